Background: an optimization exercise with open tools, aiming at small area. Do not read the settings as production practice. In this exercise RTL edits were held to simulation tests only and were not proved equivalent to the original. Order is by start time. A run may have started before the one above it ended, and the first run may already hold edits. Not every run is shown, and edits may drop behaviour that the tests do not exercise.

===== flow/design.v =====
`resetall
`timescale 1ns/1ps
module rom_addr_generate(clk,
                         rst,
                         enable,
                         addr2,
                         addr3,
                         addr4,
                         addr5,
								 addr6);
  input clk,rst;
  input enable;
  output[3:0] addr2;
  output[5:0] addr3;
  output[7:0] addr4;
  output[9:0] addr5;
  output[11:0] addr6;
  reg[11:0] ad_reg2,ad_reg3,ad_reg4,ad_reg5,ad_reg6;
  always @ (posedge clk or negedge rst)
  begin
    if (!rst) begin
      ad_reg2<=-11;    
      ad_reg3<=-21;   
      ad_reg4<=-31;   
      ad_reg5<=-41;   
		ad_reg6<=-51;   
    end
    else if(enable == 1'b1)
    begin
	  begin
      ad_reg2<=ad_reg2+1;
      ad_reg3<=ad_reg3+1;
      ad_reg4<=ad_reg4+1;
      ad_reg5<=ad_reg5+1;
		ad_reg6<=ad_reg6+1;
	  end
    end
  end
  assign addr2 = {ad_reg2[11:10],ad_reg2[1:0]};
  assign addr3 = {ad_reg3[11:8],ad_reg3[1:0]};
  assign addr4={ad_reg4[11:6],ad_reg4[1:0]};
  assign addr5={ad_reg5[11:4],ad_reg5[1:0]};
  assign addr6=ad_reg6;
endmodule
`resetall
`timescale 1ns/1ps
module ROM5_omega (ROM_data, ROM_addr,clk,rst,enable);
  parameter WORDLENGTH=18,ADDRLENGTH=10;
  output [WORDLENGTH-1:0] ROM_data;
  input 	[ADDRLENGTH-1:0] ROM_addr;
  input  clk;
  input  rst;
  input  enable;
  reg    [WORDLENGTH-1:0] ROM_data;
  always @ (posedge clk or negedge rst)
  begin
    if (!rst)
      ROM_data <= 18'b101010000101001001;
    else if (enable == 1'b1)
    case(ROM_addr)
        10'b0000000000:ROM_data<=18'b011111111000000000;
        10'b0000000001:ROM_data<=18'b011111111000000000;
        10'b0000000010:ROM_data<=18'b011111111000000000;
        10'b0000000011:ROM_data<=18'b011111111000000000;
        10'b0000000100:ROM_data<=18'b011111111000000000;
        10'b0000000101:ROM_data<=18'b011101011110011111;
        10'b0000000110:ROM_data<=18'b010110100101001100;
        10'b0000000111:ROM_data<=18'b001100001100010101;
        10'b0000001000:ROM_data<=18'b011111111000000000;
        10'b0000001001:ROM_data<=18'b010110100101001100;
        10'b0000001010:ROM_data<=18'b000000000100000001;
        10'b0000001011:ROM_data<=18'b101001100101001100;
        10'b0000001100:ROM_data<=18'b011111111000000000;
        10'b0000001101:ROM_data<=18'b001100001100010101;
        10'b0000001110:ROM_data<=18'b101001100101001100;
        10'b0000001111:ROM_data<=18'b100010101001100001;
        10'b0000010000:ROM_data<=18'b011111111000000000;
        10'b0000010001:ROM_data<=18'b011111101111101000;
        10'b0000010010:ROM_data<=18'b011111010111001111;
        10'b0000010011:ROM_data<=18'b011110100110110110;
        10'b0000010100:ROM_data<=18'b011111111000000000;
        10'b0000010101:ROM_data<=18'b011100000110001000;
        10'b0000010110:ROM_data<=18'b010001101100101100;
        10'b0000010111:ROM_data<=18'b000011000100000011;
        10'b0000011000:ROM_data<=18'b011111111000000000;
        10'b0000011001:ROM_data<=18'b010100001100111011;
        10'b0000011010:ROM_data<=18'b111001111100000110;
        10'b0000011011:ROM_data<=18'b100100000110001000;
        10'b0000011100:ROM_data<=18'b011111111000000000;
        10'b0000011101:ROM_data<=18'b001001010100001100;
        10'b0000011110:ROM_data<=18'b100101100101110011;
        10'b0000011111:ROM_data<=18'b100111011010100001;
        10'b0000100000:ROM_data<=18'b011111111000000000;
        10'b0000100001:ROM_data<=18'b011111010111001111;
        10'b0000100010:ROM_data<=18'b011101011110011111;
        10'b0000100011:ROM_data<=18'b011010100101110011;
        10'b0000100100:ROM_data<=18'b011111111000000000;
        10'b0000100101:ROM_data<=18'b011010100101110011;
        10'b0000100110:ROM_data<=18'b001100001100010101;
        10'b0000100111:ROM_data<=18'b111001111100000110;
        10'b0000101000:ROM_data<=18'b011111111000000000;
        10'b0000101001:ROM_data<=18'b010001101100101100;
        10'b0000101010:ROM_data<=18'b110011111100010101;
        10'b0000101011:ROM_data<=18'b100000110111001111;
        10'b0000101100:ROM_data<=18'b011111111000000000;
        10'b0000101101:ROM_data<=18'b000110001100000110;
        10'b0000101110:ROM_data<=18'b100010101110011111;
        10'b0000101111:ROM_data<=18'b101110011011010100;
        10'b0000110000:ROM_data<=18'b011111111000000000;
        10'b0000110001:ROM_data<=18'b011110100110110110;
        10'b0000110010:ROM_data<=18'b011010100101110011;
        10'b0000110011:ROM_data<=18'b010100001100111011;
        10'b0000110100:ROM_data<=18'b011111111000000000;
        10'b0000110101:ROM_data<=18'b011000101101011111;
        10'b0000110110:ROM_data<=18'b000110001100000110;
        10'b0000110111:ROM_data<=18'b110001000100100000;
        10'b0000111000:ROM_data<=18'b011111111000000000;
        10'b0000111001:ROM_data<=18'b001111000100100000;
        10'b0000111010:ROM_data<=18'b101110011100101100;
        10'b0000111011:ROM_data<=18'b100000011000011000;
        10'b0000111100:ROM_data<=18'b011111111000000000;
        10'b0000111101:ROM_data<=18'b000011000100000011;
        10'b0000111110:ROM_data<=18'b100000110111001111;
        10'b0000111111:ROM_data<=18'b110110110011110100;
        10'b0001000000:ROM_data<=18'b011111111000000000;
        10'b0001000001:ROM_data<=18'b011111110111111010;
        10'b0001000010:ROM_data<=18'b011111110111110100;
        10'b0001000011:ROM_data<=18'b011111110111101110;
        10'b0001000100:ROM_data<=18'b011111111000000000;
        10'b0001000101:ROM_data<=18'b011101001110011001;
        10'b0001000110:ROM_data<=18'b010101011101000100;
        10'b0001000111:ROM_data<=18'b001001111100001110;
        10'b0001001000:ROM_data<=18'b011111111000000000;
        10'b0001001001:ROM_data<=18'b010101111101001000;
        10'b0001001010:ROM_data<=18'b111110100100000010;
        10'b0001001011:ROM_data<=18'b100111111101011010;
        10'b0001001100:ROM_data<=18'b011111111000000000;
        10'b0001001101:ROM_data<=18'b001011011100010011;
        10'b0001001110:ROM_data<=18'b101000100101010101;
        10'b0001001111:ROM_data<=18'b100011101001110010;
        10'b0001010000:ROM_data<=18'b011111111000000000;
        10'b0001010001:ROM_data<=18'b011111101111100001;
        10'b0001010010:ROM_data<=18'b011110111111000011;
        10'b0001010011:ROM_data<=18'b011101101110100101;
        10'b0001010100:ROM_data<=18'b011111111000000000;
        10'b0001010101:ROM_data<=18'b011011101110000011;
        10'b0001010110:ROM_data<=18'b010000011100100110;
        10'b0001010111:ROM_data<=18'b000000110100000010;
        10'b0001011000:ROM_data<=18'b011111111000000000;
        10'b0001011001:ROM_data<=18'b010011100100110111;
        10'b0001011010:ROM_data<=18'b111000011100001001;
        10'b0001011011:ROM_data<=18'b100010111110011001;
        10'b0001011100:ROM_data<=18'b011111111000000000;
        10'b0001011101:ROM_data<=18'b001000100100001011;
        10'b0001011110:ROM_data<=18'b100100110101111101;
        10'b0001011111:ROM_data<=18'b101001000010101111;
        10'b0001100000:ROM_data<=18'b011111111000000000;
        10'b0001100001:ROM_data<=18'b011111000111001001;
        10'b0001100010:ROM_data<=18'b011100110110010011;
        10'b0001100011:ROM_data<=18'b011001001101100100;
        10'b0001100100:ROM_data<=18'b011111111000000000;
        10'b0001100101:ROM_data<=18'b011010000101101110;
        10'b0001100110:ROM_data<=18'b001010101100010000;
        10'b0001100111:ROM_data<=18'b110111100100001011;
        10'b0001101000:ROM_data<=18'b011111111000000000;
        10'b0001101001:ROM_data<=18'b010001000100101001;
        10'b0001101010:ROM_data<=18'b110010011100011010;
        10'b0001101011:ROM_data<=18'b100000011111100001;
        10'b0001101100:ROM_data<=18'b011111111000000000;
        10'b0001101101:ROM_data<=18'b000101011100000101;
        10'b0001101110:ROM_data<=18'b100010000110101011;
        10'b0001101111:ROM_data<=18'b110000011011011101;
        10'b0001110000:ROM_data<=18'b011111111000000000;
        10'b0001110001:ROM_data<=18'b011110010110110001;
        10'b0001110010:ROM_data<=18'b011001100101101001;
        10'b0001110011:ROM_data<=18'b010010010100110000;
        10'b0001110100:ROM_data<=18'b011111111000000000;
        10'b0001110101:ROM_data<=18'b011000001101011010;
        10'b0001110110:ROM_data<=18'b000100101100000100;
        10'b0001110111:ROM_data<=18'b101111000100101001;
        10'b0001111000:ROM_data<=18'b011111111000000000;
        10'b0001111001:ROM_data<=18'b001110010100011101;
        10'b0001111010:ROM_data<=18'b101101001100110100;
        10'b0001111011:ROM_data<=18'b100000101000101011;
        10'b0001111100:ROM_data<=18'b011111111000000000;
        10'b0001111101:ROM_data<=18'b000010010100000010;
        10'b0001111110:ROM_data<=18'b100000100111011011;
        10'b0001111111:ROM_data<=18'b111001001011111000;
        10'b0010000000:ROM_data<=18'b011111111000000000;
        10'b0010000001:ROM_data<=18'b011111110111110100;
        10'b0010000010:ROM_data<=18'b011111101111101000;
        10'b0010000011:ROM_data<=18'b011111100111011011;
        10'b0010000100:ROM_data<=18'b011111111000000000;
        10'b0010000101:ROM_data<=18'b011100110110010011;
        10'b0010000110:ROM_data<=18'b010100001100111011;
        10'b0010000111:ROM_data<=18'b000111101100001001;
        10'b0010001000:ROM_data<=18'b011111111000000000;
        10'b0010001001:ROM_data<=18'b010101011101000100;
        10'b0010001010:ROM_data<=18'b111101000100000011;
        10'b0010001011:ROM_data<=18'b100110100101101001;
        10'b0010001100:ROM_data<=18'b011111111000000000;
        10'b0010001101:ROM_data<=18'b001010101100010000;
        10'b0010001110:ROM_data<=18'b100111011101011111;
        10'b0010001111:ROM_data<=18'b100100110010000011;
        10'b0010010000:ROM_data<=18'b011111111000000000;
        10'b0010010001:ROM_data<=18'b011111100111011011;
        10'b0010010010:ROM_data<=18'b011110100110110110;
        10'b0010010011:ROM_data<=18'b011100110110010011;
        10'b0010010100:ROM_data<=18'b011111111000000000;
        10'b0010010101:ROM_data<=18'b011011010101111101;
        10'b0010010110:ROM_data<=18'b001111000100100000;
        10'b0010010111:ROM_data<=18'b111110100100000010;
        10'b0010011000:ROM_data<=18'b011111111000000000;
        10'b0010011001:ROM_data<=18'b010010111100110100;
        10'b0010011010:ROM_data<=18'b110110110100001100;
        10'b0010011011:ROM_data<=18'b100010000110101011;
        10'b0010011100:ROM_data<=18'b011111111000000000;
        10'b0010011101:ROM_data<=18'b000111101100001001;
        10'b0010011110:ROM_data<=18'b100100000110001000;
        10'b0010011111:ROM_data<=18'b101010101010111100;
        10'b0010100000:ROM_data<=18'b011111111000000000;
        10'b0010100001:ROM_data<=18'b011110111111000011;
        10'b0010100010:ROM_data<=18'b011100000110001000;
        10'b0010100011:ROM_data<=18'b010111100101010101;
        10'b0010100100:ROM_data<=18'b011111111000000000;
        10'b0010100101:ROM_data<=18'b011001100101101001;
        10'b0010100110:ROM_data<=18'b001001010100001100;
        10'b0010100111:ROM_data<=18'b110101011100010000;
        10'b0010101000:ROM_data<=18'b011111111000000000;
        10'b0010101001:ROM_data<=18'b010000011100100110;
        10'b0010101010:ROM_data<=18'b110001000100100000;
        10'b0010101011:ROM_data<=18'b100000010111110100;
        10'b0010101100:ROM_data<=18'b011111111000000000;
        10'b0010101101:ROM_data<=18'b000100101100000100;
        10'b0010101110:ROM_data<=18'b100001100110110110;
        10'b0010101111:ROM_data<=18'b110010011011100110;
        10'b0010110000:ROM_data<=18'b011111111000000000;
        10'b0010110001:ROM_data<=18'b011110000110101011;
        10'b0010110010:ROM_data<=18'b011000101101011111;
        10'b0010110011:ROM_data<=18'b010000011100100110;
        10'b0010110100:ROM_data<=18'b011111111000000000;
        10'b0010110101:ROM_data<=18'b010111100101010101;
        10'b0010110110:ROM_data<=18'b000011000100000011;
        10'b0010110111:ROM_data<=18'b101101001100110100;
        10'b0010111000:ROM_data<=18'b011111111000000000;
        10'b0010111001:ROM_data<=18'b001101101100011010;
        10'b0010111010:ROM_data<=18'b101011111100111011;
        10'b0010111011:ROM_data<=18'b100001001000111101;
        10'b0010111100:ROM_data<=18'b011111111000000000;
        10'b0010111101:ROM_data<=18'b000001100100000010;
        10'b0010111110:ROM_data<=18'b100000011111101000;
        10'b0010111111:ROM_data<=18'b111011011011111100;
        10'b0011000000:ROM_data<=18'b011111111000000000;
        10'b0011000001:ROM_data<=18'b011111110111101110;
        10'b0011000010:ROM_data<=18'b011111100111011011;
        10'b0011000011:ROM_data<=18'b011111000111001001;
        10'b0011000100:ROM_data<=18'b011111111000000000;
        10'b0011000101:ROM_data<=18'b011100011110001110;
        10'b0011000110:ROM_data<=18'b010010111100110100;
        10'b0011000111:ROM_data<=18'b000101011100000101;
        10'b0011001000:ROM_data<=18'b011111111000000000;
        10'b0011001001:ROM_data<=18'b010100110100111111;
        10'b0011001010:ROM_data<=18'b111011011100000100;
        10'b0011001011:ROM_data<=18'b100101001101111000;
        10'b0011001100:ROM_data<=18'b011111111000000000;
        10'b0011001101:ROM_data<=18'b001001111100001110;
        10'b0011001110:ROM_data<=18'b100110100101101001;
        10'b0011001111:ROM_data<=18'b100110000010010010;
        10'b0011010000:ROM_data<=18'b011111111000000000;
        10'b0011010001:ROM_data<=18'b011111011111010101;
        10'b0011010010:ROM_data<=18'b011110000110101011;
        10'b0011010011:ROM_data<=18'b011011101110000011;
        10'b0011010100:ROM_data<=18'b011111111000000000;
        10'b0011010101:ROM_data<=18'b011010111101111000;
        10'b0011010110:ROM_data<=18'b001101101100011010;
        10'b0011010111:ROM_data<=18'b111100001100000011;
        10'b0011011000:ROM_data<=18'b011111111000000000;
        10'b0011011001:ROM_data<=18'b010010010100110000;
        10'b0011011010:ROM_data<=18'b110101011100010000;
        10'b0011011011:ROM_data<=18'b100001011110111100;
        10'b0011011100:ROM_data<=18'b011111111000000000;
        10'b0011011101:ROM_data<=18'b000110111100001000;
        10'b0011011110:ROM_data<=18'b100011010110010011;
        10'b0011011111:ROM_data<=18'b101100100011001001;
        10'b0011100000:ROM_data<=18'b011111111000000000;
        10'b0011100001:ROM_data<=18'b011110101110111100;
        10'b0011100010:ROM_data<=18'b011011010101111101;
        10'b0011100011:ROM_data<=18'b010101111101001000;
        10'b0011100100:ROM_data<=18'b011111111000000000;
        10'b0011100101:ROM_data<=18'b011001001101100100;
        10'b0011100110:ROM_data<=18'b000111101100001001;
        10'b0011100111:ROM_data<=18'b110011001100010111;
        10'b0011101000:ROM_data<=18'b011111111000000000;
        10'b0011101001:ROM_data<=18'b001111101100100011;
        10'b0011101010:ROM_data<=18'b101111101100100110;
        10'b0011101011:ROM_data<=18'b100000010000000110;
        10'b0011101100:ROM_data<=18'b011111111000000000;
        10'b0011101101:ROM_data<=18'b000011111100000011;
        10'b0011101110:ROM_data<=18'b100001001111000011;
        10'b0011101111:ROM_data<=18'b110100101011101101;
        10'b0011110000:ROM_data<=18'b011111111000000000;
        10'b0011110001:ROM_data<=18'b011101101110100101;
        10'b0011110010:ROM_data<=18'b010111100101010101;
        10'b0011110011:ROM_data<=18'b001110010100011101;
        10'b0011110100:ROM_data<=18'b011111111000000000;
        10'b0011110101:ROM_data<=18'b010111000101010001;
        10'b0011110110:ROM_data<=18'b000001100100000010;
        10'b0011110111:ROM_data<=18'b101011010100111111;
        10'b0011111000:ROM_data<=18'b011111111000000000;
        10'b0011111001:ROM_data<=18'b001100111100010111;
        10'b0011111010:ROM_data<=18'b101010101101000100;
        10'b0011111011:ROM_data<=18'b100001110001001111;
        10'b0011111100:ROM_data<=18'b011111111000000000;
        10'b0011111101:ROM_data<=18'b000000110100000010;
        10'b0011111110:ROM_data<=18'b100000010111110100;
        10'b0011111111:ROM_data<=18'b111101110011111110;
        10'b0100000000:ROM_data<=18'b011111111000000000;
        10'b0100000001:ROM_data<=18'b011111110111111111;
        10'b0100000010:ROM_data<=18'b011111110111111101;
        10'b0100000011:ROM_data<=18'b011111110111111100;
        10'b0100000100:ROM_data<=18'b011111111000000000;
        10'b0100000101:ROM_data<=18'b011101010110011101;
        10'b0100000110:ROM_data<=18'b010110010101001010;
        10'b0100000111:ROM_data<=18'b001011101100010011;
        10'b0100001000:ROM_data<=18'b011111111000000000;
        10'b0100001001:ROM_data<=18'b010110011101001011;
        10'b0100001010:ROM_data<=18'b111111101100000010;
        10'b0100001011:ROM_data<=18'b101001001101010000;
        10'b0100001100:ROM_data<=18'b011111111000000000;
        10'b0100001101:ROM_data<=18'b001100000100010100;
        10'b0100001110:ROM_data<=18'b101001010101001110;
        10'b0100001111:ROM_data<=18'b100010111001100101;
        10'b0100010000:ROM_data<=18'b011111111000000000;
        10'b0100010001:ROM_data<=18'b011111101111100110;
        10'b0100010010:ROM_data<=18'b011111001111001100;
        10'b0100010011:ROM_data<=18'b011110010110110010;
        10'b0100010100:ROM_data<=18'b011111111000000000;
        10'b0100010101:ROM_data<=18'b011100000110000111;
        10'b0100010110:ROM_data<=18'b010001011100101011;
        10'b0100010111:ROM_data<=18'b000010100100000010;
        10'b0100011000:ROM_data<=18'b011111111000000000;
        10'b0100011001:ROM_data<=18'b010100000100111010;
        10'b0100011010:ROM_data<=18'b111001100100000111;
        10'b0100011011:ROM_data<=18'b100011101110001100;
        10'b0100011100:ROM_data<=18'b011111111000000000;
        10'b0100011101:ROM_data<=18'b001001000100001100;
        10'b0100011110:ROM_data<=18'b100101011101110101;
        10'b0100011111:ROM_data<=18'b100111110010100101;
        10'b0100100000:ROM_data<=18'b011111111000000000;
        10'b0100100001:ROM_data<=18'b011111001111001101;
        10'b0100100010:ROM_data<=18'b011101010110011100;
        10'b0100100011:ROM_data<=18'b011010001101101111;
        10'b0100100100:ROM_data<=18'b011111111000000000;
        10'b0100100101:ROM_data<=18'b011010011101110010;
        10'b0100100110:ROM_data<=18'b001011110100010100;
        10'b0100100111:ROM_data<=18'b111001010100000111;
        10'b0100101000:ROM_data<=18'b011111111000000000;
        10'b0100101001:ROM_data<=18'b010001100100101100;
        10'b0100101010:ROM_data<=18'b110011100100010110;
        10'b0100101011:ROM_data<=18'b100000110111010011;
        10'b0100101100:ROM_data<=18'b011111111000000000;
        10'b0100101101:ROM_data<=18'b000110000100000110;
        10'b0100101110:ROM_data<=18'b100010100110100010;
        10'b0100101111:ROM_data<=18'b101110111011010110;
        10'b0100110000:ROM_data<=18'b011111111000000000;
        10'b0100110001:ROM_data<=18'b011110011110110101;
        10'b0100110010:ROM_data<=18'b011010010101110000;
        10'b0100110011:ROM_data<=18'b010011110100111000;
        10'b0100110100:ROM_data<=18'b011111111000000000;
        10'b0100110101:ROM_data<=18'b011000100101011110;
        10'b0100110110:ROM_data<=18'b000101110100000110;
        10'b0100110111:ROM_data<=18'b110000100100100010;
        10'b0100111000:ROM_data<=18'b011111111000000000;
        10'b0100111001:ROM_data<=18'b001110110100011111;
        10'b0100111010:ROM_data<=18'b101110000100101110;
        10'b0100111011:ROM_data<=18'b100000011000011101;
        10'b0100111100:ROM_data<=18'b011111111000000000;
        10'b0100111101:ROM_data<=18'b000010111100000011;
        10'b0100111110:ROM_data<=18'b100000110111010010;
        10'b0100111111:ROM_data<=18'b110111011011110101;
        10'b0101000000:ROM_data<=18'b011111111000000000;
        10'b0101000001:ROM_data<=18'b011111110111111001;
        10'b0101000010:ROM_data<=18'b011111110111110001;
        10'b0101000011:ROM_data<=18'b011111101111101001;
        10'b0101000100:ROM_data<=18'b011111111000000000;
        10'b0101000101:ROM_data<=18'b011101000110011000;
        10'b0101000110:ROM_data<=18'b010101000101000001;
        10'b0101000111:ROM_data<=18'b001001011100001101;
        10'b0101001000:ROM_data<=18'b011111111000000000;
        10'b0101001001:ROM_data<=18'b010101110101000111;
        10'b0101001010:ROM_data<=18'b111110001100000010;
        10'b0101001011:ROM_data<=18'b100111100101011110;
        10'b0101001100:ROM_data<=18'b011111111000000000;
        10'b0101001101:ROM_data<=18'b001011010100010010;
        10'b0101001110:ROM_data<=18'b101000001101011000;
        10'b0101001111:ROM_data<=18'b100011111001110110;
        10'b0101010000:ROM_data<=18'b011111111000000000;
        10'b0101010001:ROM_data<=18'b011111100111100000;
        10'b0101010010:ROM_data<=18'b011110110111000000;
        10'b0101010011:ROM_data<=18'b011101100110100000;
        10'b0101010100:ROM_data<=18'b011111111000000000;
        10'b0101010101:ROM_data<=18'b011011101110000001;
        10'b0101010110:ROM_data<=18'b010000000100100100;
        10'b0101010111:ROM_data<=18'b000000001100000010;
        10'b0101011000:ROM_data<=18'b011111111000000000;
        10'b0101011001:ROM_data<=18'b010011011100110111;
        10'b0101011010:ROM_data<=18'b111000000100001010;
        10'b0101011011:ROM_data<=18'b100010110110011101;
        10'b0101011100:ROM_data<=18'b011111111000000000;
        10'b0101011101:ROM_data<=18'b001000010100001010;
        10'b0101011110:ROM_data<=18'b100100100110000000;
        10'b0101011111:ROM_data<=18'b101001011010110011;
        10'b0101100000:ROM_data<=18'b011111111000000000;
        10'b0101100001:ROM_data<=18'b011111000111000111;
        10'b0101100010:ROM_data<=18'b011100101110010001;
        10'b0101100011:ROM_data<=18'b011000110101100000;
        10'b0101100100:ROM_data<=18'b011111111000000000;
        10'b0101100101:ROM_data<=18'b011001111101101100;
        10'b0101100110:ROM_data<=18'b001010010100001111;
        10'b0101100111:ROM_data<=18'b110111000100001100;
        10'b0101101000:ROM_data<=18'b011111111000000000;
        10'b0101101001:ROM_data<=18'b010000111100101000;
        10'b0101101010:ROM_data<=18'b110010001100011011;
        10'b0101101011:ROM_data<=18'b100000011111100110;
        10'b0101101100:ROM_data<=18'b011111111000000000;
        10'b0101101101:ROM_data<=18'b000101010100000101;
        10'b0101101110:ROM_data<=18'b100001111110101110;
        10'b0101101111:ROM_data<=18'b110000111011100000;
        10'b0101110000:ROM_data<=18'b011111111000000000;
        10'b0101110001:ROM_data<=18'b011110001110101111;
        10'b0101110010:ROM_data<=18'b011001010101100110;
        10'b0101110011:ROM_data<=18'b010001110100101101;
        10'b0101110100:ROM_data<=18'b011111111000000000;
        10'b0101110101:ROM_data<=18'b011000000101011001;
        10'b0101110110:ROM_data<=18'b000100010100000100;
        10'b0101110111:ROM_data<=18'b101110100100101100;
        10'b0101111000:ROM_data<=18'b011111111000000000;
        10'b0101111001:ROM_data<=18'b001110001100011100;
        10'b0101111010:ROM_data<=18'b101100110100110110;
        10'b0101111011:ROM_data<=18'b100000110000110000;
        10'b0101111100:ROM_data<=18'b011111111000000000;
        10'b0101111101:ROM_data<=18'b000010001100000010;
        10'b0101111110:ROM_data<=18'b100000100111011110;
        10'b0101111111:ROM_data<=18'b111001101011111001;
        10'b0110000000:ROM_data<=18'b011111111000000000;
        10'b0110000001:ROM_data<=18'b011111110111110010;
        10'b0110000010:ROM_data<=18'b011111101111100100;
        10'b0110000011:ROM_data<=18'b011111011111010110;
        10'b0110000100:ROM_data<=18'b011111111000000000;
        10'b0110000101:ROM_data<=18'b011100101110010010;
        10'b0110000110:ROM_data<=18'b010011111100111001;
        10'b0110000111:ROM_data<=18'b000111001100001000;
        10'b0110001000:ROM_data<=18'b011111111000000000;
        10'b0110001001:ROM_data<=18'b010101010101000011;
        10'b0110001010:ROM_data<=18'b111100100100000011;
        10'b0110001011:ROM_data<=18'b100110001101101100;
        10'b0110001100:ROM_data<=18'b011111111000000000;
        10'b0110001101:ROM_data<=18'b001010100100010000;
        10'b0110001110:ROM_data<=18'b100111001101100001;
        10'b0110001111:ROM_data<=18'b100101000010000111;
        10'b0110010000:ROM_data<=18'b011111111000000000;
        10'b0110010001:ROM_data<=18'b011111100111011010;
        10'b0110010010:ROM_data<=18'b011110011110110011;
        10'b0110010011:ROM_data<=18'b011100100110001111;
        10'b0110010100:ROM_data<=18'b011111111000000000;
        10'b0110010101:ROM_data<=18'b011011001101111100;
        10'b0110010110:ROM_data<=18'b001110101100011110;
        10'b0110010111:ROM_data<=18'b111101111100000010;
        10'b0110011000:ROM_data<=18'b011111111000000000;
        10'b0110011001:ROM_data<=18'b010010110100110011;
        10'b0110011010:ROM_data<=18'b110110011100001101;
        10'b0110011011:ROM_data<=18'b100001111110101111;
        10'b0110011100:ROM_data<=18'b011111111000000000;
        10'b0110011101:ROM_data<=18'b000111100100001001;
        10'b0110011110:ROM_data<=18'b100011110110001011;
        10'b0110011111:ROM_data<=18'b101011001011000000;
        10'b0110100000:ROM_data<=18'b011111111000000000;
        10'b0110100001:ROM_data<=18'b011110110111000001;
        10'b0110100010:ROM_data<=18'b011011111110000110;
        10'b0110100011:ROM_data<=18'b010111001101010010;
        10'b0110100100:ROM_data<=18'b011111111000000000;
        10'b0110100101:ROM_data<=18'b011001011101100111;
        10'b0110100110:ROM_data<=18'b001000111100001100;
        10'b0110100111:ROM_data<=18'b110100110100010010;
        10'b0110101000:ROM_data<=18'b011111111000000000;
        10'b0110101001:ROM_data<=18'b010000001100100101;
        10'b0110101010:ROM_data<=18'b110000110100100001;
        10'b0110101011:ROM_data<=18'b100000010111111001;
        10'b0110101100:ROM_data<=18'b011111111000000000;
        10'b0110101101:ROM_data<=18'b000100011100000100;
        10'b0110101110:ROM_data<=18'b100001100110111001;
        10'b0110101111:ROM_data<=18'b110011000011101000;
        10'b0110110000:ROM_data<=18'b011111111000000000;
        10'b0110110001:ROM_data<=18'b011101111110101001;
        10'b0110110010:ROM_data<=18'b011000011101011100;
        10'b0110110011:ROM_data<=18'b001111111100100011;
        10'b0110110100:ROM_data<=18'b011111111000000000;
        10'b0110110101:ROM_data<=18'b010111011101010100;
        10'b0110110110:ROM_data<=18'b000010101100000010;
        10'b0110110111:ROM_data<=18'b101100101100110111;
        10'b0110111000:ROM_data<=18'b011111111000000000;
        10'b0110111001:ROM_data<=18'b001101011100011001;
        10'b0110111010:ROM_data<=18'b101011100100111101;
        10'b0110111011:ROM_data<=18'b100001010001000010;
        10'b0110111100:ROM_data<=18'b011111111000000000;
        10'b0110111101:ROM_data<=18'b000001010100000010;
        10'b0110111110:ROM_data<=18'b100000010111101011;
        10'b0110111111:ROM_data<=18'b111100000011111100;
        10'b0111000000:ROM_data<=18'b011111111000000000;
        10'b0111000001:ROM_data<=18'b011111110111101100;
        10'b0111000010:ROM_data<=18'b011111011111011000;
        10'b0111000011:ROM_data<=18'b011110111111000100;
        10'b0111000100:ROM_data<=18'b011111111000000000;
        10'b0111000101:ROM_data<=18'b011100011110001100;
        10'b0111000110:ROM_data<=18'b010010101100110010;
        10'b0111000111:ROM_data<=18'b000100110100000100;
        10'b0111001000:ROM_data<=18'b011111111000000000;
        10'b0111001001:ROM_data<=18'b010100101100111110;
        10'b0111001010:ROM_data<=18'b111011000100000101;
        10'b0111001011:ROM_data<=18'b100100111101111100;
        10'b0111001100:ROM_data<=18'b011111111000000000;
        10'b0111001101:ROM_data<=18'b001001110100001110;
        10'b0111001110:ROM_data<=18'b100110010101101011;
        10'b0111001111:ROM_data<=18'b100110011010010110;
        10'b0111010000:ROM_data<=18'b011111111000000000;
        10'b0111010001:ROM_data<=18'b011111010111010011;
        10'b0111010010:ROM_data<=18'b011101111110101000;
        10'b0111010011:ROM_data<=18'b011011011101111111;
        10'b0111010100:ROM_data<=18'b011111111000000000;
        10'b0111010101:ROM_data<=18'b011010110101110111;
        10'b0111010110:ROM_data<=18'b001101010100011001;
        10'b0111010111:ROM_data<=18'b111011101100000100;
        10'b0111011000:ROM_data<=18'b011111111000000000;
        10'b0111011001:ROM_data<=18'b010010001100101111;
        10'b0111011010:ROM_data<=18'b110101000100010001;
        10'b0111011011:ROM_data<=18'b100001010111000001;
        10'b0111011100:ROM_data<=18'b011111111000000000;
        10'b0111011101:ROM_data<=18'b000110110100000111;
        10'b0111011110:ROM_data<=18'b100011001110010110;
        10'b0111011111:ROM_data<=18'b101100111011001011;
        10'b0111100000:ROM_data<=18'b011111111000000000;
        10'b0111100001:ROM_data<=18'b011110101110111011;
        10'b0111100010:ROM_data<=18'b011011001101111011;
        10'b0111100011:ROM_data<=18'b010101100101000101;
        10'b0111100100:ROM_data<=18'b011111111000000000;
        10'b0111100101:ROM_data<=18'b011001000101100010;
        10'b0111100110:ROM_data<=18'b000111010100001000;
        10'b0111100111:ROM_data<=18'b110010101100011001;
        10'b0111101000:ROM_data<=18'b011111111000000000;
        10'b0111101001:ROM_data<=18'b001111100100100010;
        10'b0111101010:ROM_data<=18'b101111011100100111;
        10'b0111101011:ROM_data<=18'b100000010000001010;
        10'b0111101100:ROM_data<=18'b011111111000000000;
        10'b0111101101:ROM_data<=18'b000011101100000011;
        10'b0111101110:ROM_data<=18'b100001000111000110;
        10'b0111101111:ROM_data<=18'b110101001011101111;
        10'b0111110000:ROM_data<=18'b011111111000000000;
        10'b0111110001:ROM_data<=18'b011101101110100011;
        10'b0111110010:ROM_data<=18'b010111010101010011;
        10'b0111110011:ROM_data<=18'b001101110100011011;
        10'b0111110100:ROM_data<=18'b011111111000000000;
        10'b0111110101:ROM_data<=18'b010110111101010000;
        10'b0111110110:ROM_data<=18'b000001001100000010;
        10'b0111110111:ROM_data<=18'b101010110101000011;
        10'b0111111000:ROM_data<=18'b011111111000000000;
        10'b0111111001:ROM_data<=18'b001100101100010111;
        10'b0111111010:ROM_data<=18'b101010011101000110;
        10'b0111111011:ROM_data<=18'b100010000001010100;
        10'b0111111100:ROM_data<=18'b011111111000000000;
        10'b0111111101:ROM_data<=18'b000000100100000010;
        10'b0111111110:ROM_data<=18'b100000010111110111;
        10'b0111111111:ROM_data<=18'b111110010011111110;
        10'b1000000000:ROM_data<=18'b011111111000000000;
        10'b1000000001:ROM_data<=18'b011111110111111101;
        10'b1000000010:ROM_data<=18'b011111110111111010;
        10'b1000000011:ROM_data<=18'b011111110111110111;
        10'b1000000100:ROM_data<=18'b011111111000000000;
        10'b1000000101:ROM_data<=18'b011101010110011100;
        10'b1000000110:ROM_data<=18'b010101111101001000;
        10'b1000000111:ROM_data<=18'b001011000100010001;
        10'b1000001000:ROM_data<=18'b011111111000000000;
        10'b1000001001:ROM_data<=18'b010110010101001010;
        10'b1000001010:ROM_data<=18'b111111010100000010;
        10'b1000001011:ROM_data<=18'b101000110101010011;
        10'b1000001100:ROM_data<=18'b011111111000000000;
        10'b1000001101:ROM_data<=18'b001011110100010100;
        10'b1000001110:ROM_data<=18'b101001000101010001;
        10'b1000001111:ROM_data<=18'b100011001001101010;
        10'b1000010000:ROM_data<=18'b011111111000000000;
        10'b1000010001:ROM_data<=18'b011111101111100100;
        10'b1000010010:ROM_data<=18'b011111000111001001;
        10'b1000010011:ROM_data<=18'b011110001110101110;
        10'b1000010100:ROM_data<=18'b011111111000000000;
        10'b1000010101:ROM_data<=18'b011011111110000110;
        10'b1000010110:ROM_data<=18'b010001000100101001;
        10'b1000010111:ROM_data<=18'b000001111100000010;
        10'b1000011000:ROM_data<=18'b011111111000000000;
        10'b1000011001:ROM_data<=18'b010011111100111001;
        10'b1000011010:ROM_data<=18'b111001001100001000;
        10'b1000011011:ROM_data<=18'b100011011110010001;
        10'b1000011100:ROM_data<=18'b011111111000000000;
        10'b1000011101:ROM_data<=18'b001000111100001100;
        10'b1000011110:ROM_data<=18'b100101001101111000;
        10'b1000011111:ROM_data<=18'b101000001010101000;
        10'b1000100000:ROM_data<=18'b011111111000000000;
        10'b1000100001:ROM_data<=18'b011111001111001100;
        10'b1000100010:ROM_data<=18'b011101001110011001;
        10'b1000100011:ROM_data<=18'b011001110101101011;
        10'b1000100100:ROM_data<=18'b011111111000000000;
        10'b1000100101:ROM_data<=18'b011010010101110000;
        10'b1000100110:ROM_data<=18'b001011011100010011;
        10'b1000100111:ROM_data<=18'b111000110100001000;
        10'b1000101000:ROM_data<=18'b011111111000000000;
        10'b1000101001:ROM_data<=18'b010001011100101011;
        10'b1000101010:ROM_data<=18'b110011001100010111;
        10'b1000101011:ROM_data<=18'b100000101111011000;
        10'b1000101100:ROM_data<=18'b011111111000000000;
        10'b1000101101:ROM_data<=18'b000101110100000110;
        10'b1000101110:ROM_data<=18'b100010011110100101;
        10'b1000101111:ROM_data<=18'b101111011011011001;
        10'b1000110000:ROM_data<=18'b011111111000000000;
        10'b1000110001:ROM_data<=18'b011110011110110011;
        10'b1000110010:ROM_data<=18'b011010000101101110;
        10'b1000110011:ROM_data<=18'b010011010100110110;
        10'b1000110100:ROM_data<=18'b011111111000000000;
        10'b1000110101:ROM_data<=18'b011000011101011100;
        10'b1000110110:ROM_data<=18'b000101011100000101;
        10'b1000110111:ROM_data<=18'b110000000100100100;
        10'b1000111000:ROM_data<=18'b011111111000000000;
        10'b1000111001:ROM_data<=18'b001110101100011110;
        10'b1000111010:ROM_data<=18'b101101110100110000;
        10'b1000111011:ROM_data<=18'b100000100000100010;
        10'b1000111100:ROM_data<=18'b011111111000000000;
        10'b1000111101:ROM_data<=18'b000010101100000010;
        10'b1000111110:ROM_data<=18'b100000101111010101;
        10'b1000111111:ROM_data<=18'b111000000011110110;
        10'b1001000000:ROM_data<=18'b011111111000000000;
        10'b1001000001:ROM_data<=18'b011111110111110111;
        10'b1001000010:ROM_data<=18'b011111110111101110;
        10'b1001000011:ROM_data<=18'b011111101111100100;
        10'b1001000100:ROM_data<=18'b011111111000000000;
        10'b1001000101:ROM_data<=18'b011100111110010110;
        10'b1001000110:ROM_data<=18'b010100110100111111;
        10'b1001000111:ROM_data<=18'b001000111100001100;
        10'b1001001000:ROM_data<=18'b011111111000000000;
        10'b1001001001:ROM_data<=18'b010101101101000110;
        10'b1001001010:ROM_data<=18'b111101110100000010;
        10'b1001001011:ROM_data<=18'b100111001101100001;
        10'b1001001100:ROM_data<=18'b011111111000000000;
        10'b1001001101:ROM_data<=18'b001011000100010001;
        10'b1001001110:ROM_data<=18'b100111111101011010;
        10'b1001001111:ROM_data<=18'b100100001001111010;
        10'b1001010000:ROM_data<=18'b011111111000000000;
        10'b1001010001:ROM_data<=18'b011111100111011110;
        10'b1001010010:ROM_data<=18'b011110101110111100;
        10'b1001010011:ROM_data<=18'b011101010110011100;
        10'b1001010100:ROM_data<=18'b011111111000000000;
        10'b1001010101:ROM_data<=18'b011011100110000000;
        10'b1001010110:ROM_data<=18'b001111101100100011;
        10'b1001010111:ROM_data<=18'b111111101100000010;
        10'b1001011000:ROM_data<=18'b011111111000000000;
        10'b1001011001:ROM_data<=18'b010011010100110110;
        10'b1001011010:ROM_data<=18'b110111100100001011;
        10'b1001011011:ROM_data<=18'b100010100110100010;
        10'b1001011100:ROM_data<=18'b011111111000000000;
        10'b1001011101:ROM_data<=18'b001000000100001010;
        10'b1001011110:ROM_data<=18'b100100011110000011;
        10'b1001011111:ROM_data<=18'b101001110010110110;
        10'b1001100000:ROM_data<=18'b011111111000000000;
        10'b1001100001:ROM_data<=18'b011111000111000110;
        10'b1001100010:ROM_data<=18'b011100011110001110;
        10'b1001100011:ROM_data<=18'b011000011101011100;
        10'b1001100100:ROM_data<=18'b011111111000000000;
        10'b1001100101:ROM_data<=18'b011001110101101011;
        10'b1001100110:ROM_data<=18'b001001111100001110;
        10'b1001100111:ROM_data<=18'b110110011100001101;
        10'b1001101000:ROM_data<=18'b011111111000000000;
        10'b1001101001:ROM_data<=18'b010000101100100111;
        10'b1001101010:ROM_data<=18'b110001110100011101;
        10'b1001101011:ROM_data<=18'b100000010111101011;
        10'b1001101100:ROM_data<=18'b011111111000000000;
        10'b1001101101:ROM_data<=18'b000101000100000101;
        10'b1001101110:ROM_data<=18'b100001110110110001;
        10'b1001101111:ROM_data<=18'b110001011011100010;
        10'b1001110000:ROM_data<=18'b011111111000000000;
        10'b1001110001:ROM_data<=18'b011110001110101110;
        10'b1001110010:ROM_data<=18'b011001001101100100;
        10'b1001110011:ROM_data<=18'b010001011100101011;
        10'b1001110100:ROM_data<=18'b011111111000000000;
        10'b1001110101:ROM_data<=18'b010111111101011000;
        10'b1001110110:ROM_data<=18'b000011111100000011;
        10'b1001110111:ROM_data<=18'b101110000100101110;
        10'b1001111000:ROM_data<=18'b011111111000000000;
        10'b1001111001:ROM_data<=18'b001101111100011011;
        10'b1001111010:ROM_data<=18'b101100100100110111;
        10'b1001111011:ROM_data<=18'b100000111000110100;
        10'b1001111100:ROM_data<=18'b011111111000000000;
        10'b1001111101:ROM_data<=18'b000001111100000010;
        10'b1001111110:ROM_data<=18'b100000011111100001;
        10'b1001111111:ROM_data<=18'b111010010011111010;
        10'b1010000000:ROM_data<=18'b011111111000000000;
        10'b1010000001:ROM_data<=18'b011111110111110001;
        10'b1010000010:ROM_data<=18'b011111101111100001;
        10'b1010000011:ROM_data<=18'b011111010111010010;
        10'b1010000100:ROM_data<=18'b011111111000000000;
        10'b1010000101:ROM_data<=18'b011100101110010001;
        10'b1010000110:ROM_data<=18'b010011100100110111;
        10'b1010000111:ROM_data<=18'b000110100100000111;
        10'b1010001000:ROM_data<=18'b011111111000000000;
        10'b1010001001:ROM_data<=18'b010101000101000001;
        10'b1010001010:ROM_data<=18'b111100001100000011;
        10'b1010001011:ROM_data<=18'b100101110101110000;
        10'b1010001100:ROM_data<=18'b011111111000000000;
        10'b1010001101:ROM_data<=18'b001010010100001111;
        10'b1010001110:ROM_data<=18'b100110111101100100;
        10'b1010001111:ROM_data<=18'b100101011010001011;
        10'b1010010000:ROM_data<=18'b011111111000000000;
        10'b1010010001:ROM_data<=18'b011111011111011000;
        10'b1010010010:ROM_data<=18'b011110010110110001;
        10'b1010010011:ROM_data<=18'b011100010110001011;
        10'b1010010100:ROM_data<=18'b011111111000000000;
        10'b1010010101:ROM_data<=18'b011011001101111011;
        10'b1010010110:ROM_data<=18'b001110010100011101;
        10'b1010010111:ROM_data<=18'b111101011100000010;
        10'b1010011000:ROM_data<=18'b011111111000000000;
        10'b1010011001:ROM_data<=18'b010010101100110010;
        10'b1010011010:ROM_data<=18'b110110001100001110;
        10'b1010011011:ROM_data<=18'b100001101110110011;
        10'b1010011100:ROM_data<=18'b011111111000000000;
        10'b1010011101:ROM_data<=18'b000111010100001000;
        10'b1010011110:ROM_data<=18'b100011101110001110;
        10'b1010011111:ROM_data<=18'b101011100011000011;
        10'b1010100000:ROM_data<=18'b011111111000000000;
        10'b1010100001:ROM_data<=18'b011110110111000000;
        10'b1010100010:ROM_data<=18'b011011101110000011;
        10'b1010100011:ROM_data<=18'b010110110101001110;
        10'b1010100100:ROM_data<=18'b011111111000000000;
        10'b1010100101:ROM_data<=18'b011001010101100110;
        10'b1010100110:ROM_data<=18'b001000100100001011;
        10'b1010100111:ROM_data<=18'b110100010100010100;
        10'b1010101000:ROM_data<=18'b011111111000000000;
        10'b1010101001:ROM_data<=18'b010000000100100100;
        10'b1010101010:ROM_data<=18'b110000011100100011;
        10'b1010101011:ROM_data<=18'b100000010111111101;
        10'b1010101100:ROM_data<=18'b011111111000000000;
        10'b1010101101:ROM_data<=18'b000100010100000100;
        10'b1010101110:ROM_data<=18'b100001011110111100;
        10'b1010101111:ROM_data<=18'b110011100011101010;
        10'b1010110000:ROM_data<=18'b011111111000000000;
        10'b1010110001:ROM_data<=18'b011101111110101000;
        10'b1010110010:ROM_data<=18'b011000001101011010;
        10'b1010110011:ROM_data<=18'b001111010100100001;
        10'b1010110100:ROM_data<=18'b011111111000000000;
        10'b1010110101:ROM_data<=18'b010111010101010011;
        10'b1010110110:ROM_data<=18'b000010010100000010;
        10'b1010110111:ROM_data<=18'b101100001100111001;
        10'b1010111000:ROM_data<=18'b011111111000000000;
        10'b1010111001:ROM_data<=18'b001101010100011001;
        10'b1010111010:ROM_data<=18'b101011010100111111;
        10'b1010111011:ROM_data<=18'b100001100001000111;
        10'b1010111100:ROM_data<=18'b011111111000000000;
        10'b1010111101:ROM_data<=18'b000001001100000010;
        10'b1010111110:ROM_data<=18'b100000010111101110;
        10'b1010111111:ROM_data<=18'b111100100011111101;
        10'b1011000000:ROM_data<=18'b011111111000000000;
        10'b1011000001:ROM_data<=18'b011111110111101011;
        10'b1011000010:ROM_data<=18'b011111011111010101;
        10'b1011000011:ROM_data<=18'b011110110111000000;
        10'b1011000100:ROM_data<=18'b011111111000000000;
        10'b1011000101:ROM_data<=18'b011100010110001011;
        10'b1011000110:ROM_data<=18'b010010010100110000;
        10'b1011000111:ROM_data<=18'b000100010100000100;
        10'b1011001000:ROM_data<=18'b011111111000000000;
        10'b1011001001:ROM_data<=18'b010100100100111101;
        10'b1011001010:ROM_data<=18'b111010101100000101;
        10'b1011001011:ROM_data<=18'b100100100110000000;
        10'b1011001100:ROM_data<=18'b011111111000000000;
        10'b1011001101:ROM_data<=18'b001001101100001101;
        10'b1011001110:ROM_data<=18'b100110000101101110;
        10'b1011001111:ROM_data<=18'b100110110010011010;
        10'b1011010000:ROM_data<=18'b011111111000000000;
        10'b1011010001:ROM_data<=18'b011111010111010010;
        10'b1011010010:ROM_data<=18'b011101101110100101;
        10'b1011010011:ROM_data<=18'b011011001101111011;
        10'b1011010100:ROM_data<=18'b011111111000000000;
        10'b1011010101:ROM_data<=18'b011010101101110101;
        10'b1011010110:ROM_data<=18'b001100111100010111;
        10'b1011010111:ROM_data<=18'b111011000100000101;
        10'b1011011000:ROM_data<=18'b011111111000000000;
        10'b1011011001:ROM_data<=18'b010010000100101110;
        10'b1011011010:ROM_data<=18'b110100101100010011;
        10'b1011011011:ROM_data<=18'b100001000111000110;
        10'b1011011100:ROM_data<=18'b011111111000000000;
        10'b1011011101:ROM_data<=18'b000110100100000111;
        10'b1011011110:ROM_data<=18'b100010111110011001;
        10'b1011011111:ROM_data<=18'b101101011011001110;
        10'b1011100000:ROM_data<=18'b011111111000000000;
        10'b1011100001:ROM_data<=18'b011110100110111001;
        10'b1011100010:ROM_data<=18'b011010111101111000;
        10'b1011100011:ROM_data<=18'b010101000101000001;
        10'b1011100100:ROM_data<=18'b011111111000000000;
        10'b1011100101:ROM_data<=18'b011000111101100001;
        10'b1011100110:ROM_data<=18'b000110111100001000;
        10'b1011100111:ROM_data<=18'b110010001100011011;
        10'b1011101000:ROM_data<=18'b011111111000000000;
        10'b1011101001:ROM_data<=18'b001111010100100001;
        10'b1011101010:ROM_data<=18'b101111000100101001;
        10'b1011101011:ROM_data<=18'b100000010000001111;
        10'b1011101100:ROM_data<=18'b011111111000000000;
        10'b1011101101:ROM_data<=18'b000011100100000011;
        10'b1011101110:ROM_data<=18'b100001000111001001;
        10'b1011101111:ROM_data<=18'b110101110011110001;
        10'b1011110000:ROM_data<=18'b011111111000000000;
        10'b1011110001:ROM_data<=18'b011101100110100010;
        10'b1011110010:ROM_data<=18'b010111000101010001;
        10'b1011110011:ROM_data<=18'b001101010100011001;
        10'b1011110100:ROM_data<=18'b011111111000000000;
        10'b1011110101:ROM_data<=18'b010110110101001110;
        10'b1011110110:ROM_data<=18'b000000110100000010;
        10'b1011110111:ROM_data<=18'b101010011101000110;
        10'b1011111000:ROM_data<=18'b011111111000000000;
        10'b1011111001:ROM_data<=18'b001100100100010110;
        10'b1011111010:ROM_data<=18'b101010001101001000;
        10'b1011111011:ROM_data<=18'b100010001001011000;
        10'b1011111100:ROM_data<=18'b011111111000000000;
        10'b1011111101:ROM_data<=18'b000000011100000010;
        10'b1011111110:ROM_data<=18'b100000010111111010;
        10'b1011111111:ROM_data<=18'b111110111011111110;
        10'b1100000000:ROM_data<=18'b011111111000000000;
        10'b1100000001:ROM_data<=18'b011111110111111100;
        10'b1100000010:ROM_data<=18'b011111110111110111;
        10'b1100000011:ROM_data<=18'b011111110111110010;
        10'b1100000100:ROM_data<=18'b011111111000000000;
        10'b1100000101:ROM_data<=18'b011101001110011011;
        10'b1100000110:ROM_data<=18'b010101101101000110;
        10'b1100000111:ROM_data<=18'b001010100100010000;
        10'b1100001000:ROM_data<=18'b011111111000000000;
        10'b1100001001:ROM_data<=18'b010110000101001001;
        10'b1100001010:ROM_data<=18'b111110111100000010;
        10'b1100001011:ROM_data<=18'b101000011101010110;
        10'b1100001100:ROM_data<=18'b011111111000000000;
        10'b1100001101:ROM_data<=18'b001011101100010011;
        10'b1100001110:ROM_data<=18'b101000110101010011;
        10'b1100001111:ROM_data<=18'b100011011001101110;
        10'b1100010000:ROM_data<=18'b011111111000000000;
        10'b1100010001:ROM_data<=18'b011111101111100011;
        10'b1100010010:ROM_data<=18'b011111000111000110;
        10'b1100010011:ROM_data<=18'b011101111110101001;
        10'b1100010100:ROM_data<=18'b011111111000000000;
        10'b1100010101:ROM_data<=18'b011011110110000100;
        10'b1100010110:ROM_data<=18'b010000101100100111;
        10'b1100010111:ROM_data<=18'b000001010100000010;
        10'b1100011000:ROM_data<=18'b011111111000000000;
        10'b1100011001:ROM_data<=18'b010011110100111000;
        10'b1100011010:ROM_data<=18'b111000110100001000;
        10'b1100011011:ROM_data<=18'b100011001110010101;
        10'b1100011100:ROM_data<=18'b011111111000000000;
        10'b1100011101:ROM_data<=18'b001000101100001011;
        10'b1100011110:ROM_data<=18'b100100111101111011;
        10'b1100011111:ROM_data<=18'b101000101010101100;
        10'b1100100000:ROM_data<=18'b011111111000000000;
        10'b1100100001:ROM_data<=18'b011111001111001010;
        10'b1100100010:ROM_data<=18'b011100111110010110;
        10'b1100100011:ROM_data<=18'b011001011101100111;
        10'b1100100100:ROM_data<=18'b011111111000000000;
        10'b1100100101:ROM_data<=18'b011010001101101111;
        10'b1100100110:ROM_data<=18'b001011000100010001;
        10'b1100100111:ROM_data<=18'b111000001100001010;
        10'b1100101000:ROM_data<=18'b011111111000000000;
        10'b1100101001:ROM_data<=18'b010001001100101010;
        10'b1100101010:ROM_data<=18'b110010110100011001;
        10'b1100101011:ROM_data<=18'b100000100111011101;
        10'b1100101100:ROM_data<=18'b011111111000000000;
        10'b1100101101:ROM_data<=18'b000101101100000110;
        10'b1100101110:ROM_data<=18'b100010001110101000;
        10'b1100101111:ROM_data<=18'b101111111011011011;
        10'b1100110000:ROM_data<=18'b011111111000000000;
        10'b1100110001:ROM_data<=18'b011110010110110010;
        10'b1100110010:ROM_data<=18'b011001110101101011;
        10'b1100110011:ROM_data<=18'b010010110100110011;
        10'b1100110100:ROM_data<=18'b011111111000000000;
        10'b1100110101:ROM_data<=18'b011000010101011011;
        10'b1100110110:ROM_data<=18'b000101000100000101;
        10'b1100110111:ROM_data<=18'b101111100100100111;
        10'b1100111000:ROM_data<=18'b011111111000000000;
        10'b1100111001:ROM_data<=18'b001110100100011101;
        10'b1100111010:ROM_data<=18'b101101011100110010;
        10'b1100111011:ROM_data<=18'b100000100000100110;
        10'b1100111100:ROM_data<=18'b011111111000000000;
        10'b1100111101:ROM_data<=18'b000010100100000010;
        10'b1100111110:ROM_data<=18'b100000101111011000;
        10'b1100111111:ROM_data<=18'b111000100011110111;
        10'b1101000000:ROM_data<=18'b011111111000000000;
        10'b1101000001:ROM_data<=18'b011111110111110110;
        10'b1101000010:ROM_data<=18'b011111110111101011;
        10'b1101000011:ROM_data<=18'b011111100111100000;
        10'b1101000100:ROM_data<=18'b011111111000000000;
        10'b1101000101:ROM_data<=18'b011100111110010101;
        10'b1101000110:ROM_data<=18'b010100100100111101;
        10'b1101000111:ROM_data<=18'b001000010100001010;
        10'b1101001000:ROM_data<=18'b011111111000000000;
        10'b1101001001:ROM_data<=18'b010101100101000101;
        10'b1101001010:ROM_data<=18'b111101011100000010;
        10'b1101001011:ROM_data<=18'b100110111101100101;
        10'b1101001100:ROM_data<=18'b011111111000000000;
        10'b1101001101:ROM_data<=18'b001010111100010001;
        10'b1101001110:ROM_data<=18'b100111101101011100;
        10'b1101001111:ROM_data<=18'b100100011001111111;
        10'b1101010000:ROM_data<=18'b011111111000000000;
        10'b1101010001:ROM_data<=18'b011111100111011101;
        10'b1101010010:ROM_data<=18'b011110100110111001;
        10'b1101010011:ROM_data<=18'b011101000110011000;
        10'b1101010100:ROM_data<=18'b011111111000000000;
        10'b1101010101:ROM_data<=18'b011011011101111111;
        10'b1101010110:ROM_data<=18'b001111010100100001;
        10'b1101010111:ROM_data<=18'b111111001100000010;
        10'b1101011000:ROM_data<=18'b011111111000000000;
        10'b1101011001:ROM_data<=18'b010011001100110101;
        10'b1101011010:ROM_data<=18'b110111001100001100;
        10'b1101011011:ROM_data<=18'b100010010110100110;
        10'b1101011100:ROM_data<=18'b011111111000000000;
        10'b1101011101:ROM_data<=18'b000111111100001010;
        10'b1101011110:ROM_data<=18'b100100001110000110;
        10'b1101011111:ROM_data<=18'b101010010010111001;
        10'b1101100000:ROM_data<=18'b011111111000000000;
        10'b1101100001:ROM_data<=18'b011110111111000100;
        10'b1101100010:ROM_data<=18'b011100010110001011;
        10'b1101100011:ROM_data<=18'b011000000101011001;
        10'b1101100100:ROM_data<=18'b011111111000000000;
        10'b1101100101:ROM_data<=18'b011001101101101010;
        10'b1101100110:ROM_data<=18'b001001101100001101;
        10'b1101100111:ROM_data<=18'b110101111100001111;
        10'b1101101000:ROM_data<=18'b011111111000000000;
        10'b1101101001:ROM_data<=18'b010000100100100111;
        10'b1101101010:ROM_data<=18'b110001011100011110;
        10'b1101101011:ROM_data<=18'b100000010111101111;
        10'b1101101100:ROM_data<=18'b011111111000000000;
        10'b1101101101:ROM_data<=18'b000100110100000100;
        10'b1101101110:ROM_data<=18'b100001101110110011;
        10'b1101101111:ROM_data<=18'b110001111011100100;
        10'b1101110000:ROM_data<=18'b011111111000000000;
        10'b1101110001:ROM_data<=18'b011110000110101100;
        10'b1101110010:ROM_data<=18'b011000111101100001;
        10'b1101110011:ROM_data<=18'b010000111100101000;
        10'b1101110100:ROM_data<=18'b011111111000000000;
        10'b1101110101:ROM_data<=18'b010111101101010110;
        10'b1101110110:ROM_data<=18'b000011100100000011;
        10'b1101110111:ROM_data<=18'b101101100100110001;
        10'b1101111000:ROM_data<=18'b011111111000000000;
        10'b1101111001:ROM_data<=18'b001101110100011011;
        10'b1101111010:ROM_data<=18'b101100001100111001;
        10'b1101111011:ROM_data<=18'b100001000000111001;
        10'b1101111100:ROM_data<=18'b011111111000000000;
        10'b1101111101:ROM_data<=18'b000001110100000010;
        10'b1101111110:ROM_data<=18'b100000011111100100;
        10'b1101111111:ROM_data<=18'b111010110011111011;
        10'b1110000000:ROM_data<=18'b011111111000000000;
        10'b1110000001:ROM_data<=18'b011111110111101111;
        10'b1110000010:ROM_data<=18'b011111100111011110;
        10'b1110000011:ROM_data<=18'b011111001111001101;
        10'b1110000100:ROM_data<=18'b011111111000000000;
        10'b1110000101:ROM_data<=18'b011100100110001111;
        10'b1110000110:ROM_data<=18'b010011010100110110;
        10'b1110000111:ROM_data<=18'b000110000100000110;
        10'b1110001000:ROM_data<=18'b011111111000000000;
        10'b1110001001:ROM_data<=18'b010100111101000000;
        10'b1110001010:ROM_data<=18'b111011110100000100;
        10'b1110001011:ROM_data<=18'b100101100101110100;
        10'b1110001100:ROM_data<=18'b011111111000000000;
        10'b1110001101:ROM_data<=18'b001010001100001111;
        10'b1110001110:ROM_data<=18'b100110110101100110;
        10'b1110001111:ROM_data<=18'b100101101010001110;
        10'b1110010000:ROM_data<=18'b011111111000000000;
        10'b1110010001:ROM_data<=18'b011111011111010110;
        10'b1110010010:ROM_data<=18'b011110001110101110;
        10'b1110010011:ROM_data<=18'b011100000110000111;
        10'b1110010100:ROM_data<=18'b011111111000000000;
        10'b1110010101:ROM_data<=18'b011011000101111001;
        10'b1110010110:ROM_data<=18'b001101111100011011;
        10'b1110010111:ROM_data<=18'b111100110100000011;
        10'b1110011000:ROM_data<=18'b011111111000000000;
        10'b1110011001:ROM_data<=18'b010010100100110001;
        10'b1110011010:ROM_data<=18'b110101110100001111;
        10'b1110011011:ROM_data<=18'b100001100110111000;
        10'b1110011100:ROM_data<=18'b011111111000000000;
        10'b1110011101:ROM_data<=18'b000111001100001000;
        10'b1110011110:ROM_data<=18'b100011011110010001;
        10'b1110011111:ROM_data<=18'b101100000011000110;
        10'b1110100000:ROM_data<=18'b011111111000000000;
        10'b1110100001:ROM_data<=18'b011110110110111110;
        10'b1110100010:ROM_data<=18'b011011100110000000;
        10'b1110100011:ROM_data<=18'b010110011101001011;
        10'b1110100100:ROM_data<=18'b011111111000000000;
        10'b1110100101:ROM_data<=18'b011001001101100101;
        10'b1110100110:ROM_data<=18'b001000000100001010;
        10'b1110100111:ROM_data<=18'b110011101100010110;
        10'b1110101000:ROM_data<=18'b011111111000000000;
        10'b1110101001:ROM_data<=18'b001111111100100011;
        10'b1110101010:ROM_data<=18'b110000000100100100;
        10'b1110101011:ROM_data<=18'b100000010000000001;
        10'b1110101100:ROM_data<=18'b011111111000000000;
        10'b1110101101:ROM_data<=18'b000100000100000100;
        10'b1110101110:ROM_data<=18'b100001010111000000;
        10'b1110101111:ROM_data<=18'b110100000011101100;
        10'b1110110000:ROM_data<=18'b011111111000000000;
        10'b1110110001:ROM_data<=18'b011101110110100110;
        10'b1110110010:ROM_data<=18'b010111111101011000;
        10'b1110110011:ROM_data<=18'b001110110100011111;
        10'b1110110100:ROM_data<=18'b011111111000000000;
        10'b1110110101:ROM_data<=18'b010111001101010010;
        10'b1110110110:ROM_data<=18'b000001111100000010;
        10'b1110110111:ROM_data<=18'b101011110100111100;
        10'b1110111000:ROM_data<=18'b011111111000000000;
        10'b1110111001:ROM_data<=18'b001101000100011000;
        10'b1110111010:ROM_data<=18'b101011000101000001;
        10'b1110111011:ROM_data<=18'b100001101001001011;
        10'b1110111100:ROM_data<=18'b011111111000000000;
        10'b1110111101:ROM_data<=18'b000000111100000010;
        10'b1110111110:ROM_data<=18'b100000010111110001;
        10'b1110111111:ROM_data<=18'b111101001011111101;
        10'b1111000000:ROM_data<=18'b011111111000000000;
        10'b1111000001:ROM_data<=18'b011111101111101001;
        10'b1111000010:ROM_data<=18'b011111010111010010;
        10'b1111000011:ROM_data<=18'b011110101110111011;
        10'b1111000100:ROM_data<=18'b011111111000000000;
        10'b1111000101:ROM_data<=18'b011100001110001010;
        10'b1111000110:ROM_data<=18'b010010000100101110;
        10'b1111000111:ROM_data<=18'b000011101100000011;
        10'b1111001000:ROM_data<=18'b011111111000000000;
        10'b1111001001:ROM_data<=18'b010100010100111100;
        10'b1111001010:ROM_data<=18'b111010010100000110;
        10'b1111001011:ROM_data<=18'b100100010110000100;
        10'b1111001100:ROM_data<=18'b011111111000000000;
        10'b1111001101:ROM_data<=18'b001001011100001101;
        10'b1111001110:ROM_data<=18'b100101110101110000;
        10'b1111001111:ROM_data<=18'b100111000010011110;
        10'b1111010000:ROM_data<=18'b011111111000000000;
        10'b1111010001:ROM_data<=18'b011111010111010000;
        10'b1111010010:ROM_data<=18'b011101100110100010;
        10'b1111010011:ROM_data<=18'b011010110101110111;
        10'b1111010100:ROM_data<=18'b011111111000000000;
        10'b1111010101:ROM_data<=18'b011010100101110100;
        10'b1111010110:ROM_data<=18'b001100100100010110;
        10'b1111010111:ROM_data<=18'b111010011100000110;
        10'b1111011000:ROM_data<=18'b011111111000000000;
        10'b1111011001:ROM_data<=18'b010001110100101101;
        10'b1111011010:ROM_data<=18'b110100010100010100;
        10'b1111011011:ROM_data<=18'b100000111111001010;
        10'b1111011100:ROM_data<=18'b011111111000000000;
        10'b1111011101:ROM_data<=18'b000110011100000111;
        10'b1111011110:ROM_data<=18'b100010110110011100;
        10'b1111011111:ROM_data<=18'b101101111011010001;
        10'b1111100000:ROM_data<=18'b011111111000000000;
        10'b1111100001:ROM_data<=18'b011110100110111000;
        10'b1111100010:ROM_data<=18'b011010101101110101;
        10'b1111100011:ROM_data<=18'b010100101100111110;
        10'b1111100100:ROM_data<=18'b011111111000000000;
        10'b1111100101:ROM_data<=18'b011000110101100000;
        10'b1111100110:ROM_data<=18'b000110100100000111;
        10'b1111100111:ROM_data<=18'b110001100100011101;
        10'b1111101000:ROM_data<=18'b011111111000000000;
        10'b1111101001:ROM_data<=18'b001111001100100000;
        10'b1111101010:ROM_data<=18'b101110101100101011;
        10'b1111101011:ROM_data<=18'b100000010000010100;
        10'b1111101100:ROM_data<=18'b011111111000000000;
        10'b1111101101:ROM_data<=18'b000011010100000011;
        10'b1111101110:ROM_data<=18'b100000111111001100;
        10'b1111101111:ROM_data<=18'b110110010011110010;
        10'b1111110000:ROM_data<=18'b011111111000000000;
        10'b1111110001:ROM_data<=18'b011101100110100000;
        10'b1111110010:ROM_data<=18'b010110110101001110;
        10'b1111110011:ROM_data<=18'b001100101100010111;
        10'b1111110100:ROM_data<=18'b011111111000000000;
        10'b1111110101:ROM_data<=18'b010110101101001101;
        10'b1111110110:ROM_data<=18'b000000011100000010;
        10'b1111110111:ROM_data<=18'b101010000101001001;
        10'b1111111000:ROM_data<=18'b011111111000000000;
        10'b1111111001:ROM_data<=18'b001100011100010110;
        10'b1111111010:ROM_data<=18'b101001110101001010;
        10'b1111111011:ROM_data<=18'b100010011001011101;
        10'b1111111100:ROM_data<=18'b011111111000000000;
        10'b1111111101:ROM_data<=18'b000000001100000010;
        10'b1111111110:ROM_data<=18'b100000010111111101;
        10'b1111111111:ROM_data<=18'b111111100011111110;
    endcase
  end
endmodule
`resetall
`timescale 1ns/1ps
module s4p1_5(clk,
            rst,
            enable,
            counter,
            data_in,
            data_out0,
            data_out1,
            data_out2,
            data_out3);
  parameter WORDLENGTH=16;
  input clk,rst;
  input [1:0]counter;
  input enable;
  input [WORDLENGTH-1:0] data_in;
  output[WORDLENGTH-1:0] data_out0,
                         data_out1,
                         data_out2,
                         data_out3;
  reg   [WORDLENGTH-1:0] data_out0,
                         data_out1,
                         data_out2,
                         data_out3;
  reg   [WORDLENGTH-1:0] data0,
                         data1,
                         data2,
                         data3;
  always @ (posedge clk or negedge rst)
  begin
    if (!rst) 
	 begin
     data0<=0;
     data1<=0;
     data2<=0;
     data3<=0;
    end
    else if (enable == 1'b1) 
	 begin
      data0<=data_in;   
		data1<=data0;
      data2<=data1;
      data3<=data2;
    end
	end
 always @ (posedge clk or negedge rst)
begin
  if (!rst) begin
    data_out0<=0;
    data_out1<=0;
    data_out2<=0;
    data_out3<=0;
  end
  else if(enable == 1'b1 && counter==3) 
  begin
    data_out0<=data0;
    data_out1<=data1;
    data_out2<=data2;
    data_out3<=data3;
  end
end
endmodule
`resetall
`timescale 1ns/1ps
module b4_unit_david (
                      clk,
							 rst,
							 ena,
							 enable,
                      ar,ai,
                      br,bi,
                      cr,ci,
                      dr,di,
                      w1pr,w1pi,
                      w2pr,w2pi,
                      w3pr,w3pi,
                      er,ei,
                      fr,fi,
                      gr,gi,
                      hr,hi);
  parameter 
  WORDLENGTH_IO = 16,
  WORDLENGTH_WP = 9; 
  input clk;
  input rst;
  input enable;
  input ena;
  input [WORDLENGTH_IO-1:0] 
  ar,ai,
  br,bi,
  cr,ci,
  dr,di;
  input [WORDLENGTH_WP-1:0]
  w1pr,w1pi,
  w2pr,w2pi,                       
  w3pr,w3pi; 
  output [WORDLENGTH_IO-1:0]   
  er,ei,
  fr,fi,
  gr,gi,            
  hr,hi;
  reg [WORDLENGTH_IO+WORDLENGTH_WP-1:0] 
  arw0pr,aiw0pi,
  brw1pr,biw1pi,
  crw2pr,ciw2pi,
  drw3pr,diw3pi,
  brw1pi,biw1pr,
  crw2pi,ciw2pr,
  drw3pi,diw3pr;
  wire [WORDLENGTH_IO-1:0] 
  ar1,ai1,
  br1,bi1,
  cr1,ci1,
  dr1,di1;
  wire [WORDLENGTH_WP-1:0]
  w0pr, w0pi,
  w1pr1,w1pi1,
  w2pr1,w2pi1,                       
  w3pr1,w3pi1;
  reg [WORDLENGTH_IO+WORDLENGTH_WP-1:0]   
  mer,mei,
  mfr,mfi,
  mgr,mgi,            
  mhr,mhi;
  reg [WORDLENGTH_IO+WORDLENGTH_WP-1:0]   
  mer1,mei1,
  mfr1,mfi1,
  mgr1,mgi1,            
  mhr1,mhi1;
  reg [WORDLENGTH_IO+WORDLENGTH_WP-1:0]   
  mer2,mei2,
  mfr2,mfi2,
  mgr2,mgi2,            
  mhr2,mhi2;
  reg [WORDLENGTH_IO+WORDLENGTH_WP-1:0]   
  mer3,mei3,
  mfr3,mfi3,
  mgr3,mgi3,            
  mhr3,mhi3;
 always @(posedge clk or negedge rst)
  begin
   if(!rst)
    begin
	   arw0pr <= 0;aiw0pi <= 0;
	   brw1pr <= 0;biw1pi <= 0;
      crw2pr <= 0;ciw2pi <= 0;
      drw3pr <= 0;diw3pi <= 0;
	   brw1pi <= 0;biw1pr <= 0;
      crw2pi <= 0;ciw2pr <= 0;
      drw3pi <= 0;diw3pr <= 0;
	 end
	else if(enable==1)
	 begin
	   arw0pr <= $signed(ar)*256;
		aiw0pi <= $signed(ai)*256;
	   brw1pr <= $signed(br)*$signed(w1pr);
		biw1pi <= $signed(bi)*$signed(w1pi);
      crw2pr <= $signed(cr)*$signed(w2pr);
		ciw2pi <= $signed(ci)*$signed(w2pi);
      drw3pr <= $signed(dr)*$signed(w3pr);
		diw3pi <= $signed(di)*$signed(w3pi);
	   brw1pi <= $signed(br)*$signed(w1pi);
		biw1pr <= $signed(bi)*$signed(w1pr);
      crw2pi <= $signed(cr)*$signed(w2pi);
		ciw2pr <= $signed(ci)*$signed(w2pr);
      drw3pi <= $signed(dr)*$signed(w3pi);
		diw3pr <= $signed(di)*$signed(w3pr);
	end
end
always @(posedge clk or negedge rst)
begin
  if(!rst)
  begin
   	  mer1 <= 0; mer2 <= 0;
		  mei1 <= 0; mei2 <= 0;
        mfr1 <= 0; mfr2 <= 0;
		  mfi1 <= 0; mfi2 <= 0;
        mgr1 <= 0; mgr2 <= 0;
        mgi1 <= 0; mgi2 <= 0;
		  mhr1 <= 0; mhr2 <= 0;
        mhi1 <= 0; mhi2 <= 0;	  
        mer3 <= 0; mei3 <= 0;
        mfr3 <= 0; mfi3 <= 0;
        mgr3 <= 0; mgi3 <= 0;
        mhr3 <= 0; mhi3 <= 0;
  end
  else if(enable==1)
  begin
       mer1 <= $signed(arw0pr)+$signed(brw1pr);
		 mer3 <= -$signed(biw1pi)+$signed(crw2pr);
		 mer2 <= -$signed(ciw2pi)+$signed(drw3pr)-$signed(diw3pi);
       mei1 <= $signed(aiw0pi)+$signed(brw1pi);
		 mei3 <= $signed(biw1pr)+$signed(crw2pi);
		 mei2 <= $signed(ciw2pr)+$signed(drw3pi)+$signed(diw3pr);
	    mfr1 <= $signed(arw0pr)+$signed(brw1pi);
		 mfr3 <= $signed(biw1pr)-$signed(crw2pr);
		 mfr2 <= $signed(ciw2pi)-$signed(drw3pi)-$signed(diw3pr);  
       mfi1 <= $signed(aiw0pi)-$signed(brw1pr);
		 mfi3 <= $signed(biw1pi)-$signed(crw2pi);
		 mfi2 <= -$signed(ciw2pr)+$signed(drw3pr)-$signed(diw3pi);
		 mgr1 <= $signed(arw0pr)-$signed(brw1pr);
		 mgr3 <= $signed(biw1pi)+$signed(crw2pr);
		 mgr2 <= -$signed(ciw2pi)-$signed(drw3pr)+$signed(diw3pi);
    	 mgi1 <= $signed(aiw0pi)-$signed(brw1pi);
		 mgi3 <= -$signed(biw1pr)+$signed(crw2pi);
		 mgi2 <= $signed(ciw2pr)-$signed(drw3pi)-$signed(diw3pr);
		 mhr1 <= $signed(arw0pr)-$signed(brw1pi);
		 mhr3 <= -$signed(biw1pr)-$signed(crw2pr);
		 mhr2 <= $signed(ciw2pi)+$signed(drw3pi)+$signed(diw3pr);  
		 mhi1 <= $signed(aiw0pi)+$signed(brw1pr);
		 mhi3 <= -$signed(biw1pi)-$signed(crw2pi);
		 mhi2 <= -$signed(ciw2pr)-$signed(drw3pr)+$signed(diw3pi);
  end
end
 always @(posedge clk or negedge rst)
 begin
   if(!rst)
	begin
	   mer <= 0; mei <= 0;
	   mfr <= 0; mfi <= 0;
	   mgr <= 0; mgi <= 0;
	   mhr <= 0; mhi <= 0; 
	end
	else if(enable == 1)
	 begin
	    mer <= $signed(mer1)+$signed(mer2)+$signed(mer3);
	    mei <= $signed(mei1)+$signed(mei2)+$signed(mei3);
	    mfr <= $signed(mfr1)+$signed(mfr2)+$signed(mfr3);
	    mfi <= $signed(mfi1)+$signed(mfi2)+$signed(mfi3);
	    mgr <= $signed(mgr1)+$signed(mgr2)+$signed(mgr3);
	    mgi <= $signed(mgi1)+$signed(mgi2)+$signed(mgi3);
	    mhr <= $signed(mhr1)+$signed(mhr2)+$signed(mhr3);
	    mhi <= $signed(mhi1)+$signed(mhi2)+$signed(mhi3); 
	 end
 end
  	 assign er = (mer[WORDLENGTH_WP-1])?{1'b0,(mer>>WORDLENGTH_WP)+1}:{1'b0,(mer>>WORDLENGTH_WP)};
    assign ei = (mei[WORDLENGTH_WP-1])?{1'b0,(mei>>WORDLENGTH_WP)+1}:{1'b0,(mei>>WORDLENGTH_WP)};
	 assign fr = (mfr[WORDLENGTH_WP-1])?{1'b0,(mfr>>WORDLENGTH_WP)+1}:{1'b0,(mfr>>WORDLENGTH_WP)};
	 assign fi = (mfi[WORDLENGTH_WP-1])?{1'b0,(mfi>>WORDLENGTH_WP)+1}:{1'b0,(mfi>>WORDLENGTH_WP)};
	 assign gr = (mgr[WORDLENGTH_WP-1])?{1'b0,(mgr>>WORDLENGTH_WP)+1}:{1'b0,(mgr>>WORDLENGTH_WP)};
	 assign gi = (mgi[WORDLENGTH_WP-1])?{1'b0,(mgi>>WORDLENGTH_WP)+1}:{1'b0,(mgi>>WORDLENGTH_WP)};
	 assign hr = (mhr[WORDLENGTH_WP-1])?{1'b0,(mhr>>WORDLENGTH_WP)+1}:{1'b0,(mhr>>WORDLENGTH_WP)};
	 assign hi = (mhi[WORDLENGTH_WP-1])?{1'b0,(mhi>>WORDLENGTH_WP)+1}:{1'b0,(mhi>>WORDLENGTH_WP)}; 
endmodule
`resetall
`timescale 1ns/1ps
module pipe_line_b4_top_5(clk,
                        rst,
                        enable,
                        data_in,
                        omega_in,
                        data_out);
  parameter WORDLENGTH_IO = 16,
            WORDLENGTH_WP = 9;
  input clk,rst;
  input enable;
  input [(WORDLENGTH_IO<<1)-1:0] data_in;
  input [(WORDLENGTH_WP<<1)-1:0] omega_in;
  output[(WORDLENGTH_IO<<1)-1:0] data_out;
  reg [1:0] counter;
  reg [(WORDLENGTH_IO<<1)-1:0] data_out_1;
  reg [(WORDLENGTH_IO<<1)-1:0] data_out_2;
  reg [(WORDLENGTH_IO<<1)-1:0] data_out_3;
  reg [(WORDLENGTH_IO<<1)-1:0] data_out_4;
  always @ (posedge clk or negedge rst)
  begin
     if (!rst)
     begin
      counter <= 1;
    end
  else if(enable == 1'b1)
    begin
       counter <= counter+1;
    end
 end	 
  wire  [(WORDLENGTH_IO<<1)-1:0] data_out_00,
                                 data_out_01,
                                 data_out_02,
                                 data_out_03;
  wire  [(WORDLENGTH_WP<<1)-1:0] omega_out_00,
                                 omega_out_01,
                                 omega_out_02,
                                 omega_out_03;
  s4p1_5 #(WORDLENGTH_IO<<1) s4pd1(.clk(clk),
                                 .rst(rst),
                                 .enable(enable),
                                 .counter(counter),
                                 .data_in(data_in),
                                 .data_out0(data_out_00),
                                 .data_out1(data_out_01),
                                 .data_out2(data_out_02),
                                 .data_out3(data_out_03));
  s4p1_5 #(WORDLENGTH_WP<<1) s4pw1(.clk(clk),
                                 .rst(rst),
                                 .enable(enable),
											.counter(counter),
                                 .data_in(omega_in),
                                 .data_out0(omega_out_00),
                                 .data_out1(omega_out_01),
                                 .data_out2(omega_out_02),
                                 .data_out3(omega_out_03));
  wire [WORDLENGTH_IO-1:0] ar,ai,br,bi,cr,ci,dr,di;
  wire [WORDLENGTH_IO-1:0] er,ei,fr,fi,gr,gi,hr,hi;
  wire [WORDLENGTH_WP-1:0] w0r,w0i,w1r,w1i,w2r,w2i,w3r,w3i;
  assign ar=data_out_03[(WORDLENGTH_IO<<1)-1:WORDLENGTH_IO];
  assign br=data_out_02[(WORDLENGTH_IO<<1)-1:WORDLENGTH_IO];
  assign cr=data_out_01[(WORDLENGTH_IO<<1)-1:WORDLENGTH_IO];
  assign dr=data_out_00[(WORDLENGTH_IO<<1)-1:WORDLENGTH_IO];
  assign ai=data_out_03[WORDLENGTH_IO-1:0];
  assign bi=data_out_02[WORDLENGTH_IO-1:0];
  assign ci=data_out_01[WORDLENGTH_IO-1:0];
  assign di=data_out_00[WORDLENGTH_IO-1:0];
  assign w0r=omega_out_03[(WORDLENGTH_WP<<1)-1:WORDLENGTH_WP];
  assign w1r=omega_out_02[(WORDLENGTH_WP<<1)-1:WORDLENGTH_WP];
  assign w2r=omega_out_01[(WORDLENGTH_WP<<1)-1:WORDLENGTH_WP];
  assign w3r=omega_out_00[(WORDLENGTH_WP<<1)-1:WORDLENGTH_WP];
  assign w0i=omega_out_03[WORDLENGTH_WP-1:0];
  assign w1i=omega_out_02[WORDLENGTH_WP-1:0];
  assign w2i=omega_out_01[WORDLENGTH_WP-1:0];
  assign w3i=omega_out_00[WORDLENGTH_WP-1:0];
  b4_unit_david b4_u(.clk(clk),.ena(1'b0),
                     .rst(rst),.enable(enable),
                     .ar(ar),.ai(ai),
                     .br(br),.bi(bi),
                     .cr(cr),.ci(ci),
                     .dr(dr),.di(di),
                     .w1pr(w1r),.w1pi(w1i),
                     .w2pr(w2r),.w2pi(w2i),
                     .w3pr(w3r),.w3pi(w3i),
                     .er(er),.ei(ei),
                     .fr(fr),.fi(fi),
                     .gr(gr),.gi(gi),
                     .hr(hr),.hi(hi));
always @(posedge clk or negedge rst)
begin
   if(!rst)
	begin
      data_out_1 <= 0;
      data_out_2 <= 0;
      data_out_3 <= 0;
      data_out_4 <= 0;
	end
   else if(enable == 1)
    begin
	   if(counter==0) 
		   begin
		     data_out_1 <= {er,ei};
	        data_out_2 <= {fr,fi};
	        data_out_3 <= {gr,gi};
	        data_out_4 <= {hr,hi};
			 end
    end	 
end
assign data_out=(counter==0)?{er,ei}:
                  ((counter==1)?{data_out_2}:
                  ((counter==2)?{data_out_3}:{data_out_4}));
endmodule
`resetall
`timescale 1ns/1ps
module fft_r4_stage5(clk,
                     rst,
                     enable,
                     data_in,
                     data_out);
  input clk;
  input rst;
  input enable;
  input  [31:0] data_in;
  output [31:0] data_out;
  wire [3:0]  addr2;
  wire [5:0]  addr3;
  wire [7:0]  addr4;
  wire [9:0]  addr5;
  wire [11:0] addr6;
  wire [17:0] omega5;
  rom_addr_generate rom_ad_gen(.clk(clk),
                               .rst(rst),
                               .enable(enable),
                               .addr2(addr2),
                               .addr3(addr3),
                               .addr4(addr4),
                               .addr5(addr5),
                               .addr6(addr6));
  ROM5_omega rm5(.ROM_data(omega5),
                 .ROM_addr(addr5),
                 .clk(clk),
                 .rst(rst),
                 .enable(enable));
  pipe_line_b4_top_5 #(16,9) L5_PPL_FFT(.clk(clk),
                                        .rst(rst),
                                        .enable(enable),
                                        .data_in(data_in),
                                        .omega_in(omega5),
                                        .data_out(data_out));
endmodule

===== flow/config.mk =====
export PLATFORM = sky130hd
export DESIGN_NAME = fft_r4_stage5
export DESIGN_NICKNAME = fft_r4_stage5
export VERILOG_FILES = /design/flow/design.v
export SDC_FILE = /design/flow/constraint.sdc
export NUM_CORES = 4
export LEC_CHECK = 0
export CAP_MARGIN = 20
export CORE_MARGIN = 2
export CORE_UTILIZATION = 40
export SLEW_MARGIN = 20
export SYNTH_MEMORY_MAX_BITS = 32768

===== flow/run.sh =====
#!/bin/bash
# synth_recipe.tcl (not shown) runs the flow's synth.tcl, then flattens the netlist and writes it again
# the make line also repeats each setting of config.mk as NAME=value (left out here)
make -C /OpenROAD-flow-scripts/flow DESIGN_CONFIG=/design/flow/config.mk WORK_HOME=/design/flow/orfs CLKGATE_MAP_FILE= SYNTH_SCRIPT=/design/flow/synth_recipe.tcl finish

===== flow/constraint.sdc =====
create_clock -name core_clock -period 7.0 [get_ports {clk}]
set_input_delay 1.4000 -clock core_clock [delete_from_list [all_inputs] [get_ports {clk}]]
set_output_delay 1.4000 -clock core_clock [all_outputs]
set_load 0.01 [all_outputs]

==> impl_results.md, run 1 <==
- Area leader, netlist: dfrtp_1
- Number of global-route vias before repair: about 130k
- Avg Inst Size Synth: 9.54 um^2
- Final Hold Viols: 0
- Top cell type's share of synthesized area: 22.7%
- Startpoint Class: register
- Pins over their slew limit: 0
- IO Count: 67
- Status: complete, no violations
- Placed instance count: roughly 22000
- WS Path Type: reg2reg
- Synth Flop Type: dfrtp_1
- Max-slew headroom: 14.3%
- YS warnings: 6
- Sequential area share after synthesis: a little under a quarter
- Post-synthesis register bit count: between 1500 and 2000
- Finished Layout Cells: approximately 23000
- Critical Path Sink Type: register
- DRT Pass-1 Iters: 6
- CP max-delay cell: dfrtp_1
- Htree depth: 4
- Crit path top cell by count: fa_1
- Initial antenna violation count: 83
- Setup Viol. Count Final: 0
- Top cells by area, synth: dfrtp_1 23%, fa_1 22%, ha_1 10%, mux2_2 6.5%, xnor2_1 4.2%
- Worst slew pin tran: 1.28 ns
- Overall Global Routing Usage: a little under a third
- Core box area: 413000 um^2
- # rows: about 240
- Nets: roughly 20000
- Clk latency of the worst-skew pair: 0.96 ns
- Clock-pin slew on the worst setup and hold paths: 0.07 ns
- Resize count post-CTS: 0
- Async SR Flop Fraction: 100%
- Period utilisation layout: 94.0%
- Utilization after layout: a little over two fifths
- Die span in x: approximately 650 um
- Largest net degree at the start of global routing: 171
- Syn_nets: 20600
- Setup TNS: 0 ns
- Initial Util: about two fifths
- GP Congestion: 1.03
- Critical path peak fanout: 20
- Max Cap Viol: 0
- Post-synth EDFFs: 0
- Cell variety after synth: around 90
- Final wirelength: 666 mm
- Hold_buf cts: 0
- Iteration-0 DRC Markers: ~14000
- Syn-to-layout area delta: 8.97%
- Post-CTS Setup Bufs: 0
- Clock buffer depth: 4
- Crit path required time: ~7.8 ns
- Fmax: ~150 MHz
- WL/cell: 29.1 um
- Synth Cell Area: roughly 170000 um^2
- Port bufs: 66
- Global route overflow: 0
- Ratio of cells with drive above 1 in the final layout: 11.0%
- Final worst slack: roughly 0.42 ns
- Via Count: roughly 130k
- Die area: between 400000 and 500000 um^2
- Global-route wire length before repair: ~950 mm
- Avg Vias per Cell: 5.82
- # DRC: 0
- Hold Path Class: in2async
- Setup repair after global routing missed its margin: no
- Num CTS Buffers: roughly 190
- Fill cells: 40200
- TritonCTS clock tree: done
- Cell Chain, Critical Path: nand2_1, fa_1, inv_1, fa_1, ha_1, inv_1, fa_1, inv_1, ha_1, ha_1, fa_1, a21o_1, a21o_1, a2111oi_0, o21ai_0, nand2_1, o211ai_1, a31o_2, a31oi_1, xnor2_1, mux2_2
- Minimum clock period: between 6 and 7 ns
- Chip Height: about 650 um
- Syn Inst Count: about 17000
- Post-route ant nets: 0
- Root Buffer: clkbuf_16
- Clock Skews: between 0.1 and 0.15 ns
- Post-Place Setup Slack: roughly 0.48 ns
- Critical Path Max Stage Delay: 0.91 ns
- Clock sink count: roughly 1500
- Dpl hpwl: 537 mm
- Critical Path AT: ~7.4 ns
flip-flops by register name, summed over array words and instances, names as in the netlist, 32 cells and up:
name,flops
L5_PPL_FFT.s4pd1.data0,32
L5_PPL_FFT.s4pd1.data_out3,32
L5_PPL_FFT.s4pd1.data_out0,32
L5_PPL_FFT.s4pd1.data_out2,32
L5_PPL_FFT.s4pd1.data_out1,32
L5_PPL_FFT.s4pd1.data3,32
L5_PPL_FFT.s4pd1.data2,32
L5_PPL_FFT.data_out_3,32
L5_PPL_FFT.s4pd1.data1,32
L5_PPL_FFT.data_out_2,32
L5_PPL_FFT.data_out_4,32
layer usage:
layer  global-route usage, %  up-vias  share of wire, %
met5                       0        -             0.042
met3                    7.79     1543               9.2
met4                    19.4       42               7.5
li1                        -    58300                 -
met1                    40.7    67300                40
met2                    47.2     5932                43
critical path: cells and delay by family (launching register included):
| kind | cells | cell delay [ns] |
|---|---|---|
| AOI/OAI and AO/OA | 7 | 2.01 |
| xor gates and xnor gates | 1 | 0.10 |
| adders and majority gates | 7 | 2.71 |
| buffers and inverters | 3 | 0.15 |
| DFF | 1 | 0.91 |
| muxes | 1 | 0.26 |
| and+or+nand+nor | 2 | 0.34 |
cell usage after synthesis (27+ instances only):
cell and instances:
a211oi_1 153, o21a_1 96, inv_1 1534, buf_2 44, o31ai_1 89, buf_1 95, nand2_1 1593, a21o_1 289
o21ai_0 737, xnor2_1 796, a31oi_1 172, or3_1 75, nand2b_1 147, nor4_1 36, clkbuf_1 745, nand4_1 87
fa_1 1818, nor2_1 1111, o22ai_1 31, and4_1 27, xor2_1 313, nor2b_1 118, a31o_2 35, nand3_1 264
o211ai_1 88, a211o_1 38, o21bai_1 97, a311oi_1 38, o311ai_0 52, and3_1 79, and2_1 843, a21oi_1 1091
o2111ai_1 28, ha_1 1347, mux2i_1 73, a221oi_1 52, nor3_1 239, mux2_2 958, a2111oi_0 35, dfrtp_1 1504
worst paths after layout:
path	cells after the start	end	startpoint	slack (ns)
max	21	L5_PPL_FFT.b4_u.ciw2pr[23]	L5_PPL_FFT.s4pw1.data_out1[10]	0.42
min	1	L5_PPL_FFT.data_out_2[23]	rst	0.33
max reg2reg	21	L5_PPL_FFT.b4_u.ciw2pr[23]	L5_PPL_FFT.s4pw1.data_out1[10]	0.42
min reg2reg	1	L5_PPL_FFT.b4_u.aiw0pi[8]	L5_PPL_FFT.s4pd1.data_out3[0]	0.41
max in group asynchronous	2	L5_PPL_FFT.s4pd1.data_out1[31]	rst	4.68
min in group core_clock	1	L5_PPL_FFT.b4_u.aiw0pi[8]	L5_PPL_FFT.s4pd1.data_out3[0]	0.41
layout by cell type, fill, tap and decap left out, types with 50 or more instances in the layout:
cell                n
a21oi_1          1091
inv_1            1531
ha_1             1342
and3_1             79
or3_1              75
nor2_1           1105
clkbuf_16         191
nand2_1          1589
o211ai_1           88
xnor2_1           793
a21o_1            289
a221oi_1           52
nand2b_1          145
mux2_2            958
xor2_1            313
buf_4             446
o21ai_0           733
dfrtp_1          1503
o31ai_1            89
a31oi_1           172
nand4_1            87
clkdlybuf4s50_1    64
nor2b_1           114
o21bai_1           97
fa_1             1818
o311ai_0           50
mux2i_1            72
nor3_1            237
o21a_1             96
nand3_1           264
and2_1            842
a211oi_1          153
logic make-up (layout without fill, tap and decap cells):
kind of cell,after synthesis,in the layout,synth area share [%]
flip-flops,1522,1522,23.0
adder cells (fa/ha/maj),3165,3165,32.2
multiplexers,1040,1040,7.08
AND/OR/NAND/NOR,4730,4730,13.6
AO/OA/AOI/OAI,3366,3366,12.8
buffers and inverters,2432,2433,5.55
other,0,30,0
XOR/XNOR,1111,1111,5.88
layout make-up:
type / count / area (um^2) / share of cell area [%]
flip-flops and latches: 1522 / 38100 / 21.1
well taps: 5474 / 6850 / 3.80
repair buffers: 539 / 4570 / 2.53
diodes: 30 / 75.1 / 0.0416
clock buffers: 235 / 5190 / 2.88
clock inverters: 114 / 1400 / 0.774
multi-input cells: 13400 / 118000 / 65.6
inverters: 1545 / 5810 / 3.22
through the flow:
step           cell area [um^2]  hold slack [ns]
3_5_place_dp             174000            0.462
6_report                 180000            0.335
3_3_place_gp             174000            0.453
2_1_floorplan            166000            0.438
4_1_cts                  180000            0.398
5_1_grt                  180000            0.394
Power of run 1 is not shown: default switching activity piles up to over one toggle a cycle in this logic, so the estimate is an artifact.
==> run 2: changes to the inputs <==
==> flow/design.v (replaced) <==
`resetall
`timescale 1ns/1ps
module rom_addr_generate(clk, rst, enable, slot, valid, wr, wi);
  input clk, rst;
  input enable;
  output [1:0] slot;             
  output valid;
  output reg signed [9:0] wr;
  output reg signed [8:0] wi;
  reg [11:0] c;
  reg fresh, vld;
  assign slot = c[1:0];
  assign valid = vld | (c[2:0] == 3'b010);
  wire special = fresh && (c[2:0] == 3'b110);
  wire [1:0] k = {c[1], c[0] | special};
  wire [7:0] m = c[11:4];
  wire [9:0] r = {2'b00, m[1:0], m[3:2], m[5:4], m[7:6]};
  wire [9:0] e = (k[0] ? r : 10'd0) + (k[1] ? {r[8:0], 1'b0} : 10'd0);
  wire [7:0] tc, ts;
  ROM5_omega tab(.j(e[7:0]), .c(tc), .s(ts));
  reg signed [9:0] nwr;
  reg signed [8:0] nwi;
  always @(*) begin
    case (e[9:8])
      2'd0: begin nwr = {2'b00, tc};  nwi = -$signed({1'b0, ts}); end
      2'd1: begin nwr = -$signed({2'b00, ts}); nwi = -$signed({1'b0, tc}); end
      2'd2: begin nwr = -$signed({2'b00, tc}); nwi = {1'b0, ts}; end
      default: begin nwr = {2'b00, ts}; nwi = {1'b0, tc}; end
    endcase
    if (k == 2'd0) begin nwr = 10'sd256; nwi = 9'sd0; end
  end
  always @(posedge clk or negedge rst) begin
    if (!rst) begin
      c <= 12'd4052;             
      fresh <= 1'b1;
      vld <= 1'b0;
    end else if (enable) begin
      c <= c + 12'd1;
      if (c[2:0] == 3'b110) fresh <= 1'b0;
      if (c[2:0] == 3'b010) vld <= 1'b1;
    end
  end
  always @(posedge clk) begin
    if (enable) begin
      wr <= nwr;
      wi <= nwi;
    end
  end
endmodule
`resetall
`timescale 1ns/1ps
module ROM5_omega(j, c, s);
  input  [7:0] j;
  output reg [7:0] c;
  output reg [7:0] s;
  always @(*) begin
    case (j)
      8'd0: begin c = 8'd255; s = 8'd0; end
      8'd1: begin c = 8'd254; s = 8'd1; end
      8'd2: begin c = 8'd254; s = 8'd3; end
      8'd3: begin c = 8'd254; s = 8'd4; end
      8'd4: begin c = 8'd254; s = 8'd6; end
      8'd5: begin c = 8'd254; s = 8'd7; end
      8'd6: begin c = 8'd254; s = 8'd9; end
      8'd7: begin c = 8'd254; s = 8'd10; end
      8'd8: begin c = 8'd254; s = 8'd12; end
      8'd9: begin c = 8'd254; s = 8'd14; end
      8'd10: begin c = 8'd254; s = 8'd15; end
      8'd11: begin c = 8'd254; s = 8'd17; end
      8'd12: begin c = 8'd254; s = 8'd18; end
      8'd13: begin c = 8'd254; s = 8'd20; end
      8'd14: begin c = 8'd254; s = 8'd21; end
      8'd15: begin c = 8'd253; s = 8'd23; end
      8'd16: begin c = 8'd253; s = 8'd24; end
      8'd17: begin c = 8'd253; s = 8'd26; end
      8'd18: begin c = 8'd253; s = 8'd28; end
      8'd19: begin c = 8'd253; s = 8'd29; end
      8'd20: begin c = 8'd253; s = 8'd31; end
      8'd21: begin c = 8'd252; s = 8'd32; end
      8'd22: begin c = 8'd252; s = 8'd34; end
      8'd23: begin c = 8'd252; s = 8'd35; end
      8'd24: begin c = 8'd252; s = 8'd37; end
      8'd25: begin c = 8'd252; s = 8'd38; end
      8'd26: begin c = 8'd251; s = 8'd40; end
      8'd27: begin c = 8'd251; s = 8'd42; end
      8'd28: begin c = 8'd251; s = 8'd43; end
      8'd29: begin c = 8'd250; s = 8'd45; end
      8'd30: begin c = 8'd250; s = 8'd46; end
      8'd31: begin c = 8'd250; s = 8'd48; end
      8'd32: begin c = 8'd250; s = 8'd49; end
      8'd33: begin c = 8'd249; s = 8'd51; end
      8'd34: begin c = 8'd249; s = 8'd52; end
      8'd35: begin c = 8'd249; s = 8'd54; end
      8'd36: begin c = 8'd248; s = 8'd55; end
      8'd37: begin c = 8'd248; s = 8'd57; end
      8'd38: begin c = 8'd248; s = 8'd58; end
      8'd39: begin c = 8'd247; s = 8'd60; end
      8'd40: begin c = 8'd247; s = 8'd61; end
      8'd41: begin c = 8'd246; s = 8'd63; end
      8'd42: begin c = 8'd246; s = 8'd64; end
      8'd43: begin c = 8'd246; s = 8'd66; end
      8'd44: begin c = 8'd245; s = 8'd68; end
      8'd45: begin c = 8'd245; s = 8'd69; end
      8'd46: begin c = 8'd244; s = 8'd71; end
      8'd47: begin c = 8'd244; s = 8'd72; end
      8'd48: begin c = 8'd244; s = 8'd74; end
      8'd49: begin c = 8'd243; s = 8'd75; end
      8'd50: begin c = 8'd243; s = 8'd77; end
      8'd51: begin c = 8'd242; s = 8'd78; end
      8'd52: begin c = 8'd242; s = 8'd79; end
      8'd53: begin c = 8'd241; s = 8'd81; end
      8'd54: begin c = 8'd241; s = 8'd82; end
      8'd55: begin c = 8'd240; s = 8'd84; end
      8'd56: begin c = 8'd240; s = 8'd85; end
      8'd57: begin c = 8'd239; s = 8'd87; end
      8'd58: begin c = 8'd239; s = 8'd88; end
      8'd59: begin c = 8'd238; s = 8'd90; end
      8'd60: begin c = 8'd237; s = 8'd91; end
      8'd61: begin c = 8'd237; s = 8'd93; end
      8'd62: begin c = 8'd236; s = 8'd94; end
      8'd63: begin c = 8'd236; s = 8'd96; end
      8'd64: begin c = 8'd235; s = 8'd97; end
      8'd65: begin c = 8'd234; s = 8'd99; end
      8'd66: begin c = 8'd234; s = 8'd100; end
      8'd67: begin c = 8'd233; s = 8'd101; end
      8'd68: begin c = 8'd233; s = 8'd103; end
      8'd69: begin c = 8'd232; s = 8'd104; end
      8'd70: begin c = 8'd231; s = 8'd106; end
      8'd71: begin c = 8'd231; s = 8'd107; end
      8'd72: begin c = 8'd230; s = 8'd109; end
      8'd73: begin c = 8'd229; s = 8'd110; end
      8'd74: begin c = 8'd229; s = 8'd111; end
      8'd75: begin c = 8'd228; s = 8'd113; end
      8'd76: begin c = 8'd227; s = 8'd114; end
      8'd77: begin c = 8'd227; s = 8'd116; end
      8'd78: begin c = 8'd226; s = 8'd117; end
      8'd79: begin c = 8'd225; s = 8'd118; end
      8'd80: begin c = 8'd224; s = 8'd120; end
      8'd81: begin c = 8'd224; s = 8'd121; end
      8'd82: begin c = 8'd223; s = 8'd122; end
      8'd83: begin c = 8'd222; s = 8'd124; end
      8'd84: begin c = 8'd221; s = 8'd125; end
      8'd85: begin c = 8'd221; s = 8'd127; end
      8'd86: begin c = 8'd220; s = 8'd128; end
      8'd87: begin c = 8'd219; s = 8'd129; end
      8'd88: begin c = 8'd218; s = 8'd131; end
      8'd89: begin c = 8'd217; s = 8'd132; end
      8'd90: begin c = 8'd217; s = 8'd133; end
      8'd91: begin c = 8'd216; s = 8'd135; end
      8'd92: begin c = 8'd215; s = 8'd136; end
      8'd93: begin c = 8'd214; s = 8'd137; end
      8'd94: begin c = 8'd213; s = 8'd139; end
      8'd95: begin c = 8'd212; s = 8'd140; end
      8'd96: begin c = 8'd212; s = 8'd141; end
      8'd97: begin c = 8'd211; s = 8'd142; end
      8'd98: begin c = 8'd210; s = 8'd144; end
      8'd99: begin c = 8'd209; s = 8'd145; end
      8'd100: begin c = 8'd208; s = 8'd146; end
      8'd101: begin c = 8'd207; s = 8'd148; end
      8'd102: begin c = 8'd206; s = 8'd149; end
      8'd103: begin c = 8'd205; s = 8'd150; end
      8'd104: begin c = 8'd204; s = 8'd151; end
      8'd105: begin c = 8'd203; s = 8'd153; end
      8'd106: begin c = 8'd202; s = 8'd154; end
      8'd107: begin c = 8'd201; s = 8'd155; end
      8'd108: begin c = 8'd201; s = 8'd156; end
      8'd109: begin c = 8'd200; s = 8'd158; end
      8'd110: begin c = 8'd199; s = 8'd159; end
      8'd111: begin c = 8'd198; s = 8'd160; end
      8'd112: begin c = 8'd197; s = 8'd161; end
      8'd113: begin c = 8'd196; s = 8'd162; end
      8'd114: begin c = 8'd195; s = 8'd164; end
      8'd115: begin c = 8'd194; s = 8'd165; end
      8'd116: begin c = 8'd193; s = 8'd166; end
      8'd117: begin c = 8'd192; s = 8'd167; end
      8'd118: begin c = 8'd191; s = 8'd168; end
      8'd119: begin c = 8'd189; s = 8'd170; end
      8'd120: begin c = 8'd188; s = 8'd171; end
      8'd121: begin c = 8'd187; s = 8'd172; end
      8'd122: begin c = 8'd186; s = 8'd173; end
      8'd123: begin c = 8'd185; s = 8'd174; end
      8'd124: begin c = 8'd184; s = 8'd175; end
      8'd125: begin c = 8'd183; s = 8'd176; end
      8'd126: begin c = 8'd182; s = 8'd178; end
      8'd127: begin c = 8'd181; s = 8'd179; end
      8'd128: begin c = 8'd180; s = 8'd180; end
      8'd129: begin c = 8'd179; s = 8'd181; end
      8'd130: begin c = 8'd178; s = 8'd182; end
      8'd131: begin c = 8'd176; s = 8'd183; end
      8'd132: begin c = 8'd175; s = 8'd184; end
      8'd133: begin c = 8'd174; s = 8'd185; end
      8'd134: begin c = 8'd173; s = 8'd186; end
      8'd135: begin c = 8'd172; s = 8'd187; end
      8'd136: begin c = 8'd171; s = 8'd188; end
      8'd137: begin c = 8'd170; s = 8'd189; end
      8'd138: begin c = 8'd168; s = 8'd191; end
      8'd139: begin c = 8'd167; s = 8'd192; end
      8'd140: begin c = 8'd166; s = 8'd193; end
      8'd141: begin c = 8'd165; s = 8'd194; end
      8'd142: begin c = 8'd164; s = 8'd195; end
      8'd143: begin c = 8'd162; s = 8'd196; end
      8'd144: begin c = 8'd161; s = 8'd197; end
      8'd145: begin c = 8'd160; s = 8'd198; end
      8'd146: begin c = 8'd159; s = 8'd199; end
      8'd147: begin c = 8'd158; s = 8'd200; end
      8'd148: begin c = 8'd156; s = 8'd201; end
      8'd149: begin c = 8'd155; s = 8'd201; end
      8'd150: begin c = 8'd154; s = 8'd202; end
      8'd151: begin c = 8'd153; s = 8'd203; end
      8'd152: begin c = 8'd151; s = 8'd204; end
      8'd153: begin c = 8'd150; s = 8'd205; end
      8'd154: begin c = 8'd149; s = 8'd206; end
      8'd155: begin c = 8'd148; s = 8'd207; end
      8'd156: begin c = 8'd146; s = 8'd208; end
      8'd157: begin c = 8'd145; s = 8'd209; end
      8'd158: begin c = 8'd144; s = 8'd210; end
      8'd159: begin c = 8'd142; s = 8'd211; end
      8'd160: begin c = 8'd141; s = 8'd212; end
      8'd161: begin c = 8'd140; s = 8'd212; end
      8'd162: begin c = 8'd139; s = 8'd213; end
      8'd163: begin c = 8'd137; s = 8'd214; end
      8'd164: begin c = 8'd136; s = 8'd215; end
      8'd165: begin c = 8'd135; s = 8'd216; end
      8'd166: begin c = 8'd133; s = 8'd217; end
      8'd167: begin c = 8'd132; s = 8'd217; end
      8'd168: begin c = 8'd131; s = 8'd218; end
      8'd169: begin c = 8'd129; s = 8'd219; end
      8'd170: begin c = 8'd128; s = 8'd220; end
      8'd171: begin c = 8'd127; s = 8'd221; end
      8'd172: begin c = 8'd125; s = 8'd221; end
      8'd173: begin c = 8'd124; s = 8'd222; end
      8'd174: begin c = 8'd122; s = 8'd223; end
      8'd175: begin c = 8'd121; s = 8'd224; end
      8'd176: begin c = 8'd120; s = 8'd224; end
      8'd177: begin c = 8'd118; s = 8'd225; end
      8'd178: begin c = 8'd117; s = 8'd226; end
      8'd179: begin c = 8'd116; s = 8'd227; end
      8'd180: begin c = 8'd114; s = 8'd227; end
      8'd181: begin c = 8'd113; s = 8'd228; end
      8'd182: begin c = 8'd111; s = 8'd229; end
      8'd183: begin c = 8'd110; s = 8'd229; end
      8'd184: begin c = 8'd109; s = 8'd230; end
      8'd185: begin c = 8'd107; s = 8'd231; end
      8'd186: begin c = 8'd106; s = 8'd231; end
      8'd187: begin c = 8'd104; s = 8'd232; end
      8'd188: begin c = 8'd103; s = 8'd233; end
      8'd189: begin c = 8'd101; s = 8'd233; end
      8'd190: begin c = 8'd100; s = 8'd234; end
      8'd191: begin c = 8'd99; s = 8'd234; end
      8'd192: begin c = 8'd97; s = 8'd235; end
      8'd193: begin c = 8'd96; s = 8'd236; end
      8'd194: begin c = 8'd94; s = 8'd236; end
      8'd195: begin c = 8'd93; s = 8'd237; end
      8'd196: begin c = 8'd91; s = 8'd237; end
      8'd197: begin c = 8'd90; s = 8'd238; end
      8'd198: begin c = 8'd88; s = 8'd239; end
      8'd199: begin c = 8'd87; s = 8'd239; end
      8'd200: begin c = 8'd85; s = 8'd240; end
      8'd201: begin c = 8'd84; s = 8'd240; end
      8'd202: begin c = 8'd82; s = 8'd241; end
      8'd203: begin c = 8'd81; s = 8'd241; end
      8'd204: begin c = 8'd79; s = 8'd242; end
      8'd205: begin c = 8'd78; s = 8'd242; end
      8'd206: begin c = 8'd77; s = 8'd243; end
      8'd207: begin c = 8'd75; s = 8'd243; end
      8'd208: begin c = 8'd74; s = 8'd244; end
      8'd209: begin c = 8'd72; s = 8'd244; end
      8'd210: begin c = 8'd71; s = 8'd244; end
      8'd211: begin c = 8'd69; s = 8'd245; end
      8'd212: begin c = 8'd68; s = 8'd245; end
      8'd213: begin c = 8'd66; s = 8'd246; end
      8'd214: begin c = 8'd64; s = 8'd246; end
      8'd215: begin c = 8'd63; s = 8'd246; end
      8'd216: begin c = 8'd61; s = 8'd247; end
      8'd217: begin c = 8'd60; s = 8'd247; end
      8'd218: begin c = 8'd58; s = 8'd248; end
      8'd219: begin c = 8'd57; s = 8'd248; end
      8'd220: begin c = 8'd55; s = 8'd248; end
      8'd221: begin c = 8'd54; s = 8'd249; end
      8'd222: begin c = 8'd52; s = 8'd249; end
      8'd223: begin c = 8'd51; s = 8'd249; end
      8'd224: begin c = 8'd49; s = 8'd250; end
      8'd225: begin c = 8'd48; s = 8'd250; end
      8'd226: begin c = 8'd46; s = 8'd250; end
      8'd227: begin c = 8'd45; s = 8'd250; end
      8'd228: begin c = 8'd43; s = 8'd251; end
      8'd229: begin c = 8'd42; s = 8'd251; end
      8'd230: begin c = 8'd40; s = 8'd251; end
      8'd231: begin c = 8'd38; s = 8'd252; end
      8'd232: begin c = 8'd37; s = 8'd252; end
      8'd233: begin c = 8'd35; s = 8'd252; end
      8'd234: begin c = 8'd34; s = 8'd252; end
      8'd235: begin c = 8'd32; s = 8'd252; end
      8'd236: begin c = 8'd31; s = 8'd253; end
      8'd237: begin c = 8'd29; s = 8'd253; end
      8'd238: begin c = 8'd28; s = 8'd253; end
      8'd239: begin c = 8'd26; s = 8'd253; end
      8'd240: begin c = 8'd24; s = 8'd253; end
      8'd241: begin c = 8'd23; s = 8'd253; end
      8'd242: begin c = 8'd21; s = 8'd254; end
      8'd243: begin c = 8'd20; s = 8'd254; end
      8'd244: begin c = 8'd18; s = 8'd254; end
      8'd245: begin c = 8'd17; s = 8'd254; end
      8'd246: begin c = 8'd15; s = 8'd254; end
      8'd247: begin c = 8'd14; s = 8'd254; end
      8'd248: begin c = 8'd12; s = 8'd254; end
      8'd249: begin c = 8'd10; s = 8'd254; end
      8'd250: begin c = 8'd9; s = 8'd254; end
      8'd251: begin c = 8'd7; s = 8'd254; end
      8'd252: begin c = 8'd6; s = 8'd254; end
      8'd253: begin c = 8'd4; s = 8'd254; end
      8'd254: begin c = 8'd3; s = 8'd254; end
      8'd255: begin c = 8'd1; s = 8'd254; end
      default: begin c = 8'd0; s = 8'd0; end
    endcase
  end
endmodule
`resetall
`timescale 1ns/1ps
module s4p1_5(clk, rst, enable, data_in, data_out);
  parameter WORDLENGTH = 32;
  input clk, rst, enable;
  input  [WORDLENGTH-1:0] data_in;
  output [WORDLENGTH-1:0] data_out;
  reg [WORDLENGTH-1:0] d0, d1, d2;
  assign data_out = d2;
  always @(posedge clk or negedge rst) begin
    if (!rst) begin
      d0 <= 0; d1 <= 0;
    end else if (enable) begin
      d0 <= data_in; d1 <= d0;
    end
  end
  always @(posedge clk) begin
    if (enable) d2 <= d1;
  end
endmodule
`resetall
`timescale 1ns/1ps
module b4_unit_david(clk, enable, slot, pr, pi, zr, zi);
  input clk, enable;
  input [1:0] slot;
  input [24:0] pr, pi;
  output [24:0] zr, zi;
  reg [24:0] m1r, m1i, m2r, m2i, nr, ni;
  wire cd = slot[1];                        
  wire sd = (slot == 2'd3);
  wire sbd = slot[0];                       
  wire [24:0] ar, ai, sr, si;
  bkadd #(25) a1(.a(m2r), .b(pr), .cin(1'b0), .s(ar));
  bkadd #(25) a2(.a(m2i), .b(pi), .cin(1'b0), .s(ai));
  bkadd #(25) s1(.a(m2r), .b(~pr), .cin(1'b1), .s(sr));
  bkadd #(25) s2(.a(m2i), .b(~pi), .cin(1'b1), .s(si));
  wire [24:0] ur = cd ? ar : m2r;
  wire [24:0] ui = cd ? ai : m2i;
  wire [24:0] vr = sd ? ur : ui;
  wire [24:0] vi = sd ? ui : ur;
  wire [24:0] xr, xi, yr, yi;
  bkadd #(25) a3(.a(nr), .b(vr), .cin(1'b0), .s(xr));
  bkadd #(25) s3(.a(nr), .b(~vr), .cin(1'b1), .s(yr));
  bkadd #(25) a4(.a(ni), .b(vi), .cin(1'b0), .s(xi));
  bkadd #(25) s4(.a(ni), .b(~vi), .cin(1'b1), .s(yi));
  assign zr = sbd ? xr : nr;
  assign zi = sbd ? (sd ? xi : yi) : ni;
  wire [15:0] nhr = sbd ? yr[24:9] : ur[24:9];
  wire [15:0] nhi = sbd ? (sd ? yi[24:9] : xi[24:9]) : ui[24:9];
  always @(posedge clk) begin
    if (enable) begin
      m1r <= cd ? sr : pr;
      m1i <= cd ? si : pi;
      m2r <= m1r; m2i <= m1i;
      nr <= {nhr, ur[8:0]};
      ni <= {nhi, ui[8:0]};
    end
  end
endmodule
module bkadd(a, b, cin, s);
  parameter N = 25;
  input [N-1:0] a, b;
  input cin;
  output [N-1:0] s;
  parameter L = 5;                  
  wire [N-1:0] g [0:L];
  wire [N-1:0] p [0:L];
  wire [N-1:0] p0 = a ^ b;
  assign g[0] = (a & b) | {{(N-1){1'b0}}, p0[0] & cin};
  assign p[0] = p0;
  genvar l, i;
  generate
    for (l = 0; l < L; l = l + 1) begin : lv
      for (i = 0; i < N; i = i + 1) begin : bt
        if ((i >> l) & 1) begin : cmb
          localparam integer J = ((i >> l) << l) - 1;
          assign g[l+1][i] = g[l][i] | (p[l][i] & g[l][J]);
          assign p[l+1][i] = p[l][i] & p[l][J];
        end else begin : pass
          assign g[l+1][i] = g[l][i];
          assign p[l+1][i] = p[l][i];
        end
      end
    end
  endgenerate
  assign s = p0 ^ {g[L][N-2:0], cin};
endmodule
`resetall
`timescale 1ns/1ps
module pipe_line_b4_top_5(clk, rst, enable, slot, valid, x, wr, wi, data_out);
  input clk, rst, enable;
  input [1:0] slot;              
  input valid;
  input [31:0] x;
  input [9:0] wr;
  input [8:0] wi;
  output [31:0] data_out;
  wire [24:0] pr, pi;
  cmul mul(.xr(x[31:16]), .xi(x[15:0]), .wr(wr), .wi(wi),
           .bias(slot == 2'd1), .pr(pr), .pi(pi));
  reg [24:0] ppr, ppi;
  always @(posedge clk) begin
    if (enable) begin
      ppr <= pr; ppi <= pi;
    end
  end
  wire [1:0] bslot = slot - 2'd2;     
  wire [24:0] zr, zi;
  b4_unit_david bf(.clk(clk), .enable(enable), .slot(bslot),
                   .pr(ppr), .pi(ppi), .zr(zr), .zi(zi));
  wire [31:0] z = {zr[24:9], zi[24:9]};
  reg [31:0] hr, dout;
  assign data_out = dout;
  wire sb = (bslot == 2'd1);
  always @(posedge clk or negedge rst) begin
    if (!rst) begin
      dout <= 0;
    end else if (enable) begin
      dout <= valid ? (sb ? z : hr) : 32'd0;
    end
  end
  always @(posedge clk) begin
    if (enable && !sb) hr <= z;
  end
endmodule
module cmul(xr, xi, wr, wi, bias, pr, pi);
  input [15:0] xr, xi;
  input [9:0] wr;
  input [8:0] wi;
  input bias;
  output [24:0] pr, pi;
  wire r_0 = wr[0] ^ 1'b0;
  wire r_1 = (wr[1] & ~wr[0] & ~1'b0) | (~wr[1] & wr[0] & 1'b0);
  wire r_2 = wr[1];
  wire r_3 = ((r_0 & xr[0]) | (r_1 & 1'b0)) ^ r_2;
  wire r_4 = ((r_0 & xr[1]) | (r_1 & xr[0])) ^ r_2;
  wire r_5 = ((r_0 & xr[2]) | (r_1 & xr[1])) ^ r_2;
  wire r_6 = ((r_0 & xr[3]) | (r_1 & xr[2])) ^ r_2;
  wire r_7 = ((r_0 & xr[4]) | (r_1 & xr[3])) ^ r_2;
  wire r_8 = ((r_0 & xr[5]) | (r_1 & xr[4])) ^ r_2;
  wire r_9 = ((r_0 & xr[6]) | (r_1 & xr[5])) ^ r_2;
  wire r_10 = ((r_0 & xr[7]) | (r_1 & xr[6])) ^ r_2;
  wire r_11 = ((r_0 & xr[8]) | (r_1 & xr[7])) ^ r_2;
  wire r_12 = ((r_0 & xr[9]) | (r_1 & xr[8])) ^ r_2;
  wire r_13 = ((r_0 & xr[10]) | (r_1 & xr[9])) ^ r_2;
  wire r_14 = ((r_0 & xr[11]) | (r_1 & xr[10])) ^ r_2;
  wire r_15 = ((r_0 & xr[12]) | (r_1 & xr[11])) ^ r_2;
  wire r_16 = ((r_0 & xr[13]) | (r_1 & xr[12])) ^ r_2;
  wire r_17 = ((r_0 & xr[14]) | (r_1 & xr[13])) ^ r_2;
  wire r_18 = ((r_0 & xr[15]) | (r_1 & xr[14])) ^ r_2;
  wire r_19 = ((r_0 & xr[15]) | (r_1 & xr[15])) ^ r_2;
  wire r_20 = ~r_19;
  wire r_21 = wr[2] ^ wr[1];
  wire r_22 = (wr[3] & ~wr[2] & ~wr[1]) | (~wr[3] & wr[2] & wr[1]);
  wire r_23 = wr[3];
  wire r_24 = ((r_21 & xr[0]) | (r_22 & 1'b0)) ^ r_23;
  wire r_25 = ((r_21 & xr[1]) | (r_22 & xr[0])) ^ r_23;
  wire r_26 = ((r_21 & xr[2]) | (r_22 & xr[1])) ^ r_23;
  wire r_27 = ((r_21 & xr[3]) | (r_22 & xr[2])) ^ r_23;
  wire r_28 = ((r_21 & xr[4]) | (r_22 & xr[3])) ^ r_23;
  wire r_29 = ((r_21 & xr[5]) | (r_22 & xr[4])) ^ r_23;
  wire r_30 = ((r_21 & xr[6]) | (r_22 & xr[5])) ^ r_23;
  wire r_31 = ((r_21 & xr[7]) | (r_22 & xr[6])) ^ r_23;
  wire r_32 = ((r_21 & xr[8]) | (r_22 & xr[7])) ^ r_23;
  wire r_33 = ((r_21 & xr[9]) | (r_22 & xr[8])) ^ r_23;
  wire r_34 = ((r_21 & xr[10]) | (r_22 & xr[9])) ^ r_23;
  wire r_35 = ((r_21 & xr[11]) | (r_22 & xr[10])) ^ r_23;
  wire r_36 = ((r_21 & xr[12]) | (r_22 & xr[11])) ^ r_23;
  wire r_37 = ((r_21 & xr[13]) | (r_22 & xr[12])) ^ r_23;
  wire r_38 = ((r_21 & xr[14]) | (r_22 & xr[13])) ^ r_23;
  wire r_39 = ((r_21 & xr[15]) | (r_22 & xr[14])) ^ r_23;
  wire r_40 = ((r_21 & xr[15]) | (r_22 & xr[15])) ^ r_23;
  wire r_41 = ~r_40;
  wire r_42 = wr[4] ^ wr[3];
  wire r_43 = (wr[5] & ~wr[4] & ~wr[3]) | (~wr[5] & wr[4] & wr[3]);
  wire r_44 = wr[5];
  wire r_45 = ((r_42 & xr[0]) | (r_43 & 1'b0)) ^ r_44;
  wire r_46 = ((r_42 & xr[1]) | (r_43 & xr[0])) ^ r_44;
  wire r_47 = ((r_42 & xr[2]) | (r_43 & xr[1])) ^ r_44;
  wire r_48 = ((r_42 & xr[3]) | (r_43 & xr[2])) ^ r_44;
  wire r_49 = ((r_42 & xr[4]) | (r_43 & xr[3])) ^ r_44;
  wire r_50 = ((r_42 & xr[5]) | (r_43 & xr[4])) ^ r_44;
  wire r_51 = ((r_42 & xr[6]) | (r_43 & xr[5])) ^ r_44;
  wire r_52 = ((r_42 & xr[7]) | (r_43 & xr[6])) ^ r_44;
  wire r_53 = ((r_42 & xr[8]) | (r_43 & xr[7])) ^ r_44;
  wire r_54 = ((r_42 & xr[9]) | (r_43 & xr[8])) ^ r_44;
  wire r_55 = ((r_42 & xr[10]) | (r_43 & xr[9])) ^ r_44;
  wire r_56 = ((r_42 & xr[11]) | (r_43 & xr[10])) ^ r_44;
  wire r_57 = ((r_42 & xr[12]) | (r_43 & xr[11])) ^ r_44;
  wire r_58 = ((r_42 & xr[13]) | (r_43 & xr[12])) ^ r_44;
  wire r_59 = ((r_42 & xr[14]) | (r_43 & xr[13])) ^ r_44;
  wire r_60 = ((r_42 & xr[15]) | (r_43 & xr[14])) ^ r_44;
  wire r_61 = ((r_42 & xr[15]) | (r_43 & xr[15])) ^ r_44;
  wire r_62 = ~r_61;
  wire r_63 = wr[6] ^ wr[5];
  wire r_64 = (wr[7] & ~wr[6] & ~wr[5]) | (~wr[7] & wr[6] & wr[5]);
  wire r_65 = wr[7];
  wire r_66 = ((r_63 & xr[0]) | (r_64 & 1'b0)) ^ r_65;
  wire r_67 = ((r_63 & xr[1]) | (r_64 & xr[0])) ^ r_65;
  wire r_68 = ((r_63 & xr[2]) | (r_64 & xr[1])) ^ r_65;
  wire r_69 = ((r_63 & xr[3]) | (r_64 & xr[2])) ^ r_65;
  wire r_70 = ((r_63 & xr[4]) | (r_64 & xr[3])) ^ r_65;
  wire r_71 = ((r_63 & xr[5]) | (r_64 & xr[4])) ^ r_65;
  wire r_72 = ((r_63 & xr[6]) | (r_64 & xr[5])) ^ r_65;
  wire r_73 = ((r_63 & xr[7]) | (r_64 & xr[6])) ^ r_65;
  wire r_74 = ((r_63 & xr[8]) | (r_64 & xr[7])) ^ r_65;
  wire r_75 = ((r_63 & xr[9]) | (r_64 & xr[8])) ^ r_65;
  wire r_76 = ((r_63 & xr[10]) | (r_64 & xr[9])) ^ r_65;
  wire r_77 = ((r_63 & xr[11]) | (r_64 & xr[10])) ^ r_65;
  wire r_78 = ((r_63 & xr[12]) | (r_64 & xr[11])) ^ r_65;
  wire r_79 = ((r_63 & xr[13]) | (r_64 & xr[12])) ^ r_65;
  wire r_80 = ((r_63 & xr[14]) | (r_64 & xr[13])) ^ r_65;
  wire r_81 = ((r_63 & xr[15]) | (r_64 & xr[14])) ^ r_65;
  wire r_82 = ((r_63 & xr[15]) | (r_64 & xr[15])) ^ r_65;
  wire r_83 = ~r_82;
  wire r_84 = wr[8] ^ wr[7];
  wire r_85 = (wr[9] & ~wr[8] & ~wr[7]) | (~wr[9] & wr[8] & wr[7]);
  wire r_86 = wr[9];
  wire r_87 = ((r_84 & xr[0]) | (r_85 & 1'b0)) ^ r_86;
  wire r_88 = ((r_84 & xr[1]) | (r_85 & xr[0])) ^ r_86;
  wire r_89 = ((r_84 & xr[2]) | (r_85 & xr[1])) ^ r_86;
  wire r_90 = ((r_84 & xr[3]) | (r_85 & xr[2])) ^ r_86;
  wire r_91 = ((r_84 & xr[4]) | (r_85 & xr[3])) ^ r_86;
  wire r_92 = ((r_84 & xr[5]) | (r_85 & xr[4])) ^ r_86;
  wire r_93 = ((r_84 & xr[6]) | (r_85 & xr[5])) ^ r_86;
  wire r_94 = ((r_84 & xr[7]) | (r_85 & xr[6])) ^ r_86;
  wire r_95 = ((r_84 & xr[8]) | (r_85 & xr[7])) ^ r_86;
  wire r_96 = ((r_84 & xr[9]) | (r_85 & xr[8])) ^ r_86;
  wire r_97 = ((r_84 & xr[10]) | (r_85 & xr[9])) ^ r_86;
  wire r_98 = ((r_84 & xr[11]) | (r_85 & xr[10])) ^ r_86;
  wire r_99 = ((r_84 & xr[12]) | (r_85 & xr[11])) ^ r_86;
  wire r_100 = ((r_84 & xr[13]) | (r_85 & xr[12])) ^ r_86;
  wire r_101 = ((r_84 & xr[14]) | (r_85 & xr[13])) ^ r_86;
  wire r_102 = ((r_84 & xr[15]) | (r_85 & xr[14])) ^ r_86;
  wire r_103 = ((r_84 & xr[15]) | (r_85 & xr[15])) ^ r_86;
  wire r_104 = ~r_103;
  wire r_105 = wi[0] ^ 1'b0;
  wire r_106 = (wi[1] & ~wi[0] & ~1'b0) | (~wi[1] & wi[0] & 1'b0);
  wire r_107 = ~wi[1];
  wire r_108 = ((r_105 & xi[0]) | (r_106 & 1'b0)) ^ r_107;
  wire r_109 = ((r_105 & xi[1]) | (r_106 & xi[0])) ^ r_107;
  wire r_110 = ((r_105 & xi[2]) | (r_106 & xi[1])) ^ r_107;
  wire r_111 = ((r_105 & xi[3]) | (r_106 & xi[2])) ^ r_107;
  wire r_112 = ((r_105 & xi[4]) | (r_106 & xi[3])) ^ r_107;
  wire r_113 = ((r_105 & xi[5]) | (r_106 & xi[4])) ^ r_107;
  wire r_114 = ((r_105 & xi[6]) | (r_106 & xi[5])) ^ r_107;
  wire r_115 = ((r_105 & xi[7]) | (r_106 & xi[6])) ^ r_107;
  wire r_116 = ((r_105 & xi[8]) | (r_106 & xi[7])) ^ r_107;
  wire r_117 = ((r_105 & xi[9]) | (r_106 & xi[8])) ^ r_107;
  wire r_118 = ((r_105 & xi[10]) | (r_106 & xi[9])) ^ r_107;
  wire r_119 = ((r_105 & xi[11]) | (r_106 & xi[10])) ^ r_107;
  wire r_120 = ((r_105 & xi[12]) | (r_106 & xi[11])) ^ r_107;
  wire r_121 = ((r_105 & xi[13]) | (r_106 & xi[12])) ^ r_107;
  wire r_122 = ((r_105 & xi[14]) | (r_106 & xi[13])) ^ r_107;
  wire r_123 = ((r_105 & xi[15]) | (r_106 & xi[14])) ^ r_107;
  wire r_124 = ((r_105 & xi[15]) | (r_106 & xi[15])) ^ r_107;
  wire r_125 = ~r_124;
  wire r_126 = wi[2] ^ wi[1];
  wire r_127 = (wi[3] & ~wi[2] & ~wi[1]) | (~wi[3] & wi[2] & wi[1]);
  wire r_128 = ~wi[3];
  wire r_129 = ((r_126 & xi[0]) | (r_127 & 1'b0)) ^ r_128;
  wire r_130 = ((r_126 & xi[1]) | (r_127 & xi[0])) ^ r_128;
  wire r_131 = ((r_126 & xi[2]) | (r_127 & xi[1])) ^ r_128;
  wire r_132 = ((r_126 & xi[3]) | (r_127 & xi[2])) ^ r_128;
  wire r_133 = ((r_126 & xi[4]) | (r_127 & xi[3])) ^ r_128;
  wire r_134 = ((r_126 & xi[5]) | (r_127 & xi[4])) ^ r_128;
  wire r_135 = ((r_126 & xi[6]) | (r_127 & xi[5])) ^ r_128;
  wire r_136 = ((r_126 & xi[7]) | (r_127 & xi[6])) ^ r_128;
  wire r_137 = ((r_126 & xi[8]) | (r_127 & xi[7])) ^ r_128;
  wire r_138 = ((r_126 & xi[9]) | (r_127 & xi[8])) ^ r_128;
  wire r_139 = ((r_126 & xi[10]) | (r_127 & xi[9])) ^ r_128;
  wire r_140 = ((r_126 & xi[11]) | (r_127 & xi[10])) ^ r_128;
  wire r_141 = ((r_126 & xi[12]) | (r_127 & xi[11])) ^ r_128;
  wire r_142 = ((r_126 & xi[13]) | (r_127 & xi[12])) ^ r_128;
  wire r_143 = ((r_126 & xi[14]) | (r_127 & xi[13])) ^ r_128;
  wire r_144 = ((r_126 & xi[15]) | (r_127 & xi[14])) ^ r_128;
  wire r_145 = ((r_126 & xi[15]) | (r_127 & xi[15])) ^ r_128;
  wire r_146 = ~r_145;
  wire r_147 = wi[4] ^ wi[3];
  wire r_148 = (wi[5] & ~wi[4] & ~wi[3]) | (~wi[5] & wi[4] & wi[3]);
  wire r_149 = ~wi[5];
  wire r_150 = ((r_147 & xi[0]) | (r_148 & 1'b0)) ^ r_149;
  wire r_151 = ((r_147 & xi[1]) | (r_148 & xi[0])) ^ r_149;
  wire r_152 = ((r_147 & xi[2]) | (r_148 & xi[1])) ^ r_149;
  wire r_153 = ((r_147 & xi[3]) | (r_148 & xi[2])) ^ r_149;
  wire r_154 = ((r_147 & xi[4]) | (r_148 & xi[3])) ^ r_149;
  wire r_155 = ((r_147 & xi[5]) | (r_148 & xi[4])) ^ r_149;
  wire r_156 = ((r_147 & xi[6]) | (r_148 & xi[5])) ^ r_149;
  wire r_157 = ((r_147 & xi[7]) | (r_148 & xi[6])) ^ r_149;
  wire r_158 = ((r_147 & xi[8]) | (r_148 & xi[7])) ^ r_149;
  wire r_159 = ((r_147 & xi[9]) | (r_148 & xi[8])) ^ r_149;
  wire r_160 = ((r_147 & xi[10]) | (r_148 & xi[9])) ^ r_149;
  wire r_161 = ((r_147 & xi[11]) | (r_148 & xi[10])) ^ r_149;
  wire r_162 = ((r_147 & xi[12]) | (r_148 & xi[11])) ^ r_149;
  wire r_163 = ((r_147 & xi[13]) | (r_148 & xi[12])) ^ r_149;
  wire r_164 = ((r_147 & xi[14]) | (r_148 & xi[13])) ^ r_149;
  wire r_165 = ((r_147 & xi[15]) | (r_148 & xi[14])) ^ r_149;
  wire r_166 = ((r_147 & xi[15]) | (r_148 & xi[15])) ^ r_149;
  wire r_167 = ~r_166;
  wire r_168 = wi[6] ^ wi[5];
  wire r_169 = (wi[7] & ~wi[6] & ~wi[5]) | (~wi[7] & wi[6] & wi[5]);
  wire r_170 = ~wi[7];
  wire r_171 = ((r_168 & xi[0]) | (r_169 & 1'b0)) ^ r_170;
  wire r_172 = ((r_168 & xi[1]) | (r_169 & xi[0])) ^ r_170;
  wire r_173 = ((r_168 & xi[2]) | (r_169 & xi[1])) ^ r_170;
  wire r_174 = ((r_168 & xi[3]) | (r_169 & xi[2])) ^ r_170;
  wire r_175 = ((r_168 & xi[4]) | (r_169 & xi[3])) ^ r_170;
  wire r_176 = ((r_168 & xi[5]) | (r_169 & xi[4])) ^ r_170;
  wire r_177 = ((r_168 & xi[6]) | (r_169 & xi[5])) ^ r_170;
  wire r_178 = ((r_168 & xi[7]) | (r_169 & xi[6])) ^ r_170;
  wire r_179 = ((r_168 & xi[8]) | (r_169 & xi[7])) ^ r_170;
  wire r_180 = ((r_168 & xi[9]) | (r_169 & xi[8])) ^ r_170;
  wire r_181 = ((r_168 & xi[10]) | (r_169 & xi[9])) ^ r_170;
  wire r_182 = ((r_168 & xi[11]) | (r_169 & xi[10])) ^ r_170;
  wire r_183 = ((r_168 & xi[12]) | (r_169 & xi[11])) ^ r_170;
  wire r_184 = ((r_168 & xi[13]) | (r_169 & xi[12])) ^ r_170;
  wire r_185 = ((r_168 & xi[14]) | (r_169 & xi[13])) ^ r_170;
  wire r_186 = ((r_168 & xi[15]) | (r_169 & xi[14])) ^ r_170;
  wire r_187 = ((r_168 & xi[15]) | (r_169 & xi[15])) ^ r_170;
  wire r_188 = ~r_187;
  wire r_189 = wi[8] ^ wi[7];
  wire r_190 = (wi[8] & ~wi[8] & ~wi[7]) | (~wi[8] & wi[8] & wi[7]);
  wire r_191 = ~wi[8];
  wire r_192 = ((r_189 & xi[0]) | (r_190 & 1'b0)) ^ r_191;
  wire r_193 = ((r_189 & xi[1]) | (r_190 & xi[0])) ^ r_191;
  wire r_194 = ((r_189 & xi[2]) | (r_190 & xi[1])) ^ r_191;
  wire r_195 = ((r_189 & xi[3]) | (r_190 & xi[2])) ^ r_191;
  wire r_196 = ((r_189 & xi[4]) | (r_190 & xi[3])) ^ r_191;
  wire r_197 = ((r_189 & xi[5]) | (r_190 & xi[4])) ^ r_191;
  wire r_198 = ((r_189 & xi[6]) | (r_190 & xi[5])) ^ r_191;
  wire r_199 = ((r_189 & xi[7]) | (r_190 & xi[6])) ^ r_191;
  wire r_200 = ((r_189 & xi[8]) | (r_190 & xi[7])) ^ r_191;
  wire r_201 = ((r_189 & xi[9]) | (r_190 & xi[8])) ^ r_191;
  wire r_202 = ((r_189 & xi[10]) | (r_190 & xi[9])) ^ r_191;
  wire r_203 = ((r_189 & xi[11]) | (r_190 & xi[10])) ^ r_191;
  wire r_204 = ((r_189 & xi[12]) | (r_190 & xi[11])) ^ r_191;
  wire r_205 = ((r_189 & xi[13]) | (r_190 & xi[12])) ^ r_191;
  wire r_206 = ((r_189 & xi[14]) | (r_190 & xi[13])) ^ r_191;
  wire r_207 = ((r_189 & xi[15]) | (r_190 & xi[14])) ^ r_191;
  wire r_208 = ((r_189 & xi[15]) | (r_190 & xi[15])) ^ r_191;
  wire r_209 = ~r_208;
  wire r_210 = r_9 ^ r_28;
  wire r_211 = r_9 & r_28;
  wire r_212 = r_11 ^ r_30 ^ r_49;
  wire r_213 = (r_11 & r_30) | (r_11 & r_49) | (r_30 & r_49);
  wire r_214 = r_68 ^ r_87 ^ r_86;
  wire r_215 = (r_68 & r_87) | (r_68 & r_86) | (r_87 & r_86);
  wire r_216 = r_12 ^ r_31 ^ r_50;
  wire r_217 = (r_12 & r_31) | (r_12 & r_50) | (r_31 & r_50);
  wire r_218 = r_69 ^ r_88;
  wire r_219 = r_69 & r_88;
  wire r_220 = r_13 ^ r_32 ^ r_51;
  wire r_221 = (r_13 & r_32) | (r_13 & r_51) | (r_32 & r_51);
  wire r_222 = r_70 ^ r_89;
  wire r_223 = r_70 & r_89;
  wire r_224 = r_14 ^ r_33 ^ r_52;
  wire r_225 = (r_14 & r_33) | (r_14 & r_52) | (r_33 & r_52);
  wire r_226 = r_71 ^ r_90;
  wire r_227 = r_71 & r_90;
  wire r_228 = r_15 ^ r_34 ^ r_53;
  wire r_229 = (r_15 & r_34) | (r_15 & r_53) | (r_34 & r_53);
  wire r_230 = r_72 ^ r_91;
  wire r_231 = r_72 & r_91;
  wire r_232 = r_16 ^ r_35 ^ r_54;
  wire r_233 = (r_16 & r_35) | (r_16 & r_54) | (r_35 & r_54);
  wire r_234 = r_73 ^ r_92;
  wire r_235 = r_73 & r_92;
  wire r_236 = r_17 ^ r_36 ^ r_55;
  wire r_237 = (r_17 & r_36) | (r_17 & r_55) | (r_36 & r_55);
  wire r_238 = r_74 ^ r_93;
  wire r_239 = r_74 & r_93;
  wire r_240 = r_18 ^ r_37 ^ r_56;
  wire r_241 = (r_18 & r_37) | (r_18 & r_56) | (r_37 & r_56);
  wire r_242 = r_75 ^ r_94;
  wire r_243 = r_75 & r_94;
  wire r_244 = r_20 ^ r_38 ^ r_57;
  wire r_245 = (r_20 & r_38) | (r_20 & r_57) | (r_38 & r_57);
  wire r_246 = r_76 ^ r_95;
  wire r_247 = r_76 & r_95;
  wire r_248 = r_39 ^ r_58 ^ r_77;
  wire r_249 = (r_39 & r_58) | (r_39 & r_77) | (r_58 & r_77);
  wire r_250 = r_41 ^ r_59;
  wire r_251 = r_41 & r_59;
  wire r_252 = r_7 ^ r_26 ^ r_45;
  wire r_253 = (r_7 & r_26) | (r_7 & r_45) | (r_26 & r_45);
  wire r_254 = r_8 ^ r_27;
  wire r_255 = r_8 & r_27;
  wire r_256 = r_210 ^ r_47 ^ r_66;
  wire r_257 = (r_210 & r_47) | (r_210 & r_66) | (r_47 & r_66);
  wire r_258 = r_65 ^ r_114 ^ r_133;
  wire r_259 = (r_65 & r_114) | (r_65 & r_133) | (r_114 & r_133);
  wire r_260 = r_211 ^ r_10 ^ r_29;
  wire r_261 = (r_211 & r_10) | (r_211 & r_29) | (r_10 & r_29);
  wire r_262 = r_48 ^ r_67 ^ r_115;
  wire r_263 = (r_48 & r_67) | (r_48 & r_115) | (r_67 & r_115);
  wire r_264 = r_134 ^ r_153;
  wire r_265 = r_134 & r_153;
  wire r_266 = r_212 ^ r_214 ^ r_116;
  wire r_267 = (r_212 & r_214) | (r_212 & r_116) | (r_214 & r_116);
  wire r_268 = r_135 ^ r_154 ^ r_173;
  wire r_269 = (r_135 & r_154) | (r_135 & r_173) | (r_154 & r_173);
  wire r_270 = r_192 ^ r_191 ^ bias;
  wire r_271 = (r_192 & r_191) | (r_192 & bias) | (r_191 & bias);
  wire r_272 = r_213 ^ r_215 ^ r_216;
  wire r_273 = (r_213 & r_215) | (r_213 & r_216) | (r_215 & r_216);
  wire r_274 = r_218 ^ r_117 ^ r_136;
  wire r_275 = (r_218 & r_117) | (r_218 & r_136) | (r_117 & r_136);
  wire r_276 = r_155 ^ r_174 ^ r_193;
  wire r_277 = (r_155 & r_174) | (r_155 & r_193) | (r_174 & r_193);
  wire r_278 = r_217 ^ r_219 ^ r_220;
  wire r_279 = (r_217 & r_219) | (r_217 & r_220) | (r_219 & r_220);
  wire r_280 = r_222 ^ r_118 ^ r_137;
  wire r_281 = (r_222 & r_118) | (r_222 & r_137) | (r_118 & r_137);
  wire r_282 = r_156 ^ r_175 ^ r_194;
  wire r_283 = (r_156 & r_175) | (r_156 & r_194) | (r_175 & r_194);
  wire r_284 = r_221 ^ r_223 ^ r_224;
  wire r_285 = (r_221 & r_223) | (r_221 & r_224) | (r_223 & r_224);
  wire r_286 = r_226 ^ r_119 ^ r_138;
  wire r_287 = (r_226 & r_119) | (r_226 & r_138) | (r_119 & r_138);
  wire r_288 = r_157 ^ r_176 ^ r_195;
  wire r_289 = (r_157 & r_176) | (r_157 & r_195) | (r_176 & r_195);
  wire r_290 = r_225 ^ r_227 ^ r_228;
  wire r_291 = (r_225 & r_227) | (r_225 & r_228) | (r_227 & r_228);
  wire r_292 = r_230 ^ r_120 ^ r_139;
  wire r_293 = (r_230 & r_120) | (r_230 & r_139) | (r_120 & r_139);
  wire r_294 = r_158 ^ r_177 ^ r_196;
  wire r_295 = (r_158 & r_177) | (r_158 & r_196) | (r_177 & r_196);
  wire r_296 = r_229 ^ r_231 ^ r_232;
  wire r_297 = (r_229 & r_231) | (r_229 & r_232) | (r_231 & r_232);
  wire r_298 = r_234 ^ r_121 ^ r_140;
  wire r_299 = (r_234 & r_121) | (r_234 & r_140) | (r_121 & r_140);
  wire r_300 = r_159 ^ r_178 ^ r_197;
  wire r_301 = (r_159 & r_178) | (r_159 & r_197) | (r_178 & r_197);
  wire r_302 = r_233 ^ r_235 ^ r_236;
  wire r_303 = (r_233 & r_235) | (r_233 & r_236) | (r_235 & r_236);
  wire r_304 = r_238 ^ r_122 ^ r_141;
  wire r_305 = (r_238 & r_122) | (r_238 & r_141) | (r_122 & r_141);
  wire r_306 = r_160 ^ r_179 ^ r_198;
  wire r_307 = (r_160 & r_179) | (r_160 & r_198) | (r_179 & r_198);
  wire r_308 = r_237 ^ r_239 ^ r_240;
  wire r_309 = (r_237 & r_239) | (r_237 & r_240) | (r_239 & r_240);
  wire r_310 = r_242 ^ r_123 ^ r_142;
  wire r_311 = (r_242 & r_123) | (r_242 & r_142) | (r_123 & r_142);
  wire r_312 = r_161 ^ r_180 ^ r_199;
  wire r_313 = (r_161 & r_180) | (r_161 & r_199) | (r_180 & r_199);
  wire r_314 = r_241 ^ r_243 ^ r_244;
  wire r_315 = (r_241 & r_243) | (r_241 & r_244) | (r_243 & r_244);
  wire r_316 = r_246 ^ r_125 ^ r_143;
  wire r_317 = (r_246 & r_125) | (r_246 & r_143) | (r_125 & r_143);
  wire r_318 = r_162 ^ r_181 ^ r_200;
  wire r_319 = (r_162 & r_181) | (r_162 & r_200) | (r_181 & r_200);
  wire r_320 = r_245 ^ r_247 ^ r_248;
  wire r_321 = (r_245 & r_247) | (r_245 & r_248) | (r_247 & r_248);
  wire r_322 = r_96 ^ r_144 ^ r_163;
  wire r_323 = (r_96 & r_144) | (r_96 & r_163) | (r_144 & r_163);
  wire r_324 = r_182 ^ r_201 ^ 1'b1;
  wire r_325 = (r_182 & r_201) | (r_182 & 1'b1) | (r_201 & 1'b1);
  wire r_326 = r_249 ^ r_250 ^ r_78;
  wire r_327 = (r_249 & r_250) | (r_249 & r_78) | (r_250 & r_78);
  wire r_328 = r_97 ^ r_146 ^ r_164;
  wire r_329 = (r_97 & r_146) | (r_97 & r_164) | (r_146 & r_164);
  wire r_330 = r_183 ^ r_202 ^ 1'b1;
  wire r_331 = (r_183 & r_202) | (r_183 & 1'b1) | (r_202 & 1'b1);
  wire r_332 = r_251 ^ r_60 ^ r_79;
  wire r_333 = (r_251 & r_60) | (r_251 & r_79) | (r_60 & r_79);
  wire r_334 = r_98 ^ r_165 ^ r_184;
  wire r_335 = (r_98 & r_165) | (r_98 & r_184) | (r_165 & r_184);
  wire r_336 = r_62 ^ r_80 ^ r_99;
  wire r_337 = (r_62 & r_80) | (r_62 & r_99) | (r_80 & r_99);
  wire r_338 = r_167 ^ r_185;
  wire r_339 = r_167 & r_185;
  wire r_340 = r_5 ^ r_24 ^ r_23;
  wire r_341 = (r_5 & r_24) | (r_5 & r_23) | (r_24 & r_23);
  wire r_342 = r_6 ^ r_25;
  wire r_343 = r_6 & r_25;
  wire r_344 = r_252 ^ r_44 ^ r_112;
  wire r_345 = (r_252 & r_44) | (r_252 & r_112) | (r_44 & r_112);
  wire r_346 = r_131 ^ r_150;
  wire r_347 = r_131 & r_150;
  wire r_348 = r_253 ^ r_254 ^ r_46;
  wire r_349 = (r_253 & r_254) | (r_253 & r_46) | (r_254 & r_46);
  wire r_350 = r_113 ^ r_132 ^ r_151;
  wire r_351 = (r_113 & r_132) | (r_113 & r_151) | (r_132 & r_151);
  wire r_352 = r_255 ^ r_256 ^ r_258;
  wire r_353 = (r_255 & r_256) | (r_255 & r_258) | (r_256 & r_258);
  wire r_354 = r_152 ^ r_171 ^ r_170;
  wire r_355 = (r_152 & r_171) | (r_152 & r_170) | (r_171 & r_170);
  wire r_356 = r_257 ^ r_259 ^ r_260;
  wire r_357 = (r_257 & r_259) | (r_257 & r_260) | (r_259 & r_260);
  wire r_358 = r_262 ^ r_264 ^ r_172;
  wire r_359 = (r_262 & r_264) | (r_262 & r_172) | (r_264 & r_172);
  wire r_360 = r_261 ^ r_263 ^ r_265;
  wire r_361 = (r_261 & r_263) | (r_261 & r_265) | (r_263 & r_265);
  wire r_362 = r_266 ^ r_268 ^ r_270;
  wire r_363 = (r_266 & r_268) | (r_266 & r_270) | (r_268 & r_270);
  wire r_364 = r_267 ^ r_269 ^ r_271;
  wire r_365 = (r_267 & r_269) | (r_267 & r_271) | (r_269 & r_271);
  wire r_366 = r_272 ^ r_274 ^ r_276;
  wire r_367 = (r_272 & r_274) | (r_272 & r_276) | (r_274 & r_276);
  wire r_368 = r_273 ^ r_275 ^ r_277;
  wire r_369 = (r_273 & r_275) | (r_273 & r_277) | (r_275 & r_277);
  wire r_370 = r_278 ^ r_280 ^ r_282;
  wire r_371 = (r_278 & r_280) | (r_278 & r_282) | (r_280 & r_282);
  wire r_372 = r_279 ^ r_281 ^ r_283;
  wire r_373 = (r_279 & r_281) | (r_279 & r_283) | (r_281 & r_283);
  wire r_374 = r_284 ^ r_286 ^ r_288;
  wire r_375 = (r_284 & r_286) | (r_284 & r_288) | (r_286 & r_288);
  wire r_376 = r_285 ^ r_287 ^ r_289;
  wire r_377 = (r_285 & r_287) | (r_285 & r_289) | (r_287 & r_289);
  wire r_378 = r_290 ^ r_292 ^ r_294;
  wire r_379 = (r_290 & r_292) | (r_290 & r_294) | (r_292 & r_294);
  wire r_380 = r_291 ^ r_293 ^ r_295;
  wire r_381 = (r_291 & r_293) | (r_291 & r_295) | (r_293 & r_295);
  wire r_382 = r_296 ^ r_298 ^ r_300;
  wire r_383 = (r_296 & r_298) | (r_296 & r_300) | (r_298 & r_300);
  wire r_384 = r_297 ^ r_299 ^ r_301;
  wire r_385 = (r_297 & r_299) | (r_297 & r_301) | (r_299 & r_301);
  wire r_386 = r_302 ^ r_304 ^ r_306;
  wire r_387 = (r_302 & r_304) | (r_302 & r_306) | (r_304 & r_306);
  wire r_388 = r_303 ^ r_305 ^ r_307;
  wire r_389 = (r_303 & r_305) | (r_303 & r_307) | (r_305 & r_307);
  wire r_390 = r_308 ^ r_310 ^ r_312;
  wire r_391 = (r_308 & r_310) | (r_308 & r_312) | (r_310 & r_312);
  wire r_392 = r_309 ^ r_311 ^ r_313;
  wire r_393 = (r_309 & r_311) | (r_309 & r_313) | (r_311 & r_313);
  wire r_394 = r_314 ^ r_316 ^ r_318;
  wire r_395 = (r_314 & r_316) | (r_314 & r_318) | (r_316 & r_318);
  wire r_396 = r_315 ^ r_317 ^ r_319;
  wire r_397 = (r_315 & r_317) | (r_315 & r_319) | (r_317 & r_319);
  wire r_398 = r_320 ^ r_322 ^ r_324;
  wire r_399 = (r_320 & r_322) | (r_320 & r_324) | (r_322 & r_324);
  wire r_400 = r_321 ^ r_323 ^ r_325;
  wire r_401 = (r_321 & r_323) | (r_321 & r_325) | (r_323 & r_325);
  wire r_402 = r_326 ^ r_328 ^ r_330;
  wire r_403 = (r_326 & r_328) | (r_326 & r_330) | (r_328 & r_330);
  wire r_404 = r_327 ^ r_329 ^ r_331;
  wire r_405 = (r_327 & r_329) | (r_327 & r_331) | (r_329 & r_331);
  wire r_406 = r_332 ^ r_334 ^ r_203;
  wire r_407 = (r_332 & r_334) | (r_332 & r_203) | (r_334 & r_203);
  wire r_408 = r_333 ^ r_335 ^ r_336;
  wire r_409 = (r_333 & r_335) | (r_333 & r_336) | (r_335 & r_336);
  wire r_410 = r_338 ^ r_204 ^ 1'b1;
  wire r_411 = (r_338 & r_204) | (r_338 & 1'b1) | (r_204 & 1'b1);
  wire r_412 = r_337 ^ r_339 ^ r_81;
  wire r_413 = (r_337 & r_339) | (r_337 & r_81) | (r_339 & r_81);
  wire r_414 = r_100 ^ r_186 ^ r_205;
  wire r_415 = (r_100 & r_186) | (r_100 & r_205) | (r_186 & r_205);
  wire r_416 = r_83 ^ r_101 ^ r_188;
  wire r_417 = (r_83 & r_101) | (r_83 & r_188) | (r_101 & r_188);
  wire r_418 = r_206 ^ 1'b1;
  wire r_419 = r_206 & 1'b1;
  wire r_420 = r_3 ^ r_2;
  wire r_421 = r_3 & r_2;
  wire r_422 = r_340 ^ r_110;
  wire r_423 = r_340 & r_110;
  wire r_424 = r_341 ^ r_342 ^ r_111;
  wire r_425 = (r_341 & r_342) | (r_341 & r_111) | (r_342 & r_111);
  wire r_426 = r_343 ^ r_344 ^ r_346;
  wire r_427 = (r_343 & r_344) | (r_343 & r_346) | (r_344 & r_346);
  wire r_428 = r_345 ^ r_347 ^ r_348;
  wire r_429 = (r_345 & r_347) | (r_345 & r_348) | (r_347 & r_348);
  wire r_430 = r_349 ^ r_351 ^ r_352;
  wire r_431 = (r_349 & r_351) | (r_349 & r_352) | (r_351 & r_352);
  wire r_432 = r_353 ^ r_355 ^ r_356;
  wire r_433 = (r_353 & r_355) | (r_353 & r_356) | (r_355 & r_356);
  wire r_434 = r_357 ^ r_359 ^ r_360;
  wire r_435 = (r_357 & r_359) | (r_357 & r_360) | (r_359 & r_360);
  wire r_436 = r_361 ^ r_363 ^ r_364;
  wire r_437 = (r_361 & r_363) | (r_361 & r_364) | (r_363 & r_364);
  wire r_438 = r_365 ^ r_367 ^ r_368;
  wire r_439 = (r_365 & r_367) | (r_365 & r_368) | (r_367 & r_368);
  wire r_440 = r_369 ^ r_371 ^ r_372;
  wire r_441 = (r_369 & r_371) | (r_369 & r_372) | (r_371 & r_372);
  wire r_442 = r_373 ^ r_375 ^ r_376;
  wire r_443 = (r_373 & r_375) | (r_373 & r_376) | (r_375 & r_376);
  wire r_444 = r_377 ^ r_379 ^ r_380;
  wire r_445 = (r_377 & r_379) | (r_377 & r_380) | (r_379 & r_380);
  wire r_446 = r_381 ^ r_383 ^ r_384;
  wire r_447 = (r_381 & r_383) | (r_381 & r_384) | (r_383 & r_384);
  wire r_448 = r_385 ^ r_387 ^ r_388;
  wire r_449 = (r_385 & r_387) | (r_385 & r_388) | (r_387 & r_388);
  wire r_450 = r_389 ^ r_391 ^ r_392;
  wire r_451 = (r_389 & r_391) | (r_389 & r_392) | (r_391 & r_392);
  wire r_452 = r_393 ^ r_395 ^ r_396;
  wire r_453 = (r_393 & r_395) | (r_393 & r_396) | (r_395 & r_396);
  wire r_454 = r_397 ^ r_399 ^ r_400;
  wire r_455 = (r_397 & r_399) | (r_397 & r_400) | (r_399 & r_400);
  wire r_456 = r_401 ^ r_403 ^ r_404;
  wire r_457 = (r_401 & r_403) | (r_401 & r_404) | (r_403 & r_404);
  wire r_458 = r_405 ^ r_407 ^ r_408;
  wire r_459 = (r_405 & r_407) | (r_405 & r_408) | (r_407 & r_408);
  wire r_460 = r_409 ^ r_411 ^ r_412;
  wire r_461 = (r_409 & r_411) | (r_409 & r_412) | (r_411 & r_412);
  wire r_462 = r_413 ^ r_415 ^ r_416;
  wire r_463 = (r_413 & r_415) | (r_413 & r_416) | (r_415 & r_416);
  wire r_464 = r_417 ^ r_419 ^ r_102;
  wire r_465 = (r_417 & r_419) | (r_417 & r_102) | (r_419 & r_102);
  wire r_466 = r_104 ^ r_209;
  wire r_467 = r_104 & r_209;
  wire r_468 = r_420 ^ r_108;
  wire r_469 = r_420 & r_108;
  wire r_470 = r_421 ^ r_4 ^ r_109;
  wire r_471 = (r_421 & r_4) | (r_421 & r_109) | (r_4 & r_109);
  wire r_472 = r_422 ^ r_129 ^ r_128;
  wire r_473 = (r_422 & r_129) | (r_422 & r_128) | (r_129 & r_128);
  wire r_474 = r_423 ^ r_424 ^ r_130;
  wire r_475 = (r_423 & r_424) | (r_423 & r_130) | (r_424 & r_130);
  wire r_476 = r_425 ^ r_426 ^ r_149;
  wire r_477 = (r_425 & r_426) | (r_425 & r_149) | (r_426 & r_149);
  wire r_478 = r_427 ^ r_428 ^ r_350;
  wire r_479 = (r_427 & r_428) | (r_427 & r_350) | (r_428 & r_350);
  wire r_480 = r_429 ^ r_430 ^ r_354;
  wire r_481 = (r_429 & r_430) | (r_429 & r_354) | (r_430 & r_354);
  wire r_482 = r_431 ^ r_432 ^ r_358;
  wire r_483 = (r_431 & r_432) | (r_431 & r_358) | (r_432 & r_358);
  wire r_484 = r_433 ^ r_434 ^ r_362;
  wire r_485 = (r_433 & r_434) | (r_433 & r_362) | (r_434 & r_362);
  wire r_486 = r_435 ^ r_436 ^ r_366;
  wire r_487 = (r_435 & r_436) | (r_435 & r_366) | (r_436 & r_366);
  wire r_488 = r_437 ^ r_438 ^ r_370;
  wire r_489 = (r_437 & r_438) | (r_437 & r_370) | (r_438 & r_370);
  wire r_490 = r_439 ^ r_440 ^ r_374;
  wire r_491 = (r_439 & r_440) | (r_439 & r_374) | (r_440 & r_374);
  wire r_492 = r_441 ^ r_442 ^ r_378;
  wire r_493 = (r_441 & r_442) | (r_441 & r_378) | (r_442 & r_378);
  wire r_494 = r_443 ^ r_444 ^ r_382;
  wire r_495 = (r_443 & r_444) | (r_443 & r_382) | (r_444 & r_382);
  wire r_496 = r_445 ^ r_446 ^ r_386;
  wire r_497 = (r_445 & r_446) | (r_445 & r_386) | (r_446 & r_386);
  wire r_498 = r_447 ^ r_448 ^ r_390;
  wire r_499 = (r_447 & r_448) | (r_447 & r_390) | (r_448 & r_390);
  wire r_500 = r_449 ^ r_450 ^ r_394;
  wire r_501 = (r_449 & r_450) | (r_449 & r_394) | (r_450 & r_394);
  wire r_502 = r_451 ^ r_452 ^ r_398;
  wire r_503 = (r_451 & r_452) | (r_451 & r_398) | (r_452 & r_398);
  wire r_504 = r_453 ^ r_454 ^ r_402;
  wire r_505 = (r_453 & r_454) | (r_453 & r_402) | (r_454 & r_402);
  wire r_506 = r_455 ^ r_456 ^ r_406;
  wire r_507 = (r_455 & r_456) | (r_455 & r_406) | (r_456 & r_406);
  wire r_508 = r_457 ^ r_458 ^ r_410;
  wire r_509 = (r_457 & r_458) | (r_457 & r_410) | (r_458 & r_410);
  wire r_510 = r_459 ^ r_460 ^ r_414;
  wire r_511 = (r_459 & r_460) | (r_459 & r_414) | (r_460 & r_414);
  wire r_512 = r_461 ^ r_462 ^ r_418;
  wire r_513 = (r_461 & r_462) | (r_461 & r_418) | (r_462 & r_418);
  wire r_514 = r_463 ^ r_464 ^ r_207;
  wire r_515 = (r_463 & r_464) | (r_463 & r_207) | (r_464 & r_207);
  wire r_516 = r_465 ^ r_466 ^ 1'b1;
  wire r_517 = (r_465 & r_466) | (r_465 & 1'b1) | (r_466 & 1'b1);
  bkadd #(25) fpr(.a({r_515,r_513,r_511,r_509,r_507,r_505,r_503,r_501,r_499,r_497,r_495,r_493,r_491,r_489,r_487,r_485,r_483,r_481,r_479,r_477,r_475,r_473,r_471,r_469,r_468}), .b({r_516,r_514,r_512,r_510,r_508,r_506,r_504,r_502,r_500,r_498,r_496,r_494,r_492,r_490,r_488,r_486,r_484,r_482,r_480,r_478,r_476,r_474,r_472,r_470,r_107}), .cin(1'b0), .s(pr));
  wire i_0 = wi[0] ^ 1'b0;
  wire i_1 = (wi[1] & ~wi[0] & ~1'b0) | (~wi[1] & wi[0] & 1'b0);
  wire i_2 = wi[1];
  wire i_3 = ((i_0 & xr[0]) | (i_1 & 1'b0)) ^ i_2;
  wire i_4 = ((i_0 & xr[1]) | (i_1 & xr[0])) ^ i_2;
  wire i_5 = ((i_0 & xr[2]) | (i_1 & xr[1])) ^ i_2;
  wire i_6 = ((i_0 & xr[3]) | (i_1 & xr[2])) ^ i_2;
  wire i_7 = ((i_0 & xr[4]) | (i_1 & xr[3])) ^ i_2;
  wire i_8 = ((i_0 & xr[5]) | (i_1 & xr[4])) ^ i_2;
  wire i_9 = ((i_0 & xr[6]) | (i_1 & xr[5])) ^ i_2;
  wire i_10 = ((i_0 & xr[7]) | (i_1 & xr[6])) ^ i_2;
  wire i_11 = ((i_0 & xr[8]) | (i_1 & xr[7])) ^ i_2;
  wire i_12 = ((i_0 & xr[9]) | (i_1 & xr[8])) ^ i_2;
  wire i_13 = ((i_0 & xr[10]) | (i_1 & xr[9])) ^ i_2;
  wire i_14 = ((i_0 & xr[11]) | (i_1 & xr[10])) ^ i_2;
  wire i_15 = ((i_0 & xr[12]) | (i_1 & xr[11])) ^ i_2;
  wire i_16 = ((i_0 & xr[13]) | (i_1 & xr[12])) ^ i_2;
  wire i_17 = ((i_0 & xr[14]) | (i_1 & xr[13])) ^ i_2;
  wire i_18 = ((i_0 & xr[15]) | (i_1 & xr[14])) ^ i_2;
  wire i_19 = ((i_0 & xr[15]) | (i_1 & xr[15])) ^ i_2;
  wire i_20 = ~i_19;
  wire i_21 = wi[2] ^ wi[1];
  wire i_22 = (wi[3] & ~wi[2] & ~wi[1]) | (~wi[3] & wi[2] & wi[1]);
  wire i_23 = wi[3];
  wire i_24 = ((i_21 & xr[0]) | (i_22 & 1'b0)) ^ i_23;
  wire i_25 = ((i_21 & xr[1]) | (i_22 & xr[0])) ^ i_23;
  wire i_26 = ((i_21 & xr[2]) | (i_22 & xr[1])) ^ i_23;
  wire i_27 = ((i_21 & xr[3]) | (i_22 & xr[2])) ^ i_23;
  wire i_28 = ((i_21 & xr[4]) | (i_22 & xr[3])) ^ i_23;
  wire i_29 = ((i_21 & xr[5]) | (i_22 & xr[4])) ^ i_23;
  wire i_30 = ((i_21 & xr[6]) | (i_22 & xr[5])) ^ i_23;
  wire i_31 = ((i_21 & xr[7]) | (i_22 & xr[6])) ^ i_23;
  wire i_32 = ((i_21 & xr[8]) | (i_22 & xr[7])) ^ i_23;
  wire i_33 = ((i_21 & xr[9]) | (i_22 & xr[8])) ^ i_23;
  wire i_34 = ((i_21 & xr[10]) | (i_22 & xr[9])) ^ i_23;
  wire i_35 = ((i_21 & xr[11]) | (i_22 & xr[10])) ^ i_23;
  wire i_36 = ((i_21 & xr[12]) | (i_22 & xr[11])) ^ i_23;
  wire i_37 = ((i_21 & xr[13]) | (i_22 & xr[12])) ^ i_23;
  wire i_38 = ((i_21 & xr[14]) | (i_22 & xr[13])) ^ i_23;
  wire i_39 = ((i_21 & xr[15]) | (i_22 & xr[14])) ^ i_23;
  wire i_40 = ((i_21 & xr[15]) | (i_22 & xr[15])) ^ i_23;
  wire i_41 = ~i_40;
  wire i_42 = wi[4] ^ wi[3];
  wire i_43 = (wi[5] & ~wi[4] & ~wi[3]) | (~wi[5] & wi[4] & wi[3]);
  wire i_44 = wi[5];
  wire i_45 = ((i_42 & xr[0]) | (i_43 & 1'b0)) ^ i_44;
  wire i_46 = ((i_42 & xr[1]) | (i_43 & xr[0])) ^ i_44;
  wire i_47 = ((i_42 & xr[2]) | (i_43 & xr[1])) ^ i_44;
  wire i_48 = ((i_42 & xr[3]) | (i_43 & xr[2])) ^ i_44;
  wire i_49 = ((i_42 & xr[4]) | (i_43 & xr[3])) ^ i_44;
  wire i_50 = ((i_42 & xr[5]) | (i_43 & xr[4])) ^ i_44;
  wire i_51 = ((i_42 & xr[6]) | (i_43 & xr[5])) ^ i_44;
  wire i_52 = ((i_42 & xr[7]) | (i_43 & xr[6])) ^ i_44;
  wire i_53 = ((i_42 & xr[8]) | (i_43 & xr[7])) ^ i_44;
  wire i_54 = ((i_42 & xr[9]) | (i_43 & xr[8])) ^ i_44;
  wire i_55 = ((i_42 & xr[10]) | (i_43 & xr[9])) ^ i_44;
  wire i_56 = ((i_42 & xr[11]) | (i_43 & xr[10])) ^ i_44;
  wire i_57 = ((i_42 & xr[12]) | (i_43 & xr[11])) ^ i_44;
  wire i_58 = ((i_42 & xr[13]) | (i_43 & xr[12])) ^ i_44;
  wire i_59 = ((i_42 & xr[14]) | (i_43 & xr[13])) ^ i_44;
  wire i_60 = ((i_42 & xr[15]) | (i_43 & xr[14])) ^ i_44;
  wire i_61 = ((i_42 & xr[15]) | (i_43 & xr[15])) ^ i_44;
  wire i_62 = ~i_61;
  wire i_63 = wi[6] ^ wi[5];
  wire i_64 = (wi[7] & ~wi[6] & ~wi[5]) | (~wi[7] & wi[6] & wi[5]);
  wire i_65 = wi[7];
  wire i_66 = ((i_63 & xr[0]) | (i_64 & 1'b0)) ^ i_65;
  wire i_67 = ((i_63 & xr[1]) | (i_64 & xr[0])) ^ i_65;
  wire i_68 = ((i_63 & xr[2]) | (i_64 & xr[1])) ^ i_65;
  wire i_69 = ((i_63 & xr[3]) | (i_64 & xr[2])) ^ i_65;
  wire i_70 = ((i_63 & xr[4]) | (i_64 & xr[3])) ^ i_65;
  wire i_71 = ((i_63 & xr[5]) | (i_64 & xr[4])) ^ i_65;
  wire i_72 = ((i_63 & xr[6]) | (i_64 & xr[5])) ^ i_65;
  wire i_73 = ((i_63 & xr[7]) | (i_64 & xr[6])) ^ i_65;
  wire i_74 = ((i_63 & xr[8]) | (i_64 & xr[7])) ^ i_65;
  wire i_75 = ((i_63 & xr[9]) | (i_64 & xr[8])) ^ i_65;
  wire i_76 = ((i_63 & xr[10]) | (i_64 & xr[9])) ^ i_65;
  wire i_77 = ((i_63 & xr[11]) | (i_64 & xr[10])) ^ i_65;
  wire i_78 = ((i_63 & xr[12]) | (i_64 & xr[11])) ^ i_65;
  wire i_79 = ((i_63 & xr[13]) | (i_64 & xr[12])) ^ i_65;
  wire i_80 = ((i_63 & xr[14]) | (i_64 & xr[13])) ^ i_65;
  wire i_81 = ((i_63 & xr[15]) | (i_64 & xr[14])) ^ i_65;
  wire i_82 = ((i_63 & xr[15]) | (i_64 & xr[15])) ^ i_65;
  wire i_83 = ~i_82;
  wire i_84 = wi[8] ^ wi[7];
  wire i_85 = (wi[8] & ~wi[8] & ~wi[7]) | (~wi[8] & wi[8] & wi[7]);
  wire i_86 = wi[8];
  wire i_87 = ((i_84 & xr[0]) | (i_85 & 1'b0)) ^ i_86;
  wire i_88 = ((i_84 & xr[1]) | (i_85 & xr[0])) ^ i_86;
  wire i_89 = ((i_84 & xr[2]) | (i_85 & xr[1])) ^ i_86;
  wire i_90 = ((i_84 & xr[3]) | (i_85 & xr[2])) ^ i_86;
  wire i_91 = ((i_84 & xr[4]) | (i_85 & xr[3])) ^ i_86;
  wire i_92 = ((i_84 & xr[5]) | (i_85 & xr[4])) ^ i_86;
  wire i_93 = ((i_84 & xr[6]) | (i_85 & xr[5])) ^ i_86;
  wire i_94 = ((i_84 & xr[7]) | (i_85 & xr[6])) ^ i_86;
  wire i_95 = ((i_84 & xr[8]) | (i_85 & xr[7])) ^ i_86;
  wire i_96 = ((i_84 & xr[9]) | (i_85 & xr[8])) ^ i_86;
  wire i_97 = ((i_84 & xr[10]) | (i_85 & xr[9])) ^ i_86;
  wire i_98 = ((i_84 & xr[11]) | (i_85 & xr[10])) ^ i_86;
  wire i_99 = ((i_84 & xr[12]) | (i_85 & xr[11])) ^ i_86;
  wire i_100 = ((i_84 & xr[13]) | (i_85 & xr[12])) ^ i_86;
  wire i_101 = ((i_84 & xr[14]) | (i_85 & xr[13])) ^ i_86;
  wire i_102 = ((i_84 & xr[15]) | (i_85 & xr[14])) ^ i_86;
  wire i_103 = ((i_84 & xr[15]) | (i_85 & xr[15])) ^ i_86;
  wire i_104 = ~i_103;
  wire i_105 = wr[0] ^ 1'b0;
  wire i_106 = (wr[1] & ~wr[0] & ~1'b0) | (~wr[1] & wr[0] & 1'b0);
  wire i_107 = wr[1];
  wire i_108 = ((i_105 & xi[0]) | (i_106 & 1'b0)) ^ i_107;
  wire i_109 = ((i_105 & xi[1]) | (i_106 & xi[0])) ^ i_107;
  wire i_110 = ((i_105 & xi[2]) | (i_106 & xi[1])) ^ i_107;
  wire i_111 = ((i_105 & xi[3]) | (i_106 & xi[2])) ^ i_107;
  wire i_112 = ((i_105 & xi[4]) | (i_106 & xi[3])) ^ i_107;
  wire i_113 = ((i_105 & xi[5]) | (i_106 & xi[4])) ^ i_107;
  wire i_114 = ((i_105 & xi[6]) | (i_106 & xi[5])) ^ i_107;
  wire i_115 = ((i_105 & xi[7]) | (i_106 & xi[6])) ^ i_107;
  wire i_116 = ((i_105 & xi[8]) | (i_106 & xi[7])) ^ i_107;
  wire i_117 = ((i_105 & xi[9]) | (i_106 & xi[8])) ^ i_107;
  wire i_118 = ((i_105 & xi[10]) | (i_106 & xi[9])) ^ i_107;
  wire i_119 = ((i_105 & xi[11]) | (i_106 & xi[10])) ^ i_107;
  wire i_120 = ((i_105 & xi[12]) | (i_106 & xi[11])) ^ i_107;
  wire i_121 = ((i_105 & xi[13]) | (i_106 & xi[12])) ^ i_107;
  wire i_122 = ((i_105 & xi[14]) | (i_106 & xi[13])) ^ i_107;
  wire i_123 = ((i_105 & xi[15]) | (i_106 & xi[14])) ^ i_107;
  wire i_124 = ((i_105 & xi[15]) | (i_106 & xi[15])) ^ i_107;
  wire i_125 = ~i_124;
  wire i_126 = wr[2] ^ wr[1];
  wire i_127 = (wr[3] & ~wr[2] & ~wr[1]) | (~wr[3] & wr[2] & wr[1]);
  wire i_128 = wr[3];
  wire i_129 = ((i_126 & xi[0]) | (i_127 & 1'b0)) ^ i_128;
  wire i_130 = ((i_126 & xi[1]) | (i_127 & xi[0])) ^ i_128;
  wire i_131 = ((i_126 & xi[2]) | (i_127 & xi[1])) ^ i_128;
  wire i_132 = ((i_126 & xi[3]) | (i_127 & xi[2])) ^ i_128;
  wire i_133 = ((i_126 & xi[4]) | (i_127 & xi[3])) ^ i_128;
  wire i_134 = ((i_126 & xi[5]) | (i_127 & xi[4])) ^ i_128;
  wire i_135 = ((i_126 & xi[6]) | (i_127 & xi[5])) ^ i_128;
  wire i_136 = ((i_126 & xi[7]) | (i_127 & xi[6])) ^ i_128;
  wire i_137 = ((i_126 & xi[8]) | (i_127 & xi[7])) ^ i_128;
  wire i_138 = ((i_126 & xi[9]) | (i_127 & xi[8])) ^ i_128;
  wire i_139 = ((i_126 & xi[10]) | (i_127 & xi[9])) ^ i_128;
  wire i_140 = ((i_126 & xi[11]) | (i_127 & xi[10])) ^ i_128;
  wire i_141 = ((i_126 & xi[12]) | (i_127 & xi[11])) ^ i_128;
  wire i_142 = ((i_126 & xi[13]) | (i_127 & xi[12])) ^ i_128;
  wire i_143 = ((i_126 & xi[14]) | (i_127 & xi[13])) ^ i_128;
  wire i_144 = ((i_126 & xi[15]) | (i_127 & xi[14])) ^ i_128;
  wire i_145 = ((i_126 & xi[15]) | (i_127 & xi[15])) ^ i_128;
  wire i_146 = ~i_145;
  wire i_147 = wr[4] ^ wr[3];
  wire i_148 = (wr[5] & ~wr[4] & ~wr[3]) | (~wr[5] & wr[4] & wr[3]);
  wire i_149 = wr[5];
  wire i_150 = ((i_147 & xi[0]) | (i_148 & 1'b0)) ^ i_149;
  wire i_151 = ((i_147 & xi[1]) | (i_148 & xi[0])) ^ i_149;
  wire i_152 = ((i_147 & xi[2]) | (i_148 & xi[1])) ^ i_149;
  wire i_153 = ((i_147 & xi[3]) | (i_148 & xi[2])) ^ i_149;
  wire i_154 = ((i_147 & xi[4]) | (i_148 & xi[3])) ^ i_149;
  wire i_155 = ((i_147 & xi[5]) | (i_148 & xi[4])) ^ i_149;
  wire i_156 = ((i_147 & xi[6]) | (i_148 & xi[5])) ^ i_149;
  wire i_157 = ((i_147 & xi[7]) | (i_148 & xi[6])) ^ i_149;
  wire i_158 = ((i_147 & xi[8]) | (i_148 & xi[7])) ^ i_149;
  wire i_159 = ((i_147 & xi[9]) | (i_148 & xi[8])) ^ i_149;
  wire i_160 = ((i_147 & xi[10]) | (i_148 & xi[9])) ^ i_149;
  wire i_161 = ((i_147 & xi[11]) | (i_148 & xi[10])) ^ i_149;
  wire i_162 = ((i_147 & xi[12]) | (i_148 & xi[11])) ^ i_149;
  wire i_163 = ((i_147 & xi[13]) | (i_148 & xi[12])) ^ i_149;
  wire i_164 = ((i_147 & xi[14]) | (i_148 & xi[13])) ^ i_149;
  wire i_165 = ((i_147 & xi[15]) | (i_148 & xi[14])) ^ i_149;
  wire i_166 = ((i_147 & xi[15]) | (i_148 & xi[15])) ^ i_149;
  wire i_167 = ~i_166;
  wire i_168 = wr[6] ^ wr[5];
  wire i_169 = (wr[7] & ~wr[6] & ~wr[5]) | (~wr[7] & wr[6] & wr[5]);
  wire i_170 = wr[7];
  wire i_171 = ((i_168 & xi[0]) | (i_169 & 1'b0)) ^ i_170;
  wire i_172 = ((i_168 & xi[1]) | (i_169 & xi[0])) ^ i_170;
  wire i_173 = ((i_168 & xi[2]) | (i_169 & xi[1])) ^ i_170;
  wire i_174 = ((i_168 & xi[3]) | (i_169 & xi[2])) ^ i_170;
  wire i_175 = ((i_168 & xi[4]) | (i_169 & xi[3])) ^ i_170;
  wire i_176 = ((i_168 & xi[5]) | (i_169 & xi[4])) ^ i_170;
  wire i_177 = ((i_168 & xi[6]) | (i_169 & xi[5])) ^ i_170;
  wire i_178 = ((i_168 & xi[7]) | (i_169 & xi[6])) ^ i_170;
  wire i_179 = ((i_168 & xi[8]) | (i_169 & xi[7])) ^ i_170;
  wire i_180 = ((i_168 & xi[9]) | (i_169 & xi[8])) ^ i_170;
  wire i_181 = ((i_168 & xi[10]) | (i_169 & xi[9])) ^ i_170;
  wire i_182 = ((i_168 & xi[11]) | (i_169 & xi[10])) ^ i_170;
  wire i_183 = ((i_168 & xi[12]) | (i_169 & xi[11])) ^ i_170;
  wire i_184 = ((i_168 & xi[13]) | (i_169 & xi[12])) ^ i_170;
  wire i_185 = ((i_168 & xi[14]) | (i_169 & xi[13])) ^ i_170;
  wire i_186 = ((i_168 & xi[15]) | (i_169 & xi[14])) ^ i_170;
  wire i_187 = ((i_168 & xi[15]) | (i_169 & xi[15])) ^ i_170;
  wire i_188 = ~i_187;
  wire i_189 = wr[8] ^ wr[7];
  wire i_190 = (wr[9] & ~wr[8] & ~wr[7]) | (~wr[9] & wr[8] & wr[7]);
  wire i_191 = wr[9];
  wire i_192 = ((i_189 & xi[0]) | (i_190 & 1'b0)) ^ i_191;
  wire i_193 = ((i_189 & xi[1]) | (i_190 & xi[0])) ^ i_191;
  wire i_194 = ((i_189 & xi[2]) | (i_190 & xi[1])) ^ i_191;
  wire i_195 = ((i_189 & xi[3]) | (i_190 & xi[2])) ^ i_191;
  wire i_196 = ((i_189 & xi[4]) | (i_190 & xi[3])) ^ i_191;
  wire i_197 = ((i_189 & xi[5]) | (i_190 & xi[4])) ^ i_191;
  wire i_198 = ((i_189 & xi[6]) | (i_190 & xi[5])) ^ i_191;
  wire i_199 = ((i_189 & xi[7]) | (i_190 & xi[6])) ^ i_191;
  wire i_200 = ((i_189 & xi[8]) | (i_190 & xi[7])) ^ i_191;
  wire i_201 = ((i_189 & xi[9]) | (i_190 & xi[8])) ^ i_191;
  wire i_202 = ((i_189 & xi[10]) | (i_190 & xi[9])) ^ i_191;
  wire i_203 = ((i_189 & xi[11]) | (i_190 & xi[10])) ^ i_191;
  wire i_204 = ((i_189 & xi[12]) | (i_190 & xi[11])) ^ i_191;
  wire i_205 = ((i_189 & xi[13]) | (i_190 & xi[12])) ^ i_191;
  wire i_206 = ((i_189 & xi[14]) | (i_190 & xi[13])) ^ i_191;
  wire i_207 = ((i_189 & xi[15]) | (i_190 & xi[14])) ^ i_191;
  wire i_208 = ((i_189 & xi[15]) | (i_190 & xi[15])) ^ i_191;
  wire i_209 = ~i_208;
  wire i_210 = i_9 ^ i_28;
  wire i_211 = i_9 & i_28;
  wire i_212 = i_11 ^ i_30 ^ i_49;
  wire i_213 = (i_11 & i_30) | (i_11 & i_49) | (i_30 & i_49);
  wire i_214 = i_68 ^ i_87 ^ i_86;
  wire i_215 = (i_68 & i_87) | (i_68 & i_86) | (i_87 & i_86);
  wire i_216 = i_12 ^ i_31 ^ i_50;
  wire i_217 = (i_12 & i_31) | (i_12 & i_50) | (i_31 & i_50);
  wire i_218 = i_69 ^ i_88;
  wire i_219 = i_69 & i_88;
  wire i_220 = i_13 ^ i_32 ^ i_51;
  wire i_221 = (i_13 & i_32) | (i_13 & i_51) | (i_32 & i_51);
  wire i_222 = i_70 ^ i_89;
  wire i_223 = i_70 & i_89;
  wire i_224 = i_14 ^ i_33 ^ i_52;
  wire i_225 = (i_14 & i_33) | (i_14 & i_52) | (i_33 & i_52);
  wire i_226 = i_71 ^ i_90;
  wire i_227 = i_71 & i_90;
  wire i_228 = i_15 ^ i_34 ^ i_53;
  wire i_229 = (i_15 & i_34) | (i_15 & i_53) | (i_34 & i_53);
  wire i_230 = i_72 ^ i_91;
  wire i_231 = i_72 & i_91;
  wire i_232 = i_16 ^ i_35 ^ i_54;
  wire i_233 = (i_16 & i_35) | (i_16 & i_54) | (i_35 & i_54);
  wire i_234 = i_73 ^ i_92;
  wire i_235 = i_73 & i_92;
  wire i_236 = i_17 ^ i_36 ^ i_55;
  wire i_237 = (i_17 & i_36) | (i_17 & i_55) | (i_36 & i_55);
  wire i_238 = i_74 ^ i_93;
  wire i_239 = i_74 & i_93;
  wire i_240 = i_18 ^ i_37 ^ i_56;
  wire i_241 = (i_18 & i_37) | (i_18 & i_56) | (i_37 & i_56);
  wire i_242 = i_75 ^ i_94;
  wire i_243 = i_75 & i_94;
  wire i_244 = i_20 ^ i_38 ^ i_57;
  wire i_245 = (i_20 & i_38) | (i_20 & i_57) | (i_38 & i_57);
  wire i_246 = i_76 ^ i_95;
  wire i_247 = i_76 & i_95;
  wire i_248 = i_39 ^ i_58 ^ i_77;
  wire i_249 = (i_39 & i_58) | (i_39 & i_77) | (i_58 & i_77);
  wire i_250 = i_41 ^ i_59;
  wire i_251 = i_41 & i_59;
  wire i_252 = i_7 ^ i_26 ^ i_45;
  wire i_253 = (i_7 & i_26) | (i_7 & i_45) | (i_26 & i_45);
  wire i_254 = i_8 ^ i_27;
  wire i_255 = i_8 & i_27;
  wire i_256 = i_210 ^ i_47 ^ i_66;
  wire i_257 = (i_210 & i_47) | (i_210 & i_66) | (i_47 & i_66);
  wire i_258 = i_65 ^ i_114 ^ i_133;
  wire i_259 = (i_65 & i_114) | (i_65 & i_133) | (i_114 & i_133);
  wire i_260 = i_211 ^ i_10 ^ i_29;
  wire i_261 = (i_211 & i_10) | (i_211 & i_29) | (i_10 & i_29);
  wire i_262 = i_48 ^ i_67 ^ i_115;
  wire i_263 = (i_48 & i_67) | (i_48 & i_115) | (i_67 & i_115);
  wire i_264 = i_134 ^ i_153;
  wire i_265 = i_134 & i_153;
  wire i_266 = i_212 ^ i_214 ^ i_116;
  wire i_267 = (i_212 & i_214) | (i_212 & i_116) | (i_214 & i_116);
  wire i_268 = i_135 ^ i_154 ^ i_173;
  wire i_269 = (i_135 & i_154) | (i_135 & i_173) | (i_154 & i_173);
  wire i_270 = i_192 ^ i_191 ^ bias;
  wire i_271 = (i_192 & i_191) | (i_192 & bias) | (i_191 & bias);
  wire i_272 = i_213 ^ i_215 ^ i_216;
  wire i_273 = (i_213 & i_215) | (i_213 & i_216) | (i_215 & i_216);
  wire i_274 = i_218 ^ i_117 ^ i_136;
  wire i_275 = (i_218 & i_117) | (i_218 & i_136) | (i_117 & i_136);
  wire i_276 = i_155 ^ i_174 ^ i_193;
  wire i_277 = (i_155 & i_174) | (i_155 & i_193) | (i_174 & i_193);
  wire i_278 = i_217 ^ i_219 ^ i_220;
  wire i_279 = (i_217 & i_219) | (i_217 & i_220) | (i_219 & i_220);
  wire i_280 = i_222 ^ i_118 ^ i_137;
  wire i_281 = (i_222 & i_118) | (i_222 & i_137) | (i_118 & i_137);
  wire i_282 = i_156 ^ i_175 ^ i_194;
  wire i_283 = (i_156 & i_175) | (i_156 & i_194) | (i_175 & i_194);
  wire i_284 = i_221 ^ i_223 ^ i_224;
  wire i_285 = (i_221 & i_223) | (i_221 & i_224) | (i_223 & i_224);
  wire i_286 = i_226 ^ i_119 ^ i_138;
  wire i_287 = (i_226 & i_119) | (i_226 & i_138) | (i_119 & i_138);
  wire i_288 = i_157 ^ i_176 ^ i_195;
  wire i_289 = (i_157 & i_176) | (i_157 & i_195) | (i_176 & i_195);
  wire i_290 = i_225 ^ i_227 ^ i_228;
  wire i_291 = (i_225 & i_227) | (i_225 & i_228) | (i_227 & i_228);
  wire i_292 = i_230 ^ i_120 ^ i_139;
  wire i_293 = (i_230 & i_120) | (i_230 & i_139) | (i_120 & i_139);
  wire i_294 = i_158 ^ i_177 ^ i_196;
  wire i_295 = (i_158 & i_177) | (i_158 & i_196) | (i_177 & i_196);
  wire i_296 = i_229 ^ i_231 ^ i_232;
  wire i_297 = (i_229 & i_231) | (i_229 & i_232) | (i_231 & i_232);
  wire i_298 = i_234 ^ i_121 ^ i_140;
  wire i_299 = (i_234 & i_121) | (i_234 & i_140) | (i_121 & i_140);
  wire i_300 = i_159 ^ i_178 ^ i_197;
  wire i_301 = (i_159 & i_178) | (i_159 & i_197) | (i_178 & i_197);
  wire i_302 = i_233 ^ i_235 ^ i_236;
  wire i_303 = (i_233 & i_235) | (i_233 & i_236) | (i_235 & i_236);
  wire i_304 = i_238 ^ i_122 ^ i_141;
  wire i_305 = (i_238 & i_122) | (i_238 & i_141) | (i_122 & i_141);
  wire i_306 = i_160 ^ i_179 ^ i_198;
  wire i_307 = (i_160 & i_179) | (i_160 & i_198) | (i_179 & i_198);
  wire i_308 = i_237 ^ i_239 ^ i_240;
  wire i_309 = (i_237 & i_239) | (i_237 & i_240) | (i_239 & i_240);
  wire i_310 = i_242 ^ i_123 ^ i_142;
  wire i_311 = (i_242 & i_123) | (i_242 & i_142) | (i_123 & i_142);
  wire i_312 = i_161 ^ i_180 ^ i_199;
  wire i_313 = (i_161 & i_180) | (i_161 & i_199) | (i_180 & i_199);
  wire i_314 = i_241 ^ i_243 ^ i_244;
  wire i_315 = (i_241 & i_243) | (i_241 & i_244) | (i_243 & i_244);
  wire i_316 = i_246 ^ i_125 ^ i_143;
  wire i_317 = (i_246 & i_125) | (i_246 & i_143) | (i_125 & i_143);
  wire i_318 = i_162 ^ i_181 ^ i_200;
  wire i_319 = (i_162 & i_181) | (i_162 & i_200) | (i_181 & i_200);
  wire i_320 = i_245 ^ i_247 ^ i_248;
  wire i_321 = (i_245 & i_247) | (i_245 & i_248) | (i_247 & i_248);
  wire i_322 = i_96 ^ i_144 ^ i_163;
  wire i_323 = (i_96 & i_144) | (i_96 & i_163) | (i_144 & i_163);
  wire i_324 = i_182 ^ i_201 ^ 1'b1;
  wire i_325 = (i_182 & i_201) | (i_182 & 1'b1) | (i_201 & 1'b1);
  wire i_326 = i_249 ^ i_250 ^ i_78;
  wire i_327 = (i_249 & i_250) | (i_249 & i_78) | (i_250 & i_78);
  wire i_328 = i_97 ^ i_146 ^ i_164;
  wire i_329 = (i_97 & i_146) | (i_97 & i_164) | (i_146 & i_164);
  wire i_330 = i_183 ^ i_202 ^ 1'b1;
  wire i_331 = (i_183 & i_202) | (i_183 & 1'b1) | (i_202 & 1'b1);
  wire i_332 = i_251 ^ i_60 ^ i_79;
  wire i_333 = (i_251 & i_60) | (i_251 & i_79) | (i_60 & i_79);
  wire i_334 = i_98 ^ i_165 ^ i_184;
  wire i_335 = (i_98 & i_165) | (i_98 & i_184) | (i_165 & i_184);
  wire i_336 = i_62 ^ i_80 ^ i_99;
  wire i_337 = (i_62 & i_80) | (i_62 & i_99) | (i_80 & i_99);
  wire i_338 = i_167 ^ i_185;
  wire i_339 = i_167 & i_185;
  wire i_340 = i_5 ^ i_24 ^ i_23;
  wire i_341 = (i_5 & i_24) | (i_5 & i_23) | (i_24 & i_23);
  wire i_342 = i_6 ^ i_25;
  wire i_343 = i_6 & i_25;
  wire i_344 = i_252 ^ i_44 ^ i_112;
  wire i_345 = (i_252 & i_44) | (i_252 & i_112) | (i_44 & i_112);
  wire i_346 = i_131 ^ i_150;
  wire i_347 = i_131 & i_150;
  wire i_348 = i_253 ^ i_254 ^ i_46;
  wire i_349 = (i_253 & i_254) | (i_253 & i_46) | (i_254 & i_46);
  wire i_350 = i_113 ^ i_132 ^ i_151;
  wire i_351 = (i_113 & i_132) | (i_113 & i_151) | (i_132 & i_151);
  wire i_352 = i_255 ^ i_256 ^ i_258;
  wire i_353 = (i_255 & i_256) | (i_255 & i_258) | (i_256 & i_258);
  wire i_354 = i_152 ^ i_171 ^ i_170;
  wire i_355 = (i_152 & i_171) | (i_152 & i_170) | (i_171 & i_170);
  wire i_356 = i_257 ^ i_259 ^ i_260;
  wire i_357 = (i_257 & i_259) | (i_257 & i_260) | (i_259 & i_260);
  wire i_358 = i_262 ^ i_264 ^ i_172;
  wire i_359 = (i_262 & i_264) | (i_262 & i_172) | (i_264 & i_172);
  wire i_360 = i_261 ^ i_263 ^ i_265;
  wire i_361 = (i_261 & i_263) | (i_261 & i_265) | (i_263 & i_265);
  wire i_362 = i_266 ^ i_268 ^ i_270;
  wire i_363 = (i_266 & i_268) | (i_266 & i_270) | (i_268 & i_270);
  wire i_364 = i_267 ^ i_269 ^ i_271;
  wire i_365 = (i_267 & i_269) | (i_267 & i_271) | (i_269 & i_271);
  wire i_366 = i_272 ^ i_274 ^ i_276;
  wire i_367 = (i_272 & i_274) | (i_272 & i_276) | (i_274 & i_276);
  wire i_368 = i_273 ^ i_275 ^ i_277;
  wire i_369 = (i_273 & i_275) | (i_273 & i_277) | (i_275 & i_277);
  wire i_370 = i_278 ^ i_280 ^ i_282;
  wire i_371 = (i_278 & i_280) | (i_278 & i_282) | (i_280 & i_282);
  wire i_372 = i_279 ^ i_281 ^ i_283;
  wire i_373 = (i_279 & i_281) | (i_279 & i_283) | (i_281 & i_283);
  wire i_374 = i_284 ^ i_286 ^ i_288;
  wire i_375 = (i_284 & i_286) | (i_284 & i_288) | (i_286 & i_288);
  wire i_376 = i_285 ^ i_287 ^ i_289;
  wire i_377 = (i_285 & i_287) | (i_285 & i_289) | (i_287 & i_289);
  wire i_378 = i_290 ^ i_292 ^ i_294;
  wire i_379 = (i_290 & i_292) | (i_290 & i_294) | (i_292 & i_294);
  wire i_380 = i_291 ^ i_293 ^ i_295;
  wire i_381 = (i_291 & i_293) | (i_291 & i_295) | (i_293 & i_295);
  wire i_382 = i_296 ^ i_298 ^ i_300;
  wire i_383 = (i_296 & i_298) | (i_296 & i_300) | (i_298 & i_300);
  wire i_384 = i_297 ^ i_299 ^ i_301;
  wire i_385 = (i_297 & i_299) | (i_297 & i_301) | (i_299 & i_301);
  wire i_386 = i_302 ^ i_304 ^ i_306;
  wire i_387 = (i_302 & i_304) | (i_302 & i_306) | (i_304 & i_306);
  wire i_388 = i_303 ^ i_305 ^ i_307;
  wire i_389 = (i_303 & i_305) | (i_303 & i_307) | (i_305 & i_307);
  wire i_390 = i_308 ^ i_310 ^ i_312;
  wire i_391 = (i_308 & i_310) | (i_308 & i_312) | (i_310 & i_312);
  wire i_392 = i_309 ^ i_311 ^ i_313;
  wire i_393 = (i_309 & i_311) | (i_309 & i_313) | (i_311 & i_313);
  wire i_394 = i_314 ^ i_316 ^ i_318;
  wire i_395 = (i_314 & i_316) | (i_314 & i_318) | (i_316 & i_318);
  wire i_396 = i_315 ^ i_317 ^ i_319;
  wire i_397 = (i_315 & i_317) | (i_315 & i_319) | (i_317 & i_319);
  wire i_398 = i_320 ^ i_322 ^ i_324;
  wire i_399 = (i_320 & i_322) | (i_320 & i_324) | (i_322 & i_324);
  wire i_400 = i_321 ^ i_323 ^ i_325;
  wire i_401 = (i_321 & i_323) | (i_321 & i_325) | (i_323 & i_325);
  wire i_402 = i_326 ^ i_328 ^ i_330;
  wire i_403 = (i_326 & i_328) | (i_326 & i_330) | (i_328 & i_330);
  wire i_404 = i_327 ^ i_329 ^ i_331;
  wire i_405 = (i_327 & i_329) | (i_327 & i_331) | (i_329 & i_331);
  wire i_406 = i_332 ^ i_334 ^ i_203;
  wire i_407 = (i_332 & i_334) | (i_332 & i_203) | (i_334 & i_203);
  wire i_408 = i_333 ^ i_335 ^ i_336;
  wire i_409 = (i_333 & i_335) | (i_333 & i_336) | (i_335 & i_336);
  wire i_410 = i_338 ^ i_204 ^ 1'b1;
  wire i_411 = (i_338 & i_204) | (i_338 & 1'b1) | (i_204 & 1'b1);
  wire i_412 = i_337 ^ i_339 ^ i_81;
  wire i_413 = (i_337 & i_339) | (i_337 & i_81) | (i_339 & i_81);
  wire i_414 = i_100 ^ i_186 ^ i_205;
  wire i_415 = (i_100 & i_186) | (i_100 & i_205) | (i_186 & i_205);
  wire i_416 = i_83 ^ i_101 ^ i_188;
  wire i_417 = (i_83 & i_101) | (i_83 & i_188) | (i_101 & i_188);
  wire i_418 = i_206 ^ 1'b1;
  wire i_419 = i_206 & 1'b1;
  wire i_420 = i_3 ^ i_2;
  wire i_421 = i_3 & i_2;
  wire i_422 = i_340 ^ i_110;
  wire i_423 = i_340 & i_110;
  wire i_424 = i_341 ^ i_342 ^ i_111;
  wire i_425 = (i_341 & i_342) | (i_341 & i_111) | (i_342 & i_111);
  wire i_426 = i_343 ^ i_344 ^ i_346;
  wire i_427 = (i_343 & i_344) | (i_343 & i_346) | (i_344 & i_346);
  wire i_428 = i_345 ^ i_347 ^ i_348;
  wire i_429 = (i_345 & i_347) | (i_345 & i_348) | (i_347 & i_348);
  wire i_430 = i_349 ^ i_351 ^ i_352;
  wire i_431 = (i_349 & i_351) | (i_349 & i_352) | (i_351 & i_352);
  wire i_432 = i_353 ^ i_355 ^ i_356;
  wire i_433 = (i_353 & i_355) | (i_353 & i_356) | (i_355 & i_356);
  wire i_434 = i_357 ^ i_359 ^ i_360;
  wire i_435 = (i_357 & i_359) | (i_357 & i_360) | (i_359 & i_360);
  wire i_436 = i_361 ^ i_363 ^ i_364;
  wire i_437 = (i_361 & i_363) | (i_361 & i_364) | (i_363 & i_364);
  wire i_438 = i_365 ^ i_367 ^ i_368;
  wire i_439 = (i_365 & i_367) | (i_365 & i_368) | (i_367 & i_368);
  wire i_440 = i_369 ^ i_371 ^ i_372;
  wire i_441 = (i_369 & i_371) | (i_369 & i_372) | (i_371 & i_372);
  wire i_442 = i_373 ^ i_375 ^ i_376;
  wire i_443 = (i_373 & i_375) | (i_373 & i_376) | (i_375 & i_376);
  wire i_444 = i_377 ^ i_379 ^ i_380;
  wire i_445 = (i_377 & i_379) | (i_377 & i_380) | (i_379 & i_380);
  wire i_446 = i_381 ^ i_383 ^ i_384;
  wire i_447 = (i_381 & i_383) | (i_381 & i_384) | (i_383 & i_384);
  wire i_448 = i_385 ^ i_387 ^ i_388;
  wire i_449 = (i_385 & i_387) | (i_385 & i_388) | (i_387 & i_388);
  wire i_450 = i_389 ^ i_391 ^ i_392;
  wire i_451 = (i_389 & i_391) | (i_389 & i_392) | (i_391 & i_392);
  wire i_452 = i_393 ^ i_395 ^ i_396;
  wire i_453 = (i_393 & i_395) | (i_393 & i_396) | (i_395 & i_396);
  wire i_454 = i_397 ^ i_399 ^ i_400;
  wire i_455 = (i_397 & i_399) | (i_397 & i_400) | (i_399 & i_400);
  wire i_456 = i_401 ^ i_403 ^ i_404;
  wire i_457 = (i_401 & i_403) | (i_401 & i_404) | (i_403 & i_404);
  wire i_458 = i_405 ^ i_407 ^ i_408;
  wire i_459 = (i_405 & i_407) | (i_405 & i_408) | (i_407 & i_408);
  wire i_460 = i_409 ^ i_411 ^ i_412;
  wire i_461 = (i_409 & i_411) | (i_409 & i_412) | (i_411 & i_412);
  wire i_462 = i_413 ^ i_415 ^ i_416;
  wire i_463 = (i_413 & i_415) | (i_413 & i_416) | (i_415 & i_416);
  wire i_464 = i_417 ^ i_419 ^ i_102;
  wire i_465 = (i_417 & i_419) | (i_417 & i_102) | (i_419 & i_102);
  wire i_466 = i_104 ^ i_209;
  wire i_467 = i_104 & i_209;
  wire i_468 = i_420 ^ i_108;
  wire i_469 = i_420 & i_108;
  wire i_470 = i_421 ^ i_4 ^ i_109;
  wire i_471 = (i_421 & i_4) | (i_421 & i_109) | (i_4 & i_109);
  wire i_472 = i_422 ^ i_129 ^ i_128;
  wire i_473 = (i_422 & i_129) | (i_422 & i_128) | (i_129 & i_128);
  wire i_474 = i_423 ^ i_424 ^ i_130;
  wire i_475 = (i_423 & i_424) | (i_423 & i_130) | (i_424 & i_130);
  wire i_476 = i_425 ^ i_426 ^ i_149;
  wire i_477 = (i_425 & i_426) | (i_425 & i_149) | (i_426 & i_149);
  wire i_478 = i_427 ^ i_428 ^ i_350;
  wire i_479 = (i_427 & i_428) | (i_427 & i_350) | (i_428 & i_350);
  wire i_480 = i_429 ^ i_430 ^ i_354;
  wire i_481 = (i_429 & i_430) | (i_429 & i_354) | (i_430 & i_354);
  wire i_482 = i_431 ^ i_432 ^ i_358;
  wire i_483 = (i_431 & i_432) | (i_431 & i_358) | (i_432 & i_358);
  wire i_484 = i_433 ^ i_434 ^ i_362;
  wire i_485 = (i_433 & i_434) | (i_433 & i_362) | (i_434 & i_362);
  wire i_486 = i_435 ^ i_436 ^ i_366;
  wire i_487 = (i_435 & i_436) | (i_435 & i_366) | (i_436 & i_366);
  wire i_488 = i_437 ^ i_438 ^ i_370;
  wire i_489 = (i_437 & i_438) | (i_437 & i_370) | (i_438 & i_370);
  wire i_490 = i_439 ^ i_440 ^ i_374;
  wire i_491 = (i_439 & i_440) | (i_439 & i_374) | (i_440 & i_374);
  wire i_492 = i_441 ^ i_442 ^ i_378;
  wire i_493 = (i_441 & i_442) | (i_441 & i_378) | (i_442 & i_378);
  wire i_494 = i_443 ^ i_444 ^ i_382;
  wire i_495 = (i_443 & i_444) | (i_443 & i_382) | (i_444 & i_382);
  wire i_496 = i_445 ^ i_446 ^ i_386;
  wire i_497 = (i_445 & i_446) | (i_445 & i_386) | (i_446 & i_386);
  wire i_498 = i_447 ^ i_448 ^ i_390;
  wire i_499 = (i_447 & i_448) | (i_447 & i_390) | (i_448 & i_390);
  wire i_500 = i_449 ^ i_450 ^ i_394;
  wire i_501 = (i_449 & i_450) | (i_449 & i_394) | (i_450 & i_394);
  wire i_502 = i_451 ^ i_452 ^ i_398;
  wire i_503 = (i_451 & i_452) | (i_451 & i_398) | (i_452 & i_398);
  wire i_504 = i_453 ^ i_454 ^ i_402;
  wire i_505 = (i_453 & i_454) | (i_453 & i_402) | (i_454 & i_402);
  wire i_506 = i_455 ^ i_456 ^ i_406;
  wire i_507 = (i_455 & i_456) | (i_455 & i_406) | (i_456 & i_406);
  wire i_508 = i_457 ^ i_458 ^ i_410;
  wire i_509 = (i_457 & i_458) | (i_457 & i_410) | (i_458 & i_410);
  wire i_510 = i_459 ^ i_460 ^ i_414;
  wire i_511 = (i_459 & i_460) | (i_459 & i_414) | (i_460 & i_414);
  wire i_512 = i_461 ^ i_462 ^ i_418;
  wire i_513 = (i_461 & i_462) | (i_461 & i_418) | (i_462 & i_418);
  wire i_514 = i_463 ^ i_464 ^ i_207;
  wire i_515 = (i_463 & i_464) | (i_463 & i_207) | (i_464 & i_207);
  wire i_516 = i_465 ^ i_466 ^ 1'b1;
  wire i_517 = (i_465 & i_466) | (i_465 & 1'b1) | (i_466 & 1'b1);
  bkadd #(25) fpi(.a({i_515,i_513,i_511,i_509,i_507,i_505,i_503,i_501,i_499,i_497,i_495,i_493,i_491,i_489,i_487,i_485,i_483,i_481,i_479,i_477,i_475,i_473,i_471,i_469,i_468}), .b({i_516,i_514,i_512,i_510,i_508,i_506,i_504,i_502,i_500,i_498,i_496,i_494,i_492,i_490,i_488,i_486,i_484,i_482,i_480,i_478,i_476,i_474,i_472,i_470,i_107}), .cin(1'b0), .s(pi));
endmodule
`resetall
`timescale 1ns/1ps
module fft_r4_stage5(clk, rst, enable, data_in, data_out);
  input clk;
  input rst;
  input enable;
  input  [31:0] data_in;
  output [31:0] data_out;
  wire [1:0] slot;
  wire valid;
  wire [9:0] wr;
  wire [8:0] wi;
  wire [31:0] x;
  rom_addr_generate tw(.clk(clk), .rst(rst), .enable(enable),
                       .slot(slot), .valid(valid), .wr(wr), .wi(wi));
  s4p1_5 #(32) dly(.clk(clk), .rst(rst), .enable(enable),
                   .data_in(data_in), .data_out(x));
  pipe_line_b4_top_5 dp(.clk(clk), .rst(rst), .enable(enable), .slot(slot),
                        .valid(valid), .x(x), .wr(wr), .wi(wi),
                        .data_out(data_out));
endmodule
==> run 2 against run 1 <==
  * Still clean on timing, DRC and antenna
  * Register-to-register slack worse by 0.09 ns
  * Die area is 71% lower
  * Non-clock buffer count fell by 251
  * Clock skew fell by 0.092 ns
  * Core utilization is 0.064 points higher
  * Sequential share of layout area increased by 0.35 points
  * Critical endpoint is now dp.ppi[24]
==> impl_results.md, run 2 <==
- Global-route wire length before repair: 229 mm (-76%)
- Setup TNS: 0 ns (unchanged)
- Final Hold Viols: 0 (unchanged)
- GP Congestion: 0.914 (-11%)
- Global route overflow: 0 (unchanged)
- Ratio of cells with drive above 1 in the final layout: 8.41% (-2.6 points)
- Nets: 6371 (-69%)
- Top cell type's share of synthesized area: 17.6% (-5.1 points)
- Htree depth: 2 (-2)
- Placed Area: 50900 um^2 (-71%)
- R2R depth: 22 (+4.8%)
- YS warnings: 6 (unchanged)
- Overall Global Routing Usage: 23.4% (-8.0 points)
- Iteration-0 DRC Markers: 3798 (-73%)
- # DRC: 0 (unchanged)
- Crit path max-delay family: adder cells
- Fill cells: 11800 (-71%)
- Post-synth EDFFs: 283 (+283)
- Finished Cell Area: 52500 um^2 (-71%)
- Synth Flop Type: edfxtp_1
- Setup repair after global routing missed its margin: no
- Async SR Flop Fraction: 28.0% (-72 points)
- Post-CTS Setup Bufs: 0 (unchanged)
- Avg Inst Size Synth: 8.11 um^2 (-15%)
- Area taken by multi-input logic gates: 33200 um^2 (-72%)
- DRT met1 WL: 65.5 mm (-76%)
- Critical Path Sink Type: register
- Max-slew headroom: 20.1% (+5.9 points)
- Pins over their slew limit: 0 (unchanged)
- Clock Skews: 0.0361 ns (-0.0923 ns)
- Hold Path Class: reg2reg
- Crit path required time: 7.34 ns (-0.43 ns)
- Root Buffer: clkbuf_16
- Buf/Inv on CP: 3 (unchanged)
- IO Count: 67 (unchanged)
- Clock sink count: 393 (-74%)
- Clk latency of the worst-skew pair: 0.63 ns (-0.33 ns)
- Startpoint Class: register
- Synth Cell Area: 48300 um^2 (-71%)
- Die area: 124000 um^2 (-71%)
- Fmax: 150 MHz (-1.3%)
- Most common cell after layout, fill and taps aside: nand2_1
- Clock-pin slew on the worst setup and hold paths: 0.06 ns (about the same)
- Minimum clock period: 6.66 ns (+0.0862 ns)
- Area leader, netlist: edfxtp_1
- Initial Util: 40.3% (+0.19 points)
- Area taken by flip-flops and latches: 11300 um^2 (-70%)
- CP max-delay cell: edfxtp_1
- Syn-to-layout area delta: 8.62%
- Syn_nets: 6582 (-68%)
- Critical Path Max Stage Delay: 0.55 ns (-0.36 ns)
- Most frequent cells in the layout: 690 x nand2_1, 564 x o21ai_0, 546 x nor2_1, 461 x a21oi_1, 451 x inv_1
- Post-synthesis register bit count: 393 (-74%)
- DRT Pass-1 Iters: 6 (unchanged)
- Largest net degree at the start of global routing: 170 (-0.58%)
- Critical Path AT: 7.01 ns (-0.34 ns)
- Period utilisation layout: 95.2% (+1.2 points)
- Via Count: 42300 (-68%)
- Top cells by area, synth: edfxtp_1 18%, fa_1 12%, ha_1 8.0%, o21ai_0 5.9%, nand2_1 5.4%
- Post-route ant nets: 0 (unchanged)
- Die span in x: 351 um (-46%)
- Final wirelength: 147 mm (-78%)
- Status: complete, no violations
- WS Path Type: reg2reg
- Crit path top cell by count: fa_1
- Met2 wire len: 65.1 mm (-77%)
- Cell Chain, Critical Path: inv_2, or3_1, o21ai_0, a21oi_1, fa_1, fa_1, fa_1, inv_1, fa_1, inv_1, fa_1, ha_1, a21o_1, a2111o_1, a31oi_1, o21ai_0, o211ai_1, a21boi_0, o21a_1, o21a_1, o31ai_1, xnor2_1
- Chip Height: 351 um (-46%)
- WL/cell: 19.9 um (-32%)
- Number of diodes: 0 (-100%)
- # rows: 127 (-46%)
- Core box area: 120000 um^2 (-71%)
- Syn Inst Count: 5952 (-66%)
- Port bufs: 66 (unchanged)
- Most common library cells after synthesis: 690 x nand2_1, 565 x o21ai_0, 548 x nor2_1, 462 x a21oi_1, 454 x inv_1
- Clock buffer depth: 3 (-1)
- Initial antenna violation count: 4 (-95%)
- Setup Viol. Count Final: 0 (unchanged)
- Dpl hpwl: 109 mm (-80%)
- Uppermost layer routed: met5
- Hold depth: 0
- TritonCTS clock tree: done
- Num CTS Buffers: 46 (-76%)
- Avg Vias per Cell: 5.72 (-1.7%)
- Worst slew pin tran: 1.19 ns (-0.0858 ns)
- CP Depth: 22 (+4.8%)
- Sequential area share after synthesis: 23.3% (+0.31 points)
- Most frequent cell after synthesis: nand2_1
- Number of global-route vias before repair: 39400 (-70%)
- Met3 routed WL: 9.74 mm (-84%)
- Critical path peak fanout: 13 (-35%)
- Max Cap Viol: 0 (unchanged)
- Cell variety after synth: 99 (+11%)
[run 2: logic make-up after synthesis]
group                    after synthesis  share of synthesized area (%)
AND/OR/NAND/NOR                     1629                           14.5
multiplexers                         235                           5.36
XOR/XNOR                             228                           4.18
buffers and inverters               1005                           8.09
flip-flops                           393                           23.3
adder cells (fa/ha/maj)              722                           22.5
AO/OA/AOI/OAI                       1740                           22.0
[run 2: worst paths after layout]
path                                     from       endpoint  slack, ns
worst max-delay path                 tw.wi[1]     dp.ppi[24]       0.34
worst min-delay path            dp.bf.m1i[17]  dp.bf.m2i[17]       0.38
worst max register to register       tw.wi[1]     dp.ppi[24]       0.34
worst min register to register  dp.bf.m1i[17]  dp.bf.m2i[17]       0.38
max in group asynchronous                 rst      dly.d1[1]       5.01
min in group asynchronous                 rst    dp.dout[17]       0.70
[run 2: area by class of cell]
type | count | share of cell area (%)
repair buffers | 288 | 5.14
clock inverters | 22 | 0.460
multi-input cells | 4554 | 63.3
flip-flops and latches | 393 | 21.5
inverters | 458 | 3.28
well taps | 1612 | 3.85
clock buffers | 63 | 2.50
[run 2: metrics by stage]
step | hold slack [ns] | util [%] | std cells | worst slack (ns)
5_1_grt | 0.390 | 43.8 | 7390 | 0.00250
4_1_cts | 0.385 | 43.8 | 7390 | 0.221
6_report | 0.384 | 43.8 | 7390 | 0.337
3_5_place_dp | 0.405 | 42.5 | 7305 | 0.246
2_1_floorplan | 0.400 | - | 5952 | 0.0402
3_3_place_gp | 0.401 | 42.5 | 7304 | 0.289
[run 2: repair_timing]
action / CTS / global route
resized for setup: 0 / 4
hold buffers: 0 / 0
endpoints found under the setup margin: 0 / 2
[run 2: layer usage]
layer / global-route usage (%) / vias up
li1: - / 20300
met4: 9.99 / 4
met2: 36.8 / 1480
met5: 0 / -
met3: 3.28 / 282
met1: 32.2 / 20300
Power of run 2 is left out for the same reason.
==> run 3: changes to the inputs <==
--- a/flow/config.mk
+++ b/flow/config.mk
@@ -7,2 +7,3 @@
 export LEC_CHECK = 0
+export ABC_AREA = 1
 export CAP_MARGIN = 20
==> run 3 against run 2 <==
  * First-iteration DRC count down 22%
  * Die area shrank 14%
  * Cell count fell by 9.6%
  * Hold slack improved by 0.022 ns
  * Sequential share of layout area grew 3.3 points
  * Wire length down 18%
  * Core utilization is 0.23 points higher
  * Critical endpoint is now dp.ppi[23]
  * Highest routed layer is now met4
==> impl_results.md, run 3 <==
- Root Buffer: clkbuf_16
- Via Count: 35200 (-17%)
- Top cells by area, synth: edfxtp_1 20%, fa_1 14%, nand2_1 10%, ha_1 9.3%, xor2_1 7.4%
- Crit path top cell by count: inv_1
- Critical Path AT: 6.97 ns (-0.04 ns)
- Clock-pin slew on the worst setup and hold paths: 0.06 ns (about the same)
- Clk latency of the worst-skew pair: 0.64 ns (about the same)
- Critical Path Max Stage Delay: 0.50 ns (-0.05 ns)
- Syn_nets: 5918 (-10%)
- CP max-delay cell: fa_1
- Number of diodes: 0 (unchanged)
- Avg Inst Size Synth: 7.87 um^2 (-3.0%)
- DRT met1 WL: 53.4 mm (-18%)
- GP Congestion: 0.961 (+5.1%)
- Final wirelength: 121 mm (-18%)
- Clock sink count: 393 (unchanged)
- Global route overflow: 0 (unchanged)
- Post-CTS Setup Bufs: 0 (unchanged)
- WS Path Type: reg2reg
- Critical path peak fanout: 10 (-3)
- Hold depth: 0 (unchanged)
- Hold EP: dp.bf.m2r[20]
- Nets: 5896 (-7.5%)
- Met2 wire len: 53.1 mm (-18%)
- Synth Cell Area: 41600 um^2 (-14%)
- Max Cap Viol: 0 (unchanged)
- WL/cell: 18.1 um (-9.0%)
- Async SR Flop Fraction: 28.0% (unchanged)
- R2R Path Start: tw.wr[5]
- Num CTS Buffers: 48 (+4.3%)
- Status: complete, no violations
- Die span in x: 327 um (-7.1%)
- Uppermost layer routed: met4
- Initial Util: 40.3% (about the same)
- Number of global-route vias before repair: 33900 (-14%)
- Synth Flop Type: edfxtp_1
- Hold_buf cts: 0 (unchanged)
- Clock buffer depth: 3 (unchanged)
- Min-delay src: dp.bf.m1r[20]
- Hold Path Class: reg2reg
- Sequential area share after synthesis: 27.1% (+3.7 points)
- Internal reg-to-reg setup slack: 0.41 ns (+0.07 ns)
- Dpl hpwl: 90.1 mm (-17%)
- Overall Global Routing Usage: 22.5% (-0.91 points)
- Largest net degree at the start of global routing: 100 (-41%)
- Minimum clock period: 6.59 ns (-0.0709 ns)
- Ratio of cells with drive above 1 in the final layout: 5.86% (-2.5 points)
- Post-route ant nets: 0 (unchanged)
- Clock Skews: 0.0185 ns (-0.0176 ns)
- Startpoint Class: register
- Reg-to-Reg End: dp.ppi[23]
- Met3 routed WL: 9.77 mm (+0.30%)
- Post-synth EDFFs: 283 (unchanged)
- Period utilisation layout: 94.2% (-1.0 points)
- Top cell type's share of synthesized area: 20.4% (+2.8 points)
- Critical Path Sink Type: register
- Crit path required time: 7.38 ns (+0.04 ns)
- Syn-to-layout area delta: 9.28%
- Htree depth: 2 (unchanged)
- Iteration-0 DRC Markers: 2947 (-22%)
- Most common cell after layout, fill and taps aside: nand2_1
- Resize count post-CTS: 0 (unchanged)
- Fill cells: 10400 (-12%)
- Setup repair after global routing missed its margin: no
- # rows: 118 (-7.1%)
- Syn Inst Count: 5288 (-11%)
- Max-slew headroom: 33.5% (+13 points)
- Post-synthesis register bit count: 393 (unchanged)
- # DRC: 0 (unchanged)
- R2R depth: 23 (+4.5%)
- Global-route wire length before repair: 190 mm (-17%)
- Fmax: 152 MHz (+1.1%)
- Setup TNS: 0 ns (unchanged)
- Initial antenna violation count: 2 (-2)
- TritonCTS clock tree: done
- Core box area: 103000 um^2 (-14%)
- Most frequent cell after synthesis: nand2_1
- Most common library cells after synthesis: 1139 x nand2_1, 764 x inv_1, 351 x xor2_1, 337 x o21ai_0, 315 x nor2_1
- Cell Chain, Critical Path: nand2_1, inv_1, nor2_1, inv_1, buf_4, o22ai_1, xor2_1, fa_1, fa_1, inv_1, fa_1, inv_1, fa_1, ha_1, inv_1, nor3_1, nand2_1, o21ai_0, buf_4, nand4_1, o211ai_1, a31oi_1, xnor2_1
- Worst slew pin tran: 0.997 ns (-0.194 ns)
- Pins over their slew limit: 0 (unchanged)
- Die area: 107000 um^2 (-14%)
- Cell variety after synth: 60 (-39%)
- Setup Viol. Count Final: 0 (unchanged)
- Most frequent cells in the layout: 1139 x nand2_1, 763 x inv_1, 351 x xor2_1, 330 x o21ai_0, 314 x nor2_1
- Chip Height: 327 um (-7.1%)
- YS warnings: 6 (unchanged)
- DRT Pass-1 Iters: 6 (unchanged)
- Port bufs: 66 (unchanged)
- IO Count: 67 (unchanged)
- Final Hold Viols: 0 (unchanged)
- Avg Vias per Cell: 5.27 (-7.9%)
- Area leader, netlist: edfxtp_1
==> run 3: cell types whose count changed after synthesis, sizes merged, moves of 137 or more <==
cell,before,now
xor2,66,352
o22ai,104,293
clkbuf,384,170
o21ai,571,380
inv,455,790
nor2,550,331
nand2,692,1155
xnor2,162,25
a21oi,462,185
nand3,72,282
==> run 3: area by class of cell <==
cell class | count | area (um^2) | share of cell area, %
Clock buffer | 68 | 1420 | 3.12
Clock inverter | 20 | 196 | 0.432
Inverter | 822 | 3100 | 6.80
Multi-Input combinational cell | 3817 | 26200 | 57.6
Sequential cell | 393 | 11300 | 24.8
Tap cell | 1380 | 1730 | 3.80
Timing Repair Buffer | 184 | 1580 | 3.47
==> run 3: stage by stage <==
stage	worst slack, ns	util, %	hold slack [ns]	cells	cell area [um^2]
after floorplan	0.635	-	0.400	5288	41600
after global placement	0.502	42.5	0.400	6596	43900
after detailed placement	0.466	42.5	0.405	6596	43900
after CTS	0.428	44.0	0.388	6684	45500
after global routing	0.168	44.0	0.405	6684	45500
final	0.408	44.0	0.407	6684	45500
==> run 3: worst max-delay path by stage <==
stage | slack [ns] | cells after the start | endpoint | startpoint
global placement | 0.50 | 23 | dp.ppr[17] | tw.wr[5]
floorplan | 0.64 | 25 | dp.ppr[17] | tw.c[1]
CTS | 0.43 | 22 | dp.ppr[17] | tw.wr[3]
finish | 0.41 | 23 | dp.ppi[23] | tw.wr[5]
global route | 0.17 | 24 | dp.ppr[17] | tw.wr[3]
detailed placement | 0.47 | 22 | dp.ppr[17] | tw.wr[3]
==> run 3: cells by family after synthesis <==
kind of cell             synth area share (%)
buffers and inverters                    10.1
AO/OA/AOI/OAI                            13.3
multiplexers                           0.0270
XOR/XNOR                                 7.95
adder cells (fa/ha/maj)                  23.0
flip-flops                               27.1
AND/OR/NAND/NOR                          18.6
==> run 3: routing by layer <==
layer	vias up	track usage (%)
met1	16500	30.7
met4	0	8.46
met5	-	0
met3	261	4.66
met2	1323	35.3
li1	17100	-
==> run 3: critical path, delay by kind of cell, from the launching register on <==
kind / cells / cell delay [ns]
flip-flops: 1 / 0.49
buffers and inverters: 7 / 1.30
adder cells (fa/ha/maj): 5 / 2.09
XOR/XNOR: 2 / 0.38
AO/OA/AOI/OAI: 4 / 0.98
AND/OR/NAND/NOR: 5 / 1.07
Power of run 3 is left out for the same reason.
==> run 4: changes to the inputs <==
--- a/flow/design.v
+++ b/flow/design.v
@@ -2,3 +2,3 @@
 `timescale 1ns/1ps
-module rom_addr_generate(clk, rst, enable, slot, valid, wr, wi);
+module rom_addr_generate(clk, rst, enable, slot, valid, mr, nr, mi, ni);
   input clk, rst;
@@ -7,4 +7,6 @@
   output valid;
-  output reg signed [9:0] wr;
-  output reg signed [8:0] wi;
+  output reg [8:0] mr;
+  output reg nr;
+  output reg [7:0] mi;
+  output reg ni;
   reg [11:0] c;
@@ -18,15 +20,10 @@
   wire [9:0] e = (k[0] ? r : 10'd0) + (k[1] ? {r[8:0], 1'b0} : 10'd0);
+  wire hi = e[7] & (e[6:0] != 7'd0);
+  wire [7:0] jo = hi ? 8'd0 - e[7:0] : e[7:0];
   wire [7:0] tc, ts;
-  ROM5_omega tab(.j(e[7:0]), .c(tc), .s(ts));
-  reg signed [9:0] nwr;
-  reg signed [8:0] nwi;
-  always @(*) begin
-    case (e[9:8])
-      2'd0: begin nwr = {2'b00, tc};  nwi = -$signed({1'b0, ts}); end
-      2'd1: begin nwr = -$signed({2'b00, ts}); nwi = -$signed({1'b0, tc}); end
-      2'd2: begin nwr = -$signed({2'b00, tc}); nwi = {1'b0, ts}; end
-      default: begin nwr = {2'b00, ts}; nwi = {1'b0, tc}; end
-    endcase
-    if (k == 2'd0) begin nwr = 10'sd256; nwi = 9'sd0; end
-  end
+  ROM5_omega tab(.j(jo), .c(tc), .s(ts));
+  wire [7:0] qc = hi ? ts : tc;            
+  wire [7:0] qs = hi ? tc : ts;            
+  wire q1 = (e[9:8] == 2'd1);
+  wire kz = (k == 2'd0);
   always @(posedge clk or negedge rst) begin
@@ -44,4 +41,6 @@
     if (enable) begin
-      wr <= nwr;
-      wi <= nwi;
+      mr <= kz ? 9'd256 : {1'b0, q1 ? qs : qc};
+      nr <= ~kz & (e[9:8] != 2'd0);
+      mi <= kz ? 8'd0 : (q1 ? qc : qs);
+      ni <= e[9:8] != 2'd2;
     end
@@ -186,129 +185,2 @@
       8'd128: begin c = 8'd180; s = 8'd180; end
-      8'd129: begin c = 8'd179; s = 8'd181; end
-      8'd130: begin c = 8'd178; s = 8'd182; end
-      8'd131: begin c = 8'd176; s = 8'd183; end
-      8'd132: begin c = 8'd175; s = 8'd184; end
-      8'd133: begin c = 8'd174; s = 8'd185; end
-      8'd134: begin c = 8'd173; s = 8'd186; end
-      8'd135: begin c = 8'd172; s = 8'd187; end
-      8'd136: begin c = 8'd171; s = 8'd188; end
-      8'd137: begin c = 8'd170; s = 8'd189; end
-      8'd138: begin c = 8'd168; s = 8'd191; end
-      8'd139: begin c = 8'd167; s = 8'd192; end
-      8'd140: begin c = 8'd166; s = 8'd193; end
-      8'd141: begin c = 8'd165; s = 8'd194; end
-      8'd142: begin c = 8'd164; s = 8'd195; end
-      8'd143: begin c = 8'd162; s = 8'd196; end
-      8'd144: begin c = 8'd161; s = 8'd197; end
-      8'd145: begin c = 8'd160; s = 8'd198; end
-      8'd146: begin c = 8'd159; s = 8'd199; end
-      8'd147: begin c = 8'd158; s = 8'd200; end
-      8'd148: begin c = 8'd156; s = 8'd201; end
-      8'd149: begin c = 8'd155; s = 8'd201; end
-      8'd150: begin c = 8'd154; s = 8'd202; end
-      8'd151: begin c = 8'd153; s = 8'd203; end
-      8'd152: begin c = 8'd151; s = 8'd204; end
-      8'd153: begin c = 8'd150; s = 8'd205; end
-      8'd154: begin c = 8'd149; s = 8'd206; end
-      8'd155: begin c = 8'd148; s = 8'd207; end
-      8'd156: begin c = 8'd146; s = 8'd208; end
-      8'd157: begin c = 8'd145; s = 8'd209; end
-      8'd158: begin c = 8'd144; s = 8'd210; end
-      8'd159: begin c = 8'd142; s = 8'd211; end
-      8'd160: begin c = 8'd141; s = 8'd212; end
-      8'd161: begin c = 8'd140; s = 8'd212; end
-      8'd162: begin c = 8'd139; s = 8'd213; end
-      8'd163: begin c = 8'd137; s = 8'd214; end
-      8'd164: begin c = 8'd136; s = 8'd215; end
-      8'd165: begin c = 8'd135; s = 8'd216; end
-      8'd166: begin c = 8'd133; s = 8'd217; end
-      8'd167: begin c = 8'd132; s = 8'd217; end
-      8'd168: begin c = 8'd131; s = 8'd218; end
-      8'd169: begin c = 8'd129; s = 8'd219; end
-      8'd170: begin c = 8'd128; s = 8'd220; end
-      8'd171: begin c = 8'd127; s = 8'd221; end
-      8'd172: begin c = 8'd125; s = 8'd221; end
-      8'd173: begin c = 8'd124; s = 8'd222; end
-      8'd174: begin c = 8'd122; s = 8'd223; end
-      8'd175: begin c = 8'd121; s = 8'd224; end
-      8'd176: begin c = 8'd120; s = 8'd224; end
-      8'd177: begin c = 8'd118; s = 8'd225; end
-      8'd178: begin c = 8'd117; s = 8'd226; end
-      8'd179: begin c = 8'd116; s = 8'd227; end
-      8'd180: begin c = 8'd114; s = 8'd227; end
-      8'd181: begin c = 8'd113; s = 8'd228; end
-      8'd182: begin c = 8'd111; s = 8'd229; end
-      8'd183: begin c = 8'd110; s = 8'd229; end
-      8'd184: begin c = 8'd109; s = 8'd230; end
-      8'd185: begin c = 8'd107; s = 8'd231; end
-      8'd186: begin c = 8'd106; s = 8'd231; end
-      8'd187: begin c = 8'd104; s = 8'd232; end
-      8'd188: begin c = 8'd103; s = 8'd233; end
-      8'd189: begin c = 8'd101; s = 8'd233; end
-      8'd190: begin c = 8'd100; s = 8'd234; end
-      8'd191: begin c = 8'd99; s = 8'd234; end
-      8'd192: begin c = 8'd97; s = 8'd235; end
-      8'd193: begin c = 8'd96; s = 8'd236; end
-      8'd194: begin c = 8'd94; s = 8'd236; end
-      8'd195: begin c = 8'd93; s = 8'd237; end
-      8'd196: begin c = 8'd91; s = 8'd237; end
-      8'd197: begin c = 8'd90; s = 8'd238; end
-      8'd198: begin c = 8'd88; s = 8'd239; end
-      8'd199: begin c = 8'd87; s = 8'd239; end
-      8'd200: begin c = 8'd85; s = 8'd240; end
-      8'd201: begin c = 8'd84; s = 8'd240; end
-      8'd202: begin c = 8'd82; s = 8'd241; end
-      8'd203: begin c = 8'd81; s = 8'd241; end
-      8'd204: begin c = 8'd79; s = 8'd242; end
-      8'd205: begin c = 8'd78; s = 8'd242; end
-      8'd206: begin c = 8'd77; s = 8'd243; end
-      8'd207: begin c = 8'd75; s = 8'd243; end
-      8'd208: begin c = 8'd74; s = 8'd244; end
-      8'd209: begin c = 8'd72; s = 8'd244; end
-      8'd210: begin c = 8'd71; s = 8'd244; end
-      8'd211: begin c = 8'd69; s = 8'd245; end
-      8'd212: begin c = 8'd68; s = 8'd245; end
-      8'd213: begin c = 8'd66; s = 8'd246; end
-      8'd214: begin c = 8'd64; s = 8'd246; end
-      8'd215: begin c = 8'd63; s = 8'd246; end
-      8'd216: begin c = 8'd61; s = 8'd247; end
-      8'd217: begin c = 8'd60; s = 8'd247; end
-      8'd218: begin c = 8'd58; s = 8'd248; end
-      8'd219: begin c = 8'd57; s = 8'd248; end
-      8'd220: begin c = 8'd55; s = 8'd248; end
-      8'd221: begin c = 8'd54; s = 8'd249; end
-      8'd222: begin c = 8'd52; s = 8'd249; end
-      8'd223: begin c = 8'd51; s = 8'd249; end
-      8'd224: begin c = 8'd49; s = 8'd250; end
-      8'd225: begin c = 8'd48; s = 8'd250; end
-      8'd226: begin c = 8'd46; s = 8'd250; end
-      8'd227: begin c = 8'd45; s = 8'd250; end
-      8'd228: begin c = 8'd43; s = 8'd251; end
-      8'd229: begin c = 8'd42; s = 8'd251; end
-      8'd230: begin c = 8'd40; s = 8'd251; end
-      8'd231: begin c = 8'd38; s = 8'd252; end
-      8'd232: begin c = 8'd37; s = 8'd252; end
-      8'd233: begin c = 8'd35; s = 8'd252; end
-      8'd234: begin c = 8'd34; s = 8'd252; end
-      8'd235: begin c = 8'd32; s = 8'd252; end
-      8'd236: begin c = 8'd31; s = 8'd253; end
-      8'd237: begin c = 8'd29; s = 8'd253; end
-      8'd238: begin c = 8'd28; s = 8'd253; end
-      8'd239: begin c = 8'd26; s = 8'd253; end
-      8'd240: begin c = 8'd24; s = 8'd253; end
-      8'd241: begin c = 8'd23; s = 8'd253; end
-      8'd242: begin c = 8'd21; s = 8'd254; end
-      8'd243: begin c = 8'd20; s = 8'd254; end
-      8'd244: begin c = 8'd18; s = 8'd254; end
-      8'd245: begin c = 8'd17; s = 8'd254; end
-      8'd246: begin c = 8'd15; s = 8'd254; end
-      8'd247: begin c = 8'd14; s = 8'd254; end
-      8'd248: begin c = 8'd12; s = 8'd254; end
-      8'd249: begin c = 8'd10; s = 8'd254; end
-      8'd250: begin c = 8'd9; s = 8'd254; end
-      8'd251: begin c = 8'd7; s = 8'd254; end
-      8'd252: begin c = 8'd6; s = 8'd254; end
-      8'd253: begin c = 8'd4; s = 8'd254; end
-      8'd254: begin c = 8'd3; s = 8'd254; end
-      8'd255: begin c = 8'd1; s = 8'd254; end
       default: begin c = 8'd0; s = 8'd0; end
@@ -378,27 +250,76 @@
   parameter N = 25;
-  input [N-1:0] a, b;
+  parameter L = 5;
+  input [24:0] a, b;
   input cin;
-  output [N-1:0] s;
-  parameter L = 5;                  
-  wire [N-1:0] g [0:L];
-  wire [N-1:0] p [0:L];
-  wire [N-1:0] p0 = a ^ b;
-  assign g[0] = (a & b) | {{(N-1){1'b0}}, p0[0] & cin};
-  assign p[0] = p0;
-  genvar l, i;
-  generate
-    for (l = 0; l < L; l = l + 1) begin : lv
-      for (i = 0; i < N; i = i + 1) begin : bt
-        if ((i >> l) & 1) begin : cmb
-          localparam integer J = ((i >> l) << l) - 1;
-          assign g[l+1][i] = g[l][i] | (p[l][i] & g[l][J]);
-          assign p[l+1][i] = p[l][i] & p[l][J];
-        end else begin : pass
-          assign g[l+1][i] = g[l][i];
-          assign p[l+1][i] = p[l][i];
-        end
-      end
-    end
-  endgenerate
-  assign s = p0 ^ {g[L][N-2:0], cin};
+  output [24:0] s;
+  wire [24:0] p0 = a ^ b;
+  wire [24:0] g0 = a & b;
+  wire gc0 = g0[0] | (p0[0] & cin);
+  wire gg0 = g0[1] | (p0[1] & gc0); wire pp0 = p0[1] & p0[0];
+  wire gg1 = g0[3] | (p0[3] & g0[2]); wire pp1 = p0[3] & p0[2];
+  wire gg2 = g0[5] | (p0[5] & g0[4]); wire pp2 = p0[5] & p0[4];
+  wire gg3 = g0[7] | (p0[7] & g0[6]); wire pp3 = p0[7] & p0[6];
+  wire gg4 = g0[9] | (p0[9] & g0[8]); wire pp4 = p0[9] & p0[8];
+  wire gg5 = g0[11] | (p0[11] & g0[10]); wire pp5 = p0[11] & p0[10];
+  wire gg6 = g0[13] | (p0[13] & g0[12]); wire pp6 = p0[13] & p0[12];
+  wire gg7 = g0[15] | (p0[15] & g0[14]); wire pp7 = p0[15] & p0[14];
+  wire gg8 = g0[17] | (p0[17] & g0[16]); wire pp8 = p0[17] & p0[16];
+  wire gg9 = g0[19] | (p0[19] & g0[18]); wire pp9 = p0[19] & p0[18];
+  wire gg10 = g0[21] | (p0[21] & g0[20]); wire pp10 = p0[21] & p0[20];
+  wire gg11 = g0[23] | (p0[23] & g0[22]); wire pp11 = p0[23] & p0[22];
+  wire gg12 = gg1 | (pp1 & gg0); wire pp12 = pp1 & pp0;
+  wire gg13 = gg3 | (pp3 & gg2); wire pp13 = pp3 & pp2;
+  wire gg14 = gg5 | (pp5 & gg4); wire pp14 = pp5 & pp4;
+  wire gg15 = gg7 | (pp7 & gg6); wire pp15 = pp7 & pp6;
+  wire gg16 = gg9 | (pp9 & gg8); wire pp16 = pp9 & pp8;
+  wire gg17 = gg11 | (pp11 & gg10); wire pp17 = pp11 & pp10;
+  wire gg18 = gg13 | (pp13 & gg12); wire pp18 = pp13 & pp12;
+  wire gg19 = gg15 | (pp15 & gg14); wire pp19 = pp15 & pp14;
+  wire gg20 = gg17 | (pp17 & gg16); wire pp20 = pp17 & pp16;
+  wire gg21 = gg19 | (pp19 & gg18); wire pp21 = pp19 & pp18;
+  wire gg22 = gg20 | (pp20 & gg21); wire pp22 = pp20 & pp21;
+  wire gg23 = gg14 | (pp14 & gg18); wire pp23 = pp14 & pp18;
+  wire gg24 = gg16 | (pp16 & gg21); wire pp24 = pp16 & pp21;
+  wire gg25 = gg2 | (pp2 & gg12); wire pp25 = pp2 & pp12;
+  wire gg26 = gg4 | (pp4 & gg18); wire pp26 = pp4 & pp18;
+  wire gg27 = gg6 | (pp6 & gg23); wire pp27 = pp6 & pp23;
+  wire gg28 = gg8 | (pp8 & gg21); wire pp28 = pp8 & pp21;
+  wire gg29 = gg10 | (pp10 & gg24); wire pp29 = pp10 & pp24;
+  wire gg30 = g0[2] | (p0[2] & gg0); wire pp30 = p0[2] & pp0;
+  wire gg31 = g0[4] | (p0[4] & gg12); wire pp31 = p0[4] & pp12;
+  wire gg32 = g0[6] | (p0[6] & gg25); wire pp32 = p0[6] & pp25;
+  wire gg33 = g0[8] | (p0[8] & gg18); wire pp33 = p0[8] & pp18;
+  wire gg34 = g0[10] | (p0[10] & gg26); wire pp34 = p0[10] & pp26;
+  wire gg35 = g0[12] | (p0[12] & gg23); wire pp35 = p0[12] & pp23;
+  wire gg36 = g0[14] | (p0[14] & gg27); wire pp36 = p0[14] & pp27;
+  wire gg37 = g0[16] | (p0[16] & gg21); wire pp37 = p0[16] & pp21;
+  wire gg38 = g0[18] | (p0[18] & gg28); wire pp38 = p0[18] & pp28;
+  wire gg39 = g0[20] | (p0[20] & gg24); wire pp39 = p0[20] & pp24;
+  wire gg40 = g0[22] | (p0[22] & gg29); wire pp40 = p0[22] & pp29;
+  wire gg41 = g0[24] | (p0[24] & gg22); wire pp41 = p0[24] & pp22;
+  assign s[0] = p0[0] ^ cin;
+  assign s[1] = p0[1] ^ gc0;
+  assign s[2] = p0[2] ^ gg0;
+  assign s[3] = p0[3] ^ gg30;
+  assign s[4] = p0[4] ^ gg12;
+  assign s[5] = p0[5] ^ gg31;
+  assign s[6] = p0[6] ^ gg25;
+  assign s[7] = p0[7] ^ gg32;
+  assign s[8] = p0[8] ^ gg18;
+  assign s[9] = p0[9] ^ gg33;
+  assign s[10] = p0[10] ^ gg26;
+  assign s[11] = p0[11] ^ gg34;
+  assign s[12] = p0[12] ^ gg23;
+  assign s[13] = p0[13] ^ gg35;
+  assign s[14] = p0[14] ^ gg27;
+  assign s[15] = p0[15] ^ gg36;
+  assign s[16] = p0[16] ^ gg21;
+  assign s[17] = p0[17] ^ gg37;
+  assign s[18] = p0[18] ^ gg28;
+  assign s[19] = p0[19] ^ gg38;
+  assign s[20] = p0[20] ^ gg24;
+  assign s[21] = p0[21] ^ gg39;
+  assign s[22] = p0[22] ^ gg29;
+  assign s[23] = p0[23] ^ gg40;
+  assign s[24] = p0[24] ^ gg22;
 endmodule
@@ -406,3 +327,3 @@
 `timescale 1ns/1ps
-module pipe_line_b4_top_5(clk, rst, enable, slot, valid, x, wr, wi, data_out);
+module pipe_line_b4_top_5(clk, rst, enable, slot, valid, x, mr, nr, mi, ni, data_out);
   input clk, rst, enable;
@@ -411,7 +332,9 @@
   input [31:0] x;
-  input [9:0] wr;
-  input [8:0] wi;
+  input [8:0] mr;               
+  input nr;
+  input [7:0] mi;
+  input ni;
   output [31:0] data_out;
   wire [24:0] pr, pi;
-  cmul mul(.xr(x[31:16]), .xi(x[15:0]), .wr(wr), .wi(wi),
+  cmul mul(.xr(x[31:16]), .xi(x[15:0]), .mr(mr), .nr(nr), .mi(mi), .ni(ni),
            .bias(slot == 2'd1), .pr(pr), .pi(pi));
@@ -442,11 +365,13 @@
 endmodule
-module cmul(xr, xi, wr, wi, bias, pr, pi);
+module cmul(xr, xi, mr, nr, mi, ni, bias, pr, pi);
   input [15:0] xr, xi;
-  input [9:0] wr;
-  input [8:0] wi;
+  input [8:0] mr;
+  input nr;
+  input [7:0] mi;
+  input ni;
   input bias;
   output [24:0] pr, pi;
-  wire r_0 = wr[0] ^ 1'b0;
-  wire r_1 = (wr[1] & ~wr[0] & ~1'b0) | (~wr[1] & wr[0] & 1'b0);
-  wire r_2 = wr[1];
+  wire r_0 = mr[0] ^ 1'b0;
+  wire r_1 = (mr[1] & ~mr[0] & ~1'b0) | (~mr[1] & mr[0] & 1'b0);
+  wire r_2 = mr[1] ^ nr;
   wire r_3 = ((r_0 & xr[0]) | (r_1 & 1'b0)) ^ r_2;
@@ -469,5 +394,5 @@
   wire r_20 = ~r_19;
-  wire r_21 = wr[2] ^ wr[1];
-  wire r_22 = (wr[3] & ~wr[2] & ~wr[1]) | (~wr[3] & wr[2] & wr[1]);
-  wire r_23 = wr[3];
+  wire r_21 = mr[2] ^ mr[1];
+  wire r_22 = (mr[3] & ~mr[2] & ~mr[1]) | (~mr[3] & mr[2] & mr[1]);
+  wire r_23 = mr[3] ^ nr;
   wire r_24 = ((r_21 & xr[0]) | (r_22 & 1'b0)) ^ r_23;
@@ -490,5 +415,5 @@
   wire r_41 = ~r_40;
-  wire r_42 = wr[4] ^ wr[3];
-  wire r_43 = (wr[5] & ~wr[4] & ~wr[3]) | (~wr[5] & wr[4] & wr[3]);
-  wire r_44 = wr[5];
+  wire r_42 = mr[4] ^ mr[3];
+  wire r_43 = (mr[5] & ~mr[4] & ~mr[3]) | (~mr[5] & mr[4] & mr[3]);
+  wire r_44 = mr[5] ^ nr;
   wire r_45 = ((r_42 & xr[0]) | (r_43 & 1'b0)) ^ r_44;
@@ -511,5 +436,5 @@
   wire r_62 = ~r_61;
-  wire r_63 = wr[6] ^ wr[5];
-  wire r_64 = (wr[7] & ~wr[6] & ~wr[5]) | (~wr[7] & wr[6] & wr[5]);
-  wire r_65 = wr[7];
+  wire r_63 = mr[6] ^ mr[5];
+  wire r_64 = (mr[7] & ~mr[6] & ~mr[5]) | (~mr[7] & mr[6] & mr[5]);
+  wire r_65 = mr[7] ^ nr;
   wire r_66 = ((r_63 & xr[0]) | (r_64 & 1'b0)) ^ r_65;
@@ -532,5 +457,5 @@
   wire r_83 = ~r_82;
-  wire r_84 = wr[8] ^ wr[7];
-  wire r_85 = (wr[9] & ~wr[8] & ~wr[7]) | (~wr[9] & wr[8] & wr[7]);
-  wire r_86 = wr[9];
+  wire r_84 = mr[8] ^ mr[7];
+  wire r_85 = (1'b0 & ~mr[8] & ~mr[7]) | (~1'b0 & mr[8] & mr[7]);
+  wire r_86 = 1'b0 ^ nr;
   wire r_87 = ((r_84 & xr[0]) | (r_85 & 1'b0)) ^ r_86;
@@ -553,5 +478,5 @@
   wire r_104 = ~r_103;
-  wire r_105 = wi[0] ^ 1'b0;
-  wire r_106 = (wi[1] & ~wi[0] & ~1'b0) | (~wi[1] & wi[0] & 1'b0);
-  wire r_107 = ~wi[1];
+  wire r_105 = mi[0] ^ 1'b0;
+  wire r_106 = (mi[1] & ~mi[0] & ~1'b0) | (~mi[1] & mi[0] & 1'b0);
+  wire r_107 = ~(mi[1] ^ ni);
   wire r_108 = ((r_105 & xi[0]) | (r_106 & 1'b0)) ^ r_107;
@@ -574,5 +499,5 @@
   wire r_125 = ~r_124;
-  wire r_126 = wi[2] ^ wi[1];
-  wire r_127 = (wi[3] & ~wi[2] & ~wi[1]) | (~wi[3] & wi[2] & wi[1]);
-  wire r_128 = ~wi[3];
+  wire r_126 = mi[2] ^ mi[1];
+  wire r_127 = (mi[3] & ~mi[2] & ~mi[1]) | (~mi[3] & mi[2] & mi[1]);
+  wire r_128 = ~(mi[3] ^ ni);
   wire r_129 = ((r_126 & xi[0]) | (r_127 & 1'b0)) ^ r_128;
@@ -595,5 +520,5 @@
   wire r_146 = ~r_145;
-  wire r_147 = wi[4] ^ wi[3];
-  wire r_148 = (wi[5] & ~wi[4] & ~wi[3]) | (~wi[5] & wi[4] & wi[3]);
-  wire r_149 = ~wi[5];
+  wire r_147 = mi[4] ^ mi[3];
+  wire r_148 = (mi[5] & ~mi[4] & ~mi[3]) | (~mi[5] & mi[4] & mi[3]);
+  wire r_149 = ~(mi[5] ^ ni);
   wire r_150 = ((r_147 & xi[0]) | (r_148 & 1'b0)) ^ r_149;
@@ -616,5 +541,5 @@
   wire r_167 = ~r_166;
-  wire r_168 = wi[6] ^ wi[5];
-  wire r_169 = (wi[7] & ~wi[6] & ~wi[5]) | (~wi[7] & wi[6] & wi[5]);
-  wire r_170 = ~wi[7];
+  wire r_168 = mi[6] ^ mi[5];
+  wire r_169 = (mi[7] & ~mi[6] & ~mi[5]) | (~mi[7] & mi[6] & mi[5]);
+  wire r_170 = ~(mi[7] ^ ni);
   wire r_171 = ((r_168 & xi[0]) | (r_169 & 1'b0)) ^ r_170;
@@ -637,5 +562,5 @@
   wire r_188 = ~r_187;
-  wire r_189 = wi[8] ^ wi[7];
-  wire r_190 = (wi[8] & ~wi[8] & ~wi[7]) | (~wi[8] & wi[8] & wi[7]);
-  wire r_191 = ~wi[8];
+  wire r_189 = 1'b0 ^ mi[7];
+  wire r_190 = (1'b0 & ~1'b0 & ~mi[7]) | (~1'b0 & 1'b0 & mi[7]);
+  wire r_191 = ~(1'b0 ^ ni);
   wire r_192 = ((r_189 & xi[0]) | (r_190 & 1'b0)) ^ r_191;
@@ -967,5 +892,5 @@
   bkadd #(25) fpr(.a({r_515,r_513,r_511,r_509,r_507,r_505,r_503,r_501,r_499,r_497,r_495,r_493,r_491,r_489,r_487,r_485,r_483,r_481,r_479,r_477,r_475,r_473,r_471,r_469,r_468}), .b({r_516,r_514,r_512,r_510,r_508,r_506,r_504,r_502,r_500,r_498,r_496,r_494,r_492,r_490,r_488,r_486,r_484,r_482,r_480,r_478,r_476,r_474,r_472,r_470,r_107}), .cin(1'b0), .s(pr));
-  wire i_0 = wi[0] ^ 1'b0;
-  wire i_1 = (wi[1] & ~wi[0] & ~1'b0) | (~wi[1] & wi[0] & 1'b0);
-  wire i_2 = wi[1];
+  wire i_0 = mi[0] ^ 1'b0;
+  wire i_1 = (mi[1] & ~mi[0] & ~1'b0) | (~mi[1] & mi[0] & 1'b0);
+  wire i_2 = mi[1] ^ ni;
   wire i_3 = ((i_0 & xr[0]) | (i_1 & 1'b0)) ^ i_2;
@@ -988,5 +913,5 @@
   wire i_20 = ~i_19;
-  wire i_21 = wi[2] ^ wi[1];
-  wire i_22 = (wi[3] & ~wi[2] & ~wi[1]) | (~wi[3] & wi[2] & wi[1]);
-  wire i_23 = wi[3];
+  wire i_21 = mi[2] ^ mi[1];
+  wire i_22 = (mi[3] & ~mi[2] & ~mi[1]) | (~mi[3] & mi[2] & mi[1]);
+  wire i_23 = mi[3] ^ ni;
   wire i_24 = ((i_21 & xr[0]) | (i_22 & 1'b0)) ^ i_23;
@@ -1009,5 +934,5 @@
   wire i_41 = ~i_40;
-  wire i_42 = wi[4] ^ wi[3];
-  wire i_43 = (wi[5] & ~wi[4] & ~wi[3]) | (~wi[5] & wi[4] & wi[3]);
-  wire i_44 = wi[5];
+  wire i_42 = mi[4] ^ mi[3];
+  wire i_43 = (mi[5] & ~mi[4] & ~mi[3]) | (~mi[5] & mi[4] & mi[3]);
+  wire i_44 = mi[5] ^ ni;
   wire i_45 = ((i_42 & xr[0]) | (i_43 & 1'b0)) ^ i_44;
@@ -1030,5 +955,5 @@
   wire i_62 = ~i_61;
-  wire i_63 = wi[6] ^ wi[5];
-  wire i_64 = (wi[7] & ~wi[6] & ~wi[5]) | (~wi[7] & wi[6] & wi[5]);
-  wire i_65 = wi[7];
+  wire i_63 = mi[6] ^ mi[5];
+  wire i_64 = (mi[7] & ~mi[6] & ~mi[5]) | (~mi[7] & mi[6] & mi[5]);
+  wire i_65 = mi[7] ^ ni;
   wire i_66 = ((i_63 & xr[0]) | (i_64 & 1'b0)) ^ i_65;
@@ -1051,5 +976,5 @@
   wire i_83 = ~i_82;
-  wire i_84 = wi[8] ^ wi[7];
-  wire i_85 = (wi[8] & ~wi[8] & ~wi[7]) | (~wi[8] & wi[8] & wi[7]);
-  wire i_86 = wi[8];
+  wire i_84 = 1'b0 ^ mi[7];
+  wire i_85 = (1'b0 & ~1'b0 & ~mi[7]) | (~1'b0 & 1'b0 & mi[7]);
+  wire i_86 = 1'b0 ^ ni;
   wire i_87 = ((i_84 & xr[0]) | (i_85 & 1'b0)) ^ i_86;
@@ -1072,5 +997,5 @@
   wire i_104 = ~i_103;
-  wire i_105 = wr[0] ^ 1'b0;
-  wire i_106 = (wr[1] & ~wr[0] & ~1'b0) | (~wr[1] & wr[0] & 1'b0);
-  wire i_107 = wr[1];
+  wire i_105 = mr[0] ^ 1'b0;
+  wire i_106 = (mr[1] & ~mr[0] & ~1'b0) | (~mr[1] & mr[0] & 1'b0);
+  wire i_107 = mr[1] ^ nr;
   wire i_108 = ((i_105 & xi[0]) | (i_106 & 1'b0)) ^ i_107;
@@ -1093,5 +1018,5 @@
   wire i_125 = ~i_124;
-  wire i_126 = wr[2] ^ wr[1];
-  wire i_127 = (wr[3] & ~wr[2] & ~wr[1]) | (~wr[3] & wr[2] & wr[1]);
-  wire i_128 = wr[3];
+  wire i_126 = mr[2] ^ mr[1];
+  wire i_127 = (mr[3] & ~mr[2] & ~mr[1]) | (~mr[3] & mr[2] & mr[1]);
+  wire i_128 = mr[3] ^ nr;
   wire i_129 = ((i_126 & xi[0]) | (i_127 & 1'b0)) ^ i_128;
@@ -1114,5 +1039,5 @@
   wire i_146 = ~i_145;
-  wire i_147 = wr[4] ^ wr[3];
-  wire i_148 = (wr[5] & ~wr[4] & ~wr[3]) | (~wr[5] & wr[4] & wr[3]);
-  wire i_149 = wr[5];
+  wire i_147 = mr[4] ^ mr[3];
+  wire i_148 = (mr[5] & ~mr[4] & ~mr[3]) | (~mr[5] & mr[4] & mr[3]);
+  wire i_149 = mr[5] ^ nr;
   wire i_150 = ((i_147 & xi[0]) | (i_148 & 1'b0)) ^ i_149;
@@ -1135,5 +1060,5 @@
   wire i_167 = ~i_166;
-  wire i_168 = wr[6] ^ wr[5];
-  wire i_169 = (wr[7] & ~wr[6] & ~wr[5]) | (~wr[7] & wr[6] & wr[5]);
-  wire i_170 = wr[7];
+  wire i_168 = mr[6] ^ mr[5];
+  wire i_169 = (mr[7] & ~mr[6] & ~mr[5]) | (~mr[7] & mr[6] & mr[5]);
+  wire i_170 = mr[7] ^ nr;
   wire i_171 = ((i_168 & xi[0]) | (i_169 & 1'b0)) ^ i_170;
@@ -1156,5 +1081,5 @@
   wire i_188 = ~i_187;
-  wire i_189 = wr[8] ^ wr[7];
-  wire i_190 = (wr[9] & ~wr[8] & ~wr[7]) | (~wr[9] & wr[8] & wr[7]);
-  wire i_191 = wr[9];
+  wire i_189 = mr[8] ^ mr[7];
+  wire i_190 = (1'b0 & ~mr[8] & ~mr[7]) | (~1'b0 & mr[8] & mr[7]);
+  wire i_191 = 1'b0 ^ nr;
   wire i_192 = ((i_189 & xi[0]) | (i_190 & 1'b0)) ^ i_191;
@@ -1497,7 +1422,10 @@
   wire valid;
-  wire [9:0] wr;
-  wire [8:0] wi;
+  wire [8:0] mr;
+  wire nr;
+  wire [7:0] mi;
+  wire ni;
   wire [31:0] x;
   rom_addr_generate tw(.clk(clk), .rst(rst), .enable(enable),
-                       .slot(slot), .valid(valid), .wr(wr), .wi(wi));
+                       .slot(slot), .valid(valid),
+                       .mr(mr), .nr(nr), .mi(mi), .ni(ni));
   s4p1_5 #(32) dly(.clk(clk), .rst(rst), .enable(enable),
@@ -1505,3 +1433,4 @@
   pipe_line_b4_top_5 dp(.clk(clk), .rst(rst), .enable(enable), .slot(slot),
-                        .valid(valid), .x(x), .wr(wr), .wi(wi),
+                        .valid(valid), .x(x),
+                        .mr(mr), .nr(nr), .mi(mi), .ni(ni),
                         .data_out(data_out));
==> run 4 against run 3 <==
  * Still clean on timing, DRC and antenna
  * Critical path depth grew 2
  * Via count shrank 11%
  * Flip-flop and latch count is the same
  * Setup slack lost 0.0048 ns
  * Global-route usage shrank 1.1 points
  * Clock-buffer cell count grew 1
  * Wire length shrank 10%
  * Non-clock buffer count grew 1
  * Register-to-register slack is essentially flat
  * Cell count shrank 11%
  * Design area shrank 3.4%
  * Critical path type unchanged
  * Highest routed layer unchanged
==> impl_results.md, run 4 <==
- Fill cells: 9676 (-7.3%)
- Sequential area share after synthesis: 28.1% (+1.1 points)
- GP Congestion: 0.944 (-1.8%)
- Number of diodes: 0 (unchanged)
- Fmax: 152 MHz (about the same)
- Global-route wire length before repair: 175 mm (-7.9%)
- Setup Viol. Count Final: 0 (unchanged)
- Critical path peak fanout: 21 (+11)
- DRT Pass-1 Iters: 5 (-1)
- Top cells by area, synth: edfxtp_1 21%, fa_1 18%, ha_1 9.2%, xor2_1 8.1%, nand2_1 7.4%
- Async SR Flop Fraction: 28.0% (unchanged)
- # rows: 116 (-1.7%)
- IO Count: 67 (unchanged)
- Syn Inst Count: 4645 (-12%)
- Status: complete, no violations
- Port bufs: 66 (unchanged)
- Global route overflow: 0 (unchanged)
- Htree depth: 2 (unchanged)
- Synth Cell Area: 40100 um^2 (-3.7%)
- Most common library cells after synthesis: 793 x nand2_1, 698 x inv_1, 372 x xor2_1, 351 x fa_1, 337 x o21ai_0
- Die area: 103000 um^2 (-3.7%)
- Max Cap Viol: 0 (unchanged)
- Post-synth EDFFs: 283 (unchanged)
- R2R depth: 25 (+8.7%)
- Cell variety after synth: 53 (-12%)
- Hold Path Class: reg2reg
- Max-slew headroom: 26.4% (-7.1 points)
- YS warnings: 5 (-1)
- Via Count: 31200 (-11%)
- Hold depth: 0 (unchanged)
- Final wirelength: 109 mm (-10%)
- Avg Inst Size Synth: 8.63 um^2 (+9.6%)
- Utilization after layout: 44.1% (about the same)
- Setup repair after global routing missed its margin: no
- Clk latency of the worst-skew pair: 0.63 ns (about the same)
- Crit path required time: 7.37 ns (about the same)
- Post-Place Setup Slack: 0.373 ns (-0.0926 ns)
- Pins over their slew limit: 0 (unchanged)
- Most frequent cells in the layout: 793 x nand2_1, 696 x inv_1, 370 x xor2_1, 351 x fa_1, 337 x o21ai_0
- Area leader, netlist: edfxtp_1
- WS Path Type: reg2reg
- Avg Vias per Cell: 5.25 (-0.45%)
- Clock sink count: 393 (unchanged)
- Initial antenna violation count: 0 (-2)
- Post-route ant nets: 0 (unchanged)
- Num CTS Buffers: 46 (-4.2%)
- Clock buffer depth: 3 (unchanged)
- Critical Path Sink Type: register
- Setup TNS: 0 ns (unchanged)
- Worst slew pin tran: 1.10 ns (+0.0987 ns)
- Synth Flop Type: edfxtp_1
- Startpoint Class: register
- Core box area: 99700 um^2 (-3.5%)
- Largest net degree at the start of global routing: 86 (-14%)
- Finished Cell Area: 43900 um^2 (-3.4%)
- Hold_buf cts: 0 (unchanged)
- WL/cell: 18.3 um (+0.98%)
- Minimum clock period: 6.60 ns (+0.00476 ns)
- # DRC: 0 (unchanged)
- Dpl hpwl: 81.1 mm (-10%)
- Initial Util: 40.2% (-0.091 points)
- Final worst slack: 0.403 ns (-0.00476 ns)
- Clock Skews: 0.0267 ns (+0.00814 ns)
- Top cell type's share of synthesized area: 21.2% (+0.79 points)
- Ratio of cells with drive above 1 in the final layout: 6.34% (+0.47 points)
- Die span in x: 321 um (-1.9%)
- Syn_nets: 5325 (-10%)
- Period utilisation layout: 94.2% (about the same)
- Iteration-0 DRC Markers: 2851 (-3.3%)
- Placed Area: 42300 um^2 (-3.5%)
- Chip Height: 321 um (-1.9%)
- Most frequent cell after synthesis: nand2_1
- Syn-to-layout area delta: 9.63%
- Clock-pin slew on the worst setup and hold paths: 0.06 ns (about the same)
- TritonCTS clock tree: done
- Post-synthesis register bit count: 393 (unchanged)
- Number of global-route vias before repair: 31400 (-7.4%)
- Overall Global Routing Usage: 21.4% (-1.1 points)
- Root Buffer: clkbuf_16
- Final Hold Viols: 0 (unchanged)
- Nets: 5298 (-10%)
- Most common cell after layout, fill and taps aside: nand2_1
- Critical Path AT: 6.96 ns (about the same)
run 4: changes by cell type in the layout (fill, tap and decap cells not counted), sizes merged, moves of 22 or more:
cell,change
nand2,-346
nand3,-134
nor2,-100
inv,-72
fa,+66
xnor2,+36
clkinv,-25
o21ai,-25
a21oi,-23
o22ai,-22
xor2,+22
run 4: metrics by stage:
stage / instances / hold WS, ns
after floorplan: 4645 / 0.400
after global placement: 5868 / 0.401
after detailed placement: 5868 / 0.405
after CTS: 5954 / 0.407
after global routing: 5954 / 0.423
final: 5954 / 0.415
run 4: worst paths after layout:
path                                     from             to  slack, ns
max in group asynchronous                 rst     dly.d0[20]       4.91
min in group asynchronous                 rst    dp.dout[16]       0.80
worst min register to register  dp.bf.m1r[14]  dp.bf.m2r[14]       0.42
worst min-delay path            dp.bf.m1r[14]  dp.bf.m2r[14]       0.42
worst max-delay path                 tw.mr[1]     dp.ppr[23]       0.40
worst max register to register       tw.mr[1]     dp.ppr[23]       0.40
run 4: kinds of logic (layout without fill, tap and decap cells):
group           after synthesis  in the layout  synth area share [%]
compound gates              906            906                  12.9
xor+xnor                    435            435                  9.55
fa+ha+maj                   645            645                  26.7
buf+inv                     990           1001                  9.47
flops                       393            393                  28.1
mux                           1              1                0.0250
simple gates               1275           1275                  13.2
run 4: layer usage:
| metal | vias up | share of wire, % | global-route usage, % |
|---|---|---|---|
| li1 | 15000 | - | - |
| met1 | 14900 | 45 | 29.9 |
| met2 | 1105 | 46 | 34.7 |
| met3 | 220 | 6.4 | 2.53 |
| met4 | 0 | 3.1 | 6.77 |
| met5 | - | 0 | 0 |
run 4: what timing repair did:
item,4_1_cts,5_1_grt
setup endpoints to repair,0,9
buffers inserted,0,0
resized for setup,0,5
run 4: critical path, stage by stage (launching register included):
cell and delay (ns):
edfxtp_1 0.49, nand2_1 0.15, nor2_1 0.06, a21oi_2 0.28, buf_12 0.21, o22ai_1 0.10
xor2_1 0.16, ha_1 0.29, inv_1 0.05, fa_1 0.53, inv_1 0.06, fa_1 0.52
fa_1 0.44, fa_1 0.57, ha_1 0.24, a21o_1 0.18, a21oi_1 0.39, o21ai_0 0.27
nand3_1 0.12, nand2_1 0.08, nand2_1 0.07, nand3_1 0.13, a21oi_1 0.27, o21ai_0 0.14
fa_1 0.39, xor2_1 0.15
run 4: final cells by class:
class	count	area, um^2	share of cell area, %
multi-input combinational	3262	25100	57.2
sequential	393	11300	25.6
inverter	730	2740	6.25
tap	1298	1620	3.70
timing repair buffer	185	1580	3.60
clock buffer	69	1350	3.07
clock inverter	17	229	0.521
Power of run 4 is left out for the same reason.
## Run 5: large edit since run 4, in outline
flow/design.v: 1437 -> 1508 lines; modules unchanged: 3
  rom_addr_generate: edited, 46 -> 47 lines
  s4p1_5: edited, 18 -> 13 lines
  b4_unit_david: edited, 37 -> 37 lines
  bksub: new, 77 lines
  cmul: edited, 1047 -> 1045 lines, shown in part
  fft_r4_stage5: edited, 23 -> 23 lines
==> module rom_addr_generate, changes in run 5 <==
@@ -1,2 +1,2 @@
-module rom_addr_generate(clk, rst, enable, slot, valid, mr, nr, mi, ni);
+module rom_addr_generate(clk, rst, enable, slot, valid, fresh, mr, nr, mi, ni);
   input clk, rst;
@@ -5,2 +5,3 @@
   output valid;
+  output reg fresh;              
   output reg [8:0] mr;
@@ -10,3 +11,3 @@
   reg [11:0] c;
-  reg fresh, vld;
+  reg vld;
   assign slot = c[1:0];
==> module s4p1_5 as of run 5 <==
module s4p1_5(clk, enable, data_in, data_out);
  parameter WORDLENGTH = 32;
  input clk, enable;
  input  [WORDLENGTH-1:0] data_in;
  output [WORDLENGTH-1:0] data_out;
  reg [WORDLENGTH-1:0] d0, d1, d2;
  assign data_out = d2;
  always @(posedge clk) begin
    if (enable) begin
      d0 <= data_in; d1 <= d0; d2 <= d1;
    end
  end
endmodule
==> module b4_unit_david as of run 5 <==
module b4_unit_david(clk, enable, slot, pr, pi, zr, zi);
  input clk, enable;
  input [1:0] slot;
  input [24:0] pr, pi;
  output [24:0] zr, zi;
  reg [24:0] m1r, m1i, m2r, m2i, nr, ni;
  wire cd = slot[1];                        
  wire sd = (slot == 2'd3);
  wire sbd = slot[0];                       
  wire [24:0] ar, ai, sr, si;
  bkadd #(25) a1(.a(m2r), .b(pr), .cin(1'b0), .s(ar));
  bkadd #(25) a2(.a(m2i), .b(pi), .cin(1'b0), .s(ai));
  bksub #(25) s1(.a(m2r), .b(pr), .cin(1'b1), .s(sr));
  bksub #(25) s2(.a(m2i), .b(pi), .cin(1'b1), .s(si));
  wire [24:0] ur = cd ? ar : m2r;
  wire [24:0] ui = cd ? ai : m2i;
  wire [24:0] vr = sd ? ur : ui;
  wire [24:0] wi = sd ? ui : ~ur;
  wire [24:0] xr, xi, yr, yi;
  bkadd #(25) a3(.a(nr), .b(vr), .cin(1'b0), .s(xr));
  bksub #(25) s3(.a(nr), .b(vr), .cin(1'b1), .s(yr));
  bkadd #(25) a4(.a(ni), .b(wi), .cin(~sd), .s(xi));
  bksub #(25) s4(.a(ni), .b(wi), .cin(sd), .s(yi));
  assign zr = sbd ? xr : nr;
  assign zi = sbd ? xi : ni;
  wire [15:0] nhr = sbd ? yr[24:9] : ur[24:9];
  wire [15:0] nhi = sbd ? yi[24:9] : ui[24:9];
  always @(posedge clk) begin
    if (enable) begin
      m1r <= cd ? sr : pr;
      m1i <= cd ? si : pi;
      m2r <= m1r; m2i <= m1i;
      nr <= {nhr, ur[8:0]};
      ni <= {nhi, ui[8:0]};
    end
  end
endmodule
==> module bksub as of run 5 <==
module bksub(a, b, cin, s);
  parameter N = 25;
  parameter L = 5;
  input [24:0] a, b;
  input cin;
  output [24:0] s;
  wire [24:0] p0 = ~(a ^ b);
  wire [24:0] g0 = a & ~b;
  wire gc0 = g0[0] | (p0[0] & cin);
  wire gg0 = g0[1] | (p0[1] & gc0); wire pp0 = p0[1] & p0[0];
  wire gg1 = g0[3] | (p0[3] & g0[2]); wire pp1 = p0[3] & p0[2];
  wire gg2 = g0[5] | (p0[5] & g0[4]); wire pp2 = p0[5] & p0[4];
  wire gg3 = g0[7] | (p0[7] & g0[6]); wire pp3 = p0[7] & p0[6];
  wire gg4 = g0[9] | (p0[9] & g0[8]); wire pp4 = p0[9] & p0[8];
  wire gg5 = g0[11] | (p0[11] & g0[10]); wire pp5 = p0[11] & p0[10];
  wire gg6 = g0[13] | (p0[13] & g0[12]); wire pp6 = p0[13] & p0[12];
  wire gg7 = g0[15] | (p0[15] & g0[14]); wire pp7 = p0[15] & p0[14];
  wire gg8 = g0[17] | (p0[17] & g0[16]); wire pp8 = p0[17] & p0[16];
  wire gg9 = g0[19] | (p0[19] & g0[18]); wire pp9 = p0[19] & p0[18];
  wire gg10 = g0[21] | (p0[21] & g0[20]); wire pp10 = p0[21] & p0[20];
  wire gg11 = g0[23] | (p0[23] & g0[22]); wire pp11 = p0[23] & p0[22];
  wire gg12 = gg1 | (pp1 & gg0); wire pp12 = pp1 & pp0;
  wire gg13 = gg3 | (pp3 & gg2); wire pp13 = pp3 & pp2;
  wire gg14 = gg5 | (pp5 & gg4); wire pp14 = pp5 & pp4;
  wire gg15 = gg7 | (pp7 & gg6); wire pp15 = pp7 & pp6;
  wire gg16 = gg9 | (pp9 & gg8); wire pp16 = pp9 & pp8;
  wire gg17 = gg11 | (pp11 & gg10); wire pp17 = pp11 & pp10;
  wire gg18 = gg13 | (pp13 & gg12); wire pp18 = pp13 & pp12;
  wire gg19 = gg15 | (pp15 & gg14); wire pp19 = pp15 & pp14;
  wire gg20 = gg17 | (pp17 & gg16); wire pp20 = pp17 & pp16;
  wire gg21 = gg19 | (pp19 & gg18); wire pp21 = pp19 & pp18;
  wire gg22 = gg20 | (pp20 & gg21); wire pp22 = pp20 & pp21;
  wire gg23 = gg14 | (pp14 & gg18); wire pp23 = pp14 & pp18;
  wire gg24 = gg16 | (pp16 & gg21); wire pp24 = pp16 & pp21;
  wire gg25 = gg2 | (pp2 & gg12); wire pp25 = pp2 & pp12;
  wire gg26 = gg4 | (pp4 & gg18); wire pp26 = pp4 & pp18;
  wire gg27 = gg6 | (pp6 & gg23); wire pp27 = pp6 & pp23;
  wire gg28 = gg8 | (pp8 & gg21); wire pp28 = pp8 & pp21;
  wire gg29 = gg10 | (pp10 & gg24); wire pp29 = pp10 & pp24;
  wire gg30 = g0[2] | (p0[2] & gg0); wire pp30 = p0[2] & pp0;
  wire gg31 = g0[4] | (p0[4] & gg12); wire pp31 = p0[4] & pp12;
  wire gg32 = g0[6] | (p0[6] & gg25); wire pp32 = p0[6] & pp25;
  wire gg33 = g0[8] | (p0[8] & gg18); wire pp33 = p0[8] & pp18;
  wire gg34 = g0[10] | (p0[10] & gg26); wire pp34 = p0[10] & pp26;
  wire gg35 = g0[12] | (p0[12] & gg23); wire pp35 = p0[12] & pp23;
  wire gg36 = g0[14] | (p0[14] & gg27); wire pp36 = p0[14] & pp27;
  wire gg37 = g0[16] | (p0[16] & gg21); wire pp37 = p0[16] & pp21;
  wire gg38 = g0[18] | (p0[18] & gg28); wire pp38 = p0[18] & pp28;
  wire gg39 = g0[20] | (p0[20] & gg24); wire pp39 = p0[20] & pp24;
  wire gg40 = g0[22] | (p0[22] & gg29); wire pp40 = p0[22] & pp29;
  wire gg41 = g0[24] | (p0[24] & gg22); wire pp41 = p0[24] & pp22;
  assign s[0] = p0[0] ^ cin;
  assign s[1] = p0[1] ^ gc0;
  assign s[2] = p0[2] ^ gg0;
  assign s[3] = p0[3] ^ gg30;
  assign s[4] = p0[4] ^ gg12;
  assign s[5] = p0[5] ^ gg31;
  assign s[6] = p0[6] ^ gg25;
  assign s[7] = p0[7] ^ gg32;
  assign s[8] = p0[8] ^ gg18;
  assign s[9] = p0[9] ^ gg33;
  assign s[10] = p0[10] ^ gg26;
  assign s[11] = p0[11] ^ gg34;
  assign s[12] = p0[12] ^ gg23;
  assign s[13] = p0[13] ^ gg35;
  assign s[14] = p0[14] ^ gg27;
  assign s[15] = p0[15] ^ gg36;
  assign s[16] = p0[16] ^ gg21;
  assign s[17] = p0[17] ^ gg37;
  assign s[18] = p0[18] ^ gg28;
  assign s[19] = p0[19] ^ gg38;
  assign s[20] = p0[20] ^ gg24;
  assign s[21] = p0[21] ^ gg39;
  assign s[22] = p0[22] ^ gg29;
  assign s[23] = p0[23] ^ gg40;
  assign s[24] = p0[24] ^ gg22;
endmodule
==> module cmul as of run 5, first 40 of 1045 lines <==
module cmul(xr, xi, mr, nr, mi, ni, bias, pr, pi);
  input [15:0] xr, xi;
  input [8:0] mr;
  input nr;
  input [7:0] mi;
  input ni;
  input bias;
  output [24:0] pr, pi;
  wire r_0 = mr[0] ^ 1'b0;
  wire r_1 = (mr[1] & ~mr[0] & ~1'b0) | (~mr[1] & mr[0] & 1'b0);
  wire r_2 = mr[1] ^ nr;
  wire r_3 = ((r_0 & xr[0]) | (r_1 & 1'b0)) ^ r_2;
  wire r_4 = ((r_0 & xr[1]) | (r_1 & xr[0])) ^ r_2;
  wire r_5 = ((r_0 & xr[2]) | (r_1 & xr[1])) ^ r_2;
  wire r_6 = ((r_0 & xr[3]) | (r_1 & xr[2])) ^ r_2;
  wire r_7 = ((r_0 & xr[4]) | (r_1 & xr[3])) ^ r_2;
  wire r_8 = ((r_0 & xr[5]) | (r_1 & xr[4])) ^ r_2;
  wire r_9 = ((r_0 & xr[6]) | (r_1 & xr[5])) ^ r_2;
  wire r_10 = ((r_0 & xr[7]) | (r_1 & xr[6])) ^ r_2;
  wire r_11 = ((r_0 & xr[8]) | (r_1 & xr[7])) ^ r_2;
  wire r_12 = ((r_0 & xr[9]) | (r_1 & xr[8])) ^ r_2;
  wire r_13 = ((r_0 & xr[10]) | (r_1 & xr[9])) ^ r_2;
  wire r_14 = ((r_0 & xr[11]) | (r_1 & xr[10])) ^ r_2;
  wire r_15 = ((r_0 & xr[12]) | (r_1 & xr[11])) ^ r_2;
  wire r_16 = ((r_0 & xr[13]) | (r_1 & xr[12])) ^ r_2;
  wire r_17 = ((r_0 & xr[14]) | (r_1 & xr[13])) ^ r_2;
  wire r_18 = ((r_0 & xr[15]) | (r_1 & xr[14])) ^ r_2;
  wire r_19 = ((r_0 & xr[15]) | (r_1 & xr[15])) ^ r_2;
  wire r_20 = ~r_19;
  wire r_21 = mr[2] ^ mr[1];
  wire r_22 = (mr[3] & ~mr[2] & ~mr[1]) | (~mr[3] & mr[2] & mr[1]);
  wire r_23 = mr[3] ^ nr;
  wire r_24 = ((r_21 & xr[0]) | (r_22 & 1'b0)) ^ r_23;
  wire r_25 = ((r_21 & xr[1]) | (r_22 & xr[0])) ^ r_23;
  wire r_26 = ((r_21 & xr[2]) | (r_22 & xr[1])) ^ r_23;
  wire r_27 = ((r_21 & xr[3]) | (r_22 & xr[2])) ^ r_23;
  wire r_28 = ((r_21 & xr[4]) | (r_22 & xr[3])) ^ r_23;
  wire r_29 = ((r_21 & xr[5]) | (r_22 & xr[4])) ^ r_23;
  wire r_30 = ((r_21 & xr[6]) | (r_22 & xr[5])) ^ r_23;
  wire r_31 = ((r_21 & xr[7]) | (r_22 & xr[6])) ^ r_23;
==> module fft_r4_stage5 as of run 5 <==
module fft_r4_stage5(clk, rst, enable, data_in, data_out);
  input clk;
  input rst;
  input enable;
  input  [31:0] data_in;
  output [31:0] data_out;
  wire [1:0] slot;
  wire valid, fresh;
  wire [8:0] mr;
  wire nr;
  wire [7:0] mi;
  wire ni;
  wire [31:0] x;
  rom_addr_generate tw(.clk(clk), .rst(rst), .enable(enable),
                       .slot(slot), .valid(valid), .fresh(fresh),
                       .mr(mr), .nr(nr), .mi(mi), .ni(ni));
  s4p1_5 #(32) dly(.clk(clk), .enable(enable),
                   .data_in(data_in), .data_out(x));
  pipe_line_b4_top_5 dp(.clk(clk), .rst(rst), .enable(enable), .slot(slot),
                        .valid(valid), .x(fresh ? 32'd0 : x),
                        .mr(mr), .nr(nr), .mi(mi), .ni(ni),
                        .data_out(data_out));
endmodule
==> run 5 against run 4 <==
  * Wire length fell by 6.4%
  * Cell count is 4.9% lower
  * Area after synthesis shrank 2.3%
  * Die area down 2.3%
  * Design area fell by 2.2%
  * Clock skew up 0.0099 ns
  * Non-clock buffer count decreased by 3
  * Hold slack lost 0.0073 ns
  * Clock-buffer cell count decreased by 11
==> impl_results.md, run 5 <==
- Setup TNS: 0 ns (unchanged)
- Async SR Flop Fraction: 11.7% (-16 points)
- Core box area: 96900 um^2 (-2.9%)
- Sequential area share after synthesis: 29.6% (+1.5 points)
- Minimum clock period: 6.62 ns (+0.0225 ns)
- Iteration-0 DRC Markers: 1964 (-31%)
- Crit path required time: 7.38 ns (about the same)
- Most frequent cells in the layout: 661 x nand2_1, 647 x inv_1, 358 x xor2_1, 351 x fa_1, 347 x edfxtp_1
- Ratio of cells with drive above 1 in the final layout: 6.77% (+0.43 points)
- Most frequent cell after synthesis: nand2_1
- Final wirelength: 102 mm (-6.4%)
- Critical path peak fanout: 14 (-33%)
- Syn_nets: 5014 (-5.8%)
- Initial Util: 40.4% (+0.22 points)
- Post-synth EDFFs: 347 (+23%)
- WS Path Type: reg2reg
- Max Cap Viol: 0 (unchanged)
- Clock Skews: 0.0366 ns (+0.00989 ns)
- Most common library cells after synthesis: 661 x nand2_1, 648 x inv_1, 360 x xor2_1, 351 x fa_1, 347 x edfxtp_1
- Area leader, netlist: edfxtp_1
- Post-CTS Setup Bufs: 0 (unchanged)
- Syn-to-layout area delta: 9.79%
- TritonCTS clock tree: done
- Internal reg-to-reg setup slack: 0.38 ns (-0.02 ns)
- Hold EP: dp.bf.m2i[9]
- Avg Vias per Cell: 5.20 (-0.83%)
- Worst slew pin tran: 0.972 ns (-0.124 ns)
- Final Hold Viols: 0 (unchanged)
- R2R Path Start: tw.fresh
- Chip Height: 317 um (-1.2%)
- Synth Flop Type: edfxtp_1
- Buf/Inv on CP: 8 (+5)
- Post-route ant nets: 0 (unchanged)
- Min-delay src: dp.bf.m1i[9]
- Die area: 100000 um^2 (-2.3%)
- CP max-delay cell: dfstp_2
- YS warnings: 5 (unchanged)
- Top cells by area, synth: edfxtp_1 27%, fa_1 18%, ha_1 9.3%, xor2_1 8.1%, nand2_1 6.3%
- Largest net degree at the start of global routing: 152 (+77%)
- Clk latency of the worst-skew pair: 0.64 ns (about the same)
- Initial antenna violation count: 0 (unchanged)
- Number of global-route vias before repair: 29600 (-5.8%)
- Fill cells: 9332 (-3.6%)
- Area taken by multi-input logic gates: 24200 um^2 (-3.6%)
- Num CTS Buffers: 46 (unchanged)
- Die span in x: 317 um (-1.2%)
- WL/cell: 18.0 um (-1.6%)
- Overall Global Routing Usage: 20.5% (-0.87 points)
- Startpoint Class: register
- Critical Path Max Stage Delay: 0.62 ns (+0.05 ns)
- Syn Inst Count: 4336 (-6.7%)
- Fmax: 151 MHz (-0.34%)
- GP Congestion: 0.917 (-2.8%)
- Area taken by flip-flops and latches: 11600 um^2 (+2.9%)
- Global-route wire length before repair: 163 mm (-6.8%)
- Critical Path AT: 6.99 ns (+0.03 ns)
- Post-synthesis register bit count: 393 (unchanged)
- Setup repair after global routing missed its margin: no
- DRT Pass-1 Iters: 5 (unchanged)
- Clock sink count: 393 (unchanged)
- Setup Viol. Count Final: 0 (unchanged)
- Reg-to-Reg End: dp.ppi[23]
- # DRC: 0 (unchanged)
- Critical Path Sink Type: register
- Status: complete, no violations
- Max-slew headroom: 35.2% (+8.8 points)
- Dpl hpwl: 76.1 mm (-6.1%)
- Crit path top cell by count: inv_1
- Global route overflow: 0 (unchanged)
- Cell variety after synth: 63 (+19%)
- Clock-pin slew on the worst setup and hold paths: 0.06 ns (about the same)
- Period utilisation layout: 94.6% (+0.32 points)
- Nets: 5027 (-5.1%)
- Via Count: 29500 (-5.7%)
- Port bufs: 66 (unchanged)
- Root Buffer: clkbuf_16
- Hold depth: 0 (unchanged)
- Htree depth: 2 (unchanged)
- IO Count: 67 (unchanged)
- Crit path max-delay family: adder cells
- Pins over their slew limit: 0 (unchanged)
- Avg Inst Size Synth: 9.03 um^2 (+4.6%)
- Synth Cell Area: 39100 um^2 (-2.3%)
- R2R depth: 29 (+16%)
- Hold Path Class: reg2reg
- Hold_ws: 0.408 ns (-0.00729 ns)
- # rows: 114 (-1.7%)
- Most common cell after layout, fill and taps aside: nand2_1
- Top cell type's share of synthesized area: 26.6% (+5.4 points)
- Clock buffer depth: 3 (unchanged)
-- run 5: cell types whose count changed after synthesis, sizes merged, moves of 13 or more --
cell and delta:
nor2 +15, o22ai -28, xor2 -13, nand3 -16, edfxtp +64, xnor2 +13
o21ai -35, clkbuf -31, nand2 -123, inv -49, dfrtp -64
-- run 5: cell type report --
class / instances / share of cell area, %
Antenna cell: 1 / 0.00582
Clock buffer: 58 / 2.78
Clock inverter: 28 / 0.614
Inverter: 674 / 5.91
Multi-Input combinational cell: 3052 / 56.4
Sequential cell: 393 / 27.0
Tap cell: 1276 / 3.72
Timing Repair Buffer: 182 / 3.63
-- run 5: timing repair --
action                                  4_1_cts  5_1_grt
gates resized for setup                       0        2
endpoints found under the setup margin        0        1
hold buffers                                  0        0
-- run 5: worst max-delay path by stage --
stage	slack (ns)	cells after the start	to	from
2_1_floorplan	0.38	29	dp.ppi[23]	tw.ni
3_3_place_gp	0.32	29	dp.ppi[23]	tw.fresh
3_5_place_dp	0.30	29	dp.ppi[23]	tw.fresh
4_1_cts	0.33	29	dp.ppi[23]	tw.fresh
5_1_grt	0.01	32	dp.ppr[23]	tw.fresh
6_report	0.38	29	dp.ppi[23]	tw.fresh
-- run 5: logic make-up (layout without fill, tap and decap cells) --
group / after synthesis / count (layout) / synth area share [%]
other: 0 / 1 / 0
DFF: 393 / 393 / 29.6
xor gates and xnor gates: 435 / 435 / 9.79
buffers and inverters: 891 / 942 / 8.74
AOI/OAI and AO/OA: 830 / 830 / 12.1
and+or+nand+nor: 1139 / 1139 / 12.3
muxes: 5 / 5 / 0.128
adders and majority gates: 643 / 643 / 27.3
-- run 5: metrics by stage --
stage / instances / setup WS (ns) / cell area (um^2) / utilization [%]
final: 5664 / 0.380 / 43000 / 44.4
after global routing: 5663 / 0.0117 / 43000 / 44.4
after CTS: 5663 / 0.329 / 43000 / 44.4
after detailed placement: 5577 / 0.300 / 41500 / 42.9
after global placement: 5577 / 0.317 / 41500 / 42.9
after floorplan: 4336 / 0.381 / 39100 / -
-- run 5: routing by layer --
metal,GRT usage (%),wire length [um]
met5,0,0
met3,3.33,6780
met1,27.7,45100
met4,7.45,3790
met2,33.4,46300
Power of run 5 is left out for the same reason.
==> run 6: changes to the inputs <==
--- a/flow/config.mk
+++ b/flow/config.mk
@@ -11,2 +11,4 @@
 export CORE_UTILIZATION = 40
+export CTS_BUF_LIST = sky130_fd_sc_hd__clkbuf_8
+export CTS_CLUSTER_SIZE = 12
 export SLEW_MARGIN = 20
==> run 6 against run 5 <==
  * Still clean
  * Fmax up 0.14%
  * Clock skew increased by 0.016 ns
  * Flip-flop and latch count unchanged
  * Setup slack improved by 0.0092 ns
  * Clock-buffer cell count increased by 27
  * Critical endpoint unchanged
  * Highest routed layer unchanged
==> impl_results.md, run 6 <==
- Cell Chain, Critical Path: inv_2, buf_4, buf_4, nand2_1, buf_4, o22ai_1, xor2_1, fa_1, inv_1, fa_1, inv_1, fa_1, fa_1, fa_1, ha_1, a21oi_1, o21ai_0, a21oi_1, o21ai_0, fa_1, xor2_1
- Pins over their slew limit: 0 (unchanged)
- Largest net degree at the start of global routing: 152 (unchanged)
- Worst slew pin tran: 0.922 ns (-0.0493 ns)
- Max-slew headroom: 38.5% (+3.3 points)
- Global route overflow: 0 (unchanged)
- Ratio of cells with drive above 1 in the final layout: 7.80% (+1.0 points)
- Die span in x: 317 um (unchanged)
- Syn_nets: 5014 (unchanged)
- Cell variety after synth: 63 (unchanged)
- Post-synthesis register bit count: 393 (unchanged)
- DRT Pass-1 Iters: 5 (unchanged)
- Synth Cell Area: 39100 um^2 (unchanged)
- Chip Height: 317 um (unchanged)
- Syn Inst Count: 4336 (unchanged)
- Critical Path Sink Type: register
- Initial Util: 40.4% (unchanged)
- Final Hold Viols: 0 (unchanged)
- Overall Global Routing Usage: 20.6% (+0.086 points)
- Critical path peak fanout: 14 (unchanged)
- Iteration-0 DRC Markers: 1928 (-1.8%)
- Area leader, netlist: edfxtp_1
- Final wirelength: 102 mm (about the same)
- Async SR Flop Fraction: 11.7% (unchanged)
- Most frequent cell after synthesis: nand2_1
- Avg Inst Size Synth: 9.03 um^2 (unchanged)
- Resize count post-CTS: 0 (unchanged)
- Root Buffer: clkbuf_8
- Initial antenna violation count: 1 (+1)
- Post-CTS Setup Bufs: 0 (unchanged)
- Clock Skews: 0.0525 ns (+0.0159 ns)
- Fmax: 151 MHz (+0.14%)
- Nets: 5056 (+0.58%)
- # rows: 114 (unchanged)
- Crit path top cell by count: fa_1
- Setup repair after global routing missed its margin: no
- Port bufs: 66 (unchanged)
- GP Congestion: 0.917 (unchanged)
- Fill cells: 9326 (-0.064%)
- Top cell type's share of synthesized area: 26.6% (unchanged)
- Buf/Inv on CP: 6 (-2)
- Status: complete, no violations
- Global-route wire length before repair: 163 mm (+0.11%)
- Most frequent cells in the layout: 662 x inv_1, 661 x nand2_1, 358 x xor2_1, 351 x fa_1, 347 x edfxtp_1
- Dpl hpwl: 76.1 mm (unchanged)
- R2R Path Start: tw.fresh
- Startpoint Class: register
- Clock sink count: 393 (unchanged)
- Setup TNS: 0 ns (unchanged)
- Max Cap Viol: 0 (unchanged)
- Most common library cells after synthesis: 661 x nand2_1, 648 x inv_1, 360 x xor2_1, 351 x fa_1, 347 x edfxtp_1
- WL/cell: 17.9 um (-0.82%)
- WS Path Type: reg2reg
- Clock buffer depth: 3 (unchanged)
- Hold EP: dly.d2[30]
- Htree depth: 3 (+1)
- Top cells by area, synth: edfxtp_1 27%, fa_1 18%, ha_1 9.3%, xor2_1 8.1%, nand2_1 6.3%
- Clk latency of the worst-skew pair: 0.73 ns (+0.09 ns)
- Hold_buf cts: 0 (unchanged)
- R2R depth: 21 (-28%)
- Hold Path Class: reg2reg
- Critical Path AT: 7.07 ns (+0.08 ns)
- Most common cell after layout, fill and taps aside: inv_1
- Hold depth: 0 (unchanged)
- Period utilisation layout: 94.4% (-0.13 points)
- Number of global-route vias before repair: 29700 (+0.37%)
- Crit path max-delay family: adder cells
- Minimum clock period: 6.61 ns (-0.00924 ns)
- CP max-delay cell: dfstp_2
- IO Count: 67 (unchanged)
- Syn-to-layout area delta: 10.0%
- Synth Flop Type: edfxtp_1
- Post-route ant nets: 0 (unchanged)
- Post-synth EDFFs: 347 (unchanged)
- # DRC: 0 (unchanged)
- Min-delay src: dly.d1[30]
- Via Count: 29500 (-0.010%)
- Reg-to-Reg End: dp.ppi[23]
- Internal reg-to-reg setup slack: 0.39 ns (about the same)
- Sequential area share after synthesis: 29.6% (unchanged)
- Clock-pin slew on the worst setup and hold paths: 0.06 ns (about the same)
- Core box area: 96900 um^2 (unchanged)
- Setup Viol. Count Final: 0 (unchanged)
- Crit path required time: 7.45 ns (+0.07 ns)
- Critical Path Max Stage Delay: 0.60 ns (-0.02 ns)
- Avg Vias per Cell: 5.16 (-0.85%)
- Num CTS Buffers: 75 (+63%)
- TritonCTS clock tree: done
- YS warnings: 5 (unchanged)
- Die area: 100000 um^2 (unchanged)
[run 6: cell count changes in the layout (fill, tap and decap cells not counted), moves of 2 or more]
cell,change
clkbuf_8,+85
clkbuf_16,-46
inv_1,+15
clkbuf_1,-12
clkinv_2,+7
clkinv_1,-5
inv_12,+4
clkinv_16,-2
[run 6: stage by stage]
| step | hold slack, ns | utilization [%] | worst slack, ns | area [um^2] | instances |
|---|---|---|---|---|---|
| 6_report | 0.399 | 44.5 | 0.390 | 43100 | 5712 |
| 5_1_grt | 0.399 | 44.5 | 0.00330 | 43100 | 5711 |
| 4_1_cts | 0.387 | 44.4 | 0.311 | 43000 | 5710 |
| 3_5_place_dp | 0.405 | 42.9 | 0.300 | 41500 | 5577 |
| 3_3_place_gp | 0.400 | 42.9 | 0.317 | 41500 | 5577 |
| 2_1_floorplan | 0.400 | - | 0.381 | 39100 | 4336 |
[run 6: cells by family after synthesis]
family,share of synthesized area (%)
adders and majority gates,27.3
buffers and inverters,8.74
DFF,29.6
xor gates and xnor gates,9.79
AOI/OAI and AO/OA,12.1
muxes,0.128
and+or+nand+nor,12.3
[run 6: worst max-delay path by stage]
stage	startpoint	end	cells past startpoint
5_1_grt	tw.fresh	dp.ppr[23]	32
3_5_place_dp	tw.fresh	dp.ppi[23]	29
6_report	tw.fresh	dp.ppi[23]	21
4_1_cts	tw.fresh	dp.ppi[23]	29
3_3_place_gp	tw.fresh	dp.ppi[23]	29
2_1_floorplan	tw.ni	dp.ppi[23]	29
[run 6: layer usage]
metal / GRT usage [%] / up-vias / share of wire, %
met2: 33.4 / 901 / 45
met1: 27.8 / 14100 / 45
met5: 0 / - / 0
li1: - / 14300 / -
met3: 3.72 / 204 / 6.3
met4: 7.36 / 0 / 3.5
[run 6: worst reg2reg max path, delay by kind of cell (launching register included)]
kind / cells / cell delay [ns]
flip-flops: 1 / 0.60
AND/OR/NAND/NOR: 1 / 0.45
buffers and inverters: 6 / 0.95
AO/OA/AOI/OAI: 5 / 0.85
XOR/XNOR: 2 / 0.35
adder cells (fa/ha/maj): 7 / 3.18
[run 6: layout make-up]
| cell class | count | area, um^2 | area share (%) |
|---|---|---|---|
| sequential | 393 | 11600 | 26.9 |
| tap | 1276 | 1600 | 3.71 |
| clock buffer | 85 | 1170 | 2.72 |
| multi-input combinational | 3052 | 24200 | 56.3 |
| clock inverter | 48 | 369 | 0.857 |
| antenna | 2 | 5.00 | 0.0116 |
| inverter | 674 | 2540 | 5.90 |
| timing repair buffer | 182 | 1560 | 3.62 |
Power of run 6 is left out for the same reason.
==> run 7: changes to the inputs <==
--- a/flow/config.mk
+++ b/flow/config.mk
@@ -11,4 +11,5 @@
 export CORE_UTILIZATION = 40
-export CTS_BUF_LIST = sky130_fd_sc_hd__clkbuf_8
-export CTS_CLUSTER_SIZE = 12
+export CTS_BUF_LIST = sky130_fd_sc_hd__clkbuf_16
+export CTS_CLUSTER_DIAMETER = 60
+export CTS_CLUSTER_SIZE = 24
 export SLEW_MARGIN = 20
==> run 7 against run 6 <==
  * Hold slack better by 0.016 ns
  * Design area shrank 0.11%
  * Critical path depth is 8 higher
  * Largest cell class unchanged
  * Via count fell by 0.34%
  * Fmax decreased by 0.60%
  * First-iteration DRC count fell by 3.0%
==> impl_results.md, run 7 <==
- Post-Place Setup Slack: 0.300 ns (unchanged)
- Worst slew pin tran: 0.931 ns (+0.00855 ns)
- Syn Inst Count: 4336 (unchanged)
- Cell variety after synth: 63 (unchanged)
- Clock buffer depth: 3 (unchanged)
- Htree depth: 2 (-1)
- Met1 usage: 27.6% (-0.13 points)
- # rows: 114 (unchanged)
- Pins over their slew limit: 0 (unchanged)
- Global-route wire length before repair: 163 mm (-0.43%)
- Post-synth EDFFs: 347 (unchanged)
- Largest net degree at the start of global routing: 152 (unchanged)
- # DRC: 0 (unchanged)
- DRT Pass-1 Iters: 6 (+1)
- Grt met3 use: 3.30% (-0.42 points)
- Critical path peak fanout: 14 (unchanged)
- Post-CTS Setup Bufs: 0 (unchanged)
- Overall Global Routing Usage: 20.4% (-0.19 points)
- Critical Path Sink Type: register
- Met2 usage: 33.2% (-0.14 points)
- Hold Path Class: reg2reg
- Iteration-0 DRC Markers: 1871 (-3.0%)
- IO Count: 67 (unchanged)
- Most frequent cell after synthesis: nand2_1
- Via Count: 29400 (-0.34%)
- Clock sink count: 393 (unchanged)
- Hold_buf cts: 0 (unchanged)
- Initial Util: 40.4% (unchanged)
- Num CTS Buffers: 41 (-45%)
- Setup repair after global routing missed its margin: no
- Async SR Flop Fraction: 11.7% (unchanged)
- Chip Height: 317 um (unchanged)
- Most Crowded Layer GR: met2
- Setup TNS: 0 ns (unchanged)
- Port bufs: 66 (unchanged)
- Crit path top cell by count: inv_1
- Global route overflow: 0 (unchanged)
- Final wirelength: 101 mm (-0.54%)
- Max-slew headroom: 37.9% (-0.57 points)
- Most frequent cells in the layout: 661 x nand2_1, 647 x inv_1, 358 x xor2_1, 351 x fa_1, 347 x edfxtp_1
- Post-route ant nets: 0 (unchanged)
- Critical Path AT: 6.99 ns (-0.08 ns)
- Sequential area share after synthesis: 29.6% (unchanged)
- Avg Inst Size Synth: 9.03 um^2 (unchanged)
- Area leader, netlist: edfxtp_1
- TritonCTS clock tree: done
- Ratio of cells with drive above 1 in the final layout: 7.06% (-0.74 points)
- Top cell type's share of synthesized area: 26.6% (unchanged)
- Core box area: 96900 um^2 (unchanged)
- Fmax: 150 MHz (-0.60%)
- Post-synthesis register bit count: 393 (unchanged)
- Final Hold Viols: 0 (unchanged)
- Status: complete, no violations
- Initial antenna violation count: 0 (-1)
- YS warnings: 5 (unchanged)
- Synth Cell Area: 39100 um^2 (unchanged)
- Final worst slack: 0.350 ns (-0.0401 ns)
- Most common cell after layout, fill and taps aside: nand2_1
- Period utilisation layout: 95.0% (+0.57 points)
- WL/cell: 18.0 um (+0.51%)
- Max Cap Viol: 0 (unchanged)
- Setup Viol. Count Final: 0 (unchanged)
- Syn-to-layout area delta: 9.87%
- CP max-delay cell: dfstp_2
- Dpl hpwl: 76.1 mm (unchanged)
- Die area: 100000 um^2 (unchanged)
- Nets: 5022 (-0.67%)
- Clock Skews: 0.0401 ns (-0.0124 ns)
- Most common library cells after synthesis: 661 x nand2_1, 648 x inv_1, 360 x xor2_1, 351 x fa_1, 347 x edfxtp_1
- Critical Path Max Stage Delay: 0.62 ns (+0.02 ns)
- GP Congestion: 0.917 (unchanged)
- Number of global-route vias before repair: 29500 (-0.66%)
- Startpoint Class: register
- Number of diodes: 0 (-2)
- Clock-pin slew on the worst setup and hold paths: 0.08 ns (+0.02 ns)
- Avg Vias per Cell: 5.20 (+0.72%)
- Synth Flop Type: edfxtp_1
- Crit path required time: 7.34 ns (-0.11 ns)
- Top cells by area, synth: edfxtp_1 27%, fa_1 18%, ha_1 9.3%, xor2_1 8.1%, nand2_1 6.3%
- Clk latency of the worst-skew pair: 0.62 ns (-0.11 ns)
- Syn_nets: 5014 (unchanged)
- Root Buffer: clkbuf_16
- Die span in x: 317 um (unchanged)
- WS Path Type: reg2reg
- Minimum clock period: 6.65 ns (+0.0401 ns)
run 7: cell types whose count changed in the layout (fill, tap and decap cells not counted), moves of 3 or more:
cell / change
bufinv_16: -3
clkbuf_16: +44
inv_6: +3
clkinv_2: -11
clkinv_8: +7
inv_4: +4
clkbuf_8: -85
clkinvlp_4: -4
clkinv_4: +3
inv_1: -15
clkinv_1: -5
run 7: kinds of logic (layout without fill, tap and decap cells):
| logic type | count (synthesis) | after routing | share of synthesized area, % |
|---|---|---|---|
| AOI/OAI and AO/OA | 830 | 830 | 12.1 |
| xor gates and xnor gates | 435 | 435 | 9.79 |
| adders and majority gates | 643 | 643 | 27.3 |
| buffers and inverters | 891 | 931 | 8.74 |
| DFF | 393 | 393 | 29.6 |
| muxes | 5 | 5 | 0.128 |
| and+or+nand+nor | 1139 | 1139 | 12.3 |
run 7: per-layer routing:
layer | wire (um) | share of wire, % | up-vias
li1 | - | - | 14200
met5 | 0 | 0 | -
met1 | 45400 | 45 | 14100
met4 | 3820 | 3.8 | 0
met2 | 46000 | 45 | 868
met3 | 6270 | 6.2 | 201
run 7: worst paths after layout:
kind | from | end | slack (ns) | depth (start not counted)
max | tw.fresh | dp.ppi[23] | 0.35 | 29
min | dp.bf.m1i[3] | dp.bf.m2i[3] | 0.42 | 0
max reg2reg | tw.fresh | dp.ppi[23] | 0.35 | 29
min reg2reg | dp.bf.m1i[3] | dp.bf.m2i[3] | 0.42 | 0
max in group asynchronous | rst | tw.c[0] | 5.52 | 2
min in group asynchronous | rst | dp.dout[1] | 0.92 | 2
run 7: per-stage QoR:
step | instances | hold slack (ns) | utilization, % | area (um^2)
2_1_floorplan | 4336 | 0.400 | - | 39100
3_3_place_gp | 5577 | 0.400 | 42.9 | 41500
3_5_place_dp | 5577 | 0.405 | 42.9 | 41500
4_1_cts | 5652 | 0.419 | 44.4 | 43000
5_1_grt | 5652 | 0.423 | 44.4 | 43000
6_report | 5652 | 0.415 | 44.4 | 43000
run 7: layout make-up:
cell class,instances,area (um^2)
Timing Repair Buffer,182,1560
Fill cell,9300,53800
Clock buffer,44,1100
Multi-Input combinational cell,3052,24200
Clock inverter,31,383
Sequential cell,393,11600
Inverter,674,2540
Tap cell,1276,1600
run 7: worst max-delay path: cells and delay by family, from the launching register on:
family	cells	cell delay, ns
buffers and inverters	8	0.63
adder cells (fa/ha/maj)	7	2.97
AND/OR/NAND/NOR	6	0.60
flip-flops	1	0.62
XOR/XNOR	2	0.33
AO/OA/AOI/OAI	6	1.22
run 7: repair_timing:
action / in CTS / in global routing
hold endpoints to repair: 0 / 0
resized for setup: 0 / 4
endpoints found under the setup margin: 0 / 4
Power of run 7 is left out for the same reason.
==> run 8: changes to the inputs <==
==> flow/flow/run.sh (new file) <==
#!/bin/bash
# The standard layout, with two changes:
#  - the final ABC mapping of the standard synthesis uses flow/abc_area2.script
#    (two rounds of dc2 / dch -f / area-oriented map) instead of abc_area.script;
#    registers, their names and cell types are those of the standard synthesis;
#  - the ports are buffered with sky130_fd_sc_hd__buf_1.
set -euo pipefail
HERE=$(pwd)
cat > my_synth.tcl <<TCL
proc abc {args} {
  set i [lsearch -exact \$args -script]
  if {\$i >= 0} { lset args [expr {\$i + 1}] $HERE/flow/abc_area2.script }
  yosys abc {*}\$args
}
source $HERE/synth_recipe.tcl
TCL
bash standard.sh SYNTH_SCRIPT=$HERE/my_synth.tcl \
  "BUFFER_PORTS_ARGS=-buffer_cell sky130_fd_sc_hd__buf_1" finish > standard.log 2>&1
==> flow/flow/abc_area2.script (new file) <==
strash
dc2
dch -f
map -a
strash
dc2
dch -f
map -a
topo
stime -c
buffer -c
upsize -c
dnsize -c
==> flow/standard.sh (new file) <==
#!/bin/bash
# synth_recipe.tcl (not shown) runs the flow's synth.tcl, then flattens the netlist and writes it again
# the make line also repeats each setting of config.mk as NAME=value (left out here)
make -C /OpenROAD-flow-scripts/flow DESIGN_CONFIG=/design/flow/config.mk WORK_HOME=/design/flow/orfs CLKGATE_MAP_FILE= SYNTH_SCRIPT=/design/flow/synth_recipe.tcl "${@:-finish}"
--- a/flow/config.mk
+++ b/flow/config.mk
@@ -11,5 +11,2 @@
 export CORE_UTILIZATION = 40
-export CTS_BUF_LIST = sky130_fd_sc_hd__clkbuf_16
-export CTS_CLUSTER_DIAMETER = 60
-export CTS_CLUSTER_SIZE = 24
 export SLEW_MARGIN = 20
removed: flow/run.sh
==> run 8 against run 7 <==
  * Via count decreased by 4.6%
  * Area after synthesis is 3.8% lower
  * Clock skew shrank 0.013 ns
  * Critical path type unchanged
  * Fmax shrank 1.6%
  * Cell count shrank 3.3%
  * Wire length down 3.7%
  * First-iteration DRC count rose by 16%
  * Design area is 0.78% lower
  * Core utilization rose by 1.3 points
  * Critical endpoint unchanged
  * Non-clock buffer count rose by 130
  * Setup slack lost 0.11 ns
  * Synthesized cell count decreased by 7.4%
==> impl_results.md, run 8 <==
- R2R depth: 29 (unchanged)
- WS Path Type: reg2reg
- TritonCTS clock tree: done
- Area taken by multi-input logic gates: 23200 um^2 (-4.1%)
- Global-route wire length before repair: 156 mm (-4.3%)
- Number of global-route vias before repair: 28000 (-5.2%)
- Core box area: 93300 um^2 (-3.6%)
- Most frequent cells in the layout: 619 x inv_1, 463 x nand2_1, 347 x edfxtp_1, 344 x fa_1, 315 x xor2_1
- Root Buffer: clkbuf_16
- Most common cell after layout, fill and taps aside: inv_1
- DRT Pass-1 Iters: 5 (-1)
- Post-synth EDFFs: 347 (unchanged)
- Overall Global Routing Usage: 20.1% (-0.31 points)
- Top cell type's share of synthesized area: 27.7% (+1.1 points)
- Htree depth: 2 (unchanged)
- IO Count: 67 (unchanged)
- Avg Inst Size Synth: 9.38 um^2 (+3.9%)
- Syn_nets: 4691 (-6.4%)
- Pins over their slew limit: 0 (unchanged)
- Die span in x: 311 um (-1.9%)
- Initial antenna violation count: 0 (unchanged)
- Num CTS Buffers: 46 (+12%)
- Hold_buf cts: 0 (unchanged)
- Minimum clock period: 6.76 ns (+0.109 ns)
- Hold EP: dly.d2[25]
- Fill cells: 9057 (-2.6%)
- Area leader, netlist: edfxtp_1
- Clock buffer depth: 3 (unchanged)
- Setup Viol. Count Final: 0 (unchanged)
- Critical Path AT: 7.12 ns (+0.13 ns)
- Startpoint Class: register
- Max-slew headroom: 30.9% (-7.0 points)
- Critical Path Max Stage Delay: 0.63 ns (about the same)
- Finished Layout Cells: 5466 (-3.3%)
- Avg Vias per Cell: 5.13 (-1.4%)
- Clock sink count: 393 (unchanged)
- Largest net degree at the start of global routing: 158 (+3.9%)
- Initial Util: 40.3% (-0.088 points)
- Setup repair after global routing missed its margin: yes
- Die area: 96600 um^2 (-3.8%)
- WL/cell: 17.9 um (-0.43%)
- Worst slew pin tran: 1.04 ns (+0.105 ns)
- Clock-pin slew on the worst setup and hold paths: 0.07 ns (about the same)
- CP max-delay cell: fa_1
- Syn Inst Count: 4013 (-7.4%)
- Synth Cell Area: 37600 um^2 (-3.8%)
- Area taken by flip-flops and latches: 11600 um^2 (about the same)
- Internal reg-to-reg setup slack: 0.24 ns (-0.11 ns)
- Final worst slack: 0.241 ns (-0.109 ns)
- Fmax: 148 MHz (-1.6%)
- Reg-to-Reg End: dp.ppi[23]
- Post-Place Setup Slack: -0.0881 ns (-0.388 ns)
- Most frequent cell after synthesis: inv_1
- R2R Path Start: tw.mi[3]
- Hold Path Class: reg2reg
- GP Congestion: 0.922 (+0.49%)
- Iteration-0 DRC Markers: 2166 (+16%)
- Period utilisation layout: 96.6% (+1.6 points)
- Number of diodes: 0 (unchanged)
- Hold depth: 0 (unchanged)
- Top cells by area, synth: edfxtp_1 28%, fa_1 19%, ha_1 9.7%, xor2_1 7.4%, inv_1 6.3%
- Hold_ws: 0.392 ns (-0.0231 ns)
- Dpl hpwl: 73.0 mm (-4.1%)
- Status: complete, no violations
- Placed instance count: 5336 (-4.3%)
- Port bufs: 66 (unchanged)
- Cell variety after synth: 50 (-21%)
- Post-synthesis register bit count: 393 (unchanged)
- Post-route ant nets: 0 (unchanged)
- Final wirelength: 97.7 mm (-3.7%)
- Via Count: 28000 (-4.6%)
- Clk latency of the worst-skew pair: 0.64 ns (+0.02 ns)
- Nets: 4852 (-3.4%)
- Max Cap Viol: 0 (unchanged)
- Min-delay src: dly.d1[25]
- Crit path top cell by count: fa_1
- Ratio of cells with drive above 1 in the final layout: 11.4% (+4.3 points)
- Sequential area share after synthesis: 30.8% (+1.2 points)
- Clock Skews: 0.0267 ns (-0.0134 ns)
- Async SR Flop Fraction: 11.7% (unchanged)
- Chip Height: 311 um (-1.9%)
- Syn-to-layout area delta: 13.4%
- Most common library cells after synthesis: 628 x inv_1, 473 x nand2_1, 351 x fa_1, 347 x edfxtp_1, 317 x xor2_1
- Crit path required time: 7.36 ns (+0.02 ns)
- Global route overflow: 0 (unchanged)
- Synth Flop Type: edfxtp_1
- # DRC: 0 (unchanged)
- YS warnings: 5 (unchanged)
- Critical path peak fanout: 7 (-7)
- Critical Path Sink Type: register
- Final Hold Viols: 0 (unchanged)
- # rows: 112 (-1.8%)
- Setup TNS: 0 ns (unchanged)
==> run 8: changes by cell type in the layout (fill, tap and decap cells not counted), sizes merged, moves of 42 or more <==
cell / change
nand2: -213
buf: +191
nand3: -107
clkdlybuf4s50: -64
o21bai: +54
nor2: +49
xnor2: +44
inv: -43
xor2: -42
==> run 8: worst max-delay path by stage <==
stage              endpoint  cells after the start       from
3_5_place_dp     dp.ppi[22]                     30   tw.mi[1]
5_1_grt        dp.bf.ni[23]                     42  dp.ppi[0]
6_report         dp.ppi[23]                     29   tw.mi[3]
4_1_cts         dp.dout[30]                     36  dp.ppr[0]
3_3_place_gp     dp.ppi[22]                     30   tw.mi[1]
2_1_floorplan    dp.ppi[22]                     27      tw.ni
==> run 8: kinds of logic after synthesis <==
logic type | share of synthesized area, %
AOI/OAI and AO/OA | 13.6
xor gates and xnor gates | 10.2
muxes | 0.0266
DFF | 30.8
adders and majority gates | 28.4
buffers and inverters | 8.59
and+or+nand+nor | 8.41
==> run 8: repair_timing <==
item / CTS / global route
setup endpoints to repair: 5 / 40
cloned: 0 / 3
buffers inserted: 1 / 40
pin swaps: 1 / 58
resized for setup: 9 / 166
==> run 8: layout make-up <==
cell class,instances,share of cell area [%]
clock inverters,25,0.557
multi-input cells,2776,54.5
clock buffers,61,3.07
repair buffers,312,5.38
inverters,645,5.69
flip-flops and latches,393,27.2
well taps,1254,3.68
==> run 8: through the flow <==
| stage | cell area (um^2) | util, % |
|---|---|---|
| global route | 42700 | 45.7 |
| detailed placement | 40400 | 43.3 |
| finish | 42700 | 45.7 |
| CTS | 41900 | 44.9 |
| global placement | 40400 | 43.3 |
| floorplan | 37600 | - |
==> run 8: layer usage <==
| metal | wire, um | vias to the layer above | GRT usage [%] |
|---|---|---|---|
| met5 | 0 | - | 0 |
| met4 | 2740 | 0 | 5.74 |
| met3 | 7170 | 181 | 3.15 |
| met2 | 44400 | 958 | 32.5 |
| met1 | 43400 | 13400 | 28.0 |
| li1 | - | 13500 | - |
==> run 8: critical path: cells and delay by family (launching register included) <==
| family | cells | cell delay (ns) |
|---|---|---|
| buffers and inverters | 9 | 1.16 |
| adder cells (fa/ha/maj) | 7 | 3.26 |
| flip-flops | 1 | 0.40 |
| AND/OR/NAND/NOR | 2 | 0.14 |
| AO/OA/AOI/OAI | 9 | 1.13 |
| XOR/XNOR | 2 | 0.38 |
Power of run 8 is left out for the same reason.
==> run 9: changes to the inputs <==
--- a/flow/flow/run.sh
+++ b/flow/flow/run.sh
@@ -3,3 +3,3 @@
 #  - the final ABC mapping of the standard synthesis uses flow/abc_area2.script
-#    (two rounds of dc2 / dch -f / area-oriented map) instead of abc_area.script;
+#    (dc2 / dch -f / map -a, then dc2 / dch -f / amap) instead of abc_area.script;
 #    registers, their names and cell types are those of the standard synthesis;
==> flow/flow/abc_area2.script (replaced) <==
strash
dc2
dch -f
map -a
strash
dc2
dch -f
amap
topo
stime -c
buffer -c
upsize -c
dnsize -c
==> run 9 against run 8 <==
  * Register-to-register slack better by 0.05 ns
  * Design area about the same
  * Die area down 1.7%
  * Clock-buffer cell count up 3
  * Wire length up 8.6%
  * Critical path depth up 1
  * Setup slack better by 0.053 ns
==> impl_results.md, run 9 <==
- Status: complete, no violations
- Overall Global Routing Usage: 22.2% (+2.0 points)
- Post-route ant nets: 0 (unchanged)
- Final Hold Viols: 0 (unchanged)
- Fmax: 149 MHz (+0.80%)
- Critical Path Max Stage Delay: 0.51 ns (-0.12 ns)
- Crit path top cell by count: fa_1
- Via Count: 30000 (+7.0%)
- Die area: 94900 um^2 (-1.7%)
- Synth Flop Type: edfxtp_1
- Worst slew pin tran: 1.03 ns (-0.00159 ns)
- Final wirelength: 106 mm (+8.6%)
- Synth Cell Area: 37000 um^2 (-1.7%)
- Hold_buf cts: 0 (unchanged)
- Max-slew headroom: 31.0% (+0.11 points)
- Initial antenna violation count: 1 (+1)
- Placed instance count: 5422 (+1.6%)
- YS warnings: 5 (unchanged)
- Critical Path AT: 7.09 ns (-0.03 ns)
- WL/cell: 19.1 um (+7.0%)
- Core box area: 91700 um^2 (-1.8%)
- Post-synthesis register bit count: 393 (unchanged)
- Nets: 5003 (+3.1%)
- Most common cell after layout, fill and taps aside: inv_1
- Top cells by area, synth: edfxtp_1 28%, fa_1 19%, ha_1 9.9%, o22ai_1 7.3%, inv_1 6.0%
- Num CTS Buffers: 48 (+4.3%)
- Pins over their slew limit: 0 (unchanged)
- Largest net degree at the start of global routing: 136 (-14%)
- Area leader, netlist: edfxtp_1
- Global route overflow: 0 (unchanged)
- Initial Util: 40.4% (about the same)
- # DRC: 0 (unchanged)
- Number of global-route vias before repair: 29200 (+4.2%)
- Most frequent cell after synthesis: inv_1
- Avg Inst Size Synth: 8.90 um^2 (-5.1%)
- Clock sink count: 393 (unchanged)
- Die span in x: 308 um (-0.84%)
- Hold Path Class: reg2reg
- Setup repair after global routing missed its margin: yes
- DRT Pass-1 Iters: 5 (unchanged)
- Post-Place Setup Slack: -0.0598 ns (+0.0283 ns)
- Chip Height: 308 um (-0.84%)
- TritonCTS clock tree: done
- Finished Layout Cells: 5550 (+1.5%)
- Fill cells: 8683 (-4.1%)
- Post-synth EDFFs: 347 (unchanged)
- Global-route wire length before repair: 165 mm (+6.0%)
- Syn-to-layout area delta: 15.3%
- Clock-pin slew on the worst setup and hold paths: 0.06 ns (about the same)
- Clk latency of the worst-skew pair: 0.64 ns (about the same)
- Critical Path Sink Type: register
- Ratio of cells with drive above 1 in the final layout: 13.6% (+2.2 points)
- GP Congestion: 0.966 (+4.8%)
- Max Cap Viol: 0 (unchanged)
- Root Buffer: clkbuf_16
- Top cell type's share of synthesized area: 28.2% (+0.48 points)
- Port bufs: 66 (unchanged)
- Htree depth: 2 (unchanged)
- # rows: 111 (-0.89%)
- WS Path Type: reg2reg
- Clock Skews: 0.0373 ns (+0.0107 ns)
- Cell variety after synth: 59 (+18%)
- Setup Viol. Count Final: 0 (unchanged)
- Final worst slack: 0.294 ns (+0.0534 ns)
- Period utilisation layout: 95.8% (-0.76 points)
- Utilization after layout: 46.5% (+0.83 points)
- Crit path required time: 7.39 ns (+0.03 ns)
- Async SR Flop Fraction: 11.7% (unchanged)
- Critical path peak fanout: 14 (+7)
- Syn Inst Count: 4158 (+3.6%)
- Avg Vias per Cell: 5.40 (+5.4%)
- Dpl hpwl: 79.8 mm (+9.3%)
- Startpoint Class: register
- Most common library cells after synthesis: 593 x inv_1, 454 x nor2_1, 450 x nand2_1, 439 x o21ai_0, 434 x o22ai_1
- Syn_nets: 4836 (+3.1%)
- Minimum clock period: 6.71 ns (-0.0534 ns)
- Number of diodes: 0 (unchanged)
- Sequential area share after synthesis: 31.3% (+0.53 points)
- IO Count: 67 (unchanged)
- CP max-delay cell: fa_1
- Iteration-0 DRC Markers: 2213 (+2.2%)
- Clock buffer depth: 3 (unchanged)
- Most frequent cells in the layout: 569 x inv_1, 447 x nand2_1, 437 x nor2_1, 415 x o21ai_0, 375 x o22ai_1
==> run 9: changes by cell type after synthesis, sizes merged, moves of 16 or more <==
| cell | delta |
|---|---|
| nor2 | +180 |
| o21ai | +137 |
| xor2 | -318 |
| o21bai | -24 |
| o22ai | +191 |
| clkbuf | +32 |
| a21oi | +32 |
| o221a | +18 |
| nand2 | -23 |
| a22o | +16 |
| inv | -36 |
| xnor2 | -116 |
==> run 9: cell type report <==
cell class | count | area (um^2) | share of cell area [%]
well taps | 1186 | 1480 | 3.48
flip-flops and latches | 393 | 11600 | 27.2
multi-input cells | 2932 | 23100 | 54.2
clock buffers | 64 | 1350 | 3.17
repair buffers | 347 | 2580 | 6.05
inverters | 603 | 2280 | 5.34
clock inverters | 25 | 243 | 0.569
==> run 9: worst paths after layout <==
| path | start | to | slack (ns) | cells past startpoint |
|---|---|---|---|---|
| max in group asynchronous | rst | tw.c[1] | 5.58 | 2 |
| max reg2reg | tw.mi[3] | dp.ppi[23] | 0.29 | 30 |
| min reg2reg | dly.d1[0] | dly.d2[0] | 0.40 | 0 |
| min in group asynchronous | rst | dp.dout[26] | 0.88 | 2 |
| max | tw.mi[3] | dp.ppi[23] | 0.29 | 30 |
| min | dly.d1[0] | dly.d2[0] | 0.40 | 0 |
==> run 9: what timing repair did <==
item	4_1_cts	5_1_grt
gates resized for setup	4	197
pin swaps	0	53
endpoints found under the setup margin	3	52
buffers inserted	0	37
gates cloned	0	1
==> run 9: through the flow <==
stage	setup TNS [ns]	hold WS (ns)	area (um^2)
detailed placement	-0.115	0.405	40000
global route	-2.53	0.412	42700
CTS	0	0.405	41600
global placement	0	0.400	40000
finish	0	0.395	42700
floorplan	0	0.400	37000
==> run 9: worst max-delay path: cells and delay by family (launching register included) <==
family / cells / cell delay [ns]
adder cells (fa/ha/maj): 7 / 2.90
flip-flops: 1 / 0.44
AO/OA/AOI/OAI: 10 / 1.46
AND/OR/NAND/NOR: 4 / 0.48
buffers and inverters: 9 / 1.18
==> run 9: cell families after synthesis <==
logic type	count (synthesis)	share of synthesized area (%)
compound gates	1286	20.6
simple gates	999	10.6
buf+inv	834	8.50
fa+ha+maj	643	28.9
flops	393	31.3
xor+xnor	3	0.0710
==> run 9: metal layers <==
metal	share of wire, %	track usage (%)	wire (um)
met5	0.012	0	13
met4	3.3	7.48	3520
met3	6.4	3.44	6820
met2	46	35.5	48600
met1	44	30.6	47100
Power of run 9 is left out for the same reason.
==> run 10: changes to the inputs <==
--- a/flow/design.v
+++ b/flow/design.v
@@ -2,3 +2,3 @@
 `timescale 1ns/1ps
-module rom_addr_generate(clk, rst, enable, slot, valid, fresh, mr, nr, mi, ni);
+module rom_addr_generate(clk, rst, enable, slot, valid, clr, mr, nr, mi, ni);
   input clk, rst;
@@ -7,3 +7,3 @@
   output valid;
-  output reg fresh;              
+  output clr;                    
   output reg [8:0] mr;
@@ -13,3 +13,4 @@
   reg [11:0] c;
-  reg vld;
+  reg fresh, vld;
+  assign clr = fresh & ~c[1];
   assign slot = c[1:0];
@@ -192,5 +193,5 @@
 `timescale 1ns/1ps
-module s4p1_5(clk, enable, data_in, data_out);
+module s4p1_5(clk, enable, clr, data_in, data_out);
   parameter WORDLENGTH = 32;
-  input clk, enable;
+  input clk, enable, clr;
   input  [WORDLENGTH-1:0] data_in;
@@ -201,3 +202,3 @@
     if (enable) begin
-      d0 <= data_in; d1 <= d0; d2 <= d1;
+      d0 <= data_in; d1 <= d0; d2 <= clr ? {WORDLENGTH{1'b0}} : d1;
     end
@@ -1492,3 +1493,3 @@
   wire [1:0] slot;
-  wire valid, fresh;
+  wire valid, clr;
   wire [8:0] mr;
@@ -1499,8 +1500,8 @@
   rom_addr_generate tw(.clk(clk), .rst(rst), .enable(enable),
-                       .slot(slot), .valid(valid), .fresh(fresh),
+                       .slot(slot), .valid(valid), .clr(clr),
                        .mr(mr), .nr(nr), .mi(mi), .ni(ni));
-  s4p1_5 #(32) dly(.clk(clk), .enable(enable),
+  s4p1_5 #(32) dly(.clk(clk), .enable(enable), .clr(clr),
                    .data_in(data_in), .data_out(x));
   pipe_line_b4_top_5 dp(.clk(clk), .rst(rst), .enable(enable), .slot(slot),
-                        .valid(valid), .x(fresh ? 32'd0 : x),
+                        .valid(valid), .x(x),
                         .mr(mr), .nr(nr), .mi(mi), .ni(ni),
--- a/flow/flow/run.sh
+++ b/flow/flow/run.sh
@@ -3,3 +3,3 @@
 #  - the final ABC mapping of the standard synthesis uses flow/abc_area2.script
-#    (dc2 / dch -f / map -a, then dc2 / dch -f / amap) instead of abc_area.script;
+#    (two rounds of dc2 / dch -f / area-oriented map) instead of abc_area.script;
 #    registers, their names and cell types are those of the standard synthesis;
==> flow/flow/abc_area2.script (replaced) <==
strash
dc2
dch -f
map -a
strash
dc2
dch -f
map -a
topo
stime -c
buffer -c
upsize -c
dnsize -c
==> run 10 against run 9 <==
  * Still clean
  * Synthesized cell count fell by 1.8%
  * Flip-flop and latch count unchanged
  * Global-route usage down 2.4 points
  * Design area fell by 1.9%
  * Clock skew shrank 0.0075 ns
  * Cell count down 1.8%
  * Core utilization shrank 1.8 points
  * Critical path depth fell by 2
  * First-iteration DRC count down 10%
  * Via count is 8.6% lower
  * Critical endpoint is now dp.ppr[23]
  * Largest cell class unchanged
==> impl_results.md, run 10 <==
- Final Hold Viols: 0 (unchanged)
- Most common library cells after synthesis: 670 x inv_1, 464 x nand2_1, 351 x fa_1, 347 x edfxtp_1, 321 x o21ai_0
- Placed instance count: 5361 (-1.1%)
- Port bufs: 66 (unchanged)
- Top cells by area, synth: edfxtp_1 28%, fa_1 19%, ha_1 9.6%, xor2_1 7.2%, inv_1 6.7%
- GP Congestion: 0.917 (-5.0%)
- Cell variety after synth: 49 (-17%)
- Period utilisation layout: 93.5% (-2.3 points)
- WS Path Type: reg2reg
- Critical Path Sink Type: register
- Area leader, netlist: edfxtp_1
- Core box area: 93500 um^2 (+2.0%)
- Finished Layout Cells: 5449 (-1.8%)
- Initial antenna violation count: 2 (+1)
- Number of global-route vias before repair: 28300 (-3.0%)
- Post-route ant nets: 0 (unchanged)
- Chip Height: 311 um (+1.0%)
- Syn_nets: 4760 (-1.6%)
- Worst slew pin tran: 0.956 ns (-0.0789 ns)
- Avg Vias per Cell: 5.03 (-6.9%)
- Buf/Inv on CP: 5 (-4)
- Crit path required time: 7.35 ns (-0.04 ns)
- Most common cell after layout, fill and taps aside: inv_1
- Startpoint Class: register
- Syn Inst Count: 4084 (-1.8%)
- Die span in x: 311 um (+1.0%)
- Synth Flop Type: edfxtp_1
- Clock buffer depth: 3 (unchanged)
- Num CTS Buffers: 46 (-4.2%)
- Via Count: 27400 (-8.6%)
- Overall Global Routing Usage: 19.7% (-2.4 points)
- WL/cell: 17.3 um (-9.5%)
- Utilization after layout: 44.8% (-1.8 points)
- Post-synth EDFFs: 347 (unchanged)
- Avg Inst Size Synth: 9.25 um^2 (+3.9%)
- CP max-delay cell: fa_1
- Crit path top cell by count: fa_1
- YS warnings: 5 (unchanged)
- # rows: 112 (+0.90%)
- Most frequent cells in the layout: 666 x inv_1, 462 x nand2_1, 348 x fa_1, 347 x edfxtp_1, 310 x xor2_1
- Final wirelength: 94.4 mm (-11%)
- Nets: 4837 (-3.3%)
- Placed Area: 40100 um^2 (+0.42%)
- Pins over their slew limit: 0 (unchanged)
- Dpl hpwl: 70.8 mm (-11%)
- Setup repair after global routing missed its margin: yes
- Clock sink count: 393 (unchanged)
- Critical path peak fanout: 13 (-1)
- Number of diodes: 0 (unchanged)
- IO Count: 67 (unchanged)
- Die area: 96900 um^2 (+2.1%)
- Global route overflow: 0 (unchanged)
- Internal reg-to-reg setup slack: 0.45 ns (+0.16 ns)
- Htree depth: 2 (unchanged)
- Top cell type's share of synthesized area: 27.6% (-0.58 points)
- Critical Path AT: 6.90 ns (-0.19 ns)
- Async SR Flop Fraction: 11.7% (unchanged)
- Global-route wire length before repair: 154 mm (-6.5%)
- Hold_buf cts: 0 (unchanged)
- Setup Viol. Count Final: 0 (unchanged)
- Initial Util: 40.4% (+0.047 points)
- Max Cap Viol: 0 (unchanged)
- Crit path max-delay family: adder cells
- Clock-pin slew on the worst setup and hold paths: 0.06 ns (about the same)
- DRT Pass-1 Iters: 7 (+2)
- Finished Cell Area: 41900 um^2 (-1.9%)
- # DRC: 0 (unchanged)
- Root Buffer: clkbuf_16
- Largest net degree at the start of global routing: 96 (-29%)
- Iteration-0 DRC Markers: 1986 (-10%)
- Hold Path Class: reg2reg
- Critical Path Max Stage Delay: 0.52 ns (about the same)
- Status: complete, no violations
- TritonCTS clock tree: done
- Minimum clock period: 6.55 ns (-0.159 ns)
- Sequential area share after synthesis: 30.7% (-0.64 points)
- Clock Skews: 0.0298 ns (-0.00750 ns)
- Post-synthesis register bit count: 393 (unchanged)
- Max-slew headroom: 36.3% (+5.3 points)
- Most frequent cell after synthesis: inv_1
- Synth Cell Area: 37800 um^2 (+2.1%)
- Syn-to-layout area delta: 10.8%
- Ratio of cells with drive above 1 in the final layout: 8.10% (-5.5 points)
- Clk latency of the worst-skew pair: 0.63 ns (about the same)
- Fmax: 153 MHz (+2.4%)
-- run 10: cell types whose count changed after synthesis, sizes merged, moves of 32 or more --
cell and change:
o22ai -189, a21oi -50, xnor2 +116, clkinv +32
inv +75, clkbuf -37, nor2 -168, o21ai -118
xor2 +312
-- run 10: cell type report --
| type | count | area, um^2 |
|---|---|---|
| fillers | 9060 | 51600 |
| multi-input cells | 2782 | 23100 |
| flip-flops and latches | 393 | 11600 |
| inverters | 710 | 2670 |
| well taps | 1254 | 1570 |
| repair buffers | 228 | 1530 |
| clock buffers | 52 | 1170 |
| clock inverters | 30 | 259 |
-- run 10: timing repair --
action / CTS / global route
resized for setup: 0 / 110
setup buffers: 0 / 6
setup endpoints to repair: 0 / 36
-- run 10: path summary, 6_finish.rpt --
check                           depth (start not counted)       endpoint           from
worst min register to register                          0  dp.bf.m2r[10]  dp.bf.m1r[10]
worst min-delay path                                    0  dp.bf.m2r[10]  dp.bf.m1r[10]
max in group asynchronous                               2        tw.c[1]            rst
worst max-delay path                                   28     dp.ppr[23]       tw.mr[3]
min in group asynchronous                               2        tw.c[3]            rst
worst max register to register                         28     dp.ppr[23]       tw.mr[3]
-- run 10: kinds of logic after synthesis --
kind of cell,share of synthesized area (%)
buffers and inverters,9.04
adders and majority gates,28.2
DFF,30.7
and+or+nand+nor,8.57
AOI/OAI and AO/OA,13.4
muxes,0.0530
xor gates and xnor gates,10.0
-- run 10: per-stage QoR --
step / TNS, ns / setup slack [ns] / hold slack (ns)
final: 0 / 0.453 / 0.413
after global routing: -0.0781 / -0.0408 / 0.420
after CTS: 0 / 0.0213 / 0.417
after detailed placement: 0 / 0.0465 / 0.405
after global placement: 0 / 0.122 / 0.400
after floorplan: 0 / 0.316 / 0.400
-- run 10: per-layer routing --
metal | vias up | track usage, % | part of all wire [%] | wire length (um)
met2 | 752 | 31.1 | 44 | 41500
met3 | 166 | 4.23 | 6.7 | 6280
met1 | 13100 | 27.2 | 46 | 43600
met4 | 2 | 6.14 | 3.1 | 2940
li1 | 13400 | - | - | -
met5 | - | 0 | 0.019 | 18
-- run 10: worst reg2reg max path: cells and delay by family (launching register included) --
family	cells	cell delay [ns]
adder cells (fa/ha/maj)	7	3.14
AO/OA/AOI/OAI	7	1.06
AND/OR/NAND/NOR	7	0.79
XOR/XNOR	2	0.35
flip-flops	1	0.46
buffers and inverters	5	0.51
Power of run 10 is left out for the same reason.
==> run 11: changes to the inputs <==
--- a/flow/config.mk
+++ b/flow/config.mk
@@ -10,3 +10,4 @@
 export CORE_MARGIN = 2
-export CORE_UTILIZATION = 40
+export CORE_UTILIZATION = 60
+export PLACE_DENSITY = 0.68
 export SLEW_MARGIN = 20
==> run 11 against run 10 <==
  * Non-clock buffer count fell by 10
  * Critical path depth grew 1
  * Area after synthesis unchanged
  * Setup slack worse by 0.16 ns
  * Synthesized cell count did not move
  * Hold slack got worse by 0.0059 ns
  * Core utilization increased by 22 points
  * Design area decreased by 1.7%
  * Global-route usage up 8.8 points
  * Via count is 2.1% higher
  * Flip-flop and latch count unchanged
  * Critical endpoint unchanged
  * Largest cell class unchanged
==> impl_results.md, run 11 <==
- Number of diodes: 0 (unchanged)
- Post-synthesis register bit count: 393 (unchanged)
- # DRC: 0 (unchanged)
- Clk latency of the worst-skew pair: 0.59 ns (-0.04 ns)
- Core box area: 61900 um^2 (-34%)
- Clock buffer depth: 3 (unchanged)
- Port bufs: 66 (unchanged)
- Global-route wire length before repair: 147 mm (-4.9%)
- Via Count: 28000 (+2.1%)
- Max-slew headroom: 34.2% (-2.0 points)
- Syn-to-layout area delta: 8.97%
- WL/cell: 18.0 um (+4.1%)
- Critical Path Max Stage Delay: 0.50 ns (-0.02 ns)
- Die span in x: 255 um (-18%)
- Most common library cells after synthesis: 670 x inv_1, 464 x nand2_1, 351 x fa_1, 347 x edfxtp_1, 321 x o21ai_0
- Post-synth EDFFs: 347 (unchanged)
- DRT met1 WL: 39.5 mm (-9.4%)
- Top cell type's share of synthesized area: 27.6% (unchanged)
- Synth Flop Type: edfxtp_1
- Status: complete, no violations
- Setup TNS: 0 ns (unchanged)
- Largest net degree at the start of global routing: 81 (-16%)
- Finished Cell Area: 41200 um^2 (-1.7%)
- Most common cell after layout, fill and taps aside: inv_1
- Avg Inst Size Synth: 9.25 um^2 (unchanged)
- Clock Skews: 0.0195 ns (-0.0104 ns)
- Pins over their slew limit: 0 (unchanged)
- Async SR Flop Fraction: 11.7% (unchanged)
- Period utilisation layout: 95.8% (+2.3 points)
- Utilization after layout: 66.4% (+22 points)
- Clock-pin slew on the worst setup and hold paths: 0.06 ns (about the same)
- TritonCTS clock tree: done
- Most frequent cell after synthesis: inv_1
- Placed Area: 39500 um^2 (-1.6%)
- Minimum clock period: 6.71 ns (+0.160 ns)
- Htree depth: 2 (unchanged)
- Critical Path AT: 7.04 ns (+0.14 ns)
- Global route overflow: 0 (unchanged)
- Avg Vias per Cell: 5.57 (+11%)
- Met3 routed WL: 7.19 mm (+15%)
- Area leader, netlist: edfxtp_1
- Num CTS Buffers: 44 (-4.3%)
- Nets: 4825 (-0.25%)
- Startpoint Class: register
- DRT Pass-1 Iters: 8 (+1)
- Crit path required time: 7.34 ns (about the same)
- Iteration-0 DRC Markers: 2424 (+22%)
- Final Hold Viols: 0 (unchanged)
- Critical path peak fanout: 11 (-2)
- Met2 wire len: 40.9 mm (-1.4%)
- GP Congestion: 0.968 (+5.5%)
- Top cells by area, synth: edfxtp_1 28%, fa_1 19%, ha_1 9.6%, xor2_1 7.2%, inv_1 6.7%
- Syn_nets: 4760 (unchanged)
- Die area: 65000 um^2 (-33%)
- Setup repair after global routing missed its margin: yes
- Buf/Inv on CP: 9 (+4)
- Setup Viol. Count Final: 0 (unchanged)
- Final wirelength: 90.5 mm (-4.1%)
- # rows: 91 (-19%)
- CP max-delay cell: fa_1
- Most frequent cells in the layout: 669 x inv_1, 463 x nand2_1, 348 x fa_1, 347 x edfxtp_1, 311 x xor2_1
- Sequential area share after synthesis: 30.7% (unchanged)
- IO Count: 67 (unchanged)
- Hold Path Class: reg2reg
- Syn Inst Count: 4084 (unchanged)
- Critical Path Sink Type: register
- YS warnings: 5 (unchanged)
- Worst slew pin tran: 0.985 ns (+0.0295 ns)
- Initial antenna violation count: 1 (-1)
- WS Path Type: reg2reg
- Synth Cell Area: 37800 um^2 (unchanged)
- Number of global-route vias before repair: 28000 (-0.83%)
- Ratio of cells with drive above 1 in the final layout: 7.48% (-0.62 points)
- Uppermost layer routed: met5
- Initial Util: 61.0% (+21 points)
- Hold_ws: 0.407 ns (-0.00592 ns)
- Root Buffer: clkbuf_16
- Fmax: 149 MHz (-2.4%)
- Dpl hpwl: 68.2 mm (-3.7%)
- Overall Global Routing Usage: 28.5% (+8.8 points)
- Crit path max-delay family: adder cells
- Post-route ant nets: 0 (unchanged)
- Chip Height: 255 um (-18%)
- Max Cap Viol: 0 (unchanged)
- Cell variety after synth: 49 (unchanged)
- Clock sink count: 393 (unchanged)
-- run 11: cell counts after synthesis --
Identical to the previous run, type by type.
-- run 11: path summary, 6_finish.rpt --
kind | start | endpoint | slack [ns] | cells after the start
min in group asynchronous | rst | dp.dout[4] | 0.92 | 2
max in group asynchronous | rst | tw.c[1] | 5.60 | 2
hold / removal | dp.bf.m1r[23] | dp.bf.m2r[23] | 0.41 | 0
hold reg to reg | dp.bf.m1r[23] | dp.bf.m2r[23] | 0.41 | 0
setup reg to reg | tw.mr[1] | dp.ppr[23] | 0.29 | 29
setup / recovery | tw.mr[1] | dp.ppr[23] | 0.29 | 29
-- run 11: cell type report --
class	instances	area, um^2
sequential	393	11600
timing repair buffer	218	1430
inverter	710	2670
fill	5165	20800
clock inverter	19	164
tap	837	1050
multi-input combinational	2782	23000
clock buffer	62	1260
-- run 11: repair_timing --
item	4_1_cts	5_1_grt
setup endpoints to repair	0	35
resized for setup	0	78
hold buffers	0	0
setup buffers	0	14
-- run 11: per-stage QoR --
step | instances | setup slack, ns
2_1_floorplan | 4084 | 0.316
3_3_place_gp | 4926 | 0.0701
3_5_place_dp | 4926 | 0.0267
4_1_cts | 5007 | 0.0101
5_1_grt | 5021 | -0.0443
6_report | 5021 | 0.293
-- run 11: logic make-up (layout without fill, tap and decap cells) --
logic type / after synthesis / count (layout) / share of synthesized area [%]
flops: 393 / 393 / 30.7
simple gates: 835 / 835 / 8.57
fa+ha+maj: 641 / 641 / 28.2
mux: 2 / 2 / 0.0530
buf+inv: 909 / 1009 / 9.04
xor+xnor: 431 / 431 / 10.0
compound gates: 873 / 873 / 13.4
-- run 11: routing by layer --
metal	vias up	track usage, %
li1	13400	-
met1	13400	39.4
met2	1018	46.0
met3	211	5.15
met4	2	8.96
met5	-	0
Power of run 11 is left out for the same reason.
==> run 12: changes to the inputs <==
--- a/flow/config.mk
+++ b/flow/config.mk
@@ -10,4 +10,5 @@
 export CORE_MARGIN = 2
-export CORE_UTILIZATION = 60
-export PLACE_DENSITY = 0.68
+export CORE_UTILIZATION = 50
+export GPL_TIMING_DRIVEN = 0
+export PLACE_DENSITY = 0.6
 export SLEW_MARGIN = 20
==> run 12 against run 11 <==
  * Still clean
  * Design area increased by 3.8%
  * Clock skew increased by 0.020 ns
  * Flip-flop and latch count unchanged
  * Wire length increased by 30%
  * Global-route usage increased by 2.1 points
  * Clock-buffer cell count decreased by 2
  * Critical path type unchanged
==> impl_results.md, run 12 <==
- Iteration-0 DRC Markers: 2392 (-1.3%)
- Fmax: 146 MHz (-2.2%)
- Num CTS Buffers: 47 (+6.8%)
- Initial antenna violation count: 3 (+2)
- Die span in x: 279 um (+9.4%)
- Period utilisation layout: 98.0% (+2.2 points)
- Critical Path Sink Type: register
- Most common cell after layout, fill and taps aside: inv_1
- Post-synth EDFFs: 347 (unchanged)
- Syn_nets: 4760 (unchanged)
- Hold Path Class: reg2reg
- Pins over their slew limit: 0 (unchanged)
- Number of global-route vias before repair: 29900 (+6.7%)
- Overall Global Routing Usage: 30.6% (+2.1 points)
- Global route overflow: 0 (unchanged)
- WL/cell: 22.3 um (+24%)
- # rows: 100 (+9.9%)
- Cell variety after synth: 49 (unchanged)
- Port bufs: 66 (unchanged)
- Async SR Flop Fraction: 11.7% (unchanged)
- Finished Layout Cells: 5279 (+5.1%)
- GP Congestion: 1.05 (+8.7%)
- TritonCTS clock tree: done
- Clock buffer depth: 3 (unchanged)
- Ratio of cells with drive above 1 in the final layout: 10.3% (+2.8 points)
- Syn Inst Count: 4084 (unchanged)
- Avg Vias per Cell: 5.54 (-0.66%)
- Post-route ant nets: 0 (unchanged)
- Most frequent cells in the layout: 663 x inv_1, 456 x nand2_1, 347 x fa_1, 347 x edfxtp_1, 308 x xor2_1
- Clock Skews: 0.0393 ns (+0.0198 ns)
- Syn-to-layout area delta: 13.1%
- Clock-pin slew on the worst setup and hold paths: 0.07 ns (about the same)
- # DRC: 0 (unchanged)
- Startpoint Class: register
- Dpl hpwl: 92.3 mm (+35%)
- YS warnings: 5 (unchanged)
- Area leader, netlist: edfxtp_1
- Crit path required time: 7.35 ns (about the same)
- DRT Pass-1 Iters: 6 (-2)
- Setup Viol. Count Final: 0 (unchanged)
- Synth Cell Area: 37800 um^2 (unchanged)
- Critical Path AT: 7.21 ns (+0.17 ns)
- Status: complete, no violations
- Fill cells: 6767 (+31%)
- Most common library cells after synthesis: 670 x inv_1, 464 x nand2_1, 351 x fa_1, 347 x edfxtp_1, 321 x o21ai_0
- Synth Flop Type: edfxtp_1
- Critical Path Max Stage Delay: 0.58 ns (+0.08 ns)
- Hold_buf cts: 0 (unchanged)
- Setup repair after global routing missed its margin: yes
- Initial Util: 50.6% (-10 points)
- Most frequent cell after synthesis: inv_1
- Final Hold Viols: 0 (unchanged)
- Via Count: 29200 (+4.4%)
- Core box area: 74600 um^2 (+20%)
- Top cell type's share of synthesized area: 27.6% (unchanged)
- Post-synthesis register bit count: 393 (unchanged)
- Root Buffer: clkbuf_16
- Avg Inst Size Synth: 9.25 um^2 (unchanged)
- Global-route wire length before repair: 179 mm (+22%)
- Max-slew headroom: 27.1% (-7.2 points)
- Placed instance count: 5133 (+4.2%)
- CP max-delay cell: fa_1
- IO Count: 67 (unchanged)
- Htree depth: 2 (unchanged)
- Worst slew pin tran: 1.09 ns (+0.109 ns)
- Largest net degree at the start of global routing: 36 (-56%)
- Chip Height: 279 um (+9.4%)
- Minimum clock period: 6.86 ns (+0.153 ns)
- Crit path top cell by count: fa_1
- Nets: 4948 (+2.5%)
- Clk latency of the worst-skew pair: 0.62 ns (+0.03 ns)
- Final wirelength: 118 mm (+30%)
- Top cells by area, synth: edfxtp_1 28%, fa_1 19%, ha_1 9.6%, xor2_1 7.2%, inv_1 6.7%
- Max Cap Viol: 0 (unchanged)
- Critical path peak fanout: 10 (-1)
- Die area: 77800 um^2 (+20%)
- Sequential area share after synthesis: 30.7% (unchanged)
- Clock sink count: 393 (unchanged)
- WS Path Type: reg2reg
run 12: logic make-up after synthesis:
family | share of synthesized area [%]
DFF | 30.7
and+or+nand+nor | 8.57
muxes | 0.0530
AOI/OAI and AO/OA | 13.4
buffers and inverters | 9.04
xor gates and xnor gates | 10.0
adders and majority gates | 28.2
run 12: critical path, delay by kind of cell, from the launching register on:
kind / cells / cell delay [ns]
compound gates: 10 / 1.76
xor+xnor: 2 / 0.29
fa+ha+maj: 6 / 2.72
buf+inv: 4 / 1.00
flops: 1 / 0.48
simple gates: 4 / 0.36
run 12: layout make-up:
type	count	area [um^2]	area share, %
Clock buffer	60	1310	3.06
Inverter	710	2720	6.37
Antenna cell	1	2.50	0.00586
Multi-Input combinational cell	2782	23500	55.0
Tap cell	969	1210	2.84
Buffer	193	1080	2.54
Sequential cell	393	11600	27.1
Clock inverter	26	302	0.706
Timing Repair Buffer	145	1020	2.39
run 12: what timing repair did:
action / 4_1_cts / 5_1_grt
pin swaps: 2 / 48
endpoints found under the setup margin: 128 / 57
cloned: 0 / 1
resized for setup: 198 / 325
buffers inserted: 11 / 53
run 12: stage by stage:
stage	setup TNS (ns)	util (%)	instance area, um^2	hold WS, ns	setup slack, ns
floorplan	0	-	37800	0.400	0.316
global placement	-3199.91	52.6	39200	0.400	-10.39
detailed placement	-142.82	53.0	39500	0.405	-2.43
CTS	-0.0355	55.9	41700	0.393	-0.0278
global route	-0.527	57.3	42700	0.413	-0.182
finish	0	57.3	42700	0.398	0.140
run 12: layer usage:
metal  vias up  track usage, %  part of all wire (%)
met5         -               0                 0.022
met4         4            15.3                   5.6
met3       367            4.47                   6.5
met2      1178            52.0                    48
met1     14000            38.2                    40
li1      13700               -                     -
run 12: final timing paths:
path	slack [ns]	cells past startpoint	start	end
max reg2reg	0.14	26	dly.d2[6]	dp.ppi[23]
max	0.14	26	dly.d2[6]	dp.ppi[23]
max in group asynchronous	5.74	2	rst	dp.dout[14]
min in group asynchronous	0.73	1	rst	tw.c[0]
min	0.40	0	dp.bf.m1i[4]	dp.bf.m2i[4]
min reg2reg	0.40	0	dp.bf.m1i[4]	dp.bf.m2i[4]
Power of run 12 is left out for the same reason.
==> run 13: changes to the inputs <==
--- a/flow/config.mk
+++ b/flow/config.mk
@@ -10,5 +10,5 @@
 export CORE_MARGIN = 2
-export CORE_UTILIZATION = 50
+export CORE_UTILIZATION = 60
 export GPL_TIMING_DRIVEN = 0
-export PLACE_DENSITY = 0.6
+export PLACE_DENSITY = 0.68
 export SLEW_MARGIN = 20
==> run 13 against run 12 <==
  * Global-route usage grew 5.3 points
  * Synthesized cell count is the same
  * Critical path depth is 1 lower
  * Area after synthesis did not move
  * Still clean on timing, DRC and antenna
  * Cell count is 2.5% lower
  * Setup slack gained 0.058 ns
  * Die area is 16% lower
  * Via count rose by 3.1%
  * Clock skew grew 0.0020 ns
==> impl_results.md, run 13 <==
- WS Path Type: reg2reg
- Adder-Cell Fraction of Synth Area: 28.2% (unchanged)
- Largest family of logic cells by synthesized area: adder cells
- Setup Viol. Count Final: 0 (unchanged)
- Avg Vias per Cell: 5.86 (+5.8%)
- Nets: 4949 (+0.020%)
- Hold Path Class: reg2reg
- Number of diodes: 0 (-1)
- # DRC: 0 (unchanged)
- Iteration-0 DRC Markers: 2719 (+14%)
- Utilization after layout: 69.0% (+12 points)
- R2R depth: 25 (-3.8%)
- YS warnings: 5 (unchanged)
- Most frequent cells in the layout: 654 x inv_1, 454 x nand2_1, 347 x edfxtp_1, 345 x fa_1, 306 x xor2_1
- Clock-pin slew on the worst setup and hold paths: 0.06 ns (about the same)
- Pins over their slew limit: 0 (unchanged)
- Minimum clock period: 6.80 ns (-0.0584 ns)
- Top cell type's share of synthesized area: 27.6% (unchanged)
- Critical Path Sink Type: register
- Internal reg-to-reg setup slack: 0.20 ns (+0.06 ns)
- Port bufs: 66 (unchanged)
- DRT Pass-1 Iters: 7 (+1)
- Clock buffer depth: 3 (unchanged)
- Root Buffer: clkbuf_16
- Post-route ant nets: 0 (unchanged)
- Most common library cells after synthesis: 670 x inv_1, 464 x nand2_1, 351 x fa_1, 347 x edfxtp_1, 321 x o21ai_0
- Met2 wire len: 54.1 mm (-3.6%)
- Min-delay src: dp.bf.m1i[14]
- Sequential area share after synthesis: 30.7% (unchanged)
- XOR/XNOR Fraction of Synth Area: 10.0% (unchanged)
- Global route overflow: 0 (unchanged)
- Async SR Flop Fraction: 11.7% (unchanged)
- Most common cell after layout, fill and taps aside: inv_1
- Core box area: 61900 um^2 (-17%)
- Post-synthesis simple-gate area fraction: 8.57% (unchanged)
- Htree depth: 2 (unchanged)
- Via Count: 30100 (+3.1%)
- Die area: 65000 um^2 (-16%)
- Num CTS Buffers: 44 (-6.4%)
- Max Cap Viol: 0 (unchanged)
- WL/cell: 22.5 um (+0.65%)
- Ratio of cells with drive above 1 in the final layout: 10.8% (+0.49 points)
- Crit path to: dp.ppi[23]
- Mux cell area share after synthesis: 0.0530% (unchanged)
- Initial antenna violation count: 1 (-2)
- Max-slew headroom: 8.17% (-19 points)
- Final Hold Viols: 0 (unchanged)
- Top cells by area, synth: edfxtp_1 28%, fa_1 19%, ha_1 9.6%, xor2_1 7.2%, inv_1 6.7%
- Syn Inst Count: 4084 (unchanged)
- Period utilisation layout: 97.2% (-0.83 points)
- Syn-to-layout area delta: 13.1% (about the same)
- Clock sink count: 393 (unchanged)
- Number of global-route vias before repair: 30000 (+0.35%)
- Dpl hpwl: 88.5 mm (-4.0%)
- Critical path peak fanout: 10 (unchanged)
- Syn_nets: 4760 (unchanged)
- Final wirelength: 116 mm (-1.9%)
- GP Congestion: 1.09 (+3.6%)
- Critical Path AT: 7.12 ns (-0.09 ns)
- Synth Cell Area: 37800 um^2 (unchanged)
- Chip Height: 255 um (-8.6%)
- Startpoint Class: register
- Reg-to-Reg End: dp.ppi[23]
- Cell variety after synth: 49 (unchanged)
- Worst setup startpoint: tw.mi[7]
- DRT met1 WL: 43.2 mm (-9.2%)
- Area leader, netlist: edfxtp_1
- # rows: 91 (-9.0%)
- Uppermost layer routed: met5
- Most frequent cell after synthesis: inv_1
- Overall Global Routing Usage: 35.8% (+5.3 points)
- Post-synth EDFFs: 347 (unchanged)
- Clock Skews: 0.0413 ns (+0.00204 ns)
- Largest net degree at the start of global routing: 36 (unchanged)
- Fmax: 147 MHz (+0.86%)
- Clk latency of the worst-skew pair: 0.62 ns (about the same)
- Die span in x: 255 um (-8.6%)
- Status: complete, no violations
- Initial Util: 61.0% (+10 points)
- Setup repair after global routing missed its margin: yes
- Synth Flop Type: edfxtp_1
- Met3 routed WL: 9.88 mm (+30%)
- Worst slew pin tran: 1.38 ns (+0.283 ns)
- R2R Path Start: tw.mi[7]
- Avg Inst Size Synth: 9.25 um^2 (unchanged)
- Post-synthesis register bit count: 393 (unchanged)
- IO Count: 67 (unchanged)
- TritonCTS clock tree: done
- Global-route wire length before repair: 173 mm (-3.5%)
- Compound-cell area share of the yosys netlist: 13.4% (unchanged)
- Crit path required time: 7.32 ns (-0.03 ns)
-- run 13: cell counts after synthesis --
Identical to the previous run, type by type.
-- run 13: cell type report --
cell class	count	area, um^2
clock buffers	58	1210
multi-input cells	2782	23600
fillers	5012	19200
clock inverters	23	295
flip-flops and latches	393	11600
plain buffers	192	1120
well taps	837	1050
inverters	710	2720
repair buffers	150	1090
-- run 13: cell families after synthesis --
| logic type | count (synthesis) |
|---|---|
| AO/OA/AOI/OAI | 873 |
| XOR/XNOR | 431 |
| adder cells (fa/ha/maj) | 641 |
| buffers and inverters | 909 |
| flip-flops | 393 |
| multiplexers | 2 |
| AND/OR/NAND/NOR | 835 |
-- run 13: critical path, cell delays in order, from the launching register on --
cell and delay, ns:
edfxtp_1 0.44, inv_1 0.12, o21ai_1 0.48, clkbuf_1 0.51
o22ai_1 0.17, xor2_1 0.17, ha_1 0.34, fa_1 0.48
fa_1 0.50, fa_1 0.50, inv_1 0.05, fa_1 0.49
inv_1 0.04, ha_1 0.31, a21oi_1 0.13, nand2_1 0.11
nand3_1 0.10, nand2_2 0.10, a31oi_4 0.23, o21ai_2 0.09
a21oi_1 0.13, o21bai_1 0.12, a31oi_1 0.25, inv_1 0.09
fa_2 0.36, xor2_2 0.22
-- run 13: worst min-delay path by stage --
stage | endpoint | slack (ns) | cells after the start
3_3_place_gp | dp.bf.m2r[19] | 0.40 | 0
6_report | dp.bf.m2i[14] | 0.40 | 0
2_1_floorplan | dly.d1[0] | 0.40 | 0
4_1_cts | dp.bf.m2i[14] | 0.39 | 0
5_1_grt | dp.bf.m2i[14] | 0.40 | 0
3_5_place_dp | dp.bf.m2i[16] | 0.40 | 0
-- run 13: metal layers --
metal	track usage, %	up-vias
met3	7.36	427
met4	21.4	2
met5	0	-
li1	-	13700
met2	59.3	1531
met1	43.4	14500
-- run 13: timing repair --
item,CTS,global route
resized for setup,223,314
endpoints found under the setup margin,126,59
buffers inserted,16,56
hold buffers,0,0
pin swaps,8,72
-- run 13: through the flow --
stage               instances  TNS (ns)  hold slack [ns]  setup slack (ns)  cell area [um^2]
floorplan                4084         0            0.400             0.316             37800
global placement         4987  -3068.16            0.401            -10.13             39100
detailed placement       4999   -130.75            0.405             -2.19             39300
CTS                      5092   -0.0314            0.394           -0.0314             41500
global route             5145    -0.290            0.396           -0.0796             42700
finish                   5145         0            0.399             0.199             42700
Power of run 13 is left out for the same reason.
==> run 14: changes to the inputs <==
--- a/flow/config.mk
+++ b/flow/config.mk
@@ -10,5 +10,4 @@
 export CORE_MARGIN = 2
-export CORE_UTILIZATION = 60
-export GPL_TIMING_DRIVEN = 0
-export PLACE_DENSITY = 0.68
+export CORE_UTILIZATION = 66
+export PLACE_DENSITY = 0.74
 export SLEW_MARGIN = 20
==> run 14 against run 13 <==
  * Fmax is 0.63% higher
  * Largest cell class unchanged
  * Still clean
  * Die area is 9.0% lower
  * Wire length is 22% lower
  * Critical path depth is 1 lower
  * Critical path type unchanged
  * Area after synthesis stayed put
  * Critical endpoint is now dp.ppr[23]
  * Register-to-register slack better by 0.04 ns
  * Sequential share of layout area is 1.0 points higher
  * Non-clock buffer count is 108 lower
==> impl_results.md, run 14 <==
- Number of diodes: 0 (unchanged)
- Overall Global Routing Usage: 30.8% (-5.1 points)
- Die area: 59200 um^2 (-9.0%)
- Syn_nets: 4760 (unchanged)
- Async SR Flop Fraction: 11.7% (unchanged)
- Placed Area: 39500 um^2 (+0.34%)
- R2R Path Start: tw.nr
- Port bufs: 66 (unchanged)
- Dpl hpwl: 67.8 mm (-23%)
- # DRC: 0 (unchanged)
- Global-route wire length before repair: 146 mm (-15%)
- Synth Cell Area: 37800 um^2 (unchanged)
- Crit path required time: 7.31 ns (about the same)
- Startpoint Class: register
- Setup Viol. Count Final: 0 (unchanged)
- Global route overflow: 0 (unchanged)
- WL/cell: 18.1 um (-19%)
- Minimum clock period: 6.76 ns (-0.0429 ns)
- Via Count: 28300 (-6.3%)
- Finished Layout Cells: 4953 (-3.7%)
- Hold EP: dp.bf.m2r[22]
- Num CTS Buffers: 42 (-4.5%)
- Area leader, netlist: edfxtp_1
- Ratio of cells with drive above 1 in the final layout: 7.93% (-2.8 points)
- Critical path peak fanout: 10 (unchanged)
- Avg Inst Size Synth: 9.25 um^2 (unchanged)
- Post-synthesis register bit count: 393 (unchanged)
- R2R depth: 24 (-4.0%)
- Final Hold Viols: 0 (unchanged)
- Nets: 4839 (-2.2%)
- Fill cells: 4199 (-16%)
- # rows: 87 (-4.4%)
- Initial Util: 66.9% (+5.9 points)
- Setup repair after global routing missed its margin: yes
- Top cells by area, synth: edfxtp_1 28%, fa_1 19%, ha_1 9.6%, xor2_1 7.2%, inv_1 6.7%
- Clk latency of the worst-skew pair: 0.58 ns (-0.04 ns)
- Chip Height: 243 um (-4.6%)
- Hold_ws: 0.401 ns (+0.00202 ns)
- Synth Flop Type: edfxtp_1
- Hold Path Class: reg2reg
- Internal reg-to-reg setup slack: 0.24 ns (+0.04 ns)
- DRT Pass-1 Iters: 8 (+1)
- IO Count: 67 (unchanged)
- YS warnings: 5 (unchanged)
- Clock sink count: 393 (unchanged)
- Core box area: 56500 um^2 (-8.8%)
- Htree depth: 2 (unchanged)
- Hold_buf cts: 0 (unchanged)
- Post-route ant nets: 0 (unchanged)
- Final wirelength: 89.8 mm (-22%)
- Finished Cell Area: 41200 um^2 (-3.6%)
- GP Congestion: 0.997 (-8.4%)
- Number of global-route vias before repair: 28200 (-5.9%)
- Hold depth: 0 (unchanged)
- Most common library cells after synthesis: 670 x inv_1, 464 x nand2_1, 351 x fa_1, 347 x edfxtp_1, 321 x o21ai_0
- Most common cell after layout, fill and taps aside: inv_1
- WS Path Type: reg2reg
- Worst slew pin tran: 0.973 ns (-0.404 ns)
- Post-synth EDFFs: 347 (unchanged)
- Top cell type's share of synthesized area: 27.6% (unchanged)
- Status: complete, no violations
- Period utilisation layout: 96.5% (-0.61 points)
- Max Cap Viol: 0 (unchanged)
- Clock buffer depth: 3 (unchanged)
- Clock-pin slew on the worst setup and hold paths: 0.06 ns (about the same)
- TritonCTS clock tree: done
- Clock Skews: 0.0178 ns (-0.0235 ns)
- Sequential area share after synthesis: 30.7% (unchanged)
- Die span in x: 243 um (-4.6%)
- Fmax: 148 MHz (+0.63%)
- Largest net degree at the start of global routing: 137 (+280%)
- Max-slew headroom: 35.0% (+27 points)
- Critical Path Sink Type: register
- Cell variety after synth: 49 (unchanged)
- Critical Path AT: 7.07 ns (-0.05 ns)
- Reg-to-Reg End: dp.ppr[23]
- Avg Vias per Cell: 5.70 (-2.6%)
- Min-delay src: dp.bf.m1r[22]
- Root Buffer: clkbuf_16
- Pins over their slew limit: 0 (unchanged)
- Syn Inst Count: 4084 (unchanged)
- Placed instance count: 4857 (-2.8%)
- Initial antenna violation count: 0 (-1)
- Syn-to-layout area delta: 9.00%
- Most frequent cell after synthesis: inv_1
- Iteration-0 DRC Markers: 2796 (+2.8%)
- Most frequent cells in the layout: 668 x inv_1, 462 x nand2_1, 350 x fa_1, 347 x edfxtp_1, 308 x xor2_1
run 14: cell counts after synthesis:
No cell type changed its count.
run 14: repair_timing:
action | 4_1_cts | 5_1_grt
endpoints found under the setup margin | 0 | 37
resized for setup | 0 | 82
setup buffers | 0 | 18
run 14: metal layers:
layer / GRT usage [%] / share of wire, % / up-vias
li1: - / - / 13400
met1: 43.0 / 43 / 13400
met2: 49.6 / 46 / 1166
met3: 4.95 / 8.2 / 215
met4: 9.62 / 3.0 / 0
met5: 0 / 0 / -
run 14: worst max-delay path by stage:
| stage | start | endpoint | cells after the start |
|---|---|---|---|
| floorplan | tw.nr | dp.ppr[23] | 31 |
| global placement | dp.ppi[0] | dp.bf.ni[23] | 43 |
| detailed placement | tw.mr[1] | dp.ppr[23] | 32 |
| CTS | tw.mr[1] | dp.ppr[23] | 32 |
| global route | dp.bf.m2i[0] | dp.bf.ni[23] | 38 |
| finish | tw.nr | dp.ppr[23] | 24 |
run 14: critical path, stage by stage (launching register included):
cell      delay [ns]
edfxtp_1        0.45
buf_4           0.19
xnor2_2         0.66
buf_4           0.36
xnor2_1         0.12
ha_1            0.35
fa_1            0.47
fa_1            0.46
fa_1            0.55
inv_1           0.05
fa_1            0.49
inv_1           0.04
ha_1            0.32
a21oi_1         0.20
nand2_2         0.12
a31oi_4         0.22
nor2_1          0.06
o21ai_1         0.13
nand2_1         0.13
a21oi_2         0.15
o21bai_1        0.12
a31oi_1         0.25
inv_1           0.08
fa_1            0.37
xor2_1          0.17
run 14: metrics by stage:
| step | util, % | TNS, ns | setup slack [ns] |
|---|---|---|---|
| 6_report | 72.9 | 0 | 0.242 |
| 4_1_cts | 72.3 | 0 | 0.0802 |
| 3_5_place_dp | 69.8 | 0 | 0.0791 |
| 5_1_grt | 72.9 | -0.405 | -0.103 |
| 3_3_place_gp | 69.8 | 0 | 0.138 |
| 2_1_floorplan | - | 0 | 0.316 |
run 14: kinds of logic after synthesis:
group,Yosys count,share of synthesized area [%]
adder cells (fa/ha/maj),641,28.2
flip-flops,393,30.7
AO/OA/AOI/OAI,873,13.4
AND/OR/NAND/NOR,835,8.57
multiplexers,2,0.0530
XOR/XNOR,431,10.0
buffers and inverters,909,9.04
run 14: cell type report:
class                           count  area, um^2  area share [%]
Sequential cell                   393       11600            28.1
Multi-Input combinational cell   2782       23000            55.9
Clock buffer                       58        1200            2.93
Tap cell                          756         946            2.30
Timing Repair Buffer              234        1560            3.78
Inverter                          710        2670            6.49
Clock inverter                     20         180           0.438
Power of run 14 is left out for the same reason.
==> run 15: changes to the inputs <==
--- a/flow/flow/run.sh
+++ b/flow/flow/run.sh
@@ -3,3 +3,3 @@
 #  - the final ABC mapping of the standard synthesis uses flow/abc_area2.script
-#    (two rounds of dc2 / dch -f / area-oriented map) instead of abc_area.script;
+#    (dc2 / dch -f / map -a, then dc2 / dch -f / amap) instead of abc_area.script;
 #    registers, their names and cell types are those of the standard synthesis;
==> flow/flow/abc_area2.script (replaced) <==
strash
dc2
dch -f
map -a
strash
dc2
dch -f
amap
topo
stime -c
buffer -c
upsize -c
dnsize -c
--- a/flow/config.mk
+++ b/flow/config.mk
@@ -10,4 +10,4 @@
 export CORE_MARGIN = 2
-export CORE_UTILIZATION = 66
-export PLACE_DENSITY = 0.74
+export CORE_UTILIZATION = 60
+export PLACE_DENSITY = 0.68
 export SLEW_MARGIN = 20
==> run 15 against run 14 <==
  * Non-clock buffer count increased by 63
  * Global-route usage shrank 0.26 points
  * Wire length rose by 8.9%
  * First-iteration DRC count decreased by 7.7%
  * Fmax up 1.2%
  * Setup slack better by 0.082 ns
  * Via count increased by 5.9%
  * Flip-flop and latch count did not move
  * Hold slack got worse by 0.0018 ns
  * Core utilization fell by 4.8 points
  * Cell count grew 2.7%
  * Die area increased by 7.9%
==> impl_results.md, run 15 <==
- Status: complete, no violations
- Max Cap Viol: 0 (unchanged)
- Overall Global Routing Usage: 30.5% (-0.26 points)
- WL/cell: 19.2 um (+6.0%)
- R2R Path Start: dp.ppr[0]
- Syn Inst Count: 4149 (+1.6%)
- Adder-Cell Fraction of Synth Area: 28.7% (+0.53 points)
- DRT Pass-1 Iters: 6 (-2)
- Global route overflow: 0 (unchanged)
- Minimum clock period: 6.68 ns (-0.0819 ns)
- Cell variety after synth: 57 (+16%)
- Mux cell area share after synthesis: 0% (-0.053 points)
- Largest family of logic cells by synthesized area: adder cells
- Clock-pin slew on the worst setup and hold paths: 0.06 ns (about the same)
- Final wirelength: 97.8 mm (+8.9%)
- Iteration-0 DRC Markers: 2581 (-7.7%)
- Port bufs: 66 (unchanged)
- Pins over their slew limit: 0 (unchanged)
- Setup repair after global routing missed its margin: yes
- Synth Cell Area: 37100 um^2 (-1.8%)
- Final worst slack: 0.324 ns (+0.0819 ns)
- Fill cells: 4891 (+16%)
- Clk latency of the worst-skew pair: 0.60 ns (+0.02 ns)
- Worst setup startpoint: dp.ppr[0]
- Number of global-route vias before repair: 29000 (+2.6%)
- Startpoint Class: register
- Most common cell after layout, fill and taps aside: inv_1
- Dpl hpwl: 72.6 mm (+7.0%)
- Most frequent cells in the layout: 575 x inv_1, 422 x nor2_1, 404 x nand2_1, 400 x o22ai_1, 391 x o21ai_0
- Hold_buf cts: 0 (unchanged)
- Num CTS Buffers: 44 (+4.8%)
- Hold Path Class: reg2reg
- Via Count: 29900 (+5.9%)
- Post-synth EDFFs: 347 (unchanged)
- Most frequent cell after synthesis: inv_1
- Area taken by flip-flops and latches: 11600 um^2 (unchanged)
- Initial Util: 60.4% (-6.4 points)
- Avg Vias per Cell: 5.88 (+3.1%)
- Chip Height: 253 um (+3.9%)
- Compound-cell area share of the yosys netlist: 20.7% (+7.3 points)
- Crit path required time: 7.49 ns (+0.18 ns)
- Synth Flop Type: edfxtp_1
- Setup Viol. Count Final: 0 (unchanged)
- YS warnings: 5 (unchanged)
- Final Hold Viols: 0 (unchanged)
- IO Count: 67 (unchanged)
- Clock sink count: 393 (unchanged)
- Avg Inst Size Synth: 8.94 um^2 (-3.4%)
- Area taken by multi-input logic gates: 23300 um^2 (+1.1%)
- Core box area: 61400 um^2 (+8.6%)
- Most common library cells after synthesis: 595 x inv_1, 460 x o22ai_1, 443 x nor2_1, 417 x o21ai_0, 405 x nand2_1
- Post-Place Setup Slack: 0.0491 ns (-0.0300 ns)
- Clock buffer depth: 3 (unchanged)
- Syn_nets: 4825 (+1.4%)
- Die area: 63800 um^2 (+7.9%)
- Sequential area share after synthesis: 31.2% (+0.57 points)
- Area leader, netlist: edfxtp_1
- Async SR Flop Fraction: 11.7% (unchanged)
- Post-route ant nets: 0 (unchanged)
- Max-slew headroom: 33.8% (-1.2 points)
- Largest net degree at the start of global routing: 157 (+15%)
- Critical Path Sink Type: register
- Global-route wire length before repair: 153 mm (+4.9%)
- Min-delay src: dp.bf.m1r[24]
- Critical path peak fanout: 7 (-3)
- CP max-delay cell: edfxtp_1
- TritonCTS clock tree: done
- Nets: 4938 (+2.0%)
- WS Path Type: reg2reg
- Ratio of cells with drive above 1 in the final layout: 12.9% (+4.9 points)
- GP Congestion: 0.976 (-2.1%)
- Critical Path AT: 7.17 ns (+0.10 ns)
- # DRC: 0 (unchanged)
- Fmax: 150 MHz (+1.2%)
- Period utilisation layout: 95.4% (-1.2 points)
- Post-synthesis register bit count: 393 (unchanged)
- Worst slew pin tran: 0.993 ns (+0.0194 ns)
- Syn-to-layout area delta: 12.6%
- Post-synthesis simple-gate area fraction: 10.5% (+1.9 points)
- Clock Skews: 0.0291 ns (+0.0113 ns)
- Top cells by area, synth: edfxtp_1 28%, fa_1 19%, ha_1 9.8%, o22ai_1 7.8%, inv_1 6.0%
- Die span in x: 253 um (+3.9%)
- Root Buffer: clkbuf_16
- Htree depth: 2 (unchanged)
- Initial antenna violation count: 2 (+2)
- Crit path top cell by count: nor2_1
- Critical Path Max Stage Delay: 0.39 ns (-0.27 ns)
- Number of diodes: 0 (unchanged)
- Top cell type's share of synthesized area: 28.1% (+0.51 points)
- XOR/XNOR Fraction of Synth Area: 0.0709% (-9.9 points)
- # rows: 91 (+4.6%)
run 15: cells by family after synthesis:
family | count (synthesis)
buffers and inverters | 863
and+or+nand+nor | 968
AOI/OAI and AO/OA | 1281
DFF | 393
adders and majority gates | 641
xor gates and xnor gates | 3
run 15: worst paths after layout:
| path | slack, ns | depth (start not counted) | endpoint |
|---|---|---|---|
| setup / recovery | 0.32 | 52 | dp.dout[14] |
| hold / removal | 0.40 | 0 | dp.bf.m2r[24] |
| setup reg to reg | 0.32 | 52 | dp.dout[14] |
| hold reg to reg | 0.40 | 0 | dp.bf.m2r[24] |
| max in group asynchronous | 5.55 | 2 | tw.c[1] |
| min in group asynchronous | 0.94 | 2 | dp.dout[19] |
run 15: worst max-delay path, delay by kind of cell, from the launching register on:
| family | cells | cell delay [ns] |
|---|---|---|
| compound gates | 9 | 1.39 |
| fa+ha+maj | 5 | 1.59 |
| buf+inv | 3 | 0.26 |
| flops | 1 | 0.39 |
| simple gates | 35 | 2.91 |
run 15: cell type report:
type | instances | share of cell area, %
Clock buffer | 62 | 3.10
Clock inverter | 19 | 0.402
Inverter | 633 | 5.71
Multi-Input combinational cell | 2893 | 55.8
Sequential cell | 393 | 27.8
Tap cell | 790 | 2.37
Timing Repair Buffer | 297 | 4.92
run 15: routing by layer:
layer	share of wire, %	track usage (%)	up-vias
met5	0.013	0	-
met4	4.0	11.5	2
met3	7.9	6.16	258
met2	45	48.0	1176
met1	43	41.9	14000
li1	-	-	14500
run 15: what timing repair did:
| action | 4_1_cts | 5_1_grt |
|---|---|---|
| gates resized for setup | 0 | 231 |
| buffers inserted | 0 | 50 |
| endpoints found under the setup margin | 0 | 57 |
run 15: metrics by stage:
step | std cells | setup TNS [ns] | hold slack [ns] | util [%] | instance area, um^2
floorplan | 4149 | 0 | 0.400 | - | 37100
global placement | 4955 | 0 | 0.400 | 63.4 | 38900
detailed placement | 4955 | 0 | 0.405 | 63.4 | 38900
CTS | 5036 | 0 | 0.408 | 65.8 | 40400
global route | 5087 | -3.23 | 0.419 | 68.0 | 41800
finish | 5087 | 0 | 0.399 | 68.0 | 41800
Power of run 15 is left out for the same reason.
==> run 16: changes to the inputs <==
--- a/flow/flow/run.sh
+++ b/flow/flow/run.sh
@@ -3,3 +3,3 @@
 #  - the final ABC mapping of the standard synthesis uses flow/abc_area2.script
-#    (dc2 / dch -f / map -a, then dc2 / dch -f / amap) instead of abc_area.script;
+#    (two rounds of dc2 / dch -f / area-oriented map) instead of abc_area.script;
 #    registers, their names and cell types are those of the standard synthesis;
==> flow/flow/abc_area2.script (replaced) <==
strash
dc2
dch -f
map -a
strash
dc2
dch -f
map -a
topo
stime -c
buffer -c
upsize -c
dnsize -c
--- a/flow/config.mk
+++ b/flow/config.mk
@@ -8,3 +8,3 @@
 export ABC_AREA = 1
-export CAP_MARGIN = 20
+export CAP_MARGIN = 10
 export CORE_MARGIN = 2
@@ -12,3 +12,3 @@
 export PLACE_DENSITY = 0.68
-export SLEW_MARGIN = 20
+export SLEW_MARGIN = 10
 export SYNTH_MEMORY_MAX_BITS = 32768
==> run 16 against run 15 <==
  * Highest routed layer unchanged
  * First-iteration DRC count is 6.1% lower
  * Area after synthesis grew 1.9%
  * Core utilization down 1.6 points
  * Via count fell by 6.4%
  * Cell count is 1.3% lower
  * Die area grew 1.8%
  * Design area decreased by 1.4%
  * Sequential share of layout area grew 0.40 points
  * Global-route usage fell by 2.0 points
  * Clock skew shrank 0.0097 ns
  * Still clean
==> impl_results.md, run 16 <==
- Post-route ant nets: 0 (unchanged)
- # rows: 91 (unchanged)
- WS Path Type: reg2reg
- Syn Inst Count: 4084 (-1.6%)
- Number of global-route vias before repair: 28000 (-3.3%)
- Hold_ws: 0.407 ns (+0.00864 ns)
- Max Cap Viol: 0 (unchanged)
- Die span in x: 255 um (+0.91%)
- Core box area: 61900 um^2 (+0.93%)
- Fill cells: 5165 (+5.6%)
- Num CTS Buffers: 44 (unchanged)
- Final Hold Viols: 0 (unchanged)
- GP Congestion: 0.968 (-0.87%)
- Async SR Flop Fraction: 11.7% (unchanged)
- Critical path peak fanout: 11 (+4)
- Max-slew headroom: 34.2% (+0.41 points)
- Finished Cell Area: 41200 um^2 (-1.4%)
- Htree depth: 2 (unchanged)
- Global-route wire length before repair: 147 mm (-4.3%)
- Placed instance count: 4926 (-0.59%)
- Setup repair after global routing missed its margin: yes
- Synth Cell Area: 37800 um^2 (+1.9%)
- TritonCTS clock tree: done
- Pins over their slew limit: 0 (unchanged)
- Largest net degree at the start of global routing: 81 (-48%)
- Port bufs: 66 (unchanged)
- YS warnings: 5 (unchanged)
- Critical Path Max Stage Delay: 0.50 ns (+0.11 ns)
- Initial Util: 61.0% (+0.56 points)
- Worst slew pin tran: 0.985 ns (-0.00726 ns)
- Hold Path Class: reg2reg
- Fmax: 149 MHz (-0.45%)
- Iteration-0 DRC Markers: 2424 (-6.1%)
- CP max-delay cell: fa_1
- Most common cell after layout, fill and taps aside: inv_1
- Global route overflow: 0 (unchanged)
- Clock Skews: 0.0195 ns (-0.00967 ns)
- Syn_nets: 4760 (-1.3%)
- Hold_buf cts: 0 (unchanged)
- Ratio of cells with drive above 1 in the final layout: 7.48% (-5.4 points)
- DRT Pass-1 Iters: 8 (+2)
- Most frequent cells in the layout: 669 x inv_1, 463 x nand2_1, 348 x fa_1, 347 x edfxtp_1, 311 x xor2_1
- Placed Area: 39500 um^2 (+1.4%)
- Clk latency of the worst-skew pair: 0.59 ns (about the same)
- Critical Path AT: 7.04 ns (-0.13 ns)
- Clock sink count: 393 (unchanged)
- Status: complete, no violations
- Initial antenna violation count: 1 (-1)
- Die area: 65000 um^2 (+1.8%)
- Minimum clock period: 6.71 ns (+0.0302 ns)
- Area leader, netlist: edfxtp_1
- Top cell type's share of synthesized area: 27.6% (-0.51 points)
- Syn-to-layout area delta: 8.97%
- Finished Layout Cells: 5021 (-1.3%)
- Avg Inst Size Synth: 9.25 um^2 (+3.5%)
- Period utilisation layout: 95.8% (+0.43 points)
- WL/cell: 18.0 um (-6.3%)
- Startpoint Class: register
- Most common library cells after synthesis: 670 x inv_1, 464 x nand2_1, 351 x fa_1, 347 x edfxtp_1, 321 x o21ai_0
- Synth Flop Type: edfxtp_1
- Most frequent cell after synthesis: inv_1
- Avg Vias per Cell: 5.57 (-5.2%)
- Clock-pin slew on the worst setup and hold paths: 0.06 ns (about the same)
- Root Buffer: clkbuf_16
- Final wirelength: 90.5 mm (-7.5%)
- Top cells by area, synth: edfxtp_1 28%, fa_1 19%, ha_1 9.6%, xor2_1 7.2%, inv_1 6.7%
- Cell variety after synth: 49 (-14%)
- IO Count: 67 (unchanged)
- Setup Viol. Count Final: 0 (unchanged)
- Overall Global Routing Usage: 28.5% (-2.0 points)
- Chip Height: 255 um (+0.91%)
- Sequential area share after synthesis: 30.7% (-0.57 points)
- # DRC: 0 (unchanged)
- Post-synth EDFFs: 347 (unchanged)
- Via Count: 28000 (-6.4%)
- Dpl hpwl: 68.2 mm (-6.0%)
- Number of diodes: 0 (unchanged)
- Clock buffer depth: 3 (unchanged)
- Crit path required time: 7.34 ns (-0.15 ns)
- Nets: 4825 (-2.3%)
- Post-synthesis register bit count: 393 (unchanged)
- Critical Path Sink Type: register
==> run 16: area by class of cell <==
cell class	count	area, um^2	area share [%]
clock inverter	19	164	0.398
sequential	393	11600	28.2
inverter	710	2670	6.48
multi-input combinational	2782	23000	55.9
tap	837	1050	2.54
clock buffer	62	1260	3.06
timing repair buffer	218	1430	3.48
==> run 16: repair_timing <==
action	4_1_cts	5_1_grt
endpoints found under the setup margin	0	35
resized for setup	0	78
buffers inserted	0	14
==> run 16: kinds of logic (layout without fill, tap and decap cells) <==
kind of cell	after synthesis	count (layout)	synth area share, %
AND/OR/NAND/NOR	835	835	8.57
multiplexers	2	2	0.0530
buffers and inverters	909	1009	9.04
adder cells (fa/ha/maj)	641	641	28.2
XOR/XNOR	431	431	10.0
flip-flops	393	393	30.7
AO/OA/AOI/OAI	873	873	13.4
==> run 16: worst max-delay path: cells and delay by family, from the launching register on <==
kind,cells,cell delay (ns)
adders and majority gates,7,2.85
buffers and inverters,9,1.22
AOI/OAI and AO/OA,6,1.02
and+or+nand+nor,5,0.53
DFF,1,0.43
xor gates and xnor gates,2,0.39
==> run 16: worst paths after layout <==
check	slack, ns	end	depth (start not counted)	start
max	0.29	dp.ppr[23]	29	tw.mr[1]
min	0.41	dp.bf.m2r[23]	0	dp.bf.m1r[23]
max reg2reg	0.29	dp.ppr[23]	29	tw.mr[1]
min reg2reg	0.41	dp.bf.m2r[23]	0	dp.bf.m1r[23]
max in group asynchronous	5.60	tw.c[1]	2	rst
min in group asynchronous	0.92	dp.dout[4]	2	rst
==> run 16: stage by stage <==
stage	TNS [ns]	setup WS, ns	util (%)
6_report	0	0.293	66.4
5_1_grt	-0.0529	-0.0443	66.4
4_1_cts	0	0.0101	66.0
3_5_place_dp	0	0.0267	63.7
3_3_place_gp	0	0.0701	63.7
2_1_floorplan	0	0.316	-
==> run 16: metal layers <==
metal  GRT usage (%)  routed length [um]  up-vias
li1                -                   -    13400
met1            39.4               39500    13400
met2            46.0               40900     1018
met3            5.15                7190      211
met4            8.96                2850        2
met5               0                  13        -
Power of run 16 is left out for the same reason.
==> run 17: changes to the inputs <==
==> flow/run.sh (new file) <==
#!/bin/bash
# synth_recipe.tcl (not shown) runs the flow's synth.tcl, then flattens the netlist and writes it again
# the make line also repeats each setting of config.mk as NAME=value (left out here)
make -C /OpenROAD-flow-scripts/flow DESIGN_CONFIG=/design/flow/config.mk WORK_HOME=/design/flow/orfs CLKGATE_MAP_FILE= SYNTH_SCRIPT=/design/flow/synth_recipe.tcl finish
--- a/flow/config.mk
+++ b/flow/config.mk
@@ -8,3 +8,3 @@
 export ABC_AREA = 1
-export CAP_MARGIN = 10
+export CAP_MARGIN = 20
 export CORE_MARGIN = 2
@@ -12,3 +12,3 @@
 export PLACE_DENSITY = 0.68
-export SLEW_MARGIN = 10
+export SLEW_MARGIN = 20
 export SYNTH_MEMORY_MAX_BITS = 32768
removed: flow/flow/run.sh
removed: flow/flow/abc_area2.script
removed: flow/standard.sh
==> run 17 against run 16 <==
  * Still clean
  * Hold slack worse by 0.0032 ns
  * Clock skew up 0.014 ns
  * Register-to-register slack better by 0.16 ns
  * First-iteration DRC count up 12%
  * Critical path depth down 2
  * Die area up 3.8%
  * Core utilization down 0.35 points
  * Fmax up 2.4%
  * Clock-buffer cell count up 1
  * Wire length up 12%
  * Critical endpoint unchanged
==> impl_results.md, run 17 <==
- Status: complete, no violations
- Hold_buf cts: 0 (unchanged)
- Post-synth EDFFs: 347 (unchanged)
- Setup TNS: 0 ns (unchanged)
- Number of diodes: 0 (unchanged)
- Initial antenna violation count: 0 (-1)
- Crit path top cell by count: fa_1
- Port bufs: 66 (unchanged)
- Final Hold Viols: 0 (unchanged)
- Global route overflow: 0 (unchanged)
- Critical Path Max Stage Delay: 0.55 ns (+0.05 ns)
- Largest family of logic cells by synthesized area: adder cells
- Post-synthesis register bit count: 393 (unchanged)
- Pins over their slew limit: 0 (unchanged)
- Largest net degree at the start of global routing: 143 (+77%)
- Initial Util: 60.7% (-0.25 points)
- XOR/XNOR Fraction of Synth Area: 9.69% (-0.32 points)
- Root Buffer: clkbuf_16
- Setup Viol. Count Final: 0 (unchanged)
- # rows: 93 (+2.2%)
- Clock-pin slew on the worst setup and hold paths: 0.06 ns (about the same)
- Synth Flop Type: edfxtp_1
- Clock buffer depth: 3 (unchanged)
- Placed Area: 41000 um^2 (+4.0%)
- Top cells by area, synth: edfxtp_1 27%, fa_1 18%, ha_1 9.3%, xor2_1 8.0%, inv_1 6.5%
- Most frequent cells in the layout: 682 x inv_1, 626 x nand2_1, 357 x xor2_1, 351 x fa_1, 347 x edfxtp_1
- Cell variety after synth: 62 (+27%)
- Utilization after layout: 66.1% (-0.35 points)
- Area leader, netlist: edfxtp_1
- Post-route ant nets: 0 (unchanged)
- Die area: 67400 um^2 (+3.8%)
- Clk latency of the worst-skew pair: 0.62 ns (+0.03 ns)
- Htree depth: 2 (unchanged)
- Clock sink count: 393 (unchanged)
- Max Cap Viol: 0 (unchanged)
- Iteration-0 DRC Markers: 2712 (+12%)
- Startpoint Class: register
- Post-synthesis simple-gate area fraction: 12.2% (+3.6 points)
- Syn_nets: 5061 (+6.3%)
- Most frequent cell after synthesis: inv_1
- Period utilisation layout: 93.5% (-2.3 points)
- Fmax: 153 MHz (+2.4%)
- Most common cell after layout, fill and taps aside: inv_1
- GP Congestion: 0.946 (-2.3%)
- DRT Pass-1 Iters: 6 (-2)
- Adder-Cell Fraction of Synth Area: 27.2% (-1.0 points)
- Critical Path Sink Type: register
- Avg Inst Size Synth: 8.94 um^2 (-3.3%)
- Core box area: 64600 um^2 (+4.3%)
- Dpl hpwl: 76.3 mm (+12%)
- Ratio of cells with drive above 1 in the final layout: 6.41% (-1.1 points)
- # DRC: 0 (unchanged)
- Critical path peak fanout: 12 (+1)
- IO Count: 67 (unchanged)
- Number of global-route vias before repair: 29300 (+4.6%)
- Critical Path AT: 6.90 ns (-0.14 ns)
- WL/cell: 19.1 um (+6.2%)
- Syn-to-layout area delta: 8.85%
- Max-slew headroom: 34.0% (-0.19 points)
- Resize count post-CTS: 0 (unchanged)
- WS Path Type: reg2reg
- Hold Path Class: reg2reg
- YS warnings: 5 (unchanged)
- Syn Inst Count: 4385 (+7.4%)
- Top cell type's share of synthesized area: 26.6% (-1.0 points)
- Setup repair after global routing missed its margin: no
- Finished Cell Area: 42700 um^2 (+3.7%)
- Overall Global Routing Usage: 30.4% (+1.9 points)
- Clock Skews: 0.0331 ns (+0.0137 ns)
- Async SR Flop Fraction: 11.7% (unchanged)
- Crit path required time: 7.35 ns (about the same)
- Synth Cell Area: 39200 um^2 (+3.8%)
- Nets: 5069 (+5.1%)
- Worst slew pin tran: 0.989 ns (+0.00395 ns)
- Most common library cells after synthesis: 683 x inv_1, 626 x nand2_1, 360 x xor2_1, 351 x fa_1, 347 x edfxtp_1
- Compound-cell area share of the yosys netlist: 12.0% (-1.4 points)
- Post-CTS Setup Bufs: 0 (unchanged)
- Avg Vias per Cell: 5.70 (+2.2%)
- CP max-delay cell: fa_1
- Die span in x: 260 um (+1.9%)
- Global-route wire length before repair: 161 mm (+9.8%)
- Mux cell area share after synthesis: 0.0766% (+0.024 points)
- Finished Layout Cells: 5288 (+5.3%)
- TritonCTS clock tree: done
- Num CTS Buffers: 48 (+9.1%)
- Sequential area share after synthesis: 29.5% (-1.1 points)
- Placed instance count: 5198 (+5.5%)
- Final wirelength: 101 mm (+12%)
- Chip Height: 260 um (+1.9%)
- Minimum clock period: 6.55 ns (-0.158 ns)
- Via Count: 30100 (+7.6%)
==> run 17: cell types whose count changed after synthesis, moves of 15 or more <==
cell | before | now
nor2_1 | 307 | 259
o21bai_1 | 68 | 21
nand2_1 | 464 | 626
xnor2_1 | 118 | 69
xor2_1 | 312 | 360
nand3_1 | 32 | 148
nand4_1 | 4 | 19
a21o_1 | 5 | 20
==> run 17: final timing paths <==
kind,start,endpoint,slack [ns],depth (start not counted)
setup / recovery,dly.d2[20],dp.ppr[23],0.45,27
hold / removal,dp.bf.m1r[10],dp.bf.m2r[10],0.40,0
setup reg to reg,dly.d2[20],dp.ppr[23],0.45,27
hold reg to reg,dp.bf.m1r[10],dp.bf.m2r[10],0.40,0
max in group asynchronous,rst,tw.c[1],5.59,2
min in group asynchronous,rst,dp.dout[5],0.90,2
==> run 17: critical path, delay by kind of cell (launching register included) <==
kind / cells / cell delay [ns]
adders and majority gates: 7 / 2.87
AOI/OAI and AO/OA: 5 / 1.09
buffers and inverters: 7 / 1.04
and+or+nand+nor: 6 / 0.46
xor gates and xnor gates: 2 / 0.41
DFF: 1 / 0.38
==> run 17: final cells by class <==
class	instances	area, um^2
Multi-Input combinational cell	3040	24100
Clock buffer	63	1320
Clock inverter	27	329
Inverter	731	2750
Sequential cell	393	11600
Fill cell	5368	21900
Tap cell	855	1070
Timing Repair Buffer	179	1560
==> run 17: per-layer routing <==
layer / wire (um) / global-route usage, % / part of all wire [%] / up-vias
met3: 6150 / 3.60 / 6.1 / 241
met2: 46900 / 48.7 / 46 / 1058
met4: 5030 / 14.0 / 5.0 / 0
met5: 0 / 0 / 0 / -
li1: - / - / - / 14300
met1: 43100 / 41.7 / 43 / 14500
==> run 17: cells by family (layout without fill, tap and decap cells) <==
family / Yosys count / after routing
AO/OA/AOI/OAI: 830 / 830
AND/OR/NAND/NOR: 1135 / 1135
adder cells (fa/ha/maj): 641 / 641
buffers and inverters: 952 / 1000
multiplexers: 3 / 3
flip-flops: 393 / 393
XOR/XNOR: 431 / 431
==> run 17: metrics by stage <==
step           hold WS (ns)  worst slack, ns
3_3_place_gp          0.401            0.554
2_1_floorplan         0.400            0.317
4_1_cts               0.388            0.494
6_report              0.404            0.452
5_1_grt               0.420            0.152
3_5_place_dp          0.405            0.516
Power of run 17 is left out for the same reason.
==> run 18: changes to the inputs <==
==> flow/flow/run.sh (new file) <==
#!/bin/bash
# The standard layout, with two changes:
#  - the final ABC mapping of the standard synthesis uses flow/abc_area2.script
#    (two rounds of dc2 / dch -f / area-oriented map) instead of abc_area.script;
#    registers, their names and cell types are those of the standard synthesis;
#  - the ports are buffered with sky130_fd_sc_hd__buf_1.
set -euo pipefail
HERE=$(pwd)
cat > my_synth.tcl <<TCL
proc abc {args} {
  set i [lsearch -exact \$args -script]
  if {\$i >= 0} { lset args [expr {\$i + 1}] $HERE/flow/abc_area2.script }
  yosys abc {*}\$args
}
source $HERE/synth_recipe.tcl
TCL
bash standard.sh SYNTH_SCRIPT=$HERE/my_synth.tcl \
  "BUFFER_PORTS_ARGS=-buffer_cell sky130_fd_sc_hd__buf_1" finish > standard.log 2>&1
==> flow/flow/abc_area2.script (new file) <==
strash
dc2
dch -f
map -a
strash
dc2
dch -f
map -a
topo
stime -c
buffer -c
upsize -c
dnsize -c
==> flow/standard.sh (new file) <==
#!/bin/bash
# synth_recipe.tcl (not shown) runs the flow's synth.tcl, then flattens the netlist and writes it again
# the make line also repeats each setting of config.mk as NAME=value (left out here)
make -C /OpenROAD-flow-scripts/flow DESIGN_CONFIG=/design/flow/config.mk WORK_HOME=/design/flow/orfs CLKGATE_MAP_FILE= SYNTH_SCRIPT=/design/flow/synth_recipe.tcl "${@:-finish}"
--- a/flow/config.mk
+++ b/flow/config.mk
@@ -11,2 +11,4 @@
 export CORE_UTILIZATION = 60
+export CTS_BUF_LIST = sky130_fd_sc_hd__clkbuf_4
+export CTS_CLUSTER_SIZE = 8
 export PLACE_DENSITY = 0.68
removed: flow/run.sh
==> run 18 against run 17 <==
  * Design area down 3.7%
  * Critical path depth did not move
  * Cell count fell by 3.0%
  * Flip-flop and latch count did not move
  * Setup slack worse by 0.13 ns
  * Register-to-register slack lost 0.13 ns
  * Critical path type unchanged
==> impl_results.md, run 18 <==
- Die area: 65000 um^2 (-3.6%)
- Pins over their slew limit: 0 (unchanged)
- R2R Path Start: tw.mr[3]
- Synth Flop Type: edfxtp_1
- Adder-Cell Fraction of Synth Area: 28.2% (+1.0 points)
- Largest family of logic cells by synthesized area: adder cells
- Met2 wire len: 41.1 mm (-12%)
- Avg Inst Size Synth: 9.25 um^2 (+3.4%)
- Top cell type's share of synthesized area: 27.6% (+1.0 points)
- # DRC: 0 (unchanged)
- Max Cap Viol: 0 (unchanged)
- DRT Pass-1 Iters: 7 (+1)
- Clock sink count: 393 (unchanged)
- IO Count: 67 (unchanged)
- Syn Inst Count: 4084 (-6.9%)
- Htree depth: 3 (+1)
- Global route overflow: 0 (unchanged)
- YS warnings: 5 (unchanged)
- Compound-cell area share of the yosys netlist: 13.4% (+1.4 points)
- Area leader, netlist: edfxtp_1
- Sequential area share after synthesis: 30.7% (+1.1 points)
- Minimum clock period: 6.68 ns (+0.128 ns)
- Syn-to-layout area delta: 8.88% (about the same)
- Dpl hpwl: 68.2 mm (-11%)
- Core box area: 61900 um^2 (-4.1%)
- Global-route wire length before repair: 148 mm (-8.5%)
- Worst setup startpoint: tw.mr[3]
- Startpoint Class: register
- Setup Viol. Count Final: 0 (unchanged)
- Synth Cell Area: 37800 um^2 (-3.7%)
- WS Path Type: reg2reg
- Clock buffer depth: 3 (unchanged)
- Hold_buf cts: 0 (unchanged)
- Die span in x: 255 um (-1.8%)
- Post-route ant nets: 0 (unchanged)
- Met3 routed WL: 7.57 mm (+23%)
- Most common library cells after synthesis: 670 x inv_1, 464 x nand2_1, 351 x fa_1, 347 x edfxtp_1, 321 x o21ai_0
- Post-synthesis register bit count: 393 (unchanged)
- Most common cell after layout, fill and taps aside: inv_1
- Largest net degree at the start of global routing: 81 (-43%)
- Min-delay src: dp.bf.m1i[24]
- Iteration-0 DRC Markers: 2218 (-18%)
- Number of global-route vias before repair: 28500 (-2.9%)
- Ratio of cells with drive above 1 in the final layout: 9.69% (+3.3 points)
- Post-Place Setup Slack: 0.0267 ns (-0.489 ns)
- Most frequent cell after synthesis: inv_1
- Critical path peak fanout: 15 (+3)
- Fill cells: 5228 (-2.6%)
- Critical Path Sink Type: register
- Clock-pin slew on the worst setup and hold paths: 0.06 ns (about the same)
- TritonCTS clock tree: done
- Period utilisation layout: 95.4% (+1.8 points)
- Initial antenna violation count: 2 (+2)
- Clk latency of the worst-skew pair: 0.93 ns (+0.31 ns)
- XOR/XNOR Fraction of Synth Area: 10.0% (+0.32 points)
- Async SR Flop Fraction: 11.7% (unchanged)
- WL/cell: 17.8 um (-7.2%)
- DRT met1 WL: 39.4 mm (-8.7%)
- Setup repair after global routing missed its margin: yes
- Hold_ws: 0.364 ns (-0.0397 ns)
- Port bufs: 66 (unchanged)
- Final worst slack: 0.324 ns (-0.128 ns)
- Most frequent cells in the layout: 670 x inv_1, 463 x nand2_1, 348 x fa_1, 347 x edfxtp_1, 311 x xor2_1
- Post-synthesis simple-gate area fraction: 8.57% (-3.6 points)
- Crit path required time: 7.64 ns (+0.29 ns)
- Max-slew headroom: 34.3% (+0.27 points)
- Clock Skews: 0.106 ns (+0.0724 ns)
- Num CTS Buffers: 106 (+120%)
- Overall Global Routing Usage: 28.7% (-1.7 points)
- Final Hold Viols: 0 (unchanged)
- Chip Height: 255 um (-1.8%)
- Root Buffer: clkbuf_4
- Mux cell area share after synthesis: 0.0530% (-0.024 points)
- Uppermost layer routed: met5
- Cell variety after synth: 49 (-21%)
- Critical Path AT: 7.32 ns (+0.42 ns)
- GP Congestion: 0.968 (+2.3%)
- Worst slew pin tran: 0.984 ns (-0.00509 ns)
- Fmax: 150 MHz (-1.9%)
- # rows: 91 (-2.2%)
- Top cells by area, synth: edfxtp_1 28%, fa_1 19%, ha_1 9.6%, xor2_1 7.2%, inv_1 6.7%
- Hold Path Class: reg2reg
- Syn_nets: 4760 (-5.9%)
- Via Count: 28400 (-5.7%)
- Final wirelength: 91.1 mm (-10%)
- Avg Vias per Cell: 5.54 (-2.8%)
- Post-synth EDFFs: 347 (unchanged)
- Nets: 4885 (-3.6%)
- Status: complete, no violations
- Initial Util: 61.0% (+0.25 points)
## run 18: cell types whose count changed after synthesis, moves of 12 or more
cell,delta
nand2_1,-162
nand3_1,-116
xnor2_1,+49
nor2_1,+48
xor2_1,-48
o21bai_1,+47
a21o_1,-15
nand4_1,-15
buf_2,-14
nand2_2,-14
nor4_1,-14
inv_1,-13
o31ai_1,+13
a21oi_2,+12
## run 18: layout make-up
type                       count  area, um^2  area share [%]
inverter                     710        2670            6.48
clock buffer                 165        1240            3.01
sequential                   393       11600            28.2
timing repair buffer         216        1420            3.44
multi-input combinational   2782       23000            56.0
tap                          837        1050            2.55
clock inverter                25         148           0.359
antenna                        1        2.50         0.00608
## run 18: kinds of logic (layout without fill, tap and decap cells)
kind of cell | count (synthesis) | count (layout)
other cells | 0 | 1
compound gates | 873 | 873
flops | 393 | 393
xor+xnor | 431 | 431
buf+inv | 909 | 1116
simple gates | 835 | 835
mux | 2 | 2
fa+ha+maj | 641 | 641
## run 18: worst paths after layout
| kind | slack [ns] | depth (start not counted) | end |
|---|---|---|---|
| worst max register to register | 0.32 | 27 | dp.ppr[23] |
| worst min-delay path | 0.36 | 0 | dp.bf.m2i[24] |
| worst min register to register | 0.36 | 0 | dp.bf.m2i[24] |
| max in group asynchronous | 5.90 | 2 | tw.c[1] |
| min in group asynchronous | 0.59 | 2 | tw.c[3] |
| worst max-delay path | 0.32 | 27 | dp.ppr[23] |
## run 18: critical path, stage by stage (launching register included)
cell and delay [ns]:
edfxtp_1 0.44, inv_1 0.16, nand2_1 0.11, o21ai_4 0.14
buf_6 0.21, buf_4 0.26, o22ai_1 0.12, xor2_1 0.20
fa_1 0.48, fa_1 0.41, fa_1 0.47, fa_1 0.57
inv_1 0.06, fa_1 0.49, inv_1 0.04, ha_1 0.31
a21oi_1 0.14, nand2_1 0.14, a31oi_4 0.18, nor2_1 0.05
o21ai_0 0.15, nand2_1 0.12, a21oi_2 0.15, o21bai_2 0.09
a31oi_1 0.22, inv_1 0.08, fa_1 0.38, xor2_1 0.17
## run 18: stage by stage
| step | utilization [%] | area (um^2) | setup TNS, ns | std cells |
|---|---|---|---|---|
| floorplan | - | 37800 | 0 | 4084 |
| global placement | 63.7 | 39500 | 0 | 4926 |
| detailed placement | 63.7 | 39500 | 0 | 4926 |
| CTS | 66.0 | 40900 | 0 | 5116 |
| global route | 66.4 | 41100 | -0.0857 | 5129 |
| finish | 66.4 | 41100 | 0 | 5129 |
## run 18: per-layer routing
metal / up-vias / GRT usage, %
met2: 1110 / 45.9
met4: 4 / 10.2
met3: 237 / 5.64
met5: - / 0
met1: 13500 / 39.2
li1: 13600 / -
## run 18: what timing repair did
item,4_1_cts,5_1_grt
setup endpoints to repair,1,33
pin swaps,0,13
buffers inserted,0,12
gates resized for setup,5,75
Power of run 18 is left out for the same reason.
==> run 19: changes to the inputs <==
==> flow/flow/abc_area2.script (replaced) <==
strash
dc2
dch -f
map -a
strash
dc2
dch -f
map -a
topo
stime -c
upsize -c
dnsize -c
==> run 19 against run 18 <==
  * Die area fell by 2.0%
  * Non-clock buffer count rose by 35
  * Sequential share of layout area fell by 0.45 points
  * Fmax rose by 0.15%
  * Area after synthesis fell by 2.0%
  * Flip-flop and latch count did not move
  * Core utilization rose by 1.7 points
  * Wire length fell by 0.72%
  * Largest cell class unchanged
  * Register-to-register slack barely moved
  * Setup slack improved by 0.010 ns
  * First-iteration DRC count fell by 4.7%
==> impl_results.md, run 19 <==
- Status: complete, no violations
- Crit path top cell by count: fa_1
- Port bufs: 66 (unchanged)
- Crit path max-delay family: adder cells
- Final wirelength: 90.4 mm (-0.72%)
- Root Buffer: clkbuf_4
- Syn_nets: 4561 (-4.2%)
- Placed instance count: 4909 (-0.35%)
- Crit path required time: 7.65 ns (about the same)
- Area leader, netlist: edfxtp_1
- Syn-to-layout area delta: 12.9%
- Finished Layout Cells: 5116 (-0.25%)
- Utilization after layout: 68.1% (+1.7 points)
- Clk latency of the worst-skew pair: 0.91 ns (-0.02 ns)
- Critical path peak fanout: 21 (+6)
- Most frequent cells in the layout: 696 x clkinv_1, 458 x nand2_1, 347 x fa_1, 347 x edfxtp_1, 311 x xor2_1
- Hold_buf cts: 0 (unchanged)
- Iteration-0 DRC Markers: 2113 (-4.7%)
- Initial antenna violation count: 2 (unchanged)
- Most common library cells after synthesis: 708 x clkinv_1, 462 x nand2_1, 351 x fa_1, 347 x edfxtp_1, 319 x o21ai_0
- Fill cells: 4899 (-6.3%)
- Critical Path Max Stage Delay: 0.51 ns (-0.06 ns)
- Top cells by area, synth: edfxtp_1 28%, fa_1 19%, ha_1 9.8%, xor2_1 7.4%, clkinv_1 7.2%
- Startpoint Class: register
- Critical Path AT: 7.31 ns (about the same)
- Buf/Inv on CP: 6 (unchanged)
- DRT Pass-1 Iters: 5 (-2)
- Die area: 63700 um^2 (-2.0%)
- Fmax: 150 MHz (+0.15%)
- Worst slew pin tran: 0.951 ns (-0.0330 ns)
- Post-route ant nets: 0 (unchanged)
- Internal reg-to-reg setup slack: 0.33 ns (about the same)
- Period utilisation layout: 95.2% (-0.15 points)
- Global-route wire length before repair: 147 mm (-0.60%)
- Final Hold Viols: 0 (unchanged)
- Synth Cell Area: 37000 um^2 (-2.0%)
- # rows: 91 (unchanged)
- Avg Vias per Cell: 5.57 (+0.61%)
- Sequential area share after synthesis: 31.3% (+0.63 points)
- Top cell type's share of synthesized area: 28.2% (+0.56 points)
- Setup Viol. Count Final: 0 (unchanged)
- Max-slew headroom: 36.2% (+1.9 points)
- Chip Height: 252 um (-0.99%)
- YS warnings: 5 (unchanged)
- Hold Path Class: reg2reg
- Initial Util: 60.3% (-0.67 points)
- Clock sink count: 393 (unchanged)
- GP Congestion: 0.955 (-1.3%)
- Avg Inst Size Synth: 9.53 um^2 (+3.0%)
- WL/cell: 17.7 um (-0.47%)
- Largest net degree at the start of global routing: 125 (+54%)
- Clock-pin slew on the worst setup and hold paths: 0.07 ns (about the same)
- Setup TNS: 0 ns (unchanged)
- CP max-delay cell: edfxtp_1
- Core box area: 61400 um^2 (-0.92%)
- TritonCTS clock tree: done
- Number of global-route vias before repair: 28800 (+1.2%)
- Synth Flop Type: edfxtp_1
- Async SR Flop Fraction: 11.7% (unchanged)
- Htree depth: 3 (unchanged)
- Overall Global Routing Usage: 28.9% (+0.19 points)
- Global route overflow: 0 (unchanged)
- Via Count: 28500 (+0.36%)
- Clock Skews: 0.103 ns (-0.00283 ns)
- Most common cell after layout, fill and taps aside: clkinv_1
- Max Cap Viol: 0 (unchanged)
- Clock buffer depth: 3 (unchanged)
- WS Path Type: reg2reg
- Syn Inst Count: 3885 (-4.9%)
- Pins over their slew limit: 0 (unchanged)
- Ratio of cells with drive above 1 in the final layout: 12.3% (+2.6 points)
- Cell variety after synth: 50 (+2.0%)
- Critical Path Sink Type: register
- Post-synth EDFFs: 347 (unchanged)
- Nets: 4921 (+0.74%)
- # DRC: 0 (unchanged)
- IO Count: 67 (unchanged)
- Minimum clock period: 6.67 ns (-0.0103 ns)
- Most frequent cell after synthesis: clkinv_1
- Post-synthesis register bit count: 393 (unchanged)
- Num CTS Buffers: 107 (+0.94%)
- Die span in x: 252 um (-0.99%)
- Dpl hpwl: 66.8 mm (-2.0%)
run 19: metal layers:
layer / routed length [um] / global-route usage [%]
met4: 2920 / 10.9
met3: 6910 / 5.37
met1: 39500 / 39.3
met5: 0 / 0
met2: 41100 / 46.6
run 19: worst register-to-register path: stages (launching register included):
cell,delay (ns)
edfxtp_1,0.51
clkinv_2,0.12
nor2_1,0.07
nor2_4,0.46
buf_4,0.41
xor2_1,0.20
ha_1,0.28
fa_1,0.47
fa_1,0.49
fa_1,0.50
clkinv_1,0.08
fa_1,0.51
clkinv_1,0.07
ha_1,0.32
a21oi_1,0.14
nand2_1,0.09
nand3_1,0.08
nand2_1,0.11
a31oi_4,0.18
o21ai_0,0.12
buf_4,0.16
a21oi_1,0.16
o21bai_2,0.12
a31oi_4,0.17
clkinv_1,0.10
fa_1,0.38
xor2_1,0.17
run 19: final cells by class:
class                      count  area (um^2)  area share, %
inverter                     710         2720           6.52
timing repair buffer         251         1760           4.21
clock inverter                29          210          0.503
antenna                        1         2.50        0.00599
sequential                   393        11600           27.7
tap                          790          988           2.36
multi-input combinational   2782        23300           55.8
clock buffer                 160         1200           2.87
run 19: path summary, 6_finish.rpt:
path	startpoint	endpoint	cells after the start
max	tw.ni	dp.ppi[23]	26
min	dly.d0[26]	dly.d1[26]	0
max reg2reg	tw.ni	dp.ppi[23]	26
min reg2reg	dly.d0[26]	dly.d1[26]	0
max in group asynchronous	rst	tw.c[1]	2
min in group asynchronous	rst	dp.dout[21]	2
run 19: cell families after synthesis:
group	after synthesis	synth area share (%)
adder cells (fa/ha/maj)	641	28.8
AND/OR/NAND/NOR	835	8.78
AO/OA/AOI/OAI	873	13.7
flip-flops	393	31.3
XOR/XNOR	431	10.2
multiplexers	2	0.0541
buffers and inverters	710	7.24
run 19: through the flow:
stage          area [um^2]  worst slack [ns]  hold slack [ns]
2_1_floorplan        37200           -0.0485            0.400
3_3_place_gp         39800            0.0579            0.400
3_5_place_dp         39800           -0.0917            0.405
4_1_cts              41200            0.0404            0.334
5_1_grt              41800           -0.0559            0.335
6_report             41800             0.334            0.320
run 19: what timing repair did:
action | 4_1_cts | 5_1_grt
gates cloned | 0 | 1
gates resized for setup | 1 | 167
endpoints found under the setup margin | 2 | 47
pin swaps | 0 | 29
setup buffers | 0 | 16
Power of run 19 is left out for the same reason.
==> run 20: changes to the inputs <==
--- a/flow/flow/run.sh
+++ b/flow/flow/run.sh
@@ -1,5 +1,7 @@
 #!/bin/bash
-# The standard layout, with two changes:
+# The standard layout, with three changes:
 #  - the final ABC mapping of the standard synthesis uses flow/abc_area2.script
 #    (two rounds of dc2 / dch -f / area-oriented map) instead of abc_area.script;
+#  - after synthesis, flow/fa_polarity.py removes inverters between full-adder
+#    cells by flipping the polarity of full adders (a full adder is self-dual);
 #    registers, their names and cell types are those of the standard synthesis;
@@ -15,2 +17,3 @@
 source $HERE/synth_recipe.tcl
+exec python3 $HERE/flow/fa_polarity.py \$::env(RESULTS_DIR)/1_2_yosys.v 2> $HERE/fa_polarity.log
 TCL
==> flow/flow/abc_area2.script (replaced) <==
strash
dc2
dch -f
map -a
strash
dc2
dch -f
map -a
topo
stime -c
buffer -c
upsize -c
dnsize -c
==> flow/flow/fa_polarity.py (new file) <==
#!/usr/bin/env python3
# Removes inverters between full adders by flipping full-adder polarity.
# A full adder is self-dual: FA(~a,~b,~c) = (~sum, ~cout). Flipping one means
# feeding it the complements of its inputs (taken from the inputs of the
# inverters that drive them, or from new inverters) and giving its outputs'
# loads the complements (by dropping the inverters they drive, or adding one).
# A flip is made only when it removes more inverters than it adds.
# usage: fa_polarity.py netlist.v   (rewritten in place)
import re, sys, collections

path = sys.argv[1]
text = open(path).read()
inst_re = re.compile(r'^(\s*)(sky130_fd_sc_hd__\w+)\s+(\S+)\s*\((.*?)\);\s*$', re.S | re.M)
pin_re = re.compile(r'\.(\w+)\(\s*(.*?)\s*\)\s*(?:,|$)', re.S)

cells = {}      # name -> [type, {pin: net}]
order = []
for m in inst_re.finditer(text):
    typ, name, body = m.group(2), m.group(3), m.group(4)
    pins = {p: n.strip() for p, n in pin_re.findall(body)}
    cells[name] = [typ, pins]
    order.append(name)

INV = ('sky130_fd_sc_hd__inv_1', 'sky130_fd_sc_hd__clkinv_1')
FA = ('sky130_fd_sc_hd__fa_1', 'sky130_fd_sc_hd__fa_2')
OUTPINS = {'X', 'Y', 'Q', 'Q_N', 'SUM', 'COUT', 'HI', 'LO'}

driver = {}
loads = collections.defaultdict(set)
def is_out(typ, pin):
    return pin in OUTPINS
for name in order:
    typ, pins = cells[name]
    for p, n in pins.items():
        if is_out(typ, p): driver[n] = (name, p)
        else: loads[n].add((name, p))

# nets that are module ports cannot lose their meaning
hdr = text[:text.index(');')]
ports = set(re.findall(r'[\w\\.$\[\]]+', hdr))
portnets = set()
for n in list(driver) + list(loads):
    base = n.split('[')[0].strip()
    if base in ports or n in ports: portnets.add(n)

newid = [0]
newwires = []
def new_net():
    newid[0] += 1
    n = '_fap%d_' % newid[0]
    newwires.append(n)
    return n
def add_cell(typ, pins):
    newid[0] += 1
    name = '_fapc%d_' % newid[0]
    cells[name] = [typ, dict(pins)]
    order.append(name)
    for p, n in pins.items():
        if is_out(typ, p): driver[n] = (name, p)
        else: loads[n].add((name, p))
    return name
def del_cell(name):
    typ, pins = cells.pop(name)
    for p, n in pins.items():
        if is_out(typ, p):
            if driver.get(n) == (name, p): del driver[n]
        else: loads[n].discard((name, p))
def reconnect(cell, pin, net):
    typ, pins = cells[cell]
    old = pins[pin]
    loads[old].discard((cell, pin))
    pins[pin] = net
    loads[net].add((cell, pin))
def inv_of(net):
    # an existing inverter driven by net
    for c, p in loads[net]:
        if cells[c][0] in INV and p == 'A': return c
    return None
def is_const(n): return n in ("1'b0", "1'b1")

def input_cost(n):
    # (inverters removed, inverters added) to get the complement of net n
    if is_const(n): return 0, 0
    d = driver.get(n)
    if d and cells[d[0]][0] in INV:
        # complement available; inverter removable if this is its only load
        rem = 1 if (len(loads[n]) == 1 and n not in portnets) else 0
        return rem, 0
    if inv_of(n): return 0, 0
    return 0, 1

def output_cost(n):
    rem = 0; other = 0
    for c, p in loads[n]:
        if cells[c][0] in INV and p == 'A' and cells[c][1]['Y'] not in portnets: rem += 1
        else: other += 1
    if n in portnets: other += 1
    return rem, (1 if other else 0)

def gain(fa):
    typ, pins = cells[fa]
    r = a = 0
    seen = {}
    for p in ('A', 'B', 'CIN'):
        n = pins[p]
        if n in seen: continue
        seen[n] = 1
        x, y = input_cost(n)
        # a net feeding several pins of this cell: count once; removal only if all loads are here
        if x and sum(1 for c, q in loads[n] if c == fa) != len(loads[n]): x = 0
        r += x; a += y
    for p in ('SUM', 'COUT'):
        x, y = output_cost(pins[p]); r += x; a += y
    return r - a

def flip(fa):
    typ, pins = cells[fa]
    # inputs
    for p in ('A', 'B', 'CIN'):
        n = pins[p]
        if is_const(n):
            reconnect(fa, p, "1'b1" if n == "1'b0" else "1'b0"); continue
        d = driver.get(n)
        if d and cells[d[0]][0] in INV:
            x = cells[d[0]][1]['A']
            reconnect(fa, p, x)
            if not loads[n] and n not in portnets: del_cell(d[0])
            continue
        j = inv_of(n)
        if j: reconnect(fa, p, cells[j][1]['Y']); continue
        y = new_net(); add_cell('sky130_fd_sc_hd__inv_1', {'A': n, 'Y': y}); reconnect(fa, p, y)
    # outputs: the cell now drives the complement on a new net
    for p in ('SUM', 'COUT'):
        n = pins[p]
        phys = new_net()
        del driver[n]
        pins[p] = phys; driver[phys] = (fa, p)
        others = []
        for c, q in list(loads[n]):
            if cells[c][0] in INV and q == 'A' and cells[c][1]['Y'] not in portnets:
                y = cells[c][1]['Y']
                for c2, q2 in list(loads[y]): reconnect(c2, q2, phys)
                del_cell(c)
            else:
                others.append((c, q))
        if others or n in portnets:
            # keep net n with its logical value through a new inverter
            add_cell('sky130_fd_sc_hd__inv_1', {'A': phys, 'Y': n})

changed = True
flips = 0
while changed:
    changed = False
    for fa in [c for c in order if c in cells and cells[c][0] in FA]:
        if fa in cells and gain(fa) > 0:
            flip(fa); flips += 1; changed = True

# rewrite the module body
start = text.index(';', text.index('module')) + 1
end = text.rindex('endmodule')
body = text[start:end]
decls = [l for l in body.split('\n') if re.match(r'\s*(input|output|inout|wire|reg)\b', l)]
out = [text[:start]]
out += decls
for w in newwires: out.append('  wire %s;' % w)
for name in order:
    if name not in cells: continue
    typ, pins = cells[name]
    out.append('  %s %s (' % (typ, name))
    out.append(',\n'.join('    .%s(%s%s)' % (p, n, ' ' if n.startswith('\\') else '') for p, n in pins.items()))
    out.append('  );')
out.append(text[end:])
open(path, 'w').write('\n'.join(out))
ninv = sum(1 for c in cells.values() if c[0] in INV)
sys.stderr.write('fa_polarity: %d flips, %d inverters left\n' % (flips, ninv))
==> run 20 against run 19 <==
  * Register-to-register slack improved by 0.06 ns
  * Still clean on timing, DRC and antenna
  * Design area is 2.7% lower
  * Critical endpoint is now dp.ppr[23]
  * Clock-buffer cell count grew 8
  * Flip-flop and latch count unchanged
  * Hold slack improved by 0.041 ns
  * First-iteration DRC count grew 10%
==> impl_results.md, run 20 <==
- IO Count: 67 (unchanged)
- Critical path peak fanout: 13 (-38%)
- Critical Path AT: 7.25 ns (-0.06 ns)
- Clock Skews: 0.0723 ns (-0.0304 ns)
- TritonCTS clock tree: done
- Chip Height: 253 um (+0.33%)
- Via Count: 27600 (-3.1%)
- Root Buffer: clkbuf_4
- Max-slew headroom: 30.7% (-5.5 points)
- Most frequent cells in the layout: 533 x inv_1, 462 x nand2_1, 351 x fa_1, 347 x edfxtp_1, 310 x xor2_1
- Hold Path Class: reg2reg
- Post-Place Setup Slack: -0.0171 ns (+0.0746 ns)
- Syn-to-layout area delta: 9.12%
- Die span in x: 253 um (+0.33%)
- Max Cap Viol: 0 (unchanged)
- Clock-pin slew on the worst setup and hold paths: 0.06 ns (about the same)
- Ratio of cells with drive above 1 in the final layout: 10.3% (-2.0 points)
- Global route overflow: 0 (unchanged)
- Number of global-route vias before repair: 27700 (-3.7%)
- DRT Pass-1 Iters: 6 (+1)
- Pins over their slew limit: 0 (unchanged)
- Utilization after layout: 66.0% (-2.1 points)
- Nets: 4751 (-3.5%)
- Crit path required time: 7.65 ns (about the same)
- Overall Global Routing Usage: 28.0% (-0.96 points)
- Dpl hpwl: 66.1 mm (-1.0%)
- Finished Layout Cells: 5005 (-2.2%)
- Worst slew pin tran: 1.04 ns (+0.0844 ns)
- Post-route ant nets: 0 (unchanged)
- Avg Inst Size Synth: 9.43 um^2 (-0.97%)
- Status: complete, no violations
- Hold_buf cts: 0 (unchanged)
- Num CTS Buffers: 108 (+0.93%)
- Critical Path Sink Type: register
- Final Hold Viols: 0 (unchanged)
- Clk latency of the worst-skew pair: 0.92 ns (about the same)
- Htree depth: 3 (unchanged)
- Die area: 64100 um^2 (+0.67%)
- Final worst slack: 0.392 ns (+0.0577 ns)
- WL/cell: 17.5 um (-0.75%)
- YS warnings: 5 (unchanged)
- Avg Vias per Cell: 5.52 (-0.94%)
- Final wirelength: 87.8 mm (-2.9%)
- Syn Inst Count: 3950 (+1.7%)
- Global-route wire length before repair: 143 mm (-2.6%)
- GP Congestion: 0.963 (+0.77%)
- Largest net degree at the start of global routing: 134 (+7.2%)
- # rows: 91 (unchanged)
- Placed instance count: 4790 (-2.4%)
- Syn_nets: 4626 (+1.4%)
- Port bufs: 66 (unchanged)
- Fmax: 151 MHz (+0.87%)
- Period utilisation layout: 94.4% (-0.82 points)
- Initial Util: 60.5% (+0.19 points)
- Setup Viol. Count Final: 0 (unchanged)
- Setup repair after global routing missed its margin: yes
- Synth Cell Area: 37300 um^2 (+0.68%)
- Clock sink count: 393 (unchanged)
- Core box area: 61600 um^2 (+0.37%)
- Clock buffer depth: 3 (unchanged)
- Minimum clock period: 6.61 ns (-0.0577 ns)
- WS Path Type: reg2reg
- Most common cell after layout, fill and taps aside: inv_1
- Initial antenna violation count: 3 (+1)
- # DRC: 0 (unchanged)
- Iteration-0 DRC Markers: 2324 (+10%)
- Startpoint Class: register
## run 20: cell type report
type	count	area, um^2
Timing Repair Buffer	214	1390
Tap cell	837	1050
Clock buffer	168	1260
Clock inverter	29	153
Antenna cell	6	15.0
Multi-Input combinational cell	2782	23000
Fill cell	5050	20900
Inverter	576	2160
Sequential cell	393	11600
## run 20: routing by layer
metal	vias up	share of wire [%]	GRT usage [%]
li1	13300	-	-
met1	13100	44	38.5
met2	1025	46	45.0
met3	199	7.4	4.87
met4	2	2.7	9.38
met5	-	0.015	0
## run 20: metrics by stage
| stage | TNS, ns | hold WS (ns) | area (um^2) |
|---|---|---|---|
| global placement | 0 | 0.401 | 38900 |
| CTS | 0 | 0.346 | 40400 |
| finish | 0 | 0.361 | 40700 |
| detailed placement | -0.0171 | 0.405 | 38900 |
| global route | -0.287 | 0.347 | 40700 |
| floorplan | 0 | 0.400 | 37300 |
## run 20: worst paths after layout
| kind | startpoint | cells after the start | slack [ns] | to |
|---|---|---|---|---|
| min in group asynchronous | rst | 2 | 0.59 | dp.dout[17] |
| min reg2reg | dp.bf.m1i[11] | 0 | 0.36 | dp.bf.m2i[11] |
| max reg2reg | tw.nr | 27 | 0.39 | dp.ppr[23] |
| min | dp.bf.m1i[11] | 0 | 0.36 | dp.bf.m2i[11] |
| max | tw.nr | 27 | 0.39 | dp.ppr[23] |
| max in group asynchronous | rst | 2 | 5.90 | tw.c[1] |
## run 20: what timing repair did
item	4_1_cts	5_1_grt
endpoints found under the hold margin	0	0
gates resized for setup	0	86
buffers inserted	0	12
endpoints found under the setup margin	0	32
## run 20: critical path, cell delays in order, from the launching register on
cell and delay [ns]:
edfxtp_1 0.46, buf_6 0.24, nor2_1 0.09, nor2_2 0.17, inv_2 0.13, xor2_1 0.25, fa_1 0.52, fa_1 0.47
fa_1 0.57, fa_1 0.44, fa_1 0.48, ha_1 0.34, a21oi_1 0.14, nand2_1 0.11, nand3_1 0.08, nand2_1 0.09
nand3_1 0.09, nand2_1 0.12, a31oi_4 0.18, nor2_1 0.06, o21ai_1 0.12, nand2_1 0.11, a21oi_1 0.15, o21bai_1 0.12
a31oi_1 0.24, inv_1 0.08, fa_1 0.38, xor2_1 0.17
Power of run 20 is left out for the same reason.
==> run 21: changes to the inputs <==
--- a/flow/flow/run.sh
+++ b/flow/flow/run.sh
@@ -4,4 +4,5 @@
 #    (two rounds of dc2 / dch -f / area-oriented map) instead of abc_area.script;
-#  - after synthesis, flow/fa_polarity.py removes inverters between full-adder
-#    cells by flipping the polarity of full adders (a full adder is self-dual);
+#  - after synthesis, flow/fa_polarity.py chooses the polarity of each
+#    full-adder cell (a full adder is self-dual) and rebuilds the inverters so
+#    that each signal has at most one, as few as the polarities allow;
 #    registers, their names and cell types are those of the standard synthesis;
==> flow/flow/fa_polarity.py (replaced) <==
#!/usr/bin/env python3
# Removes inverters around full-adder cells by choosing each full adder's
# polarity (a full adder is self-dual: FA(~a,~b,~c) = (~sum, ~cout)).
# Every inverter is taken out, each signal is kept in the polarity its driver
# gives, and one inverter per signal is added back where some load needs the
# complement. The polarities are chosen by local search to need the fewest.
# usage: fa_pol2.py netlist.v   (rewritten in place)
import re, sys, collections, random

path = sys.argv[1]
text = open(path).read()
inst_re = re.compile(r'^(\s*)(sky130_fd_sc_hd__\w+)\s+(\S+)\s*\((.*?)\);\s*$', re.S | re.M)
pin_re = re.compile(r'\.(\w+)\(\s*(.*?)\s*\)\s*(?:,|$)', re.S)
cells = {}; order = []
for m in inst_re.finditer(text):
    typ, name, body = m.group(2), m.group(3), m.group(4)
    cells[name] = [typ, {p: n.strip() for p, n in pin_re.findall(body)}]
    order.append(name)
INV = ('sky130_fd_sc_hd__inv_1', 'sky130_fd_sc_hd__clkinv_1')
FA = ('sky130_fd_sc_hd__fa_1', 'sky130_fd_sc_hd__fa_2')
OUTPINS = {'X', 'Y', 'Q', 'Q_N', 'SUM', 'COUT', 'HI', 'LO'}
start = text.index(';', text.index('module')) + 1
hdr = text[:start]
portnames = set(re.findall(r'[A-Za-z_][\w$]*', hdr))
def isport(n): return n.split('[')[0].strip() in portnames
def is_const(n): return n in ("1'b0", "1'b1")

driver = {}
for name in order:
    typ, pins = cells[name]
    for p, n in pins.items():
        if p in OUTPINS: driver[n] = (name, p)
# inverters that stay: those driving a port
inv_cells = [c for c in order if cells[c][0] in INV and not isport(cells[c][1]['Y'])]
inv_set = set(inv_cells)
def base(n):
    pol = 0
    seen = 0
    while True:
        d = driver.get(n)
        if d and d[0] in inv_set:
            n = cells[d[0]][1]['A']; pol ^= 1; seen += 1
            if seen > 50: raise Exception('loop')
        else:
            return n, pol
fas = [c for c in order if cells[c][0] in FA]
fa_idx = {c: i for i, c in enumerate(fas)}
# demands: for each load pin of a non-inverter cell: (base, pol, fa or None)
demands = collections.defaultdict(list)  # base -> list of (pol, fa_index or -1)
pinrefs = []   # (cell, pin, base, pol)
for name in order:
    if name in inv_set: continue
    typ, pins = cells[name]
    for p, n in pins.items():
        if p in OUTPINS: continue
        b, pol = base(n)
        fi = fa_idx.get(name, -1) if p in ('A', 'B', 'CIN') else -1
        pinrefs.append((name, p, b, pol))
        if not is_const(b): demands[b].append((pol, fi))
# physical polarity of a base signal: flip of the FA driving it
owner = {}
for c in fas:
    for p in ('SUM', 'COUT'):
        owner[cells[c][1][p]] = fa_idx[c]
# a base that is an output port, or drives one through a kept inverter: its FA may not flip
frozen = set()
for b in list(owner):
    if isport(b): frozen.add(owner[b])
for c in order:
    if cells[c][0] in INV and c not in inv_set:
        b, _ = base(cells[c][1]['A'])
        if b in owner: frozen.add(owner[b])
F = [0] * len(fas)
touch = collections.defaultdict(set)
for b, ds in demands.items():
    if b in owner: touch[owner[b]].add(b)
    for pol, fi in ds:
        if fi >= 0: touch[fi].add(b)
def cost_b(b):
    ph = F[owner[b]] if b in owner else 0
    for pol, fi in demands[b]:
        d = pol ^ (F[fi] if fi >= 0 else 0)
        if d != ph: return 1
    return 0
def total(): return sum(cost_b(b) for b in demands)
def delta(i):
    bs = touch[i]
    before = sum(cost_b(b) for b in bs)
    F[i] ^= 1
    after = sum(cost_b(b) for b in bs)
    F[i] ^= 1
    return after - before
cur = total()
start_cost = cur
best = cur; bestF = F[:]
rng = random.Random(1)
idx = [i for i in range(len(fas)) if i not in frozen]
for rnd in range(60):
    improved = True
    while improved:
        improved = False
        for i in idx:
            d = delta(i)
            if d < 0:
                F[i] ^= 1; cur += d; improved = True
    if cur < best: best = cur; bestF = F[:]
    # perturb: zero-gain and random moves
    F = bestF[:]; cur = best
    for i in rng.sample(idx, max(1, len(idx) // 10)):
        d = delta(i)
        if d <= 1: F[i] ^= 1; cur += d
F = bestF
assert total() == best
# rebuild
newcells = []
invnet = {}
k = [0]
def comp_net(b):
    if b not in invnet:
        k[0] += 1
        y = '_fapn%d_' % k[0]
        invnet[b] = y
        newcells.append(('sky130_fd_sc_hd__inv_1', '_fapi%d_' % k[0], {'A': b, 'Y': y}))
    return invnet[b]
for name, p, b, pol in pinrefs:
    fi = fa_idx.get(name, -1) if p in ('A', 'B', 'CIN') else -1
    d = pol ^ (F[fi] if fi >= 0 else 0)
    if is_const(b):
        v = (b == "1'b1") ^ d
        cells[name][1][p] = "1'b1" if v else "1'b0"
        continue
    ph = F[owner[b]] if b in owner else 0
    cells[name][1][p] = b if d == ph else comp_net(b)
# kept inverters (driving ports): their input demand
for c in order:
    if cells[c][0] in INV and c not in inv_set:
        b, pol = base(cells[c][1]['A'])
        ph = F[owner[b]] if b in owner else 0
        cells[c][1]['A'] = b if pol == ph else comp_net(b)
end = text.rindex('endmodule')
body = text[start:end]
decls = [l for l in body.split('\n') if re.match(r'\s*(input|output|inout|wire|reg)\b', l)]
out = [hdr] + decls + ['  wire %s;' % y for y in invnet.values()]
def em(typ, name, pins):
    out.append('  %s %s (' % (typ, name))
    out.append(',\n'.join('    .%s(%s%s)' % (p, n, ' ' if n.startswith('\\') else '') for p, n in pins.items()))
    out.append('  );')
for name in order:
    if name in inv_set: continue
    em(cells[name][0], name, cells[name][1])
for typ, name, pins in newcells: em(typ, name, pins)
out.append(text[end:])
open(path, 'w').write('\n'.join(out))
sys.stderr.write('fa_pol2: inverters %d -> %d (flips %d)\n' % (len(inv_cells), best, sum(F)))
==> run 21 against run 20 <==
  * Still clean on timing, DRC and antenna
  * Hold slack worse by 0.011 ns
  * Sequential share of layout area rose by 0.087 points
  * Core utilization down 0.079 points
  * Clock-buffer cell count fell by 1
  * Critical path depth shrank 1
  * Design area is 0.30% lower
  * Highest routed layer is now met4
==> impl_results.md, run 21 <==
- Status: complete, no violations
- Via Count: 27500 (-0.39%)
- Fill cells: 5087 (+0.73%)
- Worst slew pin tran: 0.988 ns (-0.0473 ns)
- Clock buffer depth: 3 (unchanged)
- Dpl hpwl: 67.1 mm (+1.4%)
- Crit path max-delay family: adder cells
- Utilization after layout: 65.9% (-0.079 points)
- Largest net degree at the start of global routing: 95 (-29%)
- Reg-to-Reg End: dp.ppr[23]
- IO Count: 67 (unchanged)
- Buf/Inv on CP: 4 (+1)
- Avg Inst Size Synth: 9.45 um^2 (+0.14%)
- Critical path peak fanout: 11 (-2)
- R2R depth: 26 (-3.7%)
- Fmax: 152 MHz (+0.28%)
- Core box area: 61500 um^2 (-0.18%)
- Hold_ws: 0.350 ns (-0.0106 ns)
- Most frequent cells in the layout: 558 x inv_1, 462 x nand2_1, 350 x fa_1, 347 x edfxtp_1, 311 x xor2_1
- WL/cell: 17.8 um (+1.7%)
- Die area: 64100 um^2 (about the same)
- Nets: 4742 (-0.19%)
- Syn-to-layout area delta: 8.89%
- R2R Path Start: tw.mr[1]
- Port bufs: 66 (unchanged)
- Ratio of cells with drive above 1 in the final layout: 10.3% (about the same)
- DRT Pass-1 Iters: 6 (unchanged)
- Die span in x: 253 um (about the same)
- Clock Skews: 0.101 ns (+0.0283 ns)
- Avg Vias per Cell: 5.56 (+0.77%)
- Critical Path Max Stage Delay: 0.54 ns (-0.03 ns)
- Root Buffer: clkbuf_4
- Synth Cell Area: 37200 um^2 (about the same)
- Initial antenna violation count: 2 (-1)
- Chip Height: 253 um (about the same)
- Htree depth: 3 (unchanged)
- Setup repair after global routing missed its margin: yes
- Number of global-route vias before repair: 27700 (-0.16%)
- Crit path top cell by count: fa_1
- Finished Cell Area: 40500 um^2 (-0.30%)
- Period utilisation layout: 94.1% (-0.26 points)
- # DRC: 0 (unchanged)
- Most common cell after layout, fill and taps aside: inv_1
- TritonCTS clock tree: done
- Num CTS Buffers: 107 (-0.93%)
- Hold Path Class: reg2reg
- Max-slew headroom: 34.0% (+3.3 points)
- Global-route wire length before repair: 143 mm (+0.20%)
- Pins over their slew limit: 0 (unchanged)
- Clock sink count: 393 (unchanged)
- Final Hold Viols: 0 (unchanged)
- Critical Path AT: 7.21 ns (-0.04 ns)
- Internal reg-to-reg setup slack: 0.41 ns (+0.02 ns)
- Hold EP: dp.bf.m2r[1]
- Min-delay src: dp.bf.m1r[1]
- Setup Viol. Count Final: 0 (unchanged)
- Startpoint Class: register
- Clock-pin slew on the worst setup and hold paths: 0.06 ns (about the same)
- Syn_nets: 4617 (-0.19%)
- Placed Area: 38900 um^2 (-0.19%)
- Clk latency of the worst-skew pair: 0.92 ns (about the same)
- Hold_buf cts: 0 (unchanged)
- WS Path Type: reg2reg
- Overall Global Routing Usage: 28.2% (+0.21 points)
- Final wirelength: 88.3 mm (+0.51%)
- Initial Util: 60.6% (about the same)
- Max Cap Viol: 0 (unchanged)
- Post-route ant nets: 0 (unchanged)
- Hold depth: 0 (unchanged)
- # rows: 91 (unchanged)
- Iteration-0 DRC Markers: 1881 (-19%)
- YS warnings: 5 (unchanged)
- Global route overflow: 0 (unchanged)
- Minimum clock period: 6.59 ns (-0.0185 ns)
- GP Congestion: 0.961 (-0.18%)
- Crit path required time: 7.63 ns (-0.02 ns)
- Syn Inst Count: 3941 (-0.23%)
- CP max-delay cell: fa_1
- Critical Path Sink Type: register
==> run 21: worst max path at each step <==
stage,cells after the start,slack [ns],start,endpoint
3_3_place_gp,36,0.15,dp.ppr[0],dp.bf.nr[23]
3_5_place_dp,36,0.05,dp.ppr[0],dp.bf.nr[23]
5_1_grt,36,-0.02,dp.ppi[0],dp.dout[13]
4_1_cts,38,0.12,dp.ppi[0],dp.bf.nr[23]
6_report,26,0.41,tw.mr[1],dp.ppr[23]
2_1_floorplan,31,0.36,tw.nr,dp.ppr[23]
==> run 21: area by class of cell <==
cell class / instances / area [um^2] / share of cell area [%]
Antenna cell: 3 / 7.51 / 0.0185
Clock buffer: 167 / 1250 / 3.09
Tap cell: 790 / 988 / 2.44
Multi-Input combinational cell: 2782 / 23000 / 56.8
Timing Repair Buffer: 215 / 1400 / 3.44
Sequential cell: 393 / 11600 / 28.6
Inverter: 567 / 2130 / 5.25
Clock inverter: 30 / 169 / 0.417
==> run 21: worst register-to-register path: stages (launching register included) <==
cell,delay (ns)
edfxtp_1,0.47
buf_4,0.18
nand2_1,0.06
inv_1,0.07
nor2_4,0.28
buf_4,0.30
xor2_1,0.24
fa_1,0.44
fa_1,0.49
fa_1,0.48
fa_1,0.54
fa_1,0.42
ha_1,0.33
a21oi_1,0.14
nand2_1,0.11
nand3_1,0.08
nand2_1,0.10
a31oi_2,0.19
nor2_1,0.06
o21ai_0,0.15
nand2_1,0.13
a21oi_1,0.15
o21bai_1,0.11
a31oi_1,0.23
inv_1,0.08
fa_1,0.38
xor2_1,0.16
==> run 21: repair_timing <==
action                                  CTS  global route
endpoints found under the setup margin    0            28
buffers inserted                          0            11
resized for setup                         0            92
==> run 21: through the flow <==
stage | setup WS [ns] | TNS (ns) | std cells
floorplan | 0.360 | 0 | 3941
global placement | 0.154 | 0 | 4736
detailed placement | 0.0531 | 0 | 4736
CTS | 0.123 | 0 | 4933
global route | -0.0248 | -0.0723 | 4947
finish | 0.410 | 0 | 4947
==> run 21: per-layer routing <==
layer	wire length, um	global-route usage (%)	up-vias
li1	-	-	13300
met4	2050	8.84	0
met2	40900	45.5	931
met1	39500	39.1	13100
met3	5810	4.61	161
met5	0	0	-
Power of run 21 is left out for the same reason.
==> run 22: changes to the inputs <==
--- a/flow/config.mk
+++ b/flow/config.mk
@@ -10,6 +10,6 @@
 export CORE_MARGIN = 2
-export CORE_UTILIZATION = 60
+export CORE_UTILIZATION = 55
 export CTS_BUF_LIST = sky130_fd_sc_hd__clkbuf_4
 export CTS_CLUSTER_SIZE = 8
-export PLACE_DENSITY = 0.68
+export PLACE_DENSITY = 0.63
 export SLEW_MARGIN = 20
==> run 22 against run 21 <==
  * Still clean on timing, DRC and antenna
  * Global-route usage decreased by 2.0 points
  * Non-clock buffer count increased by 20
  * Flip-flop and latch count unchanged
  * Synthesized cell count unchanged
  * Design area increased by 1.0%
  * Hold slack improved by 0.0043 ns
  * Via count increased by 0.72%
  * Sequential share of layout area decreased by 0.29 points
  * Fmax decreased by 0.56%
  * Critical path type unchanged
  * Largest cell class unchanged
==> impl_results.md, run 22 <==
- Setup Viol. Count Final: 0 (unchanged)
- Minimum clock period: 6.63 ns (+0.0374 ns)
- Finished Cell Area: 41000 um^2 (+1.0%)
- Reg-to-Reg End: dp.ppr[23]
- Buf/Inv on CP: 4 (unchanged)
- WS Path Type: reg2reg
- Crit path max-delay family: adder cells
- Most frequent cells in the layout: 556 x inv_1, 459 x nand2_1, 350 x fa_1, 347 x edfxtp_1, 311 x xor2_1
- Nets: 4763 (+0.44%)
- WL/cell: 17.7 um (-0.57%)
- Initial antenna violation count: 4 (+2)
- Via Count: 27700 (+0.72%)
- Post-Place Setup Slack: 0.148 ns (+0.0944 ns)
- R2R Path Start: tw.mr[1]
- Syn_nets: 4617 (unchanged)
- CP max-delay cell: fa_1
- Core box area: 67000 um^2 (+9.0%)
- Final Hold Viols: 0 (unchanged)
- Hold depth: 0 (unchanged)
- Final wirelength: 89.6 mm (+1.6%)
- Global-route wire length before repair: 146 mm (+2.2%)
- Crit path required time: 7.65 ns (+0.02 ns)
- Clk latency of the worst-skew pair: 0.95 ns (+0.03 ns)
- Number of global-route vias before repair: 27900 (+0.66%)
- Syn-to-layout area delta: 10.0%
- DRT Pass-1 Iters: 6 (unchanged)
- Pins over their slew limit: 0 (unchanged)
- Avg Vias per Cell: 5.49 (-1.4%)
- Die span in x: 264 um (+4.4%)
- Clock sink count: 393 (unchanged)
- Placed Area: 39000 um^2 (+0.45%)
- Root Buffer: clkbuf_4
- Final worst slack: 0.373 ns (-0.0374 ns)
- Worst slew pin tran: 0.933 ns (-0.0549 ns)
- GP Congestion: 0.924 (-3.8%)
- Dpl hpwl: 67.1 mm (+0.13%)
- Clock-pin slew on the worst setup and hold paths: 0.08 ns (+0.02 ns)
- Min-delay src: dp.bf.m1i[9]
- Global route overflow: 0 (unchanged)
- Hold EP: dp.bf.m2i[9]
- TritonCTS clock tree: done
- Setup repair after global routing missed its margin: yes
- Most common cell after layout, fill and taps aside: inv_1
- Clock Skews: 0.0888 ns (-0.0118 ns)
- Startpoint Class: register
- Critical Path Max Stage Delay: 0.52 ns (-0.02 ns)
- Status: complete, no violations
- Overall Global Routing Usage: 26.2% (-2.0 points)
- Max-slew headroom: 37.7% (+3.7 points)
- Hold Path Class: reg2reg
- Crit path top cell by count: fa_1
- # DRC: 0 (unchanged)
- Iteration-0 DRC Markers: 1924 (+2.3%)
- Ratio of cells with drive above 1 in the final layout: 11.2% (+0.95 points)
- Critical path peak fanout: 8 (-3)
- R2R depth: 32 (+23%)
- Die area: 69800 um^2 (+8.9%)
- Port bufs: 66 (unchanged)
- Chip Height: 264 um (+4.4%)
- Syn Inst Count: 3941 (unchanged)
- # rows: 95 (+4.4%)
- Htree depth: 3 (unchanged)
- Clock buffer depth: 3 (unchanged)
- Critical Path Sink Type: register
- Internal reg-to-reg setup slack: 0.37 ns (-0.04 ns)
- Period utilisation layout: 94.7% (+0.53 points)
- Avg Inst Size Synth: 9.45 um^2 (unchanged)
- Post-route ant nets: 0 (unchanged)
- Initial Util: 55.5% (-5.0 points)
- Critical Path AT: 7.28 ns (+0.07 ns)
- Max Cap Viol: 0 (unchanged)
- Synth Cell Area: 37200 um^2 (unchanged)
- Largest net degree at the start of global routing: 86 (-9.5%)
- Fmax: 151 MHz (-0.56%)
- Num CTS Buffers: 108 (+0.93%)
- YS warnings: 5 (unchanged)
- IO Count: 67 (unchanged)
-- run 22: area by class of cell --
| cell class | count | area [um^2] |
|---|---|---|
| antenna | 5 | 12.5 |
| clock buffer | 152 | 1140 |
| clock inverter | 46 | 268 |
| multi-input combinational | 2782 | 23100 |
| fill | 5846 | 26100 |
| timing repair buffer | 235 | 1600 |
| inverter | 567 | 2130 |
| tap | 873 | 1090 |
| sequential | 393 | 11600 |
-- run 22: metal layers --
| metal | part of all wire, % | global-route usage (%) | vias to the layer above |
|---|---|---|---|
| met5 | 0 | 0 | - |
| met2 | 46 | 41.7 | 936 |
| met1 | 45 | 36.5 | 13200 |
| li1 | - | - | 13400 |
| met4 | 2.7 | 8.72 | 0 |
| met3 | 6.9 | 4.35 | 209 |
-- run 22: worst max path at each step --
| stage | start | endpoint | slack (ns) | cells past startpoint |
|---|---|---|---|---|
| after floorplan | tw.nr | dp.ppr[23] | 0.36 | 31 |
| after global placement | tw.mi[3] | dp.ppi[23] | 0.26 | 32 |
| after detailed placement | dp.ppr[0] | dp.dout[14] | 0.15 | 34 |
| after CTS | dp.ppr[0] | dp.dout[14] | 0.13 | 34 |
| after global routing | dp.bf.m2r[0] | dp.dout[13] | -0.05 | 34 |
| final | tw.mr[1] | dp.ppr[23] | 0.37 | 32 |
-- run 22: per-stage QoR --
| step | utilization [%] | hold WS (ns) | std cells | setup TNS (ns) |
|---|---|---|---|---|
| after global routing | 61.1 | 0.342 | 5052 | -0.179 |
| after CTS | 60.3 | 0.342 | 5023 | 0 |
| after detailed placement | 58.2 | 0.405 | 4825 | 0 |
| after floorplan | - | 0.400 | 3941 | 0 |
| final | 61.1 | 0.355 | 5053 | 0 |
| after global placement | 58.2 | 0.400 | 4825 | 0 |
-- run 22: what timing repair did --
item                                    in CTS  in global routing
endpoints found under the setup margin       0                 43
hold buffers                                 0                  0
setup buffers                                0                 25
gates resized for setup                      0                133
Power of run 22 is left out for the same reason.
==> run 23: changes to the inputs <==
--- a/flow/config.mk
+++ b/flow/config.mk
@@ -10,6 +10,6 @@
 export CORE_MARGIN = 2
-export CORE_UTILIZATION = 55
+export CORE_UTILIZATION = 65
 export CTS_BUF_LIST = sky130_fd_sc_hd__clkbuf_4
 export CTS_CLUSTER_SIZE = 8
-export PLACE_DENSITY = 0.63
+export PLACE_DENSITY = 0.72
 export SLEW_MARGIN = 20
==> run 23 against run 22 <==
  * Setup slack worse by 0.12 ns
  * Design area shrank 0.63%
  * Synthesized cell count unchanged
  * Critical endpoint is now dp.ppi[22]
==> impl_results.md, run 23 <==
- TritonCTS clock tree: done
- Worst slew pin tran: 0.974 ns (+0.0404 ns)
- Syn Inst Count: 3941 (unchanged)
- Dpl hpwl: 74.1 mm (+10%)
- Largest net degree at the start of global routing: 85 (-1.2%)
- Core box area: 56500 um^2 (-16%)
- Minimum clock period: 6.74 ns (+0.116 ns)
- Via Count: 28800 (+4.1%)
- Initial antenna violation count: 5 (+1)
- Clock buffer depth: 3 (unchanged)
- Num CTS Buffers: 102 (-5.6%)
- Setup TNS: 0 ns (unchanged)
- Final Hold Viols: 0 (unchanged)
- Max Cap Viol: 0 (unchanged)
- Ratio of cells with drive above 1 in the final layout: 10.8% (-0.39 points)
- Max-slew headroom: 35.0% (-2.7 points)
- Chip Height: 243 um (-7.9%)
- # rows: 87 (-8.4%)
- Root Buffer: clkbuf_4
- Critical Path Max Stage Delay: 0.56 ns (+0.04 ns)
- Clk latency of the worst-skew pair: 0.91 ns (-0.04 ns)
- Avg Inst Size Synth: 9.45 um^2 (unchanged)
- Critical Path AT: 7.34 ns (+0.06 ns)
- Final wirelength: 97.5 mm (+8.8%)
- Period utilisation layout: 96.3% (+1.7 points)
- Clock Skews: 0.0956 ns (+0.00677 ns)
- Global route overflow: 0 (unchanged)
- GP Congestion: 0.980 (+6.1%)
- Finished Layout Cells: 4927 (-2.5%)
- Syn-to-layout area delta: 9.31%
- Iteration-0 DRC Markers: 2530 (+31%)
- Buf/Inv on CP: 3 (-1)
- IO Count: 67 (unchanged)
- WS Path Type: reg2reg
- Initial Util: 65.9% (+10 points)
- Nets: 4759 (-0.084%)
- Crit path required time: 7.60 ns (-0.05 ns)
- CP max-delay cell: fa_1
- Status: complete, no violations
- Port bufs: 66 (unchanged)
- Crit path max-delay family: adder cells
- Overall Global Routing Usage: 33.3% (+7.1 points)
- Number of global-route vias before repair: 29900 (+7.5%)
- Utilization after layout: 72.0% (+11 points)
- YS warnings: 5 (unchanged)
- DRT Pass-1 Iters: 7 (+1)
- Avg Vias per Cell: 5.85 (+6.7%)
- Synth Cell Area: 37200 um^2 (unchanged)
- Crit path top cell by count: fa_1
- Most common cell after layout, fill and taps aside: inv_1
- Startpoint Class: register
- # DRC: 0 (unchanged)
- Setup repair after global routing missed its margin: yes
- Fmax: 148 MHz (-1.7%)
- Die area: 59200 um^2 (-15%)
- Placed instance count: 4711 (-2.4%)
- Pins over their slew limit: 0 (unchanged)
- Critical path peak fanout: 13 (+5)
- Post-route ant nets: 0 (unchanged)
- Clock-pin slew on the worst setup and hold paths: 0.07 ns (about the same)
- Syn_nets: 4617 (unchanged)
- Htree depth: 3 (unchanged)
- Setup Viol. Count Final: 0 (unchanged)
- Most frequent cells in the layout: 558 x inv_1, 461 x nand2_1, 350 x fa_1, 347 x edfxtp_1, 311 x xor2_1
- Hold Path Class: reg2reg
- Die span in x: 243 um (-7.9%)
- WL/cell: 19.8 um (+12%)
- Clock sink count: 393 (unchanged)
- Critical Path Sink Type: register
- Global-route wire length before repair: 156 mm (+6.8%)
[run 23: metrics by stage]
| step | hold WS, ns | area (um^2) | setup WS (ns) |
|---|---|---|---|
| finish | 0.364 | 40700 | 0.256 |
| detailed placement | 0.405 | 38900 | -0.0484 |
| CTS | 0.353 | 40300 | 0.0128 |
| floorplan | 0.400 | 37200 | 0.360 |
| global placement | 0.401 | 38900 | 0.150 |
| global route | 0.376 | 40700 | -0.0484 |
[run 23: layout make-up]
cell class	count	area, um^2
fill	4036	15800
clock inverter	34	225
antenna	4	10.0
timing repair buffer	237	1560
inverter	567	2130
multi-input combinational	2782	23100
tap	756	946
clock buffer	154	1160
sequential	393	11600
[run 23: repair_timing]
item / CTS / global route
setup endpoints to repair: 3 / 36
setup buffers: 0 / 24
pin swaps: 0 / 31
hold buffers: 0 / 0
resized for setup: 3 / 108
[run 23: layer usage]
metal | global-route usage (%) | wire length (um) | vias up
li1 | - | - | 13300
met1 | 45.2 | 40300 | 14000
met2 | 54.1 | 46000 | 1275
met3 | 5.76 | 8330 | 237
met4 | 11.8 | 2940 | 4
met5 | 0 | 26 | -
[run 23: final timing paths]
kind	depth (start not counted)	slack [ns]	start	to
max	25	0.26	tw.mi[1]	dp.ppi[22]
min	0	0.36	dp.bf.m1i[10]	dp.bf.m2i[10]
max reg2reg	25	0.26	tw.mi[1]	dp.ppi[22]
min reg2reg	0	0.36	dp.bf.m1i[10]	dp.bf.m2i[10]
max in group asynchronous	2	5.85	rst	tw.c[1]
min in group asynchronous	2	0.61	rst	dp.dout[3]
Power of run 23 is left out for the same reason.
==> run 24: changes to the inputs <==
--- a/flow/config.mk
+++ b/flow/config.mk
@@ -8,8 +8,9 @@
 export ABC_AREA = 1
+export ABC_CLOCK_PERIOD_IN_PS = 8000
 export CAP_MARGIN = 20
 export CORE_MARGIN = 2
-export CORE_UTILIZATION = 65
+export CORE_UTILIZATION = 60
 export CTS_BUF_LIST = sky130_fd_sc_hd__clkbuf_4
 export CTS_CLUSTER_SIZE = 8
-export PLACE_DENSITY = 0.72
+export PLACE_DENSITY = 0.68
 export SLEW_MARGIN = 20
==> run 24 against run 23 <==
  * Critical path depth is 1 higher
  * Critical path type unchanged
  * Still clean on timing, DRC and antenna
  * Design area fell by 0.39%
  * Setup slack improved by 0.15 ns
==> impl_results.md, run 24 <==
- Root Buffer: clkbuf_4
- # rows: 91 (+4.6%)
- Status: complete, no violations
- Startpoint Class: register
- Core box area: 61500 um^2 (+8.8%)
- Setup Viol. Count Final: 0 (unchanged)
- Syn_nets: 4617 (unchanged)
- Final worst slack: 0.410 ns (+0.154 ns)
- Most Crowded Layer GR: met2
- TritonCTS clock tree: done
- Clock Skews: 0.101 ns (+0.00508 ns)
- Crit path to: dp.ppr[23]
- Hold_buf cts: 0 (unchanged)
- Num CTS Buffers: 107 (+4.9%)
- Die span in x: 253 um (+4.0%)
- DRT Pass-1 Iters: 6 (-1)
- Period utilisation layout: 94.1% (-2.2 points)
- Critical path peak fanout: 11 (-2)
- Pins over their slew limit: 0 (unchanged)
- Clock-pin slew on the worst setup and hold paths: 0.06 ns (about the same)
- IO Count: 67 (unchanged)
- Grt met3 use: 4.61% (-1.2 points)
- Global-route wire length before repair: 143 mm (-8.4%)
- GP Congestion: 0.961 (-2.0%)
- Syn-to-layout area delta: 8.89%
- Nets: 4742 (-0.36%)
- Clk latency of the worst-skew pair: 0.92 ns (about the same)
- WL/cell: 17.8 um (-9.9%)
- YS warnings: 5 (unchanged)
- Met1 usage: 39.1% (-6.1 points)
- Fmax: 152 MHz (+2.3%)
- Crit path required time: 7.63 ns (+0.03 ns)
- Reg-to-Reg End: dp.ppr[23]
- Avg Vias per Cell: 5.56 (-5.0%)
- Final wirelength: 88.3 mm (-9.5%)
- Internal reg-to-reg setup slack: 0.41 ns (+0.15 ns)
- Worst setup startpoint: tw.mr[1]
- Syn Inst Count: 3941 (unchanged)
- Overall Global Routing Usage: 28.2% (-5.1 points)
- Final Hold Viols: 0 (unchanged)
- Ratio of cells with drive above 1 in the final layout: 10.3% (-0.57 points)
- Fill cells: 5087 (+26%)
- Iteration-0 DRC Markers: 1881 (-26%)
- Critical Path Sink Type: register
- Synth Cell Area: 37200 um^2 (unchanged)
- Hold_ws: 0.350 ns (-0.0135 ns)
- Clock buffer depth: 3 (unchanged)
- Placed instance count: 4736 (+0.53%)
- Global route overflow: 0 (unchanged)
- Minimum clock period: 6.59 ns (-0.154 ns)
- Post-Place Setup Slack: 0.0531 ns (+0.101 ns)
- Initial Util: 60.6% (-5.3 points)
- Initial antenna violation count: 2 (-3)
- Clock sink count: 393 (unchanged)
- Port bufs: 66 (unchanged)
- Most frequent cells in the layout: 558 x inv_1, 462 x nand2_1, 350 x fa_1, 347 x edfxtp_1, 311 x xor2_1
- WS Path Type: reg2reg
- Worst slew pin tran: 0.988 ns (+0.0145 ns)
- Largest net degree at the start of global routing: 95 (+12%)
- Critical Path AT: 7.21 ns (-0.13 ns)
- Min-delay src: dp.bf.m1r[1]
- Placed Area: 38900 um^2 (about the same)
- Finished Cell Area: 40500 um^2 (-0.39%)
- Most common cell after layout, fill and taps aside: inv_1
- R2R depth: 26 (+4.0%)
- Number of global-route vias before repair: 27700 (-7.6%)
- # DRC: 0 (unchanged)
- Avg Inst Size Synth: 9.45 um^2 (unchanged)
- Htree depth: 3 (unchanged)
- Chip Height: 253 um (+4.0%)
- Via Count: 27500 (-4.6%)
- Finished Layout Cells: 4947 (+0.41%)
- Max-slew headroom: 34.0% (-0.97 points)
- Post-route ant nets: 0 (unchanged)
- Dpl hpwl: 67.1 mm (-9.6%)
- Die area: 64100 um^2 (+8.2%)
- Hold Path Class: reg2reg
- Setup repair after global routing missed its margin: yes
- Met2 usage: 45.5% (-8.6 points)
- Max Cap Viol: 0 (unchanged)
- R2R Path Start: tw.mr[1]
run 24: layout make-up:
type / count / area (um^2) / share of cell area [%]
Timing Repair Buffer: 215 / 1400 / 3.44
Antenna cell: 3 / 7.51 / 0.0185
Tap cell: 790 / 988 / 2.44
Clock buffer: 167 / 1250 / 3.09
Multi-Input combinational cell: 2782 / 23000 / 56.8
Clock inverter: 30 / 169 / 0.417
Inverter: 567 / 2130 / 5.25
Sequential cell: 393 / 11600 / 28.6
run 24: per-stage QoR:
stage               utilization (%)  setup TNS, ns
floorplan                         -              0
global route                   65.9        -0.0723
detailed placement             63.2              0
CTS                            65.5              0
finish                         65.9              0
global placement               63.2              0
run 24: what timing repair did:
action / 4_1_cts / 5_1_grt
gates resized for setup: 0 / 92
endpoints found under the setup margin: 0 / 28
buffers inserted: 0 / 11
run 24: critical path, stage by stage (launching register included):
cell and delay [ns]:
edfxtp_1 0.47, buf_4 0.18, nand2_1 0.06, inv_1 0.07, nor2_4 0.28, buf_4 0.30
xor2_1 0.24, fa_1 0.44, fa_1 0.49, fa_1 0.48, fa_1 0.54, fa_1 0.42
ha_1 0.33, a21oi_1 0.14, nand2_1 0.11, nand3_1 0.08, nand2_1 0.10, a31oi_2 0.18
nor2_1 0.06, o21ai_0 0.15, nand2_1 0.13, a21oi_1 0.15, o21bai_1 0.11, a31oi_1 0.23
inv_1 0.08, fa_1 0.38, xor2_1 0.16
run 24: worst min path at each step:
stage / end / slack [ns] / depth (start not counted)
3_5_place_dp: dp.bf.m2i[22] / 0.40 / 0
2_1_floorplan: dly.d1[0] / 0.40 / 0
6_report: dp.bf.m2r[1] / 0.35 / 0
5_1_grt: dp.bf.m2r[1] / 0.38 / 0
4_1_cts: dp.bf.m2r[1] / 0.36 / 0
3_3_place_gp: dp.bf.m2r[5] / 0.40 / 0
run 24: layer usage:
layer,vias up,routed length [um]
met3,161,5810
li1,13300,-
met1,13100,39500
met5,-,0
met2,931,40900
met4,0,2050
Power of run 24 is left out for the same reason.
==> run 25: changes to the inputs <==
--- a/flow/config.mk
+++ b/flow/config.mk
@@ -8,3 +8,3 @@
 export ABC_AREA = 1
-export ABC_CLOCK_PERIOD_IN_PS = 8000
+export ABC_CLOCK_PERIOD_IN_PS = 6300
 export CAP_MARGIN = 20
==> run 25 against run 24 <==
  * Still clean
  * Hold slack unchanged
  * Global-route usage unchanged
  * Core utilization unchanged
  * Critical path type unchanged
  * Critical endpoint unchanged
==> impl_results.md, run 25 <==
- Critical Path Sink Type: register
- Hold depth: 0 (unchanged)
- WL/cell: 17.8 um (unchanged)
- Largest net degree at the start of global routing: 95 (unchanged)
- Clock sink count: 393 (unchanged)
- Root Buffer: clkbuf_4
- Post-route ant nets: 0 (unchanged)
- DRT Pass-1 Iters: 6 (unchanged)
- Critical path peak fanout: 11 (unchanged)
- WS Path Type: reg2reg
- Min-delay src: dp.bf.m1r[1]
- Global route overflow: 0 (unchanged)
- Minimum clock period: 6.59 ns (unchanged)
- Hold_buf cts: 0 (unchanged)
- Avg Vias per Cell: 5.56 (unchanged)
- Critical Path AT: 7.21 ns (about the same)
- IO Count: 67 (unchanged)
- Clk latency of the worst-skew pair: 0.92 ns (about the same)
- Clock Skews: 0.101 ns (unchanged)
- GP Congestion: 0.961 (unchanged)
- Reg-to-Reg End: dp.ppr[23]
- Chip Height: 253 um (unchanged)
- Final wirelength: 88.3 mm (unchanged)
- Area taken by multi-input logic gates: 23000 um^2 (unchanged)
- Period utilisation layout: 94.1% (unchanged)
- Dpl hpwl: 67.1 mm (unchanged)
- Max-slew headroom: 34.0% (unchanged)
- YS warnings: 5 (unchanged)
- Avg Inst Size Synth: 9.45 um^2 (unchanged)
- Syn Inst Count: 3941 (unchanged)
- R2R Path Start: tw.mr[1]
- Setup repair after global routing missed its margin: yes
- Crit path required time: 7.63 ns (about the same)
- # DRC: 0 (unchanged)
- Internal reg-to-reg setup slack: 0.41 ns (about the same)
- Num CTS Buffers: 107 (unchanged)
- Syn-to-layout area delta: 8.89% (unchanged)
- Overall Global Routing Usage: 28.2% (unchanged)
- Fmax: 152 MHz (unchanged)
- # rows: 91 (unchanged)
- Area taken by flip-flops and latches: 11600 um^2 (unchanged)
- Utilization after layout: 65.9% (unchanged)
- Synth Cell Area: 37200 um^2 (unchanged)
- Global-route wire length before repair: 143 mm (unchanged)
- Die area: 64100 um^2 (unchanged)
- Die span in x: 253 um (unchanged)
- Final Hold Viols: 0 (unchanged)
- Initial Util: 60.6% (unchanged)
- Worst slew pin tran: 0.988 ns (unchanged)
- Nets: 4742 (unchanged)
- Syn_nets: 4617 (unchanged)
- Max Cap Viol: 0 (unchanged)
- Iteration-0 DRC Markers: 1881 (unchanged)
- Setup Viol. Count Final: 0 (unchanged)
- Port bufs: 66 (unchanged)
- Hold EP: dp.bf.m2r[1]
- Clock buffer depth: 3 (unchanged)
- Startpoint Class: register
- Most frequent cells in the layout: 558 x inv_1, 462 x nand2_1, 350 x fa_1, 347 x edfxtp_1, 311 x xor2_1
- Clock-pin slew on the worst setup and hold paths: 0.06 ns (about the same)
- Status: complete, no violations
- R2R depth: 26 (unchanged)
- Via Count: 27500 (unchanged)
- Pins over their slew limit: 0 (unchanged)
- Htree depth: 3 (unchanged)
- TritonCTS clock tree: done
- Initial antenna violation count: 2 (unchanged)
- Core box area: 61500 um^2 (unchanged)
- Ratio of cells with drive above 1 in the final layout: 10.3% (unchanged)
- Fill cells: 5087 (unchanged)
- Hold Path Class: reg2reg
- Most common cell after layout, fill and taps aside: inv_1
- Number of global-route vias before repair: 27700 (unchanged)
[run 25: timing repair]
action	4_1_cts	5_1_grt
buffers inserted	0	11
endpoints found under the setup margin	0	28
resized for setup	0	92
[run 25: layout make-up]
type / instances / share of cell area (%)
clock inverter: 30 / 0.417
antenna: 3 / 0.0185
sequential: 393 / 28.6
tap: 790 / 2.44
clock buffer: 167 / 3.09
inverter: 567 / 5.25
timing repair buffer: 215 / 3.44
multi-input combinational: 2782 / 56.8
[run 25: critical path, stage by stage (launching register included)]
cell and delay, ns:
edfxtp_1 0.47, buf_4 0.18, nand2_1 0.06, inv_1 0.07, nor2_4 0.28, buf_4 0.30
xor2_1 0.24, fa_1 0.44, fa_1 0.49, fa_1 0.48, fa_1 0.54, fa_1 0.42
ha_1 0.33, a21oi_1 0.14, nand2_1 0.11, nand3_1 0.08, nand2_1 0.10, a31oi_2 0.18
nor2_1 0.06, o21ai_0 0.15, nand2_1 0.13, a21oi_1 0.15, o21bai_1 0.11, a31oi_1 0.23
inv_1 0.08, fa_1 0.38, xor2_1 0.16
[run 25: per-stage QoR]
stage	setup WS, ns	hold slack (ns)	TNS (ns)	area (um^2)	std cells
finish	0.410	0.350	0	40500	4947
global route	-0.0248	0.377	-0.0723	40500	4947
CTS	0.123	0.356	0	40300	4933
global placement	0.154	0.400	0	38900	4736
detailed placement	0.0531	0.405	0	38900	4736
floorplan	0.360	0.400	0	37200	3941
[run 25: metal layers]
metal	part of all wire [%]	wire length [um]	GRT usage, %
met5	0	0	0
met4	2.3	2050	8.84
met3	6.6	5810	4.61
met2	46	40900	45.5
met1	45	39500	39.1
[run 25: how the worst max path moves through the flow]
stage / startpoint / endpoint / slack, ns
6_report: tw.mr[1] / dp.ppr[23] / 0.41
4_1_cts: dp.ppi[0] / dp.bf.nr[23] / 0.12
3_5_place_dp: dp.ppr[0] / dp.bf.nr[23] / 0.05
2_1_floorplan: tw.nr / dp.ppr[23] / 0.36
5_1_grt: dp.ppi[0] / dp.dout[13] / -0.02
3_3_place_gp: dp.ppr[0] / dp.bf.nr[23] / 0.15
Power of run 25 is left out for the same reason.

-- re-timing with driven ports --
Ports are ideal in the flow. The routed layouts listed here were re-timed in OpenROAD.
Step 1 assumes that a clkbuf_16 drives the clock port and a buf_2 every other input.
Step 2 moves the port delays by t, midway between the first and last clock arrival at a register: inputs arrive t later, outputs are due t later. That takes back most of the time a late clock gives input paths.
Three values: ideal, step 1, step 2; two values: the first two.
| run | shift t [ns] | setup WS [ns] | worst hold slack (ns) | worst setup path at the end | slew at the worst register clock pin (ns) |
|---|---|---|---|---|---|
| run 1 | 0.994 | 0.423 / 0.423 / 0.423 | 0.335 / 0.330 / 0.407 | register to register | 0.08 / 0.08 |
| run 2 | 0.684 | 0.337 / 0.337 / 0.337 | 0.384 / 0.384 / 0.384 | register to register | 0.07 / 0.07 |
| run 3 | 0.702 | 0.408 / 0.408 / 0.408 | 0.407 / 0.407 / 0.407 | register to register | 0.07 / 0.07 |
| run 4 | 0.682 | 0.403 / 0.403 / 0.403 | 0.415 / 0.415 / 0.415 | register to register | 0.08 / 0.08 |
| run 5 | 0.690 | 0.380 / 0.380 / 0.380 | 0.408 / 0.408 / 0.408 | register to register | 0.07 / 0.07 |
| run 6 | 0.770 | 0.390 / 0.390 / 0.390 | 0.399 / 0.399 / 0.399 | register to register | 0.07 / 0.07 |
| run 7 | 0.670 | 0.350 / 0.350 / 0.350 | 0.415 / 0.415 / 0.415 | register to register | 0.08 / 0.08 |
| run 8 | 0.696 | 0.241 / 0.241 / 0.241 | 0.392 / 0.392 / 0.392 | register to register | 0.07 / 0.07 |
| run 9 | 0.688 | 0.294 / 0.294 / 0.294 | 0.395 / 0.395 / 0.395 | register to register | 0.06 / 0.06 |
| run 10 | 0.680 | 0.453 / 0.453 / 0.453 | 0.413 / 0.413 / 0.413 | register to register | 0.06 / 0.06 |
| run 11 | 0.641 | 0.293 / 0.293 / 0.293 | 0.407 / 0.407 / 0.407 | register to register | 0.06 / 0.06 |
| run 12 | 0.669 | 0.140 / 0.140 / 0.140 | 0.398 / 0.398 / 0.398 | register to register | 0.07 / 0.07 |
| run 13 | 0.674 | 0.199 / 0.199 / 0.199 | 0.399 / 0.399 / 0.399 | register to register | 0.06 / 0.06 |
| run 14 | 0.639 | 0.242 / 0.242 / 0.242 | 0.401 / 0.401 / 0.401 | register to register | 0.07 / 0.07 |
| run 15 | 0.653 | 0.324 / 0.324 / 0.324 | 0.399 / 0.399 / 0.399 | register to register | 0.06 / 0.06 |
| run 16 | 0.641 | 0.293 / 0.293 / 0.293 | 0.407 / 0.407 / 0.407 | register to register | 0.06 / 0.06 |
| run 17 | 0.669 | 0.452 / 0.452 / 0.452 | 0.404 / 0.404 / 0.404 | register to register | 0.07 / 0.07 |
| run 18 | 0.936 | 0.324 / 0.324 / 0.324 | 0.364 / 0.364 / 0.364 | register to register | 0.07 / 0.07 |
| run 19 | 0.917 | 0.334 / 0.334 / 0.334 | 0.320 / 0.320 / 0.320 | register to register | 0.08 / 0.08 |
| run 20 | 0.944 | 0.392 / 0.392 / 0.392 | 0.361 / 0.361 / 0.361 | register to register | 0.07 / 0.07 |
| run 21 | 0.929 | 0.410 / 0.410 / 0.410 | 0.350 / 0.350 / 0.350 | register to register | 0.09 / 0.09 |
| run 22 | 0.974 | 0.373 / 0.373 / 0.373 | 0.355 / 0.355 / 0.355 | register to register | 0.08 / 0.08 |
| run 23 | 0.923 | 0.256 / 0.256 / 0.256 | 0.364 / 0.364 / 0.364 | register to register | 0.07 / 0.07 |
| run 24 | 0.929 | 0.410 / 0.410 / 0.410 | 0.350 / 0.350 / 0.350 | register to register | 0.09 / 0.09 |
| run 25 | 0.929 | 0.410 / 0.410 / 0.410 | 0.350 / 0.350 / 0.350 | register to register | 0.09 / 0.09 |
After both steps every run listed still meets setup and hold.
